Background: an optimization exercise with open tools, aiming at small area and a short achievable clock period. Do not read the settings as production practice.
Where RTL was checked, it was by simulation tests only, not by an equivalence proof against the original.
Runs are listed by start time; runs that overlapped did not see each other's results, and the first one shown may already differ from the original design.
Not every run is shown, and edits may drop behaviour that the tests do not exercise.
Function not checked in runs 2 to 7, 9, 10, 14 and 17 to 22: the RTL went through the layout flow alone.
No driver is modelled on the clock port, so clocking that relies on it looks cheaper here than on a real chip.
Power figures rest on the tool's default switching activity, not on a simulated workload.

==> flow/design.v <==
`timescale 1ns / 1ps
module neuron_unit #(
    parameter N = 16                
)(
    input wire clk,                
    input wire rst,                
    input wire [N-1:0] inputs,     
    input wire [N-1:0] weights,    
    input wire [7:0] threshold,    
    input wire valid_in,           
    output reg out,                
    output reg valid_out,          
    output reg [7:0] debug_popcount  
);
    reg [N-1:0] xnor_result;
    integer i;
    reg [7:0] popcnt;
    always @(*) begin
        xnor_result = ~(inputs ^ weights);  
        popcnt = 0;
        for (i = 0; i < N; i = i + 1) begin
            popcnt = popcnt + xnor_result[i];
        end
    end
    always @(posedge clk or posedge rst) begin
        if (rst) begin
            out <= 1'b0;
            valid_out <= 1'b0;
            debug_popcount <= 8'd0;
        end else begin
            if (valid_in) begin
                out <= (popcnt >= threshold) ? 1'b1 : 1'b0;
                debug_popcount <= popcnt;
                valid_out <= 1'b1;
            end else begin
                valid_out <= 1'b0;
            end
        end
    end
endmodule
`timescale 1ns / 1ps
module bnn_layer #(
    parameter N = 32,          
    parameter NEURONS = 16     
)(
    input wire clk,
    input wire rst,
    input wire valid_in,                           
    input wire [N-1:0] input_vector,               
    input wire [NEURONS*N-1:0] weights_flat,       
    input wire [8*NEURONS-1:0] thresholds_flat,    
    output wire [NEURONS-1:0] output_vector,        
    output reg valid_out,                          
    output wire [8*NEURONS-1:0] debug_popcounts     
);
    wire [NEURONS-1:0] neuron_outputs;
    wire [7:0] popcount_outputs [0:NEURONS-1];  
    genvar i;
    generate
        for (i = 0; i < NEURONS; i = i + 1) begin : neuron_array
            wire [N-1:0] weight_i;
            wire [7:0] threshold_i;
            assign weight_i = weights_flat[(i+1)*N-1 -: N];
            assign threshold_i = thresholds_flat[(i+1)*8-1 -: 8];
            neuron_unit #(.N(N)) neuron_inst (
                .clk(clk),
                .rst(rst),
                .inputs(input_vector),
                .weights(weight_i),
                .threshold(threshold_i),
                .valid_in(valid_in),
                .out(neuron_outputs[i]),
                .valid_out(),  
                .debug_popcount(popcount_outputs[i])
            );
        end
    endgenerate
    assign output_vector = neuron_outputs;
    genvar j;
    generate
        for (j = 0; j < NEURONS; j = j + 1) begin : popcount_out
            assign debug_popcounts[(j+1)*8-1 -: 8] = popcount_outputs[j];
        end
    endgenerate
    always @(posedge clk or posedge rst) begin
        if (rst) begin
            valid_out <= 0;
        end else begin
            valid_out <= valid_in;
        end
    end
endmodule
==> flow/run.sh <==
#!/bin/bash
# synth_recipe.tcl (not shown) runs the flow's synth.tcl, then flattens the netlist and writes it again
# the make line also repeats each setting of config.mk as NAME=value (left out here)
make -C /OpenROAD-flow-scripts/flow DESIGN_CONFIG=/design/flow/config.mk WORK_HOME=/design/flow/orfs CLKGATE_MAP_FILE= SYNTH_SCRIPT=/design/flow/synth_recipe.tcl finish
==> flow/config.mk <==
export PLATFORM = sky130hd
export DESIGN_NAME = bnn_layer
export DESIGN_NICKNAME = bnn_layer
export VERILOG_FILES = /design/flow/design.v
export SDC_FILE = /design/flow/constraint.sdc
export NUM_CORES = 4
export LEC_CHECK = 0
export CAP_MARGIN = 20
export CORE_MARGIN = 2
export CORE_UTILIZATION = 40
export SLEW_MARGIN = 20
==> flow/constraint.sdc <==
create_clock -name core_clock -period 9.0 [get_ports {clk}]
set_input_delay 1.8000 -clock core_clock [delete_from_list [all_inputs] [get_ports {clk}]]
set_output_delay 1.8000 -clock core_clock [all_outputs]
set_load 0.01 [all_outputs]
==> impl_metrics.ini, run 1 <==
[placement]
dpl_cell_area_um2 = 33000
gp_congestion = 0.998
dp_cells = 3963
dpl.hpwl_mm = 87.0
port_buffers = 787

[global_route]
grt_max_degree = 88
grt_overflow = 0
first_global_vias = 21300
grt_antenna_before_repair = 38
grt_usage_pct = 31.1
grt_pass1_wl_mm = 141

[yosys]
ys.flop_type = dfrtp_1
synth_top_area_cell = fa_1
async_flop_share_pct = 100
yosys.cell_types.count = 34
ys_ff_latch = 113
synthTopCellsByCount = 527 x inv_1, 384 x fa_1, 339 x xor2_1, 224 x ha_1, 201 x xnor2_1
ys_seq_area_share_pct = 11.6
syn_area_per_cell_um2 = 9.94
synth-edff-count = 0
synth_most_common_cell = inv_1
synth_warnings = 2
netlist.area_leader.share_pct = 31.4
synthTopCellsByArea = fa_1 31%, xor2_1 12%, dfrtp_1 12%
syn-instance-count = 2459
netlist_area_um2 = 24400

[sta]
setup_violations = 0
slew_headroom_pct = 32.4
finalHoldViolCount = 0
tns_ns = 0
fmax_mhz = 119
timing.final.crit_period_ns = 8.43
skew_ns = 0
rsz0062_at_grt = false
period_share_pct = 93.6
worstMarginPinSlew_ns = 1.01
slew_viol_final = 0

[status]
status = complete, no violations

[drt]
dr_total_vias = 19700
drt_iter0_drc = 1133
wl_per_cell_um = 24.5
routed_via_density = 4.89
drc = 0
dr.pass1.iters = 7
wirelength_mm = 98.6
ant_nets = 0

[critical_path]
crit_end = neuron_array[14].neuron_inst.out$_DFFE_PP0P_
cp.required_ns = 9.34
r2r_cells = 2
cp_top_family = adder cells
crit_start = input_vector[0]
r2r_end = neuron_array[8].neuron_inst.debug_popcount[3]$_DFFE_PP0P_
slowest_stage = fa_1
critical_path_cell_count = 23
arrival_ns = 8.77
critPathBufInv = 5
reg2reg_from = neuron_array[8].neuron_inst.debug_popcount[3]$_DFFE_PP0P_
r2r_setup_slack_ns = 8.11
path_max_fanout = 16
cpMostUsedCell = fa_1
slowest_delay_ns = 0.61
crit_type = input port to flop
crit_chain = clkdlybuf4s50_1 -> buf_12 -> xnor2_1 -> ha_1 -> inv_1 -> fa_1 -> fa_1 -> fa_1 -> fa_1 -> fa_1 -> inv_1 -> fa_1 -> inv_1 -> fa_1 -> fa_1 -> nor2b_1 -> o21ai_1 -> nor2b_1 -> xnor2_1 -> ha_1 -> o211ai_1 -> o31a_1 -> o41ai_2
end_kind = flop
crit_path_start_kind = input port

[floorplan]
initial_core_util_pct = 40.5
core_um2 = 60400
fp.dieH_um = 251
ios = 820
die_w_um = 251
rows = 90
dieArea_um2 = 63100

[clock_tree]
tritoncts = built
cts_hold_buffers = 0
ctsResizeCount = 0
numClockSinks = 113
clkTransAtPathRegs_ns = 0.06
clockRootBuffer = clkbuf_16
cts_setup_buffers = 0
clk_latency_ns = 0.44
cts_buffer_depth = 2
cts_made_buffers = 17
htreeDepth = 4

[final_layout]
fin_cells = 4026
layout-drive-gt1-share_pct = 4.61
nNetsFinal = 4483
post-route-cell-area_um2 = 33700
area_growth_syn_to_layout_pct = 37.9
num-fill-cells = 5474

[hold_path]
min_path_type = flop to flop

[job]
drv_cap = 0
## worst reg2reg max path, stage by stage (launching register included)
cell      delay [ns]
dfrtp_1         0.47
nor2_1          0.07
a221oi_1        0.24
## layout by cell type, fill, tap and decap left out, drive strengths merged
master	count
clkdlybuf4s50	785
inv	529
fa	384
xor2	339
ha	224
xnor2	201
dfrtp	113
nor2	111
nand2	53
a21oi	47
nor2b	44
buf	43
o21ai	41
diode	32
nor3	32
o31a	32
conb	32
mux2	24
a21boi	20
clkbuf	18
nand2b	16
a2111oi	16
o211ai	16
o41ai	16
a221oi	16
o21a	16
mux2i	12
a22oi	12
clkinvlp	5
bufinv	5
nor3b	4
o31ai	4
clkinv	2
## final cells by class
class,count,area [µm²],share of cell area (%)
clock buffers,18,439,1.30
clock inverters,13,210,0.624
diodes,32,80.1,0.238
repair buffers,828,8340,24.7
well taps,782,978,2.90
inverters,528,1990,5.89
multi-input cells,1712,18800,55.9
flip-flops and latches,113,2830,8.39
## how the worst min path moves through the flow
stage	to	cells past startpoint	slack (ns)	from
final	neuron_array[1].neuron_inst.out$_DFFE_PP0P_	2	0.49	neuron_array[1].neuron_inst.out$_DFFE_PP0P_
after global routing	neuron_array[3].neuron_inst.out$_DFFE_PP0P_	2	0.51	neuron_array[3].neuron_inst.out$_DFFE_PP0P_
after CTS	neuron_array[1].neuron_inst.out$_DFFE_PP0P_	2	0.49	neuron_array[1].neuron_inst.out$_DFFE_PP0P_
after detailed placement	neuron_array[6].neuron_inst.out$_DFFE_PP0P_	2	0.47	neuron_array[6].neuron_inst.out$_DFFE_PP0P_
after global placement	neuron_array[3].neuron_inst.out$_DFFE_PP0P_	2	0.47	neuron_array[3].neuron_inst.out$_DFFE_PP0P_
after floorplan	neuron_array[15].neuron_inst.out$_DFFE_PP0P_	2	0.45	neuron_array[15].neuron_inst.out$_DFFE_PP0P_
## state kept, by name, summed over array words and instances (netlist names)
name,cells
neuron_array.neuron_inst.debug_popcount,96
neuron_array.neuron_inst.out,16
valid_out,1
## cells by family after synthesis
| logic type | synth area share [%] |
|---|---|
| AO/OA/AOI/OAI | 7.90 |
| XOR/XNOR | 19.3 |
| adder cells (fa/ha/maj) | 42.9 |
| buffers and inverters | 11.8 |
| flip-flops | 11.6 |
| multiplexers | 1.60 |
| other | 0.0153 |
| AND/OR/NAND/NOR | 4.83 |
## metrics by stage
| step | hold slack (ns) | util, % | setup WS [ns] |
|---|---|---|---|
| after floorplan | 0.450 | - | 1.04 |
| after global placement | 0.466 | 54.6 | 0.159 |
| after detailed placement | 0.468 | 54.6 | 0.116 |
| after CTS | 0.485 | 55.7 | 0.578 |
| after global routing | 0.505 | 55.8 | 0.312 |
| final | 0.487 | 55.8 | 0.574 |
## per-layer routing
layer / wire, µm / share of wire (%) / global-route usage [%] / up-vias
met2: 49100 / 50 / 53.3 / 747
met5: 94 / 0.095 / 0 / -
met4: 3340 / 3.4 / 12.1 / 14
li1: - / - / - / 8926
met1: 40900 / 41 / 39.6 / 9836
met3: 5160 / 5.2 / 4.70 / 156
Power of run 1 is left out: the tool's default activity adds up to more than one toggle a clock period on the data nets, which glitch-free logic cannot reach.
==> run 2, diff against run 1 <==
==> flow/design.v (replaced) <==
module neuron_unit (
    input wire clk,
    input wire [31:0] inputs,
    input wire [31:0] weights,
    input wire [7:0] threshold,
    output reg out,
    output reg [5:0] popcount
);
    wire [31:0] x = ~(inputs ^ weights);
    wire [6:0] thr0 = {|threshold[7:6], threshold[5:0]};
    wire n1;
    wire n2;
    wire n3;
    wire n4;
    wire n5;
    wire n6;
    wire n7;
    wire n8;
    wire n9;
    wire n10;
    wire n11;
    wire n12;
    wire n13;
    wire n14;
    wire n15;
    wire n16;
    wire n17;
    wire n18;
    wire n19;
    wire n20;
    wire n21;
    wire n22;
    wire n23;
    wire n24;
    wire n25;
    wire n26;
    wire n27;
    wire n28;
    wire n29;
    wire n30;
    wire n31;
    wire n32;
    wire n33;
    wire n34;
    wire n35;
    wire n36;
    wire n37;
    wire n38;
    wire n39;
    wire n40;
    wire n41;
    wire n42;
    wire n43;
    wire n44;
    wire n45;
    wire n46;
    wire n47;
    wire n48;
    wire n49;
    wire n50;
    wire n51;
    wire n52;
    wire n53;
    wire n54;
    wire n55;
    wire n56;
    wire n57;
    wire n58;
    wire n59;
    wire n60;
    wire n61;
    wire n62;
    fa_cell un1 (.a(x[0]), .b(x[10]), .c(x[11]), .s(n1), .co(n2));
    fa_cell un3 (.a(x[12]), .b(x[13]), .c(x[14]), .s(n3), .co(n4));
    fa_cell un5 (.a(x[15]), .b(x[16]), .c(x[17]), .s(n5), .co(n6));
    fa_cell un7 (.a(x[18]), .b(x[19]), .c(x[1]), .s(n7), .co(n8));
    fa_cell un9 (.a(x[20]), .b(x[21]), .c(x[22]), .s(n9), .co(n10));
    fa_cell un11 (.a(x[23]), .b(x[24]), .c(x[25]), .s(n11), .co(n12));
    fa_cell un13 (.a(x[26]), .b(x[27]), .c(x[28]), .s(n13), .co(n14));
    fa_cell un15 (.a(x[29]), .b(x[2]), .c(x[30]), .s(n15), .co(n16));
    fa_cell un17 (.a(x[31]), .b(x[3]), .c(x[4]), .s(n17), .co(n18));
    fa_cell un19 (.a(x[5]), .b(x[6]), .c(x[7]), .s(n19), .co(n20));
    fa_cell un21 (.a(x[8]), .b(x[9]), .c(n1), .s(n21), .co(n22));
    fa_cell un23 (.a(n11), .b(n13), .c(n15), .s(n23), .co(n24));
    fa_cell un25 (.a(n17), .b(n19), .c(n3), .s(n25), .co(n26));
    fa_cell un27 (.a(n5), .b(n7), .c(n9), .s(n27), .co(n28));
    fa_cell un29 (.a(n21), .b(n23), .c(n25), .s(n29), .co(n30));
    ha_cell un31 (.a(n27), .b(n29), .s(n31), .co(n32));
    fa_cell un33 (.a(n10), .b(n12), .c(n14), .s(n33), .co(n34));
    fa_cell un35 (.a(n16), .b(n18), .c(n2), .s(n35), .co(n36));
    fa_cell un37 (.a(n20), .b(n4), .c(n6), .s(n37), .co(n38));
    fa_cell un39 (.a(n8), .b(n22), .c(n24), .s(n39), .co(n40));
    fa_cell un41 (.a(n26), .b(n28), .c(n33), .s(n41), .co(n42));
    fa_cell un43 (.a(n35), .b(n37), .c(n30), .s(n43), .co(n44));
    fa_cell un45 (.a(n39), .b(n41), .c(n32), .s(n45), .co(n46));
    ha_cell un47 (.a(n43), .b(n45), .s(n47), .co(n48));
    fa_cell un49 (.a(n34), .b(n36), .c(n38), .s(n49), .co(n50));
    fa_cell un51 (.a(n40), .b(n42), .c(n49), .s(n51), .co(n52));
    fa_cell un53 (.a(n44), .b(n51), .c(n46), .s(n53), .co(n54));
    ha_cell un55 (.a(n48), .b(n53), .s(n55), .co(n56));
    fa_cell un57 (.a(n50), .b(n52), .c(n54), .s(n57), .co(n58));
    ha_cell un59 (.a(n56), .b(n57), .s(n59), .co(n60));
    ha_cell un61 (.a(n58), .b(n60), .s(n61), .co(n62));
    wire [5:0] p = {n62, n61, n59, n55, n47, n31};
    wire [6:0] g;
    assign g[0] = 1'b1;
    genvar k;
    generate for (k = 0; k < 6; k = k + 1) begin : cmp
        assign g[k+1] = (p[k] & ~thr0[k]) | (p[k] & g[k]) | (~thr0[k] & g[k]);
    end endgenerate
    wire fire = ~thr0[6] & g[6];
    always @(posedge clk) begin
        out <= fire;
        popcount <= p;
    end
endmodule
module fa_cell (input wire a, input wire b, input wire c, output wire s, output wire co);
    assign s = a ^ b ^ c;
    assign co = (a & b) | (a & c) | (b & c);
endmodule
module ha_cell (input wire a, input wire b, output wire s, output wire co);
    assign s = a ^ b;
    assign co = a & b;
endmodule
module bnn_layer #(
    parameter N = 32,
    parameter NEURONS = 16
)(
    input wire clk,
    input wire rst,
    input wire valid_in,
    input wire [N-1:0] input_vector,
    input wire [NEURONS*N-1:0] weights_flat,
    input wire [8*NEURONS-1:0] thresholds_flat,
    output wire [NEURONS-1:0] output_vector,
    output wire valid_out,
    output wire [8*NEURONS-1:0] debug_popcounts
);
    genvar i;
    generate
        for (i = 0; i < NEURONS; i = i + 1) begin : neuron_array
            wire [5:0] pc;
            neuron_unit neuron_inst (
                .clk(clk),
                .inputs(input_vector),
                .weights(weights_flat[32*i +: 32]),
                .threshold(thresholds_flat[8*i +: 8]),
                .out(output_vector[i]),
                .popcount(pc)
            );
            assign debug_popcounts[8*i +: 8] = {2'b00, pc};
        end
    endgenerate
    reg vld;
    always @(posedge clk or posedge rst) begin
        if (rst) vld <= 1'b0;
        else vld <= valid_in;
    end
    assign valid_out = vld;
endmodule
--- a/flow/config.mk
+++ b/flow/config.mk
@@ -9,3 +9,5 @@
 export CORE_MARGIN = 2
 export CORE_UTILIZATION = 40
 export SLEW_MARGIN = 20
+export SYNTH_HIERARCHICAL = 1
+export SYNTH_MINIMUM_KEEP_SIZE = 0
==> run 2 against run 1 <==
Against the previous run:
- the flow now stops in 3_2_place_iop
- synthesized cell count decreased by 43%
- area after synthesis decreased by 26%
==> impl_metrics.ini, run 2 <==
[yosys]
ys_seq_area_share_pct = 12.6
synth_top_area_cell = fa_1
syn-instance-count = 1411
syn_area_per_cell_um2 = 12.8
async_flop_share_pct = 0.885
synth_warnings = 8
netlist_area_um2 = 18000
synth_most_common_cell = xnor2_1
ys.flop_type = dfxtp_1
netlist.area_leader.share_pct = 46.2
synthTopCellsByArea = fa_1 46%, xnor2_1 25%, dfxtp_1 12%
synthTopCellsByCount = 512 x xnor2_1, 416 x fa_1, 112 x dfxtp_1, 80 x ha_1, 49 x inv_1
yosys.cell_types.count = 18
synth-edff-count = 0
ys_ff_latch = 113

[floorplan]
die_w_um = 216
initial_core_util_pct = 40.7
rows = 77
fp.dieH_um = 216

[status]
error = [ERROR PPL-0024] Number of IO pins (820) exceeds maximum number of available positions (776). Increase the die perimeter from 865.22um to 1115.20um.
haltStage = 3_2_place_iop
status = stopped before the end
-- run 2: per-module statistics from Yosys (local to each module, per instance) --
module       cells  area (µm²)
bnn_layer       35         273
fa_cell          1        20.0
ha_cell          1        12.5
neuron_unit     55         527
-- run 2: cells by family after synthesis --
logic type               synth area share, %
buffers and inverters                   2.69
XOR/XNOR                                24.9
AND/OR/NAND/NOR                         2.55
other                                 0.0208
adder cells (fa/ha/maj)                 51.7
flip-flops                              12.6
AO/OA/AOI/OAI                           5.55
==> run 3, diff against run 2 <==
--- a/flow/config.mk
+++ b/flow/config.mk
@@ -6,8 +6,8 @@
 export NUM_CORES = 4
 export LEC_CHECK = 0
 export CAP_MARGIN = 20
-export CORE_MARGIN = 2
-export CORE_UTILIZATION = 40
+export CORE_AREA = 2 2 288 288
+export DIE_AREA = 0 0 290 290
 export SLEW_MARGIN = 20
 export SYNTH_HIERARCHICAL = 1
 export SYNTH_MINIMUM_KEEP_SIZE = 0
==> run 3 against run 2 <==
Against the previous run:
- the run now finishes clean
- synthesized cell count did not move
- area after synthesis stayed put
==> impl_metrics.ini, run 3 <==
[power]
power_density_nw_per_um2 = 429
sequentialPowerShare_pct = 8.6
clockPowerShare_pct = 6.7
switching_share_pct = 50.5
peakVddDrop_mv = 0.504
switching_power_w = 0.00600
leakagePower_nw = 9.83
p_comb_share_pct = 84.8
power.internal_w = 0.00588

[floorplan]
dieArea_um2 = 84100
die_w_um = 290
fp.dieH_um = 290
ios = 820
core_um2 = 80800
rows = 104
initial_core_util_pct = 22.3

[sta]
finalHoldViolCount = 0
tns_ns = 0
setup_violations = 0
period_share_pct = 75.1
timing.final.crit_period_ns = 6.76
rsz0062_at_grt = false
slew_viol_final = 0
fmax_mhz = 148
whs_ns = 1.44
slew_headroom_pct = 25.3
worstMarginPinSlew_ns = 1.12

[yosys]
netlist_area_um2 = 18000
async_flop_share_pct = 0.885
synth_warnings = 8
synth_fa_ha_area_share_pct = 51.7
synth-edff-count = 0
syn_area_per_cell_um2 = 12.8
synthTopCellsByCount = 512 x xnor2_1, 416 x fa_1, 112 x dfxtp_1, 80 x ha_1, 49 x inv_1
synth_top_family_by_area = adder cells
synth-compound-area-share_pct = 5.55
synth_top_area_cell = fa_1
yosys.cell_types.count = 18
ys_ff_latch = 113
ys_seq_area_share_pct = 12.6
ys.flop_type = dfxtp_1
synth_simple_gate_area_share_pct = 2.55
synthTopCellsByArea = fa_1 46%, xnor2_1 25%, dfxtp_1 12%
yosys-mux-area-fraction_pct = 0
syn-instance-count = 1411
synth_xor_area_share_pct = 24.9
synth_most_common_cell = xnor2_1
netlist.area_leader.share_pct = 46.2

[critical_path]
crit_type = input port to flop
crit_path_start_kind = input port
crit_start = input_vector[24]
arrival_ns = 7.19
cp.required_ns = 9.43
path_max_fanout = 16
end_kind = flop

[status]
status = complete, no violations

[placement]
port_buffers = 787
dpl.hpwl_mm = 81.1
gp_congestion = 0.951

[global_route]
grt_pass1_wl_mm = 135
grt_max_degree = 17
grt_overflow = 0
grt_antenna_before_repair = 23
grt_usage_pct = 23.6
first_global_vias = 17200

[clock_tree]
clkTransAtPathRegs_ns = 0.06
ctsResizeCount = 0
numClockSinks = 113
cts_made_buffers = 17
clockRootBuffer = clkbuf_16
tritoncts = built
htreeDepth = 4
cts_setup_buffers = 0
cts_buffer_depth = 2
cts_hold_buffers = 0

[final_layout]
regMostFlops = neuron_array.neuron_inst.popcount
largest_reg_flops = 96
num-fill-cells = 8032
area_growth_syn_to_layout_pct = 53.5
nNetsFinal = 3396
final_common_cell = clkdlybuf4s50_1
mostFrequentLayoutCells = 755 x clkdlybuf4s50_1, 512 x xnor2_1, 416 x fa_1
top_regs = neuron_array.neuron_inst.popcount (96), neuron_array.neuron_inst.out (16), vld (1)
layout-drive-gt1-share_pct = 3.98

[drt]
wirelength_mm = 98.9
dr.pass1.iters = 5
dr_total_vias = 14600
drt_iter0_drc = 831
drc = 0
wl_per_cell_um = 29.8
routed_via_density = 4.42
ant_nets = 0

[job]
drv_cap = 0

[hold_path]
min_path_type = input port to async pin
==> run 3: cells by family after synthesis <==
group / count (synthesis)
AO/OA/AOI/OAI: 112
adder cells (fa/ha/maj): 496
AND/OR/NAND/NOR: 80
other: 1
flip-flops: 113
XOR/XNOR: 512
buffers and inverters: 97
==> run 3: per-stage QoR <==
step | setup WS, ns | instances | util [%] | power [W] | area (µm²)
2_1_floorplan | 3.02 | 1442 | - | 0.00754 | 18100
3_3_place_gp | 1.77 | 3266 | 33.4 | 0.0109 | 27000
3_5_place_dp | 1.71 | 3266 | 33.4 | 0.0110 | 27000
4_1_cts | 2.25 | 3298 | 34.2 | 0.0120 | 27600
5_1_grt | 2.09 | 3314 | 34.3 | 0.0132 | 27700
6_report | 2.24 | 3314 | 34.3 | 0.0119 | 27700
==> run 3: power by group through the flow <==
stage	Clock [W]	Combinational, W	Sequential, W
after CTS	0.000814	0.0101	0.00102
after floorplan	0	0.00645	0.00110
after global placement	0	0.00984	0.00103
final	0.000793	0.0101	0.00102
after detailed placement	0	0.0100	0.00103
after global routing	0.000828	0.0113	0.00103
==> run 3: path summary, 6_finish.rpt <==
kind	end	slack [ns]	cells past startpoint
worst max-delay path	neuron_array[10].neuron_inst.out$_DFF_P_	2.24	15
worst min-delay path	vld$_DFF_PP0_	1.44	2
max in group asynchronous	vld$_DFF_PP0_	7.47	2
min in group core_clock	vld$_DFF_PP0_	1.75	1
==> run 3: per-module statistics from Yosys, one instance, submodules excluded <==
module,cells inside,flops+latches,area [µm²]
bnn_layer,35,1,273
fa_cell,1,0,20.0
ha_cell,1,0,12.5
neuron_unit,55,7,527
==> run 3: cell type report <==
class,instances,area (µm²),share of cell area [%]
clock buffer,20,467,1.69
antenna,16,40.0,0.145
clock inverter,12,156,0.565
sequential,113,2270,8.19
multi-input combinational,1232,15400,55.6
timing repair buffer,796,7780,28.1
inverter,65,244,0.881
tap,1060,1330,4.79
==> run 3: metal layers <==
layer	global-route usage [%]	up-vias	wire length, µm
met2	39.8	737	48300
met5	0	-	46
li1	-	6075	-
met4	8.59	8	3250
met3	6.07	141	6740
met1	29.1	7679	40600
==> run 3: worst max-delay path: stages <==
cell and delay [ns]:
buf_2 0.81, xnor2_1 0.30, fa_1 0.55, fa_1 0.59, fa_1 0.42, ha_1 0.21, fa_1 0.40, fa_1 0.39
fa_1 0.45, ha_1 0.19, ha_1 0.30, clkinv_1 0.12, a2111oi_4 0.40, nand2_1 0.10, o21ai_1 0.13
==> run 4, diff against run 3 <==
==> flow/flow/run.sh (new file) <==
#!/bin/bash
# Own layout flow: the standard flow (standard synthesis unchanged), with the
# port buffers made from the smallest buffer cell instead of the resizer's default.
set -euo pipefail
export BUFFER_PORTS_ARGS="-buffer_cell sky130_fd_sc_hd__buf_1"
bash standard.sh finish > flow_standard.log 2>&1 || { tail -50 flow_standard.log; exit 1; }
tail -5 flow_standard.log
==> flow/standard.sh (new file) <==
#!/bin/bash
# synth_recipe.tcl (not shown) runs the flow's synth.tcl, then flattens the netlist and writes it again
# the make line also repeats each setting of config.mk as NAME=value (left out here)
make -C /OpenROAD-flow-scripts/flow DESIGN_CONFIG=/design/flow/config.mk WORK_HOME=/design/flow/orfs CLKGATE_MAP_FILE= SYNTH_SCRIPT=/design/flow/synth_recipe.tcl "${@:-finish}"
removed: flow/run.sh
==> run 4 against run 3 <==
Against the previous run:
- critical path depth increased by 1
- maximum frequency fell by 1.9%
- via count decreased by 0.46%
- total power is 3.7% lower
- non-clock buffer count is 14 higher
- clock-buffer cell count is 1 higher
- final area fell by 17%
- global-route usage decreased by 1.5 points
- die area unchanged
- sequential power is essentially flat
- utilization shrank 5.7 points
==> impl_metrics.ini, run 4 <==
[status]
status = complete, no violations

[critical_path]
crit_path_start_kind = input port
crit_chain = clkbuf_2 -> buf_4 -> xnor2_1 -> fa_1 -> fa_1 -> fa_1 -> ha_1 -> fa_1 -> fa_1 -> fa_1 -> ha_1 -> ha_1 -> clkinv_1 -> a2111oi_4 -> nand2_1 -> o21ai_1
arrival_ns = 7.33
path_max_fanout = 12
slowest_stage = fa_1
cp.required_ns = 9.44
end_kind = flop
critPathBufInv = 3
crit_type = input port to flop
slowest_delay_ns = 0.53
cpMostUsedCell = fa_1
cp_top_family = adder cells

[drt]
drc = 0
ant_nets = 0
dr_total_vias = 14600
routed_via_density = 4.39
wirelength_mm = 92.7
wl_per_cell_um = 27.9
dr.pass1.iters = 5
drt_iter0_drc = 984

[sta]
timing.final.crit_period_ns = 6.89
slew_headroom_pct = 18.9
setup_violations = 0
fmax_mhz = 145
tns_ns = 0
finalHoldViolCount = 0
period_share_pct = 76.6
worst_slack_ns = 2.11
slew_viol_final = 0
worstMarginPinSlew_ns = 1.22
rsz0062_at_grt = false

[clock_tree]
htreeDepth = 4
clockRootBuffer = clkbuf_16
numClockSinks = 113
cts_made_buffers = 17
ctsResizeCount = 0
cts_hold_buffers = 0
clkTransAtPathRegs_ns = 0.07
cts_setup_buffers = 0
cts_buffer_depth = 2
tritoncts = built

[final_layout]
area_growth_syn_to_layout_pct = 27.9
top_regs = neuron_array.neuron_inst.popcount (96), neuron_array.neuron_inst.out (16), vld (1)
multi_input_area_um2 = 15400
final_common_cell = buf_1
post-route-cell-area_um2 = 23100
mostFrequentLayoutCells = 755 x buf_1, 512 x xnor2_1, 416 x fa_1
nNetsFinal = 3410
ff_latch_area_um2 = 2270
num-fill-cells = 8537
layout-drive-gt1-share_pct = 4.44
regMostFlops = neuron_array.neuron_inst.popcount
largest_reg_flops = 96
fin_cells = 3321

[placement]
dpl.hpwl_mm = 77.9
dp_cells = 3280
gp_congestion = 0.975
dpl_cell_area_um2 = 22400
dp_worst_setup_slack_ns = 1.46
port_buffers = 787

[global_route]
grt_antenna_before_repair = 17
grt_max_degree = 17
first_global_vias = 16400
grt_use_met3_pct = 6.50
grt_pass1_wl_mm = 126
grt_use_met2_pct = 36.4
grt_usage_pct = 22.1
grt_overflow = 0
grt_use_met1_pct = 27.1
top_usage_layer = met2

[floorplan]
core_um2 = 80800
dieArea_um2 = 84100
die_w_um = 290
initial_core_util_pct = 22.3
fp.dieH_um = 290
ios = 820
rows = 104

[yosys]
syn_area_per_cell_um2 = 12.8
yosys.cell_types.count = 18
synth_top_area_cell = fa_1
syn-instance-count = 1411
ys_seq_area_share_pct = 12.6
ys_ff_latch = 113
ys.flop_type = dfxtp_1
async_flop_share_pct = 0.885
netlist_area_um2 = 18000
synth_warnings = 8
synth-edff-count = 0
synthTopCellsByCount = 512 x xnor2_1, 416 x fa_1, 112 x dfxtp_1, 80 x ha_1, 49 x inv_1
netlist.area_leader.share_pct = 46.2
synthTopCellsByArea = fa_1 46%, xnor2_1 25%, dfxtp_1 12%
synth_most_common_cell = xnor2_1

[power]
peakVddDrop_mv = 0.664
power_density_nw_per_um2 = 496
finalPower_w = 0.0114
leakagePower_nw = 7.87

[job]
drv_cap = 0

[hold_path]
min_path_type = input port to async pin
[run 4: worst max-delay path by stage]
stage,startpoint,end,slack (ns),cells past startpoint
5_1_grt,input_vector[10],neuron_array[10].neuron_inst.out$_DFF_P_,1.84,16
3_3_place_gp,input_vector[10],neuron_array[10].neuron_inst.out$_DFF_P_,1.48,16
3_5_place_dp,input_vector[10],neuron_array[10].neuron_inst.out$_DFF_P_,1.46,16
6_report,input_vector[10],neuron_array[10].neuron_inst.out$_DFF_P_,2.11,16
2_1_floorplan,weights_flat[24],neuron_array[0].neuron_inst.out$_DFF_P_,3.02,14
4_1_cts,input_vector[10],neuron_array[10].neuron_inst.out$_DFF_P_,2.01,16
[run 4: cell type report]
class	instances	share of cell area, %
inverters	65	1.06
multi-input cells	1232	66.8
diodes	9	0.0977
well taps	1060	5.75
clock inverters	11	0.803
clock buffers	21	1.95
flip-flops and latches	113	9.83
repair buffers	810	13.8
[run 4: Yosys stat by module (local to each module, per instance)]
module / area, µm² / cells inside / copies in the design
neuron_unit: 527 / 55 / 16
bnn_layer: 273 / 35 / 1
fa_cell: 20.0 / 1 / 416
ha_cell: 12.5 / 1 / 80
[run 4: routing by layer]
layer | wire (µm) | up-vias
met5 | 97 | -
met4 | 3510 | 16
met3 | 7660 | 155
met2 | 44100 | 862
met1 | 37300 | 7432
li1 | - | 6107
[run 4: stage by stage]
step	utilization [%]	hold WS (ns)
global placement	27.7	1.61
detailed placement	27.7	1.61
CTS	28.5	1.04
global route	28.5	1.07
floorplan	-	1.53
finish	28.5	1.08
[run 4: cells by family after synthesis]
kind of cell    Yosys count  synth area share [%]
fa+ha+maj               496                  51.7
compound gates          112                  5.55
simple gates             80                  2.55
flops                   113                  12.6
other cells               1                0.0208
xor+xnor                512                  24.9
buf+inv                  97                  2.69
[run 4: power by group]
| part | internal, W | switching, W |
|---|---|---|
| logic | 0.00406 | 0.00559 |
| registers | 0.000926 | 0.0000631 |
| clock network | 0.000494 | 0.000306 |
==> run 5, diff against run 4 <==
--- a/flow/design.v
+++ b/flow/design.v
@@ -3,8 +3,8 @@
     input wire [31:0] inputs,
     input wire [31:0] weights,
     input wire [7:0] threshold,
-    output reg out,
-    output reg [5:0] popcount
+    output wire out,
+    output wire [5:0] popcount
 );
     wire [31:0] x = ~(inputs ^ weights);
     wire [6:0] thr0 = {|threshold[7:6], threshold[5:0]};
@@ -70,6 +70,16 @@
     wire n60;
     wire n61;
     wire n62;
+    reg r0_n31;
+    reg r0_n39;
+    reg r0_n41;
+    reg r0_n32;
+    reg r0_n43;
+    reg r0_n44;
+    reg r0_n47;
+    reg r0_n46;
+    reg r0_n48;
+    reg [6:0] r0_thr;
     fa_cell un1 (.a(x[0]), .b(x[10]), .c(x[11]), .s(n1), .co(n2));
     fa_cell un3 (.a(x[12]), .b(x[13]), .c(x[14]), .s(n3), .co(n4));
     fa_cell un5 (.a(x[15]), .b(x[16]), .c(x[17]), .s(n5), .co(n6));
@@ -92,27 +102,37 @@
     fa_cell un39 (.a(n8), .b(n22), .c(n24), .s(n39), .co(n40));
     fa_cell un41 (.a(n26), .b(n28), .c(n33), .s(n41), .co(n42));
     fa_cell un43 (.a(n35), .b(n37), .c(n30), .s(n43), .co(n44));
-    fa_cell un45 (.a(n39), .b(n41), .c(n32), .s(n45), .co(n46));
-    ha_cell un47 (.a(n43), .b(n45), .s(n47), .co(n48));
-    fa_cell un49 (.a(n34), .b(n36), .c(n38), .s(n49), .co(n50));
-    fa_cell un51 (.a(n40), .b(n42), .c(n49), .s(n51), .co(n52));
-    fa_cell un53 (.a(n44), .b(n51), .c(n46), .s(n53), .co(n54));
-    ha_cell un55 (.a(n48), .b(n53), .s(n55), .co(n56));
-    fa_cell un57 (.a(n50), .b(n52), .c(n54), .s(n57), .co(n58));
+    fa_cell un45 (.a(n34), .b(n36), .c(n38), .s(n45), .co(n46));
+    fa_cell un47 (.a(n40), .b(n42), .c(n45), .s(n47), .co(n48));
+    fa_cell un49 (.a(r0_n32), .b(r0_n39), .c(r0_n41), .s(n49), .co(n50));
+    ha_cell un51 (.a(r0_n43), .b(n49), .s(n51), .co(n52));
+    fa_cell un53 (.a(r0_n44), .b(r0_n47), .c(n50), .s(n53), .co(n54));
+    ha_cell un55 (.a(n52), .b(n53), .s(n55), .co(n56));
+    fa_cell un57 (.a(r0_n46), .b(r0_n48), .c(n54), .s(n57), .co(n58));
     ha_cell un59 (.a(n56), .b(n57), .s(n59), .co(n60));
     ha_cell un61 (.a(n58), .b(n60), .s(n61), .co(n62));
-    wire [5:0] p = {n62, n61, n59, n55, n47, n31};
+    always @(posedge clk) begin
+        r0_n31 <= n31;
+        r0_n39 <= n39;
+        r0_n41 <= n41;
+        r0_n32 <= n32;
+        r0_n43 <= n43;
+        r0_n44 <= n44;
+        r0_n47 <= n47;
+        r0_n46 <= n46;
+        r0_n48 <= n48;
+        r0_thr <= thr0;
+    end
+    wire [5:0] p = {n62, n61, n59, n55, n51, r0_n31};
     wire [6:0] g;
     assign g[0] = 1'b1;
     genvar k;
     generate for (k = 0; k < 6; k = k + 1) begin : cmp
-        assign g[k+1] = (p[k] & ~thr0[k]) | (p[k] & g[k]) | (~thr0[k] & g[k]);
+        assign g[k+1] = (p[k] & ~r0_thr[k]) | (p[k] & g[k]) | (~r0_thr[k] & g[k]);
     end endgenerate
-    wire fire = ~thr0[6] & g[6];
-    always @(posedge clk) begin
-        out <= fire;
-        popcount <= p;
-    end
+    wire fire = ~r0_thr[6] & g[6];
+    assign out = fire;
+    assign popcount = p;
 endmodule
 module fa_cell (input wire a, input wire b, input wire c, output wire s, output wire co);
     assign s = a ^ b ^ c;
==> run 5 against run 4 <==
Against the previous run:
- still clean on timing, DRC and antenna
- combinational power fell by 39%
- critical path depth decreased by 6
- routed wire length decreased by 1.7%
- global-route usage decreased by 0.61 points
- synthesized cell count grew 16%
- total power down 20%
- first-iteration DRC count grew 0.81%
- utilization rose by 4.3 points
- non-clock buffer count is 2 higher
- clock power grew 96%
- sequential share of layout area up 9.6 points
- critical path type is now flop to primary output
- largest cell class unchanged
- largest power group unchanged
==> impl_metrics.ini, run 5 <==
[drt]
routed_via_density = 4.43
wl_per_cell_um = 26.2
ant_nets = 0
drt_iter0_drc = 992
dr.pass1.iters = 5
wirelength_mm = 91.2
dr_total_vias = 15400
drc = 0

[hold_path]
min_path_type = input port to async pin

[yosys]
synth_fa_ha_area_share_pct = 44.1
synthTopCellsByArea = fa_1 39%, dfxtp_1 24%, xnor2_1 21%
yosys.cell_types.count = 17
ys_ff_latch = 257
synth_xor_area_share_pct = 20.8
ys.flop_type = dfxtp_1
synth_warnings = 8
yosys-mux-area-fraction_pct = 0
synth_most_common_cell = xnor2_1
syn_area_per_cell_um2 = 13.2
synth_top_family_by_area = adder cells
synth_simple_gate_area_share_pct = 1.30
netlist.area_leader.share_pct = 38.6
syn-instance-count = 1635
async_flop_share_pct = 0.389
synth-compound-area-share_pct = 3.99
synth_top_area_cell = fa_1
synthTopCellsByCount = 512 x xnor2_1, 416 x fa_1, 256 x dfxtp_1, 128 x buf_4, 81 x inv_1
synth-edff-count = 0
ys_seq_area_share_pct = 23.9
netlist_area_um2 = 21600

[clock_tree]
tritoncts = built
cts_hold_buffers = 0
cts_made_buffers = 37
cts_buffer_depth = 3
clkTransAtPathRegs_ns = 0.06
cts_setup_buffers = 0
ctsResizeCount = 0
clockRootBuffer = clkbuf_16
numClockSinks = 257
htreeDepth = 2

[placement]
dpl.hpwl_mm = 71.8
port_buffers = 787
gp_congestion = 0.886

[sta]
timing.final.crit_period_ns = 5.47
finalHoldViolCount = 0
slew_viol_final = 0
rsz0062_at_grt = false
tns_ns = 0
fmax_mhz = 183
slew_headroom_pct = 19.8
period_share_pct = 60.8
worstMarginPinSlew_ns = 1.20
setup_violations = 0

[floorplan]
die_w_um = 290
fp.dieH_um = 290
rows = 104
initial_core_util_pct = 26.7
core_um2 = 80800
ios = 820
dieArea_um2 = 84100

[critical_path]
crit_path_start_kind = flop
crit_start = neuron_array[15].neuron_inst.r0_n32$_DFF_P_
critPathBufInv = 2
arrival_ns = 3.67
slowest_delay_ns = 0.61
cpMostUsedCell = fa_1
path_max_fanout = 2
crit_type = flop to primary output
cp.required_ns = 7.20
crit_chain = fa_1 -> fa_1 -> fa_1 -> ha_1 -> ha_1 -> inv_1 -> a221oi_2 -> o221ai_2 -> o21ai_1 -> buf_1
end_kind = primary output
cp_top_family = adder cells
slowest_stage = fa_1

[power]
power_density_nw_per_um2 = 347
peakVddDrop_mv = 0.226
leakagePower_nw = 9.47

[global_route]
first_global_vias = 17500
grt_pass1_wl_mm = 126
grt_max_degree = 17
grt_overflow = 0
grt_antenna_before_repair = 12
grt_usage_pct = 21.5

[final_layout]
final_common_cell = buf_1
regMostFlops = neuron_array.neuron_inst.r0_thr
largest_reg_flops = 112
layout-drive-gt1-share_pct = 7.53
utilization_pct = 32.8
mostFrequentLayoutCells = 755 x buf_1, 512 x xnor2_1, 416 x fa_1
area_growth_syn_to_layout_pct = 23.1
nNetsFinal = 3560

[job]
drv_cap = 0

[status]
status = complete, no violations
==> run 5: cell types whose count changed in the layout (fill, tap and decap cells not counted), sizes merged, moves of 30 or more <==
cell    before  now
clkbuf      53   83
nor2b       32    0
dfxtp      112  256
o22ai       32    0
inv         49   85
==> run 5: cell type report <==
cell class | instances | area (µm²)
inverters | 81 | 304
clock buffers | 51 | 1080
clock inverters | 16 | 210
fillers | 8210 | 54300
multi-input cells | 1200 | 15300
diodes | 5 | 12.5
flip-flops and latches | 257 | 5150
well taps | 1060 | 1330
repair buffers | 812 | 3190
==> run 5: cells by family (layout without fill, tap and decap cells) <==
logic type / after synthesis / count (layout)
AO/OA/AOI/OAI: 96 / 96
XOR/XNOR: 512 / 512
adder cells (fa/ha/maj): 512 / 512
buffers and inverters: 209 / 960
flip-flops: 257 / 257
other: 1 / 37
AND/OR/NAND/NOR: 48 / 48
==> run 5: through the flow <==
step / cell area, µm² / worst slack, ns / instances / total power [W] / hold slack (ns)
finish: 26500 / 3.53 / 3482 / 0.00920 / 1.14
CTS: 26500 / 3.48 / 3477 / 0.00928 / 1.08
global route: 26500 / 3.34 / 3482 / 0.00996 / 1.10
detailed placement: 25200 / 3.92 / 3410 / 0.00763 / 1.67
global placement: 25200 / 3.92 / 3409 / 0.00752 / 1.67
floorplan: 21700 / 4.55 / 1666 / 0.00620 / 1.53
==> run 5: final timing paths <==
kind / end / cells after the start
min: vld$_DFF_PP0_ / 2
max: output_vector[15] / 10
max in group asynchronous: vld$_DFF_PP0_ / 2
min in group core_clock: neuron_array[14].neuron_inst.r0_thr[4]$_DFF_P_ / 1
==> run 5: metal layers <==
metal	vias up	wire [µm]	global-route usage, %	part of all wire (%)
li1	6514	-	-	-
met1	7863	36000	26.3	40
met2	860	42600	35.2	47
met3	198	7020	4.84	7.7
met4	6	5420	11.4	5.9
met5	-	36	0	0.039
==> run 5: power by group <==
group          switching [W]  internal [W]
clock network       0.000611      0.000961
logic                0.00348       0.00236
registers           0.000213       0.00157
total                0.00430       0.00490
==> run 5: modules after synthesis (local to each module, per instance) <==
module	flops+latches	copies in the design	cells
ha_cell	0	80	1
neuron_unit	16	16	69
bnn_layer	1	1	35
fa_cell	0	416	1
==> run 6, diff against run 5 <==
--- a/flow/design.v
+++ b/flow/design.v
@@ -70,15 +70,17 @@
     wire n60;
     wire n61;
     wire n62;
-    reg r0_n31;
+    reg r0_n27;
+    reg r0_n29;
+    reg r0_n33;
+    reg r0_n35;
+    reg r0_n30;
+    reg r0_n37;
     reg r0_n39;
+    reg r0_n38;
+    reg r0_n40;
     reg r0_n41;
-    reg r0_n32;
-    reg r0_n43;
-    reg r0_n44;
-    reg r0_n47;
-    reg r0_n46;
-    reg r0_n48;
+    reg r0_n42;
     reg [6:0] r0_thr;
     fa_cell un1 (.a(x[0]), .b(x[10]), .c(x[11]), .s(n1), .co(n2));
     fa_cell un3 (.a(x[12]), .b(x[13]), .c(x[14]), .s(n3), .co(n4));
@@ -95,35 +97,37 @@
     fa_cell un25 (.a(n17), .b(n19), .c(n3), .s(n25), .co(n26));
     fa_cell un27 (.a(n5), .b(n7), .c(n9), .s(n27), .co(n28));
     fa_cell un29 (.a(n21), .b(n23), .c(n25), .s(n29), .co(n30));
-    ha_cell un31 (.a(n27), .b(n29), .s(n31), .co(n32));
-    fa_cell un33 (.a(n10), .b(n12), .c(n14), .s(n33), .co(n34));
-    fa_cell un35 (.a(n16), .b(n18), .c(n2), .s(n35), .co(n36));
-    fa_cell un37 (.a(n20), .b(n4), .c(n6), .s(n37), .co(n38));
-    fa_cell un39 (.a(n8), .b(n22), .c(n24), .s(n39), .co(n40));
-    fa_cell un41 (.a(n26), .b(n28), .c(n33), .s(n41), .co(n42));
-    fa_cell un43 (.a(n35), .b(n37), .c(n30), .s(n43), .co(n44));
-    fa_cell un45 (.a(n34), .b(n36), .c(n38), .s(n45), .co(n46));
-    fa_cell un47 (.a(n40), .b(n42), .c(n45), .s(n47), .co(n48));
-    fa_cell un49 (.a(r0_n32), .b(r0_n39), .c(r0_n41), .s(n49), .co(n50));
-    ha_cell un51 (.a(r0_n43), .b(n49), .s(n51), .co(n52));
-    fa_cell un53 (.a(r0_n44), .b(r0_n47), .c(n50), .s(n53), .co(n54));
-    ha_cell un55 (.a(n52), .b(n53), .s(n55), .co(n56));
-    fa_cell un57 (.a(r0_n46), .b(r0_n48), .c(n54), .s(n57), .co(n58));
+    fa_cell un31 (.a(n10), .b(n12), .c(n14), .s(n31), .co(n32));
+    fa_cell un33 (.a(n16), .b(n18), .c(n2), .s(n33), .co(n34));
+    fa_cell un35 (.a(n20), .b(n4), .c(n6), .s(n35), .co(n36));
+    fa_cell un37 (.a(n8), .b(n22), .c(n24), .s(n37), .co(n38));
+    fa_cell un39 (.a(n26), .b(n28), .c(n31), .s(n39), .co(n40));
+    fa_cell un41 (.a(n32), .b(n34), .c(n36), .s(n41), .co(n42));
+    ha_cell un43 (.a(r0_n27), .b(r0_n29), .s(n43), .co(n44));
+    fa_cell un45 (.a(r0_n30), .b(r0_n33), .c(r0_n35), .s(n45), .co(n46));
+    fa_cell un47 (.a(r0_n37), .b(r0_n39), .c(n44), .s(n47), .co(n48));
+    ha_cell un49 (.a(n45), .b(n47), .s(n49), .co(n50));
+    fa_cell un51 (.a(r0_n38), .b(r0_n40), .c(r0_n41), .s(n51), .co(n52));
+    fa_cell un53 (.a(n46), .b(n51), .c(n48), .s(n53), .co(n54));
+    ha_cell un55 (.a(n50), .b(n53), .s(n55), .co(n56));
+    fa_cell un57 (.a(r0_n42), .b(n52), .c(n54), .s(n57), .co(n58));
     ha_cell un59 (.a(n56), .b(n57), .s(n59), .co(n60));
     ha_cell un61 (.a(n58), .b(n60), .s(n61), .co(n62));
     always @(posedge clk) begin
-        r0_n31 <= n31;
+        r0_n27 <= n27;
+        r0_n29 <= n29;
+        r0_n33 <= n33;
+        r0_n35 <= n35;
+        r0_n30 <= n30;
+        r0_n37 <= n37;
         r0_n39 <= n39;
+        r0_n38 <= n38;
+        r0_n40 <= n40;
         r0_n41 <= n41;
-        r0_n32 <= n32;
-        r0_n43 <= n43;
-        r0_n44 <= n44;
-        r0_n47 <= n47;
-        r0_n46 <= n46;
-        r0_n48 <= n48;
+        r0_n42 <= n42;
         r0_thr <= thr0;
     end
-    wire [5:0] p = {n62, n61, n59, n55, n51, r0_n31};
+    wire [5:0] p = {n62, n61, n59, n55, n49, n43};
     wire [6:0] g;
     assign g[0] = 1'b1;
     genvar k;
==> run 6 against run 5 <==
Against the previous run:
- still clean
- non-clock buffer count is 7 higher
- via count is 0.78% higher
- total power increased by 19%
- routed wire length down 4.0%
- die area unchanged
- final cell count up 0.98%
- maximum frequency fell by 1.2%
- worst hold slack worse by 0.084 ns
- setup slack lost 0.069 ns
- clock-buffer cell count rose by 8
- critical path type unchanged
- largest cell class unchanged
==> impl_metrics.ini, run 6 <==
[placement]
gp_congestion = 0.880
port_buffers = 787
dpl.hpwl_mm = 68.0
dp_worst_setup_slack_ns = 4.08
dpl_cell_area_um2 = 25900

[sta]
fmax_mhz = 180
timing.final.crit_period_ns = 5.54
worstMarginPinSlew_ns = 0.712
worst_slack_ns = 3.46
period_share_pct = 61.6
rsz0062_at_grt = false
slew_viol_final = 0
finalHoldViolCount = 0
tns_ns = 0
setup_violations = 0
slew_headroom_pct = 52.5

[global_route]
grt_overflow = 0
grt_pass1_wl_mm = 121
top_usage_layer = met2
grt_use_met1_pct = 25.1
grt_antenna_before_repair = 3
grt_use_met2_pct = 34.7
grt_use_met3_pct = 4.32
grt_max_degree = 17
grt_usage_pct = 20.5
first_global_vias = 17200

[critical_path]
end_kind = primary output
cp.required_ns = 7.20
cp_top_family = adder cells
slowest_stage = fa_1
slowest_delay_ns = 0.46
critPathBufInv = 2
crit_chain = ha_1 -> fa_1 -> fa_1 -> fa_1 -> ha_1 -> ha_1 -> inv_1 -> a221oi_2 -> o221ai_2 -> o21ai_1 -> buf_1
arrival_ns = 3.74
crit_path_start_kind = flop
crit_type = flop to primary output
path_max_fanout = 2

[drt]
wirelength_mm = 87.5
dr.pass1.iters = 5
dr_total_vias = 15600
routed_via_density = 4.43
ant_nets = 0
drt_iter0_drc = 977
wl_per_cell_um = 24.9
drc = 0

[clock_tree]
htreeDepth = 2
clockRootBuffer = clkbuf_16
clkTransAtPathRegs_ns = 0.06
numClockSinks = 289
cts_made_buffers = 38
ctsResizeCount = 0
cts_setup_buffers = 0
cts_buffer_depth = 3
cts_hold_buffers = 0
tritoncts = built

[final_layout]
layout-drive-gt1-share_pct = 7.62
final_common_cell = buf_1
nNetsFinal = 3600
regMostFlops = neuron_array.neuron_inst.r0_thr
num-fill-cells = 8226
mostFrequentLayoutCells = 755 x buf_1, 512 x xnor2_1, 416 x fa_1
multi_input_area_um2 = 15300
ff_latch_area_um2 = 5790
post-route-cell-area_um2 = 27200
area_growth_syn_to_layout_pct = 22.7
largest_reg_flops = 112

[yosys]
async_flop_share_pct = 0.346
synth_most_common_cell = xnor2_1
netlist_area_um2 = 22200
synth_top_area_cell = fa_1
synth_warnings = 8
synthTopCellsByCount = 512 x xnor2_1, 416 x fa_1, 288 x dfxtp_1, 128 x buf_4, 81 x inv_1
synth-edff-count = 0
ys_seq_area_share_pct = 26.1
syn-instance-count = 1667
ys_ff_latch = 289
syn_area_per_cell_um2 = 13.3
netlist.area_leader.share_pct = 37.5
synthTopCellsByArea = fa_1 38%, dfxtp_1 26%, xnor2_1 20%
ys.flop_type = dfxtp_1
yosys.cell_types.count = 17

[floorplan]
rows = 104
fp.dieH_um = 290
die_w_um = 290
core_um2 = 80800
ios = 820
dieArea_um2 = 84100
initial_core_util_pct = 27.5

[power]
peakVddDrop_mv = 0.296
leakagePower_nw = 9.79
power_density_nw_per_um2 = 404

[hold_path]
min_path_type = input port to async pin

[job]
drv_cap = 0

[status]
status = complete, no violations
## run 6: cell types whose count changed in the layout (fill, tap and decap cells not counted)
cell and delta:
dfxtp_1 +32, clkbuf_8 +5, buf_4 +8, inv_8 -1, clkbuf_16 +2, clkbuf_1 +1
diode_2 -4, buf_12 -1, clkinv_2 -2, clkinvlp_4 -2, bufinv_16 -1, inv_6 -3
## run 6: stage by stage
step           hold slack [ns]  power, W  util [%]  instances
2_1_floorplan             1.53   0.00792         -       1698
3_3_place_gp              1.61   0.00932      32.1       3449
3_5_place_dp              1.61   0.00939      32.1       3449
4_1_cts                   1.00    0.0111      33.7       3515
5_1_grt                   1.02    0.0118      33.7       3516
6_report                  1.05    0.0110      33.7       3516
## run 6: routing by layer
metal | up-vias | wire length [µm]
met5 | - | 13
met4 | 2 | 4360
met3 | 171 | 7520
met2 | 920 | 42000
met1 | 7843 | 33500
li1 | 6625 | -
## run 6: final cells by class
cell class                 count  share of cell area (%)
multi-input combinational   1200                    56.0
sequential                   289                    21.3
timing repair buffer         819                    11.9
tap                         1060                    4.87
clock buffer                  59                    4.42
inverter                      81                    1.12
clock inverter                 7                   0.432
antenna                        1                 0.00919
## run 6: final timing paths
check	startpoint	slack, ns	depth (start not counted)	end
min	rst	1.05	2	vld$_DFF_PP0_
max	neuron_array[9].neuron_inst.r0_n27$_DFF_P_	3.46	11	output_vector[9]
min in group core_clock	thresholds_flat[75]	1.34	1	neuron_array[9].neuron_inst.r0_thr[3]$_DFF_P_
max in group asynchronous	rst	7.86	2	vld$_DFF_PP0_
## run 6: cells by family (layout without fill, tap and decap cells)
family | count (synthesis) | in the layout | share of synthesized area, %
other | 1 | 33 | 0.0169
AOI/OAI and AO/OA | 96 | 96 | 3.88
DFF | 289 | 289 | 26.1
adders and majority gates | 512 | 512 | 42.8
xor gates and xnor gates | 512 | 512 | 20.2
and+or+nand+nor | 48 | 48 | 1.26
buffers and inverters | 209 | 966 | 5.70
## run 6: per-module statistics from Yosys, one instance, submodules excluded
module,flops+latches,cell area [µm²],cells,copies in the design
ha_cell,0,12.5,1,80
neuron_unit,18,787,71,16
fa_cell,0,20.0,1,416
bnn_layer,1,273,35,1
## run 6: power breakdown
part,total (W),internal [W],switching (W)
Sequential,0.00197,0.00175,0.000220
Combinational,0.00742,0.00293,0.00449
Clock,0.00160,0.00100,0.000604
Total,0.0110,0.00567,0.00532
==> run 7, diff against run 6 <==
--- a/flow/design.v
+++ b/flow/design.v
@@ -70,17 +70,14 @@
     wire n60;
     wire n61;
     wire n62;
-    reg r0_n27;
-    reg r0_n29;
-    reg r0_n33;
-    reg r0_n35;
-    reg r0_n30;
-    reg r0_n37;
-    reg r0_n39;
-    reg r0_n38;
-    reg r0_n40;
-    reg r0_n41;
-    reg r0_n42;
+    reg r0_n31;
+    reg r0_n43;
+    reg r0_n45;
+    reg r0_n44;
+    reg r0_n49;
+    reg r0_n46;
+    reg r0_n48;
+    reg r0_n50;
     reg [6:0] r0_thr;
     fa_cell un1 (.a(x[0]), .b(x[10]), .c(x[11]), .s(n1), .co(n2));
     fa_cell un3 (.a(x[12]), .b(x[13]), .c(x[14]), .s(n3), .co(n4));
@@ -97,37 +94,34 @@
     fa_cell un25 (.a(n17), .b(n19), .c(n3), .s(n25), .co(n26));
     fa_cell un27 (.a(n5), .b(n7), .c(n9), .s(n27), .co(n28));
     fa_cell un29 (.a(n21), .b(n23), .c(n25), .s(n29), .co(n30));
-    fa_cell un31 (.a(n10), .b(n12), .c(n14), .s(n31), .co(n32));
-    fa_cell un33 (.a(n16), .b(n18), .c(n2), .s(n33), .co(n34));
-    fa_cell un35 (.a(n20), .b(n4), .c(n6), .s(n35), .co(n36));
-    fa_cell un37 (.a(n8), .b(n22), .c(n24), .s(n37), .co(n38));
-    fa_cell un39 (.a(n26), .b(n28), .c(n31), .s(n39), .co(n40));
-    fa_cell un41 (.a(n32), .b(n34), .c(n36), .s(n41), .co(n42));
-    ha_cell un43 (.a(r0_n27), .b(r0_n29), .s(n43), .co(n44));
-    fa_cell un45 (.a(r0_n30), .b(r0_n33), .c(r0_n35), .s(n45), .co(n46));
-    fa_cell un47 (.a(r0_n37), .b(r0_n39), .c(n44), .s(n47), .co(n48));
-    ha_cell un49 (.a(n45), .b(n47), .s(n49), .co(n50));
-    fa_cell un51 (.a(r0_n38), .b(r0_n40), .c(r0_n41), .s(n51), .co(n52));
-    fa_cell un53 (.a(n46), .b(n51), .c(n48), .s(n53), .co(n54));
-    ha_cell un55 (.a(n50), .b(n53), .s(n55), .co(n56));
-    fa_cell un57 (.a(r0_n42), .b(n52), .c(n54), .s(n57), .co(n58));
+    ha_cell un31 (.a(n27), .b(n29), .s(n31), .co(n32));
+    fa_cell un33 (.a(n10), .b(n12), .c(n14), .s(n33), .co(n34));
+    fa_cell un35 (.a(n16), .b(n18), .c(n2), .s(n35), .co(n36));
+    fa_cell un37 (.a(n20), .b(n4), .c(n6), .s(n37), .co(n38));
+    fa_cell un39 (.a(n8), .b(n22), .c(n24), .s(n39), .co(n40));
+    fa_cell un41 (.a(n26), .b(n28), .c(n33), .s(n41), .co(n42));
+    fa_cell un43 (.a(n35), .b(n37), .c(n30), .s(n43), .co(n44));
+    fa_cell un45 (.a(n39), .b(n41), .c(n32), .s(n45), .co(n46));
+    fa_cell un47 (.a(n34), .b(n36), .c(n38), .s(n47), .co(n48));
+    fa_cell un49 (.a(n40), .b(n42), .c(n47), .s(n49), .co(n50));
+    ha_cell un51 (.a(r0_n43), .b(r0_n45), .s(n51), .co(n52));
+    fa_cell un53 (.a(r0_n44), .b(r0_n46), .c(r0_n49), .s(n53), .co(n54));
+    ha_cell un55 (.a(n52), .b(n53), .s(n55), .co(n56));
+    fa_cell un57 (.a(r0_n48), .b(r0_n50), .c(n54), .s(n57), .co(n58));
     ha_cell un59 (.a(n56), .b(n57), .s(n59), .co(n60));
     ha_cell un61 (.a(n58), .b(n60), .s(n61), .co(n62));
     always @(posedge clk) begin
-        r0_n27 <= n27;
-        r0_n29 <= n29;
-        r0_n33 <= n33;
-        r0_n35 <= n35;
-        r0_n30 <= n30;
-        r0_n37 <= n37;
-        r0_n39 <= n39;
-        r0_n38 <= n38;
-        r0_n40 <= n40;
-        r0_n41 <= n41;
-        r0_n42 <= n42;
+        r0_n31 <= n31;
+        r0_n43 <= n43;
+        r0_n45 <= n45;
+        r0_n44 <= n44;
+        r0_n49 <= n49;
+        r0_n46 <= n46;
+        r0_n48 <= n48;
+        r0_n50 <= n50;
         r0_thr <= thr0;
     end
-    wire [5:0] p = {n62, n61, n59, n55, n49, n43};
+    wire [5:0] p = {n62, n61, n59, n55, n51, r0_n31};
     wire [6:0] g;
     assign g[0] = 1'b1;
     genvar k;
==> run 7 against run 6 <==
Against the previous run:
- still clean on timing, DRC and antenna
- first-iteration DRC count is 24% lower
- routed wire length increased by 4.0%
- setup slack better by 0.51 ns
- clock power decreased by 7%
- critical path depth shrank 2
- sequential share of layout area fell by 2.8 points
- area after synthesis shrank 4.3%
- global-route usage is 0.94 points higher
- utilization decreased by 1.3 points
- via count decreased by 2.2%
- largest power group unchanged
- highest routed layer unchanged
==> impl_metrics.ini, run 7 <==
[final_layout]
layout-drive-gt1-share_pct = 7.59
area_growth_syn_to_layout_pct = 23.2
utilization_pct = 32.4
post-route-cell-area_um2 = 26200
final_common_cell = buf_1
nNetsFinal = 3542
largest_reg_flops = 112
regMostFlops = neuron_array.neuron_inst.r0_thr
mostFrequentLayoutCells = 755 x buf_1, 512 x xnor2_1, 416 x fa_1

[yosys]
synthTopCellsByCount = 512 x xnor2_1, 416 x fa_1, 240 x dfxtp_1, 128 x buf_4, 81 x inv_1
synth_top_area_cell = fa_1
netlist.area_leader.share_pct = 39.2
netlist_area_um2 = 21200
synth-edff-count = 0
synth_warnings = 8
async_flop_share_pct = 0.415
synthTopCellsByArea = fa_1 39%, dfxtp_1 23%, xnor2_1 21%
ys_seq_area_share_pct = 22.7
ys_ff_latch = 241
syn-instance-count = 1619
synth_most_common_cell = xnor2_1
ys.flop_type = dfxtp_1
syn_area_per_cell_um2 = 13.1
yosys.cell_types.count = 17

[clock_tree]
clockRootBuffer = clkbuf_16
numClockSinks = 241
ctsResizeCount = 0
cts_setup_buffers = 0
cts_hold_buffers = 0
tritoncts = built
htreeDepth = 2
clkTransAtPathRegs_ns = 0.06
cts_buffer_depth = 3
cts_made_buffers = 36

[sta]
finalHoldViolCount = 0
fmax_mhz = 199
rsz0062_at_grt = false
worst_slack_ns = 3.97
timing.final.crit_period_ns = 5.03
period_share_pct = 55.9
slew_headroom_pct = 25.3
setup_violations = 0
worstMarginPinSlew_ns = 1.12
tns_ns = 0
slew_viol_final = 0

[critical_path]
slowest_delay_ns = 0.44
crit_chain = fa_1 -> fa_1 -> ha_1 -> ha_1 -> inv_1 -> a221oi_2 -> o221ai_2 -> o21ai_1 -> buf_1
crit_path_start_kind = flop
crit_type = flop to primary output
critPathBufInv = 2
arrival_ns = 3.23
critical_path_cell_count = 9
slowest_stage = fa_1
cp.required_ns = 7.20
cp_top_family = adder cells
path_max_fanout = 2
end_kind = primary output
crit_start = neuron_array[2].neuron_inst.r0_n44$_DFF_P_

[power]
peakVddDrop_mv = 0.224
finalPower_w = 0.00837
leakagePower_nw = 9.31
power_density_nw_per_um2 = 320

[drt]
top_layer = met5
ant_nets = 0
dr.pass1.iters = 4
dr_total_vias = 15200
wirelength_mm = 91.0
routed_via_density = 4.39
wl_per_cell_um = 26.2
wl_met2_mm = 43.7
drt_iter0_drc = 744
drt-met1-wl_mm = 36.0
drc = 0
wl_met3_mm = 7.06

[floorplan]
dieArea_um2 = 84100
die_w_um = 290
ios = 820
core_um2 = 80800
fp.dieH_um = 290
rows = 104
initial_core_util_pct = 26.3

[status]
status = complete, no violations

[global_route]
grt_overflow = 0
grt_usage_pct = 21.4
grt_pass1_wl_mm = 126
grt_antenna_before_repair = 13
grt_max_degree = 17
first_global_vias = 17300

[placement]
dpl.hpwl_mm = 72.0
dpl_cell_area_um2 = 24900
port_buffers = 787
gp_congestion = 0.919
dp_worst_setup_slack_ns = 3.79

[job]
drv_cap = 0

[hold_path]
min_path_type = input port to async pin
==> run 7: routing by layer <==
metal	vias up	GRT usage, %
met5	-	0
met4	2	10.0
met3	166	5.23
met2	806	35.7
met1	7765	26.1
li1	6478	-
==> run 7: layout make-up <==
cell class | count | area [µm²]
diodes | 12 | 30.0
clock buffers | 46 | 1020
clock inverters | 19 | 219
fillers | 8353 | 54600
inverters | 81 | 304
multi-input cells | 1200 | 15300
flip-flops and latches | 241 | 4830
well taps | 1060 | 1330
repair buffers | 811 | 3170
==> run 7: worst paths after layout <==
path	end	slack, ns
hold / removal	vld$_DFF_PP0_	1.06
min in group core_clock	neuron_array[5].neuron_inst.r0_thr[1]$_DFF_P_	1.33
max in group asynchronous	vld$_DFF_PP0_	7.85
setup / recovery	output_vector[2]	3.97
==> run 7: cell families (layout without fill, tap and decap cells) <==
family / count (synthesis) / after routing / share of synthesized area [%]
fa+ha+maj: 512 / 512 / 44.8
other cells: 1 / 44 / 0.0177
compound gates: 96 / 96 / 4.05
flops: 241 / 241 / 22.7
buf+inv: 209 / 957 / 5.96
simple gates: 48 / 48 / 1.32
xor+xnor: 512 / 512 / 21.1
==> run 7: power by group <==
| part | switching, W | total [W] | internal [W] |
|---|---|---|---|
| Sequential | 0.000172 | 0.00166 | 0.00148 |
| Clock | 0.000574 | 0.00149 | 0.000919 |
| Combinational | 0.00302 | 0.00522 | 0.00219 |
| Total | 0.00377 | 0.00837 | 0.00460 |
==> run 7: modules after synthesis, one instance, submodules excluded <==
| module | times used | flops+latches | cells inside |
|---|---|---|---|
| bnn_layer | 1 | 1 | 35 |
| ha_cell | 80 | 0 | 1 |
| neuron_unit | 16 | 15 | 68 |
| fa_cell | 416 | 0 | 1 |
==> run 7: through the flow <==
step	hold WS (ns)	std cells
floorplan	1.53	1650
global placement	1.61	3393
detailed placement	1.61	3393
CTS	1.01	3458
global route	1.03	3466
finish	1.06	3470
==> run 8, diff against run 7 <==
--- a/flow/design.v
+++ b/flow/design.v
@@ -3,8 +3,8 @@
     input wire [31:0] inputs,
     input wire [31:0] weights,
     input wire [7:0] threshold,
-    output wire out,
-    output wire [5:0] popcount
+    output reg out,
+    output reg [5:0] popcount
 );
     wire [31:0] x = ~(inputs ^ weights);
     wire [6:0] thr0 = {|threshold[7:6], threshold[5:0]};
@@ -70,14 +70,21 @@
     wire n60;
     wire n61;
     wire n62;
+    reg r0_n21;
+    reg r0_n23;
+    reg r0_n25;
+    reg r0_n27;
+    reg r0_n8;
+    reg r0_n22;
+    reg r0_n24;
+    reg r0_n26;
+    reg r0_n28;
+    reg r0_n29;
     reg r0_n31;
-    reg r0_n43;
-    reg r0_n45;
-    reg r0_n44;
-    reg r0_n49;
-    reg r0_n46;
-    reg r0_n48;
-    reg r0_n50;
+    reg r0_n33;
+    reg r0_n30;
+    reg r0_n32;
+    reg r0_n34;
     reg [6:0] r0_thr;
     fa_cell un1 (.a(x[0]), .b(x[10]), .c(x[11]), .s(n1), .co(n2));
     fa_cell un3 (.a(x[12]), .b(x[13]), .c(x[14]), .s(n3), .co(n4));
@@ -93,35 +100,42 @@
     fa_cell un23 (.a(n11), .b(n13), .c(n15), .s(n23), .co(n24));
     fa_cell un25 (.a(n17), .b(n19), .c(n3), .s(n25), .co(n26));
     fa_cell un27 (.a(n5), .b(n7), .c(n9), .s(n27), .co(n28));
-    fa_cell un29 (.a(n21), .b(n23), .c(n25), .s(n29), .co(n30));
-    ha_cell un31 (.a(n27), .b(n29), .s(n31), .co(n32));
-    fa_cell un33 (.a(n10), .b(n12), .c(n14), .s(n33), .co(n34));
-    fa_cell un35 (.a(n16), .b(n18), .c(n2), .s(n35), .co(n36));
-    fa_cell un37 (.a(n20), .b(n4), .c(n6), .s(n37), .co(n38));
-    fa_cell un39 (.a(n8), .b(n22), .c(n24), .s(n39), .co(n40));
-    fa_cell un41 (.a(n26), .b(n28), .c(n33), .s(n41), .co(n42));
-    fa_cell un43 (.a(n35), .b(n37), .c(n30), .s(n43), .co(n44));
-    fa_cell un45 (.a(n39), .b(n41), .c(n32), .s(n45), .co(n46));
-    fa_cell un47 (.a(n34), .b(n36), .c(n38), .s(n47), .co(n48));
-    fa_cell un49 (.a(n40), .b(n42), .c(n47), .s(n49), .co(n50));
-    ha_cell un51 (.a(r0_n43), .b(r0_n45), .s(n51), .co(n52));
-    fa_cell un53 (.a(r0_n44), .b(r0_n46), .c(r0_n49), .s(n53), .co(n54));
-    ha_cell un55 (.a(n52), .b(n53), .s(n55), .co(n56));
-    fa_cell un57 (.a(r0_n48), .b(r0_n50), .c(n54), .s(n57), .co(n58));
+    fa_cell un29 (.a(n10), .b(n12), .c(n14), .s(n29), .co(n30));
+    fa_cell un31 (.a(n16), .b(n18), .c(n2), .s(n31), .co(n32));
+    fa_cell un33 (.a(n20), .b(n4), .c(n6), .s(n33), .co(n34));
+    fa_cell un35 (.a(r0_n21), .b(r0_n23), .c(r0_n25), .s(n35), .co(n36));
+    ha_cell un37 (.a(r0_n27), .b(n35), .s(n37), .co(n38));
+    fa_cell un39 (.a(r0_n22), .b(r0_n24), .c(r0_n26), .s(n39), .co(n40));
+    fa_cell un41 (.a(r0_n28), .b(r0_n29), .c(r0_n31), .s(n41), .co(n42));
+    fa_cell un43 (.a(r0_n33), .b(r0_n8), .c(n36), .s(n43), .co(n44));
+    fa_cell un45 (.a(n39), .b(n41), .c(n38), .s(n45), .co(n46));
+    ha_cell un47 (.a(n43), .b(n45), .s(n47), .co(n48));
+    fa_cell un49 (.a(r0_n30), .b(r0_n32), .c(r0_n34), .s(n49), .co(n50));
+    fa_cell un51 (.a(n40), .b(n42), .c(n49), .s(n51), .co(n52));
+    fa_cell un53 (.a(n44), .b(n51), .c(n46), .s(n53), .co(n54));
+    ha_cell un55 (.a(n48), .b(n53), .s(n55), .co(n56));
+    fa_cell un57 (.a(n50), .b(n52), .c(n54), .s(n57), .co(n58));
     ha_cell un59 (.a(n56), .b(n57), .s(n59), .co(n60));
     ha_cell un61 (.a(n58), .b(n60), .s(n61), .co(n62));
     always @(posedge clk) begin
+        r0_n21 <= n21;
+        r0_n23 <= n23;
+        r0_n25 <= n25;
+        r0_n27 <= n27;
+        r0_n8 <= n8;
+        r0_n22 <= n22;
+        r0_n24 <= n24;
+        r0_n26 <= n26;
+        r0_n28 <= n28;
+        r0_n29 <= n29;
         r0_n31 <= n31;
-        r0_n43 <= n43;
-        r0_n45 <= n45;
-        r0_n44 <= n44;
-        r0_n49 <= n49;
-        r0_n46 <= n46;
-        r0_n48 <= n48;
-        r0_n50 <= n50;
+        r0_n33 <= n33;
+        r0_n30 <= n30;
+        r0_n32 <= n32;
+        r0_n34 <= n34;
         r0_thr <= thr0;
     end
-    wire [5:0] p = {n62, n61, n59, n55, n51, r0_n31};
+    wire [5:0] p = {n62, n61, n59, n55, n47, n37};
     wire [6:0] g;
     assign g[0] = 1'b1;
     genvar k;
@@ -129,8 +143,10 @@
         assign g[k+1] = (p[k] & ~r0_thr[k]) | (p[k] & g[k]) | (~r0_thr[k] & g[k]);
     end endgenerate
     wire fire = ~r0_thr[6] & g[6];
-    assign out = fire;
-    assign popcount = p;
+    always @(posedge clk) begin
+        out <= fire;
+        popcount <= p;
+    end
 endmodule
 module fa_cell (input wire a, input wire b, input wire c, output wire s, output wire co);
     assign s = a ^ b ^ c;
@@ -169,10 +185,10 @@
             assign debug_popcounts[8*i +: 8] = {2'b00, pc};
         end
     endgenerate
-    reg vld;
+    reg [1:0] vld;
     always @(posedge clk or posedge rst) begin
-        if (rst) vld <= 1'b0;
-        else vld <= valid_in;
+        if (rst) vld <= 2'd0;
+        else vld <= {vld[0:0], valid_in};
     end
-    assign valid_out = vld;
+    assign valid_out = vld[1];
 endmodule
==> run 8 against run 7 <==
Against the previous run:
- largest power group unchanged
- global-route usage rose by 0.34 points
- utilization rose by 6.5 points
- critical endpoint is now neuron_array[11].neuron_inst.out$_DFF_P_
- worst hold slack got worse by 0.70 ns
- maximum frequency rose by 40%
- routed wire length rose by 1.1%
==> impl_metrics.ini, run 8 <==
[sta]
tns_ns = 0
worstMarginPinSlew_ns = 1.21
whs_ns = 0.358
period_share_pct = 39.8
skew_ns = 0.0113
slew_headroom_pct = 19.3
setup_violations = 0
rsz0062_at_grt = false
fmax_mhz = 279
finalHoldViolCount = 0
slew_viol_final = 0
timing.final.crit_period_ns = 3.58

[power]
sequentialPowerShare_pct = 24.6
switching_share_pct = 41.7
power.internal_w = 0.00784
clockPowerShare_pct = 18.4
switching_power_w = 0.00561
peakVddDrop_mv = 0.341
leakagePower_nw = 11.5
p_comb_share_pct = 57.1
power_density_nw_per_um2 = 429

[yosys]
ys.flop_type = dfxtp_1
syn_area_per_cell_um2 = 14.3
synthTopCellsByCount = 512 x xnor2_1, 464 x dfxtp_1, 416 x fa_1, 81 x inv_1, 80 x ha_1
yosys.cell_types.count = 17
syn-instance-count = 1748
ys_seq_area_share_pct = 37.3
netlist.area_leader.share_pct = 37.1
synth_warnings = 8
synthTopCellsByArea = dfxtp_1 37%, fa_1 33%, xnor2_1 18%
ys_ff_latch = 466
netlist_area_um2 = 25000
async_flop_share_pct = 0.429
synth-edff-count = 0
synth_most_common_cell = xnor2_1
synth_top_area_cell = dfxtp_1

[global_route]
first_global_vias = 18400
grt_antenna_before_repair = 16
grt_max_degree = 17
grt_overflow = 0
grt_pass1_wl_mm = 128
grt_usage_pct = 21.8

[placement]
gp_congestion = 0.865
dp_cells = 3606
port_buffers = 787
dpl.hpwl_mm = 71.6

[clock_tree]
ctsResizeCount = 0
cts_made_buffers = 55
cts_hold_buffers = 0
tritoncts = built
numClockSinks = 466
cts_buffer_depth = 3
clk_latency_ns = 0.59
cts_setup_buffers = 0
clkTransAtPathRegs_ns = 0.06
htreeDepth = 2
clockRootBuffer = clkbuf_16

[drt]
routed_via_density = 4.40
ant_nets = 0
dr.pass1.iters = 5
wirelength_mm = 92.0
wl_per_cell_um = 24.7
drt_iter0_drc = 858
dr_total_vias = 16400
drc = 0

[final_layout]
nNetsFinal = 3775
final_common_cell = buf_1
fin_cells = 3721
regMostFlops = neuron_array.neuron_inst.r0_thr
area_growth_syn_to_layout_pct = 25.5
largest_reg_flops = 112
mostFrequentLayoutCells = 755 x buf_1, 512 x xnor2_1, 464 x dfxtp_1
num-fill-cells = 7865
layout-drive-gt1-share_pct = 7.66
utilization_pct = 38.9
top_regs = neuron_array.neuron_inst.r0_thr (112), neuron_array.neuron_inst.popcount (96)

[floorplan]
core_um2 = 80800
ios = 820
rows = 104
dieArea_um2 = 84100
die_w_um = 290
initial_core_util_pct = 31.0
fp.dieH_um = 290

[critical_path]
path_max_fanout = 2
arrival_ns = 4.10
crit_path_start_kind = flop
crit_type = flop to flop
end_kind = flop
cp.required_ns = 9.52

[hold_path]
min_path_type = flop to flop

[status]
status = complete, no violations

[job]
drv_cap = 0
[run 8: stage by stage]
step	instance area (µm²)	total power [W]	setup slack [ns]
3_3_place_gp	29300	0.0110	4.86
3_5_place_dp	29300	0.0110	4.84
5_1_grt	31400	0.0147	5.25
4_1_cts	31300	0.0136	5.36
6_report	31400	0.0135	5.42
2_1_floorplan	25100	0.00842	5.79
[run 8: worst max-delay path: stages, from the launching register on]
cell,delay [ns]
dfxtp_1,0.45
fa_1,0.44
ha_1,0.20
fa_1,0.39
fa_1,0.40
fa_1,0.49
ha_1,0.21
ha_1,0.30
inv_1,0.06
a221oi_2,0.28
o221ai_2,0.13
o21ai_1,0.16
[run 8: cell type report]
type	count	area [µm²]	share of cell area [%]
Tap cell	1060	1330	4.22
Sequential cell	466	9340	29.7
Antenna cell	11	27.5	0.0877
Clock inverter	23	385	1.23
Inverter	81	304	0.968
Timing Repair Buffer	800	3110	9.91
Clock buffer	80	1650	5.26
Multi-Input combinational cell	1200	15300	48.6
[run 8: cell families after synthesis]
group	share of synthesized area [%]
buffers and inverters	2.18
adder cells (fa/ha/maj)	38.0
XOR/XNOR	17.9
other	0.0150
flip-flops	37.3
AND/OR/NAND/NOR	1.12
AO/OA/AOI/OAI	3.44
[run 8: metal layers]
metal	up-vias	track usage [%]	wire, µm
met5	-	0	54
met4	8	7.86	3330
met3	159	5.09	6610
met2	752	37.7	45500
met1	8242	26.3	36400
li1	7203	-	-
[run 8: worst paths after layout]
kind,startpoint,to,slack (ns),depth (start not counted)
worst max-delay path,neuron_array[11].neuron_inst.r0_n21$_DFF_P_,neuron_array[11].neuron_inst.out$_DFF_P_,5.42,11
worst min-delay path,vld[0]$_DFF_PP0_,vld[1]$_DFF_PP0_,0.36,0
worst max register to register,neuron_array[11].neuron_inst.r0_n21$_DFF_P_,neuron_array[11].neuron_inst.out$_DFF_P_,5.42,11
worst min register to register,vld[0]$_DFF_PP0_,vld[1]$_DFF_PP0_,0.36,0
max in group asynchronous,rst,vld[0]$_DFF_PP0_,7.87,2
min in group asynchronous,rst,vld[1]$_DFF_PP0_,1.02,2
[run 8: power groups by stage]
stage / logic [W] / registers (W) / clock network, W
after floorplan: 0.00507 / 0.00335 / 0
after global placement: 0.00762 / 0.00336 / 0
after detailed placement: 0.00765 / 0.00335 / 0
after CTS: 0.00777 / 0.00332 / 0.00253
after global routing: 0.00870 / 0.00337 / 0.00262
final: 0.00768 / 0.00330 / 0.00248
[run 8: modules after synthesis (local to each module, per instance)]
module       copies in the design  cell area, µm²  cells
bnn_layer                       1             298     36
fa_cell                       416            20.0      1
ha_cell                        80            12.5      1
neuron_unit                    16             962     76
==> run 9, diff against run 8 <==
--- a/flow/design.v
+++ b/flow/design.v
@@ -3,8 +3,8 @@
     input wire [31:0] inputs,
     input wire [31:0] weights,
     input wire [7:0] threshold,
-    output reg out,
-    output reg [5:0] popcount
+    output wire out,
+    output wire [5:0] popcount
 );
     wire [31:0] x = ~(inputs ^ weights);
     wire [6:0] thr0 = {|threshold[7:6], threshold[5:0]};
@@ -70,21 +70,13 @@
     wire n60;
     wire n61;
     wire n62;
-    reg r0_n21;
-    reg r0_n23;
-    reg r0_n25;
-    reg r0_n27;
-    reg r0_n8;
-    reg r0_n22;
-    reg r0_n24;
-    reg r0_n26;
-    reg r0_n28;
-    reg r0_n29;
     reg r0_n31;
-    reg r0_n33;
-    reg r0_n30;
-    reg r0_n32;
-    reg r0_n34;
+    reg r0_n47;
+    reg r0_n48;
+    reg r0_n53;
+    reg r0_n50;
+    reg r0_n52;
+    reg r0_n54;
     reg [6:0] r0_thr;
     fa_cell un1 (.a(x[0]), .b(x[10]), .c(x[11]), .s(n1), .co(n2));
     fa_cell un3 (.a(x[12]), .b(x[13]), .c(x[14]), .s(n3), .co(n4));
@@ -100,42 +92,34 @@
     fa_cell un23 (.a(n11), .b(n13), .c(n15), .s(n23), .co(n24));
     fa_cell un25 (.a(n17), .b(n19), .c(n3), .s(n25), .co(n26));
     fa_cell un27 (.a(n5), .b(n7), .c(n9), .s(n27), .co(n28));
-    fa_cell un29 (.a(n10), .b(n12), .c(n14), .s(n29), .co(n30));
-    fa_cell un31 (.a(n16), .b(n18), .c(n2), .s(n31), .co(n32));
-    fa_cell un33 (.a(n20), .b(n4), .c(n6), .s(n33), .co(n34));
-    fa_cell un35 (.a(r0_n21), .b(r0_n23), .c(r0_n25), .s(n35), .co(n36));
-    ha_cell un37 (.a(r0_n27), .b(n35), .s(n37), .co(n38));
-    fa_cell un39 (.a(r0_n22), .b(r0_n24), .c(r0_n26), .s(n39), .co(n40));
-    fa_cell un41 (.a(r0_n28), .b(r0_n29), .c(r0_n31), .s(n41), .co(n42));
-    fa_cell un43 (.a(r0_n33), .b(r0_n8), .c(n36), .s(n43), .co(n44));
-    fa_cell un45 (.a(n39), .b(n41), .c(n38), .s(n45), .co(n46));
+    fa_cell un29 (.a(n21), .b(n23), .c(n25), .s(n29), .co(n30));
+    ha_cell un31 (.a(n27), .b(n29), .s(n31), .co(n32));
+    fa_cell un33 (.a(n10), .b(n12), .c(n14), .s(n33), .co(n34));
+    fa_cell un35 (.a(n16), .b(n18), .c(n2), .s(n35), .co(n36));
+    fa_cell un37 (.a(n20), .b(n4), .c(n6), .s(n37), .co(n38));
+    fa_cell un39 (.a(n8), .b(n22), .c(n24), .s(n39), .co(n40));
+    fa_cell un41 (.a(n26), .b(n28), .c(n33), .s(n41), .co(n42));
+    fa_cell un43 (.a(n35), .b(n37), .c(n30), .s(n43), .co(n44));
+    fa_cell un45 (.a(n39), .b(n41), .c(n32), .s(n45), .co(n46));
     ha_cell un47 (.a(n43), .b(n45), .s(n47), .co(n48));
-    fa_cell un49 (.a(r0_n30), .b(r0_n32), .c(r0_n34), .s(n49), .co(n50));
+    fa_cell un49 (.a(n34), .b(n36), .c(n38), .s(n49), .co(n50));
     fa_cell un51 (.a(n40), .b(n42), .c(n49), .s(n51), .co(n52));
     fa_cell un53 (.a(n44), .b(n51), .c(n46), .s(n53), .co(n54));
-    ha_cell un55 (.a(n48), .b(n53), .s(n55), .co(n56));
-    fa_cell un57 (.a(n50), .b(n52), .c(n54), .s(n57), .co(n58));
+    ha_cell un55 (.a(r0_n48), .b(r0_n53), .s(n55), .co(n56));
+    fa_cell un57 (.a(r0_n50), .b(r0_n52), .c(r0_n54), .s(n57), .co(n58));
     ha_cell un59 (.a(n56), .b(n57), .s(n59), .co(n60));
     ha_cell un61 (.a(n58), .b(n60), .s(n61), .co(n62));
     always @(posedge clk) begin
-        r0_n21 <= n21;
-        r0_n23 <= n23;
-        r0_n25 <= n25;
-        r0_n27 <= n27;
-        r0_n8 <= n8;
-        r0_n22 <= n22;
-        r0_n24 <= n24;
-        r0_n26 <= n26;
-        r0_n28 <= n28;
-        r0_n29 <= n29;
         r0_n31 <= n31;
-        r0_n33 <= n33;
-        r0_n30 <= n30;
-        r0_n32 <= n32;
-        r0_n34 <= n34;
+        r0_n47 <= n47;
+        r0_n48 <= n48;
+        r0_n53 <= n53;
+        r0_n50 <= n50;
+        r0_n52 <= n52;
+        r0_n54 <= n54;
         r0_thr <= thr0;
     end
-    wire [5:0] p = {n62, n61, n59, n55, n47, n37};
+    wire [5:0] p = {n62, n61, n59, n55, r0_n47, r0_n31};
     wire [6:0] g;
     assign g[0] = 1'b1;
     genvar k;
@@ -143,10 +127,8 @@
         assign g[k+1] = (p[k] & ~r0_thr[k]) | (p[k] & g[k]) | (~r0_thr[k] & g[k]);
     end endgenerate
     wire fire = ~r0_thr[6] & g[6];
-    always @(posedge clk) begin
-        out <= fire;
-        popcount <= p;
-    end
+    assign out = fire;
+    assign popcount = p;
 endmodule
 module fa_cell (input wire a, input wire b, input wire c, output wire s, output wire co);
     assign s = a ^ b ^ c;
@@ -185,10 +167,10 @@
             assign debug_popcounts[8*i +: 8] = {2'b00, pc};
         end
     endgenerate
-    reg [1:0] vld;
+    reg vld;
     always @(posedge clk or posedge rst) begin
-        if (rst) vld <= 2'd0;
-        else vld <= {vld[0:0], valid_in};
+        if (rst) vld <= 1'b0;
+        else vld <= valid_in;
     end
-    assign valid_out = vld[1];
+    assign valid_out = vld;
 endmodule
==> run 9 against run 8 <==
Against the previous run:
- routed wire length decreased by 1.7%
- die area unchanged
- clock-buffer cell count decreased by 40
- non-clock buffer count increased by 10
- utilization decreased by 7.0 points
- sequential share of layout area decreased by 12 points
- area after synthesis decreased by 16%
- clock power decreased by 44%
- setup slack got worse by 1.5 ns
- synthesized cell count decreased by 8.3%
- critical endpoint is now neuron_array[1].neuron_inst.r0_n53$_DFF_P_
- largest cell class unchanged
==> impl_metrics.ini, run 9 <==
[status]
status = complete, no violations

[clock_tree]
cts_setup_buffers = 0
cts_buffer_depth = 3
htreeDepth = 1
clockRootBuffer = clkbuf_16
numClockSinks = 225
ctsResizeCount = 0
tritoncts = built
clkTransAtPathRegs_ns = 0.06
cts_hold_buffers = 0
cts_made_buffers = 31

[drt]
dr_total_vias = 15200
wl_per_cell_um = 26.3
drt_iter0_drc = 919
wirelength_mm = 90.4
dr.pass1.iters = 7
drc = 0
routed_via_density = 4.41
ant_nets = 0

[final_layout]
nNetsFinal = 3520
mostFrequentLayoutCells = 755 x buf_1, 512 x xnor2_1, 416 x fa_1
regMostFlops = neuron_array.neuron_inst.r0_thr
final_common_cell = buf_1
num-fill-cells = 8384
multi_input_area_um2 = 15300
ff_latch_area_um2 = 4510
largest_reg_flops = 112
layout-drive-gt1-share_pct = 7.25
area_growth_syn_to_layout_pct = 23.0

[yosys]
synth_top_family_by_area = adder cells
synth-compound-area-share_pct = 4.12
synthTopCellsByArea = fa_1 40%, dfxtp_1 21%, xnor2_1 21%
ys.flop_type = dfxtp_1
synth_warnings = 8
yosys-mux-area-fraction_pct = 0
synth_most_common_cell = xnor2_1
synthTopCellsByCount = 512 x xnor2_1, 416 x fa_1, 224 x dfxtp_1, 128 x buf_4, 81 x inv_1
ys_ff_latch = 225
synth_top_area_cell = fa_1
synth_fa_ha_area_share_pct = 45.5
yosys.cell_types.count = 17
synth-edff-count = 0
synth_xor_area_share_pct = 21.4
netlist_area_um2 = 20900
synth_simple_gate_area_share_pct = 1.34
syn-instance-count = 1603
ys_seq_area_share_pct = 21.6
netlist.area_leader.share_pct = 39.8
syn_area_per_cell_um2 = 13.0
async_flop_share_pct = 0.444

[critical_path]
end_kind = flop
arrival_ns = 5.63
crit_chain = clkbuf_2 -> xnor2_1 -> fa_1 -> fa_1 -> fa_1 -> ha_1 -> fa_1 -> fa_1
slowest_delay_ns = 0.66
crit_start = input_vector[28]
path_max_fanout = 16
cp.required_ns = 9.51
cpMostUsedCell = fa_1
slowest_stage = clkbuf_2
crit_path_start_kind = input port
crit_type = input port to flop

[sta]
fmax_mhz = 195
worstMarginPinSlew_ns = 1.21
timing.final.crit_period_ns = 5.13
worst_slack_ns = 3.87
finalHoldViolCount = 0
slew_viol_final = 0
tns_ns = 0
setup_violations = 0
slew_headroom_pct = 19.5
rsz0062_at_grt = false
period_share_pct = 57.0

[placement]
gp_congestion = 0.902
port_buffers = 787
dpl.hpwl_mm = 70.4
dp_worst_setup_slack_ns = 3.26

[global_route]
grt_use_met3_pct = 4.41
grt_antenna_before_repair = 12
first_global_vias = 17100
top_usage_layer = met2
grt_overflow = 0
grt_usage_pct = 21.3
grt_pass1_wl_mm = 125
grt_use_met2_pct = 35.9
grt_max_degree = 17
grt_use_met1_pct = 26.7

[power]
power_density_nw_per_um2 = 314
leakagePower_nw = 9.11
peakVddDrop_mv = 0.180

[floorplan]
fp.dieH_um = 290
core_um2 = 80800
dieArea_um2 = 84100
ios = 820
die_w_um = 290
initial_core_util_pct = 25.9
rows = 104

[hold_path]
min_path_type = input port to async pin

[job]
drv_cap = 0
run 9: Yosys stat by module, one instance, submodules excluded:
module | copies in the design | flip-flops and latches | cells | area, µm²
bnn_layer | 1 | 1 | 35 | 273
neuron_unit | 16 | 14 | 67 | 707
fa_cell | 416 | 0 | 1 | 20.0
ha_cell | 80 | 0 | 1 | 12.5
run 9: layout make-up:
cell class | instances | share of cell area [%]
multi-input combinational | 1200 | 59.3
inverter | 81 | 1.18
clock inverter | 16 | 0.983
tap | 1060 | 5.16
sequential | 225 | 17.5
timing repair buffer | 810 | 12.4
clock buffer | 40 | 3.38
antenna | 6 | 0.0584
run 9: per-layer routing:
layer / part of all wire, % / vias to the layer above
met5: 0.055 / -
met2: 48 / 807
met3: 7.6 / 169
met4: 4.8 / 8
met1: 40 / 7767
li1: - / 6403
run 9: worst max path at each step:
stage,to,slack [ns]
2_1_floorplan,neuron_array[0].neuron_inst.r0_n53$_DFF_P_,4.46
3_3_place_gp,neuron_array[8].neuron_inst.r0_n53$_DFF_P_,3.24
3_5_place_dp,neuron_array[4].neuron_inst.r0_n53$_DFF_P_,3.26
4_1_cts,neuron_array[4].neuron_inst.r0_n53$_DFF_P_,3.92
5_1_grt,neuron_array[4].neuron_inst.r0_n53$_DFF_P_,3.80
6_report,neuron_array[1].neuron_inst.r0_n53$_DFF_P_,3.87
run 9: critical path, delay by kind of cell:
| kind | cells | cell delay (ns) |
|---|---|---|
| xor gates and xnor gates | 1 | 0.63 |
| adders and majority gates | 6 | 2.53 |
| buffers and inverters | 1 | 0.66 |
run 9: report_power, final:
| group | internal [W] | switching (W) | total [W] |
|---|---|---|---|
| Clock | 0.000849 | 0.000554 | 0.00140 |
| Sequential | 0.00142 | 0.000163 | 0.00158 |
| Combinational | 0.00226 | 0.00283 | 0.00508 |
| Total | 0.00452 | 0.00354 | 0.00807 |
run 9: per-stage QoR:
stage | cells | hold slack, ns | instance area (µm²) | util, % | power (W)
3_3_place_gp | 3375 | 1.69 | 24600 | 30.4 | 0.00662
5_1_grt | 3433 | 1.03 | 25700 | 31.8 | 0.00893
4_1_cts | 3431 | 1.01 | 25700 | 31.8 | 0.00820
6_report | 3438 | 1.06 | 25700 | 31.8 | 0.00807
3_5_place_dp | 3375 | 1.69 | 24600 | 30.4 | 0.00673
2_1_floorplan | 1634 | 1.53 | 21000 | - | 0.00537
run 9: cell families after synthesis:
family / Yosys count
DFF: 225
xor gates and xnor gates: 512
buffers and inverters: 209
and+or+nand+nor: 48
adders and majority gates: 512
other: 1
AOI/OAI and AO/OA: 96
==> run 10, diff against run 9 <==
--- a/flow/design.v
+++ b/flow/design.v
@@ -70,14 +70,36 @@
     wire n60;
     wire n61;
     wire n62;
-    reg r0_n31;
-    reg r0_n47;
-    reg r0_n48;
-    reg r0_n53;
-    reg r0_n50;
-    reg r0_n52;
-    reg r0_n54;
+    reg r0_x_8;
+    reg r0_x_9;
+    reg r0_n1;
+    reg r0_n11;
+    reg r0_n13;
+    reg r0_n15;
+    reg r0_n17;
+    reg r0_n19;
+    reg r0_n3;
+    reg r0_n5;
+    reg r0_n7;
+    reg r0_n9;
+    reg r0_n10;
+    reg r0_n12;
+    reg r0_n14;
+    reg r0_n16;
+    reg r0_n18;
+    reg r0_n2;
+    reg r0_n20;
+    reg r0_n4;
+    reg r0_n6;
+    reg r0_n8;
     reg [6:0] r0_thr;
+    reg r1_n31;
+    reg r1_n47;
+    reg r1_n55;
+    reg r1_n56;
+    reg r1_n57;
+    reg r1_n58;
+    reg [6:0] r1_thr;
     fa_cell un1 (.a(x[0]), .b(x[10]), .c(x[11]), .s(n1), .co(n2));
     fa_cell un3 (.a(x[12]), .b(x[13]), .c(x[14]), .s(n3), .co(n4));
     fa_cell un5 (.a(x[15]), .b(x[16]), .c(x[17]), .s(n5), .co(n6));
@@ -88,16 +110,16 @@
     fa_cell un15 (.a(x[29]), .b(x[2]), .c(x[30]), .s(n15), .co(n16));
     fa_cell un17 (.a(x[31]), .b(x[3]), .c(x[4]), .s(n17), .co(n18));
     fa_cell un19 (.a(x[5]), .b(x[6]), .c(x[7]), .s(n19), .co(n20));
-    fa_cell un21 (.a(x[8]), .b(x[9]), .c(n1), .s(n21), .co(n22));
-    fa_cell un23 (.a(n11), .b(n13), .c(n15), .s(n23), .co(n24));
-    fa_cell un25 (.a(n17), .b(n19), .c(n3), .s(n25), .co(n26));
-    fa_cell un27 (.a(n5), .b(n7), .c(n9), .s(n27), .co(n28));
+    fa_cell un21 (.a(r0_n1), .b(r0_n11), .c(r0_n13), .s(n21), .co(n22));
+    fa_cell un23 (.a(r0_n15), .b(r0_n17), .c(r0_n19), .s(n23), .co(n24));
+    fa_cell un25 (.a(r0_n3), .b(r0_n5), .c(r0_n7), .s(n25), .co(n26));
+    fa_cell un27 (.a(r0_n9), .b(r0_x_8), .c(r0_x_9), .s(n27), .co(n28));
     fa_cell un29 (.a(n21), .b(n23), .c(n25), .s(n29), .co(n30));
     ha_cell un31 (.a(n27), .b(n29), .s(n31), .co(n32));
-    fa_cell un33 (.a(n10), .b(n12), .c(n14), .s(n33), .co(n34));
-    fa_cell un35 (.a(n16), .b(n18), .c(n2), .s(n35), .co(n36));
-    fa_cell un37 (.a(n20), .b(n4), .c(n6), .s(n37), .co(n38));
-    fa_cell un39 (.a(n8), .b(n22), .c(n24), .s(n39), .co(n40));
+    fa_cell un33 (.a(r0_n10), .b(r0_n12), .c(r0_n14), .s(n33), .co(n34));
+    fa_cell un35 (.a(r0_n16), .b(r0_n18), .c(r0_n2), .s(n35), .co(n36));
+    fa_cell un37 (.a(r0_n20), .b(r0_n4), .c(r0_n6), .s(n37), .co(n38));
+    fa_cell un39 (.a(r0_n8), .b(n22), .c(n24), .s(n39), .co(n40));
     fa_cell un41 (.a(n26), .b(n28), .c(n33), .s(n41), .co(n42));
     fa_cell un43 (.a(n35), .b(n37), .c(n30), .s(n43), .co(n44));
     fa_cell un45 (.a(n39), .b(n41), .c(n32), .s(n45), .co(n46));
@@ -105,28 +127,50 @@
     fa_cell un49 (.a(n34), .b(n36), .c(n38), .s(n49), .co(n50));
     fa_cell un51 (.a(n40), .b(n42), .c(n49), .s(n51), .co(n52));
     fa_cell un53 (.a(n44), .b(n51), .c(n46), .s(n53), .co(n54));
-    ha_cell un55 (.a(r0_n48), .b(r0_n53), .s(n55), .co(n56));
-    fa_cell un57 (.a(r0_n50), .b(r0_n52), .c(r0_n54), .s(n57), .co(n58));
-    ha_cell un59 (.a(n56), .b(n57), .s(n59), .co(n60));
-    ha_cell un61 (.a(n58), .b(n60), .s(n61), .co(n62));
+    ha_cell un55 (.a(n48), .b(n53), .s(n55), .co(n56));
+    fa_cell un57 (.a(n50), .b(n52), .c(n54), .s(n57), .co(n58));
+    ha_cell un59 (.a(r1_n56), .b(r1_n57), .s(n59), .co(n60));
+    ha_cell un61 (.a(r1_n58), .b(n60), .s(n61), .co(n62));
     always @(posedge clk) begin
-        r0_n31 <= n31;
-        r0_n47 <= n47;
-        r0_n48 <= n48;
-        r0_n53 <= n53;
-        r0_n50 <= n50;
-        r0_n52 <= n52;
-        r0_n54 <= n54;
+        r0_x_8 <= x[8];
+        r0_x_9 <= x[9];
+        r0_n1 <= n1;
+        r0_n11 <= n11;
+        r0_n13 <= n13;
+        r0_n15 <= n15;
+        r0_n17 <= n17;
+        r0_n19 <= n19;
+        r0_n3 <= n3;
+        r0_n5 <= n5;
+        r0_n7 <= n7;
+        r0_n9 <= n9;
+        r0_n10 <= n10;
+        r0_n12 <= n12;
+        r0_n14 <= n14;
+        r0_n16 <= n16;
+        r0_n18 <= n18;
+        r0_n2 <= n2;
+        r0_n20 <= n20;
+        r0_n4 <= n4;
+        r0_n6 <= n6;
+        r0_n8 <= n8;
         r0_thr <= thr0;
+        r1_n31 <= n31;
+        r1_n47 <= n47;
+        r1_n55 <= n55;
+        r1_n56 <= n56;
+        r1_n57 <= n57;
+        r1_n58 <= n58;
+        r1_thr <= r0_thr;
     end
-    wire [5:0] p = {n62, n61, n59, n55, r0_n47, r0_n31};
+    wire [5:0] p = {n62, n61, n59, r1_n55, r1_n47, r1_n31};
     wire [6:0] g;
     assign g[0] = 1'b1;
     genvar k;
     generate for (k = 0; k < 6; k = k + 1) begin : cmp
-        assign g[k+1] = (p[k] & ~r0_thr[k]) | (p[k] & g[k]) | (~r0_thr[k] & g[k]);
+        assign g[k+1] = (p[k] & ~r1_thr[k]) | (p[k] & g[k]) | (~r1_thr[k] & g[k]);
     end endgenerate
-    wire fire = ~r0_thr[6] & g[6];
+    wire fire = ~r1_thr[6] & g[6];
     assign out = fire;
     assign popcount = p;
 endmodule
@@ -167,10 +211,10 @@
             assign debug_popcounts[8*i +: 8] = {2'b00, pc};
         end
     endgenerate
-    reg vld;
+    reg [1:0] vld;
     always @(posedge clk or posedge rst) begin
-        if (rst) vld <= 1'b0;
-        else vld <= valid_in;
+        if (rst) vld <= 2'd0;
+        else vld <= {vld[0:0], valid_in};
     end
-    assign valid_out = vld;
-endmodule
+    assign valid_out = vld[1];
+endmodule
==> run 10 against run 9 <==
Against the previous run:
- still clean on timing, DRC and antenna
- sequential share of layout area grew 20 points
- non-clock buffer count shrank 1
- final area grew 41%
- largest cell class unchanged
- largest power group unchanged
==> impl_metrics.ini, run 10 <==
[status]
status = complete, no violations

[critical_path]
end_kind = primary output
path_max_fanout = 2
arrival_ns = 2.32
r2r_end = neuron_array[3].neuron_inst.r1_n57$_DFF_P_
crit_path_start_kind = flop
crit_type = flop to primary output
crit_end = output_vector[5]
r2r_cells = 6
cp.required_ns = 7.20
r2r_setup_slack_ns = 5.96
reg2reg_from = neuron_array[3].neuron_inst.r0_n1$_DFF_P_
crit_start = neuron_array[5].neuron_inst.r1_n56$_DFF_P_

[clock_tree]
cts_hold_buffers = 0
cts_made_buffers = 77
cts_setup_buffers = 0
tritoncts = built
clkTransAtPathRegs_ns = 0.06
cts_buffer_depth = 3
numClockSinks = 674
htreeDepth = 3
clockRootBuffer = clkbuf_16
ctsResizeCount = 0
clk_latency_ns = 0.62

[yosys]
netlist_area_um2 = 29900
ys_ff_latch = 674
async_flop_share_pct = 0.297
ys_seq_area_share_pct = 45.2
yosys.cell_types.count = 17
synth_warnings = 8
syn-instance-count = 2052
synth-edff-count = 0
synthTopCellsByCount = 672 x dfxtp_1, 512 x xnor2_1, 416 x fa_1, 128 x buf_4, 81 x inv_1
synth_most_common_cell = dfxtp_1
synth_top_area_cell = dfxtp_1
synthTopCellsByArea = dfxtp_1 45%, fa_1 28%, xnor2_1 15%
syn_area_per_cell_um2 = 14.6
ys.flop_type = dfxtp_1
netlist.area_leader.share_pct = 45.0

[placement]
dpl_cell_area_um2 = 33500
gp_congestion = 0.901
dpl.hpwl_mm = 73.2
port_buffers = 787

[drt]
drt-met1-wl_mm = 37.5
dr.pass1.iters = 5
wirelength_mm = 96.8
wl_per_cell_um = 24.3
drt_iter0_drc = 931
wl_met2_mm = 50.2
top_layer = met5
ant_nets = 0
drc = 0
dr_total_vias = 17800
routed_via_density = 4.47
wl_met3_mm = 6.32

[floorplan]
initial_core_util_pct = 37.0
fp.dieH_um = 290
ios = 820
die_w_um = 290
rows = 104
core_um2 = 80800
dieArea_um2 = 84100

[final_layout]
top_regs = neuron_array.neuron_inst.r0_thr (112), neuron_array.neuron_inst.r1_thr (112)
nNetsFinal = 4014
area_growth_syn_to_layout_pct = 21.2
mostFrequentLayoutCells = 755 x buf_1, 672 x dfxtp_1, 512 x xnor2_1
layout-drive-gt1-share_pct = 8.39
post-route-cell-area_um2 = 36300
final_common_cell = buf_1

[power]
leakagePower_nw = 13.6
power.internal_w = 0.00817
p_comb_share_pct = 40.9
sequentialPowerShare_pct = 33.3
switching_share_pct = 35.4
peakVddDrop_mv = 0.160
switching_power_w = 0.00448
power_density_nw_per_um2 = 349
clockPowerShare_pct = 25.9

[global_route]
grt_usage_pct = 23.1
grt_pass1_wl_mm = 137
grt_antenna_before_repair = 14
first_global_vias = 19800
grt_max_degree = 17
grt_overflow = 0

[sta]
finalHoldViolCount = 0
worstMarginPinSlew_ns = 1.15
fmax_mhz = 243
setup_violations = 0
slew_headroom_pct = 23.3
skew_ns = 0.0286
period_share_pct = 45.7
slew_viol_final = 0
rsz0062_at_grt = false
timing.final.crit_period_ns = 4.12
tns_ns = 0

[hold_path]
min_path_type = flop to flop

[job]
drv_cap = 0
## run 10: cell count changes after synthesis, sizes merged
cell	before	now
dfxtp	224	672
dfrtp	1	2
## run 10: kinds of logic (layout without fill, tap and decap cells)
kind of cell / Yosys count / after routing / synth area share (%)
flops: 674 / 674 / 45.2
fa+ha+maj: 512 / 512 / 31.8
xor+xnor: 512 / 512 / 15.0
buf+inv: 209 / 1033 / 4.23
compound gates: 96 / 96 / 2.88
simple gates: 48 / 48 / 0.937
other cells: 1 / 40 / 0.0125
## run 10: final cells by class
| type | instances | area [µm²] |
|---|---|---|
| well taps | 1060 | 1330 |
| diodes | 8 | 20.0 |
| multi-input cells | 1200 | 15300 |
| repair buffers | 809 | 3160 |
| clock inverters | 29 | 395 |
| fillers | 7471 | 44600 |
| flip-flops and latches | 674 | 13500 |
| clock buffers | 114 | 2290 |
| inverters | 81 | 304 |
## run 10: stage by stage
stage | cells | setup WS [ns] | utilization, % | power, W | hold slack (ns)
after floorplan | 2083 | 5.81 | - | 0.00783 | 0.310
after global placement | 3824 | 5.47 | 41.5 | 0.00942 | 0.310
after detailed placement | 3824 | 5.45 | 41.5 | 0.00949 | 0.312
after CTS | 3967 | 4.83 | 44.8 | 0.0128 | 0.325
after global routing | 3973 | 4.74 | 44.9 | 0.0138 | 0.328
final | 3975 | 4.88 | 44.9 | 0.0126 | 0.324
## run 10: metal layers
layer | track usage [%] | up-vias
met5 | 0 | -
met4 | 7.11 | 10
met3 | 4.99 | 142
met2 | 41.5 | 714
met1 | 27.5 | 9000
li1 | - | 7900
## run 10: critical path: stages (launching register included)
cell and delay (ns):
dfxtp_1 0.31, ha_1 0.19, ha_1 0.29, inv_1 0.06, a221oi_2 0.30, o221ai_2 0.14, o21ai_1 0.22, buf_1 0.19
## run 10: worst min-delay path by stage
stage          slack, ns                                        endpoint                                           start  depth (start not counted)
2_1_floorplan       0.31   neuron_array[0].neuron_inst.r1_thr[0]$_DFF_P_   neuron_array[0].neuron_inst.r0_thr[0]$_DFF_P_                          0
3_3_place_gp        0.31  neuron_array[15].neuron_inst.r1_thr[5]$_DFF_P_  neuron_array[15].neuron_inst.r0_thr[5]$_DFF_P_                          0
3_5_place_dp        0.31  neuron_array[10].neuron_inst.r1_thr[1]$_DFF_P_  neuron_array[10].neuron_inst.r0_thr[1]$_DFF_P_                          0
4_1_cts             0.32  neuron_array[10].neuron_inst.r1_thr[4]$_DFF_P_  neuron_array[10].neuron_inst.r0_thr[4]$_DFF_P_                          0
5_1_grt             0.33  neuron_array[10].neuron_inst.r1_thr[1]$_DFF_P_  neuron_array[10].neuron_inst.r0_thr[1]$_DFF_P_                          0
6_report            0.32  neuron_array[10].neuron_inst.r1_thr[6]$_DFF_P_  neuron_array[10].neuron_inst.r0_thr[6]$_DFF_P_                          0
## run 10: Yosys stat by module, one instance, submodules excluded
module	cell area, µm²	cells	copies in the design
neuron_unit	1270	95	16
bnn_layer	298	36	1
fa_cell	20.0	1	416
ha_cell	12.5	1	80
## run 10: power groups by stage
stage / registers, W / logic, W / clock network, W
after floorplan: 0.00412 / 0.00371 / 0
after global placement: 0.00428 / 0.00514 / 0
after detailed placement: 0.00427 / 0.00522 / 0
after CTS: 0.00422 / 0.00529 / 0.00334
after global routing: 0.00428 / 0.00606 / 0.00346
final: 0.00421 / 0.00517 / 0.00327
==> run 11, diff against run 10 <==
==> flow/design.v: back to that of run 8 <==
--- a/flow/flow/run.sh
+++ b/flow/flow/run.sh
@@ -3,5 +3,6 @@
 # port buffers made from the smallest buffer cell instead of the resizer's default.
 set -euo pipefail
 export BUFFER_PORTS_ARGS="-buffer_cell sky130_fd_sc_hd__buf_1"
+export SETUP_SLACK_MARGIN=5.6
 bash standard.sh finish > flow_standard.log 2>&1 || { tail -50 flow_standard.log; exit 1; }
 tail -5 flow_standard.log
==> run 11 against run 10 <==
Against the previous run:
- first-iteration DRC count decreased by 5.3%
- largest power group unchanged
- largest cell class unchanged
- die area unchanged
- sequential power decreased by 21%
- non-clock buffer count decreased by 8
- final area decreased by 12%
==> impl_metrics.ini, run 11 <==
[status]
status = complete, no violations

[drt]
routed_via_density = 4.41
wirelength_mm = 92.3
wl_per_cell_um = 24.8
drc = 0
dr.pass1.iters = 5
drt-met1-wl_mm = 36.6
wl_met2_mm = 46.2
wl_met3_mm = 6.46
ant_nets = 0
dr_total_vias = 16400
drt_iter0_drc = 882
top_layer = met5

[yosys]
synth_fa_ha_area_share_pct = 38.0
synthTopCellsByCount = 512 x xnor2_1, 464 x dfxtp_1, 416 x fa_1, 81 x inv_1, 80 x ha_1
synth_top_area_cell = dfxtp_1
syn-instance-count = 1748
synth-compound-area-share_pct = 3.44
synth_simple_gate_area_share_pct = 1.12
ys_ff_latch = 466
syn_area_per_cell_um2 = 14.3
synth_xor_area_share_pct = 17.9
synth_most_common_cell = xnor2_1
synth_warnings = 8
netlist_area_um2 = 25000
netlist.area_leader.share_pct = 37.1
ys_seq_area_share_pct = 37.3
synth-edff-count = 0
yosys-mux-area-fraction_pct = 0
yosys.cell_types.count = 17
synth_top_family_by_area = adder cells
ys.flop_type = dfxtp_1
synthTopCellsByArea = dfxtp_1 37%, fa_1 33%, xnor2_1 18%
async_flop_share_pct = 0.429

[global_route]
grt_antenna_before_repair = 13
grt_max_degree = 17
grt_usage_pct = 21.8
grt_pass1_wl_mm = 129
grt_overflow = 0
first_global_vias = 18400

[clock_tree]
clk_latency_ns = 0.59
cts_made_buffers = 55
numClockSinks = 466
cts_buffer_depth = 3
clkTransAtPathRegs_ns = 0.06
htreeDepth = 2
clockRootBuffer = clkbuf_16
tritoncts = built
cts_hold_buffers = 0

[power]
switching_power_w = 0.00586
power_density_nw_per_um2 = 446
leakagePower_nw = 11.5
clockPowerShare_pct = 17.5
p_comb_share_pct = 59.2
peakVddDrop_mv = 0.324
power.internal_w = 0.00833
sequentialPowerShare_pct = 23.3
switching_share_pct = 41.3

[final_layout]
area_growth_syn_to_layout_pct = 27.1
regMostFlops = neuron_array.neuron_inst.r0_thr
top_regs = neuron_array.neuron_inst.r0_thr (112), neuron_array.neuron_inst.popcount (96)
largest_reg_flops = 112
mostFrequentLayoutCells = 755 x buf_1, 512 x xnor2_1, 454 x dfxtp_1
nNetsFinal = 3776
final_common_cell = buf_1
layout-drive-gt1-share_pct = 11.1

[floorplan]
rows = 104
fp.dieH_um = 290
initial_core_util_pct = 31.0
die_w_um = 290
core_um2 = 80800
ios = 820
dieArea_um2 = 84100

[sta]
worst_slack_ns = 5.60
setup_violations = 0
slew_headroom_pct = 27.7
tns_ns = 0
rsz0062_at_grt = true
skew_ns = 0.0131
worstMarginPinSlew_ns = 1.08
fmax_mhz = 294
timing.final.crit_period_ns = 3.40
finalHoldViolCount = 0
slew_viol_final = 0
period_share_pct = 37.7

[critical_path]
r2r_cells = 11
path_max_fanout = 16
cp.required_ns = 9.47
crit_type = input port to flop
arrival_ns = 3.87
end_kind = flop
crit_path_start_kind = input port

[placement]
gp_congestion = 0.865
dp_worst_setup_slack_ns = 4.84
port_buffers = 787
dpl.hpwl_mm = 71.6

[hold_path]
whs_path_depth = 0
min_path_type = flop to flop

[job]
drv_cap = 0
## run 11: worst paths after layout
check	slack [ns]	end	from
hold / removal	0.36	vld[1]$_DFF_PP0_	vld[0]$_DFF_PP0_
setup / recovery	5.60	neuron_array[9].neuron_inst.r0_n27$_DFF_P_	input_vector[20]
setup reg to reg	5.62	neuron_array[11].neuron_inst.out$_DFF_P_	neuron_array[11].neuron_inst.r0_n21$_DFF_P_
hold reg to reg	0.36	vld[1]$_DFF_PP0_	vld[0]$_DFF_PP0_
max in group asynchronous	7.88	vld[0]$_DFF_PP0_	rst
min in group asynchronous	1.02	vld[1]$_DFF_PP0_	rst
## run 11: kinds of logic after synthesis
| family | Yosys count |
|---|---|
| buffers and inverters | 113 |
| adder cells (fa/ha/maj) | 512 |
| other | 1 |
| flip-flops | 466 |
| AO/OA/AOI/OAI | 96 |
| XOR/XNOR | 512 |
| AND/OR/NAND/NOR | 48 |
## run 11: per-module statistics from Yosys, one instance, submodules excluded
module	cells inside	times used	cell area (µm²)	flip-flops and latches
neuron_unit	76	16	962	29
bnn_layer	36	1	298	2
fa_cell	1	416	20.0	0
ha_cell	1	80	12.5	0
## run 11: repair_timing
item / CTS / global route
endpoints found under the setup margin: 50 / 39
pin swaps: 32 / 69
gates resized for setup: 52 / 62
buffers inserted: 1 / 1
## run 11: metal layers
metal / vias up / global-route usage, %
met2: 736 / 38.1
met3: 155 / 4.84
li1: 7206 / -
met4: 6 / 7.27
met1: 8316 / 26.5
met5: - / 0
## run 11: layout make-up
class	instances	area, µm²
Sequential cell	466	9350
Tap cell	1060	1330
Inverter	81	304
Multi-Input combinational cell	1200	15600
Timing Repair Buffer	801	3130
Fill cell	7824	49000
Clock buffer	80	1650
Clock inverter	23	385
Antenna cell	9	22.5
## run 11: metrics by stage
stage | instance area [µm²] | hold slack [ns] | std cells | utilization [%] | total power [W]
6_report | 31800 | 0.359 | 3720 | 39.3 | 0.0142
2_1_floorplan | 25100 | 0.331 | 1779 | - | 0.00842
4_1_cts | 31500 | 0.361 | 3710 | 39.0 | 0.0139
3_3_place_gp | 29300 | 0.349 | 3606 | 36.3 | 0.0110
3_5_place_dp | 29300 | 0.339 | 3606 | 36.3 | 0.0110
5_1_grt | 31800 | 0.374 | 3716 | 39.3 | 0.0154
## run 11: power by group through the flow
stage / clock (W) / combinational, W / sequential (W)
finish: 0.00248 / 0.00840 / 0.00331
global route: 0.00262 / 0.00941 / 0.00338
CTS: 0.00253 / 0.00807 / 0.00332
detailed placement: 0 / 0.00765 / 0.00335
global placement: 0 / 0.00762 / 0.00336
floorplan: 0 / 0.00507 / 0.00335
## run 11: critical path, cell delays in order
cell	delay (ns)
buf_2	0.72
xnor2_1	0.20
fa_1	0.67
fa_1	0.44
==> run 12, diff against run 11 <==
==> flow/flow/run.sh (replaced) <==
#!/bin/bash
# Own layout flow: the standard flow (standard synthesis unchanged), with the
# port buffers made from the smallest buffer cell instead of the resizer's default.
set -euo pipefail
export BUFFER_PORTS_ARGS="-buffer_cell sky130_fd_sc_hd__buf_1"
export SETUP_SLACK_MARGIN=6.0
bash standard.sh finish > flow_standard.log 2>&1 || { tail -50 flow_standard.log; exit 1; }
tail -5 flow_standard.log
==> run 12 against run 11 <==
Against the previous run:
- final cell count rose by 0.78%
- global-route usage rose by 1.3 points
- non-clock buffer count rose by 30
- total power rose by 3.9%
- critical endpoint is now neuron_array[15].neuron_inst.out$_DFF_P_
- die area did not move
- sequential power barely moved
- sequential cell count did not move
- sequential share of layout area fell by 2.6 points
- maximum frequency fell by 1.1%
- still clean
- worst hold slack got worse by 0.0032 ns
- clock skew fell by 0.0044 ns
- first-iteration DRC count fell by 15%
==> impl_metrics.ini, run 12 <==
[yosys]
synth_top_area_cell = dfxtp_1
syn_area_per_cell_um2 = 14.3
netlist_area_um2 = 25000
synthTopCellsByArea = dfxtp_1 37%, fa_1 33%, xnor2_1 18%
syn-instance-count = 1748
ys_ff_latch = 466
ys.flop_type = dfxtp_1
async_flop_share_pct = 0.429
ys_seq_area_share_pct = 37.3
synth_most_common_cell = xnor2_1
netlist.area_leader.share_pct = 37.1
synth-edff-count = 0
synth_warnings = 8
synthTopCellsByCount = 512 x xnor2_1, 464 x dfxtp_1, 416 x fa_1, 81 x inv_1, 80 x ha_1
yosys.cell_types.count = 17

[final_layout]
final_common_cell = buf_1
area_growth_syn_to_layout_pct = 39.6
mostFrequentLayoutCells = 750 x buf_1, 446 x dfxtp_1, 380 x fa_1
regMostFlops = neuron_array.neuron_inst.r0_thr
fin_cells = 3749
nNetsFinal = 3805
num-fill-cells = 7400
multi_input_area_um2 = 18300
layout-drive-gt1-share_pct = 20.3
top_regs = neuron_array.neuron_inst.r0_thr (112), neuron_array.neuron_inst.popcount (96)
ff_latch_area_um2 = 9360
largest_reg_flops = 112

[placement]
gp_congestion = 0.948
dpl.hpwl_mm = 75.1
dp_cells = 3617
port_buffers = 787

[drt]
dr_total_vias = 17000
routed_via_density = 4.53
drt_iter0_drc = 751
wl_per_cell_um = 26.0
ant_nets = 0
drc = 0
top_layer = met5
dr.pass1.iters = 5
wirelength_mm = 97.5
wl_met3_mm = 6.64
drt-met1-wl_mm = 37.1
wl_met2_mm = 49.4

[sta]
slew_viol_final = 0
timing.final.crit_period_ns = 3.43
skew_ns = 0.00875
worstMarginPinSlew_ns = 0.613
fmax_mhz = 291
setup_violations = 0
finalHoldViolCount = 0
tns_ns = 0
period_share_pct = 38.2
slew_headroom_pct = 59.1
rsz0062_at_grt = true

[global_route]
first_global_vias = 19900
grt_overflow = 0
grt_max_degree = 17
grt_usage_pct = 23.1
grt_pass1_wl_mm = 138
grt_antenna_before_repair = 21

[critical_path]
crit_path_start_kind = flop
end_kind = flop
arrival_ns = 3.94
cp.required_ns = 9.51
crit_type = flop to flop
path_max_fanout = 2
r2r_setup_slack_ns = 5.57

[power]
peakVddDrop_mv = 0.407
leakagePower_nw = 12.9
power_density_nw_per_um2 = 422
finalPower_w = 0.0148

[floorplan]
initial_core_util_pct = 31.0
ios = 820
dieArea_um2 = 84100
core_um2 = 80800
fp.dieH_um = 290
die_w_um = 290
rows = 104

[clock_tree]
cts_buffer_depth = 3
tritoncts = built
numClockSinks = 466
clkTransAtPathRegs_ns = 0.06
clockRootBuffer = clkbuf_16
cts_made_buffers = 54
clk_latency_ns = 0.59
htreeDepth = 2

[job]
drv_cap = 0

[hold_path]
min_path_type = flop to flop

[status]
status = complete, no violations
run 12: critical path, stage by stage (launching register included):
cell      delay, ns
dfxtp_4        0.36
fa_1           0.46
ha_2           0.19
fa_2           0.34
fa_2           0.35
fa_1           0.46
ha_2           0.21
ha_4           0.29
inv_1          0.07
a221oi_2       0.28
o221ai_2       0.15
o21ai_2        0.20
run 12: stage by stage:
stage / setup WS [ns] / cell area (µm²) / utilization [%] / hold slack [ns]
finish: 5.57 / 34900 / 43.2 / 0.355
global route: 5.45 / 34900 / 43.2 / 0.360
CTS: 5.51 / 34400 / 42.5 / 0.358
detailed placement: 4.86 / 32000 / 39.6 / 0.345
global placement: 4.86 / 32000 / 39.6 / 0.345
floorplan: 5.88 / 27700 / - / 0.331
run 12: worst paths after layout:
check                                                       startpoint                                        to  cells past startpoint
setup / recovery           neuron_array[15].neuron_inst.r0_n23$_DFF_P_  neuron_array[15].neuron_inst.out$_DFF_P_                     11
hold / removal                                        vld[0]$_DFF_PP0_                          vld[1]$_DFF_PP0_                      0
setup reg to reg           neuron_array[15].neuron_inst.r0_n23$_DFF_P_  neuron_array[15].neuron_inst.out$_DFF_P_                     11
hold reg to reg                                       vld[0]$_DFF_PP0_                          vld[1]$_DFF_PP0_                      0
max in group asynchronous                                          rst                          vld[1]$_DFF_PP0_                      2
min in group asynchronous                                          rst                          vld[0]$_DFF_PP0_                      2
run 12: Yosys stat by module, one instance, submodules excluded:
module,cells,times used,flops+latches
fa_cell,1,416,0
ha_cell,1,80,0
neuron_unit,76,16,29
bnn_layer,36,1,2
run 12: cell type report:
type	count	share of cell area [%]
antenna	13	0.0931
clock buffer	73	4.51
clock inverter	25	0.978
inverter	81	0.906
multi-input combinational	1200	52.4
sequential	466	26.8
tap	1060	3.80
timing repair buffer	831	10.6
run 12: timing repair:
action	4_1_cts	5_1_grt
gates resized for setup	96	79
setup buffers	1	20
pin swaps	42	90
hold buffers	0	0
endpoints found under the setup margin	233	44
run 12: kinds of logic after synthesis:
kind of cell / count (synthesis) / synth area share [%]
AOI/OAI and AO/OA: 96 / 3.44
other: 1 / 0.0150
adders and majority gates: 512 / 38.0
xor gates and xnor gates: 512 / 17.9
DFF: 466 / 37.3
and+or+nand+nor: 48 / 1.12
buffers and inverters: 113 / 2.18
run 12: metal layers:
layer  track usage [%]  vias to the layer above
met5                 0                        -
met4              9.48                       12
met3              5.05                      202
met2              40.4                      809
met1              27.5                     8654
li1                  -                     7310
run 12: power breakdown:
group	internal (W)	switching, W	total, W
sequential	0.00296	0.000375	0.00333
combinational	0.00422	0.00483	0.00905
clock	0.00145	0.000923	0.00237
total	0.00863	0.00612	0.0148
==> run 13, diff against run 12 <==
==> flow/flow/run.sh (replaced) <==
#!/bin/bash
# Own layout flow: the standard flow (standard synthesis unchanged), with the
# port buffers made from the smallest buffer cell instead of the resizer's default.
set -euo pipefail
export BUFFER_PORTS_ARGS="-buffer_cell sky130_fd_sc_hd__buf_1"
export SETUP_SLACK_MARGIN=5.6
bash standard.sh finish > flow_standard.log 2>&1 || { tail -50 flow_standard.log; exit 1; }
tail -5 flow_standard.log
--- a/flow/config.mk
+++ b/flow/config.mk
@@ -7,6 +7,7 @@
 export LEC_CHECK = 0
 export CAP_MARGIN = 20
 export CORE_AREA = 2 2 288 288
+export CTS_BUF_LIST = sky130_fd_sc_hd__clkbuf_4 sky130_fd_sc_hd__clkbuf_8
 export DIE_AREA = 0 0 290 290
 export SLEW_MARGIN = 20
 export SYNTH_HIERARCHICAL = 1
==> run 13 against run 12 <==
Against the previous run:
- synthesized cell count is the same
- largest power group unchanged
- still clean on timing, DRC and antenna
- first-iteration DRC count rose by 15%
- clock skew rose by 0.020 ns
- clock-buffer cell count up 57
- combinational power shrank 6.4%
- sequential cell count unchanged
==> impl_metrics.ini, run 13 <==
[drt]
drc = 0
dr.pass1.iters = 5
dr_total_vias = 16600
drt_iter0_drc = 863
ant_nets = 0
routed_via_density = 4.42
wl_per_cell_um = 24.8
wirelength_mm = 93.3

[placement]
dpl_cell_area_um2 = 29300
dp_cells = 3606
gp_congestion = 0.865
port_buffers = 787
dpl.hpwl_mm = 71.6

[critical_path]
path_max_fanout = 16
crit_path_start_kind = input port
r2r_cells = 10
arrival_ns = 4.00
crit_type = input port to flop
crit_chain = clkbuf_2 -> xnor2_1 -> fa_1 -> fa_1
cpMostUsedCell = fa_1
slowest_stage = clkbuf_2
cp.required_ns = 9.54
slowest_delay_ns = 0.62
end_kind = flop

[floorplan]
fp.dieH_um = 290
rows = 104
dieArea_um2 = 84100
ios = 820
die_w_um = 290
core_um2 = 80800
initial_core_util_pct = 31.0

[final_layout]
area_growth_syn_to_layout_pct = 26.8
post-route-cell-area_um2 = 31700
mostFrequentLayoutCells = 755 x buf_1, 512 x xnor2_1, 450 x dfxtp_1
fin_cells = 3769
final_common_cell = buf_1
ff_latch_area_um2 = 9360
layout-drive-gt1-share_pct = 13.4
utilization_pct = 39.3
nNetsFinal = 3811
regMostFlops = neuron_array.neuron_inst.r0_thr
top_regs = neuron_array.neuron_inst.r0_thr (112), neuron_array.neuron_inst.popcount (96)
multi_input_area_um2 = 15600
num-fill-cells = 7866
largest_reg_flops = 112

[yosys]
ys_ff_latch = 466
synthTopCellsByArea = dfxtp_1 37%, fa_1 33%, xnor2_1 18%
synth_top_area_cell = dfxtp_1
ys.flop_type = dfxtp_1
syn-instance-count = 1748
synth-edff-count = 0
synth_warnings = 8
netlist.area_leader.share_pct = 37.1
ys_seq_area_share_pct = 37.3
netlist_area_um2 = 25000
synthTopCellsByCount = 512 x xnor2_1, 464 x dfxtp_1, 416 x fa_1, 81 x inv_1, 80 x ha_1
syn_area_per_cell_um2 = 14.3
yosys.cell_types.count = 17
synth_most_common_cell = xnor2_1
async_flop_share_pct = 0.429

[clock_tree]
htreeDepth = 3
numClockSinks = 466
cts_hold_buffers = 0
clkTransAtPathRegs_ns = 0.06
cts_made_buffers = 87
clockRootBuffer = clkbuf_8
clk_latency_ns = 0.68
cts_buffer_depth = 3
tritoncts = built

[global_route]
grt_use_met1_pct = 26.4
grt_antenna_before_repair = 11
grt_use_met2_pct = 38.4
first_global_vias = 18600
grt_pass1_wl_mm = 130
grt_use_met3_pct = 5.38
grt_overflow = 0
grt_max_degree = 17
grt_usage_pct = 22.0
top_usage_layer = met2

[hold_path]
min_path_type = flop to flop
whs_path_depth = 0

[job]
drv_cap = 0

[sta]
tns_ns = 0
slew_headroom_pct = 21.3
setup_violations = 0
slew_viol_final = 0
period_share_pct = 38.5
whs_ns = 0.358
timing.final.crit_period_ns = 3.46
rsz0062_at_grt = true
finalHoldViolCount = 0
fmax_mhz = 289
worstMarginPinSlew_ns = 1.18
skew_ns = 0.0290

[status]
status = complete, no violations

[power]
peakVddDrop_mv = 0.313
power_density_nw_per_um2 = 444
leakagePower_nw = 11.5
-- run 13: per-layer routing --
layer / vias up / routed length (µm)
met5: - / 44
li1: 7264 / -
met1: 8413 / 36500
met4: 6 / 3380
met3: 177 / 6980
met2: 787 / 46400
-- run 13: logic make-up after synthesis --
logic type / count (synthesis) / share of synthesized area, %
flops: 466 / 37.3
other cells: 1 / 0.0150
simple gates: 48 / 1.12
buf+inv: 113 / 2.18
fa+ha+maj: 512 / 38.0
xor+xnor: 512 / 17.9
compound gates: 96 / 3.44
-- run 13: where the power goes --
group	total (W)	leakage, nW	internal, W	switching [W]
clock network	0.00230	1.02	0.00135	0.000950
logic	0.00847	6.56	0.00387	0.00461
registers	0.00332	3.93	0.00295	0.000363
-- run 13: final timing paths --
| kind | slack, ns | endpoint | startpoint |
|---|---|---|---|
| worst max-delay path | 5.54 | neuron_array[0].neuron_inst.r0_n27$_DFF_P_ | input_vector[15] |
| worst min-delay path | 0.36 | vld[1]$_DFF_PP0_ | vld[0]$_DFF_PP0_ |
| worst max register to register | 5.63 | neuron_array[2].neuron_inst.out$_DFF_P_ | neuron_array[2].neuron_inst.r0_n34$_DFF_P_ |
| worst min register to register | 0.36 | vld[1]$_DFF_PP0_ | vld[0]$_DFF_PP0_ |
| max in group asynchronous | 7.96 | vld[0]$_DFF_PP0_ | rst |
| min in group asynchronous | 0.93 | vld[1]$_DFF_PP0_ | rst |
-- run 13: metrics by stage --
step | total power, W | worst slack [ns]
2_1_floorplan | 0.00842 | 5.79
3_3_place_gp | 0.0110 | 4.86
3_5_place_dp | 0.0110 | 4.84
4_1_cts | 0.0137 | 5.55
5_1_grt | 0.0153 | 5.45
6_report | 0.0141 | 5.54
-- run 13: final cells by class --
class	count	share of cell area (%)
Sequential cell	466	29.5
Clock inverter	23	0.891
Clock buffer	130	5.23
Multi-Input combinational cell	1200	49.3
Timing Repair Buffer	804	9.91
Tap cell	1060	4.18
Inverter	81	0.974
Antenna cell	5	0.0394
-- run 13: critical path, delay by kind of cell --
family | cells | cell delay [ns]
XOR/XNOR | 1 | 0.53
adder cells (fa/ha/maj) | 2 | 1.01
buffers and inverters | 1 | 0.62
-- run 13: per-module statistics from Yosys (local to each module, per instance) --
| module | flip-flops and latches | cells inside |
|---|---|---|
| neuron_unit | 29 | 76 |
| bnn_layer | 2 | 36 |
| fa_cell | 0 | 1 |
| ha_cell | 0 | 1 |
-- run 13: timing repair --
action	CTS	global route
resized for setup	41	70
endpoints found under the setup margin	16	22
pin swaps	36	73
setup buffers	1	3
==> run 14, diff against run 13 <==
--- a/flow/design.v
+++ b/flow/design.v
@@ -70,21 +70,17 @@
     wire n60;
     wire n61;
     wire n62;
-    reg r0_n21;
-    reg r0_n23;
-    reg r0_n25;
     reg r0_n27;
-    reg r0_n8;
-    reg r0_n22;
-    reg r0_n24;
-    reg r0_n26;
-    reg r0_n28;
     reg r0_n29;
-    reg r0_n31;
     reg r0_n33;
+    reg r0_n35;
     reg r0_n30;
-    reg r0_n32;
-    reg r0_n34;
+    reg r0_n37;
+    reg r0_n39;
+    reg r0_n38;
+    reg r0_n40;
+    reg r0_n41;
+    reg r0_n42;
     reg [6:0] r0_thr;
     fa_cell un1 (.a(x[0]), .b(x[10]), .c(x[11]), .s(n1), .co(n2));
     fa_cell un3 (.a(x[12]), .b(x[13]), .c(x[14]), .s(n3), .co(n4));
@@ -100,49 +96,39 @@
     fa_cell un23 (.a(n11), .b(n13), .c(n15), .s(n23), .co(n24));
     fa_cell un25 (.a(n17), .b(n19), .c(n3), .s(n25), .co(n26));
     fa_cell un27 (.a(n5), .b(n7), .c(n9), .s(n27), .co(n28));
-    fa_cell un29 (.a(n10), .b(n12), .c(n14), .s(n29), .co(n30));
-    fa_cell un31 (.a(n16), .b(n18), .c(n2), .s(n31), .co(n32));
-    fa_cell un33 (.a(n20), .b(n4), .c(n6), .s(n33), .co(n34));
-    fa_cell un35 (.a(r0_n21), .b(r0_n23), .c(r0_n25), .s(n35), .co(n36));
-    ha_cell un37 (.a(r0_n27), .b(n35), .s(n37), .co(n38));
-    fa_cell un39 (.a(r0_n22), .b(r0_n24), .c(r0_n26), .s(n39), .co(n40));
-    fa_cell un41 (.a(r0_n28), .b(r0_n29), .c(r0_n31), .s(n41), .co(n42));
-    fa_cell un43 (.a(r0_n33), .b(r0_n8), .c(n36), .s(n43), .co(n44));
-    fa_cell un45 (.a(n39), .b(n41), .c(n38), .s(n45), .co(n46));
-    ha_cell un47 (.a(n43), .b(n45), .s(n47), .co(n48));
-    fa_cell un49 (.a(r0_n30), .b(r0_n32), .c(r0_n34), .s(n49), .co(n50));
-    fa_cell un51 (.a(n40), .b(n42), .c(n49), .s(n51), .co(n52));
-    fa_cell un53 (.a(n44), .b(n51), .c(n46), .s(n53), .co(n54));
-    ha_cell un55 (.a(n48), .b(n53), .s(n55), .co(n56));
-    fa_cell un57 (.a(n50), .b(n52), .c(n54), .s(n57), .co(n58));
+    fa_cell un29 (.a(n21), .b(n23), .c(n25), .s(n29), .co(n30));
+    fa_cell un31 (.a(n10), .b(n12), .c(n14), .s(n31), .co(n32));
+    fa_cell un33 (.a(n16), .b(n18), .c(n2), .s(n33), .co(n34));
+    fa_cell un35 (.a(n20), .b(n4), .c(n6), .s(n35), .co(n36));
+    fa_cell un37 (.a(n8), .b(n22), .c(n24), .s(n37), .co(n38));
+    fa_cell un39 (.a(n26), .b(n28), .c(n31), .s(n39), .co(n40));
+    fa_cell un41 (.a(n32), .b(n34), .c(n36), .s(n41), .co(n42));
+    ha_cell un43 (.a(r0_n27), .b(r0_n29), .s(n43), .co(n44));
+    fa_cell un45 (.a(r0_n30), .b(r0_n33), .c(r0_n35), .s(n45), .co(n46));
+    fa_cell un47 (.a(r0_n37), .b(r0_n39), .c(n44), .s(n47), .co(n48));
+    ha_cell un49 (.a(n45), .b(n47), .s(n49), .co(n50));
+    fa_cell un51 (.a(r0_n38), .b(r0_n40), .c(r0_n41), .s(n51), .co(n52));
+    fa_cell un53 (.a(n46), .b(n51), .c(n48), .s(n53), .co(n54));
+    ha_cell un55 (.a(n50), .b(n53), .s(n55), .co(n56));
+    fa_cell un57 (.a(r0_n42), .b(n52), .c(n54), .s(n57), .co(n58));
     ha_cell un59 (.a(n56), .b(n57), .s(n59), .co(n60));
     ha_cell un61 (.a(n58), .b(n60), .s(n61), .co(n62));
     always @(posedge clk) begin
-        r0_n21 <= n21;
-        r0_n23 <= n23;
-        r0_n25 <= n25;
         r0_n27 <= n27;
-        r0_n8 <= n8;
-        r0_n22 <= n22;
-        r0_n24 <= n24;
-        r0_n26 <= n26;
-        r0_n28 <= n28;
         r0_n29 <= n29;
-        r0_n31 <= n31;
         r0_n33 <= n33;
+        r0_n35 <= n35;
         r0_n30 <= n30;
-        r0_n32 <= n32;
-        r0_n34 <= n34;
+        r0_n37 <= n37;
+        r0_n39 <= n39;
+        r0_n38 <= n38;
+        r0_n40 <= n40;
+        r0_n41 <= n41;
+        r0_n42 <= n42;
         r0_thr <= thr0;
     end
-    wire [5:0] p = {n62, n61, n59, n55, n47, n37};
-    wire [6:0] g;
-    assign g[0] = 1'b1;
-    genvar k;
-    generate for (k = 0; k < 6; k = k + 1) begin : cmp
-        assign g[k+1] = (p[k] & ~r0_thr[k]) | (p[k] & g[k]) | (~r0_thr[k] & g[k]);
-    end endgenerate
-    wire fire = ~r0_thr[6] & g[6];
+    wire [5:0] p = {n62, n61, n59, n55, n49, n43};
+    wire fire = ~r0_thr[6] & (p >= r0_thr[5:0]);
     always @(posedge clk) begin
         out <= fire;
         popcount <= p;
@@ -151,6 +137,9 @@
 module fa_cell (input wire a, input wire b, input wire c, output wire s, output wire co);
     assign s = a ^ b ^ c;
     assign co = (a & b) | (a & c) | (b & c);
+endmodule
+module maj_cell (input wire a, input wire b, input wire c, output wire y);
+    assign y = (a & b) | (a & c) | (b & c);
 endmodule
 module ha_cell (input wire a, input wire b, output wire s, output wire co);
     assign s = a ^ b;
==> flow/config.mk (replaced) <==
export PLATFORM = sky130hd
export DESIGN_NAME = bnn_layer
export DESIGN_NICKNAME = bnn_layer
export VERILOG_FILES = /design/flow/design.v
export SDC_FILE = /design/flow/constraint.sdc
export NUM_CORES = 4
export LEC_CHECK = 0
export CAP_MARGIN = 20
export CORE_AREA = 2 2 253 253
export DIE_AREA = 0 0 255 255
export SLEW_MARGIN = 20
export SYNTH_HIERARCHICAL = 1
export SYNTH_MINIMUM_KEEP_SIZE = 0
==> run 14 against run 13 <==
Against the previous run:
- still clean on timing, DRC and antenna
- clock skew fell by 0.0083 ns
- sequential power fell by 14%
- register-to-register slack improved by 0.25 ns
- total power fell by 18%
- final area rose by 3.0%
- sequential share of layout area fell by 4.8 points
- die area fell by 23%
- maximum frequency rose by 0.51%
- first-iteration DRC count rose by 25%
- sequential cell count fell by 64
- critical path type unchanged
- largest cell class unchanged
==> impl_metrics.ini, run 14 <==
[critical_path]
crit_path_start_kind = input port
r2r_cells = 10
crit_type = input port to flop
arrival_ns = 3.89
cp.required_ns = 9.45
path_max_fanout = 16
end_kind = flop

[drt]
routed_via_density = 4.83
dr.pass1.iters = 5
drc = 0
drt_iter0_drc = 1078
ant_nets = 0
dr_total_vias = 17000
wirelength_mm = 98.2
wl_per_cell_um = 27.8

[final_layout]
post-route-cell-area_um2 = 32700
num-fill-cells = 5507
fin_cells = 3526
final_common_cell = buf_1
regMostFlops = neuron_array.neuron_inst.r0_thr
layout-drive-gt1-share_pct = 13.1
largest_reg_flops = 112
top_regs = neuron_array.neuron_inst.r0_thr (112), neuron_array.neuron_inst.popcount (96)
mostFrequentLayoutCells = 755 x buf_1, 400 x dfxtp_1, 397 x fa_1
area_growth_syn_to_layout_pct = 33.3
nNetsFinal = 3893

[yosys]
syn-instance-count = 1748
synth-edff-count = 0
synthTopCellsByCount = 512 x xnor2_1, 416 x fa_1, 400 x dfxtp_1, 176 x ha_1, 97 x inv_1
netlist.area_leader.share_pct = 34.0
async_flop_share_pct = 0.498
syn_area_per_cell_um2 = 14.0
ys.flop_type = dfxtp_1
yosys.cell_types.count = 14
synth_warnings = 8
synth_most_common_cell = xnor2_1
synthTopCellsByArea = fa_1 34%, dfxtp_1 33%, xnor2_1 18%
synth_top_area_cell = fa_1
netlist_area_um2 = 24500
ys_seq_area_share_pct = 32.9
ys_ff_latch = 402

[sta]
fmax_mhz = 290
rsz0062_at_grt = true
tns_ns = 0
worstMarginPinSlew_ns = 0.641
skew_ns = 0.0207
timing.final.crit_period_ns = 3.44
slew_headroom_pct = 57.2
setup_violations = 0
period_share_pct = 38.3
slew_viol_final = 0
finalHoldViolCount = 0

[global_route]
first_global_vias = 19400
grt_overflow = 0
grt_usage_pct = 28.8
grt_max_degree = 17
grt_antenna_before_repair = 20
grt_pass1_wl_mm = 130

[floorplan]
dieArea_um2 = 65000
rows = 92
ios = 820
core_um2 = 62700
fp.dieH_um = 255
initial_core_util_pct = 39.1
die_w_um = 255

[clock_tree]
htreeDepth = 2
tritoncts = built
cts_hold_buffers = 0
numClockSinks = 402
clockRootBuffer = clkbuf_16
cts_buffer_depth = 3
cts_made_buffers = 48
clk_latency_ns = 0.57
clkTransAtPathRegs_ns = 0.06

[placement]
dp_cells = 3395
dpl.hpwl_mm = 73.6
gp_congestion = 0.910
dpl_cell_area_um2 = 29700
port_buffers = 787

[power]
clockPowerShare_pct = 17.8
sequentialPowerShare_pct = 24.6
peakVddDrop_mv = 0.346
leakagePower_nw = 13.1
p_comb_share_pct = 57.6
switching_share_pct = 40.5
power_density_nw_per_um2 = 355
power.internal_w = 0.00690
switching_power_w = 0.00470

[job]
drv_cap = 0

[hold_path]
whs_path_depth = 0
min_path_type = flop to flop

[status]
status = complete, no violations
==> run 14: Yosys stat by module (local to each module, per instance) <==
module,flip-flops and latches,cell area [µm²],cells,copies in the design
ha_cell,0,12.5,1,80
bnn_layer,2,298,36,1
fa_cell,0,20.0,1,416
neuron_unit,25,930,76,16
==> run 14: repair_timing <==
item / CTS / global route
pin swaps: 0 / 41
endpoints found under the setup margin: 148 / 35
gates resized for setup: 83 / 90
gates cloned: 0 / 6
endpoints found under the hold margin: 0 / 0
buffers inserted: 5 / 16
==> run 14: cell type report <==
cell class | count | area (µm²) | area share, %
sequential | 402 | 8060 | 24.7
tap | 846 | 1060 | 3.24
inverter | 97 | 364 | 1.11
antenna | 19 | 47.5 | 0.146
multi-input combinational | 1248 | 17600 | 53.9
timing repair buffer | 829 | 3890 | 11.9
clock buffer | 69 | 1370 | 4.20
clock inverter | 16 | 268 | 0.820
==> run 14: stage by stage <==
step                      total power, W  worst slack [ns]  hold WS [ns]  utilization (%)
after floorplan                  0.00711              5.48         0.331                -
after global placement           0.00920              4.43         0.345             47.3
after detailed placement         0.00939              4.37         0.338             47.3
after CTS                         0.0116              5.58         0.361             50.7
after global routing              0.0127              5.55         0.370             52.0
final                             0.0116              5.56         0.371             52.1
==> run 14: routing by layer <==
| metal | GRT usage (%) | wire length, µm |
|---|---|---|
| met1 | 34.4 | 37400 |
| met2 | 49.0 | 47700 |
| met3 | 7.51 | 8180 |
| met4 | 12.5 | 4770 |
| met5 | 0 | 80 |
==> run 14: critical path, stage by stage <==
cell and delay [ns]:
buf_2 0.12, buf_12 0.17, buf_4 0.16, xnor2_2 0.13, fa_1 0.60, fa_1 0.46
fa_1 0.44
==> run 14: worst paths after layout <==
check                           slack, ns                                          to                                         from
max in group asynchronous            7.83                            vld[1]$_DFF_PP0_                                          rst
worst max register to register       5.88    neuron_array[12].neuron_inst.out$_DFF_P_  neuron_array[12].neuron_inst.r0_n27$_DFF_P_
worst min register to register       0.37                            vld[1]$_DFF_PP0_                             vld[0]$_DFF_PP0_
worst max-delay path                 5.56  neuron_array[4].neuron_inst.r0_n29$_DFF_P_                             input_vector[25]
worst min-delay path                 0.37                            vld[1]$_DFF_PP0_                             vld[0]$_DFF_PP0_
min in group asynchronous            1.06                            vld[0]$_DFF_PP0_                                          rst
==> run 14: cells by family after synthesis <==
logic type	after synthesis	share of synthesized area [%]
buffers and inverters	129	2.47
other	1	0.0153
and+or+nand+nor	32	0.980
xor gates and xnor gates	512	18.3
DFF	402	32.9
AOI/OAI and AO/OA	80	2.37
adders and majority gates	592	43.0
==> run 14: power groups by stage <==
stage / clock (W) / sequential (W) / combinational, W
2_1_floorplan: 0 / 0.00292 / 0.00419
3_3_place_gp: 0 / 0.00288 / 0.00631
3_5_place_dp: 0 / 0.00289 / 0.00650
4_1_cts: 0.00209 / 0.00286 / 0.00664
5_1_grt: 0.00216 / 0.00291 / 0.00759
6_report: 0.00206 / 0.00286 / 0.00668
==> run 15, diff against run 14 <==
==> flow/design.v: back to that of run 8 <==
--- a/flow/config.mk
+++ b/flow/config.mk
@@ -7,6 +7,8 @@
 export LEC_CHECK = 0
 export CAP_MARGIN = 20
 export CORE_AREA = 2 2 253 253
+export CTS_CLUSTER_DIAMETER = 60
+export CTS_CLUSTER_SIZE = 30
 export DIE_AREA = 0 0 255 255
 export SLEW_MARGIN = 20
 export SYNTH_HIERARCHICAL = 1
==> run 15 against run 14 <==
Against the previous run:
- final cell count decreased by 1.2%
- area after synthesis increased by 2.1%
- setup slack got worse by 0.013 ns
- first-iteration DRC count increased by 9.8%
- routed wire length decreased by 5.3%
- synthesized cell count unchanged
- total power increased by 21%
- final area decreased by 4.7%
==> impl_metrics.ini, run 15 <==
[sta]
worst_slack_ns = 5.54
skew_ns = 0.0227
worstMarginPinSlew_ns = 1.13
fmax_mhz = 289
finalHoldViolCount = 0
rsz0062_at_grt = true
slew_headroom_pct = 24.8
period_share_pct = 38.4
tns_ns = 0
timing.final.crit_period_ns = 3.46
slew_viol_final = 0
setup_violations = 0

[final_layout]
largest_reg_flops = 112
multi_input_area_um2 = 15700
final_common_cell = buf_1
area_growth_syn_to_layout_pct = 24.5
mostFrequentLayoutCells = 755 x buf_1, 512 x xnor2_1, 447 x dfxtp_1
ff_latch_area_um2 = 9360
num-fill-cells = 5685
layout-drive-gt1-share_pct = 10.9
regMostFlops = neuron_array.neuron_inst.r0_thr
top_regs = neuron_array.neuron_inst.r0_thr (112), neuron_array.neuron_inst.popcount (96)
nNetsFinal = 3758

[yosys]
netlist_area_um2 = 25000
synth-edff-count = 0
synth_warnings = 8
ys_seq_area_share_pct = 37.3
yosys.cell_types.count = 17
ys_ff_latch = 466
synth_most_common_cell = xnor2_1
async_flop_share_pct = 0.429
syn_area_per_cell_um2 = 14.3
synthTopCellsByCount = 512 x xnor2_1, 464 x dfxtp_1, 416 x fa_1, 81 x inv_1, 80 x ha_1
netlist.area_leader.share_pct = 37.1
syn-instance-count = 1748
synth_top_area_cell = dfxtp_1
ys.flop_type = dfxtp_1
synthTopCellsByArea = dfxtp_1 37%, fa_1 33%, xnor2_1 18%

[drt]
ant_nets = 0
wirelength_mm = 93.0
wl_per_cell_um = 26.7
dr_total_vias = 16800
dr.pass1.iters = 6
drt_iter0_drc = 1184
drc = 0
routed_via_density = 4.82

[power]
finalPower_w = 0.0141
peakVddDrop_mv = 0.337
leakagePower_nw = 11.2
power_density_nw_per_um2 = 452

[clock_tree]
clockRootBuffer = clkbuf_16
cts_hold_buffers = 0
htreeDepth = 2
cts_buffer_depth = 3
numClockSinks = 466
clkTransAtPathRegs_ns = 0.07
cts_made_buffers = 45
clk_latency_ns = 0.59
tritoncts = built

[critical_path]
crit_type = input port to flop
slowest_delay_ns = 0.81
crit_chain = clkbuf_2 -> xnor2_1 -> fa_1 -> fa_1
slowest_stage = clkbuf_2
path_max_fanout = 16
cp.required_ns = 9.45
arrival_ns = 3.91
cpMostUsedCell = fa_1
crit_path_start_kind = input port
end_kind = flop

[floorplan]
dieArea_um2 = 65000
core_um2 = 62700
die_w_um = 255
fp.dieH_um = 255
initial_core_util_pct = 39.9
rows = 92
ios = 820

[placement]
dp_worst_setup_slack_ns = 4.85
gp_congestion = 0.931
dpl.hpwl_mm = 72.0
port_buffers = 787

[global_route]
grt_usage_pct = 28.2
grt_max_degree = 21
first_global_vias = 18800
grt_antenna_before_repair = 23
grt_overflow = 0
grt_pass1_wl_mm = 128

[hold_path]
min_path_type = flop to flop

[job]
drv_cap = 0

[status]
status = complete, no violations
-- run 15: worst paths after layout --
kind,startpoint,to,slack [ns],cells after the start
worst max-delay path,input_vector[12],neuron_array[4].neuron_inst.r0_n25$_DFF_P_,5.54,4
worst min-delay path,vld[0]$_DFF_PP0_,vld[1]$_DFF_PP0_,0.37,0
worst max register to register,neuron_array[0].neuron_inst.r0_n25$_DFF_P_,neuron_array[0].neuron_inst.out$_DFF_P_,5.59,11
worst min register to register,vld[0]$_DFF_PP0_,vld[1]$_DFF_PP0_,0.37,0
max in group asynchronous,rst,vld[1]$_DFF_PP0_,7.87,2
min in group asynchronous,rst,vld[0]$_DFF_PP0_,1.03,2
-- run 15: cell type report --
| type | instances | share of cell area (%) |
|---|---|---|
| Clock buffer | 47 | 3.67 |
| Sequential cell | 466 | 30.1 |
| Antenna cell | 18 | 0.145 |
| Timing Repair Buffer | 793 | 9.84 |
| Tap cell | 846 | 3.40 |
| Multi-Input combinational cell | 1200 | 50.4 |
| Clock inverter | 34 | 1.53 |
| Inverter | 81 | 0.992 |
-- run 15: cell families (layout without fill, tap and decap cells) --
kind of cell / after synthesis / in the layout / share of synthesized area (%)
AO/OA/AOI/OAI: 96 / 96 / 3.44
XOR/XNOR: 512 / 512 / 17.9
adder cells (fa/ha/maj): 512 / 512 / 38.0
buffers and inverters: 113 / 955 / 2.18
flip-flops: 466 / 466 / 37.3
other: 1 / 50 / 0.0150
AND/OR/NAND/NOR: 48 / 48 / 1.12
-- run 15: timing repair --
action / CTS / global route
endpoints found under the setup margin: 67 / 57
pin swaps: 19 / 73
gates resized for setup: 41 / 97
setup buffers: 1 / 2
endpoints found under the hold margin: 0 / 0
-- run 15: Yosys stat by module (local to each module, per instance) --
module,flops+latches,area [µm²],times used
neuron_unit,29,962,16
fa_cell,0,20.0,416
bnn_layer,2,298,1
ha_cell,0,12.5,80
-- run 15: metrics by stage --
step	util [%]	area, µm²	hold WS [ns]	std cells
global placement	46.2	29000	0.343	3383
floorplan	-	25100	0.331	1779
global route	49.6	31100	0.384	3472
CTS	49.0	30700	0.370	3465
finish	49.6	31100	0.370	3485
detailed placement	46.2	29000	0.340	3383
-- run 15: where the power goes --
part	switching [W]	internal [W]	total, W	leakage, nW
sequential	0.000380	0.00295	0.00333	3.93
combinational	0.00473	0.00393	0.00865	6.50
clock	0.000975	0.00110	0.00207	0.774
-- run 15: metal layers --
layer	routed length, µm	global-route usage, %	part of all wire [%]
met1	35200	33.6	38
met2	46100	48.2	50
met3	7860	7.94	8.5
met4	3680	11.2	4.0
met5	156	0	0.17
-- run 15: worst max-delay path, delay by kind of cell --
kind | cells | cell delay [ns]
xor+xnor | 1 | 0.23
fa+ha+maj | 2 | 1.07
buf+inv | 1 | 0.81
==> run 16, diff against run 15 <==
--- a/flow/config.mk
+++ b/flow/config.mk
@@ -7,8 +7,6 @@
 export LEC_CHECK = 0
 export CAP_MARGIN = 20
 export CORE_AREA = 2 2 253 253
-export CTS_CLUSTER_DIAMETER = 60
-export CTS_CLUSTER_SIZE = 30
 export DIE_AREA = 0 0 255 255
 export SLEW_MARGIN = 20
 export SYNTH_HIERARCHICAL = 1
==> run 16 against run 15 <==
Against the previous run:
- still clean
- sequential share of layout area decreased by 0.26 points
- utilization increased by 0.37 points
- register-to-register slack about the same
- area after synthesis unchanged
- maximum frequency increased by 1.1%
- via count about the same
- sequential power about the same
- sequential cell count unchanged
- clock power increased by 14%
==> impl_metrics.ini, run 16 <==
[status]
status = complete, no violations

[drt]
dr_total_vias = 16800
routed_via_density = 4.80
drc = 0
wl_per_cell_um = 26.6
ant_nets = 0
dr.pass1.iters = 5
drt_iter0_drc = 1093
wirelength_mm = 93.0

[global_route]
grt_antenna_before_repair = 21
grt_pass1_wl_mm = 128
first_global_vias = 18900
grt_max_degree = 17
grt_usage_pct = 28.2
grt_overflow = 0

[floorplan]
die_w_um = 255
initial_core_util_pct = 39.9
fp.dieH_um = 255
ios = 820
rows = 92
core_um2 = 62700
dieArea_um2 = 65000

[yosys]
synth-edff-count = 0
ys_ff_latch = 466
syn-instance-count = 1748
synth_most_common_cell = xnor2_1
synthTopCellsByCount = 512 x xnor2_1, 464 x dfxtp_1, 416 x fa_1, 81 x inv_1, 80 x ha_1
syn_area_per_cell_um2 = 14.3
async_flop_share_pct = 0.429
synth_top_area_cell = dfxtp_1
netlist_area_um2 = 25000
yosys.cell_types.count = 17
ys_seq_area_share_pct = 37.3
ys.flop_type = dfxtp_1
synth_warnings = 8
synthTopCellsByArea = dfxtp_1 37%, fa_1 33%, xnor2_1 18%
netlist.area_leader.share_pct = 37.1

[critical_path]
crit_end = neuron_array[14].neuron_inst.r0_n25$_DFF_P_
cpMostUsedCell = fa_1
crit_chain = clkbuf_2 -> xnor2_1 -> fa_1 -> fa_1
r2r_cells = 11
cp.required_ns = 9.46
crit_start = input_vector[14]
reg2reg_from = neuron_array[15].neuron_inst.r0_n21$_DFF_P_
crit_path_start_kind = input port
end_kind = flop
path_max_fanout = 16
slowest_stage = clkbuf_2
arrival_ns = 3.88
crit_type = input port to flop
slowest_delay_ns = 0.62
r2r_setup_slack_ns = 5.59
r2r_end = neuron_array[15].neuron_inst.out$_DFF_P_

[clock_tree]
htreeDepth = 2
cts_hold_buffers = 0
clkTransAtPathRegs_ns = 0.06
cts_buffer_depth = 3
clk_latency_ns = 0.59
cts_made_buffers = 53
numClockSinks = 466
tritoncts = built
clockRootBuffer = clkbuf_16

[placement]
gp_congestion = 0.931
dp_cells = 3383
port_buffers = 787
dpl.hpwl_mm = 72.0

[final_layout]
nNetsFinal = 3766
area_growth_syn_to_layout_pct = 25.4
fin_cells = 3497
mostFrequentLayoutCells = 755 x buf_1, 512 x xnor2_1, 456 x dfxtp_1
top_regs = neuron_array.neuron_inst.r0_thr (112), neuron_array.neuron_inst.popcount (96)
final_common_cell = buf_1
largest_reg_flops = 112
regMostFlops = neuron_array.neuron_inst.r0_thr
layout-drive-gt1-share_pct = 10.7

[power]
leakagePower_nw = 11.4
finalPower_w = 0.0142
power_density_nw_per_um2 = 454
peakVddDrop_mv = 0.371

[sta]
tns_ns = 0
fmax_mhz = 293
period_share_pct = 38.0
finalHoldViolCount = 0
rsz0062_at_grt = true
skew_ns = 0.00990
worstMarginPinSlew_ns = 1.18
setup_violations = 0
slew_viol_final = 0
slew_headroom_pct = 21.6
timing.final.crit_period_ns = 3.42

[job]
drv_cap = 0

[hold_path]
min_path_type = flop to flop
run 16: cell counts after synthesis:
Identical to the previous run, type by type.
run 16: worst min-delay path by stage:
stage | startpoint | to | slack [ns] | depth (start not counted)
4_1_cts | vld[0]$_DFF_PP0_ | vld[1]$_DFF_PP0_ | 0.36 | 0
5_1_grt | vld[0]$_DFF_PP0_ | vld[1]$_DFF_PP0_ | 0.38 | 0
3_5_place_dp | vld[0]$_DFF_PP0_ | vld[1]$_DFF_PP0_ | 0.34 | 0
2_1_floorplan | vld[0]$_DFF_PP0_ | vld[1]$_DFF_PP0_ | 0.33 | 0
6_report | vld[0]$_DFF_PP0_ | vld[1]$_DFF_PP0_ | 0.37 | 0
3_3_place_gp | vld[0]$_DFF_PP0_ | vld[1]$_DFF_PP0_ | 0.34 | 0
run 16: per-module statistics from Yosys (local to each module, per instance):
module       cells inside  flip-flops and latches  copies in the design
neuron_unit            76                      29                    16
bnn_layer              36                       2                     1
ha_cell                 1                       0                    80
fa_cell                 1                       0                   416
run 16: cells by family after synthesis:
logic type	count (synthesis)	synth area share (%)
buf+inv	113	2.18
xor+xnor	512	17.9
flops	466	37.3
fa+ha+maj	512	38.0
simple gates	48	1.12
compound gates	96	3.44
other cells	1	0.0150
run 16: power by group:
group	switching, W	leakage (nW)	internal (W)
sequential	0.000379	3.93	0.00295
combinational	0.00469	6.50	0.00387
clock	0.000904	0.948	0.00146
total	0.00597	11.4	0.00828
run 16: timing repair:
action / in CTS / in global routing
pin swaps: 20 / 66
buffers inserted: 1 / 2
setup endpoints to repair: 64 / 42
gates resized for setup: 37 / 80
run 16: worst max-delay path, delay by kind of cell:
kind                     cells  cell delay (ns)
adder cells (fa/ha/maj)      2             0.92
XOR/XNOR                     1             0.52
buffers and inverters        1             0.62
run 16: metal layers:
metal	up-vias	share of wire, %	global-route usage [%]
li1	7171	-	-
met1	8572	38	33.6
met2	816	50	48.1
met3	213	8.3	7.70
met4	26	4.1	11.8
met5	-	0.18	0
run 16: area by class of cell:
class                   count  area [µm²]
clock inverters            27         375
diodes                     15        37.5
clock buffers              69        1540
multi-input cells        1200       15600
fillers                  5667       31400
repair buffers            793        3060
flip-flops and latches    466        9350
well taps                 846        1060
inverters                  81         304
run 16: through the flow:
step | cell area [µm²] | setup WS [ns] | utilization (%) | hold WS [ns]
floorplan | 25100 | 5.79 | - | 0.331
global placement | 29000 | 4.85 | 46.2 | 0.343
detailed placement | 29000 | 4.85 | 46.2 | 0.340
CTS | 31000 | 5.52 | 49.4 | 0.363
global route | 31300 | 5.47 | 50.0 | 0.377
finish | 31400 | 5.58 | 50.0 | 0.368
==> run 17, diff against run 16 <==
--- a/flow/design.v
+++ b/flow/design.v
@@ -7,7 +7,6 @@
     output reg [5:0] popcount
 );
     wire [31:0] x = ~(inputs ^ weights);
-    wire [6:0] thr0 = {|threshold[7:6], threshold[5:0]};
     wire n1;
     wire n2;
     wire n3;
@@ -70,22 +69,25 @@
     wire n60;
     wire n61;
     wire n62;
-    reg r0_n21;
-    reg r0_n23;
-    reg r0_n25;
-    reg r0_n27;
-    reg r0_n8;
-    reg r0_n22;
-    reg r0_n24;
-    reg r0_n26;
-    reg r0_n28;
-    reg r0_n29;
-    reg r0_n31;
-    reg r0_n33;
-    reg r0_n30;
-    reg r0_n32;
-    reg r0_n34;
-    reg [6:0] r0_thr;
+    wire n63;
+    wire n64;
+    wire n65;
+    reg r_n21;
+    reg r_n23;
+    reg r_n25;
+    reg r_n27;
+    reg r_n8;
+    reg r_n22;
+    reg r_n24;
+    reg r_n26;
+    reg r_n28;
+    reg r_n29;
+    reg r_n31;
+    reg r_n33;
+    reg r_n30;
+    reg r_n32;
+    reg r_n34;
+    reg [6:0] r_thr;
     fa_cell un1 (.a(x[0]), .b(x[10]), .c(x[11]), .s(n1), .co(n2));
     fa_cell un3 (.a(x[12]), .b(x[13]), .c(x[14]), .s(n3), .co(n4));
     fa_cell un5 (.a(x[15]), .b(x[16]), .c(x[17]), .s(n5), .co(n6));
@@ -103,46 +105,52 @@
     fa_cell un29 (.a(n10), .b(n12), .c(n14), .s(n29), .co(n30));
     fa_cell un31 (.a(n16), .b(n18), .c(n2), .s(n31), .co(n32));
     fa_cell un33 (.a(n20), .b(n4), .c(n6), .s(n33), .co(n34));
-    fa_cell un35 (.a(r0_n21), .b(r0_n23), .c(r0_n25), .s(n35), .co(n36));
-    ha_cell un37 (.a(r0_n27), .b(n35), .s(n37), .co(n38));
-    fa_cell un39 (.a(r0_n22), .b(r0_n24), .c(r0_n26), .s(n39), .co(n40));
-    fa_cell un41 (.a(r0_n28), .b(r0_n29), .c(r0_n31), .s(n41), .co(n42));
-    fa_cell un43 (.a(r0_n33), .b(r0_n8), .c(n36), .s(n43), .co(n44));
+    always @(posedge clk) begin
+        r_n21 <= n21;
+        r_n23 <= n23;
+        r_n25 <= n25;
+        r_n27 <= n27;
+        r_n8 <= n8;
+        r_n22 <= n22;
+        r_n24 <= n24;
+        r_n26 <= n26;
+        r_n28 <= n28;
+        r_n29 <= n29;
+        r_n31 <= n31;
+        r_n33 <= n33;
+        r_n30 <= n30;
+        r_n32 <= n32;
+        r_n34 <= n34;
+        r_thr <= {|threshold[7:6], threshold[5:0]};
+    end
+    fa_cell un35 (.a(r_n21), .b(r_n23), .c(r_n25), .s(n35), .co(n36));
+    ha_cell un37 (.a(n35), .b(r_n27), .s(n37), .co(n38));
+    fa_cell un39 (.a(r_n8), .b(r_n22), .c(r_n24), .s(n39), .co(n40));
+    fa_cell un41 (.a(r_n26), .b(r_n28), .c(r_n29), .s(n41), .co(n42));
+    fa_cell un43 (.a(r_n31), .b(r_n33), .c(n36), .s(n43), .co(n44));
     fa_cell un45 (.a(n39), .b(n41), .c(n38), .s(n45), .co(n46));
     ha_cell un47 (.a(n43), .b(n45), .s(n47), .co(n48));
-    fa_cell un49 (.a(r0_n30), .b(r0_n32), .c(r0_n34), .s(n49), .co(n50));
+    fa_cell un49 (.a(r_n30), .b(r_n32), .c(r_n34), .s(n49), .co(n50));
     fa_cell un51 (.a(n40), .b(n42), .c(n49), .s(n51), .co(n52));
     fa_cell un53 (.a(n44), .b(n51), .c(n46), .s(n53), .co(n54));
     ha_cell un55 (.a(n48), .b(n53), .s(n55), .co(n56));
     fa_cell un57 (.a(n50), .b(n52), .c(n54), .s(n57), .co(n58));
-    ha_cell un59 (.a(n56), .b(n57), .s(n59), .co(n60));
+    ha_cell un59 (.a(n57), .b(n56), .s(n59), .co(n60));
     ha_cell un61 (.a(n58), .b(n60), .s(n61), .co(n62));
-    always @(posedge clk) begin
-        r0_n21 <= n21;
-        r0_n23 <= n23;
-        r0_n25 <= n25;
-        r0_n27 <= n27;
-        r0_n8 <= n8;
-        r0_n22 <= n22;
-        r0_n24 <= n24;
-        r0_n26 <= n26;
-        r0_n28 <= n28;
-        r0_n29 <= n29;
-        r0_n31 <= n31;
-        r0_n33 <= n33;
-        r0_n30 <= n30;
-        r0_n32 <= n32;
-        r0_n34 <= n34;
-        r0_thr <= thr0;
-    end
+    assign n63 = n37 | ~r_thr[0];
+    maj_cell un64 (.a(n47), .b(~r_thr[1]), .c(n63), .y(n64));
+    maj_cell un65 (.a(n55), .b(~r_thr[2]), .c(n64), .y(n65));
+    wire G1 = n50 | n52 | n54;
+    wire G2 = (n50 & n52) | (n50 & n54) | (n52 & n54);
+    wire G3 = n50 & n52 & n54;
+    wire [2:0] th = r_thr[5:3];
+    wire ok = ~r_thr[6];
+    wire A0 = ok & ((th == 3'd0 & G1) | (th == 3'd1 & G2) | (th == 3'd2 & G3));
+    wire A1 = ok & ((th == 3'd0) | (th == 3'd1 & G1) | (th == 3'd2 & G2) | (th == 3'd3 & G3));
+    wire A2 = ok & ((th <= 3'd1) | (th == 3'd2 & G1) | (th == 3'd3 & G2) | (th == 3'd4 & G3));
+    wire fire;
+    sel_cell usel (.a0(A0), .a1(A1), .a2(A2), .d(n56), .l(n65), .y(fire));
     wire [5:0] p = {n62, n61, n59, n55, n47, n37};
-    wire [6:0] g;
-    assign g[0] = 1'b1;
-    genvar k;
-    generate for (k = 0; k < 6; k = k + 1) begin : cmp
-        assign g[k+1] = (p[k] & ~r0_thr[k]) | (p[k] & g[k]) | (~r0_thr[k] & g[k]);
-    end endgenerate
-    wire fire = ~r0_thr[6] & g[6];
     always @(posedge clk) begin
         out <= fire;
         popcount <= p;
@@ -155,6 +163,12 @@
 module ha_cell (input wire a, input wire b, output wire s, output wire co);
     assign s = a ^ b;
     assign co = a & b;
+endmodule
+module maj_cell (input wire a, input wire b, input wire c, output wire y);
+    assign y = (a & b) | (a & c) | (b & c);
+endmodule
+module sel_cell (input wire a0, input wire a1, input wire a2, input wire d, input wire l, output wire y);
+    assign y = a0 | (a1 & (d | l)) | (a2 & d & l);
 endmodule
 module bnn_layer #(
     parameter N = 32,
@@ -188,7 +202,7 @@
     reg [1:0] vld;
     always @(posedge clk or posedge rst) begin
         if (rst) vld <= 2'd0;
-        else vld <= {vld[0:0], valid_in};
+        else vld <= {vld[0], valid_in};
     end
     assign valid_out = vld[1];
 endmodule
==> flow/flow/run.sh (replaced) <==
#!/bin/bash
# Own layout flow: the standard flow (standard synthesis unchanged), with the
# port buffers made from the smallest buffer cell instead of the resizer's default.
set -euo pipefail
export BUFFER_PORTS_ARGS="-buffer_cell sky130_fd_sc_hd__buf_1"
export SETUP_SLACK_MARGIN=6.0
bash standard.sh finish > flow_standard.log 2>&1 || { tail -50 flow_standard.log; exit 1; }
tail -5 flow_standard.log
==> run 17 against run 16 <==
Against the previous run:
- utilization grew 6.6 points
- register-to-register slack gained 0.46 ns
- via count grew 9.4%
- clock-buffer cell count grew 9
- largest cell class unchanged
==> impl_metrics.ini, run 17 <==
[clock_tree]
clockRootBuffer = clkbuf_16
numClockSinks = 466
htreeDepth = 2
tritoncts = built
cts_made_buffers = 54
cts_buffer_depth = 3
clkTransAtPathRegs_ns = 0.06
clk_latency_ns = 0.61

[yosys]
yosys.cell_types.count = 26
ys_ff_latch = 466
syn_area_per_cell_um2 = 13.8
async_flop_share_pct = 0.429
synth_xor_area_share_pct = 17.0
synth_warnings = 8
synth-edff-count = 0
ys_seq_area_share_pct = 35.3
synthTopCellsByCount = 512 x xnor2_1, 464 x dfxtp_1, 416 x fa_1, 80 x ha_1, 49 x inv_1
synth_fa_ha_area_share_pct = 36.7
synth_simple_gate_area_share_pct = 2.58
yosys-mux-area-fraction_pct = 0
netlist.area_leader.share_pct = 35.2
synthTopCellsByArea = dfxtp_1 35%, fa_1 32%, xnor2_1 17%
synth_top_family_by_area = adder cells
ys.flop_type = dfxtp_1
syn-instance-count = 1908
netlist_area_um2 = 26400
synth_top_area_cell = dfxtp_1
synth-compound-area-share_pct = 6.82
synth_most_common_cell = xnor2_1

[sta]
rsz0062_at_grt = true
worst_slack_ns = 5.98
finalHoldViolCount = 0
setup_violations = 0
tns_ns = 0
worstMarginPinSlew_ns = 0.615
slew_headroom_pct = 59.0
skew_ns = 0.00965
slew_viol_final = 0
period_share_pct = 33.5
fmax_mhz = 331
timing.final.crit_period_ns = 3.02
whs_ns = 0.362

[floorplan]
rows = 92
ios = 820
fp.dieH_um = 255
initial_core_util_pct = 42.1
core_um2 = 62700
die_w_um = 255
dieArea_um2 = 65000

[final_layout]
top_regs = neuron_array.neuron_inst.r_thr (112), neuron_array.neuron_inst.popcount (96)
area_growth_syn_to_layout_pct = 34.4
num-fill-cells = 5325
final_common_cell = buf_1
nNetsFinal = 3949
mostFrequentLayoutCells = 753 x buf_1, 460 x dfxtp_1, 391 x fa_1
layout-drive-gt1-share_pct = 18.4
regMostFlops = neuron_array.neuron_inst.r_thr
largest_reg_flops = 112

[drt]
dr_total_vias = 18400
routed_via_density = 4.95
wl_per_cell_um = 26.9
dr.pass1.iters = 5
wirelength_mm = 99.8
drc = 0
drt_iter0_drc = 923
ant_nets = 0

[power]
power_density_nw_per_um2 = 400
peakVddDrop_mv = 0.256
leakagePower_nw = 13.5

[critical_path]
path_max_fanout = 16
arrival_ns = 3.51
cp.required_ns = 9.49
crit_path_start_kind = input port
crit_type = input port to flop
end_kind = flop

[placement]
port_buffers = 787
gp_congestion = 0.950
dpl.hpwl_mm = 77.6
dp_worst_setup_slack_ns = 4.85

[global_route]
grt_overflow = 0
grt_pass1_wl_mm = 138
grt_max_degree = 17
first_global_vias = 20700
grt_antenna_before_repair = 49
grt_usage_pct = 30.5

[status]
status = complete, no violations

[hold_path]
min_path_type = flop to flop

[job]
drv_cap = 0
run 17: Yosys stat by module, one instance, submodules excluded:
module	copies in the design	area [µm²]	cells
neuron_unit	16	1010	82
bnn_layer	1	298	36
fa_cell	416	20.0	1
sel_cell	16	17.5	2
ha_cell	80	12.5	1
maj_cell	32	11.3	1
run 17: final cells by class:
class	instances	area (µm²)	area share, %
diodes	40	100	0.282
clock inverters	23	280	0.789
inverters	49	184	0.518
repair buffers	815	3470	9.76
clock buffers	78	1630	4.58
well taps	846	1060	2.98
flip-flops and latches	466	9340	26.3
multi-input cells	1392	19500	54.8
run 17: power breakdown:
group	internal (W)	total, W	switching (W)
combinational	0.00409	0.00855	0.00446
clock	0.00142	0.00235	0.000931
sequential	0.00294	0.00330	0.000352
run 17: cells by family after synthesis:
family / after synthesis
DFF: 466
and+or+nand+nor: 96
other: 1
xor gates and xnor gates: 512
adders and majority gates: 528
AOI/OAI and AO/OA: 224
buffers and inverters: 81
run 17: critical path, cell delays in order:
cell      delay [ns]
clkbuf_4        0.39
xnor2_1         0.38
fa_1            0.49
fa_1            0.44
run 17: metal layers:
metal  part of all wire [%]  track usage [%]  routed length (µm)  up-vias
met2                     49             50.3               48800      858
met5                   0.20                0                 196        -
met3                    7.6             8.07                7610      277
met4                    5.7             17.1                5670       30
met1                     38             36.3               37500     9165
li1                       -                -                   -     8040
run 17: path summary, 6_finish.rpt:
check / cells past startpoint / to / slack [ns] / startpoint
max: 4 / neuron_array[13].neuron_inst.r_n27$_DFF_P_ / 5.98 / input_vector[18]
min: 0 / vld[1]$_DFF_PP0_ / 0.36 / vld[0]$_DFF_PP0_
max reg2reg: 7 / neuron_array[14].neuron_inst.popcount[4]$_DFF_P_ / 6.05 / neuron_array[14].neuron_inst.r_n21$_DFF_P_
min reg2reg: 0 / vld[1]$_DFF_PP0_ / 0.36 / vld[0]$_DFF_PP0_
max in group asynchronous: 2 / vld[0]$_DFF_PP0_ / 7.76 / rst
min in group asynchronous: 2 / vld[1]$_DFF_PP0_ / 1.13 / rst
run 17: through the flow:
step	power, W	utilization [%]	std cells	instance area (µm²)
5_1_grt	0.0153	56.6	3693	35500
6_report	0.0142	56.6	3709	35500
4_1_cts	0.0141	56.0	3655	35100
2_1_floorplan	0.00868	-	1939	29000
3_3_place_gp	0.0111	52.5	3554	32900
3_5_place_dp	0.0113	52.5	3554	33000
run 17: repair_timing:
item | CTS | global route
gates resized for setup | 62 | 52
gates cloned | 0 | 0
hold buffers | 0 | 0
setup buffers | 0 | 14
pin swaps | 1 | 7
endpoints found under the setup margin | 234 | 78
==> run 18, diff against run 17 <==
==> flow/flow/run.sh (replaced) <==
#!/bin/bash
# Own layout flow: the standard flow (standard synthesis unchanged), with the
# port buffers made from the smallest buffer cell instead of the resizer's default.
set -euo pipefail
export BUFFER_PORTS_ARGS="-buffer_cell sky130_fd_sc_hd__buf_1"
export SETUP_SLACK_MARGIN=5.8
bash standard.sh finish > flow_standard.log 2>&1 || { tail -50 flow_standard.log; exit 1; }
tail -5 flow_standard.log
==> run 18 against run 17 <==
Against the previous run:
- still clean
- combinational power is 9.0% lower
- clock skew increased by 0.014 ns
- sequential power about the same
- routed wire length shrank 3.9%
- critical path depth unchanged
- worst hold slack worse by 0.0094 ns
- register-to-register slack lost 0.11 ns
- area after synthesis stayed put
- first-iteration DRC count rose by 33%
- total power fell by 7.4%
- critical path type unchanged
- largest power group unchanged
==> impl_metrics.ini, run 18 <==
[clock_tree]
clk_latency_ns = 0.60
cts_buffer_depth = 3
clockRootBuffer = clkbuf_16
cts_hold_buffers = 0
htreeDepth = 2
numClockSinks = 466
clkTransAtPathRegs_ns = 0.06
cts_made_buffers = 52
tritoncts = built

[critical_path]
r2r_end = neuron_array[1].neuron_inst.out$_DFF_P_
critPathBufInv = 1
r2r_setup_slack_ns = 5.94
crit_path_start_kind = input port
reg2reg_from = neuron_array[1].neuron_inst.r_n21$_DFF_P_
crit_start = input_vector[3]
slowest_delay_ns = 0.56
cp.required_ns = 9.46
r2r_cells = 9
slowest_stage = fa_1
crit_chain = clkbuf_4 -> xnor2_1 -> fa_1 -> fa_1
arrival_ns = 3.66
critical_path_cell_count = 4
end_kind = flop
cp_top_family = adder cells
path_max_fanout = 16
crit_end = neuron_array[3].neuron_inst.r_n25$_DFF_P_
crit_type = input port to flop
cpMostUsedCell = fa_1

[final_layout]
largest_reg_flops = 112
layout-drive-gt1-share_pct = 8.68
final_common_cell = buf_1
utilization_pct = 51.3
nNetsFinal = 3924
top_regs = neuron_array.neuron_inst.r_thr (112), neuron_array.neuron_inst.popcount (96)
regMostFlops = neuron_array.neuron_inst.r_thr
area_growth_syn_to_layout_pct = 21.7
mostFrequentLayoutCells = 755 x buf_1, 510 x xnor2_1, 464 x dfxtp_1

[status]
status = complete, no violations

[yosys]
netlist_area_um2 = 26400
synth_most_common_cell = xnor2_1
async_flop_share_pct = 0.429
ys_ff_latch = 466
ys_seq_area_share_pct = 35.3
synth_warnings = 8
synthTopCellsByCount = 512 x xnor2_1, 464 x dfxtp_1, 416 x fa_1, 80 x ha_1, 49 x inv_1
syn-instance-count = 1908
synth-edff-count = 0
synthTopCellsByArea = dfxtp_1 35%, fa_1 32%, xnor2_1 17%
netlist.area_leader.share_pct = 35.2
syn_area_per_cell_um2 = 13.8
yosys.cell_types.count = 26
synth_top_area_cell = dfxtp_1
ys.flop_type = dfxtp_1

[global_route]
grt_max_degree = 17
grt_overflow = 0
first_global_vias = 20100
grt_antenna_before_repair = 22
grt_pass1_wl_mm = 133
grt_usage_pct = 29.1

[drt]
drt-met1-wl_mm = 36.0
drt_iter0_drc = 1223
routed_via_density = 5.00
dr_total_vias = 18300
dr.pass1.iters = 5
wl_met2_mm = 47.5
wl_met3_mm = 7.71
wl_per_cell_um = 26.3
ant_nets = 0
drc = 0
top_layer = met5
wirelength_mm = 96.0

[floorplan]
rows = 92
die_w_um = 255
dieArea_um2 = 65000
core_um2 = 62700
ios = 820
initial_core_util_pct = 42.1
fp.dieH_um = 255

[power]
peakVddDrop_mv = 0.352
finalPower_w = 0.0132
power_density_nw_per_um2 = 409
leakagePower_nw = 12.0

[sta]
slew_viol_final = 0
setup_violations = 0
rsz0062_at_grt = false
skew_ns = 0.0236
timing.final.crit_period_ns = 3.20
period_share_pct = 35.5
finalHoldViolCount = 0
slew_headroom_pct = 56.7
tns_ns = 0
worstMarginPinSlew_ns = 0.650
fmax_mhz = 313

[placement]
port_buffers = 787
gp_congestion = 0.937
dpl.hpwl_mm = 74.6

[hold_path]
min_from = vld[0]$_DFF_PP0_
min_path_type = flop to flop

[job]
drv_cap = 0
-- run 18: worst min path at each step --
stage / end / slack (ns) / cells after the start
after floorplan: vld[1]$_DFF_PP0_ / 0.33 / 0
after global placement: vld[1]$_DFF_PP0_ / 0.35 / 0
after detailed placement: vld[1]$_DFF_PP0_ / 0.34 / 0
after CTS: vld[1]$_DFF_PP0_ / 0.35 / 0
after global routing: vld[1]$_DFF_PP0_ / 0.36 / 0
final: vld[1]$_DFF_PP0_ / 0.35 / 0
-- run 18: where the power goes --
part,switching (W),internal (W)
sequential,0.000358,0.00294
combinational,0.00417,0.00361
clock,0.000867,0.00121
-- run 18: kinds of logic (layout without fill, tap and decap cells) --
| family | Yosys count | after routing | share of synthesized area, % |
|---|---|---|---|
| AOI/OAI and AO/OA | 224 | 224 | 6.82 |
| buffers and inverters | 81 | 929 | 1.61 |
| xor gates and xnor gates | 512 | 512 | 17.0 |
| adders and majority gates | 528 | 528 | 36.7 |
| and+or+nand+nor | 96 | 96 | 2.58 |
| other | 1 | 53 | 0.0142 |
| DFF | 466 | 466 | 35.3 |
-- run 18: repair_timing --
| item | CTS | global route |
|---|---|---|
| setup buffers | 0 | 0 |
| setup endpoints to repair | 193 | 1 |
| resized for setup | 31 | 1 |
| hold endpoints to repair | 0 | 0 |
| pin swaps | 0 | 0 |
-- run 18: per-module statistics from Yosys (local to each module, per instance) --
module       cells inside  cell area [µm²]
sel_cell                2             17.5
neuron_unit            82             1010
fa_cell                 1             20.0
bnn_layer              36              298
maj_cell                1             11.3
ha_cell                 1             12.5
-- run 18: cell type report --
type / instances / area [µm²]
Sequential cell: 466 / 9340
Fill cell: 5673 / 30600
Clock buffer: 79 / 1550
Antenna cell: 21 / 52.6
Tap cell: 846 / 1060
Clock inverter: 9 / 80.1
Inverter: 49 / 184
Multi-Input combinational cell: 1392 / 16800
Timing Repair Buffer: 792 / 3110
-- run 18: through the flow --
step	instances	cell area [µm²]	hold WS (ns)	setup slack (ns)
2_1_floorplan	1939	26500	0.331	5.96
3_3_place_gp	3545	30400	0.345	4.82
3_5_place_dp	3545	30400	0.341	4.85
4_1_cts	3633	32100	0.354	5.80
5_1_grt	3645	32100	0.355	5.80
6_report	3654	32200	0.353	5.80
-- run 18: layer usage --
layer  global-route usage, %  vias up
met5                       0        -
met4                    14.3       14
met3                    6.25      242
met2                    49.4      918
met1                    35.1     9178
li1                        -     7916
==> run 19, diff against run 18 <==
--- a/flow/config.mk
+++ b/flow/config.mk
@@ -7,6 +7,8 @@
 export LEC_CHECK = 0
 export CAP_MARGIN = 20
 export CORE_AREA = 2 2 253 253
+export CTS_CLUSTER_DIAMETER = 80
+export CTS_CLUSTER_SIZE = 24
 export DIE_AREA = 0 0 255 255
 export SLEW_MARGIN = 20
 export SYNTH_HIERARCHICAL = 1
==> run 19 against run 18 <==
Against the previous run:
- clock-buffer cell count decreased by 46
- sequential power about the same
- die area is the same
- largest cell class unchanged
==> impl_metrics.ini, run 19 <==
[yosys]
synth-edff-count = 0
netlist_area_um2 = 26400
ys_ff_latch = 466
synth_warnings = 8
synth_top_area_cell = dfxtp_1
async_flop_share_pct = 0.429
syn_area_per_cell_um2 = 13.8
synth_most_common_cell = xnor2_1
ys_seq_area_share_pct = 35.3
ys.flop_type = dfxtp_1
synthTopCellsByArea = dfxtp_1 35%, fa_1 32%, xnor2_1 17%
yosys.cell_types.count = 26
syn-instance-count = 1908
netlist.area_leader.share_pct = 35.2
synthTopCellsByCount = 512 x xnor2_1, 464 x dfxtp_1, 416 x fa_1, 80 x ha_1, 49 x inv_1

[critical_path]
path_max_fanout = 16
cpMostUsedCell = fa_1
end_kind = flop
critPathBufInv = 1
crit_path_start_kind = input port
cp_top_family = adder cells
crit_type = input port to flop
slowest_stage = fa_1
arrival_ns = 3.67
slowest_delay_ns = 0.55
crit_chain = clkbuf_4 -> xnor2_1 -> fa_1 -> fa_1
cp.required_ns = 9.49

[clock_tree]
clk_latency_ns = 0.62
cts_setup_buffers = 0
htreeDepth = 1
cts_made_buffers = 31
cts_buffer_depth = 3
tritoncts = built
numClockSinks = 466
clockRootBuffer = clkbuf_16
clkTransAtPathRegs_ns = 0.08
cts_hold_buffers = 0

[sta]
setup_violations = 0
rsz0062_at_grt = false
skew_ns = 0.0175
slew_headroom_pct = 57.0
timing.final.crit_period_ns = 3.18
tns_ns = 0
worstMarginPinSlew_ns = 0.645
slew_viol_final = 0
whs_ns = 0.362
finalHoldViolCount = 0
fmax_mhz = 314
period_share_pct = 35.3

[floorplan]
core_um2 = 62700
initial_core_util_pct = 42.1
rows = 92
fp.dieH_um = 255
ios = 820
die_w_um = 255
dieArea_um2 = 65000

[power]
leakagePower_nw = 11.7
power_density_nw_per_um2 = 400
peakVddDrop_mv = 0.309

[final_layout]
regMostFlops = neuron_array.neuron_inst.r_thr
layout-drive-gt1-share_pct = 8.13
area_growth_syn_to_layout_pct = 19.6
largest_reg_flops = 112
final_common_cell = buf_1
nNetsFinal = 3903
mostFrequentLayoutCells = 755 x buf_1, 510 x xnor2_1, 464 x dfxtp_1
top_regs = neuron_array.neuron_inst.r_thr (112), neuron_array.neuron_inst.popcount (96)

[drt]
routed_via_density = 4.99
dr.pass1.iters = 5
wl_met3_mm = 7.61
dr_total_vias = 18100
drc = 0
top_layer = met5
wl_met2_mm = 47.2
wl_per_cell_um = 26.3
drt-met1-wl_mm = 35.6
wirelength_mm = 95.2
ant_nets = 0
drt_iter0_drc = 1276

[hold_path]
min_path_type = flop to flop

[placement]
port_buffers = 787
dpl.hpwl_mm = 74.6
gp_congestion = 0.937

[global_route]
grt_usage_pct = 28.8
grt_antenna_before_repair = 20
grt_overflow = 0
first_global_vias = 19900
grt_max_degree = 25
grt_pass1_wl_mm = 132

[job]
drv_cap = 0

[status]
status = complete, no violations
[run 19: power breakdown]
| part | total, W | switching [W] | leakage [nW] | internal, W |
|---|---|---|---|---|
| clock | 0.00154 | 0.000832 | 0.513 | 0.000712 |
| combinational | 0.00780 | 0.00418 | 7.22 | 0.00361 |
| sequential | 0.00329 | 0.000358 | 3.93 | 0.00294 |
[run 19: layer usage]
| layer | GRT usage, % | vias up |
|---|---|---|
| li1 | - | 7858 |
| met1 | 34.7 | 9139 |
| met2 | 49.1 | 873 |
| met3 | 6.50 | 210 |
| met4 | 13.4 | 10 |
| met5 | 0 | - |
[run 19: per-module statistics from Yosys (local to each module, per instance)]
| module | flip-flops and latches | cell area (µm²) |
|---|---|---|
| fa_cell | 0 | 20.0 |
| sel_cell | 0 | 17.5 |
| bnn_layer | 2 | 298 |
| maj_cell | 0 | 11.3 |
| neuron_unit | 29 | 1010 |
| ha_cell | 0 | 12.5 |
[run 19: layout make-up]
type	count	area (µm²)
Timing Repair Buffer	792	3110
Multi-Input combinational cell	1392	16800
Clock inverter	22	241
Clock buffer	33	803
Fill cell	5728	31100
Tap cell	846	1060
Antenna cell	23	57.6
Sequential cell	466	9340
Inverter	49	184
[run 19: what timing repair did]
action,in CTS,in global routing
endpoints found under the hold margin,0,0
endpoints found under the setup margin,190,3
resized for setup,31,3
[run 19: through the flow]
| stage | cells | area, µm² | setup WS [ns] | power [W] | util, % |
|---|---|---|---|---|---|
| final | 3623 | 31600 | 5.82 | 0.0126 | 50.4 |
| after CTS | 3600 | 31500 | 5.82 | 0.0127 | 50.2 |
| after global routing | 3612 | 31600 | 5.83 | 0.0137 | 50.3 |
| after floorplan | 1939 | 26500 | 5.96 | 0.00858 | - |
| after detailed placement | 3545 | 30400 | 4.85 | 0.0110 | 48.4 |
| after global placement | 3545 | 30400 | 4.82 | 0.0109 | 48.4 |
[run 19: final timing paths]
check                                                      startpoint                                          endpoint  slack, ns  cells after the start
max                                                   input_vector[3]         neuron_array[3].neuron_inst.r_n25$_DFF_P_       5.82                      4
min                                                  vld[0]$_DFF_PP0_                                  vld[1]$_DFF_PP0_       0.36                      0
max reg2reg                neuron_array[11].neuron_inst.r_n21$_DFF_P_  neuron_array[11].neuron_inst.popcount[4]$_DFF_P_       5.94                      7
min reg2reg                                          vld[0]$_DFF_PP0_                                  vld[1]$_DFF_PP0_       0.36                      0
max in group asynchronous                                         rst                                  vld[0]$_DFF_PP0_       7.90                      2
min in group asynchronous                                         rst                                  vld[1]$_DFF_PP0_       1.00                      2
[run 19: kinds of logic (layout without fill, tap and decap cells)]
family	after synthesis	count (layout)	synth area share (%)
adder cells (fa/ha/maj)	528	528	36.7
buffers and inverters	81	896	1.61
AO/OA/AOI/OAI	224	224	6.82
other	1	55	0.0142
AND/OR/NAND/NOR	96	96	2.58
XOR/XNOR	512	512	17.0
flip-flops	466	466	35.3
==> run 20, diff against run 19 <==
--- a/flow/config.mk
+++ b/flow/config.mk
@@ -7,9 +7,8 @@
 export LEC_CHECK = 0
 export CAP_MARGIN = 20
 export CORE_AREA = 2 2 253 253
-export CTS_CLUSTER_DIAMETER = 80
-export CTS_CLUSTER_SIZE = 24
 export DIE_AREA = 0 0 255 255
+export PLACE_DENSITY = 0.8
 export SLEW_MARGIN = 20
 export SYNTH_HIERARCHICAL = 1
 export SYNTH_MINIMUM_KEEP_SIZE = 0
==> run 20 against run 19 <==
Against the previous run:
- utilization grew 1.2 points
- final area grew 2.3%
- combinational power grew 2.7%
- die area is the same
- sequential share of layout area shrank 0.68 points
- synthesized cell count is the same
- global-route usage grew 0.26 points
- area after synthesis is the same
- sequential power grew 1%
- largest power group unchanged
==> impl_metrics.ini, run 20 <==
[sta]
skew_ns = 0.0178
rsz0062_at_grt = false
fmax_mhz = 311
setup_violations = 0
tns_ns = 0
slew_viol_final = 0
worstMarginPinSlew_ns = 0.680
timing.final.crit_period_ns = 3.22
whs_ns = 0.369
slew_headroom_pct = 54.7
period_share_pct = 35.8
finalHoldViolCount = 0

[yosys]
ys_seq_area_share_pct = 35.3
synthTopCellsByArea = dfxtp_1 35%, fa_1 32%, xnor2_1 17%
netlist_area_um2 = 26400
synth_most_common_cell = xnor2_1
ys.flop_type = dfxtp_1
syn_area_per_cell_um2 = 13.8
synth_warnings = 8
syn-instance-count = 1908
async_flop_share_pct = 0.429
netlist.area_leader.share_pct = 35.2
synth_top_area_cell = dfxtp_1
synth-edff-count = 0
ys_ff_latch = 466
yosys.cell_types.count = 26
synthTopCellsByCount = 512 x xnor2_1, 464 x dfxtp_1, 416 x fa_1, 80 x ha_1, 49 x inv_1

[drt]
wl_per_cell_um = 26.3
wirelength_mm = 96.3
dr_total_vias = 18900
routed_via_density = 5.17
ant_nets = 0
drt_iter0_drc = 1551
drc = 0
dr.pass1.iters = 5

[final_layout]
fin_cells = 3666
ff_latch_area_um2 = 9340
utilization_pct = 51.5
largest_reg_flops = 112
regMostFlops = neuron_array.neuron_inst.r_thr
multi_input_area_um2 = 16800
mostFrequentLayoutCells = 755 x buf_1, 510 x xnor2_1, 464 x dfxtp_1
top_regs = neuron_array.neuron_inst.r_thr (112), neuron_array.neuron_inst.popcount (96)
nNetsFinal = 3930
layout-drive-gt1-share_pct = 9.39
final_common_cell = buf_1
post-route-cell-area_um2 = 32300
area_growth_syn_to_layout_pct = 22.4
num-fill-cells = 5344

[floorplan]
die_w_um = 255
fp.dieH_um = 255
core_um2 = 62700
dieArea_um2 = 65000
rows = 92
ios = 820
initial_core_util_pct = 42.1

[status]
status = complete, no violations

[critical_path]
slowest_delay_ns = 0.67
cp.required_ns = 9.46
reg2reg_from = neuron_array[7].neuron_inst.r_n21$_DFF_P_
path_max_fanout = 16
slowest_stage = fa_1
crit_path_start_kind = input port
crit_chain = clkbuf_2 -> buf_4 -> xnor2_1 -> fa_1 -> fa_1
cp_top_family = adder cells
critPathBufInv = 2
crit_type = input port to flop
arrival_ns = 3.68
end_kind = flop
crit_start = input_vector[30]
cpMostUsedCell = fa_1

[power]
power.internal_w = 0.00789
clockPowerShare_pct = 16.2
switching_share_pct = 41.7
peakVddDrop_mv = 0.429
switching_power_w = 0.00565
sequentialPowerShare_pct = 24.6
leakagePower_nw = 12.1
power_density_nw_per_um2 = 419
p_comb_share_pct = 59.2

[global_route]
grt_max_degree = 17
grt_overflow = 0
grt_pass1_wl_mm = 132
grt_antenna_before_repair = 22
grt_usage_pct = 29.1
first_global_vias = 20200

[clock_tree]
cts_made_buffers = 52
cts_setup_buffers = 0
clockRootBuffer = clkbuf_16
htreeDepth = 2
numClockSinks = 466
tritoncts = built
clk_latency_ns = 0.59
clkTransAtPathRegs_ns = 0.06
cts_buffer_depth = 3

[placement]
port_buffers = 787
gp_congestion = 0.948
dp_cells = 3551
dpl.hpwl_mm = 72.0
dpl_cell_area_um2 = 30400

[hold_path]
min_from = vld[0]$_DFF_PP0_
min_path_type = flop to flop

[job]
drv_cap = 0
[run 20: changes by cell type in the layout (fill, tap and decap cells not counted), sizes merged]
cell,before,now
diode,23,19
buf,760,768
clkinvlp,2,1
clkbuf,65,104
inv,60,52
clkinv,8,14
bufinv,1,4
[run 20: worst paths after layout]
check,slack [ns],cells past startpoint,end
min in group asynchronous,1.17,2,vld[0]$_DFF_PP0_
worst min-delay path,0.37,0,vld[1]$_DFF_PP0_
worst max-delay path,5.78,5,neuron_array[15].neuron_inst.r_n23$_DFF_P_
max in group asynchronous,7.71,2,vld[1]$_DFF_PP0_
worst max register to register,5.88,7,neuron_array[7].neuron_inst.popcount[4]$_DFF_P_
worst min register to register,0.37,0,vld[1]$_DFF_PP0_
[run 20: per-stage QoR]
stage                     total power (W)  setup slack (ns)
after floorplan                   0.00858              5.96
final                              0.0135              5.78
after CTS                          0.0135              5.78
after global routing               0.0146              5.80
after detailed placement           0.0111              4.85
after global placement             0.0109              4.79
[run 20: layout make-up]
cell class | instances | share of cell area (%)
flip-flops and latches | 466 | 28.9
multi-input cells | 1392 | 52.0
well taps | 846 | 3.27
repair buffers | 798 | 9.75
clock inverters | 22 | 0.704
inverters | 49 | 0.569
clock buffers | 74 | 4.72
diodes | 19 | 0.147
[run 20: power by group through the flow]
stage / clock network (W) / registers (W) / logic [W]
2_1_floorplan: 0 / 0.00335 / 0.00523
3_3_place_gp: 0 / 0.00335 / 0.00754
3_5_place_dp: 0 / 0.00336 / 0.00775
4_1_cts: 0.00222 / 0.00333 / 0.00791
5_1_grt: 0.00229 / 0.00338 / 0.00890
6_report: 0.00220 / 0.00333 / 0.00801
[run 20: timing repair]
item / 4_1_cts / 5_1_grt
hold buffers: 0 / 0
setup endpoints to repair: 190 / 14
resized for setup: 21 / 11
[run 20: per-module statistics from Yosys (local to each module, per instance)]
module,cell area (µm²),times used,flip-flops and latches,cells inside
maj_cell,11.3,32,0,1
bnn_layer,298,1,2,36
fa_cell,20.0,416,0,1
sel_cell,17.5,16,0,2
ha_cell,12.5,80,0,1
neuron_unit,1010,16,29,82
[run 20: routing by layer]
metal	up-vias	GRT usage (%)	wire, µm
met3	339	7.86	9630
met4	12	20.7	7070
met5	-	0	80
met1	9441	35.2	35600
li1	7939	-	-
met2	1214	45.0	43800
[run 20: cell families (layout without fill, tap and decap cells)]
| family | Yosys count | count (layout) | synth area share (%) |
|---|---|---|---|
| flip-flops | 466 | 466 | 35.3 |
| XOR/XNOR | 512 | 512 | 17.0 |
| other | 1 | 51 | 0.0142 |
| AO/OA/AOI/OAI | 224 | 224 | 6.82 |
| adder cells (fa/ha/maj) | 528 | 528 | 36.7 |
| AND/OR/NAND/NOR | 96 | 96 | 2.58 |
| buffers and inverters | 81 | 943 | 1.61 |
==> run 21, diff against run 20 <==
--- a/flow/config.mk
+++ b/flow/config.mk
@@ -7,8 +7,9 @@
 export LEC_CHECK = 0
 export CAP_MARGIN = 20
 export CORE_AREA = 2 2 253 253
+export CTS_CLUSTER_DIAMETER = 90
+export CTS_CLUSTER_SIZE = 28
 export DIE_AREA = 0 0 255 255
-export PLACE_DENSITY = 0.8
 export SLEW_MARGIN = 20
 export SYNTH_HIERARCHICAL = 1
 export SYNTH_MINIMUM_KEEP_SIZE = 0
==> run 21 against run 20 <==
Against the previous run:
- still clean
- clock power is 26% lower
- sequential cell count unchanged
- global-route usage decreased by 0.27 points
- register-to-register slack improved by 0.06 ns
- critical path depth unchanged
- die area unchanged
- clock skew is 0.00081 ns lower
- clock-buffer cell count fell by 44
- via count shrank 4.4%
- total power decreased by 6.1%
- final area decreased by 2.1%
- first-iteration DRC count is 23% lower
- critical path type unchanged
- critical endpoint is now neuron_array[3].neuron_inst.r_n21$_DFF_P_
- largest cell class unchanged
- highest routed layer unchanged
==> impl_metrics.ini, run 21 <==
[clock_tree]
clockRootBuffer = clkbuf_16
cts_hold_buffers = 0
ctsResizeCount = 31
tritoncts = built
htreeDepth = 1
clkTransAtPathRegs_ns = 0.10
cts_made_buffers = 28
numClockSinks = 466
cts_setup_buffers = 0
cts_buffer_depth = 3
clk_latency_ns = 0.61

[floorplan]
fp.dieH_um = 255
initial_core_util_pct = 42.1
rows = 92
die_w_um = 255
ios = 820
dieArea_um2 = 65000
core_um2 = 62700

[yosys]
netlist_area_um2 = 26400
yosys.cell_types.count = 26
syn_area_per_cell_um2 = 13.8
syn-instance-count = 1908
synth_warnings = 8
synth_top_area_cell = dfxtp_1
ys_seq_area_share_pct = 35.3
netlist.area_leader.share_pct = 35.2
synthTopCellsByArea = dfxtp_1 35%, fa_1 32%, xnor2_1 17%
synth-edff-count = 0
ys.flop_type = dfxtp_1
synth_most_common_cell = xnor2_1
async_flop_share_pct = 0.429
synthTopCellsByCount = 512 x xnor2_1, 464 x dfxtp_1, 416 x fa_1, 80 x ha_1, 49 x inv_1
ys_ff_latch = 466

[power]
power.internal_w = 0.00731
p_comb_share_pct = 61.2
sequentialPowerShare_pct = 25.9
leakagePower_nw = 11.7
finalPower_w = 0.0127
peakVddDrop_mv = 0.379
clockPowerShare_pct = 12.9
switching_share_pct = 42.5
switching_power_w = 0.00540
power_density_nw_per_um2 = 401

[global_route]
grt_max_degree = 30
grt_usage_pct = 28.8
grt_antenna_before_repair = 23
grt_overflow = 0
grt_pass1_wl_mm = 132
first_global_vias = 19900

[final_layout]
area_growth_syn_to_layout_pct = 19.8
largest_reg_flops = 112
mostFrequentLayoutCells = 755 x buf_1, 510 x xnor2_1, 464 x dfxtp_1
post-route-cell-area_um2 = 31700
final_common_cell = buf_1
top_regs = neuron_array.neuron_inst.r_thr (112), neuron_array.neuron_inst.popcount (96)
layout-drive-gt1-share_pct = 7.92
regMostFlops = neuron_array.neuron_inst.r_thr
nNetsFinal = 3900

[critical_path]
critPathBufInv = 2
arrival_ns = 3.72
r2r_setup_slack_ns = 5.94
r2r_end = neuron_array[8].neuron_inst.popcount[4]$_DFF_P_
path_max_fanout = 16
cpMostUsedCell = fa_1
end_kind = flop
crit_end = neuron_array[3].neuron_inst.r_n21$_DFF_P_
reg2reg_from = neuron_array[8].neuron_inst.r_n21$_DFF_P_
crit_chain = clkbuf_2 -> buf_4 -> xnor2_1 -> fa_1 -> fa_1
cp_top_family = adder cells
crit_type = input port to flop
cp.required_ns = 9.49
critical_path_cell_count = 5
crit_start = input_vector[11]
slowest_stage = fa_1
r2r_cells = 7
crit_path_start_kind = input port
slowest_delay_ns = 0.64

[sta]
period_share_pct = 35.8
rsz0062_at_grt = false
slew_headroom_pct = 55.9
finalHoldViolCount = 0
slew_viol_final = 0
timing.final.crit_period_ns = 3.23
setup_violations = 0
skew_ns = 0.0170
worstMarginPinSlew_ns = 0.662
tns_ns = 0
fmax_mhz = 310

[drt]
drc = 0
wirelength_mm = 95.1
wl_per_cell_um = 26.3
drt-met1-wl_mm = 35.2
ant_nets = 0
routed_via_density = 5.00
dr_total_vias = 18100
drt_iter0_drc = 1197
dr.pass1.iters = 6
wl_met3_mm = 8.00
wl_met2_mm = 47.2
top_layer = met5

[status]
status = complete, no violations

[job]
drv_cap = 0

[placement]
gp_congestion = 0.937
dpl.hpwl_mm = 74.6
dpl_cell_area_um2 = 30400
port_buffers = 787

[hold_path]
min_path_type = flop to flop
==> run 21: cell counts after synthesis <==
Identical to the previous run, type by type.
==> run 21: through the flow <==
step	utilization (%)	std cells	worst slack (ns)	hold WS, ns
final	50.5	3621	5.77	0.366
after global routing	50.4	3611	5.80	0.369
after CTS	50.4	3597	5.83	0.366
after detailed placement	48.4	3545	4.85	0.341
after global placement	48.4	3545	4.82	0.345
after floorplan	-	1939	5.96	0.331
==> run 21: kinds of logic (layout without fill, tap and decap cells) <==
logic type               after synthesis  in the layout  synth area share (%)
XOR/XNOR                             512            512                  17.0
buffers and inverters                 81            893                  1.61
AND/OR/NAND/NOR                       96             96                  2.58
AO/OA/AOI/OAI                        224            224                  6.82
adder cells (fa/ha/maj)              528            528                  36.7
other                                  1             56                0.0142
flip-flops                           466            466                  35.3
==> run 21: per-module statistics from Yosys, one instance, submodules excluded <==
module,flip-flops and latches,times used,area (µm²)
bnn_layer,2,1,298
fa_cell,0,416,20.0
ha_cell,0,80,12.5
maj_cell,0,32,11.3
neuron_unit,29,16,1010
sel_cell,0,16,17.5
==> run 21: routing by layer <==
metal  GRT usage, %  vias up
li1               -     7851
met1           34.5     9140
met2           49.1      887
met3           6.53      214
met4           13.7       12
met5              0        -
==> run 21: how the worst min path moves through the flow <==
stage                     startpoint                to  slack, ns  cells after the start
global route        vld[0]$_DFF_PP0_  vld[1]$_DFF_PP0_       0.37                      0
global placement    vld[0]$_DFF_PP0_  vld[1]$_DFF_PP0_       0.35                      0
floorplan           vld[0]$_DFF_PP0_  vld[1]$_DFF_PP0_       0.33                      0
detailed placement  vld[0]$_DFF_PP0_  vld[1]$_DFF_PP0_       0.34                      0
finish              vld[0]$_DFF_PP0_  vld[1]$_DFF_PP0_       0.37                      0
CTS                 vld[0]$_DFF_PP0_  vld[1]$_DFF_PP0_       0.37                      0
==> run 21: area by class of cell <==
class	instances	area, µm²
Multi-Input combinational cell	1392	16800
Clock buffer	30	729
Antenna cell	24	60.1
Tap cell	846	1060
Sequential cell	466	9340
Fill cell	5722	31100
Inverter	49	184
Clock inverter	22	398
Timing Repair Buffer	792	3110
==> run 21: power groups by stage <==
stage,logic (W),clock network (W),registers [W]
4_1_cts,0.00780,0.00168,0.00330
6_report,0.00778,0.00163,0.00329
3_5_place_dp,0.00769,0,0.00334
5_1_grt,0.00871,0.00175,0.00336
3_3_place_gp,0.00751,0,0.00334
2_1_floorplan,0.00523,0,0.00335
==> run 22, diff against run 21 <==
==> flow/flow/run.sh (replaced) <==
#!/bin/bash
# Own layout flow: the standard flow (standard synthesis unchanged), with the
# port buffers made from the smallest buffer cell instead of the resizer's default.
set -euo pipefail
export BUFFER_PORTS_ARGS="-buffer_cell sky130_fd_sc_hd__buf_1"
export SETUP_SLACK_MARGIN=5.9
bash standard.sh finish > flow_standard.log 2>&1 || { tail -50 flow_standard.log; exit 1; }
tail -5 flow_standard.log
--- a/flow/config.mk
+++ b/flow/config.mk
@@ -7,8 +7,8 @@
 export LEC_CHECK = 0
 export CAP_MARGIN = 20
 export CORE_AREA = 2 2 253 253
-export CTS_CLUSTER_DIAMETER = 90
-export CTS_CLUSTER_SIZE = 28
+export CTS_CLUSTER_DIAMETER = 80
+export CTS_CLUSTER_SIZE = 24
 export DIE_AREA = 0 0 255 255
 export SLEW_MARGIN = 20
 export SYNTH_HIERARCHICAL = 1
==> run 22 against run 21 <==
Against the previous run:
- register-to-register slack barely moved
- critical path depth fell by 1
- area after synthesis did not move
- via count rose by 0.28%
- global-route usage barely moved
- clock skew fell by 0.00050 ns
- die area did not move
- final area fell by 0.12%
- synthesized cell count did not move
- routed wire length rose by 0.16%
- critical path type unchanged
- critical endpoint is now neuron_array[6].neuron_inst.r_n25$_DFF_P_
- largest cell class unchanged
- largest power group unchanged
==> impl_metrics.ini, run 22 <==
[sta]
finalHoldViolCount = 0
skew_ns = 0.0165
whs_ns = 0.362
timing.final.crit_period_ns = 3.11
rsz0062_at_grt = true
slew_headroom_pct = 58.1
fmax_mhz = 321
period_share_pct = 34.6
slew_viol_final = 0
worstMarginPinSlew_ns = 0.628
setup_violations = 0
tns_ns = 0

[critical_path]
path_max_fanout = 16
cpMostUsedCell = fa_1
crit_path_start_kind = input port
slowest_stage = fa_1
crit_chain = clkbuf_4 -> xnor2_1 -> fa_1 -> fa_1
crit_type = input port to flop
slowest_delay_ns = 0.52
arrival_ns = 3.61
end_kind = flop
r2r_cells = 7
cp.required_ns = 9.50

[yosys]
syn_area_per_cell_um2 = 13.8
synth_warnings = 8
async_flop_share_pct = 0.429
netlist_area_um2 = 26400
ys.flop_type = dfxtp_1
synth-edff-count = 0
ys_seq_area_share_pct = 35.3
yosys.cell_types.count = 26
synthTopCellsByCount = 512 x xnor2_1, 464 x dfxtp_1, 416 x fa_1, 80 x ha_1, 49 x inv_1
netlist.area_leader.share_pct = 35.2
synth_top_area_cell = dfxtp_1
synth_most_common_cell = xnor2_1
syn-instance-count = 1908
synthTopCellsByArea = dfxtp_1 35%, fa_1 32%, xnor2_1 17%
ys_ff_latch = 466

[global_route]
first_global_vias = 19900
grt_overflow = 0
grt_max_degree = 25
grt_usage_pct = 28.8
grt_antenna_before_repair = 20
grt_pass1_wl_mm = 132

[final_layout]
layout-drive-gt1-share_pct = 8.61
regMostFlops = neuron_array.neuron_inst.r_thr
largest_reg_flops = 112
top_regs = neuron_array.neuron_inst.r_thr (112), neuron_array.neuron_inst.popcount (96)
final_common_cell = buf_1
mostFrequentLayoutCells = 755 x buf_1, 508 x xnor2_1, 464 x dfxtp_1
area_growth_syn_to_layout_pct = 19.7
nNetsFinal = 3903

[power]
power.internal_w = 0.00733
switching_share_pct = 42.4
clockPowerShare_pct = 12.1
power_density_nw_per_um2 = 402
sequentialPowerShare_pct = 25.9
switching_power_w = 0.00539
p_comb_share_pct = 62.0
leakagePower_nw = 11.7
peakVddDrop_mv = 0.309

[clock_tree]
numClockSinks = 466
cts_made_buffers = 31
cts_buffer_depth = 3
htreeDepth = 1
clk_latency_ns = 0.62
cts_setup_buffers = 0
cts_hold_buffers = 0
clockRootBuffer = clkbuf_16
clkTransAtPathRegs_ns = 0.09
tritoncts = built

[floorplan]
core_um2 = 62700
rows = 92
ios = 820
die_w_um = 255
fp.dieH_um = 255
dieArea_um2 = 65000
initial_core_util_pct = 42.1

[placement]
port_buffers = 787
gp_congestion = 0.937
dpl.hpwl_mm = 74.6

[drt]
wl_per_cell_um = 26.3
dr.pass1.iters = 5
dr_total_vias = 18200
drc = 0
ant_nets = 0
wirelength_mm = 95.3
drt_iter0_drc = 1227
routed_via_density = 5.01

[job]
drv_cap = 0

[hold_path]
whs_path_depth = 0
min_path_type = flop to flop

[status]
status = complete, no violations
run 22: kinds of logic after synthesis:
family / count (synthesis) / share of synthesized area (%)
other: 1 / 0.0142
and+or+nand+nor: 96 / 2.58
buffers and inverters: 81 / 1.61
xor gates and xnor gates: 512 / 17.0
AOI/OAI and AO/OA: 224 / 6.82
DFF: 466 / 35.3
adders and majority gates: 528 / 36.7
run 22: area by class of cell:
| cell class | instances | area [µm²] |
|---|---|---|
| clock buffers | 33 | 803 |
| flip-flops and latches | 466 | 9340 |
| diodes | 21 | 52.6 |
| fillers | 5721 | 31100 |
| multi-input cells | 1392 | 16800 |
| clock inverters | 22 | 241 |
| repair buffers | 792 | 3110 |
| inverters | 49 | 184 |
| well taps | 846 | 1060 |
run 22: per-module statistics from Yosys, one instance, submodules excluded:
| module | cells | flip-flops and latches |
|---|---|---|
| bnn_layer | 36 | 2 |
| sel_cell | 2 | 0 |
| ha_cell | 1 | 0 |
| maj_cell | 1 | 0 |
| fa_cell | 1 | 0 |
| neuron_unit | 82 | 29 |
run 22: metrics by stage:
stage | power (W) | worst slack [ns] | cells | util, % | cell area [µm²]
after floorplan | 0.00858 | 5.96 | 1939 | - | 26500
after global placement | 0.0109 | 4.82 | 3545 | 48.4 | 30400
after detailed placement | 0.0110 | 4.85 | 3545 | 48.4 | 30400
after CTS | 0.0127 | 5.90 | 3600 | 50.3 | 31500
after global routing | 0.0138 | 5.90 | 3612 | 50.4 | 31600
final | 0.0127 | 5.89 | 3621 | 50.4 | 31600
run 22: worst max-delay path: cells and delay by family:
kind       cells  cell delay [ns]
xor+xnor       1             0.43
fa+ha+maj      2             0.98
buf+inv        1             0.39
run 22: power groups by stage:
stage / sequential, W / clock, W / combinational [W]
final: 0.00329 / 0.00154 / 0.00788
after global routing: 0.00336 / 0.00165 / 0.00881
after CTS: 0.00330 / 0.00158 / 0.00780
after detailed placement: 0.00334 / 0 / 0.00769
after global placement: 0.00334 / 0 / 0.00751
after floorplan: 0.00335 / 0 / 0.00523
run 22: final timing paths:
| kind | start | end | slack, ns |
|---|---|---|---|
| setup / recovery | input_vector[6] | neuron_array[6].neuron_inst.r_n25$_DFF_P_ | 5.89 |
| hold / removal | vld[0]$_DFF_PP0_ | vld[1]$_DFF_PP0_ | 0.36 |
| setup reg to reg | neuron_array[8].neuron_inst.r_n21$_DFF_P_ | neuron_array[8].neuron_inst.popcount[4]$_DFF_P_ | 5.93 |
| hold reg to reg | vld[0]$_DFF_PP0_ | vld[1]$_DFF_PP0_ | 0.36 |
| max in group asynchronous | rst | vld[0]$_DFF_PP0_ | 7.90 |
| min in group asynchronous | rst | vld[1]$_DFF_PP0_ | 1.00 |
run 22: metal layers:
layer	share of wire, %	wire length [µm]	global-route usage [%]
met5	0.077	73	0
met4	5.0	4720	13.4
met3	7.9	7490	6.50
met2	50	47300	49.1
met1	37	35700	34.7
run 22: repair_timing:
item	in CTS	in global routing
resized for setup	32	18
hold endpoints to repair	0	0
setup endpoints to repair	199	33
==> run 23, diff against run 22 <==
--- a/flow/design.v
+++ b/flow/design.v
@@ -87,7 +87,7 @@
     reg r_n30;
     reg r_n32;
     reg r_n34;
-    reg [6:0] r_thr;
+    reg [5:0] r_thr;
     fa_cell un1 (.a(x[0]), .b(x[10]), .c(x[11]), .s(n1), .co(n2));
     fa_cell un3 (.a(x[12]), .b(x[13]), .c(x[14]), .s(n3), .co(n4));
     fa_cell un5 (.a(x[15]), .b(x[16]), .c(x[17]), .s(n5), .co(n6));
@@ -121,7 +121,7 @@
         r_n30 <= n30;
         r_n32 <= n32;
         r_n34 <= n34;
-        r_thr <= {|threshold[7:6], threshold[5:0]};
+        r_thr <= {threshold[5:3] | {3{|threshold[7:6]}}, threshold[2:0]};
     end
     fa_cell un35 (.a(r_n21), .b(r_n23), .c(r_n25), .s(n35), .co(n36));
     ha_cell un37 (.a(n35), .b(r_n27), .s(n37), .co(n38));
@@ -144,7 +144,7 @@
     wire G2 = (n50 & n52) | (n50 & n54) | (n52 & n54);
     wire G3 = n50 & n52 & n54;
     wire [2:0] th = r_thr[5:3];
-    wire ok = ~r_thr[6];
+    wire ok = 1'b1;
     wire A0 = ok & ((th == 3'd0 & G1) | (th == 3'd1 & G2) | (th == 3'd2 & G3));
     wire A1 = ok & ((th == 3'd0) | (th == 3'd1 & G1) | (th == 3'd2 & G2) | (th == 3'd3 & G3));
     wire A2 = ok & ((th <= 3'd1) | (th == 3'd2 & G1) | (th == 3'd3 & G2) | (th == 3'd4 & G3));
==> flow/flow/run.sh (replaced) <==
#!/bin/bash
# Own layout flow: the standard flow (standard synthesis unchanged), with
#  - port buffers made from the smallest buffer cell instead of the resizer's default,
#  - input_vector port buffers (16 loads each) enlarged after repair_design,
#  - timing repair aimed below the clock period (SETUP_SLACK_MARGIN).
# Each tool's output goes to the ORFS logs under orfs/logs; make's output to flow_standard.log.
set -euo pipefail
export BUFFER_PORTS_ARGS="-buffer_cell sky130_fd_sc_hd__buf_1"
export SETUP_SLACK_MARGIN=5.9
export FLOW_INBUF_CELL=sky130_fd_sc_hd__buf_12
export POST_RESIZE_TCL="$PWD/flow/post_resize.tcl"
bash standard.sh finish > flow_standard.log 2>&1 || { tail -50 flow_standard.log; exit 1; }
tail -5 flow_standard.log
==> flow/flow/post_resize.tcl (new file) <==
# Drive each input_vector bit (16 loads spread over the layout) with a larger
# port buffer than repair_design picks; the port itself is an ideal driver.
set n 0
foreach port [get_ports input_vector*] {
  set net [get_nets -of_objects $port]
  foreach pin [get_pins -of_objects $net -filter "direction==input"] {
    set inst [get_cells -of_objects $pin]
    set master [get_property $inst ref_name]
    if { [string match "sky130_fd_sc_hd__*buf*" $master] } {
      replace_cell $inst $::env(FLOW_INBUF_CELL)
      incr n
    }
  }
}
puts "post_resize: resized $n input_vector port buffers to $::env(FLOW_INBUF_CELL)"
==> run 23 against run 22 <==
Against the previous run:
- the flow now stops in 3_4_place_resized
- synthesized cell count grew 0.84%
- area after synthesis decreased by 1.5%
==> impl_metrics.ini, run 23 <==
[status]
status = stopped before the end
haltStage = 3_4_place_resized
error = [ERROR STA-0100] unsupported object type Port.

[yosys]
synth_most_common_cell = xnor2_1
ys_ff_latch = 450
synthTopCellsByArea = dfxtp_1 34%, fa_1 32%, xnor2_1 17%
ys_seq_area_share_pct = 34.7
async_flop_share_pct = 0.444
syn_area_per_cell_um2 = 13.5
netlist_area_um2 = 26000
synth-edff-count = 0
synth_warnings = 8
ys.flop_type = dfxtp_1
yosys.cell_types.count = 26
synth_top_area_cell = dfxtp_1
syn-instance-count = 1924
synthTopCellsByCount = 512 x xnor2_1, 448 x dfxtp_1, 416 x fa_1, 80 x ha_1, 49 x inv_1
netlist.area_leader.share_pct = 34.5

[placement]
port_buffers = 787
gp_congestion = 0.987

[floorplan]
die_w_um = 255
rows = 92
fp.dieH_um = 255
ios = 820
initial_core_util_pct = 41.5
## run 23: cell count changes after synthesis, sizes merged, moves of 32 or more
cell    previous run  this run
o21bai             0        32
or3                0        48
a211oi            48         0
or2               32         0
## run 23: modules after synthesis, one instance, submodules excluded
module       flops+latches  cells inside  area [µm²]  copies in the design
neuron_unit             28            83         985                    16
bnn_layer                2            36         298                     1
fa_cell                  0             1        20.0                   416
sel_cell                 0             2        17.5                    16
ha_cell                  0             1        12.5                    80
maj_cell                 0             1        11.3                    32
## run 23: kinds of logic after synthesis
group | Yosys count | synth area share, %
flops | 450 | 34.7
buf+inv | 81 | 1.63
simple gates | 128 | 2.69
xor+xnor | 512 | 17.2
fa+ha+maj | 528 | 37.2
compound gates | 224 | 6.54
other cells | 1 | 0.0144
## run 23: worst max path at each step
stage	end	slack [ns]	cells past startpoint
after floorplan	neuron_array[0].neuron_inst.r_n23$_DFF_P_	5.96	3
after global placement	neuron_array[6].neuron_inst.r_n25$_DFF_P_	4.93	4
## run 23: per-stage QoR
step / instances / hold WS, ns / setup WS [ns]
after floorplan: 1955 / 0.331 / 5.96
after global placement: 3561 / 0.343 / 4.93
==> run 24, diff against run 23 <==
--- a/flow/flow/run.sh
+++ b/flow/flow/run.sh
@@ -7,7 +7,7 @@
 set -euo pipefail
 export BUFFER_PORTS_ARGS="-buffer_cell sky130_fd_sc_hd__buf_1"
 export SETUP_SLACK_MARGIN=5.9
-export FLOW_INBUF_CELL=sky130_fd_sc_hd__buf_12
+export FLOW_INBUF_CELL=sky130_fd_sc_hd__buf_8
 export POST_RESIZE_TCL="$PWD/flow/post_resize.tcl"
 bash standard.sh finish > flow_standard.log 2>&1 || { tail -50 flow_standard.log; exit 1; }
 tail -5 flow_standard.log
==> run 24 against run 23 <==
Against the previous run:
- the run again fails in 3_4_place_resized
- area after synthesis is the same
- synthesized cell count is the same
==> impl_metrics.ini, run 24 <==
[yosys]
synthTopCellsByCount = 512 x xnor2_1, 448 x dfxtp_1, 416 x fa_1, 80 x ha_1, 49 x inv_1
async_flop_share_pct = 0.444
yosys.cell_types.count = 26
synthTopCellsByArea = dfxtp_1 34%, fa_1 32%, xnor2_1 17%
synth_most_common_cell = xnor2_1
synth-edff-count = 0
ys.flop_type = dfxtp_1
syn_area_per_cell_um2 = 13.5
ys_ff_latch = 450
netlist_area_um2 = 26000
synth_top_area_cell = dfxtp_1
synth_warnings = 8
syn-instance-count = 1924
netlist.area_leader.share_pct = 34.5
ys_seq_area_share_pct = 34.7

[floorplan]
fp.dieH_um = 255
rows = 92
ios = 820
die_w_um = 255
initial_core_util_pct = 41.5

[status]
status = stopped before the end
haltStage = 3_4_place_resized
error = [ERROR STA-0100] unsupported object type Port.

[placement]
gp_congestion = 0.987
port_buffers = 787
==> run 24: cells by family after synthesis <==
family          share of synthesized area (%)
fa+ha+maj                                37.2
xor+xnor                                 17.2
flops                                    34.7
compound gates                           6.54
simple gates                             2.69
buf+inv                                  1.63
other cells                            0.0144
==> run 24: Yosys stat by module (local to each module, per instance) <==
| module | cells inside | copies in the design | area, µm² | flops+latches |
|---|---|---|---|---|
| ha_cell | 1 | 80 | 12.5 | 0 |
| maj_cell | 1 | 32 | 11.3 | 0 |
| fa_cell | 1 | 416 | 20.0 | 0 |
| neuron_unit | 83 | 16 | 985 | 28 |
| bnn_layer | 36 | 1 | 298 | 2 |
| sel_cell | 2 | 16 | 17.5 | 0 |
==> run 24: worst max-delay path by stage <==
stage / end / slack (ns) / cells past startpoint
2_1_floorplan: neuron_array[0].neuron_inst.r_n23$_DFF_P_ / 5.96 / 3
3_3_place_gp: neuron_array[6].neuron_inst.r_n25$_DFF_P_ / 4.93 / 4
==> run 24: metrics by stage <==
stage	setup WS, ns	cells	instance area (µm²)	hold WS (ns)
3_3_place_gp	4.93	3561	30000	0.343
2_1_floorplan	5.96	1955	26100	0.331
==> run 25, diff against run 24 <==
==> flow/flow/post_resize.tcl (replaced) <==
# Drive each input_vector bit (16 loads spread over the layout) with a larger
# port buffer than repair_design picks; the port itself is an ideal driver.
set n 0
set block [ord::get_db_block]
foreach port [get_ports input_vector*] {
  set net [[$block findBTerm [get_full_name $port]] getNet]
  foreach it [$net getITerms] {
    if { ![$it isInputSignal] } { continue }
    set inst [$it getInst]
    if { [string match "sky130_fd_sc_hd__*buf*" [[$inst getMaster] getName]] } {
      replace_cell [get_cells [$inst getName]] $::env(FLOW_INBUF_CELL)
      incr n
    }
  }
}
puts "post_resize: resized $n input_vector port buffers to $::env(FLOW_INBUF_CELL)"
==> run 25 against run 24 <==
Against the previous run:
- the run now finishes clean
- area after synthesis stayed put
- synthesized cell count stayed put
==> impl_metrics.ini, run 25 <==
[floorplan]
initial_core_util_pct = 41.5
die_w_um = 255
rows = 92
ios = 820
dieArea_um2 = 65000
core_um2 = 62700
fp.dieH_um = 255

[drt]
drt_iter0_drc = 1296
routed_via_density = 5.08
wirelength_mm = 97.2
drc = 0
wl_per_cell_um = 26.6
dr.pass1.iters = 7
dr_total_vias = 18600
ant_nets = 0

[clock_tree]
htreeDepth = 1
tritoncts = built
clk_latency_ns = 0.62
cts_setup_buffers = 0
cts_buffer_depth = 3
clkTransAtPathRegs_ns = 0.08
cts_made_buffers = 30
clockRootBuffer = clkbuf_16
numClockSinks = 450

[global_route]
grt_usage_pct = 29.3
grt_overflow = 0
first_global_vias = 20400
grt_max_degree = 25
grt_antenna_before_repair = 33
grt_pass1_wl_mm = 135

[yosys]
async_flop_share_pct = 0.444
synth_most_common_cell = xnor2_1
yosys.cell_types.count = 26
synth_top_area_cell = dfxtp_1
synth_warnings = 8
netlist.area_leader.share_pct = 34.5
ys_seq_area_share_pct = 34.7
ys.flop_type = dfxtp_1
syn-instance-count = 1924
synthTopCellsByArea = dfxtp_1 34%, fa_1 32%, xnor2_1 17%
synth-edff-count = 0
synthTopCellsByCount = 512 x xnor2_1, 448 x dfxtp_1, 416 x fa_1, 80 x ha_1, 49 x inv_1
ys_ff_latch = 450
syn_area_per_cell_um2 = 13.5
netlist_area_um2 = 26000

[sta]
fmax_mhz = 323
tns_ns = 0
whs_ns = 0.374
worst_slack_ns = 5.91
slew_headroom_pct = 60.5
slew_viol_final = 0
skew_ns = 0.0130
timing.final.crit_period_ns = 3.09
rsz0062_at_grt = true
finalHoldViolCount = 0
setup_violations = 0
period_share_pct = 34.4
worstMarginPinSlew_ns = 0.593

[placement]
dpl_cell_area_um2 = 30300
gp_congestion = 0.987
dpl.hpwl_mm = 76.2
dp_worst_setup_slack_ns = 5.21
port_buffers = 787

[power]
p_comb_share_pct = 61.2
peakVddDrop_mv = 0.348
leakagePower_nw = 11.5
switching_share_pct = 42.7
power.internal_w = 0.00711
sequentialPowerShare_pct = 26.1
switching_power_w = 0.00531
power_density_nw_per_um2 = 394
clockPowerShare_pct = 12.7

[critical_path]
crit_path_start_kind = input port
slowest_stage = fa_1
end_kind = flop
crit_chain = buf_8 -> buf_4 -> xnor2_1 -> fa_1 -> fa_1
slowest_delay_ns = 0.62
crit_type = input port to flop
cp.required_ns = 9.49
path_max_fanout = 16
cpMostUsedCell = fa_1
arrival_ns = 3.58

[final_layout]
area_growth_syn_to_layout_pct = 21.2
post-route-cell-area_um2 = 31500
nNetsFinal = 3918
top_regs = neuron_array.neuron_inst.popcount (96), neuron_array.neuron_inst.r_thr (96)
final_common_cell = buf_1
mostFrequentLayoutCells = 755 x buf_1, 512 x xnor2_1, 447 x dfxtp_1
layout-drive-gt1-share_pct = 5.41

[job]
drv_cap = 0

[hold_path]
min_path_type = flop to flop

[status]
status = complete, no violations
run 25: cell counts after synthesis:
Identical to the previous run, type by type.
run 25: timing repair:
action / CTS / global route
hold buffers: 0 / 0
endpoints found under the setup margin: 4 / 17
pin swaps: 0 / 1
cloned: 0 / 0
resized for setup: 2 / 15
run 25: cell type report:
cell class | instances | area, µm²
sequential | 450 | 9020
antenna | 33 | 82.6
multi-input combinational | 1424 | 16700
timing repair buffer | 792 | 3360
tap | 846 | 1060
clock buffer | 38 | 832
inverter | 49 | 184
clock inverter | 18 | 263
fill | 5701 | 31200
run 25: layer usage:
layer	vias to the layer above	wire (µm)	GRT usage (%)
li1	7935	-	-
met1	9426	36500	34.7
met2	927	48200	50.2
met3	263	7290	6.69
met4	8	5240	14.6
met5	-	53	0
run 25: kinds of logic (layout without fill, tap and decap cells):
| family | count (synthesis) | in the layout | share of synthesized area [%] |
|---|---|---|---|
| adder cells (fa/ha/maj) | 528 | 528 | 37.2 |
| XOR/XNOR | 512 | 512 | 17.2 |
| flip-flops | 450 | 450 | 34.7 |
| AO/OA/AOI/OAI | 224 | 224 | 6.54 |
| AND/OR/NAND/NOR | 128 | 128 | 2.69 |
| buffers and inverters | 81 | 897 | 1.63 |
| other | 1 | 65 | 0.0144 |
run 25: worst max-delay path: cells and delay by family:
kind / cells / cell delay [ns]
XOR/XNOR: 1 / 0.17
adder cells (fa/ha/maj): 2 / 1.07
buffers and inverters: 2 / 0.51
run 25: path summary, 6_finish.rpt:
| path | startpoint | end | cells after the start | slack (ns) |
|---|---|---|---|---|
| setup / recovery | input_vector[22] | neuron_array[1].neuron_inst.r_n27$_DFF_P_ | 5 | 5.91 |
| hold / removal | vld[0]$_DFF_PP0_ | vld[1]$_DFF_PP0_ | 0 | 0.37 |
| setup reg to reg | neuron_array[15].neuron_inst.r_n21$_DFF_P_ | neuron_array[15].neuron_inst.out$_DFF_P_ | 7 | 5.97 |
| hold reg to reg | vld[0]$_DFF_PP0_ | vld[1]$_DFF_PP0_ | 0 | 0.37 |
| max in group asynchronous | rst | vld[1]$_DFF_PP0_ | 2 | 7.89 |
| min in group asynchronous | rst | vld[0]$_DFF_PP0_ | 2 | 1.00 |
run 25: stage by stage:
step           power [W]  std cells  util (%)
6_report          0.0124       3650      50.3
2_1_floorplan    0.00817       1955         -
5_1_grt           0.0135       3642      50.2
4_1_cts           0.0124       3617      50.1
3_3_place_gp      0.0105       3561      47.8
3_5_place_dp      0.0107       3561      48.3
run 25: per-module statistics from Yosys (local to each module, per instance):
module	cells inside	times used
bnn_layer	36	1
fa_cell	1	416
ha_cell	1	80
maj_cell	1	32
neuron_unit	83	16
sel_cell	2	16
run 25: power groups by stage:
stage               sequential, W  clock, W  combinational [W]
floorplan                 0.00330         0            0.00488
global placement          0.00329         0            0.00723
detailed placement        0.00328         0            0.00745
CTS                       0.00325   0.00161            0.00756
global route              0.00331   0.00168            0.00853
finish                    0.00324   0.00157            0.00761
==> run 26, diff against run 25 <==
--- a/flow/flow/run.sh
+++ b/flow/flow/run.sh
@@ -7,7 +7,7 @@
 set -euo pipefail
 export BUFFER_PORTS_ARGS="-buffer_cell sky130_fd_sc_hd__buf_1"
 export SETUP_SLACK_MARGIN=5.9
-export FLOW_INBUF_CELL=sky130_fd_sc_hd__buf_8
+export FLOW_INBUF_CELL=sky130_fd_sc_hd__buf_12
 export POST_RESIZE_TCL="$PWD/flow/post_resize.tcl"
 bash standard.sh finish > flow_standard.log 2>&1 || { tail -50 flow_standard.log; exit 1; }
 tail -5 flow_standard.log
==> run 26 against run 25 <==
Against the previous run:
- still clean
- critical path depth stayed put
- sequential power hardly changed
- clock skew is 0.0028 ns higher
- utilization is 0.28 points higher
- worst hold slack worse by 0.0011 ns
- sequential cell count stayed put
- area after synthesis stayed put
- non-clock buffer count stayed put
- sequential share of layout area is 0.16 points lower
- via count is 0.54% higher
- critical endpoint unchanged
==> impl_metrics.ini, run 26 <==
[drt]
dr.pass1.iters = 5
routed_via_density = 5.12
ant_nets = 0
dr_total_vias = 18700
drt_iter0_drc = 1243
wirelength_mm = 97.1
wl_per_cell_um = 26.7
drc = 0

[critical_path]
arrival_ns = 3.56
crit_path_start_kind = input port
r2r_cells = 7
slowest_stage = fa_1
slowest_delay_ns = 0.64
cp_top_family = adder cells
r2r_setup_slack_ns = 5.97
path_max_fanout = 16
r2r_end = neuron_array[0].neuron_inst.out$_DFF_P_
cpMostUsedCell = fa_1
crit_type = input port to flop
cp.required_ns = 9.49
end_kind = flop
crit_chain = buf_12 -> buf_4 -> xnor2_1 -> fa_1 -> fa_1
critPathBufInv = 2
reg2reg_from = neuron_array[0].neuron_inst.r_n21$_DFF_P_

[hold_path]
min_delay_worst_endpoint = vld[1]$_DFF_PP0_
whs_path_depth = 0
min_path_type = flop to flop
min_from = vld[0]$_DFF_PP0_

[clock_tree]
tritoncts = built
cts_buffer_depth = 3
cts_made_buffers = 31
numClockSinks = 450
clkTransAtPathRegs_ns = 0.09
clockRootBuffer = clkbuf_16
htreeDepth = 1
clk_latency_ns = 0.60

[global_route]
first_global_vias = 20400
grt_overflow = 0
grt_max_degree = 25
grt_antenna_before_repair = 28
grt_pass1_wl_mm = 135
grt_usage_pct = 29.3

[yosys]
synth_fa_ha_area_share_pct = 37.2
synth_warnings = 8
syn-instance-count = 1924
synth_top_family_by_area = adder cells
syn_area_per_cell_um2 = 13.5
synth_top_area_cell = dfxtp_1
ys_ff_latch = 450
synth-edff-count = 0
yosys-mux-area-fraction_pct = 0
synth_most_common_cell = xnor2_1
async_flop_share_pct = 0.444
yosys.cell_types.count = 26
ys_seq_area_share_pct = 34.7
netlist_area_um2 = 26000
synth-compound-area-share_pct = 6.54
synth_simple_gate_area_share_pct = 2.69
synthTopCellsByArea = dfxtp_1 34%, fa_1 32%, xnor2_1 17%
synth_xor_area_share_pct = 17.2
netlist.area_leader.share_pct = 34.5
synthTopCellsByCount = 512 x xnor2_1, 448 x dfxtp_1, 416 x fa_1, 80 x ha_1, 49 x inv_1
ys.flop_type = dfxtp_1

[placement]
gp_congestion = 0.987
port_buffers = 787
dpl.hpwl_mm = 76.4

[final_layout]
layout-drive-gt1-share_pct = 5.59
area_growth_syn_to_layout_pct = 21.8
utilization_pct = 50.5
multi_input_area_um2 = 16700
top_regs = neuron_array.neuron_inst.popcount (96), neuron_array.neuron_inst.r_thr (96)
nNetsFinal = 3919
final_common_cell = buf_1
num-fill-cells = 5617
ff_latch_area_um2 = 9020
mostFrequentLayoutCells = 755 x buf_1, 512 x xnor2_1, 447 x dfxtp_1

[sta]
slew_viol_final = 0
fmax_mhz = 325
setup_violations = 0
timing.final.crit_period_ns = 3.07
period_share_pct = 34.2
finalHoldViolCount = 0
worstMarginPinSlew_ns = 0.578
skew_ns = 0.0158
tns_ns = 0
slew_headroom_pct = 61.4
rsz0062_at_grt = false

[power]
peakVddDrop_mv = 0.302
leakagePower_nw = 11.6
power_density_nw_per_um2 = 394

[floorplan]
die_w_um = 255
initial_core_util_pct = 41.5
fp.dieH_um = 255
rows = 92
core_um2 = 62700
ios = 820
dieArea_um2 = 65000

[status]
status = complete, no violations

[job]
drv_cap = 0
==> run 26: worst max-delay path by stage <==
stage	startpoint	end	slack, ns	cells past startpoint
after floorplan	weights_flat[24]	neuron_array[0].neuron_inst.r_n23$_DFF_P_	5.96	3
after global placement	input_vector[31]	neuron_array[6].neuron_inst.r_n25$_DFF_P_	4.93	4
after detailed placement	input_vector[20]	neuron_array[1].neuron_inst.r_n27$_DFF_P_	5.21	5
after CTS	neuron_array[0].neuron_inst.r_n21$_DFF_P_	neuron_array[0].neuron_inst.out$_DFF_P_	5.92	9
after global routing	neuron_array[7].neuron_inst.r_n21$_DFF_P_	neuron_array[7].neuron_inst.out$_DFF_P_	5.90	9
final	input_vector[21]	neuron_array[1].neuron_inst.r_n27$_DFF_P_	5.93	5
==> run 26: cell families (layout without fill, tap and decap cells) <==
logic type / count (synthesis) / after routing
DFF: 450 / 450
adders and majority gates: 528 / 528
and+or+nand+nor: 128 / 128
other: 1 / 55
xor gates and xnor gates: 512 / 512
buffers and inverters: 81 / 898
AOI/OAI and AO/OA: 224 / 224
==> run 26: timing repair <==
action,4_1_cts,5_1_grt
pin swaps,0,0
resized for setup,1,16
hold buffers,0,0
endpoints found under the setup margin,1,17
buffers inserted,0,0
==> run 26: Yosys stat by module (local to each module, per instance) <==
module,times used,cells inside,flip-flops and latches,area [µm²]
bnn_layer,1,36,2,298
neuron_unit,16,83,28,985
sel_cell,16,2,0,17.5
ha_cell,80,1,0,12.5
fa_cell,416,1,0,20.0
maj_cell,32,1,0,11.3
==> run 26: routing by layer <==
layer / share of wire, % / vias up / routed length [µm] / global-route usage, %
met2: 50 / 936 / 48400 / 50.5
met4: 5.0 / 12 / 4820 / 13.4
li1: - / 7946 / - / -
met3: 7.9 / 231 / 7650 / 6.48
met5: 0.081 / - / 79 / 0
met1: 37 / 9534 / 36200 / 35.0
==> run 26: area by class of cell <==
type                       count  share of cell area (%)
clock buffer                  32                    2.49
sequential                   450                    28.4
tap                          846                    3.34
antenna                       23                   0.182
timing repair buffer         792                    11.1
clock inverter                25                    1.10
multi-input combinational   1424                    52.8
inverter                      49                   0.580
==> run 26: where the power goes <==
part           switching [W]  internal [W]  total (W)
clock network       0.000844      0.000775    0.00162
registers           0.000362       0.00287    0.00324
logic                0.00415       0.00348    0.00763
total                0.00536       0.00713     0.0125
==> run 26: metrics by stage <==
step	area (µm²)	total power, W	hold WS [ns]	worst slack, ns	std cells
floorplan	26100	0.00817	0.331	5.96	1955
global placement	30000	0.0105	0.343	4.93	3561
detailed placement	30500	0.0108	0.350	5.21	3561
CTS	31600	0.0125	0.382	5.92	3618
global route	31700	0.0136	0.391	5.90	3637
finish	31700	0.0125	0.373	5.93	3641
==> run 27, diff against run 26 <==
--- a/flow/flow/run.sh
+++ b/flow/flow/run.sh
@@ -7,7 +7,7 @@
 set -euo pipefail
 export BUFFER_PORTS_ARGS="-buffer_cell sky130_fd_sc_hd__buf_1"
 export SETUP_SLACK_MARGIN=5.9
-export FLOW_INBUF_CELL=sky130_fd_sc_hd__buf_12
+export FLOW_INBUF_CELL=sky130_fd_sc_hd__buf_8
 export POST_RESIZE_TCL="$PWD/flow/post_resize.tcl"
 bash standard.sh finish > flow_standard.log 2>&1 || { tail -50 flow_standard.log; exit 1; }
 tail -5 flow_standard.log
==> flow/flow/post_resize.tcl (replaced) <==
# Drive each input_vector bit (16 loads spread over the layout) with larger
# buffers than repair_design picks: every buffer between the port and the
# loads is resized. The port itself is an ideal driver.
set n 0
set block [ord::get_db_block]
foreach port [get_ports input_vector*] {
  set nets [list [[$block findBTerm [get_full_name $port]] getNet]]
  while { [llength $nets] } {
    set net [lindex $nets 0]
    set nets [lrange $nets 1 end]
    foreach it [$net getITerms] {
      if { ![$it isInputSignal] } { continue }
      set inst [$it getInst]
      if { [string match "sky130_fd_sc_hd__*buf_*" [[$inst getMaster] getName]] } {
        replace_cell [get_cells [$inst getName]] $::env(FLOW_INBUF_CELL)
        incr n
        foreach ot [$inst getITerms] {
          if { [$ot isOutputSignal] && [$ot getNet] ne "NULL" } { lappend nets [$ot getNet] }
        }
      }
    }
  }
}
puts "post_resize: resized $n input_vector buffers to $::env(FLOW_INBUF_CELL)"
==> run 27 against run 26 <==
Against the previous run:
- sequential power barely moved
- first-iteration DRC count rose by 1.4%
- combinational power hardly changed
- worst hold slack better by 0.0078 ns
- sequential share of layout area up 0.14 points
- area after synthesis unchanged
- die area unchanged
- synthesized cell count unchanged
- final area is 0.51% lower
- critical path depth shrank 4
- via count down 0.16%
- final cell count is essentially flat
- highest routed layer unchanged
==> impl_metrics.ini, run 27 <==
[clock_tree]
numClockSinks = 450
htreeDepth = 1
cts_hold_buffers = 0
cts_setup_buffers = 0
clockRootBuffer = clkbuf_16
ctsResizeCount = 0
clk_latency_ns = 0.61
tritoncts = built
cts_made_buffers = 30
clkTransAtPathRegs_ns = 0.09
cts_buffer_depth = 3

[placement]
dpl.hpwl_mm = 76.2
dp_worst_setup_slack_ns = 5.43
port_buffers = 787
gp_congestion = 0.987

[yosys]
synth_most_common_cell = xnor2_1
async_flop_share_pct = 0.444
ys_ff_latch = 450
ys_seq_area_share_pct = 34.7
yosys.cell_types.count = 26
synth-edff-count = 0
syn-instance-count = 1924
netlist.area_leader.share_pct = 34.5
synth_top_area_cell = dfxtp_1
syn_area_per_cell_um2 = 13.5
synthTopCellsByCount = 512 x xnor2_1, 448 x dfxtp_1, 416 x fa_1, 80 x ha_1, 49 x inv_1
netlist_area_um2 = 26000
ys.flop_type = dfxtp_1
synthTopCellsByArea = dfxtp_1 34%, fa_1 32%, xnor2_1 17%
synth_warnings = 8

[global_route]
grt_antenna_before_repair = 36
first_global_vias = 20400
grt_overflow = 0
grt_max_degree = 25
grt_usage_pct = 29.2
grt_pass1_wl_mm = 134

[sta]
period_share_pct = 33.9
rsz0062_at_grt = false
slew_viol_final = 0
finalHoldViolCount = 0
fmax_mhz = 328
worst_slack_ns = 5.95
setup_violations = 0
tns_ns = 0
timing.final.crit_period_ns = 3.05
skew_ns = 0.0143

[power]
power_density_nw_per_um2 = 395
peakVddDrop_mv = 0.326
leakagePower_nw = 11.5

[critical_path]
crit_path_start_kind = flop
crit_chain = buf_1
crit_type = flop to primary output
slowest_stage = buf_1
cp.required_ns = 7.20
critPathBufInv = 1
arrival_ns = 1.25
slowest_delay_ns = 0.32
cp_top_family = buffers and inverters
path_max_fanout = 1
end_kind = primary output

[drt]
dr_total_vias = 18600
wl_per_cell_um = 26.6
routed_via_density = 5.11
drc = 0
wirelength_mm = 96.9
dr.pass1.iters = 5
ant_nets = 0
drt_iter0_drc = 1261

[final_layout]
mostFrequentLayoutCells = 755 x buf_1, 512 x xnor2_1, 447 x dfxtp_1
final_common_cell = buf_1
num-fill-cells = 5699
area_growth_syn_to_layout_pct = 21.2
layout-drive-gt1-share_pct = 5.38
nNetsFinal = 3918
top_regs = neuron_array.neuron_inst.popcount (96), neuron_array.neuron_inst.r_thr (96)

[status]
status = complete, no violations

[floorplan]
rows = 92
initial_core_util_pct = 41.5
die_w_um = 255
dieArea_um2 = 65000
core_um2 = 62700
fp.dieH_um = 255
ios = 820

[hold_path]
min_path_type = flop to flop

[job]
drv_cap = 0
==> run 27: cell counts after synthesis <==
Identical to the previous run, type by type.
==> run 27: final timing paths <==
path                       depth (start not counted)                                 endpoint                                      start  slack (ns)
setup / recovery                                   1                        output_vector[13]   neuron_array[13].neuron_inst.out$_DFF_P_        5.95
hold / removal                                     0                         vld[1]$_DFF_PP0_                           vld[0]$_DFF_PP0_        0.38
setup reg to reg                                   9  neuron_array[5].neuron_inst.out$_DFF_P_  neuron_array[5].neuron_inst.r_n21$_DFF_P_        5.96
hold reg to reg                                    0                         vld[1]$_DFF_PP0_                           vld[0]$_DFF_PP0_        0.38
max in group asynchronous                          2                         vld[1]$_DFF_PP0_                                        rst        7.89
min in group asynchronous                          2                         vld[0]$_DFF_PP0_                                        rst        1.00
==> run 27: power breakdown <==
group          internal, W  switching [W]  total, W
Sequential         0.00288       0.000359   0.00323
Clock             0.000781       0.000813   0.00159
Combinational      0.00345        0.00417   0.00762
Total              0.00711        0.00534    0.0124
==> run 27: cell families after synthesis <==
family / share of synthesized area (%)
buffers and inverters: 1.63
DFF: 34.7
other: 0.0144
AOI/OAI and AO/OA: 6.54
xor gates and xnor gates: 17.2
and+or+nand+nor: 2.69
adders and majority gates: 37.2
==> run 27: routing by layer <==
metal	up-vias	routed length, µm	track usage [%]
met5	-	124	0
li1	7939	-	-
met4	16	4940	13.8
met3	254	8250	7.51
met1	9463	35400	34.3
met2	958	48100	50.0
==> run 27: cell type report <==
type / instances / area, µm² / area share [%]
antenna: 27 / 67.6 / 0.214
clock buffer: 32 / 779 / 2.47
clock inverter: 24 / 332 / 1.05
inverter: 49 / 184 / 0.583
multi-input combinational: 1424 / 16700 / 53.0
sequential: 450 / 9020 / 28.6
tap: 846 / 1060 / 3.36
timing repair buffer: 792 / 3390 / 10.7
==> run 27: per-stage QoR <==
step | power (W) | util [%] | cell area [µm²] | cells | hold slack, ns
2_1_floorplan | 0.00817 | - | 26100 | 1955 | 0.331
3_3_place_gp | 0.0105 | 47.8 | 30000 | 3561 | 0.343
3_5_place_dp | 0.0107 | 48.4 | 30300 | 3561 | 0.351
4_1_cts | 0.0124 | 50.1 | 31500 | 3617 | 0.385
5_1_grt | 0.0135 | 50.3 | 31500 | 3639 | 0.396
6_report | 0.0124 | 50.3 | 31500 | 3644 | 0.381
==> run 27: worst reg2reg max path, stage by stage (launching register included) <==
cell       delay [ns]
dfxtp_1          0.34
fa_1             0.48
ha_1             0.23
fa_1             0.38
fa_1             0.51
nor3_1           0.22
o2111ai_1        0.12
and2_1           0.15
a21o_1           0.17
a221o_1          0.31
==> run 27: per-module statistics from Yosys, one instance, submodules excluded <==
module	cells	flops+latches
bnn_layer	36	2
neuron_unit	83	28
ha_cell	1	0
maj_cell	1	0
sel_cell	2	0
fa_cell	1	0
==> run 28, diff against run 27 <==
--- a/flow/flow/run.sh
+++ b/flow/flow/run.sh
@@ -6,7 +6,7 @@
 # Each tool's output goes to the ORFS logs under orfs/logs; make's output to flow_standard.log.
 set -euo pipefail
 export BUFFER_PORTS_ARGS="-buffer_cell sky130_fd_sc_hd__buf_1"
-export SETUP_SLACK_MARGIN=5.9
+export SETUP_SLACK_MARGIN=6.0
 export FLOW_INBUF_CELL=sky130_fd_sc_hd__buf_8
 export POST_RESIZE_TCL="$PWD/flow/post_resize.tcl"
 bash standard.sh finish > flow_standard.log 2>&1 || { tail -50 flow_standard.log; exit 1; }
==> run 28 against run 27 <==
Against the previous run:
- via count decreased by 1.2%
- critical path type is now input port to flop
- sequential power about the same
- largest cell class unchanged
- utilization is 4.3 points higher
==> impl_metrics.ini, run 28 <==
[clock_tree]
cts_buffer_depth = 3
clk_latency_ns = 0.62
numClockSinks = 450
clkTransAtPathRegs_ns = 0.09
htreeDepth = 1
cts_made_buffers = 31
clockRootBuffer = clkbuf_16
tritoncts = built
cts_setup_buffers = 0
cts_hold_buffers = 0

[critical_path]
cp.required_ns = 9.50
r2r_cells = 7
r2r_setup_slack_ns = 6.05
r2r_end = neuron_array[9].neuron_inst.out$_DFF_P_
crit_path_start_kind = input port
crit_chain = buf_8 -> xnor2_4 -> fa_1 -> fa_1
reg2reg_from = neuron_array[9].neuron_inst.r_n21$_DFF_P_
end_kind = flop
path_max_fanout = 16
slowest_delay_ns = 0.63
arrival_ns = 3.48
crit_type = input port to flop
cpMostUsedCell = fa_1
slowest_stage = fa_1

[status]
status = complete, no violations

[yosys]
yosys.cell_types.count = 26
yosys-mux-area-fraction_pct = 0
netlist.area_leader.share_pct = 34.5
synth-edff-count = 0
synth_xor_area_share_pct = 17.2
synth_fa_ha_area_share_pct = 37.2
synth_simple_gate_area_share_pct = 2.69
ys.flop_type = dfxtp_1
ys_ff_latch = 450
synthTopCellsByCount = 512 x xnor2_1, 448 x dfxtp_1, 416 x fa_1, 80 x ha_1, 49 x inv_1
synth_top_family_by_area = adder cells
synth_warnings = 8
syn_area_per_cell_um2 = 13.5
synth-compound-area-share_pct = 6.54
synthTopCellsByArea = dfxtp_1 34%, fa_1 32%, xnor2_1 17%
synth_most_common_cell = xnor2_1
synth_top_area_cell = dfxtp_1
ys_seq_area_share_pct = 34.7
async_flop_share_pct = 0.444
syn-instance-count = 1924
netlist_area_um2 = 26000

[placement]
gp_congestion = 0.914
dp_cells = 3571
port_buffers = 787
dpl.hpwl_mm = 75.9

[hold_path]
min_delay_worst_endpoint = vld[1]$_DFF_PP0_
min_path_type = flop to flop
min_from = vld[0]$_DFF_PP0_
whs_path_depth = 0

[sta]
slew_headroom_pct = 57.3
rsz0062_at_grt = true
worstMarginPinSlew_ns = 0.640
skew_ns = 0.0135
fmax_mhz = 335
period_share_pct = 33.2
finalHoldViolCount = 0
setup_violations = 0
slew_viol_final = 0
timing.final.crit_period_ns = 2.99
tns_ns = 0

[global_route]
grt_antenna_before_repair = 32
grt_usage_pct = 29.7
grt_overflow = 0
first_global_vias = 20000
grt_max_degree = 25
grt_pass1_wl_mm = 134

[power]
power_density_nw_per_um2 = 367
clockPowerShare_pct = 12.1
switching_power_w = 0.00534
sequentialPowerShare_pct = 25.8
leakagePower_nw = 12.8
p_comb_share_pct = 62.0
power.internal_w = 0.00722
switching_share_pct = 42.5
peakVddDrop_mv = 0.268

[drt]
ant_nets = 0
drt_iter0_drc = 1195
dr.pass1.iters = 5
routed_via_density = 5.04
wl_per_cell_um = 26.6
wirelength_mm = 97.3
drc = 0
dr_total_vias = 18400

[final_layout]
mostFrequentLayoutCells = 740 x buf_1, 439 x dfxtp_1, 395 x fa_1
nNetsFinal = 3929
final_common_cell = buf_1
fin_cells = 3656
area_growth_syn_to_layout_pct = 31.6
layout-drive-gt1-share_pct = 14.2
top_regs = neuron_array.neuron_inst.popcount (96), neuron_array.neuron_inst.r_thr (96)

[floorplan]
core_um2 = 62700
die_w_um = 255
ios = 820
rows = 92
initial_core_util_pct = 41.5
dieArea_um2 = 65000
fp.dieH_um = 255

[job]
drv_cap = 0
## run 28: cell types whose count changed in the layout (fill, tap and decap cells not counted), sizes merged, moves of 2 or more
cell / previous run / this run
inv: 59 / 64
diode: 27 / 29
buf: 792 / 799
clkbuf: 32 / 36
bufinv: 4 / 0
## run 28: per-module statistics from Yosys (local to each module, per instance)
| module | area, µm² | cells inside |
|---|---|---|
| neuron_unit | 985 | 83 |
| bnn_layer | 298 | 36 |
| fa_cell | 20.0 | 1 |
| sel_cell | 17.5 | 2 |
| ha_cell | 12.5 | 1 |
| maj_cell | 11.3 | 1 |
## run 28: timing repair
| action | CTS | global route |
|---|---|---|
| endpoints found under the setup margin | 24 | 33 |
| resized for setup | 25 | 39 |
| hold endpoints to repair | 0 | 0 |
| pin swaps | 0 | 3 |
## run 28: per-layer routing
metal  GRT usage, %  vias up  wire length, µm
li1               -     8006                -
met1           36.7     9271            37500
met2           50.9      905            48000
met3           5.76      209             7110
met4           12.3       18             4510
met5              0        -              126
## run 28: critical path, delay by kind of cell
family	cells	cell delay (ns)
buf+inv	1	0.46
fa+ha+maj	2	1.08
xor+xnor	1	0.10
## run 28: cells by family after synthesis
logic type	Yosys count
buffers and inverters	81
DFF	450
other	1
and+or+nand+nor	128
xor gates and xnor gates	512
adders and majority gates	528
AOI/OAI and AO/OA	224
## run 28: power by group through the flow
| stage | clock (W) | combinational (W) | sequential, W |
|---|---|---|---|
| 6_report | 0.00152 | 0.00779 | 0.00325 |
| 5_1_grt | 0.00163 | 0.00872 | 0.00331 |
| 4_1_cts | 0.00156 | 0.00759 | 0.00325 |
| 3_5_place_dp | 0 | 0.00744 | 0.00329 |
| 3_3_place_gp | 0 | 0.00722 | 0.00328 |
| 2_1_floorplan | 0 | 0.00498 | 0.00330 |
## run 28: how the worst max path moves through the flow
stage	from	end	slack, ns	depth (start not counted)
floorplan	weights_flat[23]	neuron_array[0].neuron_inst.r_n23$_DFF_P_	5.97	3
global placement	input_vector[24]	neuron_array[5].neuron_inst.r_n23$_DFF_P_	4.97	4
detailed placement	input_vector[10]	neuron_array[8].neuron_inst.r_n21$_DFF_P_	5.27	5
CTS	neuron_array[3].neuron_inst.popcount[5]$_DFF_P_	debug_popcounts[29]	5.97	1
global route	neuron_array[13].neuron_inst.r_n21$_DFF_P_	neuron_array[13].neuron_inst.out$_DFF_P_	5.99	7
finish	input_vector[14]	neuron_array[0].neuron_inst.r_n25$_DFF_P_	6.01	4
## run 28: through the flow
step           setup WS [ns]  utilization, %  hold slack, ns  power (W)  area [µm²]
4_1_cts                 5.97            54.3           0.380     0.0124       34100
6_report                6.01            54.6           0.372     0.0126       34300
2_1_floorplan           5.97               -           0.331    0.00828       28600
3_5_place_dp            5.27            52.6           0.357     0.0107       33000
5_1_grt                 5.99            54.6           0.383     0.0137       34200
3_3_place_gp            4.97            51.9           0.343     0.0105       32600
## run 28: final cells by class
cell class | count | area [µm²]
diodes | 29 | 72.6
repair buffers | 802 | 3580
clock buffers | 33 | 793
multi-input cells | 1424 | 19300
fillers | 5368 | 28500
inverters | 49 | 184
flip-flops and latches | 450 | 9030
well taps | 846 | 1060
clock inverters | 23 | 248
==> run 29, diff against run 28 <==
--- a/flow/flow/run.sh
+++ b/flow/flow/run.sh
@@ -6,7 +6,7 @@
 # Each tool's output goes to the ORFS logs under orfs/logs; make's output to flow_standard.log.
 set -euo pipefail
 export BUFFER_PORTS_ARGS="-buffer_cell sky130_fd_sc_hd__buf_1"
-export SETUP_SLACK_MARGIN=6.0
+export SETUP_SLACK_MARGIN=5.9
 export FLOW_INBUF_CELL=sky130_fd_sc_hd__buf_8
 export POST_RESIZE_TCL="$PWD/flow/post_resize.tcl"
 bash standard.sh finish > flow_standard.log 2>&1 || { tail -50 flow_standard.log; exit 1; }
--- a/flow/config.mk
+++ b/flow/config.mk
@@ -6,10 +6,10 @@
 export NUM_CORES = 4
 export LEC_CHECK = 0
 export CAP_MARGIN = 20
-export CORE_AREA = 2 2 253 253
+export CORE_AREA = 2 2 238 238
 export CTS_CLUSTER_DIAMETER = 80
 export CTS_CLUSTER_SIZE = 24
-export DIE_AREA = 0 0 255 255
+export DIE_AREA = 0 0 240 240
 export SLEW_MARGIN = 20
 export SYNTH_HIERARCHICAL = 1
 export SYNTH_MINIMUM_KEEP_SIZE = 0
==> run 29 against run 28 <==
Against the previous run:
- still clean
- register-to-register slack worse by 0.11 ns
- clock-buffer cell count is 1 higher
- utilization is 2.2 points higher
- global-route usage is 3.0 points higher
- sequential share of layout area is 2.4 points higher
- combinational power is 2% lower
- sequential cell count stayed put
- first-iteration DRC count is 21% lower
- total power is 0.47% lower
- area after synthesis stayed put
- final cell count is 3.5% lower
==> impl_metrics.ini, run 29 <==
[drt]
drc = 0
wl_met3_mm = 7.33
drt_iter0_drc = 946
wl_met2_mm = 46.9
top_layer = met5
dr_total_vias = 18400
drt-met1-wl_mm = 36.3
dr.pass1.iters = 5
ant_nets = 0
wirelength_mm = 94.7
wl_per_cell_um = 26.8
routed_via_density = 5.20

[final_layout]
layout-drive-gt1-share_pct = 5.06
multi_input_area_um2 = 16700
top_regs = neuron_array.neuron_inst.popcount (96), neuron_array.neuron_inst.r_thr (96)
num-fill-cells = 4734
final_common_cell = buf_1
utilization_pct = 56.8
nNetsFinal = 3914
area_growth_syn_to_layout_pct = 20.3
ff_latch_area_um2 = 9020
post-route-cell-area_um2 = 31300
mostFrequentLayoutCells = 755 x buf_1, 512 x xnor2_1, 448 x dfxtp_1

[clock_tree]
clockRootBuffer = clkbuf_16
numClockSinks = 450
cts_made_buffers = 31
clk_latency_ns = 0.63
cts_buffer_depth = 3
htreeDepth = 1
cts_hold_buffers = 0
tritoncts = built
clkTransAtPathRegs_ns = 0.10

[critical_path]
arrival_ns = 3.56
end_kind = flop
crit_path_start_kind = flop
cp.required_ns = 9.50
crit_type = flop to flop
path_max_fanout = 6

[sta]
timing.final.crit_period_ns = 3.06
skew_ns = 0.0172
finalHoldViolCount = 0
rsz0062_at_grt = true
tns_ns = 0
whs_ns = 0.353
fmax_mhz = 327
setup_violations = 0
slew_viol_final = 0
period_share_pct = 34.0

[placement]
dpl.hpwl_mm = 74.6
port_buffers = 787
dpl_cell_area_um2 = 30100
gp_congestion = 0.969

[yosys]
syn_area_per_cell_um2 = 13.5
synth_most_common_cell = xnor2_1
synthTopCellsByCount = 512 x xnor2_1, 448 x dfxtp_1, 416 x fa_1, 80 x ha_1, 49 x inv_1
synth_top_area_cell = dfxtp_1
ys_seq_area_share_pct = 34.7
syn-instance-count = 1924
netlist.area_leader.share_pct = 34.5
yosys.cell_types.count = 26
async_flop_share_pct = 0.444
ys_ff_latch = 450
synth-edff-count = 0
netlist_area_um2 = 26000
synth_warnings = 8
ys.flop_type = dfxtp_1
synthTopCellsByArea = dfxtp_1 34%, fa_1 32%, xnor2_1 17%

[global_route]
grt_pass1_wl_mm = 132
grt_max_degree = 25
grt_overflow = 0
grt_usage_pct = 32.6
first_global_vias = 20100
grt_antenna_before_repair = 21

[power]
finalPower_w = 0.0125
leakagePower_nw = 11.5
power_density_nw_per_um2 = 399
peakVddDrop_mv = 0.276

[floorplan]
initial_core_util_pct = 47.2
core_um2 = 55100
dieArea_um2 = 57600
die_w_um = 240
ios = 820
rows = 86
fp.dieH_um = 240

[job]
drv_cap = 0

[hold_path]
min_path_type = flop to flop

[status]
status = complete, no violations
[run 29: cell counts after synthesis]
Identical to the previous run, type by type.
[run 29: cell families (layout without fill, tap and decap cells)]
kind of cell	Yosys count	in the layout	synth area share, %
adder cells (fa/ha/maj)	528	528	37.2
AND/OR/NAND/NOR	128	128	2.69
flip-flops	450	450	34.7
other	1	45	0.0144
XOR/XNOR	512	512	17.2
AO/OA/AOI/OAI	224	224	6.54
buffers and inverters	81	893	1.63
[run 29: per-module statistics from Yosys (local to each module, per instance)]
module       area [µm²]  cells inside
neuron_unit         985            83
bnn_layer           298            36
fa_cell            20.0             1
sel_cell           17.5             2
ha_cell            12.5             1
maj_cell           11.3             1
[run 29: power breakdown]
part           internal [W]  switching (W)
sequential          0.00287       0.000364
clock              0.000770       0.000829
combinational       0.00346        0.00421
total               0.00710        0.00540
[run 29: worst paths after layout]
kind | startpoint | end | slack (ns) | cells after the start
min | vld[0]$_DFF_PP0_ | vld[1]$_DFF_PP0_ | 0.35 | 0
min reg2reg | vld[0]$_DFF_PP0_ | vld[1]$_DFF_PP0_ | 0.35 | 0
max reg2reg | neuron_array[4].neuron_inst.r_n21$_DFF_P_ | neuron_array[4].neuron_inst.popcount[4]$_DFF_P_ | 5.94 | 7
max | neuron_array[4].neuron_inst.r_n21$_DFF_P_ | neuron_array[4].neuron_inst.popcount[4]$_DFF_P_ | 5.94 | 7
min in group asynchronous | rst | vld[1]$_DFF_PP0_ | 1.00 | 2
max in group asynchronous | rst | vld[0]$_DFF_PP0_ | 7.89 | 2
[run 29: layout make-up]
| type | count | share of cell area (%) |
|---|---|---|
| clock inverters | 23 | 1.03 |
| inverters | 49 | 0.587 |
| well taps | 748 | 2.99 |
| flip-flops and latches | 450 | 28.8 |
| diodes | 13 | 0.104 |
| repair buffers | 787 | 10.6 |
| clock buffers | 34 | 2.55 |
| multi-input cells | 1424 | 53.4 |
[run 29: repair_timing]
| item | CTS | global route |
|---|---|---|
| setup buffers | 0 | 0 |
| endpoints found under the setup margin | 0 | 8 |
| resized for setup | 0 | 5 |
[run 29: per-stage QoR]
step	setup WS [ns]	std cells
after floorplan	5.96	1955
after global placement	4.87	3458
after detailed placement	5.49	3458
after CTS	5.93	3515
after global routing	5.88	3525
final	5.94	3528
[run 29: worst max-delay path, stage by stage, from the launching register on]
cell     delay, ns
dfxtp_1       0.34
fa_1          0.49
ha_1          0.22
fa_1          0.38
fa_1          0.50
fa_1          0.48
ha_1          0.21
ha_1          0.32
[run 29: metal layers]
metal	track usage [%]	up-vias
met5	0	-
met4	12.4	14
met3	7.18	198
met2	55.9	812
met1	40.3	9432
li1	-	7900
==> run 30, diff against run 29 <==
==> flow/flow/run.sh (replaced) <==
#!/bin/bash
# Own layout flow: the standard flow (standard synthesis unchanged), with
#  - port buffers made from the smallest buffer cell instead of the resizer's default,
#  - input_vector port buffers (16 loads each) and output port buffers enlarged after repair_design,
#  - timing repair aimed below the clock period (SETUP_SLACK_MARGIN).
# Each tool's output goes to the ORFS logs under orfs/logs; make's output to flow_standard.log.
set -euo pipefail
export BUFFER_PORTS_ARGS="-buffer_cell sky130_fd_sc_hd__buf_1"
export SETUP_SLACK_MARGIN=5.9
export FLOW_INBUF_CELL=sky130_fd_sc_hd__buf_8
export FLOW_OUTBUF_CELL=sky130_fd_sc_hd__buf_2
export POST_RESIZE_TCL="$PWD/flow/post_resize.tcl"
bash standard.sh finish > flow_standard.log 2>&1 || { tail -50 flow_standard.log; exit 1; }
tail -5 flow_standard.log
--- a/flow/flow/post_resize.tcl
+++ b/flow/flow/post_resize.tcl
@@ -22,3 +22,20 @@
   }
 }
 puts "post_resize: resized $n input_vector buffers to $::env(FLOW_INBUF_CELL)"
+
+# Optionally enlarge the output port buffers as well.
+if { [info exists ::env(FLOW_OUTBUF_CELL)] && $::env(FLOW_OUTBUF_CELL) ne "" } {
+  set n 0
+  foreach port [get_ports -filter "direction==output" *] {
+    set net [[$block findBTerm [get_full_name $port]] getNet]
+    foreach it [$net getITerms] {
+      if { ![$it isOutputSignal] } { continue }
+      set inst [$it getInst]
+      if { [string match "sky130_fd_sc_hd__*buf_*" [[$inst getMaster] getName]] } {
+        replace_cell [get_cells [$inst getName]] $::env(FLOW_OUTBUF_CELL)
+        incr n
+      }
+    }
+  }
+  puts "post_resize: resized $n output port buffers to $::env(FLOW_OUTBUF_CELL)"
+}
--- a/flow/config.mk
+++ b/flow/config.mk
@@ -6,10 +6,10 @@
 export NUM_CORES = 4
 export LEC_CHECK = 0
 export CAP_MARGIN = 20
-export CORE_AREA = 2 2 238 238
+export CORE_AREA = 2 2 243 243
 export CTS_CLUSTER_DIAMETER = 80
 export CTS_CLUSTER_SIZE = 24
-export DIE_AREA = 0 0 240 240
+export DIE_AREA = 0 0 245 245
 export SLEW_MARGIN = 20
 export SYNTH_HIERARCHICAL = 1
 export SYNTH_MINIMUM_KEEP_SIZE = 0
==> run 30 against run 29 <==
Against the previous run:
- clock skew grew 0.0093 ns
- non-clock buffer count unchanged
- critical path depth down 6
- routed wire length is 0.12% higher
- final cell count up 0.74%
- critical endpoint is now debug_popcounts[8]
- highest routed layer unchanged
==> impl_metrics.ini, run 30 <==
[critical_path]
end_kind = primary output
slowest_stage = dfxtp_1
crit_path_start_kind = flop
crit_chain = buf_2
r2r_cells = 7
slowest_delay_ns = 0.44
crit_type = flop to primary output
cp.required_ns = 7.20
arrival_ns = 1.26
critPathBufInv = 1
path_max_fanout = 1
cp_top_family = flip-flops
critical_path_cell_count = 1

[sta]
skew_ns = 0.0264
slew_headroom_pct = 62.4
period_share_pct = 34.0
setup_violations = 0
fmax_mhz = 327
rsz0062_at_grt = false
finalHoldViolCount = 0
whs_ns = 0.357
worstMarginPinSlew_ns = 0.560
slew_viol_final = 0
timing.final.crit_period_ns = 3.06
tns_ns = 0

[clock_tree]
htreeDepth = 1
tritoncts = built
clkTransAtPathRegs_ns = 0.09
clk_latency_ns = 0.61
cts_made_buffers = 30
numClockSinks = 450
clockRootBuffer = clkbuf_16
cts_buffer_depth = 3
cts_hold_buffers = 0

[yosys]
syn-instance-count = 1924
synth-edff-count = 0
synth_warnings = 8
async_flop_share_pct = 0.444
yosys.cell_types.count = 26
netlist.area_leader.share_pct = 34.5
syn_area_per_cell_um2 = 13.5
synthTopCellsByArea = dfxtp_1 34%, fa_1 32%, xnor2_1 17%
synthTopCellsByCount = 512 x xnor2_1, 448 x dfxtp_1, 416 x fa_1, 80 x ha_1, 49 x inv_1
ys_seq_area_share_pct = 34.7
synth_top_area_cell = dfxtp_1
synth_most_common_cell = xnor2_1
ys_ff_latch = 450
netlist_area_um2 = 26000
ys.flop_type = dfxtp_1

[floorplan]
core_um2 = 57600
initial_core_util_pct = 45.2
fp.dieH_um = 245
dieArea_um2 = 60000
die_w_um = 245
ios = 820
rows = 88

[drt]
dr_total_vias = 18500
wirelength_mm = 94.8
ant_nets = 0
drc = 0
dr.pass1.iters = 8
wl_per_cell_um = 26.7
routed_via_density = 5.20
drt_iter0_drc = 1097

[final_layout]
top_regs = neuron_array.neuron_inst.popcount (96), neuron_array.neuron_inst.r_thr (96)
nNetsFinal = 3913
final_common_cell = buf_1
area_growth_syn_to_layout_pct = 20.7
layout-drive-gt1-share_pct = 9.22
num-fill-cells = 5009
utilization_pct = 54.6
mostFrequentLayoutCells = 642 x buf_1, 512 x xnor2_1, 447 x dfxtp_1
post-route-cell-area_um2 = 31400

[placement]
gp_congestion = 0.962
port_buffers = 787
dpl_cell_area_um2 = 30300
dpl.hpwl_mm = 75.1

[hold_path]
whs_path_depth = 0
min_path_type = flop to flop

[power]
peakVddDrop_mv = 0.303
power_density_nw_per_um2 = 389
leakagePower_nw = 11.8

[status]
status = complete, no violations

[global_route]
grt_overflow = 0
grt_usage_pct = 31.1
first_global_vias = 20000
grt_pass1_wl_mm = 131
grt_max_degree = 25
grt_antenna_before_repair = 28

[job]
drv_cap = 0
run 30: cells by family (layout without fill, tap and decap cells):
logic type / after synthesis / in the layout / share of synthesized area (%)
adders and majority gates: 528 / 528 / 37.2
xor gates and xnor gates: 512 / 512 / 17.2
DFF: 450 / 450 / 34.7
AOI/OAI and AO/OA: 224 / 224 / 6.54
and+or+nand+nor: 128 / 128 / 2.69
buffers and inverters: 81 / 891 / 1.63
other: 1 / 56 / 0.0144
run 30: final timing paths:
check	from	to	slack, ns
worst max-delay path	neuron_array[1].neuron_inst.popcount[0]$_DFF_P_	debug_popcounts[8]	5.94
worst min-delay path	vld[0]$_DFF_PP0_	vld[1]$_DFF_PP0_	0.36
worst max register to register	neuron_array[14].neuron_inst.r_n21$_DFF_P_	neuron_array[14].neuron_inst.popcount[4]$_DFF_P_	5.98
worst min register to register	vld[0]$_DFF_PP0_	vld[1]$_DFF_PP0_	0.36
max in group asynchronous	rst	vld[0]$_DFF_PP0_	7.89
min in group asynchronous	rst	vld[1]$_DFF_PP0_	1.00
run 30: stage by stage:
stage	worst slack, ns	power [W]	instances
2_1_floorplan	5.96	0.00817	1955
3_3_place_gp	4.87	0.0104	3475
3_5_place_dp	5.52	0.0106	3475
4_1_cts	5.91	0.0123	3530
5_1_grt	5.90	0.0134	3545
6_report	5.94	0.0122	3554
run 30: modules after synthesis, one instance, submodules excluded:
module / cells / copies in the design / flops+latches
neuron_unit: 83 / 16 / 28
bnn_layer: 36 / 1 / 2
fa_cell: 1 / 416 / 0
sel_cell: 2 / 16 / 0
ha_cell: 1 / 80 / 0
maj_cell: 1 / 32 / 0
run 30: layer usage:
layer | up-vias | track usage, % | wire, µm
met4 | 20 | 14.5 | 4880
li1 | 7913 | - | -
met3 | 214 | 7.07 | 7360
met2 | 909 | 53.4 | 46900
met5 | - | 0 | 141
met1 | 9425 | 37.1 | 35600
run 30: timing repair:
action / CTS / global route
setup endpoints to repair: 1 / 8
gates resized for setup: 1 / 7
gates cloned: 0 / 0
setup buffers: 0 / 0
run 30: area by class of cell:
type / count / area (µm²) / area share [%]
antenna: 24 / 60.1 / 0.191
sequential: 450 / 9020 / 28.7
inverter: 49 / 184 / 0.585
clock buffer: 32 / 779 / 2.48
timing repair buffer: 787 / 3460 / 11.0
tap: 765 / 957 / 3.05
multi-input combinational: 1424 / 16700 / 53.2
clock inverter: 23 / 250 / 0.796
run 30: where the power goes:
group / internal (W) / switching [W]
Combinational: 0.00347 / 0.00401
Clock: 0.000694 / 0.000802
Sequential: 0.00287 / 0.000379
==> run 31, diff against run 30 <==
==> flow/flow/run.sh (replaced) <==
#!/bin/bash
# Own layout flow: the standard flow (standard synthesis unchanged), with
#  - port buffers made from the smallest buffer cell instead of the resizer's default,
#  - input_vector port buffers (16 loads each) enlarged after repair_design,
#  - timing repair aimed below the clock period (SETUP_SLACK_MARGIN).
# Each tool's output goes to the ORFS logs under orfs/logs; make's output to flow_standard.log.
set -euo pipefail
export BUFFER_PORTS_ARGS="-buffer_cell sky130_fd_sc_hd__buf_1"
export SETUP_SLACK_MARGIN=5.9
export FLOW_INBUF_CELL=sky130_fd_sc_hd__buf_8
export POST_RESIZE_TCL="$PWD/flow/post_resize.tcl"
bash standard.sh finish > flow_standard.log 2>&1 || { tail -50 flow_standard.log; exit 1; }
tail -5 flow_standard.log
--- a/flow/flow/post_resize.tcl
+++ b/flow/flow/post_resize.tcl
@@ -22,20 +22,3 @@
   }
 }
 puts "post_resize: resized $n input_vector buffers to $::env(FLOW_INBUF_CELL)"
-
-# Optionally enlarge the output port buffers as well.
-if { [info exists ::env(FLOW_OUTBUF_CELL)] && $::env(FLOW_OUTBUF_CELL) ne "" } {
-  set n 0
-  foreach port [get_ports -filter "direction==output" *] {
-    set net [[$block findBTerm [get_full_name $port]] getNet]
-    foreach it [$net getITerms] {
-      if { ![$it isOutputSignal] } { continue }
-      set inst [$it getInst]
-      if { [string match "sky130_fd_sc_hd__*buf_*" [[$inst getMaster] getName]] } {
-        replace_cell [get_cells [$inst getName]] $::env(FLOW_OUTBUF_CELL)
-        incr n
-      }
-    }
-  }
-  puts "post_resize: resized $n output port buffers to $::env(FLOW_OUTBUF_CELL)"
-}
==> run 31 against run 30 <==
Against the previous run:
- area after synthesis unchanged
- total power about the same
- routed wire length about the same
- setup slack got worse by 0.0096 ns
- via count about the same
- sequential power about the same
- still clean on timing, DRC and antenna
- first-iteration DRC count decreased by 3.2%
- largest power group unchanged
- die area unchanged
- maximum frequency decreased by 0.31%
- combinational power decreased by 0.9%
- clock-buffer cell count unchanged
==> impl_metrics.ini, run 31 <==
[status]
status = complete, no violations

[yosys]
synthTopCellsByCount = 512 x xnor2_1, 448 x dfxtp_1, 416 x fa_1, 80 x ha_1, 49 x inv_1
syn-instance-count = 1924
ys.flop_type = dfxtp_1
synth-edff-count = 0
synth_most_common_cell = xnor2_1
synth_warnings = 8
synthTopCellsByArea = dfxtp_1 34%, fa_1 32%, xnor2_1 17%
ys_seq_area_share_pct = 34.7
syn_area_per_cell_um2 = 13.5
netlist.area_leader.share_pct = 34.5
ys_ff_latch = 450
netlist_area_um2 = 26000
async_flop_share_pct = 0.444
yosys.cell_types.count = 26
synth_top_area_cell = dfxtp_1

[drt]
dr.pass1.iters = 5
drt_iter0_drc = 1062
wl_per_cell_um = 26.7
drc = 0
dr_total_vias = 18500
ant_nets = 0
wirelength_mm = 94.8
routed_via_density = 5.20

[critical_path]
end_kind = primary output
crit_end = debug_popcounts[11]
path_max_fanout = 1
slowest_delay_ns = 0.42
cp_top_family = flip-flops
crit_start = neuron_array[1].neuron_inst.popcount[3]$_DFF_P_
crit_type = flop to primary output
critical_path_cell_count = 1
cp.required_ns = 7.20
r2r_cells = 7
slowest_stage = dfxtp_1
crit_chain = buf_1
arrival_ns = 1.27
critPathBufInv = 1
r2r_setup_slack_ns = 5.99
crit_path_start_kind = flop
reg2reg_from = neuron_array[9].neuron_inst.r_n23$_DFF_P_
r2r_end = neuron_array[9].neuron_inst.popcount[4]$_DFF_P_

[clock_tree]
cts_buffer_depth = 3
htreeDepth = 1
cts_made_buffers = 30
tritoncts = built
numClockSinks = 450
clkTransAtPathRegs_ns = 0.09
clockRootBuffer = clkbuf_16
cts_hold_buffers = 0
clk_latency_ns = 0.62

[global_route]
grt_pass1_wl_mm = 132
grt_usage_pct = 31.3
grt_antenna_before_repair = 29
grt_overflow = 0
grt_max_degree = 25
first_global_vias = 20200

[placement]
port_buffers = 787
dpl.hpwl_mm = 75.2
gp_congestion = 0.962
dp_worst_setup_slack_ns = 5.51

[sta]
fmax_mhz = 326
slew_viol_final = 0
rsz0062_at_grt = false
finalHoldViolCount = 0
tns_ns = 0
slew_headroom_pct = 52.0
skew_ns = 0.0201
worst_slack_ns = 5.93
timing.final.crit_period_ns = 3.07
period_share_pct = 34.1
worstMarginPinSlew_ns = 0.715
setup_violations = 0

[final_layout]
nNetsFinal = 3913
mostFrequentLayoutCells = 753 x buf_1, 512 x xnor2_1, 447 x dfxtp_1
num-fill-cells = 5033
top_regs = neuron_array.neuron_inst.popcount (96), neuron_array.neuron_inst.r_thr (96)
utilization_pct = 54.4
final_common_cell = buf_1
layout-drive-gt1-share_pct = 5.24
area_growth_syn_to_layout_pct = 20.5

[job]
drv_cap = 0

[floorplan]
die_w_um = 245
dieArea_um2 = 60000
core_um2 = 57600
initial_core_util_pct = 45.2
rows = 88
ios = 820
fp.dieH_um = 245

[hold_path]
min_path_type = flop to flop
min_from = vld[0]$_DFF_PP0_

[power]
leakagePower_nw = 11.5
power_density_nw_per_um2 = 390
peakVddDrop_mv = 0.297
## run 31: cell types whose count changed in the layout (fill, tap and decap cells not counted), moves of 2 or more
cell	change
clkinv_8	+2
inv_12	+3
diode_2	-3
clkinv_4	-4
buf_1	+111
bufinv_16	+2
buf_2	-111
clkinv_2	-2
inv_8	-2
## run 31: per-stage QoR
step                      cell area [µm²]  hold slack, ns  std cells  power, W
after global routing                31300           0.386       3546    0.0134
after global placement              29800           0.345       3475    0.0104
after floorplan                     26100           0.331       1955   0.00817
after detailed placement            30200           0.340       3475    0.0106
after CTS                           31300           0.360       3530    0.0123
final                               31300           0.359       3551    0.0122
## run 31: per-layer routing
metal	GRT usage, %	wire length [µm]
met5	0	145
met4	14.1	4880
met3	6.22	6760
met2	53.7	46900
met1	38.1	36100
## run 31: modules after synthesis (local to each module, per instance)
module | cells | flops+latches | copies in the design
bnn_layer | 36 | 2 | 1
fa_cell | 1 | 0 | 416
ha_cell | 1 | 0 | 80
maj_cell | 1 | 0 | 32
neuron_unit | 83 | 28 | 16
sel_cell | 2 | 0 | 16
## run 31: logic make-up (layout without fill, tap and decap cells)
logic type,Yosys count,after routing,share of synthesized area [%]
fa+ha+maj,528,528,37.2
xor+xnor,512,512,17.2
flops,450,450,34.7
compound gates,224,224,6.54
simple gates,128,128,2.69
buf+inv,81,891,1.63
other cells,1,53,0.0144
## run 31: what timing repair did
| action | 4_1_cts | 5_1_grt |
|---|---|---|
| gates resized for setup | 3 | 8 |
| buffers inserted | 0 | 0 |
| setup endpoints to repair | 3 | 9 |
## run 31: final cells by class
| class | count | area (µm²) | area share [%] |
|---|---|---|---|
| Antenna cell | 21 | 52.6 | 0.168 |
| Clock buffer | 32 | 768 | 2.45 |
| Clock inverter | 23 | 333 | 1.06 |
| Inverter | 49 | 184 | 0.587 |
| Multi-Input combinational cell | 1424 | 16700 | 53.3 |
| Sequential cell | 450 | 9020 | 28.8 |
| Tap cell | 765 | 957 | 3.05 |
| Timing Repair Buffer | 787 | 3320 | 10.6 |
## run 31: power breakdown
group	leakage, nW	total [W]	internal (W)	switching, W
Sequential	3.78	0.00326	0.00288	0.000382
Combinational	7.19	0.00741	0.00341	0.00400
Clock	0.527	0.00158	0.000753	0.000823
## run 31: worst register-to-register path: cells and delay by family (launching register included)
family                     cells  cell delay [ns]
adders and majority gates      7             2.47
DFF                            1             0.42
## run 31: worst min path at each step
stage                       endpoint  depth (start not counted)
global placement    vld[1]$_DFF_PP0_                          0
floorplan           vld[1]$_DFF_PP0_                          0
CTS                 vld[1]$_DFF_PP0_                          0
finish              vld[1]$_DFF_PP0_                          0
global route        vld[1]$_DFF_PP0_                          0
detailed placement  vld[1]$_DFF_PP0_                          0
==> run 32, diff against run 31 <==
--- a/flow/config.mk
+++ b/flow/config.mk
@@ -7,8 +7,8 @@
 export LEC_CHECK = 0
 export CAP_MARGIN = 20
 export CORE_AREA = 2 2 243 243
-export CTS_CLUSTER_DIAMETER = 80
-export CTS_CLUSTER_SIZE = 24
+export CTS_CLUSTER_DIAMETER = 100
+export CTS_CLUSTER_SIZE = 20
 export DIE_AREA = 0 0 245 245
 export SLEW_MARGIN = 20
 export SYNTH_HIERARCHICAL = 1
==> run 32 against run 31 <==
Against the previous run:
- sequential share of layout area grew 0.35 points
- maximum frequency grew 0.73%
- global-route usage shrank 0.065 points
- critical endpoint is now debug_popcounts[72]
- largest cell class unchanged
==> impl_metrics.ini, run 32 <==
[yosys]
synth-edff-count = 0
ys_ff_latch = 450
synth_warnings = 8
async_flop_share_pct = 0.444
ys.flop_type = dfxtp_1
syn-instance-count = 1924
syn_area_per_cell_um2 = 13.5
synth_top_area_cell = dfxtp_1
ys_seq_area_share_pct = 34.7
netlist_area_um2 = 26000
netlist.area_leader.share_pct = 34.5
synthTopCellsByCount = 512 x xnor2_1, 448 x dfxtp_1, 416 x fa_1, 80 x ha_1, 49 x inv_1
yosys.cell_types.count = 26
synth_most_common_cell = xnor2_1
synthTopCellsByArea = dfxtp_1 34%, fa_1 32%, xnor2_1 17%

[floorplan]
initial_core_util_pct = 45.2
ios = 820
core_um2 = 57600
dieArea_um2 = 60000
die_w_um = 245
fp.dieH_um = 245
rows = 88

[clock_tree]
cts_made_buffers = 27
cts_setup_buffers = 0
tritoncts = built
htreeDepth = 1
clkTransAtPathRegs_ns = 0.09
clk_latency_ns = 0.60
cts_buffer_depth = 3
clockRootBuffer = clkbuf_16
numClockSinks = 450
cts_hold_buffers = 0

[sta]
finalHoldViolCount = 0
worstMarginPinSlew_ns = 0.596
whs_ns = 0.358
slew_viol_final = 0
setup_violations = 0
rsz0062_at_grt = false
slew_headroom_pct = 60.0
timing.final.crit_period_ns = 3.05
skew_ns = 0.0224
tns_ns = 0
fmax_mhz = 328
period_share_pct = 33.9

[critical_path]
critPathBufInv = 1
crit_chain = buf_1
slowest_delay_ns = 0.47
path_max_fanout = 1
r2r_cells = 7
cp_top_family = flip-flops
slowest_stage = dfxtp_1
cp.required_ns = 7.20
crit_path_start_kind = flop
arrival_ns = 1.25
crit_type = flop to primary output
critical_path_cell_count = 1
end_kind = primary output

[power]
power_density_nw_per_um2 = 384
leakagePower_nw = 11.3
peakVddDrop_mv = 0.296
finalPower_w = 0.0119

[hold_path]
whs_path_depth = 0
min_path_type = flop to flop

[placement]
port_buffers = 787
dpl.hpwl_mm = 75.2
dpl_cell_area_um2 = 30200
gp_congestion = 0.962

[drt]
ant_nets = 0
dr.pass1.iters = 5
wl_per_cell_um = 26.8
dr_total_vias = 18300
drt_iter0_drc = 982
wirelength_mm = 94.6
drc = 0
routed_via_density = 5.20

[final_layout]
top_regs = neuron_array.neuron_inst.popcount (96), neuron_array.neuron_inst.r_thr (96)
num-fill-cells = 5060
mostFrequentLayoutCells = 753 x buf_1, 512 x xnor2_1, 448 x dfxtp_1
post-route-cell-area_um2 = 31000
area_growth_syn_to_layout_pct = 19.0
final_common_cell = buf_1
nNetsFinal = 3910
layout-drive-gt1-share_pct = 4.41

[status]
status = complete, no violations

[global_route]
grt_max_degree = 21
grt_pass1_wl_mm = 132
first_global_vias = 20100
grt_usage_pct = 31.2
grt_antenna_before_repair = 27
grt_overflow = 0

[job]
drv_cap = 0
## run 32: cell counts after synthesis
Identical to the previous run, type by type.
## run 32: power by group
group / internal (W) / switching [W] / total (W)
registers: 0.00288 / 0.000382 / 0.00326
clock network: 0.000550 / 0.000702 / 0.00125
logic: 0.00340 / 0.00397 / 0.00738
total: 0.00683 / 0.00506 / 0.0119
## run 32: cell families after synthesis
| group | Yosys count | synth area share, % |
|---|---|---|
| other | 1 | 0.0144 |
| adder cells (fa/ha/maj) | 528 | 37.2 |
| AND/OR/NAND/NOR | 128 | 2.69 |
| AO/OA/AOI/OAI | 224 | 6.54 |
| buffers and inverters | 81 | 1.63 |
| flip-flops | 450 | 34.7 |
| XOR/XNOR | 512 | 17.2 |
## run 32: final timing paths
path / end / slack, ns / startpoint
hold / removal: vld[1]$_DFF_PP0_ / 0.36 / vld[0]$_DFF_PP0_
max in group asynchronous: vld[0]$_DFF_PP0_ / 7.86 / rst
min in group asynchronous: vld[1]$_DFF_PP0_ / 1.03 / rst
hold reg to reg: vld[1]$_DFF_PP0_ / 0.36 / vld[0]$_DFF_PP0_
setup / recovery: debug_popcounts[72] / 5.95 / neuron_array[9].neuron_inst.popcount[0]$_DFF_P_
setup reg to reg: neuron_array[4].neuron_inst.popcount[4]$_DFF_P_ / 6.00 / neuron_array[4].neuron_inst.r_n21$_DFF_P_
## run 32: per-layer routing
layer / wire length, µm / vias to the layer above / GRT usage [%]
li1: - / 7898 / -
met1: 35800 / 9356 / 38.0
met2: 46900 / 850 / 53.6
met3: 6940 / 222 / 6.24
met4: 4860 / 14 / 14.0
met5: 92 / - / 0
## run 32: timing repair
| item | CTS | global route |
|---|---|---|
| endpoints found under the setup margin | 2 | 9 |
| resized for setup | 2 | 8 |
| endpoints found under the hold margin | 0 | 0 |
| cloned | 0 | 0 |
## run 32: modules after synthesis, one instance, submodules excluded
module | flops+latches | area, µm²
fa_cell | 0 | 20.0
ha_cell | 0 | 12.5
bnn_layer | 2 | 298
sel_cell | 0 | 17.5
maj_cell | 0 | 11.3
neuron_unit | 28 | 985
## run 32: layout make-up
cell class | instances | area, µm² | area share [%]
clock inverter | 3 | 32.5 | 0.105
antenna | 22 | 55.1 | 0.178
multi-input combinational | 1424 | 16700 | 54.0
timing repair buffer | 787 | 3320 | 10.7
tap | 765 | 957 | 3.09
clock buffer | 28 | 689 | 2.23
sequential | 450 | 9020 | 29.1
inverter | 49 | 184 | 0.594
## run 32: through the flow
step	util (%)	cells	setup WS [ns]
2_1_floorplan	-	1955	5.96
6_report	53.8	3528	5.95
4_1_cts	53.7	3506	5.91
5_1_grt	53.8	3522	5.90
3_3_place_gp	51.8	3475	4.87
3_5_place_dp	52.4	3475	5.51
==> run 33, diff against run 32 <==
--- a/flow/config.mk
+++ b/flow/config.mk
@@ -7,7 +7,7 @@
 export LEC_CHECK = 0
 export CAP_MARGIN = 20
 export CORE_AREA = 2 2 243 243
-export CTS_CLUSTER_DIAMETER = 100
+export CTS_CLUSTER_DIAMETER = 150
 export CTS_CLUSTER_SIZE = 20
 export DIE_AREA = 0 0 245 245
 export SLEW_MARGIN = 20
==> run 33 against run 32 <==
Against the previous run:
- highest routed layer unchanged
- global-route usage fell by 0.063 points
- register-to-register slack hardly changed
- utilization is 0.063 points lower
- clock power decreased by 3%
- via count increased by 0.38%
- critical path depth is the same
- still clean on timing, DRC and antenna
- die area stayed put
- clock skew down 0.0053 ns
- maximum frequency increased by 0.20%
- non-clock buffer count unchanged
==> impl_metrics.ini, run 33 <==
[global_route]
grt_use_met2_pct = 53.3
top_usage_layer = met2
grt_overflow = 0
first_global_vias = 20100
grt_usage_pct = 31.2
grt_use_met1_pct = 38.0
grt_pass1_wl_mm = 132
grt_use_met3_pct = 6.32
grt_max_degree = 22
grt_antenna_before_repair = 27

[floorplan]
dieArea_um2 = 60000
rows = 88
fp.dieH_um = 245
ios = 820
core_um2 = 57600
initial_core_util_pct = 45.2
die_w_um = 245

[yosys]
ys_seq_area_share_pct = 34.7
ys_ff_latch = 450
synth-edff-count = 0
synth_top_area_cell = dfxtp_1
synthTopCellsByCount = 512 x xnor2_1, 448 x dfxtp_1, 416 x fa_1, 80 x ha_1, 49 x inv_1
syn_area_per_cell_um2 = 13.5
synth_top_family_by_area = adder cells
netlist.area_leader.share_pct = 34.5
synth_xor_area_share_pct = 17.2
synth_warnings = 8
ys.flop_type = dfxtp_1
synth_simple_gate_area_share_pct = 2.69
synth_most_common_cell = xnor2_1
async_flop_share_pct = 0.444
yosys-mux-area-fraction_pct = 0
netlist_area_um2 = 26000
synthTopCellsByArea = dfxtp_1 34%, fa_1 32%, xnor2_1 17%
synth-compound-area-share_pct = 6.54
synth_fa_ha_area_share_pct = 37.2
yosys.cell_types.count = 26
syn-instance-count = 1924

[critical_path]
critPathBufInv = 1
crit_chain = buf_1
path_max_fanout = 1
r2r_setup_slack_ns = 5.99
crit_start = neuron_array[1].neuron_inst.popcount[3]$_DFF_P_
cp_top_family = flip-flops
arrival_ns = 1.24
cp.required_ns = 7.20
crit_end = debug_popcounts[11]
end_kind = primary output
reg2reg_from = neuron_array[11].neuron_inst.r_n21$_DFF_P_
r2r_cells = 7
slowest_delay_ns = 0.43
crit_path_start_kind = flop
r2r_end = neuron_array[11].neuron_inst.popcount[4]$_DFF_P_
slowest_stage = dfxtp_1
crit_type = flop to primary output
critical_path_cell_count = 1

[final_layout]
layout-drive-gt1-share_pct = 4.31
post-route-cell-area_um2 = 30900
top_regs = neuron_array.neuron_inst.popcount (96), neuron_array.neuron_inst.r_thr (96)
final_common_cell = buf_1
nNetsFinal = 3909
area_growth_syn_to_layout_pct = 18.9
utilization_pct = 53.7
mostFrequentLayoutCells = 753 x buf_1, 512 x xnor2_1, 448 x dfxtp_1

[sta]
skew_ns = 0.0170
whs_ns = 0.358
slew_headroom_pct = 63.2
finalHoldViolCount = 0
period_share_pct = 33.8
rsz0062_at_grt = false
fmax_mhz = 329
timing.final.crit_period_ns = 3.04
setup_violations = 0
tns_ns = 0
worstMarginPinSlew_ns = 0.548
slew_viol_final = 0

[power]
finalPower_w = 0.0119
clockPowerShare_pct = 10.2
switching_power_w = 0.00505
power.internal_w = 0.00682
p_comb_share_pct = 62.3
sequentialPowerShare_pct = 27.5
peakVddDrop_mv = 0.303
leakagePower_nw = 11.3
switching_share_pct = 42.6
power_density_nw_per_um2 = 384

[clock_tree]
cts_buffer_depth = 3
cts_made_buffers = 26
cts_setup_buffers = 0
htreeDepth = 1
clockRootBuffer = clkbuf_16
clkTransAtPathRegs_ns = 0.09
tritoncts = built
clk_latency_ns = 0.59
numClockSinks = 450

[placement]
gp_congestion = 0.962
dpl_cell_area_um2 = 30200
port_buffers = 787
dpl.hpwl_mm = 75.2

[hold_path]
min_path_type = flop to flop

[drt]
wl_per_cell_um = 26.8
ant_nets = 0
dr.pass1.iters = 5
drc = 0
routed_via_density = 5.22
drt_iter0_drc = 1105
dr_total_vias = 18400
wirelength_mm = 94.5

[status]
status = complete, no violations

[job]
drv_cap = 0
run 33: cell counts after synthesis:
Identical to the previous run, type by type.
run 33: what timing repair did:
| action | in CTS | in global routing |
|---|---|---|
| hold buffers | 0 | 0 |
| hold endpoints to repair | 0 | 0 |
| setup endpoints to repair | 1 | 11 |
| resized for setup | 1 | 9 |
run 33: routing by layer:
metal	wire, µm	vias up
li1	-	7888
met1	36000	9414
met2	46500	858
met3	7000	232
met4	4890	18
met5	112	-
run 33: layout make-up:
class	instances	area, µm²
Clock inverter	1	11.3
Inverter	49	184
Timing Repair Buffer	787	3320
Fill cell	5073	26700
Clock buffer	28	679
Multi-Input combinational cell	1424	16700
Antenna cell	20	50.0
Sequential cell	450	9020
Tap cell	765	957
run 33: kinds of logic (layout without fill, tap and decap cells):
group | Yosys count | after routing
AOI/OAI and AO/OA | 224 | 224
DFF | 450 | 450
xor gates and xnor gates | 512 | 512
and+or+nand+nor | 128 | 128
buffers and inverters | 81 | 865
adders and majority gates | 528 | 528
other | 1 | 52
run 33: worst min-delay path by stage:
stage / startpoint / to / cells after the start
2_1_floorplan: vld[0]$_DFF_PP0_ / vld[1]$_DFF_PP0_ / 0
3_3_place_gp: vld[0]$_DFF_PP0_ / vld[1]$_DFF_PP0_ / 0
3_5_place_dp: vld[0]$_DFF_PP0_ / vld[1]$_DFF_PP0_ / 0
4_1_cts: vld[0]$_DFF_PP0_ / vld[1]$_DFF_PP0_ / 0
5_1_grt: vld[0]$_DFF_PP0_ / vld[1]$_DFF_PP0_ / 0
6_report: vld[0]$_DFF_PP0_ / vld[1]$_DFF_PP0_ / 0
run 33: Yosys stat by module, one instance, submodules excluded:
module       flops+latches  times used
neuron_unit             28          16
bnn_layer                2           1
fa_cell                  0         416
sel_cell                 0          16
ha_cell                  0          80
maj_cell                 0          32
run 33: power groups by stage:
stage | Sequential, W | Clock [W] | Combinational (W)
final | 0.00326 | 0.00121 | 0.00740
after CTS | 0.00327 | 0.00124 | 0.00738
after floorplan | 0.00330 | 0 | 0.00488
after global routing | 0.00332 | 0.00131 | 0.00837
after global placement | 0.00330 | 0 | 0.00714
after detailed placement | 0.00331 | 0 | 0.00729
run 33: per-stage QoR:
stage	setup WS [ns]	std cells
2_1_floorplan	5.96	1955
3_3_place_gp	4.87	3475
3_5_place_dp	5.51	3475
4_1_cts	5.91	3504
5_1_grt	5.91	3520
6_report	5.96	3524
==> run 34, diff against run 33 <==
--- a/flow/config.mk
+++ b/flow/config.mk
@@ -7,7 +7,7 @@
 export LEC_CHECK = 0
 export CAP_MARGIN = 20
 export CORE_AREA = 2 2 243 243
-export CTS_CLUSTER_DIAMETER = 150
+export CTS_CLUSTER_DIAMETER = 250
 export CTS_CLUSTER_SIZE = 20
 export DIE_AREA = 0 0 245 245
 export SLEW_MARGIN = 20
==> run 34 against run 33 <==
Against the previous run:
- still clean
- clock-buffer cell count did not move
- final cell count did not move
- critical path type unchanged
- area after synthesis stayed put
- clock power about the same
- largest cell class unchanged
- combinational power barely moved
- via count is the same
- sequential cell count unchanged
- final area stayed put
- maximum frequency stayed put
==> impl_metrics.ini, run 34 <==
[status]
status = complete, no violations

[drt]
routed_via_density = 5.22
drt_iter0_drc = 1105
ant_nets = 0
wl_per_cell_um = 26.8
wirelength_mm = 94.5
drc = 0
dr.pass1.iters = 5
dr_total_vias = 18400

[clock_tree]
clk_latency_ns = 0.59
htreeDepth = 1
cts_setup_buffers = 0
clkTransAtPathRegs_ns = 0.09
cts_buffer_depth = 3
cts_hold_buffers = 0
tritoncts = built
numClockSinks = 450
cts_made_buffers = 26
clockRootBuffer = clkbuf_16

[final_layout]
mostFrequentLayoutCells = 753 x buf_1, 512 x xnor2_1, 448 x dfxtp_1
multi_input_area_um2 = 16700
utilization_pct = 53.7
ff_latch_area_um2 = 9020
nNetsFinal = 3909
post-route-cell-area_um2 = 30900
top_regs = neuron_array.neuron_inst.popcount (96), neuron_array.neuron_inst.r_thr (96)
layout-drive-gt1-share_pct = 4.31
final_common_cell = buf_1
num-fill-cells = 5073
area_growth_syn_to_layout_pct = 18.9

[critical_path]
end_kind = primary output
crit_path_start_kind = flop
path_max_fanout = 1
cp.required_ns = 7.20
slowest_delay_ns = 0.43
slowest_stage = dfxtp_1
cp_top_family = flip-flops
arrival_ns = 1.24
crit_type = flop to primary output
crit_chain = buf_1
critPathBufInv = 1

[global_route]
grt_antenna_before_repair = 27
grt_max_degree = 22
grt_pass1_wl_mm = 132
first_global_vias = 20100
grt_overflow = 0
grt_usage_pct = 31.2

[sta]
timing.final.crit_period_ns = 3.04
worstMarginPinSlew_ns = 0.548
slew_headroom_pct = 63.2
rsz0062_at_grt = false
period_share_pct = 33.8
setup_violations = 0
skew_ns = 0.0170
tns_ns = 0
finalHoldViolCount = 0
slew_viol_final = 0
fmax_mhz = 329

[power]
power_density_nw_per_um2 = 384
leakagePower_nw = 11.3
peakVddDrop_mv = 0.303

[yosys]
synthTopCellsByCount = 512 x xnor2_1, 448 x dfxtp_1, 416 x fa_1, 80 x ha_1, 49 x inv_1
syn_area_per_cell_um2 = 13.5
async_flop_share_pct = 0.444
syn-instance-count = 1924
synth_most_common_cell = xnor2_1
netlist_area_um2 = 26000
ys_ff_latch = 450
ys.flop_type = dfxtp_1
synth_warnings = 8
synth_top_area_cell = dfxtp_1
yosys.cell_types.count = 26
ys_seq_area_share_pct = 34.7
synth-edff-count = 0
netlist.area_leader.share_pct = 34.5
synthTopCellsByArea = dfxtp_1 34%, fa_1 32%, xnor2_1 17%

[floorplan]
fp.dieH_um = 245
die_w_um = 245
dieArea_um2 = 60000
rows = 88
ios = 820
core_um2 = 57600
initial_core_util_pct = 45.2

[placement]
dpl_cell_area_um2 = 30200
port_buffers = 787
dpl.hpwl_mm = 75.2
gp_congestion = 0.962

[hold_path]
min_path_type = flop to flop

[job]
drv_cap = 0
## run 34: cell counts after synthesis
Identical to the previous run, type by type.
## run 34: layout make-up
cell class / count / area share [%]
antenna: 20 / 0.162
sequential: 450 / 29.2
timing repair buffer: 787 / 10.7
multi-input combinational: 1424 / 54.0
clock inverter: 1 / 0.0364
tap: 765 / 3.09
clock buffer: 28 / 2.20
inverter: 49 / 0.595
## run 34: through the flow
| stage | power [W] | hold WS [ns] | instances | setup slack (ns) |
|---|---|---|---|---|
| floorplan | 0.00817 | 0.331 | 1955 | 5.96 |
| CTS | 0.0119 | 0.359 | 3504 | 5.91 |
| global route | 0.0130 | 0.384 | 3520 | 5.91 |
| finish | 0.0119 | 0.358 | 3524 | 5.96 |
| global placement | 0.0104 | 0.345 | 3475 | 4.87 |
| detailed placement | 0.0106 | 0.340 | 3475 | 5.51 |
## run 34: path summary, 6_finish.rpt
kind	cells past startpoint	slack, ns	to	from
hold / removal	0	0.36	vld[1]$_DFF_PP0_	vld[0]$_DFF_PP0_
setup reg to reg	7	5.99	neuron_array[11].neuron_inst.popcount[4]$_DFF_P_	neuron_array[11].neuron_inst.r_n21$_DFF_P_
hold reg to reg	0	0.36	vld[1]$_DFF_PP0_	vld[0]$_DFF_PP0_
min in group asynchronous	2	1.04	vld[0]$_DFF_PP0_	rst
setup / recovery	1	5.96	debug_popcounts[11]	neuron_array[1].neuron_inst.popcount[3]$_DFF_P_
max in group asynchronous	2	7.85	vld[1]$_DFF_PP0_	rst
## run 34: per-module statistics from Yosys, one instance, submodules excluded
module / times used / flops+latches
ha_cell: 80 / 0
neuron_unit: 16 / 28
fa_cell: 416 / 0
bnn_layer: 1 / 2
sel_cell: 16 / 0
maj_cell: 32 / 0
## run 34: per-layer routing
layer  global-route usage (%)  vias to the layer above  routed length, µm
li1                         -                     7888                  -
met1                     38.0                     9414              36000
met2                     53.3                      858              46500
met3                     6.32                      232               7000
met4                     14.2                       18               4890
met5                        0                        -                112
## run 34: kinds of logic after synthesis
family / synth area share [%]
adder cells (fa/ha/maj): 37.2
XOR/XNOR: 17.2
flip-flops: 34.7
AO/OA/AOI/OAI: 6.54
AND/OR/NAND/NOR: 2.69
buffers and inverters: 1.63
other: 0.0144
## run 34: report_power, final
part           switching (W)  internal [W]
sequential          0.000384       0.00288
clock               0.000678      0.000536
combinational        0.00399       0.00341
## run 34: repair_timing
action / CTS / global route
gates cloned: 0 / 0
gates resized for setup: 1 / 9
setup endpoints to repair: 1 / 11
==> run 35, diff against run 34 <==
--- a/flow/config.mk
+++ b/flow/config.mk
@@ -7,8 +7,8 @@
 export LEC_CHECK = 0
 export CAP_MARGIN = 20
 export CORE_AREA = 2 2 243 243
-export CTS_CLUSTER_DIAMETER = 250
-export CTS_CLUSTER_SIZE = 20
+export CTS_CLUSTER_DIAMETER = 150
+export CTS_CLUSTER_SIZE = 24
 export DIE_AREA = 0 0 245 245
 export SLEW_MARGIN = 20
 export SYNTH_HIERARCHICAL = 1
==> run 35 against run 34 <==
Against the previous run:
- routed wire length fell by 0.15%
- global-route usage about the same
- sequential cell count unchanged
- critical endpoint is now debug_popcounts[10]
- critical path depth stayed put
- final cell count barely moved
- area after synthesis unchanged
- sequential power about the same
- synthesized cell count did not move
- clock-buffer cell count down 4
- first-iteration DRC count shrank 4.0%
- total power fell by 0.91%
==> impl_metrics.ini, run 35 <==
[drt]
routed_via_density = 5.19
dr.pass1.iters = 5
dr_total_vias = 18300
wl_per_cell_um = 26.8
wirelength_mm = 94.4
ant_nets = 0
top_layer = met5
wl_met2_mm = 46.5
drc = 0
drt_iter0_drc = 1061
wl_met3_mm = 7.15
drt-met1-wl_mm = 35.8

[final_layout]
layout-drive-gt1-share_pct = 4.17
nNetsFinal = 3905
mostFrequentLayoutCells = 753 x buf_1, 512 x xnor2_1, 448 x dfxtp_1
fin_cells = 3521
final_common_cell = buf_1
top_regs = neuron_array.neuron_inst.popcount (96), neuron_array.neuron_inst.r_thr (96)
area_growth_syn_to_layout_pct = 18.5
num-fill-cells = 5096

[sta]
slew_headroom_pct = 61.6
setup_violations = 0
tns_ns = 0
rsz0062_at_grt = false
skew_ns = 0.0196
slew_viol_final = 0
finalHoldViolCount = 0
period_share_pct = 33.9
fmax_mhz = 328
worstMarginPinSlew_ns = 0.571
timing.final.crit_period_ns = 3.05

[critical_path]
crit_start = neuron_array[1].neuron_inst.popcount[2]$_DFF_P_
cp_top_family = flip-flops
crit_chain = buf_1
slowest_delay_ns = 0.42
crit_path_start_kind = flop
crit_type = flop to primary output
slowest_stage = dfxtp_1
path_max_fanout = 1
end_kind = primary output
critPathBufInv = 1
reg2reg_from = neuron_array[11].neuron_inst.r_n21$_DFF_P_
cp.required_ns = 7.20
arrival_ns = 1.25

[clock_tree]
htreeDepth = 1
clockRootBuffer = clkbuf_16
cts_made_buffers = 22
cts_buffer_depth = 3
clk_latency_ns = 0.58
clkTransAtPathRegs_ns = 0.10
tritoncts = built
cts_setup_buffers = 0
numClockSinks = 450
cts_hold_buffers = 0

[placement]
port_buffers = 787
gp_congestion = 0.962
dp_cells = 3475
dpl.hpwl_mm = 75.2

[power]
power_density_nw_per_um2 = 381
p_comb_share_pct = 62.8
switching_share_pct = 42.7
clockPowerShare_pct = 9.5
sequentialPowerShare_pct = 27.7
power.internal_w = 0.00674
leakagePower_nw = 11.3
switching_power_w = 0.00502
peakVddDrop_mv = 0.325

[global_route]
grt_usage_pct = 31.1
grt_max_degree = 26
grt_antenna_before_repair = 29
grt_overflow = 0
grt_pass1_wl_mm = 132
first_global_vias = 20000

[floorplan]
die_w_um = 245
rows = 88
dieArea_um2 = 60000
core_um2 = 57600
initial_core_util_pct = 45.2
fp.dieH_um = 245
ios = 820

[yosys]
async_flop_share_pct = 0.444
syn-instance-count = 1924
synth_most_common_cell = xnor2_1
synth_top_area_cell = dfxtp_1
syn_area_per_cell_um2 = 13.5
synthTopCellsByCount = 512 x xnor2_1, 448 x dfxtp_1, 416 x fa_1, 80 x ha_1, 49 x inv_1
netlist.area_leader.share_pct = 34.5
synth_fa_ha_area_share_pct = 37.2
netlist_area_um2 = 26000
ys_ff_latch = 450
ys.flop_type = dfxtp_1
synth_xor_area_share_pct = 17.2
synth_warnings = 8
synth-compound-area-share_pct = 6.54
synth_top_family_by_area = adder cells
synth_simple_gate_area_share_pct = 2.69
yosys-mux-area-fraction_pct = 0
synth-edff-count = 0
ys_seq_area_share_pct = 34.7
synthTopCellsByArea = dfxtp_1 34%, fa_1 32%, xnor2_1 17%
yosys.cell_types.count = 26

[hold_path]
min_path_type = flop to flop
min_from = vld[0]$_DFF_PP0_

[job]
drv_cap = 0

[status]
status = complete, no violations
[run 35: kinds of logic (layout without fill, tap and decap cells)]
group	after synthesis	after routing
adders and majority gates	528	528
AOI/OAI and AO/OA	224	224
and+or+nand+nor	128	128
DFF	450	450
xor gates and xnor gates	512	512
other	1	53
buffers and inverters	81	861
[run 35: path summary, 6_finish.rpt]
check                                                              endpoint  slack (ns)  cells after the start
setup / recovery                                        debug_popcounts[10]        5.95                      1
min in group asynchronous                                  vld[1]$_DFF_PP0_        1.04                      2
setup reg to reg           neuron_array[11].neuron_inst.popcount[4]$_DFF_P_        5.99                      7
max in group asynchronous                                  vld[0]$_DFF_PP0_        7.85                      2
hold / removal                                             vld[1]$_DFF_PP0_        0.36                      0
hold reg to reg                                            vld[1]$_DFF_PP0_        0.36                      0
[run 35: per-layer routing]
metal	up-vias	track usage, %
met5	-	0
li1	7875	-
met3	230	6.10
met4	18	14.9
met2	843	53.0
met1	9318	38.0
[run 35: power by group through the flow]
stage / sequential [W] / combinational, W / clock, W
6_report: 0.00326 / 0.00738 / 0.00112
5_1_grt: 0.00332 / 0.00837 / 0.00121
4_1_cts: 0.00326 / 0.00739 / 0.00115
3_5_place_dp: 0.00331 / 0.00729 / 0
3_3_place_gp: 0.00330 / 0.00714 / 0
2_1_floorplan: 0.00330 / 0.00488 / 0
[run 35: Yosys stat by module (local to each module, per instance)]
module | flip-flops and latches | cells
ha_cell | 0 | 1
fa_cell | 0 | 1
neuron_unit | 28 | 83
maj_cell | 0 | 1
sel_cell | 0 | 2
bnn_layer | 2 | 36
[run 35: per-stage QoR]
step / total power (W) / hold WS [ns] / setup WS (ns) / cell area [µm²] / util (%)
after floorplan: 0.00817 / 0.331 / 5.96 / 26100 / -
after global placement: 0.0104 / 0.345 / 4.87 / 29800 / 51.8
after detailed placement: 0.0106 / 0.340 / 5.51 / 30200 / 52.4
after CTS: 0.0118 / 0.363 / 5.91 / 30800 / 53.4
after global routing: 0.0129 / 0.387 / 5.90 / 30800 / 53.5
final: 0.0118 / 0.358 / 5.95 / 30800 / 53.5
[run 35: final cells by class]
type,instances,area [µm²],share of cell area (%)
Antenna cell,21,52.6,0.170
Clock buffer,24,579,1.88
Clock inverter,1,8.76,0.0284
Inverter,49,184,0.597
Multi-Input combinational cell,1424,16700,54.2
Sequential cell,450,9020,29.2
Tap cell,765,957,3.10
Timing Repair Buffer,787,3320,10.8
[run 35: what timing repair did]
action                                  in CTS  in global routing
endpoints found under the setup margin       1                 12
resized for setup                            1                  9
cloned                                       0                  0
endpoints found under the hold margin        0                  0
==> run 36, diff against run 35 <==
--- a/flow/config.mk
+++ b/flow/config.mk
@@ -8,7 +8,7 @@
 export CAP_MARGIN = 20
 export CORE_AREA = 2 2 243 243
 export CTS_CLUSTER_DIAMETER = 150
-export CTS_CLUSTER_SIZE = 24
+export CTS_CLUSTER_SIZE = 28
 export DIE_AREA = 0 0 245 245
 export SLEW_MARGIN = 20
 export SYNTH_HIERARCHICAL = 1
==> run 36 against run 35 <==
Against the previous run:
- total power about the same
- first-iteration DRC count increased by 4.5%
- via count increased by 0.42%
- still clean
- clock skew increased by 0.014 ns
- critical path depth unchanged
- clock-buffer cell count decreased by 2
- setup slack got worse by 0.015 ns
- non-clock buffer count unchanged
- sequential cell count unchanged
==> impl_metrics.ini, run 36 <==
[status]
status = complete, no violations

[job]
drv_cap = 0

[floorplan]
fp.dieH_um = 245
rows = 88
dieArea_um2 = 60000
die_w_um = 245
core_um2 = 57600
initial_core_util_pct = 45.2
ios = 820

[global_route]
grt_use_met1_pct = 38.0
grt_usage_pct = 31.2
top_usage_layer = met2
grt_overflow = 0
grt_max_degree = 30
grt_use_met3_pct = 6.33
first_global_vias = 20100
grt_use_met2_pct = 53.3
grt_antenna_before_repair = 28
grt_pass1_wl_mm = 132

[critical_path]
reg2reg_from = neuron_array[4].neuron_inst.r_n21$_DFF_P_
path_max_fanout = 1
crit_path_start_kind = flop
end_kind = primary output
cp_top_family = buffers and inverters
r2r_setup_slack_ns = 5.99
critPathBufInv = 1
arrival_ns = 1.26
crit_start = neuron_array[1].neuron_inst.popcount[1]$_DFF_P_
r2r_cells = 7
crit_chain = buf_1
critical_path_cell_count = 1
crit_type = flop to primary output
cp.required_ns = 7.20
slowest_stage = buf_1
r2r_end = neuron_array[4].neuron_inst.popcount[4]$_DFF_P_
slowest_delay_ns = 0.36
crit_end = debug_popcounts[9]

[clock_tree]
clkTransAtPathRegs_ns = 0.11
cts_hold_buffers = 0
htreeDepth = 1
clk_latency_ns = 0.57
numClockSinks = 450
clockRootBuffer = clkbuf_16
cts_buffer_depth = 3
cts_setup_buffers = 0
tritoncts = built
cts_made_buffers = 20

[drt]
dr_total_vias = 18400
dr.pass1.iters = 5
wirelength_mm = 94.6
ant_nets = 0
drc = 0
wl_per_cell_um = 26.9
routed_via_density = 5.22
drt_iter0_drc = 1109

[power]
sequentialPowerShare_pct = 27.7
power.internal_w = 0.00672
power_density_nw_per_um2 = 382
clockPowerShare_pct = 9.3
peakVddDrop_mv = 0.295
p_comb_share_pct = 63.0
leakagePower_nw = 11.2
switching_power_w = 0.00504
switching_share_pct = 42.9

[sta]
finalHoldViolCount = 0
slew_headroom_pct = 62.8
fmax_mhz = 327
skew_ns = 0.0339
timing.final.crit_period_ns = 3.06
whs_ns = 0.363
period_share_pct = 34.0
worstMarginPinSlew_ns = 0.553
setup_violations = 0
rsz0062_at_grt = false
tns_ns = 0
slew_viol_final = 0

[yosys]
netlist_area_um2 = 26000
synth_most_common_cell = xnor2_1
synth-edff-count = 0
synthTopCellsByCount = 512 x xnor2_1, 448 x dfxtp_1, 416 x fa_1, 80 x ha_1, 49 x inv_1
netlist.area_leader.share_pct = 34.5
ys.flop_type = dfxtp_1
synth_top_area_cell = dfxtp_1
synthTopCellsByArea = dfxtp_1 34%, fa_1 32%, xnor2_1 17%
yosys.cell_types.count = 26
ys_ff_latch = 450
async_flop_share_pct = 0.444
syn-instance-count = 1924
ys_seq_area_share_pct = 34.7
syn_area_per_cell_um2 = 13.5
synth_warnings = 8

[placement]
port_buffers = 787
dpl.hpwl_mm = 75.2
gp_congestion = 0.962

[final_layout]
area_growth_syn_to_layout_pct = 18.4
mostFrequentLayoutCells = 754 x buf_1, 512 x xnor2_1, 448 x dfxtp_1
ff_latch_area_um2 = 9020
top_regs = neuron_array.neuron_inst.popcount (96), neuron_array.neuron_inst.r_thr (96)
utilization_pct = 53.5
nNetsFinal = 3903
num-fill-cells = 5090
final_common_cell = buf_1
layout-drive-gt1-share_pct = 4.10
multi_input_area_um2 = 16700

[hold_path]
min_path_type = flop to flop
-- run 36: changes by cell type in the layout (fill, tap and decap cells not counted) --
cell / change
clkinv_16: +1
clkinv_4: -1
fa_2: +1
clkbuf_2: -1
clkbuf_16: -2
buf_1: +1
fa_1: -1
diode_2: -2
-- run 36: cell type report --
class                           instances  area share, %
Clock buffer                           22           1.72
Multi-Input combinational cell       1424           54.3
Clock inverter                          1         0.0975
Antenna cell                           19          0.154
Inverter                               49          0.597
Sequential cell                       450           29.3
Timing Repair Buffer                  787           10.8
Tap cell                              765           3.11
-- run 36: routing by layer --
| metal | wire length [µm] | part of all wire, % |
|---|---|---|
| met5 | 143 | 0.15 |
| met4 | 4870 | 5.1 |
| met3 | 7010 | 7.4 |
| met2 | 46600 | 49 |
| met1 | 35900 | 38 |
-- run 36: worst reg2reg max path: stages (launching register included) --
cell     delay (ns)
dfxtp_1        0.37
fa_1           0.51
ha_1           0.22
fa_1           0.38
fa_1           0.49
fa_1           0.48
ha_1           0.21
ha_1           0.26
-- run 36: power by group through the flow --
stage	clock, W	sequential [W]	combinational [W]
after global placement	0	0.00330	0.00714
after global routing	0.00118	0.00332	0.00840
final	0.00109	0.00326	0.00741
after detailed placement	0	0.00331	0.00729
after CTS	0.00111	0.00327	0.00740
after floorplan	0	0.00330	0.00488
-- run 36: timing repair --
| item | in CTS | in global routing |
|---|---|---|
| resized for setup | 1 | 9 |
| pin swaps | 0 | 0 |
| endpoints found under the setup margin | 1 | 11 |
-- run 36: worst min-delay path by stage --
| stage | start | cells past startpoint | endpoint |
|---|---|---|---|
| finish | vld[0]$_DFF_PP0_ | 0 | vld[1]$_DFF_PP0_ |
| global route | vld[0]$_DFF_PP0_ | 0 | vld[1]$_DFF_PP0_ |
| CTS | vld[0]$_DFF_PP0_ | 0 | vld[1]$_DFF_PP0_ |
| detailed placement | vld[0]$_DFF_PP0_ | 0 | vld[1]$_DFF_PP0_ |
| global placement | vld[0]$_DFF_PP0_ | 0 | vld[1]$_DFF_PP0_ |
| floorplan | vld[0]$_DFF_PP0_ | 0 | vld[1]$_DFF_PP0_ |
-- run 36: Yosys stat by module (local to each module, per instance) --
| module | cells inside | flip-flops and latches | cell area [µm²] | times used |
|---|---|---|---|---|
| ha_cell | 1 | 0 | 12.5 | 80 |
| fa_cell | 1 | 0 | 20.0 | 416 |
| sel_cell | 2 | 0 | 17.5 | 16 |
| maj_cell | 1 | 0 | 11.3 | 32 |
| neuron_unit | 83 | 28 | 985 | 16 |
| bnn_layer | 36 | 2 | 298 | 1 |
-- run 36: cell families (layout without fill, tap and decap cells) --
family | Yosys count | after routing | synth area share (%)
AO/OA/AOI/OAI | 224 | 224 | 6.54
adder cells (fa/ha/maj) | 528 | 528 | 37.2
flip-flops | 450 | 450 | 34.7
buffers and inverters | 81 | 859 | 1.63
other | 1 | 51 | 0.0144
AND/OR/NAND/NOR | 128 | 128 | 2.69
XOR/XNOR | 512 | 512 | 17.2
-- run 36: metrics by stage --
| stage | cells | cell area, µm² | setup WS [ns] | power, W |
|---|---|---|---|---|
| after CTS | 3498 | 30700 | 5.92 | 0.0118 |
| after global placement | 3475 | 29800 | 4.87 | 0.0104 |
| after global routing | 3513 | 30800 | 5.91 | 0.0129 |
| after detailed placement | 3475 | 30200 | 5.51 | 0.0106 |
| after floorplan | 1955 | 26100 | 5.96 | 0.00817 |
| final | 3517 | 30800 | 5.94 | 0.0118 |
==> run 37, diff against run 36 <==
--- a/flow/flow/run.sh
+++ b/flow/flow/run.sh
@@ -6,7 +6,7 @@
 # Each tool's output goes to the ORFS logs under orfs/logs; make's output to flow_standard.log.
 set -euo pipefail
 export BUFFER_PORTS_ARGS="-buffer_cell sky130_fd_sc_hd__buf_1"
-export SETUP_SLACK_MARGIN=5.9
+export SETUP_SLACK_MARGIN=5.95
 export FLOW_INBUF_CELL=sky130_fd_sc_hd__buf_8
 export POST_RESIZE_TCL="$PWD/flow/post_resize.tcl"
 bash standard.sh finish > flow_standard.log 2>&1 || { tail -50 flow_standard.log; exit 1; }
--- a/flow/config.mk
+++ b/flow/config.mk
@@ -8,7 +8,7 @@
 export CAP_MARGIN = 20
 export CORE_AREA = 2 2 243 243
 export CTS_CLUSTER_DIAMETER = 150
-export CTS_CLUSTER_SIZE = 28
+export CTS_CLUSTER_SIZE = 24
 export DIE_AREA = 0 0 245 245
 export SLEW_MARGIN = 20
 export SYNTH_HIERARCHICAL = 1
==> run 37 against run 36 <==
Against the previous run:
- area after synthesis did not move
- final area grew 0.25%
- via count shrank 0.21%
- routed wire length fell by 0.15%
- total power rose by 0.52%
- sequential cell count stayed put
- global-route usage decreased by 0.050 points
- die area did not move
- combinational power about the same
- maximum frequency rose by 1.9%
- clock power hardly changed
==> impl_metrics.ini, run 37 <==
[placement]
port_buffers = 787
gp_congestion = 0.962
dp_worst_setup_slack_ns = 5.51
dpl.hpwl_mm = 75.2

[power]
power.internal_w = 0.00678
finalPower_w = 0.0118
clockPowerShare_pct = 9.5
switching_power_w = 0.00504
leakagePower_nw = 11.3
switching_share_pct = 42.6
peakVddDrop_mv = 0.328
sequentialPowerShare_pct = 27.6
p_comb_share_pct = 63.0
power_density_nw_per_um2 = 383

[yosys]
ys.flop_type = dfxtp_1
ys_seq_area_share_pct = 34.7
synth-edff-count = 0
synth_xor_area_share_pct = 17.2
synth_warnings = 8
async_flop_share_pct = 0.444
synth_simple_gate_area_share_pct = 2.69
synthTopCellsByArea = dfxtp_1 34%, fa_1 32%, xnor2_1 17%
syn_area_per_cell_um2 = 13.5
netlist_area_um2 = 26000
synth_most_common_cell = xnor2_1
synth-compound-area-share_pct = 6.54
netlist.area_leader.share_pct = 34.5
ys_ff_latch = 450
yosys.cell_types.count = 26
yosys-mux-area-fraction_pct = 0
synth_fa_ha_area_share_pct = 37.2
syn-instance-count = 1924
synth_top_area_cell = dfxtp_1
synthTopCellsByCount = 512 x xnor2_1, 448 x dfxtp_1, 416 x fa_1, 80 x ha_1, 49 x inv_1
synth_top_family_by_area = adder cells

[clock_tree]
numClockSinks = 450
tritoncts = built
cts_made_buffers = 22
htreeDepth = 1
clk_latency_ns = 0.58
cts_setup_buffers = 0
cts_buffer_depth = 3
clockRootBuffer = clkbuf_16
cts_hold_buffers = 0
clkTransAtPathRegs_ns = 0.10

[global_route]
grt_max_degree = 26
grt_antenna_before_repair = 30
grt_usage_pct = 31.1
grt_pass1_wl_mm = 132
grt_overflow = 0
first_global_vias = 20000

[drt]
drt_iter0_drc = 1065
wirelength_mm = 94.4
routed_via_density = 5.20
wl_per_cell_um = 26.8
ant_nets = 0
drc = 0
dr.pass1.iters = 5
dr_total_vias = 18300

[critical_path]
slowest_delay_ns = 0.44
cp.required_ns = 7.20
slowest_stage = dfxtp_1
path_max_fanout = 2
r2r_setup_slack_ns = 6.01
critical_path_cell_count = 1
r2r_cells = 7
end_kind = primary output
reg2reg_from = neuron_array[12].neuron_inst.r_n21$_DFF_P_
arrival_ns = 1.21
crit_start = neuron_array[1].neuron_inst.popcount[3]$_DFF_P_
crit_chain = buf_2
crit_path_start_kind = flop
cp_top_family = flip-flops
critPathBufInv = 1
crit_type = flop to primary output
r2r_end = neuron_array[12].neuron_inst.out$_DFF_P_
crit_end = debug_popcounts[11]

[sta]
timing.final.crit_period_ns = 3.01
rsz0062_at_grt = true
setup_violations = 0
slew_viol_final = 0
worst_slack_ns = 5.99
tns_ns = 0
skew_ns = 0.0176
finalHoldViolCount = 0
slew_headroom_pct = 61.5
whs_ns = 0.360
worstMarginPinSlew_ns = 0.574
period_share_pct = 33.4
fmax_mhz = 333

[hold_path]
min_path_type = flop to flop

[status]
status = complete, no violations

[final_layout]
final_common_cell = buf_1
area_growth_syn_to_layout_pct = 18.7
num-fill-cells = 5085
mostFrequentLayoutCells = 751 x buf_1, 512 x xnor2_1, 442 x dfxtp_1
nNetsFinal = 3905
top_regs = neuron_array.neuron_inst.popcount (96), neuron_array.neuron_inst.r_thr (96)
layout-drive-gt1-share_pct = 4.83
utilization_pct = 53.6

[floorplan]
initial_core_util_pct = 45.2
fp.dieH_um = 245
rows = 88
dieArea_um2 = 60000
ios = 820
core_um2 = 57600
die_w_um = 245

[job]
drv_cap = 0
==> run 37: cell count changes in the layout (fill, tap and decap cells not counted), sizes merged <==
cell / before / now
clkbuf: 22 / 24
diode: 19 / 25
==> run 37: layout make-up <==
cell class	instances	area, µm²	share of cell area (%)
Sequential cell	450	9030	29.2
Timing Repair Buffer	787	3320	10.8
Tap cell	765	957	3.10
Antenna cell	25	62.6	0.203
Multi-Input combinational cell	1424	16700	54.2
Clock inverter	1	8.76	0.0284
Clock buffer	24	579	1.88
Inverter	49	184	0.596
==> run 37: Yosys stat by module, one instance, submodules excluded <==
module | copies in the design | cell area, µm² | flip-flops and latches
neuron_unit | 16 | 985 | 28
maj_cell | 32 | 11.3 | 0
sel_cell | 16 | 17.5 | 0
fa_cell | 416 | 20.0 | 0
ha_cell | 80 | 12.5 | 0
bnn_layer | 1 | 298 | 2
==> run 37: worst min path at each step <==
stage / startpoint / end / slack, ns / cells past startpoint
3_5_place_dp: vld[0]$_DFF_PP0_ / vld[1]$_DFF_PP0_ / 0.34 / 0
3_3_place_gp: vld[0]$_DFF_PP0_ / vld[1]$_DFF_PP0_ / 0.35 / 0
4_1_cts: vld[0]$_DFF_PP0_ / vld[1]$_DFF_PP0_ / 0.36 / 0
6_report: vld[0]$_DFF_PP0_ / vld[1]$_DFF_PP0_ / 0.36 / 0
2_1_floorplan: vld[0]$_DFF_PP0_ / vld[1]$_DFF_PP0_ / 0.33 / 0
5_1_grt: vld[0]$_DFF_PP0_ / vld[1]$_DFF_PP0_ / 0.39 / 0
==> run 37: logic make-up (layout without fill, tap and decap cells) <==
group,after synthesis,count (layout)
AO/OA/AOI/OAI,224,224
XOR/XNOR,512,512
adder cells (fa/ha/maj),528,528
buffers and inverters,81,861
flip-flops,450,450
other,1,57
AND/OR/NAND/NOR,128,128
==> run 37: timing repair <==
action                     4_1_cts  5_1_grt
resized for setup                6       22
setup endpoints to repair        6       27
pin swaps                        0        2
==> run 37: power by group through the flow <==
| stage | sequential, W | clock (W) | combinational, W |
|---|---|---|---|
| after global placement | 0.00330 | 0 | 0.00714 |
| after CTS | 0.00327 | 0.00115 | 0.00739 |
| final | 0.00326 | 0.00112 | 0.00744 |
| after global routing | 0.00332 | 0.00121 | 0.00842 |
| after detailed placement | 0.00331 | 0 | 0.00729 |
| after floorplan | 0.00330 | 0 | 0.00488 |
==> run 37: per-layer routing <==
metal / GRT usage, % / share of wire, %
met1: 38.0 / 38
met2: 53.0 / 49
met3: 6.10 / 7.9
met4: 14.9 / 5.0
met5: 0 / 0.12
==> run 37: metrics by stage <==
step / std cells / cell area, µm²
detailed placement: 3475 / 30200
CTS: 3500 / 30800
floorplan: 1955 / 26100
finish: 3525 / 30900
global placement: 3475 / 29800
global route: 3516 / 30900
==> run 38, diff against run 37 <==
--- a/flow/flow/run.sh
+++ b/flow/flow/run.sh
@@ -6,7 +6,7 @@
 # Each tool's output goes to the ORFS logs under orfs/logs; make's output to flow_standard.log.
 set -euo pipefail
 export BUFFER_PORTS_ARGS="-buffer_cell sky130_fd_sc_hd__buf_1"
-export SETUP_SLACK_MARGIN=5.95
+export SETUP_SLACK_MARGIN=6.0
 export FLOW_INBUF_CELL=sky130_fd_sc_hd__buf_8
 export POST_RESIZE_TCL="$PWD/flow/post_resize.tcl"
 bash standard.sh finish > flow_standard.log 2>&1 || { tail -50 flow_standard.log; exit 1; }
==> run 38 against run 37 <==
Against the previous run:
- still clean
- final cell count increased by 0.57%
- via count barely moved
- die area stayed put
- setup slack gained 0.0042 ns
- critical path depth up 4
- sequential cell count did not move
- sequential power about the same
- register-to-register slack about the same
- largest cell class unchanged
==> impl_metrics.ini, run 38 <==
[status]
status = complete, no violations

[clock_tree]
clockRootBuffer = clkbuf_16
cts_buffer_depth = 3
clk_latency_ns = 0.58
htreeDepth = 1
cts_hold_buffers = 0
cts_made_buffers = 22
tritoncts = built
numClockSinks = 450
cts_setup_buffers = 0
clkTransAtPathRegs_ns = 0.10

[sta]
fmax_mhz = 333
rsz0062_at_grt = true
tns_ns = 0
period_share_pct = 33.3
finalHoldViolCount = 0
timing.final.crit_period_ns = 3.00
skew_ns = 0.0242
slew_viol_final = 0
worstMarginPinSlew_ns = 0.543
slew_headroom_pct = 63.8
setup_violations = 0

[floorplan]
ios = 820
core_um2 = 57600
initial_core_util_pct = 45.2
rows = 88
die_w_um = 245
dieArea_um2 = 60000
fp.dieH_um = 245

[critical_path]
crit_chain = buf_8 -> buf_8 -> xnor2_2 -> fa_1 -> fa_1
arrival_ns = 3.45
slowest_stage = fa_1
crit_path_start_kind = input port
cp.required_ns = 9.45
cp_top_family = adder cells
path_max_fanout = 16
critPathBufInv = 2
end_kind = flop
slowest_delay_ns = 0.65
crit_type = input port to flop

[power]
peakVddDrop_mv = 0.306
power_density_nw_per_um2 = 373
leakagePower_nw = 12.5

[yosys]
synth_warnings = 8
ys_seq_area_share_pct = 34.7
syn_area_per_cell_um2 = 13.5
ys_ff_latch = 450
async_flop_share_pct = 0.444
netlist_area_um2 = 26000
synth_top_area_cell = dfxtp_1
syn-instance-count = 1924
ys.flop_type = dfxtp_1
synth-edff-count = 0
synthTopCellsByCount = 512 x xnor2_1, 448 x dfxtp_1, 416 x fa_1, 80 x ha_1, 49 x inv_1
synth_most_common_cell = xnor2_1
synthTopCellsByArea = dfxtp_1 34%, fa_1 32%, xnor2_1 17%
netlist.area_leader.share_pct = 34.5
yosys.cell_types.count = 26

[drt]
routed_via_density = 5.17
ant_nets = 0
drc = 0
wirelength_mm = 96.7
drt_iter0_drc = 968
dr.pass1.iters = 8
dr_total_vias = 18300
wl_per_cell_um = 27.3

[final_layout]
top_regs = neuron_array.neuron_inst.popcount (96), neuron_array.neuron_inst.r_thr (96)
area_growth_syn_to_layout_pct = 29.3
layout-drive-gt1-share_pct = 12.6
fin_cells = 3545
num-fill-cells = 4829
final_common_cell = buf_1
nNetsFinal = 3913
mostFrequentLayoutCells = 753 x buf_1, 442 x dfxtp_1, 391 x fa_1

[job]
drv_cap = 0

[global_route]
grt_usage_pct = 32.1
first_global_vias = 20000
grt_pass1_wl_mm = 134
grt_antenna_before_repair = 44
grt_max_degree = 26
grt_overflow = 0

[placement]
port_buffers = 787
dpl.hpwl_mm = 77.4
gp_congestion = 0.952
dp_cells = 3483

[hold_path]
min_path_type = flop to flop
## run 38: worst register-to-register path: cells and delay by family (launching register included)
family	cells	cell delay (ns)
flip-flops	1	0.34
AO/OA/AOI/OAI	1	0.33
adder cells (fa/ha/maj)	6	2.21
## run 38: what timing repair did
action / CTS / global route
pin swaps: 2 / 4
gates resized for setup: 11 / 42
setup endpoints to repair: 12 / 45
## run 38: power breakdown
group | switching, W | leakage [nW] | total [W] | internal [W]
sequential | 0.000375 | 3.78 | 0.00325 | 0.00288
clock | 0.000673 | 0.290 | 0.00114 | 0.000463
combinational | 0.00432 | 8.45 | 0.00815 | 0.00383
total | 0.00537 | 12.5 | 0.0125 | 0.00717
## run 38: per-layer routing
metal,share of wire [%],up-vias,track usage (%)
met3,6.7,208,5.61
met5,0.18,-,0
li1,-,7949,-
met2,50,838,55.3
met1,38,9311,39.8
met4,4.7,26,13.7
## run 38: final timing paths
| kind | slack [ns] | start | cells past startpoint | end |
|---|---|---|---|---|
| max | 6.00 | input_vector[13] | 5 | neuron_array[15].neuron_inst.r_n25$_DFF_P_ |
| min | 0.38 | vld[0]$_DFF_PP0_ | 0 | vld[1]$_DFF_PP0_ |
| max reg2reg | 6.01 | neuron_array[5].neuron_inst.r_n21$_DFF_P_ | 7 | neuron_array[5].neuron_inst.out$_DFF_P_ |
| min reg2reg | 0.38 | vld[0]$_DFF_PP0_ | 0 | vld[1]$_DFF_PP0_ |
| max in group asynchronous | 7.86 | rst | 2 | vld[1]$_DFF_PP0_ |
| min in group asynchronous | 1.02 | rst | 2 | vld[0]$_DFF_PP0_ |
## run 38: metrics by stage
stage | hold WS (ns) | util, % | power [W] | cell area (µm²) | worst slack (ns)
finish | 0.375 | 58.4 | 0.0125 | 33600 | 6.00
floorplan | 0.331 | - | 0.00828 | 28600 | 5.97
global placement | 0.338 | 56.3 | 0.0107 | 32400 | 4.97
global route | 0.382 | 58.4 | 0.0136 | 33600 | 5.96
detailed placement | 0.354 | 56.9 | 0.0109 | 32800 | 5.32
CTS | 0.376 | 58.0 | 0.0123 | 33400 | 5.98
## run 38: area by class of cell
cell class / instances / area [µm²] / share of cell area (%)
multi-input combinational: 1424 / 19300 / 57.5
tap: 765 / 957 / 2.85
clock inverter: 1 / 8.76 / 0.0260
inverter: 49 / 184 / 0.547
antenna: 36 / 90.1 / 0.268
timing repair buffer: 795 / 3460 / 10.3
sequential: 450 / 9030 / 26.8
clock buffer: 25 / 583 / 1.73
## run 38: logic make-up (layout without fill, tap and decap cells)
group | after synthesis | in the layout | share of synthesized area, %
AOI/OAI and AO/OA | 224 | 224 | 6.54
adders and majority gates | 528 | 528 | 37.2
xor gates and xnor gates | 512 | 512 | 17.2
other | 1 | 68 | 0.0144
and+or+nand+nor | 128 | 128 | 2.69
buffers and inverters | 81 | 870 | 1.63
DFF | 450 | 450 | 34.7
## run 38: modules after synthesis (local to each module, per instance)
module,times used,cells,area [µm²]
fa_cell,416,1,20.0
bnn_layer,1,36,298
ha_cell,80,1,12.5
neuron_unit,16,83,985
sel_cell,16,2,17.5
maj_cell,32,1,11.3
==> run 39, diff against run 38 <==
--- a/flow/flow/run.sh
+++ b/flow/flow/run.sh
@@ -6,7 +6,7 @@
 # Each tool's output goes to the ORFS logs under orfs/logs; make's output to flow_standard.log.
 set -euo pipefail
 export BUFFER_PORTS_ARGS="-buffer_cell sky130_fd_sc_hd__buf_1"
-export SETUP_SLACK_MARGIN=6.0
+export SETUP_SLACK_MARGIN=5.95
 export FLOW_INBUF_CELL=sky130_fd_sc_hd__buf_8
 export POST_RESIZE_TCL="$PWD/flow/post_resize.tcl"
 bash standard.sh finish > flow_standard.log 2>&1 || { tail -50 flow_standard.log; exit 1; }
--- a/flow/config.mk
+++ b/flow/config.mk
@@ -8,7 +8,7 @@
 export CAP_MARGIN = 20
 export CORE_AREA = 2 2 243 243
 export CTS_CLUSTER_DIAMETER = 150
-export CTS_CLUSTER_SIZE = 24
+export CTS_CLUSTER_SIZE = 20
 export DIE_AREA = 0 0 245 245
 export SLEW_MARGIN = 20
 export SYNTH_HIERARCHICAL = 1
==> run 39 against run 38 <==
Against the previous run:
- routed wire length is 2.2% lower
- critical path depth is 4 lower
- sequential cell count stayed put
- combinational power is 8.0% lower
- sequential share of layout area is 2.3 points higher
- critical path type is now flop to primary output
- critical endpoint is now debug_popcounts[11]
- highest routed layer unchanged
==> impl_metrics.ini, run 39 <==
[clock_tree]
cts_buffer_depth = 3
numClockSinks = 450
clkTransAtPathRegs_ns = 0.09
cts_setup_buffers = 0
clk_latency_ns = 0.59
htreeDepth = 1
tritoncts = built
cts_made_buffers = 26
clockRootBuffer = clkbuf_16

[placement]
dpl.hpwl_mm = 75.2
port_buffers = 787
gp_congestion = 0.962
dpl_cell_area_um2 = 30200

[yosys]
ys.flop_type = dfxtp_1
synth_top_area_cell = dfxtp_1
yosys.cell_types.count = 26
synth-edff-count = 0
ys_seq_area_share_pct = 34.7
synth_warnings = 8
synthTopCellsByCount = 512 x xnor2_1, 448 x dfxtp_1, 416 x fa_1, 80 x ha_1, 49 x inv_1
async_flop_share_pct = 0.444
syn_area_per_cell_um2 = 13.5
netlist.area_leader.share_pct = 34.5
synth_most_common_cell = xnor2_1
netlist_area_um2 = 26000
synthTopCellsByArea = dfxtp_1 34%, fa_1 32%, xnor2_1 17%
syn-instance-count = 1924
ys_ff_latch = 450

[critical_path]
r2r_setup_slack_ns = 6.01
end_kind = primary output
cp.required_ns = 7.20
slowest_delay_ns = 0.42
critical_path_cell_count = 1
slowest_stage = dfxtp_1
arrival_ns = 1.19
crit_path_start_kind = flop
reg2reg_from = neuron_array[12].neuron_inst.r_n21$_DFF_P_
crit_end = debug_popcounts[11]
crit_type = flop to primary output
path_max_fanout = 1
r2r_end = neuron_array[12].neuron_inst.out$_DFF_P_
crit_chain = buf_2
r2r_cells = 7
critPathBufInv = 1
crit_start = neuron_array[1].neuron_inst.popcount[3]$_DFF_P_
cp_top_family = flip-flops

[sta]
slew_viol_final = 0
period_share_pct = 33.3
setup_violations = 0
fmax_mhz = 334
finalHoldViolCount = 0
tns_ns = 0
slew_headroom_pct = 57.2
timing.final.crit_period_ns = 2.99
worstMarginPinSlew_ns = 0.637
rsz0062_at_grt = true
skew_ns = 0.0175

[final_layout]
final_common_cell = buf_1
mostFrequentLayoutCells = 751 x buf_1, 512 x xnor2_1, 444 x dfxtp_1
post-route-cell-area_um2 = 31000
layout-drive-gt1-share_pct = 4.86
top_regs = neuron_array.neuron_inst.popcount (96), neuron_array.neuron_inst.r_thr (96)
area_growth_syn_to_layout_pct = 19.0
nNetsFinal = 3909
num-fill-cells = 5065

[drt]
ant_nets = 0
wl_per_cell_um = 26.9
routed_via_density = 5.22
dr_total_vias = 18400
drt_iter0_drc = 1078
dr.pass1.iters = 5
wirelength_mm = 94.6
drc = 0

[job]
drv_cap = 0

[floorplan]
initial_core_util_pct = 45.2
core_um2 = 57600
rows = 88
ios = 820
die_w_um = 245
dieArea_um2 = 60000
fp.dieH_um = 245

[status]
status = complete, no violations

[global_route]
grt_usage_pct = 31.2
grt_overflow = 0
grt_pass1_wl_mm = 132
grt_max_degree = 22
grt_antenna_before_repair = 27
first_global_vias = 20100

[power]
peakVddDrop_mv = 0.303
leakagePower_nw = 11.3
power_density_nw_per_um2 = 387

[hold_path]
min_path_type = flop to flop
-- run 39: final cells by class --
type,instances,area (µm²),share of cell area [%]
Sequential cell,450,9020,29.1
Multi-Input combinational cell,1424,16700,54.1
Clock inverter,1,11.3,0.0364
Tap cell,765,957,3.09
Antenna cell,18,45.0,0.145
Clock buffer,28,679,2.19
Timing Repair Buffer,787,3320,10.7
Inverter,49,184,0.594
-- run 39: timing repair --
item / CTS / global route
pin swaps: 0 / 2
hold buffers: 0 / 0
setup endpoints to repair: 7 / 27
gates cloned: 0 / 0
resized for setup: 7 / 18
-- run 39: per-module statistics from Yosys (local to each module, per instance) --
module,copies in the design,cells
ha_cell,80,1
bnn_layer,1,36
neuron_unit,16,83
fa_cell,416,1
maj_cell,32,1
sel_cell,16,2
-- run 39: how the worst min path moves through the flow --
stage	slack [ns]	endpoint	depth (start not counted)	from
5_1_grt	0.38	vld[1]$_DFF_PP0_	0	vld[0]$_DFF_PP0_
6_report	0.36	vld[1]$_DFF_PP0_	0	vld[0]$_DFF_PP0_
4_1_cts	0.36	vld[1]$_DFF_PP0_	0	vld[0]$_DFF_PP0_
2_1_floorplan	0.33	vld[1]$_DFF_PP0_	0	vld[0]$_DFF_PP0_
3_3_place_gp	0.35	vld[1]$_DFF_PP0_	0	vld[0]$_DFF_PP0_
3_5_place_dp	0.34	vld[1]$_DFF_PP0_	0	vld[0]$_DFF_PP0_
-- run 39: cell families (layout without fill, tap and decap cells) --
logic type               count (synthesis)  count (layout)  share of synthesized area [%]
XOR/XNOR                               512             512                           17.2
flip-flops                             450             450                           34.7
adder cells (fa/ha/maj)                528             528                           37.2
AND/OR/NAND/NOR                        128             128                           2.69
buffers and inverters                   81             865                           1.63
other                                    1              50                         0.0144
AO/OA/AOI/OAI                          224             224                           6.54
-- run 39: power breakdown --
part | internal, W | switching, W | leakage, nW
clock network | 0.000536 | 0.000678 | 0.340
logic | 0.00349 | 0.00401 | 7.19
registers | 0.00288 | 0.000384 | 3.78
-- run 39: per-layer routing --
metal  global-route usage [%]  part of all wire (%)  vias up
met1                     38.0                    38     9407
met5                        0                  0.13        -
li1                         -                     -     7886
met4                     14.2                   5.2       18
met3                     6.32                   7.5      237
met2                     53.3                    49      845
-- run 39: stage by stage --
stage               utilization (%)  total power (W)  instances  worst slack [ns]  hold slack [ns]
floorplan                         -          0.00817       1955              5.96            0.331
global placement               51.8           0.0104       3475              4.87            0.345
detailed placement             52.4           0.0106       3475              5.51            0.340
CTS                            53.6           0.0119       3504              5.95            0.359
global route                   53.8           0.0131       3520              5.94            0.384
finish                         53.8           0.0120       3522              6.01            0.358
==> run 40, diff against run 39 <==
--- a/flow/config.mk
+++ b/flow/config.mk
@@ -8,7 +8,7 @@
 export CAP_MARGIN = 20
 export CORE_AREA = 2 2 243 243
 export CTS_CLUSTER_DIAMETER = 150
-export CTS_CLUSTER_SIZE = 20
+export CTS_CLUSTER_SIZE = 28
 export DIE_AREA = 0 0 245 245
 export SLEW_MARGIN = 20
 export SYNTH_HIERARCHICAL = 1
==> run 40 against run 39 <==
Against the previous run:
- global-route usage barely moved
- sequential share of layout area rose by 0.13 points
- die area did not move
- final area fell by 0.43%
- non-clock buffer count did not move
- first-iteration DRC count rose by 5.4%
- sequential cell count did not move
- critical path type unchanged
- largest cell class unchanged
- critical endpoint is now debug_popcounts[8]
- combinational power barely moved
==> impl_metrics.ini, run 40 <==
[status]
status = complete, no violations

[sta]
rsz0062_at_grt = true
finalHoldViolCount = 0
setup_violations = 0
whs_ns = 0.363
worstMarginPinSlew_ns = 0.617
worst_slack_ns = 5.98
skew_ns = 0.0342
slew_headroom_pct = 58.6
period_share_pct = 33.5
timing.final.crit_period_ns = 3.02
slew_viol_final = 0
tns_ns = 0
fmax_mhz = 331

[yosys]
ys_seq_area_share_pct = 34.7
synthTopCellsByCount = 512 x xnor2_1, 448 x dfxtp_1, 416 x fa_1, 80 x ha_1, 49 x inv_1
synth_top_area_cell = dfxtp_1
yosys.cell_types.count = 26
ys.flop_type = dfxtp_1
synth-edff-count = 0
ys_ff_latch = 450
syn_area_per_cell_um2 = 13.5
netlist_area_um2 = 26000
synth_most_common_cell = xnor2_1
netlist.area_leader.share_pct = 34.5
synth_warnings = 8
syn-instance-count = 1924
async_flop_share_pct = 0.444
synthTopCellsByArea = dfxtp_1 34%, fa_1 32%, xnor2_1 17%

[global_route]
first_global_vias = 20100
grt_max_degree = 30
grt_antenna_before_repair = 28
grt_pass1_wl_mm = 132
grt_usage_pct = 31.2
grt_overflow = 0

[clock_tree]
numClockSinks = 450
cts_made_buffers = 20
htreeDepth = 1
clkTransAtPathRegs_ns = 0.11
clk_latency_ns = 0.57
cts_buffer_depth = 3
clockRootBuffer = clkbuf_16
tritoncts = built

[final_layout]
nNetsFinal = 3903
top_regs = neuron_array.neuron_inst.popcount (96), neuron_array.neuron_inst.r_thr (96)
mostFrequentLayoutCells = 751 x buf_1, 512 x xnor2_1, 443 x dfxtp_1
layout-drive-gt1-share_pct = 4.65
area_growth_syn_to_layout_pct = 18.5
final_common_cell = buf_1

[critical_path]
crit_start = neuron_array[1].neuron_inst.popcount[0]$_DFF_P_
slowest_stage = dfxtp_1
path_max_fanout = 1
cp_top_family = flip-flops
critPathBufInv = 1
slowest_delay_ns = 0.44
crit_chain = buf_2
reg2reg_from = neuron_array[12].neuron_inst.r_n21$_DFF_P_
crit_type = flop to primary output
cp.required_ns = 7.20
end_kind = primary output
arrival_ns = 1.22
crit_path_start_kind = flop

[power]
power_density_nw_per_um2 = 383
leakagePower_nw = 11.2
peakVddDrop_mv = 0.295
finalPower_w = 0.0118

[drt]
dr_total_vias = 18300
dr.pass1.iters = 5
wirelength_mm = 94.7
wl_per_cell_um = 26.9
drt_iter0_drc = 1136
ant_nets = 0
drc = 0
routed_via_density = 5.21

[placement]
port_buffers = 787
dpl.hpwl_mm = 75.2
gp_congestion = 0.962
dp_worst_setup_slack_ns = 5.51

[hold_path]
min_from = vld[0]$_DFF_PP0_
min_path_type = flop to flop

[floorplan]
ios = 820
die_w_um = 245
initial_core_util_pct = 45.2
core_um2 = 57600
fp.dieH_um = 245
rows = 88
dieArea_um2 = 60000

[job]
drv_cap = 0
==> run 40: logic make-up (layout without fill, tap and decap cells) <==
family	count (synthesis)	after routing	share of synthesized area, %
simple gates	128	128	2.69
buf+inv	81	859	1.63
flops	450	450	34.7
other cells	1	54	0.0144
fa+ha+maj	528	528	37.2
xor+xnor	512	512	17.2
compound gates	224	224	6.54
==> run 40: layout make-up <==
class	count	area (µm²)
clock buffer	22	529
clock inverter	1	30.0
timing repair buffer	787	3320
fill	5082	26700
tap	765	957
sequential	450	9020
multi-input combinational	1424	16700
inverter	49	184
antenna	22	55.1
==> run 40: through the flow <==
step / util [%] / cell area [µm²] / instances
after global routing: 53.5 / 30800 / 3513
after floorplan: - / 26100 / 1955
after detailed placement: 52.4 / 30200 / 3475
after CTS: 53.4 / 30700 / 3498
final: 53.5 / 30800 / 3520
after global placement: 51.8 / 29800 / 3475
==> run 40: Yosys stat by module, one instance, submodules excluded <==
| module | copies in the design | area [µm²] |
|---|---|---|
| bnn_layer | 1 | 298 |
| sel_cell | 16 | 17.5 |
| ha_cell | 80 | 12.5 |
| fa_cell | 416 | 20.0 |
| maj_cell | 32 | 11.3 |
| neuron_unit | 16 | 985 |
==> run 40: worst paths after layout <==
path	to	slack, ns	cells past startpoint
setup / recovery	debug_popcounts[8]	5.98	1
hold / removal	vld[1]$_DFF_PP0_	0.36	0
setup reg to reg	neuron_array[12].neuron_inst.out$_DFF_P_	6.00	7
hold reg to reg	vld[1]$_DFF_PP0_	0.36	0
max in group asynchronous	vld[0]$_DFF_PP0_	7.85	2
min in group asynchronous	vld[1]$_DFF_PP0_	1.05	2
==> run 40: per-layer routing <==
layer | vias to the layer above | GRT usage, % | wire [µm] | part of all wire (%)
li1 | 7875 | - | - | -
met1 | 9380 | 38.0 | 36300 | 38
met2 | 825 | 53.3 | 46500 | 49
met3 | 242 | 6.33 | 6710 | 7.1
met4 | 20 | 14.0 | 4960 | 5.2
met5 | - | 0 | 145 | 0.15
==> run 40: report_power, final <==
part	internal [W]	switching, W
clock network	0.000429	0.000660
registers	0.00288	0.000386
logic	0.00345	0.00402
total	0.00676	0.00506
==> run 40: what timing repair did <==
item | 4_1_cts | 5_1_grt
hold buffers | 0 | 0
pin swaps | 0 | 1
gates resized for setup | 6 | 20
buffers inserted | 0 | 0
hold endpoints to repair | 0 | 0
setup endpoints to repair | 6 | 28

[what the ideal ports hide]
The flow's constraints put no driver on any port. The routed layouts listed below were extracted and timed again, unchanged, in two steps.
Step 1 assumes that a clkbuf_16 drives the clock port and a buf_2 every other input.
Step 2 moves the port delays by t, midway between the first and last clock arrival at a register: inputs arrive t later, outputs are due t later. That takes back most of the time a late clock gives input paths.
a / b / c = ideal ports / drivers / drivers and shift; a / b = the first two.
run | t, ns | setup WS [ns] | worst register clock-pin slew, ns | worst data-port slew with drivers (ns)
run 1 | 0.492 | 0.574 / 0.565 / 0.073 | 0.07 / 0.07 | 0.14
run 3 | 0.572 | 2.242 / 2.273 / 1.701 | 0.08 / 0.08 | 0.16
run 4 | 0.569 | 2.109 / 2.144 / 1.575 | 0.07 / 0.07 | 0.14
run 5 | 0.609 | 3.528 / 3.466 / 3.927 | 0.07 / 0.07 | 0.15
run 6 | 0.607 | 3.459 / 3.394 / 4.001 | 0.06 / 0.06 | 0.12
run 7 | 0.613 | 3.971 / 3.901 / 3.714 | 0.06 / 0.06 | 0.17
run 8 | 0.649 | 5.419 / 5.419 / 4.857 | 0.06 / 0.06 | 0.17
run 9 | 0.677 | 3.873 / 3.916 / 3.239 | 0.07 / 0.07 | 0.14
run 10 | 0.671 | 4.883 / 4.818 / 5.416 | 0.06 / 0.06 | 0.12
run 11 | 0.651 | 5.603 / 5.619 / 4.977 | 0.06 / 0.06 | 0.14
run 12 | 0.649 | 5.566 / 5.566 / 5.367 | 0.07 / 0.07 | 0.14
run 13 | 0.719 | 5.538 / 5.573 / 4.854 | 0.07 / 0.07 | 0.16
run 14 | 0.634 | 5.555 / 5.573 / 4.939 | 0.06 / 0.06 | 0.15
run 15 | 0.639 | 5.542 / 5.585 / 4.946 | 0.08 / 0.08 | 0.12
run 16 | 0.647 | 5.581 / 5.586 / 4.978 | 0.06 / 0.06 | 0.11
run 17 | 0.669 | 5.981 / 5.987 / 5.350 | 0.06 / 0.06 | 0.13
run 18 | 0.655 | 5.803 / 5.848 / 5.192 | 0.06 / 0.06 | 0.15
run 19 | 0.675 | 5.819 / 5.863 / 5.188 | 0.10 / 0.10 | 0.15
run 20 | 0.647 | 5.780 / 5.809 / 5.174 | 0.06 / 0.06 | 0.14
run 21 | 0.671 | 5.774 / 5.813 / 5.142 | 0.11 / 0.11 | 0.14
run 22 | 0.673 | 5.885 / 5.908 / 5.251 | 0.10 / 0.10 | 0.14
run 25 | 0.669 | 5.907 / 5.906 / 5.237 | 0.10 / 0.10 | 0.14
run 26 | 0.665 | 5.925 / 5.910 / 5.250 | 0.10 / 0.10 | 0.14
run 27 | 0.665 | 5.953 / 5.894 / 5.369 | 0.10 / 0.10 | 0.15
run 28 | 0.673 | 6.014 / 5.965 / 5.359 | 0.09 / 0.09 | 0.13
run 29 | 0.681 | 5.942 / 5.907 / 5.431 | 0.10 / 0.10 | 0.14
run 30 | 0.666 | 5.939 / 5.875 / 5.487 | 0.10 / 0.10 | 0.12
run 31 | 0.665 | 5.930 / 5.868 / 5.500 | 0.10 / 0.10 | 0.12
run 32 | 0.647 | 5.952 / 5.887 / 5.483 | 0.09 / 0.09 | 0.12
run 33 | 0.642 | 5.958 / 5.895 / 5.486 | 0.09 / 0.09 | 0.13
run 34 | 0.642 | 5.958 / 5.895 / 5.486 | 0.09 / 0.09 | 0.13
run 35 | 0.633 | 5.953 / 5.887 / 5.485 | 0.11 / 0.11 | 0.12
run 36 | 0.617 | 5.939 / 5.875 / 5.504 | 0.12 / 0.12 | 0.11
run 37 | 0.633 | 5.995 / 5.928 / 5.502 | 0.11 / 0.11 | 0.12
run 38 | 0.635 | 5.999 / 5.967 / 5.376 | 0.10 / 0.10 | 0.16
run 39 | 0.643 | 6.006 / 5.943 / 5.489 | 0.09 / 0.09 | 0.12
run 40 | 0.617 | 5.983 / 5.919 / 5.489 | 0.12 / 0.12 | 0.11
After both steps setup and hold are still met in every run listed. The setup slack of run 13, which loses most, moves by +0.035 ns with the drivers and by -0.684 ns with both steps.
